Context: an optimization exercise on an open-source flow, tuned for small area. The choices shown serve that exercise and are no tape-out recipe.
RTL that was checked went through simulation tests only; none was proved equivalent to the original.
Runs are listed by start time; runs that overlapped did not see each other's results, and the first one shown may already differ from the original design.
Some runs may be left out. An edit can pass the tests and still lose a function that they never use.
Only the layout flow was run in runs 1, 3 and 6; the RTL was not checked for function there.

==> flow/design.v <==
`timescale 1ns / 1ps
module counter
#(parameter   N=1,         
  parameter   M=2**N-1)    
(
    input clk,
    input rst,
    input E,                 
    output reg [N-1:0] C,    
    output T                 
);
    always@(posedge clk or posedge rst)
    begin
        if (rst == 1'b1)  
           C <= 'b0;
        else if (E == 1'b1)
        begin
            if (T == 1'b1)
                C <= 'b0;  
            else
                C <= C + 1'b1;  
        end
        else
            C <= C;  
    end
    assign T = (C == M) ? 1'b1 : 1'b0;  
endmodule
`timescale 1ns / 1ps
module shift_divider#(parameter DW=4)  
    (
    input [2**DW-1:0] I,
    input [DW-1:0] S,
    output [2**DW-1:0] Q,  
    output [2**DW-1:0] R   
    );
    assign Q = (I >> S);                    
    assign R = ~( {2**DW{1'b1}} << S) & I;  
endmodule
`timescale 1ns / 1ps
module lut#(
    parameter AW=1, 
    parameter DW=1, 
    parameter F="sprites.hex")
    (
    input clk,
    input rst,
    input [AW-1:0] A,
    output reg [DW-1:0] D
    );
    reg [DW-1:0] mem [2**AW-1:0];    
    initial $readmemh("sprites.hex", mem);       
    always@(posedge clk or posedge rst)
    begin
        if (rst == 1'b1)
            D <= 'b0;
        else        
            D <= mem[A];  
    end        
endmodule
`timescale 1ns / 1ps
module go_decode(
    input [9:0] gameover,
    input [3:0] addr,
    output reg [11:0] color
    );
    always@(gameover or addr)
    begin
        if (~gameover[9])
            color = 12'h000;
        else begin case (addr)  
            4'h0: color = (gameover[0] | gameover[3] | gameover[6]              ) ? 12'h0f0 : 12'h000; 
            4'h1: color = (gameover[0] | gameover[4]                            ) ? 12'h0f0 : 12'h000;
            4'h2: color = (gameover[0] | gameover[5] | gameover[7]              ) ? 12'h0f0 : 12'h000;
            4'h4: color = (gameover[1] | gameover[3]                            ) ? 12'h0f0 : 12'h000;
            4'h5: color = (gameover[1] | gameover[4] | gameover[6] | gameover[7]) ? 12'h0f0 : 12'h000;
            4'h6: color = (gameover[1] | gameover[5]                            ) ? 12'h0f0 : 12'h000;
            4'h8: color = (gameover[2] | gameover[3] | gameover[7]              ) ? 12'h0f0 : 12'h000;
            4'h9: color = (gameover[2] | gameover[4]                            ) ? 12'h0f0 : 12'h000;
            4'ha: color = (gameover[2] | gameover[5] | gameover[6]              ) ? 12'h0f0 : 12'h000;
            default: color = 12'h000;
        endcase
        end
    end     
endmodule
`timescale 1ns / 1ps
module go_encode(
    input [31:0] mem,
    output [9:0] gameover
    );
    wire [15:0] line;
    assign line[0] = (mem[0] & mem[2] & mem[4]);
    assign line[1] = (mem[8] & mem[10] & mem[12]);
    assign line[2] = (mem[16] & mem[18] & mem[20]);
    assign line[3] = (mem[0] & mem[8] & mem[16]);
    assign line[4] = (mem[2] & mem[10] & mem[18]);
    assign line[5] = (mem[4] & mem[12] & mem[20]);
    assign line[6] = (mem[0] & mem[10] & mem[20]);
    assign line[7] = (mem[4] & mem[10] & mem[16]);
    assign line[8] = (mem[1] & mem[3] & mem[5]);
    assign line[9] = (mem[9] & mem[11] & mem[13]);
    assign line[10] = (mem[17] & mem[19] & mem[21]);
    assign line[11] = (mem[1] & mem[9] & mem[17]);
    assign line[12] = (mem[3] & mem[11] & mem[19]);
    assign line[13] = (mem[5] & mem[13] & mem[21]);
    assign line[14] = (mem[1] & mem[11] & mem[21]);
    assign line[15] = (mem[5] & mem[11] & mem[17]);
    assign gameover[0] = line[0] | line[8];
    assign gameover[1] = line[1] | line[9];
    assign gameover[2] = line[2] | line[10];
    assign gameover[3] = line[3] | line[11];
    assign gameover[4] = line[4] | line[12];
    assign gameover[5] = line[5] | line[13];
    assign gameover[6] = line[6] | line[14];
    assign gameover[7] = line[7] | line[15];
    assign gameover[8] = gameover[9] & |line[15:8];  
    assign gameover[9] = |gameover[7:0];  
endmodule
`timescale 1ns / 1ps
module vga_color_sel
#(parameter LEdge = 10'd144, 
  parameter REdge = 10'd784, 
  parameter UEdge = 10'd35, 
  parameter DEdge = 10'd515, 
  parameter ImgSize=10'd128,
  parameter HMin = LEdge + 10'd127, 
  parameter HMax = HMin + 3*ImgSize - 10'd1, 
  parameter VMin = UEdge + 10'd47, 
  parameter VMax = VMin + 3*ImgSize - 10'd1
  )
(
    input clk,
    input rst,
    input [9:0] HC,
    input [9:0] VC,
    input [5:0] FC,
    input [3:0] uaddr,
    input [1:0] sprite,
    input [9:0] gameover,
    output [11:0] vga_color,
    output [3:0] saddr
    );
    wire [11:0] color, go_color;
    wire [1:0] u, d;
    wire [9:0] uoffset, doffset;
    wire in_range, on_screen, grid;
    go_decode m1 (
        .gameover(gameover),
        .addr(saddr),
        .color(go_color)
    );
    assign on_screen = (HC > LEdge && HC <= REdge && VC > UEdge && VC <= DEdge) ? 1'b1 : 1'b0;
    assign in_range =  (HC >= HMin  && HC <= HMax  && VC >= VMin  && VC <= VMax ) ? 1'b1 : 1'b0;
    assign grid = (HC == HMin || doffset == 10'd127 || VC == VMin || uoffset == 10'd127) ? 1'b1 : 1'b0;
    assign vga_color = (on_screen) ? (in_range) ? (grid) ? 12'h000 : (uaddr == saddr && FC < 6'd2 && ~gameover[9]) ? 12'hfff : (color == 12'h000) ? go_color : color : 12'hfff : 12'h000;
    assign saddr = {u, d};
    lut #(
        .AW(16),  
        .DW(12),  
        .F("sprites.hex")  
    ) m0 (
        .clk(clk),
        .rst(rst),
        .A({sprite, uoffset[6:0], doffset[6:0]}), 
        .D(color)
    );
    shift_divider #(
        .DW(4)
    ) sdV (
        .I(VC - VMin),
        .S(4'd7),
        .Q(u),
        .R(uoffset)
    );
    shift_divider #(
        .DW(4)
    ) sdH (
        .I(HC - HMin),
        .S(4'd7), 
        .Q(d),
        .R(doffset)
    );
endmodule
`timescale 1ns / 1ps
module VGA_AB(
    input clk,
    input rst,
    input [1:0] sprite,          
    input [3:0] uaddr,           
    input [9:0] gameover,        
    output reg HS,               
    output reg VS,               
    output reg [11:0] vgaRGB,    
    output wire [3:0] saddr,     
    output wire save             
    );
    wire [11:0] color;
    wire [9:0] HC, VC;   
    wire [5:0] FC;       
    wire [1:0] CC;
    wire CT, HT, VT;
    assign save = VT; 
    counter #( 2,   3) cc (clk,rst, 1'b1        , CC, CT); 
    counter #(10, 799) hc (clk,rst, CT          , HC, HT);
    counter #(10, 524) vc (clk,rst, CT & HT     , VC, VT); 
    counter #( 6,   3) fc (clk,rst, CT & HT & VT, FC,   );
    vga_color_sel m0 (
        .clk(clk),
        .rst(rst),
        .HC(HC),
        .VC(VC),
        .FC(FC),                 
        .uaddr(uaddr),
        .sprite(sprite),
        .gameover(gameover),
        .vga_color(color),
        .saddr(saddr)
    );
    always@(posedge clk) begin
        vgaRGB <= color;
        HS <= (HC <= 96) ? 1'b1 : 1'b0;
        VS <= (VC <=  2) ? 1'b1 : 1'b0;
    end
endmodule
`timescale 1ns / 1ps
module debouncer
#(parameter N=16'hffff)
    (
    input clk,
    input rst,
    input I,
    output Y
    );
    reg [15:0] C;            
    reg [1:0] ps;            
    always@(posedge clk or posedge rst)begin
        if (rst == 1'b1)
                C <= 'b0;
        else if (ps == 2'b01 || ps == 2'b10)
            C <= C + 1'b1;  
        else
            C <= 'b0;  
    end
    always@(posedge clk or posedge rst) begin  
        if (rst == 1'b1)
                ps <= 'b0;
        else begin case (ps)
            2'b00: ps <= (I) ? 2'b01 : 2'b00;                        
            2'b01: ps <= (I) ? (C == N) ? 2'b11 : 2'b01 : 2'b00;     
            2'b11: ps <= (I) ? 2'b11 : 2'b10;                        
            2'b10: ps <= (I) ? 2'b11 : (C == N) ? 2'b00 : 2'b10;     
        endcase
        end
    end
    assign Y = ps[1];  
endmodule
`timescale 1ns / 1ps
module pulser
#(parameter PE = 1)(
    input       clk,
    input       rst,
    input       I,
    output wire Y
    );
    reg [1:0] ps;  
    always@(posedge clk or posedge rst)begin
        if (rst == 1'b1)
            ps <= 2'b0;
        else begin case (ps)  
            2'b00: ps <= (I) ? 2'b01 : 2'b00;    
            2'b01: ps <= 2'b11;                  
            2'b10: ps <= 2'b00;                  
            2'b11: ps <= (I) ? 2'b11 : 2'b10;    
        endcase
        end
    end
    assign Y = (ps == (PE ? 2'b01 : 2'b10)) ? 1'b1 : 1'b0;
endmodule
`timescale 1ns / 1ps
module btn_flsm(
    input clk,
    input rst,
    input btnC,  
    input btnR,  
    input btnL,  
    input btnU,  
    input btnD,  
    input [1:0] ud,          
    input [9:0] gameover,    
    output reg [3:0] addr,   
    output reg [1:0] wd,     
    output wire wen          
    );
    wire [4:0] p, db; 
    debouncer dbC (clk, rst, btnC, db[0]); 
    debouncer dbL (clk, rst, btnL, db[1]);
    debouncer dbR (clk, rst, btnR, db[2]);
    debouncer dbU (clk, rst, btnU, db[3]);
    debouncer dbD (clk, rst, btnD, db[4]);
    pulser pC (clk, rst, db[0], p[0]); 
    pulser pL (clk, rst, db[1], p[1]);
    pulser pR (clk, rst, db[2], p[2]);
    pulser pU (clk, rst, db[3], p[3]);
    pulser pD (clk, rst, db[4], p[4]);
    assign wen = p[0];
    always@(posedge clk or posedge rst)
    begin
        if(rst)
            addr[1:0] <= 2'b00;
        else if (p[2:1] == 2'b10) 
            addr[1:0] <= (addr[1:0] == 2'd2) ? 2'd0 : addr[1:0] + 1'b1;
        else if (p[2:1] == 2'b01)
            addr[1:0] <= (addr[1:0] == 2'd0) ? 2'd2 : addr[1:0] - 1'b1;
        else
            addr[1:0] <= addr[1:0];
    end        
    always@(posedge clk or posedge rst)
    begin
        if(rst)
            addr[3:2] <= 2'b0;
        else if (p[4:3] == 2'b10)
            addr[3:2] <= (addr[3:2] == 2'd2) ? 2'd0 : addr[3:2] + 1'b1;
        else if (p[4:3] == 2'b01)
            addr[3:2] <= (addr[3:2] == 2'd0) ? 2'd0 : addr[3:2] - 1'b1;
        else
            addr[3:2] <= addr[3:2];
    end        
    always@(posedge clk or posedge rst)
    begin
        if(rst)
            wd <= 2'b01;
        else if (p[0] == 1'b1)begin
            if (gameover[9])
                wd <= {~gameover[8] , gameover[8]};   
            else if (ud == 2'b00)
                wd <= ~wd;
            else
                wd <= wd;
                end
        else
            wd <= wd;
       end     
endmodule
`timescale 1ns / 1ps
module reg_array(
    input clk,
    input rst,
    input wen,           
    input [1:0] I,       
    input [3:0] waddr,   
    input [3:0] raddr,   
    input save,          
    output [1:0] Y,      
    output [1:0] wY,     
    output [9:0] gameover,       
    output [9:0] gameover_vga   
    );
    reg [31:0] mem, memO; 
    always@(posedge clk or posedge rst)
    begin
        if (rst == 1'b1)
                mem <= 'b0;
        else  
        if(wen)begin
            if (|gameover)
                mem <= 'b0;  
            else
                mem <= (mem & ~(32'd3 << ({1'b0, waddr} << 1))) | ({30'd0, I} << ({1'b0, waddr} << 1));
            end
        else
            mem <= mem;
    end    
    always@(posedge clk or posedge rst)
    begin
        if (rst == 1'b1)
            memO <= 'b0;
        else if (save)
            memO <= mem;
        else
            memO <= memO;
    end
    assign  Y = memO >> ({1'b0, raddr} << 1);
    assign wY = mem  >> ({1'b0, waddr} << 1);  
    go_encode m0 (
        .mem(mem),
        .gameover(gameover)
    );
    go_encode m1 (
        .mem(memO),
        .gameover(gameover_vga)
    );
endmodule
`timescale 1ns / 1ps
module tictactoe_vga(
    input clk,
    input btnCpuReset,       
    input btnC,
    input btnR,
    input btnL,
    input btnU,
    input btnD,
    output HS,
    output VS,
    output [3:0] vgaR,
    output [3:0] vgaG,
    output [3:0] vgaB
    );
    wire [9:0] gameover;
    wire [9:0] gameover_vga;
    wire [3:0] uaddr;
    wire [3:0] vgaaddr;
    wire [1:0] wd;
    wire [1:0] rd;
    wire [1:0] ud;
    wire wen, rst, save;
    assign rst = ~btnCpuReset;
    btn_flsm m0 (
        .clk(clk),
        .rst(rst),
        .btnC(btnC),
        .btnR(btnR),
        .btnL(btnL),
        .btnU(btnU),
        .btnD(btnD),
        .ud(ud),
        .gameover(gameover),
        .addr(uaddr),
        .wd(wd),
        .wen(wen)
    );
    reg_array m1 (
        clk,
        rst,
        wen,
        wd,
        uaddr,
        vgaaddr,
        save,
        rd,
        ud,
        gameover,
        gameover_vga
    );
    VGA_AB m2 (
        clk,
        rst,
        rd,
        uaddr,
        gameover_vga,
        HS,
        VS,
        {vgaR, vgaG, vgaB},
        vgaaddr,
        save
    );
endmodule
==> flow/sprites.hex <==
000
000
000
000
000
000
000
000
000
000
000
000
000
000
000
000
000
000
000
000
000
000
000
000
000
000
000
000
000
000
000
000
000
000
000
000
000
000
000
000
000
000
000
000
000
000
000
000
000
000
000
000
000
000
000
000
000
000
000
000
000
000
000
000
000
000
000
000
000
000
000
000
000
000
000
000
000
000
000
000
000
000
000
000
000
000
000
000
000
000
000
000
000
000
000
000
000
000
000
000
000
000
000
000
000
000
000
000
000
000
000
000
000
000
000
000
000
000
000
000
000
000
000
000
000
000
000
000
000
000
000
000
000
000
000
000
000
000
000
000
000
000
000
000
000
000
000
000
000
000
000
000
000
000
000
000
000
000
000
000
000
000
000
000
000
000
000
000
000
000
000
000
000
000
000
000
000
000
000
000
000
000
000
000
000
000
000
000
000
000
000
000
000
000
000
000
000
000
000
000
000
000
000
000
000
000
000
000
000
000
000
000
000
000
000
000
000
000
000
000
000
000
000
000
000
000
000
000
000
000
000
000
000
000
000
000
000
000
000
000
000
000
000
000
000
000
000
000
000
000
000
000
000
000
000
000
000
000
000
000
000
000
000
000
000
000
000
000
000
000
000
000
000
000
000
000
000
000
000
000
000
000
000
000
000
000
000
000
000
000
000
000
000
000
000
000
000
000
000
000
000
000
000
000
000
000
000
000
000
000
000
000
000
000
000
000
000
000
000
000
000
000
000
000
000
000
000
000
000
000
000
000
000
000
000
000
000
000
000
000
000
000
000
000
000
000
000
000
000
000
000
000
000
000
000
000
000
000
000
000
000
000
000
000
000
000
000
000
000
000
000
000
000
000
000
000
000
000
000
000
000
000
000
000
000
000
000
000
000
000
000
000
000
000
000
000
000
000
000
000
000
000
000
000
000
000
000
000
000
000
000
000
000
000
000
000
000
000
000
000
000
000
000
000
000
000
000
000
000
000
000
000
000
000
000
000
000
000
000
000
000
000
000
000
000
000
000
000
000
000
000
000
000
000
000
000
000
000
000
000
000
000
000
000
000
000
000
000
000
000
000
000
000
000
000
000
000
000
000
000
000
000
000
000
000
000
000
000
000
000
000
000
000
000
000
000
000
000
000
000
000
000
000
000
000
000
000
000
000
000
000
000
000
000
000
000
000
000
000
000
000
000
000
000
000
000
000
000
000
000
000
000
000
000
000
000
000
000
000
000
000
000
000
000
000
000
000
000
000
000
000
000
000
000
000
000
000
000
000
000
000
000
000
000
000
000
000
000
000
000
000
000
000
000
000
000
000
000
000
000
000
000
000
000
000
000
000
000
000
000
000
000
000
000
000
000
000
000
000
000
000
000
000
000
000
000
000
000
000
000
000
000
000
000
000
000
000
000
000
000
000
000
000
000
000
000
000
000
000
000
000
000
000
000
000
000
000
000
000
000
000
000
000
000
000
000
000
000
000
000
000
000
000
000
000
000
000
000
000
000
000
000
000
000
000
000
000
000
000
000
000
000
000
000
000
000
000
000
000
000
000
000
000
000
000
000
000
000
000
000
000
000
000
000
000
000
000
000
000
000
000
000
000
000
000
000
000
000
000
000
000
000
000
000
000
000
000
000
000
000
000
000
000
000
000
000
000
000
000
000
000
000
000
000
000
000
000
000
000
000
000
000
000
000
000
000
000
000
000
000
000
000
000
000
000
000
000
000
000
000
000
000
000
000
000
000
000
000
000
000
000
000
000
000
000
000
000
000
000
000
000
000
000
000
000
000
000
000
000
000
000
000
000
000
000
000
000
000
000
000
000
000
000
000
000
000
000
000
000
000
000
000
000
000
000
000
000
000
000
000
000
000
000
000
000
000
000
000
000
000
000
000
000
000
000
000
000
000
000
000
000
000
000
000
000
000
000
000
000
000
000
000
000
000
000
000
000
000
000
000
000
000
000
000
000
000
000
000
000
000
000
000
000
000
000
000
000
000
000
000
000
000
000
000
000
000
000
000
000
000
000
000
000
000
000
000
000
000
000
000
000
000
000
000
000
000
000
000
000
000
000
000
000
000
000
000
000
000
000
000
000
000
000
000
000
000
000
000
000
000
000
000
000
000
000
000
000
000
000
000
000
000
000
000
000
000
000
000
000
000
000
000
000
000
000
000
000
000
000
000
000
000
000
000
000
000
000
000
000
000
000
000
000
000
000
000
000
000
000
000
000
000
000
000
000
000
000
000
000
000
000
000
000
000
000
000
000
000
000
000
000
000
000
000
000
000
000
000
000
000
000
000
000
000
000
000
000
000
000
000
000
000
000
000
000
000
000
000
000
000
000
000
000
000
000
000
000
000
000
000
000
000
000
000
000
000
000
000
000
000
000
000
000
000
000
000
000
000
000
000
000
000
000
000
000
000
000
000
000
000
000
000
000
000
000
000
000
000
000
000
000
000
000
000
000
000
000
000
000
000
000
000
000
000
000
000
000
000
000
000
000
000
000
000
000
000
000
000
000
000
000
000
000
000
000
000
000
000
000
000
000
000
000
000
000
000
000
000
000
000
000
000
000
000
000
000
000
000
000
000
000
000
000
000
000
000
000
000
000
000
000
000
000
000
000
000
000
000
000
000
000
000
000
000
000
000
000
000
000
000
000
000
000
000
000
000
000
000
000
000
000
000
000
000
000
000
000
000
000
000
000
000
000
000
000
000
000
000
000
000
000
000
000
000
000
000
000
000
000
000
000
000
000
000
000
000
000
000
000
000
000
000
000
000
000
000
000
000
000
000
000
000
000
000
000
000
000
000
000
000
000
000
000
000
000
000
000
000
000
000
000
000
000
000
000
000
000
000
000
000
000
000
000
000
000
000
000
000
000
000
000
000
000
000
000
000
000
000
000
000
000
000
000
000
000
000
000
000
000
000
000
000
000
000
000
000
000
000
000
000
000
000
000
000
000
000
000
000
000
000
000
000
000
000
000
000
000
000
000
000
000
000
000
000
000
000
000
000
000
000
000
000
000
000
000
000
000
000
000
000
000
000
000
000
000
000
000
000
000
000
000
000
000
000
000
000
000
000
000
000
000
000
000
000
000
000
000
000
000
000
000
000
000
000
000
000
000
000
000
000
000
000
000
000
000
000
000
000
000
000
000
000
000
000
000
000
000
000
000
000
000
000
000
000
000
000
000
000
000
000
000
000
000
000
000
000
000
000
000
000
000
000
000
000
000
000
000
000
000
000
000
000
000
000
000
000
000
000
000
000
000
000
000
000
000
000
000
000
000
000
000
000
000
000
000
000
000
000
000
000
000
000
000
000
000
000
000
000
000
000
000
000
000
000
000
000
000
000
000
000
000
000
000
000
000
000
000
000
000
000
000
000
000
000
000
000
000
000
000
000
000
000
000
000
000
000
000
000
000
000
000
000
000
000
000
000
000
000
000
000
000
000
000
000
000
000
000
000
000
000
000
000
000
000
000
000
000
000
000
000
000
000
000
000
000
000
000
000
000
000
000
000
000
000
000
000
000
000
000
000
000
000
000
000
000
000
000
000
000
000
000
000
000
000
000
000
000
000
000
000
000
000
000
000
000
000
000
000
000
000
000
000
000
000
000
000
000
000
000
000
000
000
000
000
000
000
000
000
000
000
000
000
000
000
000
000
000
000
000
000
000
000
000
000
000
000
000
000
000
000
000
000
000
000
000
000
000
000
000
000
000
000
000
000
000
000
000
000
000
000
000
000
000
000
000
000
000
000
000
000
000
000
000
000
000
000
000
000
000
000
000
000
000
000
000
000
000
000
000
000
000
000
000
000
000
000
000
000
000
000
000
000
000
000
000
000
000
000
000
000
000
000
000
000
000
000
000
000
000
000
000
000
000
000
000
000
000
000
000
000
000
000
000
000
000
000
000
000
000
000
000
000
000
000
000
000
000
000
000
000
000
000
000
000
000
000
000
000
000
000
000
000
000
000
000
000
000
000
000
000
000
000
000
000
000
000
000
000
000
000
000
000
000
000
000
000
000
000
000
000
000
000
000
000
000
000
000
000
000
000
000
000
000
000
000
000
000
000
000
000
000
000
000
000
000
000
000
000
000
000
000
000
000
000
000
000
000
000
000
000
000
000
000
000
000
000
000
000
000
000
000
000
000
000
000
000
000
000
000
000
000
000
000
000
000
000
000
000
000
000
000
000
000
000
000
000
000
000
000
000
000
000
000
000
000
000
000
000
000
000
000
000
000
000
000
000
000
000
000
000
000
000
000
000
000
000
000
000
000
000
000
000
000
000
000
000
000
000
000
000
000
000
000
000
000
000
000
000
000
000
000
000
000
000
000
000
000
000
000
000
000
000
000
000
000
000
000
000
000
000
000
000
000
000
000
000
000
000
000
000
000
000
000
000
000
000
000
000
000
000
000
000
000
000
000
000
000
000
000
000
000
000
000
000
000
000
000
000
000
000
000
000
000
000
000
000
000
000
000
000
000
000
000
000
000
000
000
000
000
000
000
000
000
000
000
000
000
000
000
000
000
000
000
000
000
000
000
000
000
000
000
000
000
000
000
000
000
000
000
000
000
000
000
000
000
000
000
000
000
000
000
000
000
000
000
000
000
000
000
000
000
000
000
000
000
000
000
000
000
000
000
000
000
000
000
000
000
000
000
000
000
000
000
000
000
000
000
000
000
000
000
000
000
000
000
000
000
000
000
000
000
000
000
000
000
000
000
000
000
000
000
000
000
000
000
000
000
000
000
000
000
000
000
000
000
000
000
000
000
000
000
000
000
000
000
000
000
000
000
000
000
000
000
000
000
000
000
000
000
000
000
000
000
000
000
000
000
000
000
000
000
000
000
000
000
000
000
000
000
000
000
000
000
000
000
000
000
000
000
000
000
000
000
000
000
000
000
000
000
000
000
000
000
000
000
000
000
000
000
000
000
000
000
000
000
000
000
000
000
000
000
000
000
000
000
000
000
000
000
000
000
000
000
000
000
000
000
000
000
000
000
000
000
000
000
000
000
000
000
000
000
000
000
000
000
000
000
000
000
000
000
000
000
000
000
000
000
000
000
000
000
000
000
000
000
000
000
000
000
000
000
000
000
000
000
000
000
000
000
000
000
000
000
000
000
000
000
000
000
000
000
000
000
000
000
000
000
000
000
000
000
000
000
000
000
000
000
000
000
000
000
000
000
000
000
000
000
000
000
000
000
000
000
000
000
000
000
000
000
000
000
000
000
000
000
000
000
000
000
000
000
000
000
000
000
000
000
000
000
000
000
000
000
000
000
000
000
000
000
000
000
000
000
000
000
000
000
000
000
000
000
000
000
000
000
000
000
000
000
000
000
000
000
000
000
000
000
000
000
000
000
000
000
000
000
000
000
000
000
000
000
000
000
000
000
000
000
000
000
000
000
000
000
000
000
000
000
000
000
000
000
000
000
000
000
000
000
000
000
000
000
000
000
000
000
000
000
000
000
000
000
000
000
000
000
000
000
000
000
000
000
000
000
000
000
000
000
000
000
000
000
000
000
000
000
000
000
000
000
000
000
000
000
000
000
000
000
000
000
000
000
000
000
000
000
000
000
000
000
000
000
000
000
000
000
000
000
000
000
000
000
000
000
000
000
000
000
000
000
000
000
000
000
000
000
000
000
000
000
000
000
000
000
000
000
000
000
000
000
000
000
000
000
000
000
000
000
000
000
000
000
000
000
000
000
000
000
000
000
000
000
000
000
000
000
000
000
000
000
000
000
000
000
000
000
000
000
000
000
000
000
000
000
000
000
000
000
000
000
000
000
000
000
000
000
000
000
000
000
000
000
000
000
000
000
000
000
000
000
000
000
000
000
000
000
000
000
000
000
000
000
000
000
000
000
000
000
000
000
000
000
000
000
000
000
000
000
000
000
000
000
000
000
000
000
000
000
000
000
000
000
000
000
000
000
000
000
000
000
000
000
000
000
000
000
000
000
000
000
000
000
000
000
000
000
000
000
000
000
000
000
000
000
000
000
000
000
000
000
000
000
000
000
000
000
000
000
000
000
000
000
000
000
000
000
000
000
000
000
000
000
000
000
000
000
000
000
000
000
000
000
000
000
000
000
000
000
000
000
000
000
000
000
000
000
000
000
000
000
000
000
000
000
000
000
000
000
000
000
000
000
000
000
000
000
000
000
000
000
000
000
000
000
000
000
000
000
000
000
000
000
000
000
000
000
000
000
000
000
000
000
000
000
000
000
000
000
000
000
000
000
000
000
000
000
000
000
000
000
000
000
000
000
000
000
000
000
000
000
000
000
000
000
000
000
000
000
000
000
000
000
000
000
000
000
000
000
000
000
000
000
000
000
000
000
000
000
000
000
000
000
000
000
000
000
000
000
000
000
000
000
000
000
000
000
000
000
000
000
000
000
000
000
000
000
000
000
000
000
000
000
000
000
000
000
000
000
000
000
000
000
000
000
000
000
000
000
000
000
000
000
000
000
000
000
000
000
000
000
000
000
000
000
000
000
000
000
000
000
000
000
000
000
000
000
000
000
000
000
000
000
000
000
000
000
000
000
000
000
000
000
000
000
000
000
000
000
000
000
000
000
000
000
000
000
000
000
000
000
000
000
000
000
000
000
000
000
000
000
000
000
000
000
000
000
000
000
000
000
000
000
000
000
000
000
000
000
000
000
000
000
000
000
000
000
000
000
000
000
000
000
000
000
000
000
000
000
000
000
000
000
000
000
000
000
000
000
000
000
000
000
000
000
000
000
000
000
000
000
000
000
000
000
000
000
000
000
000
000
000
000
000
000
000
000
000
000
000
000
000
000
000
000
000
000
000
000
000
000
000
000
000
000
000
000
000
000
000
000
000
000
000
000
000
000
000
000
000
000
000
000
000
000
000
000
000
000
000
000
000
000
000
000
000
000
000
000
000
000
000
000
000
000
000
000
000
000
000
000
000
000
000
000
000
000
000
000
000
000
000
000
000
000
000
000
000
000
000
000
000
000
000
000
000
000
000
000
000
000
000
000
000
000
000
000
000
000
000
000
000
000
000
000
000
000
000
000
000
000
000
000
000
000
000
000
000
000
000
000
000
000
000
000
000
000
000
000
000
000
000
000
000
000
000
000
000
000
000
000
000
000
000
000
000
000
000
000
000
000
000
000
000
000
000
000
000
000
000
000
000
000
000
000
000
000
000
000
000
000
000
000
000
000
000
000
000
000
000
000
000
000
000
000
000
000
000
000
000
000
000
000
000
000
000
000
000
000
000
000
000
000
000
000
000
000
000
000
000
000
000
000
000
000
000
000
000
000
000
000
000
000
000
000
000
000
000
000
000
000
000
000
000
000
000
000
000
000
000
000
000
000
000
000
000
000
000
000
000
000
000
000
000
000
000
000
000
000
000
000
000
000
000
000
000
000
000
000
000
000
000
000
000
000
000
000
000
000
000
000
000
000
000
000
000
000
000
000
000
000
000
000
000
000
000
000
000
000
000
000
000
000
000
000
000
000
000
000
000
000
000
000
000
000
000
000
000
000
000
000
000
000
000
000
000
000
000
000
000
000
000
000
000
000
000
000
000
000
000
000
000
000
000
000
000
000
000
000
000
000
000
000
000
000
000
000
000
000
000
000
000
000
000
000
000
000
000
000
000
000
000
000
000
000
000
000
000
000
000
000
000
000
000
000
000
000
000
000
000
000
000
000
000
000
000
000
000
000
000
000
000
000
000
000
000
000
000
000
000
000
000
000
000
000
000
000
000
000
000
000
000
000
000
000
000
000
000
000
000
000
000
000
000
000
000
000
000
000
000
000
000
000
000
000
000
000
000
000
000
000
000
000
000
000
000
000
000
000
000
000
000
000
000
000
000
000
000
000
000
000
000
000
000
000
000
000
000
000
000
000
000
000
000
000
000
000
000
000
000
000
000
000
000
000
000
000
000
000
000
000
000
000
000
000
000
000
000
000
000
000
000
000
000
000
000
000
000
000
000
000
000
000
000
000
000
000
000
000
000
000
000
000
000
000
000
000
000
000
000
000
000
000
000
000
000
000
000
000
000
000
000
000
000
000
000
000
000
000
000
000
000
000
000
000
000
000
000
000
000
000
000
000
000
000
000
000
000
000
000
000
000
000
000
000
000
000
000
000
000
000
000
000
000
000
000
000
000
000
000
000
000
000
000
000
000
000
000
000
000
000
000
000
000
000
000
000
000
000
000
000
000
000
000
000
000
000
000
000
000
000
000
000
000
000
000
000
000
000
000
000
000
000
000
000
000
000
000
000
000
000
000
000
000
000
000
000
000
000
000
000
000
000
000
000
000
000
000
000
000
000
000
000
000
000
000
000
000
000
000
000
000
000
000
000
000
000
000
000
000
000
000
000
000
000
000
000
000
000
000
000
000
000
000
000
000
000
000
000
000
000
000
000
000
000
000
000
000
000
000
000
000
000
000
000
000
000
000
000
000
000
000
000
000
000
000
000
000
000
000
000
000
000
000
000
000
000
000
000
000
000
000
000
000
000
000
000
000
000
000
000
000
000
000
000
000
000
000
000
000
000
000
000
000
000
000
000
000
000
000
000
000
000
000
000
000
000
000
000
000
000
000
000
000
000
000
000
000
000
000
000
000
000
000
000
000
000
000
000
000
000
000
000
000
000
000
000
000
000
000
000
000
000
000
000
000
000
000
000
000
000
000
000
000
000
000
000
000
000
000
000
000
000
000
000
000
000
000
000
000
000
000
000
000
000
000
000
000
000
000
000
000
000
000
000
000
000
000
000
000
000
000
000
000
000
000
000
000
000
000
000
000
000
000
000
000
000
000
000
000
000
000
000
000
000
000
000
000
000
000
000
000
000
000
000
000
000
000
000
000
000
000
000
000
000
000
000
000
000
000
000
000
000
000
000
000
000
000
000
000
000
000
000
000
000
000
000
000
000
000
000
000
000
000
000
000
000
000
000
000
000
000
000
000
000
000
000
000
000
000
000
000
000
000
000
000
000
000
000
000
000
000
000
000
000
000
000
000
000
000
000
000
000
000
000
000
000
000
000
000
000
000
000
000
000
000
000
000
000
000
000
000
000
000
000
000
000
000
000
000
000
000
000
000
000
000
000
000
000
000
000
000
000
000
000
000
000
000
000
000
000
000
000
000
000
000
000
000
000
000
000
000
000
000
000
000
000
000
000
000
000
000
000
000
000
000
000
000
000
000
000
000
000
000
000
000
000
000
000
000
000
000
000
000
000
000
000
000
000
000
000
000
000
000
000
000
000
000
000
000
000
000
000
000
000
000
000
000
000
000
000
000
000
000
000
000
000
000
000
000
000
000
000
000
000
000
000
000
000
000
000
000
000
000
000
000
000
000
000
000
000
000
000
000
000
000
000
000
000
000
000
000
000
000
000
000
000
000
000
000
000
000
000
000
000
000
000
000
000
000
000
000
000
000
000
000
000
000
000
000
000
000
000
000
000
000
000
000
000
000
000
000
000
000
000
000
000
000
000
000
000
000
000
000
000
000
000
000
000
000
000
000
000
000
000
000
000
000
000
000
000
000
000
000
000
000
000
000
000
000
000
000
000
000
000
000
000
000
000
000
000
000
000
000
000
000
000
000
000
000
000
000
000
000
000
000
000
000
000
000
000
000
000
000
000
000
000
000
000
000
000
000
000
000
000
000
000
000
000
000
000
000
000
000
000
000
000
000
000
000
000
000
000
000
000
000
000
000
000
000
000
000
000
000
000
000
000
000
000
000
000
000
000
000
000
000
000
000
000
000
000
000
000
000
000
000
000
000
000
000
000
000
000
000
000
000
000
000
000
000
000
000
000
000
000
000
000
000
000
000
000
000
000
000
000
000
000
000
000
000
000
000
000
000
000
000
000
000
000
000
000
000
000
000
000
000
000
000
000
000
000
000
000
000
000
000
000
000
000
000
000
000
000
000
000
000
000
000
000
000
000
000
000
000
000
000
000
000
000
000
000
000
000
000
000
000
000
000
000
000
000
000
000
000
000
000
000
000
000
000
000
000
000
000
000
000
000
000
000
000
000
000
000
000
000
000
000
000
000
000
000
000
000
000
000
000
000
000
000
000
000
000
000
000
000
000
000
000
000
000
000
000
000
000
000
000
000
000
000
000
000
000
000
000
000
000
000
000
000
000
000
000
000
000
000
000
000
000
000
000
000
000
000
000
000
000
000
000
000
000
000
000
000
000
000
000
000
000
000
000
000
000
000
000
000
000
000
000
000
000
000
000
000
000
000
000
000
000
000
000
000
000
000
000
000
000
000
000
000
000
000
000
000
000
000
000
000
000
000
000
000
000
000
000
000
000
000
000
000
000
000
000
000
000
000
000
000
000
000
000
000
000
000
000
000
000
000
000
000
000
000
000
000
000
000
000
000
000
000
000
000
000
000
000
000
000
000
000
000
000
000
000
000
000
000
000
000
000
000
000
000
000
000
000
000
000
000
000
000
000
000
000
000
000
000
000
000
000
000
000
000
000
000
000
000
000
000
000
000
000
000
000
000
000
000
000
000
000
000
000
000
000
000
000
000
000
000
000
000
000
000
000
000
000
000
000
000
000
000
000
000
000
000
000
000
000
000
000
000
000
000
000
000
000
000
000
000
000
000
000
000
000
000
000
000
000
000
000
000
000
000
000
000
000
000
000
000
000
000
000
000
000
000
000
000
000
000
000
000
000
000
000
000
000
000
000
000
000
000
000
000
000
000
000
000
000
000
000
000
000
000
000
000
000
000
000
000
000
000
000
000
000
000
000
000
000
000
000
000
000
000
000
000
000
000
000
000
000
000
000
000
000
000
000
000
000
000
000
000
000
000
000
000
000
000
000
000
000
000
000
000
000
000
000
000
000
000
000
000
000
000
000
000
000
000
000
000
000
000
000
000
000
000
000
000
000
000
000
000
000
000
000
000
000
000
000
000
000
000
000
000
000
000
000
000
000
000
000
000
000
000
000
000
000
000
000
000
000
000
000
000
000
000
000
000
000
000
000
000
000
000
000
000
000
000
000
000
000
000
000
000
000
000
000
000
000
000
000
000
000
000
000
000
000
000
000
000
000
000
000
000
000
000
000
000
000
000
000
000
000
000
000
000
000
000
000
000
000
000
000
000
000
000
000
000
000
000
000
000
000
000
000
000
000
000
000
000
000
000
000
000
000
000
000
000
000
000
000
000
000
000
000
000
000
000
000
000
000
000
000
000
000
000
000
000
000
000
000
000
000
000
000
000
000
000
000
000
000
000
000
000
000
000
000
000
000
000
000
000
000
000
000
000
000
000
000
000
000
000
000
000
000
000
000
000
000
000
000
000
000
000
000
000
000
000
000
000
000
000
000
000
000
000
000
000
000
000
000
000
000
000
000
000
000
000
000
000
000
000
000
000
000
000
000
000
000
000
000
000
000
000
000
000
000
000
000
000
000
000
000
000
000
000
000
000
000
000
000
000
000
000
000
000
000
000
000
000
000
000
000
000
000
000
000
000
000
000
000
000
000
000
000
000
000
000
000
000
000
000
000
000
000
000
000
000
000
000
000
000
000
000
000
000
000
000
000
000
000
000
000
000
000
000
000
000
000
000
000
000
000
000
000
000
000
000
000
000
000
000
000
000
000
000
000
000
000
000
000
000
000
000
000
000
000
000
000
000
000
000
000
000
000
000
000
000
000
000
000
000
000
000
000
000
000
000
000
000
000
000
000
000
000
000
000
000
000
000
000
000
000
000
000
000
000
000
000
000
000
000
000
000
000
000
000
000
000
000
000
000
000
000
000
000
000
000
000
000
000
000
000
000
000
000
000
000
000
000
000
000
000
000
000
000
000
000
000
000
000
000
000
000
000
000
000
000
000
000
000
000
000
000
000
000
000
000
000
000
000
000
000
000
000
000
000
000
000
000
000
000
000
000
000
000
000
000
000
000
000
000
000
000
000
000
000
000
000
000
000
000
000
000
000
000
000
000
000
000
000
000
000
000
000
000
000
000
000
000
000
000
000
000
000
000
000
000
000
000
000
000
000
000
000
000
000
000
000
000
000
000
000
000
000
000
000
000
000
000
000
000
000
000
000
000
000
000
000
000
000
000
000
000
000
000
000
000
000
000
000
000
000
000
000
000
000
000
000
000
000
000
000
000
000
000
000
000
000
000
000
000
000
000
000
000
000
000
000
000
000
000
000
000
000
000
000
000
000
000
000
000
000
000
000
000
000
000
000
000
000
000
000
000
000
000
000
000
000
000
000
000
000
000
000
000
000
000
000
000
000
000
000
000
000
000
000
000
000
000
000
000
000
000
000
000
000
000
000
000
000
000
000
000
000
000
000
000
000
000
000
000
000
000
000
000
000
000
000
000
000
000
000
000
000
000
000
000
000
000
000
000
000
000
000
000
000
000
000
000
000
000
000
000
000
000
000
000
000
000
000
000
000
000
000
000
000
000
000
000
000
000
000
000
000
000
000
000
000
000
000
000
000
000
000
000
000
000
000
000
000
000
000
000
000
000
000
000
000
000
000
000
000
000
000
000
000
000
000
000
000
000
000
000
000
000
000
000
000
000
000
000
000
000
000
000
000
000
000
000
000
000
000
000
000
000
000
000
000
000
000
000
000
000
000
000
000
000
000
000
000
000
000
000
000
000
000
000
000
000
000
000
000
000
000
000
000
000
000
000
000
000
000
000
000
000
000
000
000
000
000
000
000
000
000
000
000
000
000
000
000
000
000
000
000
000
000
000
000
000
000
000
000
000
000
000
000
000
000
000
000
000
000
000
000
000
000
000
000
000
000
000
000
000
000
000
000
000
000
000
000
000
000
000
000
000
000
000
000
000
000
000
000
000
000
000
000
000
000
000
000
000
000
000
000
000
000
000
000
000
000
000
000
000
000
000
000
000
000
000
000
000
000
000
000
000
000
000
000
000
000
000
000
000
000
000
000
000
000
000
000
000
000
000
000
000
000
000
000
000
000
000
000
000
000
000
000
000
000
000
000
000
000
000
000
000
000
000
000
000
000
000
000
000
000
000
000
000
000
000
000
000
000
000
000
000
000
000
000
000
000
000
000
000
000
000
000
000
000
000
000
000
000
000
000
000
000
000
000
000
000
000
000
000
000
000
000
000
000
000
000
000
000
000
000
000
000
000
000
000
000
000
000
000
000
000
000
000
000
000
000
000
000
000
000
000
000
000
000
000
000
000
000
000
000
000
000
000
000
000
000
000
000
000
000
000
000
000
000
000
000
000
000
000
000
000
000
000
000
000
000
000
000
000
000
000
000
000
000
000
000
000
000
000
000
000
000
000
000
000
000
000
000
000
000
000
000
000
000
000
000
000
000
000
000
000
000
000
000
000
000
000
000
000
000
000
000
000
000
000
000
000
000
000
000
000
000
000
000
000
000
000
000
000
000
000
000
000
000
000
000
000
000
000
000
000
000
000
000
000
000
000
000
000
000
000
000
000
000
000
000
000
000
000
000
000
000
000
000
000
000
000
000
000
000
000
000
000
000
000
000
000
000
000
000
000
000
000
000
000
000
000
000
000
000
000
000
000
000
000
000
000
000
000
000
000
000
000
000
000
000
000
000
000
000
000
000
000
000
000
000
000
000
000
000
000
000
000
000
000
000
000
000
000
000
000
000
000
000
000
000
000
000
000
000
000
000
000
000
000
000
000
000
000
000
000
000
000
000
000
000
000
000
000
000
000
000
000
000
000
000
000
000
000
000
000
000
000
000
000
000
000
000
000
000
000
000
000
000
000
000
000
000
000
000
000
000
000
000
000
000
000
000
000
000
000
000
000
000
000
000
000
000
000
000
000
000
000
000
000
000
000
000
000
000
000
000
000
000
000
000
000
000
000
000
000
000
000
000
000
000
000
000
000
000
000
000
000
000
000
000
000
000
000
000
000
000
000
000
000
000
000
000
000
000
000
000
000
000
000
000
000
000
000
000
000
000
000
000
000
000
000
000
000
000
000
000
000
000
000
000
000
000
000
000
000
000
000
000
000
000
000
000
000
000
000
000
000
000
000
000
000
000
000
000
000
000
000
000
000
000
000
000
000
000
000
000
000
000
000
000
000
000
000
000
000
000
000
000
000
000
000
000
000
000
000
000
000
000
000
000
000
000
000
000
000
000
000
000
000
000
000
000
000
000
000
000
000
000
000
000
000
000
000
000
000
000
000
000
000
000
000
000
000
000
000
000
000
000
000
000
000
000
000
000
000
000
000
000
000
000
000
000
000
000
000
000
000
000
000
000
000
000
000
000
000
000
000
000
000
000
000
000
000
000
000
000
000
000
000
000
000
000
000
000
000
000
000
000
000
000
000
000
000
000
000
000
000
000
000
000
000
000
000
000
000
000
000
000
000
000
000
000
000
000
000
000
000
000
000
000
000
000
000
000
000
000
000
000
000
000
000
000
000
000
000
000
000
000
000
000
000
000
000
000
000
000
000
000
000
000
000
000
000
000
000
000
000
000
000
000
000
000
000
000
000
000
000
000
000
000
000
000
000
000
000
000
000
000
000
000
000
000
000
000
000
000
000
000
000
000
000
000
000
000
000
000
000
000
000
000
000
000
000
000
000
000
000
000
000
000
000
000
000
000
000
000
000
000
000
000
000
000
000
000
000
000
000
000
000
000
000
000
000
000
000
000
000
000
000
000
000
000
000
000
000
000
000
000
000
000
000
000
000
000
000
000
000
000
000
000
000
000
000
000
000
000
000
000
000
000
000
000
000
000
000
000
000
000
000
000
000
000
000
000
000
000
000
000
000
000
000
000
000
000
000
000
000
000
000
000
000
000
000
000
000
000
000
000
000
000
000
000
000
000
000
000
000
000
000
000
000
000
000
000
000
000
000
000
000
000
000
000
000
000
000
000
000
000
000
000
000
000
000
000
000
000
000
000
000
000
000
000
000
000
000
000
000
000
000
000
000
000
000
000
000
000
000
000
000
000
000
000
000
000
000
000
000
000
000
000
000
000
000
000
000
000
000
000
000
000
000
000
000
000
000
000
000
000
000
000
000
000
000
000
000
000
000
000
000
000
000
000
000
000
000
000
000
000
000
000
000
000
000
000
000
000
000
000
000
000
000
000
000
000
000
000
000
000
000
000
000
000
000
000
000
000
000
000
000
000
000
000
000
000
000
000
000
000
000
000
000
000
000
000
000
000
000
000
000
000
000
000
000
000
000
000
000
000
000
000
000
000
000
000
000
000
000
000
000
000
000
000
000
000
000
000
000
000
000
000
000
000
000
000
000
000
000
000
000
000
000
000
000
000
000
000
000
000
000
000
000
000
000
000
000
000
000
000
000
000
000
000
000
000
000
000
000
000
000
000
000
000
000
000
000
000
000
000
000
000
000
000
000
000
000
000
000
000
000
000
000
000
000
000
000
000
000
000
000
000
000
000
000
000
000
000
000
000
000
000
000
000
000
000
000
000
000
000
000
000
000
000
000
000
000
000
000
000
000
000
000
000
000
000
000
000
000
000
000
000
000
000
000
000
000
000
000
000
000
000
000
000
000
000
000
000
000
000
000
000
000
000
000
000
000
000
000
000
000
000
000
000
000
000
000
000
000
000
000
000
000
000
000
000
000
000
000
000
000
000
000
000
000
000
000
000
000
000
000
000
000
000
000
000
000
000
000
000
000
000
000
000
000
000
000
000
000
000
000
000
000
000
000
000
000
000
000
000
000
000
000
000
000
000
000
000
000
000
000
000
000
000
000
000
000
000
000
000
000
000
000
000
000
000
000
000
000
000
000
000
000
000
000
000
000
000
000
000
000
000
000
000
000
000
000
000
000
000
000
000
000
000
000
000
000
000
000
000
000
000
000
000
000
000
000
000
000
000
000
000
000
000
000
000
000
000
000
000
000
000
000
000
000
000
000
000
000
000
000
000
000
000
000
000
000
000
000
000
000
000
000
000
000
000
000
000
000
000
000
000
000
000
000
000
000
000
000
000
000
000
000
000
000
000
000
000
000
000
000
000
000
000
000
000
000
000
000
000
000
000
000
000
000
000
000
000
000
000
000
000
000
000
000
000
000
000
000
000
000
000
000
000
000
000
000
000
000
000
000
000
000
000
000
000
000
000
000
000
000
000
000
000
000
000
000
000
000
000
000
000
000
000
000
000
000
000
000
000
000
000
000
000
000
000
000
000
000
000
000
000
000
000
000
000
000
000
000
000
000
000
000
000
000
000
000
000
000
000
000
000
000
000
000
000
000
000
000
000
000
000
000
000
000
000
000
000
000
000
000
000
000
000
000
000
000
000
000
000
000
000
000
000
000
000
000
000
000
000
000
000
000
000
000
000
000
000
000
000
000
000
000
000
000
000
000
000
000
000
000
000
000
000
000
000
000
000
000
000
000
000
000
000
000
000
000
000
000
000
000
000
000
000
000
000
000
000
000
000
000
000
000
000
000
000
000
000
000
000
000
000
000
000
000
000
000
000
000
000
000
000
000
000
000
000
000
000
000
000
000
000
000
000
000
000
000
000
000
000
000
000
000
000
000
000
000
000
000
000
000
000
000
000
000
000
000
000
000
000
000
000
000
000
000
000
000
000
000
000
000
000
000
000
000
000
000
000
000
000
000
000
000
000
000
000
000
000
000
000
000
000
000
000
000
000
000
000
000
000
000
000
000
000
000
000
000
000
000
000
000
000
000
000
000
000
000
000
000
000
000
000
000
000
000
000
000
000
000
000
000
000
000
000
000
000
000
000
000
000
000
000
000
000
000
000
000
000
000
000
000
000
000
000
000
000
000
000
000
000
000
000
000
000
000
000
000
000
000
000
000
000
000
000
000
000
000
000
000
000
000
000
000
000
000
000
000
000
000
000
000
000
000
000
000
000
000
000
000
000
000
000
000
000
000
000
000
000
000
000
000
000
000
000
000
000
000
000
000
000
000
000
000
000
000
000
000
000
000
000
000
000
000
000
000
000
000
000
000
000
000
000
000
000
000
000
000
000
000
000
000
000
000
000
000
000
000
000
000
000
000
000
000
000
000
000
000
000
000
000
000
000
000
000
000
000
000
000
000
000
000
000
000
000
000
000
000
000
000
000
000
000
000
000
000
000
000
000
000
000
000
000
000
000
000
000
000
000
000
000
000
000
000
000
000
000
000
000
000
000
000
000
000
000
000
000
000
000
000
000
000
000
000
000
000
000
000
000
000
000
000
000
000
000
000
000
000
000
000
000
000
000
000
000
000
000
000
000
000
000
000
000
000
000
000
000
000
000
000
000
000
000
000
000
000
000
000
000
000
000
000
000
000
000
000
000
000
000
000
000
000
000
000
000
000
000
000
000
000
000
000
000
000
000
000
000
000
000
000
000
000
000
000
000
000
000
000
000
000
000
000
000
000
000
000
000
000
000
000
000
000
000
000
000
000
000
000
000
000
000
000
000
000
000
000
000
000
000
000
000
000
000
000
000
000
000
000
000
000
000
000
000
000
000
000
000
000
000
000
000
000
000
000
000
000
000
000
000
000
000
000
000
000
000
000
000
000
000
000
000
000
000
000
000
000
000
000
000
000
000
000
000
000
000
000
000
000
000
000
000
000
000
000
000
000
000
000
000
000
000
000
000
000
000
000
000
000
000
000
000
000
000
000
000
000
000
000
000
000
000
000
000
000
000
000
000
000
000
000
000
000
000
000
000
000
000
000
000
000
000
000
000
000
000
000
000
000
000
000
000
000
000
000
000
000
000
000
000
000
000
000
000
000
000
000
000
000
000
000
000
000
000
000
000
000
000
000
000
000
000
000
000
000
000
000
000
000
000
000
000
000
000
000
000
000
000
000
000
000
000
000
000
000
000
000
000
000
000
000
000
000
000
000
000
000
000
000
000
000
000
000
000
000
000
000
000
000
000
000
000
000
000
000
000
000
000
000
000
000
000
000
000
000
000
000
000
000
000
000
000
000
000
000
000
000
000
000
000
000
000
000
000
000
000
000
000
000
000
000
000
000
000
000
000
000
000
000
000
000
000
000
000
000
000
000
000
000
000
000
000
000
000
000
000
000
000
000
000
000
000
000
000
000
000
000
000
000
000
000
000
000
000
000
000
000
000
000
000
000
000
000
000
000
000
000
000
000
000
000
000
000
000
000
000
000
000
000
000
000
000
000
000
000
000
000
000
000
000
000
000
000
000
000
000
000
000
000
000
000
000
000
000
000
000
000
000
000
000
000
000
000
000
000
000
000
000
000
000
000
000
000
000
000
000
000
000
000
000
000
000
000
000
000
000
000
000
000
000
000
000
000
000
000
000
000
000
000
000
000
000
000
000
000
000
000
000
000
000
000
000
000
000
000
000
000
000
000
000
000
000
000
000
000
000
000
000
000
000
000
000
000
000
000
000
000
000
000
000
000
000
000
000
000
000
000
000
000
000
000
000
000
000
000
000
000
000
000
000
000
000
000
000
000
000
000
000
000
000
000
000
000
000
000
000
000
000
000
000
000
000
000
000
000
000
000
000
000
000
000
000
000
000
000
000
000
000
000
000
000
000
000
000
000
000
000
000
000
000
000
000
000
000
000
000
000
000
000
000
000
000
000
000
000
000
000
000
000
000
000
000
000
000
000
000
000
000
000
000
000
000
000
000
000
000
000
000
000
000
000
000
000
000
000
000
000
000
000
000
000
000
000
000
000
000
000
000
000
000
000
000
000
000
000
000
000
000
000
000
000
000
000
000
000
000
000
000
000
000
000
000
000
000
000
000
000
000
000
000
000
000
000
000
000
000
000
000
000
000
000
000
000
000
000
000
000
000
000
000
000
000
000
000
000
000
000
000
000
000
000
000
000
000
000
000
000
000
000
000
000
000
000
000
000
000
000
000
000
000
000
000
000
000
000
000
000
000
000
000
000
000
000
000
000
000
000
000
000
000
000
000
000
000
000
000
000
000
000
000
000
000
000
000
000
000
000
000
000
000
000
000
000
000
000
000
000
000
000
000
000
000
000
000
000
000
000
000
000
000
000
000
000
000
000
000
000
000
000
000
000
000
000
000
000
000
000
000
000
000
000
000
000
000
000
000
000
000
000
000
000
000
000
000
000
000
000
000
000
000
000
000
000
000
000
000
000
000
000
000
000
000
000
000
000
000
000
000
000
000
000
000
000
000
000
000
000
000
000
000
000
000
000
000
000
000
000
000
000
000
000
000
000
000
000
000
000
000
000
000
000
000
000
000
000
000
000
000
000
000
000
000
000
000
000
000
000
000
000
000
000
000
000
000
000
000
000
000
000
000
000
000
000
000
000
000
000
000
000
000
000
000
000
000
000
000
000
000
000
000
000
000
000
000
000
000
000
000
000
000
000
000
000
000
000
000
000
000
000
000
000
000
000
000
000
000
000
000
000
000
000
000
000
000
000
000
000
000
000
000
000
000
000
000
000
000
000
000
000
000
000
000
000
000
000
000
000
000
000
000
000
000
000
000
000
000
000
000
000
000
000
000
000
000
000
000
000
000
000
000
000
000
000
000
000
000
000
000
000
000
000
000
000
000
000
000
000
000
000
000
000
000
000
000
000
000
000
000
000
000
000
000
000
000
000
000
000
000
000
000
000
000
000
000
000
000
000
000
000
000
000
000
000
000
000
000
000
000
000
000
000
000
000
000
000
000
000
000
000
000
000
000
000
000
000
000
000
000
000
000
000
000
000
000
000
000
000
000
000
000
000
000
000
000
000
000
000
000
000
000
000
000
000
000
000
000
000
000
000
000
000
000
000
000
000
000
000
000
000
000
000
000
000
000
000
000
000
000
000
000
000
000
000
000
000
000
000
000
000
000
000
000
000
000
000
000
000
000
000
000
000
000
000
000
000
000
000
000
000
000
000
000
000
000
000
000
000
000
000
000
000
000
000
000
000
000
000
000
000
000
000
000
000
000
000
000
000
000
000
000
000
000
000
000
000
000
000
000
000
000
000
000
000
000
000
000
000
000
000
000
000
000
000
000
000
000
000
000
000
000
000
000
000
000
000
000
000
000
000
000
000
000
000
000
000
000
000
000
000
000
000
000
000
000
000
000
000
000
000
000
000
000
000
000
000
000
000
000
000
000
000
000
000
000
000
000
000
000
000
000
000
000
000
000
000
000
000
000
000
000
000
000
000
000
000
000
000
000
000
000
000
000
000
000
000
000
000
000
000
000
000
000
000
000
000
000
000
000
000
000
000
000
000
000
000
000
000
000
000
000
000
000
000
000
000
000
000
000
000
000
000
000
000
000
000
000
000
000
000
000
000
000
000
000
000
000
000
000
000
000
000
000
000
000
000
000
000
000
000
000
000
000
000
000
000
000
000
000
000
000
000
000
000
000
000
000
000
000
000
000
000
000
000
000
000
000
000
000
000
000
000
000
000
000
000
000
000
000
000
000
000
000
000
000
000
000
000
000
000
000
000
000
000
000
000
000
000
000
000
000
000
000
000
000
000
000
000
000
000
000
000
000
000
000
000
000
000
000
000
000
000
000
000
000
000
000
000
000
000
000
000
000
000
000
000
000
000
000
000
000
000
000
000
000
000
000
000
000
000
000
000
000
000
000
000
000
000
000
000
000
000
000
000
000
000
000
000
000
000
000
000
000
000
000
000
000
000
000
000
000
000
000
000
000
000
000
000
000
000
000
000
000
000
000
000
000
000
000
000
000
000
000
000
000
000
000
000
000
000
000
000
000
000
000
000
000
000
000
000
000
000
000
000
000
000
000
000
000
000
000
000
000
000
000
000
000
000
000
000
000
000
000
000
000
000
000
000
000
000
000
000
000
000
000
000
000
000
000
000
000
000
000
000
000
000
000
000
000
000
000
000
000
000
000
000
000
000
000
000
000
000
000
000
000
000
000
000
000
000
000
000
000
000
000
000
000
000
000
000
000
000
000
000
000
000
000
000
000
000
000
000
000
000
000
000
000
000
000
000
000
000
000
000
000
000
000
000
000
000
000
000
000
000
000
000
000
000
000
000
000
000
000
000
000
000
000
000
000
000
000
000
000
000
000
000
000
000
000
000
000
000
000
000
000
000
000
000
000
000
000
000
000
000
000
000
000
000
000
000
000
000
000
000
000
000
000
000
000
000
000
000
000
000
000
000
000
000
000
000
000
000
000
000
000
000
000
000
000
000
000
000
000
000
000
000
000
000
000
000
000
000
000
000
000
000
000
000
000
000
000
000
000
000
000
000
000
000
000
000
000
000
000
000
000
000
000
000
000
000
000
000
000
000
000
000
000
000
000
000
000
000
000
000
000
000
000
000
000
000
000
000
000
000
000
000
000
000
000
000
000
000
000
000
000
000
000
000
000
000
000
000
000
000
000
000
000
000
000
000
000
000
000
000
000
000
000
000
000
000
000
000
000
000
000
000
000
000
000
000
000
000
000
000
000
000
000
000
000
000
000
000
000
000
000
000
000
000
000
000
000
000
000
000
000
000
000
000
000
000
000
000
000
000
000
000
000
000
000
000
000
000
000
000
000
000
000
000
000
000
000
000
000
000
000
000
000
000
000
000
000
000
000
000
000
000
000
000
000
000
000
000
000
000
000
000
000
000
000
000
000
000
000
000
000
000
000
000
000
000
000
000
000
000
000
000
000
000
000
000
000
000
000
000
000
000
000
000
000
000
000
000
000
000
000
000
000
000
000
000
000
000
000
000
000
000
000
000
000
000
000
000
000
000
000
000
000
000
000
000
000
000
000
000
000
000
000
000
000
000
000
000
000
000
000
000
000
000
000
000
000
000
000
000
000
000
000
000
000
000
000
000
000
000
000
000
000
000
000
000
000
000
000
000
000
000
000
000
000
000
000
000
000
000
000
000
000
000
000
000
000
000
000
000
000
000
000
000
000
000
000
000
000
000
000
000
000
000
000
000
000
000
000
000
000
000
000
000
000
000
000
000
000
000
000
000
000
000
000
000
000
000
000
000
000
000
000
000
000
000
000
000
000
000
000
000
000
000
000
000
000
000
000
000
000
000
000
000
000
000
000
000
000
000
000
000
000
000
000
000
000
000
000
000
000
000
000
000
000
000
000
000
000
000
000
000
000
000
000
000
000
000
000
000
000
000
000
000
000
000
000
000
000
000
000
000
000
000
000
000
000
000
000
000
000
000
000
000
000
000
000
000
000
000
000
000
000
000
000
000
000
000
000
000
000
000
000
000
000
000
000
000
000
000
000
000
000
000
000
000
000
000
000
000
000
000
000
000
000
000
000
000
000
000
000
000
000
000
000
000
000
000
000
000
000
000
000
000
000
000
000
000
000
000
000
000
000
000
000
000
000
000
000
000
000
000
000
000
000
000
000
000
000
000
000
000
000
000
000
000
000
000
000
000
000
000
000
000
000
000
000
000
000
000
000
000
000
000
000
000
000
000
000
000
000
000
000
000
000
000
000
000
000
000
000
000
000
000
000
000
000
000
000
000
000
000
000
000
000
000
000
000
000
000
000
000
000
000
000
000
000
000
000
000
000
000
000
000
000
000
000
000
000
000
000
000
000
000
000
000
000
000
000
000
000
000
000
000
000
000
000
000
000
000
000
000
000
000
000
000
000
000
000
000
000
000
000
000
000
000
000
000
000
000
000
000
000
000
000
000
000
000
000
000
000
000
000
000
000
000
000
000
000
000
000
000
000
000
000
000
000
000
000
000
000
000
000
000
000
000
000
000
000
000
000
000
000
000
000
000
000
000
000
000
000
000
000
000
000
000
000
000
000
000
000
000
000
000
000
000
000
000
000
000
000
000
000
000
000
000
000
000
000
000
000
000
000
000
000
000
000
000
000
000
000
000
000
000
000
000
000
000
000
000
000
000
000
000
000
000
000
000
000
000
000
000
000
000
000
000
000
000
000
000
000
000
000
000
000
000
000
000
000
000
000
000
000
000
000
000
000
000
000
000
000
000
000
000
000
000
000
000
000
000
000
000
000
000
000
000
000
000
000
000
000
000
000
000
000
000
000
000
000
000
000
000
000
000
000
000
000
000
000
000
000
000
000
000
000
000
000
000
000
000
000
000
000
000
000
000
000
000
000
000
000
000
000
000
000
000
000
000
000
000
000
000
000
000
000
000
000
000
000
000
000
000
000
000
000
000
000
000
000
000
000
000
000
000
000
000
000
000
000
000
000
000
000
000
000
000
000
000
000
000
000
000
000
000
000
000
000
000
000
000
000
000
000
000
000
000
000
000
000
000
000
000
000
000
000
000
000
000
000
000
000
000
000
000
000
000
000
000
000
000
000
000
000
000
000
000
000
000
000
000
000
000
000
000
000
000
000
000
000
000
000
000
000
000
000
000
000
000
000
000
000
000
000
000
000
000
000
000
000
000
000
000
000
000
000
000
000
000
000
000
000
000
000
000
000
000
000
000
000
000
000
000
000
000
000
000
000
000
000
000
000
000
000
000
000
000
000
000
000
000
000
000
000
000
000
000
000
000
000
000
000
000
000
000
000
000
000
000
000
000
000
000
000
000
000
000
000
000
000
000
000
000
000
000
000
000
000
000
000
000
000
000
000
000
000
000
000
000
000
000
000
000
000
000
000
000
000
000
000
000
000
000
000
000
000
000
000
000
000
000
000
000
000
000
000
000
000
000
000
000
000
000
000
000
000
000
000
000
000
000
000
000
000
000
000
000
000
000
000
000
000
000
000
000
000
000
000
000
000
000
000
000
000
000
000
000
000
000
000
000
000
000
000
000
000
000
000
000
000
000
000
000
000
000
000
000
000
000
000
000
000
000
000
000
000
000
000
000
000
000
000
000
000
000
000
000
000
000
000
000
000
000
000
000
000
000
000
000
000
000
000
000
000
000
000
000
000
000
000
000
000
000
000
000
000
000
000
000
000
000
000
000
000
000
000
000
000
000
000
000
000
000
000
000
000
000
000
000
000
000
000
000
000
000
000
000
000
000
000
000
000
000
000
000
000
000
000
000
000
000
000
000
000
000
000
000
000
000
000
000
000
000
000
000
000
000
000
000
000
000
000
000
000
000
000
000
000
000
000
000
000
000
000
000
000
000
000
000
000
000
000
000
000
000
000
000
000
000
000
000
000
000
000
000
000
000
000
000
000
000
000
000
000
000
000
000
000
000
000
000
000
000
000
000
000
000
000
000
000
000
000
000
000
000
000
000
000
000
000
000
000
000
000
000
000
000
000
000
000
000
000
000
000
000
000
000
000
000
000
000
000
000
000
000
000
000
000
000
000
000
000
000
000
000
000
000
000
000
000
000
000
000
000
000
000
000
000
000
000
000
000
000
000
000
000
000
000
000
000
000
000
000
000
000
000
000
000
000
000
000
000
000
000
000
000
000
000
000
000
000
000
000
000
000
000
000
000
000
000
000
000
000
000
000
000
000
000
000
000
000
000
000
000
000
000
000
000
000
000
000
000
000
000
000
000
000
000
000
000
000
000
000
000
000
000
000
000
000
000
000
000
000
000
000
000
000
000
000
000
000
000
000
000
000
000
000
000
000
000
000
000
000
000
000
000
000
000
000
000
000
000
000
000
000
000
000
000
000
000
000
000
000
000
000
000
000
000
000
000
000
000
000
000
000
000
000
000
000
000
000
000
000
000
000
000
000
000
000
000
000
000
000
000
000
000
000
000
000
000
000
000
000
000
000
000
000
000
000
000
000
000
000
000
000
000
000
000
000
000
000
000
000
000
000
000
000
000
000
000
000
000
000
000
000
000
000
000
000
000
000
000
000
000
000
000
000
000
000
000
000
000
000
000
000
000
000
000
000
000
000
000
000
000
000
000
000
000
000
000
000
000
000
000
000
000
000
000
000
000
000
000
000
000
000
000
000
000
000
000
000
000
000
000
000
000
000
000
000
000
000
000
000
000
000
000
000
000
000
000
000
000
000
000
000
000
000
000
000
000
000
000
000
000
000
000
000
000
000
000
000
000
000
000
000
000
000
000
000
000
000
000
000
000
000
000
000
000
000
000
000
000
000
000
000
000
000
000
000
000
000
000
000
000
000
000
000
000
000
000
000
000
000
000
000
000
000
000
000
000
000
000
000
000
000
000
000
000
000
000
000
000
000
000
000
000
000
000
000
000
000
000
000
000
000
000
000
000
000
000
000
000
000
000
000
000
000
000
000
000
000
000
000
000
000
000
000
000
000
000
000
000
000
000
000
000
000
000
000
000
000
000
000
000
000
000
000
000
000
000
000
000
000
000
000
000
000
000
000
000
000
000
000
000
000
000
000
000
000
000
000
000
000
000
000
000
000
000
000
000
000
000
000
000
000
000
000
000
000
000
000
000
000
000
000
000
000
000
000
000
000
000
000
000
000
000
000
000
000
000
000
000
000
000
000
000
000
000
000
000
000
000
000
000
000
000
000
000
000
000
000
000
000
000
000
000
000
000
000
000
000
000
000
000
000
000
000
000
000
000
000
000
000
000
000
000
000
000
000
000
000
000
000
000
000
000
000
000
000
000
000
000
000
000
000
000
000
000
000
000
000
000
000
000
000
000
000
000
000
000
000
000
000
000
000
000
000
000
000
000
000
000
000
000
000
000
000
000
000
000
000
000
000
000
000
000
000
000
000
000
000
000
000
000
000
000
000
000
000
000
000
000
000
000
000
000
000
000
000
000
000
000
000
000
000
000
000
000
000
000
000
000
000
000
000
000
000
000
000
000
000
000
000
000
000
000
000
000
000
000
000
000
000
000
000
000
000
000
000
000
000
000
000
000
000
000
000
000
000
000
000
000
000
000
000
000
000
000
000
000
000
000
000
000
000
000
000
000
000
000
000
000
000
000
000
000
000
000
000
000
000
000
000
000
000
000
000
000
000
000
000
000
000
000
000
000
000
000
000
000
000
000
000
000
000
000
000
000
000
000
000
000
000
000
000
000
000
000
000
000
000
000
000
000
000
000
000
000
000
000
000
000
000
000
000
000
000
000
000
000
000
000
000
000
000
000
000
000
000
000
000
000
000
000
000
000
000
000
000
000
000
000
000
000
000
000
000
000
000
000
000
000
000
000
000
000
000
000
000
000
000
000
000
000
000
000
000
000
000
000
000
000
000
000
000
000
000
000
000
000
000
000
000
000
000
000
000
000
000
000
000
000
000
000
000
000
000
000
000
000
000
000
000
000
000
000
000
000
000
000
000
000
000
000
000
000
000
000
000
000
000
000
000
000
000
000
000
000
000
000
000
000
000
000
000
000
000
000
000
000
000
000
000
000
000
000
000
000
000
000
000
000
000
000
000
000
000
000
000
000
000
000
000
000
000
000
000
000
000
000
000
000
000
000
000
000
000
000
000
000
000
000
000
000
000
000
000
000
000
000
000
000
000
000
000
000
000
000
000
000
000
000
000
000
000
000
000
000
000
000
000
000
000
000
000
000
000
000
000
000
000
000
000
000
000
000
000
000
000
000
000
000
000
000
000
000
000
000
000
000
000
000
000
000
000
000
000
000
000
000
000
000
000
000
000
000
000
000
000
000
000
000
000
000
000
000
000
000
000
000
000
000
000
000
000
000
000
000
000
000
000
000
000
000
000
000
000
000
000
000
000
000
000
000
000
000
000
000
000
000
000
000
000
000
000
000
000
000
000
000
000
000
000
000
000
000
000
000
000
000
000
000
000
000
000
000
000
000
000
000
000
000
000
000
000
000
000
000
000
000
000
000
000
000
000
000
000
000
000
000
000
000
000
000
000
000
000
000
000
000
000
000
000
000
000
000
000
000
000
000
000
000
000
000
000
000
000
000
000
000
000
000
000
000
000
000
000
000
000
000
000
000
000
000
000
000
000
000
000
000
000
000
000
000
000
000
000
000
000
000
000
000
000
000
000
000
000
000
000
000
000
000
000
000
000
000
000
000
000
000
000
000
000
000
000
000
000
000
000
000
000
000
000
000
000
000
000
000
000
000
000
000
000
000
000
000
000
000
000
000
000
000
000
000
000
000
000
000
000
000
000
000
000
000
000
000
000
000
000
000
000
000
000
000
000
000
000
000
000
000
000
000
000
000
000
000
000
000
000
000
000
000
000
000
000
000
000
000
000
000
000
000
000
000
000
000
000
000
000
000
000
000
000
000
000
000
000
000
000
000
000
000
000
000
000
000
000
000
000
000
000
000
000
000
000
000
000
000
000
000
000
000
000
000
000
000
000
000
000
000
000
000
000
000
000
000
000
000
000
000
000
000
000
000
000
000
000
000
000
000
000
000
000
000
000
000
000
000
000
000
000
000
000
000
000
000
000
000
000
000
000
000
000
000
000
000
000
000
000
000
000
000
000
000
000
000
000
000
000
000
000
000
000
000
000
000
000
000
000
000
000
000
000
000
000
000
000
000
000
000
000
000
000
000
000
000
000
000
000
000
000
000
000
000
000
000
000
000
000
000
000
000
000
000
000
000
000
000
000
000
000
000
000
000
000
000
000
000
000
000
000
000
000
000
000
000
000
000
000
000
000
000
000
000
000
000
000
000
000
000
000
000
000
000
000
000
000
000
000
000
000
000
000
000
000
000
000
000
000
000
000
000
000
000
000
000
000
000
000
000
000
000
000
000
000
000
000
000
000
000
000
000
000
000
000
000
000
000
000
000
000
000
000
000
000
000
000
000
000
000
000
000
000
000
000
000
000
000
000
000
000
000
000
000
000
000
000
000
000
000
000
000
000
000
000
000
000
000
000
000
000
000
000
000
000
000
000
000
000
000
000
000
000
000
000
000
000
000
000
000
000
000
000
000
000
000
000
000
000
000
000
000
000
000
000
000
000
000
000
000
000
000
000
000
000
000
000
000
000
000
000
000
000
000
000
000
000
000
000
000
000
000
000
000
000
000
000
000
000
000
000
000
000
000
000
000
000
000
000
000
000
000
000
000
000
000
000
000
000
000
000
000
000
000
000
000
000
000
000
000
000
000
000
000
000
000
000
000
000
000
000
000
000
000
000
000
000
000
000
000
000
000
000
000
000
000
000
000
000
000
000
000
000
000
000
000
000
000
000
000
000
000
000
000
000
000
000
000
000
000
000
000
000
000
000
000
000
000
000
000
000
000
000
000
000
000
000
000
000
000
000
000
000
000
000
000
000
000
000
000
000
000
000
000
000
000
000
000
000
000
000
000
000
000
000
000
000
000
000
000
000
000
000
000
000
000
000
000
000
000
000
000
000
000
000
000
000
000
000
000
000
000
000
000
000
000
000
000
000
000
000
000
000
000
000
000
000
000
000
000
000
000
000
000
000
000
000
000
000
000
000
000
000
000
000
000
000
000
000
000
000
000
000
000
000
000
000
000
000
000
000
000
000
000
000
000
000
000
000
000
000
000
000
000
000
000
000
000
000
000
000
000
000
000
000
000
000
000
000
000
000
000
000
000
000
000
000
000
000
000
000
000
000
000
000
000
000
000
000
000
000
000
000
000
000
000
000
000
000
000
000
000
000
000
000
000
000
000
000
000
000
000
000
000
000
000
000
000
000
000
000
000
000
000
000
000
000
000
000
000
000
000
000
000
000
000
000
000
000
000
000
000
000
000
000
000
000
000
000
000
000
000
000
000
000
000
000
000
000
000
000
000
000
000
000
000
000
000
000
000
000
000
000
000
000
000
000
000
000
000
000
000
000
000
000
000
000
000
000
000
000
000
000
000
000
000
000
000
000
000
000
000
000
000
000
000
000
000
000
000
000
000
000
000
000
000
000
000
000
000
000
000
000
000
000
000
000
000
000
000
000
000
000
000
000
000
000
000
000
000
000
000
000
000
000
000
000
000
000
000
000
000
000
000
000
000
000
000
000
000
000
000
000
000
000
000
000
000
000
000
000
000
000
000
000
000
000
000
000
000
000
000
000
000
000
000
000
000
000
000
000
000
000
000
000
000
000
000
000
000
000
000
000
000
000
000
000
000
000
000
000
000
000
000
000
000
000
000
000
000
000
000
000
000
000
000
000
000
000
000
000
000
000
000
000
000
000
000
000
000
000
000
000
000
000
000
000
000
000
000
000
000
000
000
000
000
000
000
000
000
000
000
000
000
000
000
000
000
000
000
000
000
000
000
000
000
000
000
000
000
000
000
000
000
000
000
000
000
000
000
000
000
000
000
000
000
000
000
000
000
000
000
000
000
000
000
000
000
000
000
000
000
000
000
000
000
000
000
000
000
000
000
000
000
000
000
000
000
000
000
000
000
000
000
000
000
000
000
000
000
000
000
000
000
000
000
000
000
000
000
000
000
000
000
000
000
000
000
000
000
000
000
000
000
000
000
000
000
000
000
000
000
000
000
000
000
000
000
000
000
000
000
000
000
000
000
000
000
000
000
000
000
000
000
000
000
000
000
000
000
000
000
000
000
000
000
000
000
000
000
000
000
000
000
000
000
000
000
000
000
000
000
000
000
000
000
000
000
000
000
000
000
000
000
000
000
000
000
000
000
000
000
000
000
000
000
000
000
000
000
000
000
000
000
000
000
000
000
000
000
000
000
000
000
000
000
000
000
000
000
000
000
000
000
000
000
000
000
000
000
000
000
000
000
000
000
000
000
000
000
000
000
000
000
000
000
000
000
000
000
000
000
000
000
000
000
000
000
000
000
000
000
000
000
000
000
000
000
000
000
000
000
000
000
000
000
000
000
000
000
000
000
000
000
000
000
000
000
000
000
000
000
000
000
000
000
000
000
000
000
000
000
000
000
000
000
000
000
000
000
000
000
000
000
000
000
000
000
000
000
000
000
000
000
000
000
000
000
000
000
000
000
000
000
000
000
000
000
000
000
000
000
000
000
000
000
000
000
000
000
000
000
000
000
000
000
000
000
000
000
000
000
000
000
000
000
000
000
000
000
000
000
000
000
000
000
000
000
000
000
000
000
000
000
000
000
000
000
000
000
000
000
000
000
000
000
000
000
000
000
000
000
000
000
000
000
000
000
000
000
000
000
000
000
000
000
000
000
000
000
000
000
000
000
000
000
000
000
000
000
000
000
000
000
000
000
000
000
000
000
000
000
000
000
000
000
000
000
000
000
000
000
000
000
000
000
000
000
000
000
000
000
000
000
000
000
000
000
000
000
000
000
000
000
000
000
000
000
000
000
000
000
000
000
000
000
000
000
000
000
000
000
000
000
000
000
000
000
000
000
000
000
000
000
000
000
000
000
000
000
000
000
000
000
000
000
000
000
000
000
000
000
000
000
000
000
000
000
000
000
000
000
000
000
000
000
000
000
000
000
000
000
000
000
000
000
000
000
000
000
000
000
000
000
000
000
000
000
000
000
000
000
000
000
000
000
000
000
000
000
000
000
000
000
000
000
000
000
000
000
000
000
000
000
000
000
000
000
000
000
000
000
000
000
000
000
000
000
000
000
000
000
000
000
000
000
000
000
000
000
000
000
000
000
000
000
000
000
000
000
000
000
000
000
000
000
000
000
000
000
000
000
000
000
000
000
000
000
000
000
000
000
000
000
000
000
000
000
000
000
000
000
000
000
000
000
000
000
000
000
000
000
000
000
000
000
000
000
000
000
000
000
000
000
000
000
000
000
000
000
000
000
000
000
000
000
000
000
000
000
000
000
000
000
000
000
000
000
000
000
000
000
000
000
000
000
000
000
000
000
000
000
000
000
000
000
000
000
000
000
000
000
000
000
000
000
000
000
000
000
000
000
000
000
000
000
000
000
000
000
000
000
000
000
000
000
000
000
000
000
000
000
000
000
000
000
000
000
000
000
000
000
000
000
000
000
000
000
000
000
000
000
000
000
000
000
000
000
000
000
000
000
000
000
000
000
000
000
000
000
000
000
000
000
000
000
000
000
000
000
000
000
000
000
000
000
000
000
000
000
000
000
000
000
000
000
000
000
000
000
000
000
000
000
000
000
000
000
000
000
000
000
000
000
000
000
000
000
000
000
000
000
000
000
000
000
000
000
000
000
000
000
000
000
000
000
000
000
000
000
000
000
000
000
000
000
000
000
000
000
000
000
000
000
000
000
000
000
000
000
000
000
000
000
000
000
000
000
000
000
000
000
000
000
000
000
000
000
000
000
000
000
000
000
000
000
000
000
000
000
000
000
000
000
000
000
000
000
000
000
000
000
000
000
000
000
000
000
000
000
000
000
000
000
000
000
000
000
000
000
000
000
000
000
000
000
000
000
000
000
000
000
000
000
000
000
000
000
000
000
000
000
000
000
000
000
000
000
000
000
000
000
000
000
000
000
000
000
000
000
000
000
000
000
000
000
000
000
000
000
000
000
000
000
000
000
000
000
000
000
000
000
000
000
000
000
000
000
000
000
000
000
000
000
000
000
000
000
000
000
000
000
000
000
000
000
000
000
000
000
000
000
000
000
000
000
000
000
000
000
000
000
000
000
000
000
000
000
000
000
000
000
000
000
000
000
000
000
000
000
000
000
000
000
000
000
000
000
000
000
000
000
000
000
000
000
000
000
000
000
000
000
000
000
000
000
000
000
000
000
000
000
000
000
000
000
000
000
000
000
000
000
000
000
000
000
000
000
000
000
000
000
000
000
000
000
000
000
000
000
000
000
000
000
000
000
000
000
000
000
000
000
000
000
000
000
000
000
000
000
000
000
000
000
000
000
000
000
000
000
000
000
000
000
000
000
000
000
000
000
000
000
000
000
000
000
000
000
000
000
000
000
000
000
000
000
000
000
000
000
000
000
000
000
000
000
000
000
000
000
000
000
000
000
000
000
000
000
000
000
000
000
000
000
000
000
000
000
000
000
000
000
000
000
000
000
000
000
000
000
000
000
000
000
000
000
000
000
000
000
000
000
000
000
000
000
000
000
000
000
000
000
000
000
000
000
000
000
000
000
000
000
000
000
000
000
000
000
000
000
000
000
000
000
000
000
000
000
000
000
000
000
000
000
000
000
000
000
000
000
000
000
000
000
000
000
000
000
000
000
000
000
000
000
000
000
000
000
000
000
000
000
000
000
000
000
000
000
000
000
000
000
000
000
000
000
000
000
000
000
000
000
000
000
000
000
000
000
000
000
000
000
000
000
000
000
000
000
000
000
000
000
000
000
000
000
000
000
000
000
000
000
000
000
000
000
000
000
000
000
000
000
000
000
000
000
000
000
000
000
000
000
000
000
000
000
000
000
000
000
000
000
000
000
000
000
000
000
000
000
000
000
000
000
000
000
000
000
000
000
000
000
000
000
000
000
000
000
000
000
000
000
000
000
000
000
000
000
000
000
000
000
000
000
000
000
000
000
000
000
000
000
000
000
000
000
000
000
000
000
000
000
000
000
000
000
000
000
000
000
000
000
000
000
000
000
000
000
000
000
000
000
000
000
000
000
000
000
000
000
000
000
000
000
000
000
000
000
000
000
000
000
000
000
000
000
000
000
000
000
000
000
000
000
000
000
000
000
000
000
000
000
000
000
000
000
000
000
000
000
000
000
000
000
000
000
000
000
000
000
000
000
000
000
000
000
000
000
000
000
000
000
000
000
000
000
000
000
000
000
000
000
000
000
000
000
000
000
000
000
000
000
000
000
000
000
000
000
000
000
000
000
000
000
000
000
000
000
000
000
000
000
000
000
000
000
000
000
000
000
000
000
000
000
000
000
000
000
000
000
000
000
000
000
000
000
000
000
000
000
000
000
000
000
000
000
000
000
000
000
000
000
000
000
000
000
000
000
000
000
000
000
000
000
000
000
000
000
000
000
000
000
000
000
000
000
000
000
000
000
000
000
000
000
000
000
000
000
000
000
000
000
000
000
000
000
000
000
000
000
000
000
000
000
000
000
000
000
000
000
000
000
000
000
000
000
000
000
000
000
000
000
000
000
000
000
000
000
000
000
000
000
000
000
000
000
000
000
000
000
000
000
000
000
000
000
000
000
000
000
000
000
000
000
000
000
000
000
000
000
000
000
000
000
000
000
000
000
000
000
000
000
000
000
000
000
000
000
000
000
000
000
000
000
000
000
000
000
000
000
000
000
000
000
000
000
000
000
000
000
000
000
000
000
000
000
000
000
000
000
000
000
000
000
000
000
000
000
000
000
000
000
000
000
000
000
000
000
000
000
000
000
000
000
000
000
000
000
000
000
000
000
000
000
000
000
000
000
000
000
000
000
000
000
000
000
000
000
000
000
000
000
000
000
000
000
000
000
000
000
000
000
000
000
000
000
000
000
000
000
000
000
000
000
000
000
000
000
000
000
000
000
000
000
000
000
000
000
000
000
000
000
000
000
000
000
000
000
000
000
000
000
000
000
000
000
000
000
000
000
000
000
000
000
000
000
000
000
000
000
000
000
000
000
000
000
000
000
000
000
000
000
000
000
000
000
000
000
000
000
000
000
000
000
000
000
000
000
000
000
000
000
000
000
000
000
000
000
000
000
000
000
000
000
000
000
000
000
000
000
000
000
000
000
000
000
000
000
000
000
000
000
000
000
000
000
000
000
000
000
000
000
000
000
000
000
000
000
000
000
000
000
000
000
000
000
000
000
000
000
000
000
000
000
000
000
000
000
000
000
000
000
000
000
000
000
000
000
000
000
000
000
000
000
000
000
000
000
000
000
000
000
000
000
000
000
000
000
000
000
000
000
000
000
000
000
000
000
000
000
000
000
000
000
000
000
000
000
000
000
000
000
000
000
000
000
000
000
000
000
000
000
000
000
000
000
000
000
000
000
000
000
000
000
000
000
000
000
000
000
000
000
000
000
000
000
000
000
000
000
000
000
000
000
000
000
000
000
000
000
000
000
000
000
000
000
000
000
000
000
000
000
000
000
000
000
000
000
000
000
000
000
000
000
000
000
000
000
000
000
000
000
000
000
000
000
000
000
000
000
000
000
000
000
000
000
000
000
000
000
000
000
000
000
000
000
000
000
000
000
000
000
000
000
000
000
000
000
000
000
000
000
000
000
000
000
000
000
000
000
000
000
000
000
000
000
000
000
000
000
000
000
000
000
000
000
000
000
000
000
000
000
000
000
000
000
000
000
000
000
000
000
000
000
000
000
000
000
000
000
000
000
000
000
000
000
000
000
000
000
000
000
000
000
000
000
000
000
000
000
000
000
000
000
000
000
000
000
000
000
000
000
000
000
000
000
000
000
000
000
000
000
000
000
000
000
000
000
000
000
000
000
000
000
000
000
000
000
000
000
000
000
000
000
000
000
000
000
000
000
000
000
000
000
000
000
000
000
000
000
000
000
000
000
000
000
000
000
000
000
000
000
000
000
000
000
000
000
000
000
000
000
000
000
000
000
000
000
000
000
000
000
000
000
000
000
000
000
000
000
000
000
000
000
000
000
000
000
000
000
000
000
000
000
000
000
000
000
000
000
000
000
000
000
000
000
000
000
000
000
000
000
000
000
000
000
000
000
000
000
000
000
000
000
000
000
000
000
000
000
000
000
000
000
000
000
000
000
000
000
000
000
000
000
000
000
000
000
000
000
000
000
000
000
000
000
000
000
000
000
000
000
000
000
000
000
000
000
000
000
000
000
000
000
000
000
000
000
000
000
000
000
000
000
000
000
000
000
000
000
000
000
000
000
000
000
000
000
000
000
000
000
000
000
000
000
000
000
000
000
000
000
000
000
000
000
000
000
000
000
000
000
000
000
000
000
000
000
000
000
000
000
000
000
000
000
000
000
000
000
000
000
000
000
000
000
000
000
000
000
000
000
000
000
000
000
000
000
000
000
000
000
000
000
000
000
000
000
000
000
000
000
000
000
000
000
000
000
000
000
000
000
000
000
000
000
000
000
000
000
000
000
000
000
000
000
000
000
000
000
000
000
000
000
000
000
000
000
000
000
000
000
000
000
000
000
000
000
000
000
000
000
000
000
000
000
000
000
000
000
000
000
000
000
000
000
000
000
000
000
000
000
000
000
000
000
000
000
000
000
000
000
000
000
000
000
000
000
000
000
000
000
000
000
000
000
000
000
000
000
000
000
000
000
000
000
000
000
000
000
000
000
000
000
000
000
000
000
000
000
000
000
000
000
000
000
000
000
000
000
000
000
000
000
000
000
000
000
000
000
000
000
000
000
000
000
000
000
000
000
000
000
000
000
000
000
000
000
000
000
000
000
000
000
000
000
000
000
000
000
000
000
000
000
000
000
000
000
000
000
000
000
000
000
000
000
000
000
000
000
000
000
000
000
000
000
000
000
000
000
000
000
000
000
000
000
000
000
000
000
000
000
000
000
000
000
000
000
000
000
000
000
000
000
000
000
000
000
000
000
000
000
000
000
000
000
000
000
000
000
000
000
000
000
000
000
000
000
000
000
000
000
000
000
000
000
000
000
000
000
000
000
000
000
000
000
000
000
000
000
000
000
000
000
000
000
000
000
000
000
000
000
000
000
000
000
000
000
000
000
000
000
000
000
000
000
000
000
000
000
000
000
000
000
000
000
000
000
000
000
000
000
000
000
000
000
000
000
000
000
000
000
000
000
000
000
000
000
000
000
000
000
000
000
000
000
000
000
000
000
000
000
000
000
000
000
000
000
000
000
000
000
000
000
000
000
000
000
000
000
000
000
000
000
000
000
000
000
000
000
000
000
000
000
000
000
000
000
000
000
000
000
000
000
000
000
000
000
000
000
000
000
000
000
000
000
000
000
000
000
000
000
000
000
000
000
000
000
000
000
000
000
000
000
000
000
000
000
000
000
000
000
000
000
000
000
000
000
000
000
000
000
000
000
000
000
000
000
000
000
000
000
000
000
000
000
000
000
000
000
000
000
000
000
000
000
000
000
000
000
000
000
000
000
000
000
000
000
000
000
000
000
000
000
000
000
000
000
000
000
000
000
000
000
000
000
000
000
000
000
000
000
000
000
000
000
000
000
000
000
000
000
000
000
000
000
000
000
000
000
000
000
000
000
000
000
000
000
000
000
000
000
000
000
000
000
000
000
000
000
000
000
000
000
000
000
000
000
000
000
000
000
000
000
000
000
000
000
000
000
000
000
000
000
000
000
000
000
000
000
000
000
000
000
000
000
000
000
000
000
000
000
000
000
000
000
000
000
000
000
000
000
000
000
000
000
000
000
000
000
000
000
000
000
000
000
000
000
000
000
000
000
000
000
000
000
000
000
000
000
000
000
000
000
000
000
000
000
000
000
000
000
000
000
000
000
000
000
000
000
000
000
000
000
000
000
000
000
000
000
000
000
000
000
000
000
000
000
000
000
000
000
000
000
000
000
000
000
000
000
000
000
000
000
000
000
000
000
000
000
000
000
000
000
000
000
000
000
000
000
000
000
000
000
000
000
000
000
000
000
000
000
000
000
000
000
000
000
000
000
000
000
000
000
000
000
000
000
000
000
000
000
000
000
000
000
000
000
000
000
000
000
000
000
000
000
000
000
000
000
000
000
000
000
000
000
000
000
000
000
000
000
000
000
000
000
000
000
000
000
000
000
000
000
000
000
000
000
000
000
000
000
000
000
000
000
000
000
000
000
000
000
000
000
000
000
000
000
000
000
000
000
000
000
000
000
000
000
000
000
000
000
000
000
000
000
000
000
000
000
000
000
000
000
000
000
000
000
000
000
000
000
000
000
000
000
000
000
000
000
000
000
000
000
000
000
000
000
000
000
000
000
000
000
000
000
000
000
000
000
000
000
000
000
000
000
000
000
000
000
000
000
000
000
000
000
000
000
000
000
000
000
000
000
000
000
000
000
000
000
000
000
000
000
000
000
000
000
000
000
000
000
000
000
000
000
000
000
000
000
000
000
000
000
000
000
000
000
000
000
000
000
000
000
000
000
000
000
000
000
000
000
000
000
000
000
000
000
000
000
000
000
000
000
000
000
000
000
000
000
000
000
000
000
000
000
000
000
000
000
000
000
000
000
000
000
000
000
000
000
000
000
000
000
000
000
000
000
000
000
000
000
000
000
000
000
000
000
000
000
000
000
000
000
000
000
000
000
000
000
000
000
000
000
000
000
000
000
000
000
000
000
000
000
000
000
000
000
000
000
000
000
000
000
000
000
000
000
000
000
000
000
000
000
000
000
000
000
000
000
000
000
000
000
000
000
000
000
000
000
000
000
000
000
000
000
000
000
000
000
fff
fff
fff
fff
fff
fff
fff
fff
fff
fff
fff
fff
fff
fff
fff
fff
fff
fff
fff
fff
fff
fff
fff
fff
fff
fff
fff
fff
fff
fff
fff
fff
fff
fff
fff
fff
fff
fff
fff
fff
fff
fff
fff
fff
fff
fff
fff
fff
fff
fff
fff
fff
fff
fff
fff
fff
fff
fff
fff
fff
fff
fff
fff
fff
fff
fff
fff
fff
fff
fff
fff
fff
fff
fff
fff
fff
fff
fff
fff
fff
fff
fff
fff
fff
fff
fff
fff
fff
fff
fff
fff
fff
fff
fff
fff
fff
fff
fff
fff
fff
fff
fff
fff
fff
fff
fff
fff
fff
fff
fff
fff
fff
fff
fff
fff
fff
fff
fff
fff
fff
fff
fff
fff
fff
fff
fff
fff
fff
fff
fff
fff
fff
fff
fff
fff
fff
fff
fff
fff
fff
fff
fff
fff
fff
fff
fff
fff
fff
fff
fff
fff
fff
fff
fff
fff
fff
fff
fff
fff
fff
fff
fff
fff
fff
fff
fff
fff
fff
fff
fff
fff
fff
fff
fff
fff
fff
fff
fff
fff
fff
fff
fff
fff
fff
fff
fff
fff
fff
fff
fff
fff
fff
fff
fff
fff
fff
fff
fff
fff
fff
fff
fff
fff
fff
fff
fff
fff
fff
fff
fff
fff
fff
fff
fff
fff
fff
fff
fff
fff
fff
fff
fff
fff
fff
fff
fff
fff
fff
fff
fff
fff
fff
fff
fff
fff
fff
fff
fff
fff
fff
fff
fff
fff
fff
fff
fff
fff
fff
fff
fff
fff
fff
fff
fff
fff
fff
fff
fff
fff
fff
fff
fff
fff
fff
fff
fff
fff
fff
fff
fff
fff
fff
fff
fff
fff
fff
fff
fff
fff
fff
fff
fff
fff
fff
fff
fff
fff
fff
fff
fff
fff
fff
fff
fff
fff
fff
fff
fff
fff
fff
fff
fff
fff
fff
fff
fff
fff
fff
fff
fff
fff
fff
fff
fff
fff
fff
fff
fff
fff
fff
fff
fff
fff
fff
fff
fff
fff
fff
fff
fff
fff
fff
fff
fff
fff
fff
fff
fff
fff
fff
fff
fff
fff
fff
fff
fff
fff
fff
fff
fff
fff
fff
fff
fff
fff
fff
fff
fff
fff
fff
fff
fff
fff
fff
fff
fff
fff
fff
fff
fff
fff
fff
fff
fff
fff
fff
fff
fff
fff
fff
fff
fff
fff
fff
fff
fff
fff
fff
fff
fff
fff
fff
fff
fff
fff
fff
fff
fff
fff
fff
fff
fff
fff
fff
fff
fff
fff
fff
fff
fff
fff
fff
fff
fff
fff
fff
fff
fff
fff
fff
fff
fff
fff
fff
fff
fff
fff
fff
fff
fff
fff
fff
fff
fff
fff
fff
fff
fff
fff
fff
fff
fff
fff
fff
fff
fff
fff
fff
fff
fff
fff
fff
fff
fff
fff
fff
fff
fff
fff
fff
fff
fff
fff
fff
fff
fff
fff
fff
fff
fff
fff
fff
fff
fff
fff
fff
fff
fff
fff
fff
fff
fff
fff
fff
fff
fff
fff
fff
fff
fff
fff
fff
fff
fff
fff
fff
fff
fff
fff
fff
fff
fff
fff
fff
fff
fff
fff
fff
fff
fff
fff
fff
fff
fff
fff
fff
fff
fff
fff
fff
fff
fff
fff
fff
fff
fff
fff
fff
fff
fff
fff
fff
fff
fff
fff
fff
fff
fff
fff
fff
fff
fff
fff
fff
fff
fff
fff
fff
fff
fff
fff
fff
fff
fff
fff
fff
fff
fff
fff
fff
fff
fff
fff
fff
fff
fff
fff
fff
fff
fff
fff
fff
fff
fff
fff
fff
fff
fff
fff
fff
fff
fff
fff
fff
fff
fff
fff
fff
fff
fff
fff
fff
fff
fff
fff
fff
fff
fff
fff
fff
fff
fff
fff
fff
fff
fff
fff
fff
fff
fff
fff
fff
fff
fff
fff
fff
fff
fff
fff
fff
fff
fff
fff
fff
fff
fff
fff
fff
fff
fff
fff
fff
fff
fff
fff
fff
fff
fff
fff
fff
fff
fff
fff
fff
fff
fff
fff
fff
fff
fff
fff
fff
fff
fff
fff
fff
fff
fff
fff
fff
fff
fff
fff
fff
fff
fff
fff
fff
fff
fff
fff
fff
fff
fff
fff
fff
fff
fff
fff
fff
fff
fff
fff
fff
fff
fff
fff
fff
fff
fff
fff
fff
fff
fff
fff
fff
fff
fff
fff
fff
fff
fff
fff
fff
fff
fff
fff
fff
fff
fff
fff
fff
fff
fff
fff
fff
fff
fff
fff
fff
fff
fff
fff
fff
fff
fff
fff
fff
fff
fff
fff
fff
fff
fff
fff
fff
fff
fff
fff
fff
fff
fff
fff
fff
fff
fff
fff
fff
fff
fff
fff
fff
fff
fff
fff
fff
fff
fff
fff
fff
fff
fff
fff
fff
fff
fff
fff
fff
fff
fff
fff
fff
fff
fff
fff
fff
fff
fff
fff
fff
fff
fff
fff
fff
fff
fff
fff
fff
fff
fff
fff
fff
fff
fff
fff
fff
fff
fff
fff
fff
fff
fff
fff
fff
fff
fff
fff
fff
fff
fff
fff
fff
fff
fff
fff
fff
fff
fff
fff
fff
fff
fff
fff
fff
fff
fff
fff
fff
fff
fff
fff
fff
fff
fff
fff
fff
fff
fff
fff
fff
fff
fff
fff
fff
fff
fff
fff
fff
fff
fff
fff
fff
fff
fff
fff
fff
fff
fff
fff
fff
fff
fff
fff
fff
fff
fff
fff
fff
fff
fff
fff
fff
fff
fff
fff
fff
fff
fff
fff
fff
fff
fff
fff
fff
fff
fff
fff
fff
fff
fff
fff
fff
fff
fff
fff
fff
fff
fff
fff
fff
fff
fff
fff
fff
fff
fff
fff
fff
fff
fff
fff
fff
fff
fff
fff
fff
fff
fff
fff
fff
fff
fff
fff
fff
fff
fff
fff
fff
fff
fff
fff
fff
fff
fff
fff
fff
fff
fff
fff
fff
fff
fff
fff
fff
fff
fff
fff
fff
fff
fff
fff
fff
fff
fff
fff
fff
fff
fff
fff
fff
fff
fff
fff
fff
fff
fff
fff
fff
fff
fff
fff
fff
fff
fff
fff
fff
fff
fff
fff
fff
fff
fff
fff
fff
fff
fff
fff
fff
fff
fff
fff
fff
fff
fff
fff
fff
fff
fff
fff
fff
fff
fff
fff
fff
fff
fff
fff
fff
fff
fff
fff
fff
fff
fff
fff
fff
fff
fff
fff
fff
fff
fff
fff
fff
fff
fff
fff
fff
fff
fff
fff
fff
fff
fff
fff
fff
fff
fff
fff
fff
fff
fff
fff
fff
fff
fff
fff
fff
fff
fff
fff
fff
fff
fff
fff
fff
fff
fff
fff
fff
fff
fff
fff
fff
fff
fff
fff
fff
fff
fff
fff
fff
fff
fff
fff
fff
fff
fff
fff
fff
fff
fff
fff
fff
fff
fff
fff
fff
fff
fff
fff
fff
fff
fff
fff
fff
fff
fff
fff
fff
fff
fff
fff
fff
fff
fff
fff
fff
fff
fff
fff
fff
fff
fff
fff
fff
fff
fff
fff
fff
fff
fff
fff
fff
fff
fff
fff
fff
fff
fff
fff
fff
fff
fff
fff
fff
fff
fff
fff
fff
fff
fff
fff
fff
fff
fff
fff
fff
fff
fff
fff
fff
fff
fff
fff
fff
fff
fff
fff
fff
fff
fff
fff
fff
fff
fff
fff
fff
fff
fff
fff
fff
fff
fff
fff
fff
fff
fff
fff
fff
fff
fff
fff
fff
fff
fff
fff
fff
fff
fff
fff
fff
fff
fff
fff
fff
fff
fff
fff
fff
fff
fff
fff
fff
fff
fff
fff
fff
fff
fff
fff
fff
fff
fff
fff
fff
fff
fff
fff
fff
fff
fff
fff
fff
fff
fff
fff
fff
fff
fff
fff
fff
fff
fff
fff
fff
fff
fff
fff
fff
fff
fff
fff
fff
fff
fff
fff
fff
fff
fff
fff
fff
fff
fff
fff
fff
fff
fff
fff
fff
fff
fff
fff
fff
fff
fff
fff
fff
fff
fff
fff
fff
fff
fff
fff
fff
fff
fff
fff
fff
fff
fff
fff
fff
fff
fff
fff
fff
fff
fff
000
000
000
000
000
000
000
000
000
000
fff
fff
fff
fff
fff
fff
fff
fff
fff
fff
fff
fff
fff
fff
fff
fff
fff
fff
fff
fff
fff
fff
fff
fff
fff
fff
fff
fff
fff
fff
fff
fff
fff
fff
fff
fff
fff
fff
fff
fff
fff
fff
fff
fff
fff
fff
fff
fff
fff
fff
fff
fff
fff
fff
fff
fff
fff
fff
fff
fff
fff
fff
fff
fff
fff
fff
fff
fff
fff
fff
fff
fff
fff
fff
fff
fff
fff
fff
fff
fff
fff
fff
fff
fff
fff
fff
fff
fff
fff
fff
000
000
000
000
000
000
000
000
000
000
fff
fff
fff
fff
fff
fff
fff
fff
fff
fff
fff
fff
fff
fff
fff
fff
fff
fff
000
000
000
000
000
000
000
000
000
000
000
fff
fff
fff
fff
fff
fff
fff
fff
fff
fff
fff
fff
fff
fff
fff
fff
fff
fff
fff
fff
fff
fff
fff
fff
fff
fff
fff
fff
fff
fff
fff
fff
fff
fff
fff
fff
fff
fff
fff
fff
fff
fff
fff
fff
fff
fff
fff
fff
fff
fff
fff
fff
fff
fff
fff
fff
fff
fff
fff
fff
fff
fff
fff
fff
fff
fff
fff
fff
fff
fff
fff
fff
fff
fff
fff
fff
fff
fff
fff
fff
fff
fff
fff
fff
fff
fff
fff
fff
000
000
000
000
000
000
000
000
000
000
000
fff
fff
fff
fff
fff
fff
fff
fff
fff
fff
fff
fff
fff
fff
fff
fff
fff
fff
000
000
000
000
000
000
000
000
000
000
000
000
fff
fff
fff
fff
fff
fff
fff
fff
fff
fff
fff
fff
fff
fff
fff
fff
fff
fff
fff
fff
fff
fff
fff
fff
fff
fff
fff
fff
fff
fff
fff
fff
fff
fff
fff
fff
fff
fff
fff
fff
fff
fff
fff
fff
fff
fff
fff
fff
fff
fff
fff
fff
fff
fff
fff
fff
fff
fff
fff
fff
fff
fff
fff
fff
fff
fff
fff
fff
fff
fff
fff
fff
fff
fff
fff
fff
fff
fff
fff
fff
fff
fff
fff
fff
fff
fff
000
000
000
000
000
000
000
000
000
000
000
000
fff
fff
fff
fff
fff
fff
fff
fff
fff
fff
fff
fff
fff
fff
fff
fff
fff
fff
000
000
000
000
000
000
000
000
000
000
000
000
000
fff
fff
fff
fff
fff
fff
fff
fff
fff
fff
fff
fff
fff
fff
fff
fff
fff
fff
fff
fff
fff
fff
fff
fff
fff
fff
fff
fff
fff
fff
fff
fff
fff
fff
fff
fff
fff
fff
fff
fff
fff
fff
fff
fff
fff
fff
fff
fff
fff
fff
fff
fff
fff
fff
fff
fff
fff
fff
fff
fff
fff
fff
fff
fff
fff
fff
fff
fff
fff
fff
fff
fff
fff
fff
fff
fff
fff
fff
fff
fff
fff
fff
fff
fff
000
000
000
000
000
000
000
000
000
000
000
000
000
fff
fff
fff
fff
fff
fff
fff
fff
fff
fff
fff
fff
fff
fff
fff
fff
fff
fff
000
000
000
000
000
000
000
000
000
000
000
000
000
000
fff
fff
fff
fff
fff
fff
fff
fff
fff
fff
fff
fff
fff
fff
fff
fff
fff
fff
fff
fff
fff
fff
fff
fff
fff
fff
fff
fff
fff
fff
fff
fff
fff
fff
fff
fff
fff
fff
fff
fff
fff
fff
fff
fff
fff
fff
fff
fff
fff
fff
fff
fff
fff
fff
fff
fff
fff
fff
fff
fff
fff
fff
fff
fff
fff
fff
fff
fff
fff
fff
fff
fff
fff
fff
fff
fff
fff
fff
fff
fff
fff
fff
000
000
000
000
000
000
000
000
000
000
000
000
000
000
fff
fff
fff
fff
fff
fff
fff
fff
fff
fff
fff
fff
fff
fff
fff
fff
fff
fff
000
000
000
000
000
000
000
000
000
000
000
000
000
000
000
fff
fff
fff
fff
fff
fff
fff
fff
fff
fff
fff
fff
fff
fff
fff
fff
fff
fff
fff
fff
fff
fff
fff
fff
fff
fff
fff
fff
fff
fff
fff
fff
fff
fff
fff
fff
fff
fff
fff
fff
fff
fff
fff
fff
fff
fff
fff
fff
fff
fff
fff
fff
fff
fff
fff
fff
fff
fff
fff
fff
fff
fff
fff
fff
fff
fff
fff
fff
fff
fff
fff
fff
fff
fff
fff
fff
fff
fff
fff
fff
000
000
000
000
000
000
000
000
000
000
000
000
000
000
000
fff
fff
fff
fff
fff
fff
fff
fff
fff
fff
fff
fff
fff
fff
fff
fff
fff
fff
000
000
000
000
000
000
000
000
000
000
000
000
000
000
000
000
fff
fff
fff
fff
fff
fff
fff
fff
fff
fff
fff
fff
fff
fff
fff
fff
fff
fff
fff
fff
fff
fff
fff
fff
fff
fff
fff
fff
fff
fff
fff
fff
fff
fff
fff
fff
fff
fff
fff
fff
fff
fff
fff
fff
fff
fff
fff
fff
fff
fff
fff
fff
fff
fff
fff
fff
fff
fff
fff
fff
fff
fff
fff
fff
fff
fff
fff
fff
fff
fff
fff
fff
fff
fff
fff
fff
fff
fff
000
000
000
000
000
000
000
000
000
000
000
000
000
000
000
000
fff
fff
fff
fff
fff
fff
fff
fff
fff
fff
fff
fff
fff
fff
fff
fff
fff
fff
000
000
000
000
000
000
000
000
000
000
000
000
000
000
000
000
fff
fff
fff
fff
fff
fff
fff
fff
fff
fff
fff
fff
fff
fff
fff
fff
fff
fff
fff
fff
fff
fff
fff
fff
fff
fff
fff
fff
fff
fff
fff
fff
fff
fff
fff
fff
fff
fff
fff
fff
fff
fff
fff
fff
fff
fff
fff
fff
fff
fff
fff
fff
fff
fff
fff
fff
fff
fff
fff
fff
fff
fff
fff
fff
fff
fff
fff
fff
fff
fff
fff
fff
fff
fff
fff
fff
fff
fff
000
000
000
000
000
000
000
000
000
000
000
000
000
000
000
000
fff
fff
fff
fff
fff
fff
fff
fff
fff
fff
fff
fff
fff
fff
fff
fff
fff
fff
000
000
000
000
000
000
000
000
000
000
000
000
000
000
000
000
000
fff
fff
fff
fff
fff
fff
fff
fff
fff
fff
fff
fff
fff
fff
fff
fff
fff
fff
fff
fff
fff
fff
fff
fff
fff
fff
fff
fff
fff
fff
fff
fff
fff
fff
fff
fff
fff
fff
fff
fff
fff
fff
fff
fff
fff
fff
fff
fff
fff
fff
fff
fff
fff
fff
fff
fff
fff
fff
fff
fff
fff
fff
fff
fff
fff
fff
fff
fff
fff
fff
fff
fff
fff
fff
fff
fff
000
000
000
000
000
000
000
000
000
000
000
000
000
000
000
000
000
fff
fff
fff
fff
fff
fff
fff
fff
fff
fff
fff
fff
fff
fff
fff
fff
fff
fff
000
000
000
000
000
000
000
000
000
000
000
000
000
000
000
000
000
000
fff
fff
fff
fff
fff
fff
fff
fff
fff
fff
fff
fff
fff
fff
fff
fff
fff
fff
fff
fff
fff
fff
fff
fff
fff
fff
fff
fff
fff
fff
fff
fff
fff
fff
fff
fff
fff
fff
fff
fff
fff
fff
fff
fff
fff
fff
fff
fff
fff
fff
fff
fff
fff
fff
fff
fff
fff
fff
fff
fff
fff
fff
fff
fff
fff
fff
fff
fff
fff
fff
fff
fff
fff
fff
000
000
000
000
000
000
000
000
000
000
000
000
000
000
000
000
000
000
fff
fff
fff
fff
fff
fff
fff
fff
fff
fff
fff
fff
fff
fff
fff
fff
fff
fff
fff
000
000
000
000
000
000
000
000
000
000
000
000
000
000
000
000
000
000
fff
fff
fff
fff
fff
fff
fff
fff
fff
fff
fff
fff
fff
fff
fff
fff
fff
fff
fff
fff
fff
fff
fff
fff
fff
fff
fff
fff
fff
fff
fff
fff
fff
fff
fff
fff
fff
fff
fff
fff
fff
fff
fff
fff
fff
fff
fff
fff
fff
fff
fff
fff
fff
fff
fff
fff
fff
fff
fff
fff
fff
fff
fff
fff
fff
fff
fff
fff
fff
fff
fff
fff
000
000
000
000
000
000
000
000
000
000
000
000
000
000
000
000
000
000
fff
fff
fff
fff
fff
fff
fff
fff
fff
fff
fff
fff
fff
fff
fff
fff
fff
fff
fff
fff
fff
000
000
000
000
000
000
000
000
000
000
000
000
000
000
000
000
000
000
fff
fff
fff
fff
fff
fff
fff
fff
fff
fff
fff
fff
fff
fff
fff
fff
fff
fff
fff
fff
fff
fff
fff
fff
fff
fff
fff
fff
fff
fff
fff
fff
fff
fff
fff
fff
fff
fff
fff
fff
fff
fff
fff
fff
fff
fff
fff
fff
fff
fff
fff
fff
fff
fff
fff
fff
fff
fff
fff
fff
fff
fff
fff
fff
fff
fff
fff
fff
fff
fff
000
000
000
000
000
000
000
000
000
000
000
000
000
000
000
000
000
000
fff
fff
fff
fff
fff
fff
fff
fff
fff
fff
fff
fff
fff
fff
fff
fff
fff
fff
fff
fff
fff
fff
fff
000
000
000
000
000
000
000
000
000
000
000
000
000
000
000
000
000
000
fff
fff
fff
fff
fff
fff
fff
fff
fff
fff
fff
fff
fff
fff
fff
fff
fff
fff
fff
fff
fff
fff
fff
fff
fff
fff
fff
fff
fff
fff
fff
fff
fff
fff
fff
fff
fff
fff
fff
fff
fff
fff
fff
fff
fff
fff
fff
fff
fff
fff
fff
fff
fff
fff
fff
fff
fff
fff
fff
fff
fff
fff
fff
fff
fff
fff
fff
fff
000
000
000
000
000
000
000
000
000
000
000
000
000
000
000
000
000
000
fff
fff
fff
fff
fff
fff
fff
fff
fff
fff
fff
fff
fff
fff
fff
fff
fff
fff
fff
fff
fff
fff
fff
fff
fff
000
000
000
000
000
000
000
000
000
000
000
000
000
000
000
000
000
000
fff
fff
fff
fff
fff
fff
fff
fff
fff
fff
fff
fff
fff
fff
fff
fff
fff
fff
fff
fff
fff
fff
fff
fff
fff
fff
fff
fff
fff
fff
fff
fff
fff
fff
fff
fff
fff
fff
fff
fff
fff
fff
fff
fff
fff
fff
fff
fff
fff
fff
fff
fff
fff
fff
fff
fff
fff
fff
fff
fff
fff
fff
fff
fff
fff
fff
000
000
000
000
000
000
000
000
000
000
000
000
000
000
000
000
000
000
fff
fff
fff
fff
fff
fff
fff
fff
fff
fff
fff
fff
fff
fff
fff
fff
fff
fff
fff
fff
fff
fff
fff
fff
fff
fff
fff
000
000
000
000
000
000
000
000
000
000
000
000
000
000
000
000
000
000
fff
fff
fff
fff
fff
fff
fff
fff
fff
fff
fff
fff
fff
fff
fff
fff
fff
fff
fff
fff
fff
fff
fff
fff
fff
fff
fff
fff
fff
fff
fff
fff
fff
fff
fff
fff
fff
fff
fff
fff
fff
fff
fff
fff
fff
fff
fff
fff
fff
fff
fff
fff
fff
fff
fff
fff
fff
fff
fff
fff
fff
fff
fff
fff
000
000
000
000
000
000
000
000
000
000
000
000
000
000
000
000
000
000
fff
fff
fff
fff
fff
fff
fff
fff
fff
fff
fff
fff
fff
fff
fff
fff
fff
fff
fff
fff
fff
fff
fff
fff
fff
fff
fff
fff
fff
000
000
000
000
000
000
000
000
000
000
000
000
000
000
000
000
000
000
fff
fff
fff
fff
fff
fff
fff
fff
fff
fff
fff
fff
fff
fff
fff
fff
fff
fff
fff
fff
fff
fff
fff
fff
fff
fff
fff
fff
fff
fff
fff
fff
fff
fff
fff
fff
fff
fff
fff
fff
fff
fff
fff
fff
fff
fff
fff
fff
fff
fff
fff
fff
fff
fff
fff
fff
fff
fff
fff
fff
fff
fff
000
000
000
000
000
000
000
000
000
000
000
000
000
000
000
000
000
000
fff
fff
fff
fff
fff
fff
fff
fff
fff
fff
fff
fff
fff
fff
fff
fff
fff
fff
fff
fff
fff
fff
fff
fff
fff
fff
fff
fff
fff
fff
fff
fff
000
000
000
000
000
000
000
000
000
000
000
000
000
000
000
000
000
fff
fff
fff
fff
fff
fff
fff
fff
fff
fff
fff
fff
fff
fff
fff
fff
fff
fff
fff
fff
fff
fff
fff
fff
fff
fff
fff
fff
fff
fff
fff
fff
fff
fff
fff
fff
fff
fff
fff
fff
fff
fff
fff
fff
fff
fff
fff
fff
fff
fff
fff
fff
fff
fff
fff
fff
fff
fff
fff
fff
000
000
000
000
000
000
000
000
000
000
000
000
000
000
000
000
000
fff
fff
fff
fff
fff
fff
fff
fff
fff
fff
fff
fff
fff
fff
fff
fff
fff
fff
fff
fff
fff
fff
fff
fff
fff
fff
fff
fff
fff
fff
fff
fff
fff
fff
fff
000
000
000
000
000
000
000
000
000
000
000
000
000
000
000
000
000
fff
fff
fff
fff
fff
fff
fff
fff
fff
fff
fff
fff
fff
fff
fff
fff
fff
fff
fff
fff
fff
fff
fff
fff
fff
fff
fff
fff
fff
fff
fff
fff
fff
fff
fff
fff
fff
fff
fff
fff
fff
fff
fff
fff
fff
fff
fff
fff
fff
fff
fff
fff
fff
fff
fff
fff
fff
fff
000
000
000
000
000
000
000
000
000
000
000
000
000
000
000
000
000
fff
fff
fff
fff
fff
fff
fff
fff
fff
fff
fff
fff
fff
fff
fff
fff
fff
fff
fff
fff
fff
fff
fff
fff
fff
fff
fff
fff
fff
fff
fff
fff
fff
fff
fff
fff
fff
000
000
000
000
000
000
000
000
000
000
000
000
000
000
000
000
000
fff
fff
fff
fff
fff
fff
fff
fff
fff
fff
fff
fff
fff
fff
fff
fff
fff
fff
fff
fff
fff
fff
fff
fff
fff
fff
fff
fff
fff
fff
fff
fff
fff
fff
fff
fff
fff
fff
fff
fff
fff
fff
fff
fff
fff
fff
fff
fff
fff
fff
fff
fff
fff
fff
fff
fff
000
000
000
000
000
000
000
000
000
000
000
000
000
000
000
000
000
fff
fff
fff
fff
fff
fff
fff
fff
fff
fff
fff
fff
fff
fff
fff
fff
fff
fff
fff
fff
fff
fff
fff
fff
fff
fff
fff
fff
fff
fff
fff
fff
fff
fff
fff
fff
fff
fff
fff
000
000
000
000
000
000
000
000
000
000
000
000
000
000
000
000
fff
fff
fff
fff
fff
fff
fff
fff
fff
fff
fff
fff
fff
fff
fff
fff
fff
fff
fff
fff
fff
fff
fff
fff
fff
fff
fff
fff
fff
fff
fff
fff
fff
fff
fff
fff
fff
fff
fff
fff
fff
fff
fff
fff
fff
fff
fff
fff
fff
fff
fff
fff
fff
fff
fff
fff
000
000
000
000
000
000
000
000
000
000
000
000
000
000
000
000
fff
fff
fff
fff
fff
fff
fff
fff
fff
fff
fff
fff
fff
fff
fff
fff
fff
fff
fff
fff
fff
fff
fff
fff
fff
fff
fff
fff
fff
fff
fff
fff
fff
fff
fff
fff
fff
fff
fff
fff
fff
000
000
000
000
000
000
000
000
000
000
000
000
000
000
000
000
fff
fff
fff
fff
fff
fff
fff
fff
fff
fff
fff
fff
fff
fff
fff
fff
fff
fff
fff
fff
fff
fff
fff
fff
fff
fff
fff
fff
fff
fff
fff
fff
fff
fff
fff
fff
fff
fff
fff
fff
fff
fff
fff
fff
fff
fff
fff
fff
fff
fff
fff
fff
fff
fff
000
000
000
000
000
000
000
000
000
000
000
000
000
000
000
000
fff
fff
fff
fff
fff
fff
fff
fff
fff
fff
fff
fff
fff
fff
fff
fff
fff
fff
fff
fff
fff
fff
fff
fff
fff
fff
fff
fff
fff
fff
fff
fff
fff
fff
fff
fff
fff
fff
fff
fff
fff
fff
fff
000
000
000
000
000
000
000
000
000
000
000
000
000
000
000
000
fff
fff
fff
fff
fff
fff
fff
fff
fff
fff
fff
fff
fff
fff
fff
fff
fff
fff
fff
fff
fff
fff
fff
fff
fff
fff
fff
fff
fff
fff
fff
fff
fff
fff
fff
fff
fff
fff
fff
fff
fff
fff
fff
fff
fff
fff
fff
fff
fff
fff
fff
fff
000
000
000
000
000
000
000
000
000
000
000
000
000
000
000
000
fff
fff
fff
fff
fff
fff
fff
fff
fff
fff
fff
fff
fff
fff
fff
fff
fff
fff
fff
fff
fff
fff
fff
fff
fff
fff
fff
fff
fff
fff
fff
fff
fff
fff
fff
fff
fff
fff
fff
fff
fff
fff
fff
fff
fff
000
000
000
000
000
000
000
000
000
000
000
000
000
000
000
000
fff
fff
fff
fff
fff
fff
fff
fff
fff
fff
fff
fff
fff
fff
fff
fff
fff
fff
fff
fff
fff
fff
fff
fff
fff
fff
fff
fff
fff
fff
fff
fff
fff
fff
fff
fff
fff
fff
fff
fff
fff
fff
fff
fff
fff
fff
fff
fff
fff
fff
000
000
000
000
000
000
000
000
000
000
000
000
000
000
000
000
fff
fff
fff
fff
fff
fff
fff
fff
fff
fff
fff
fff
fff
fff
fff
fff
fff
fff
fff
fff
fff
fff
fff
fff
fff
fff
fff
fff
fff
fff
fff
fff
fff
fff
fff
fff
fff
fff
fff
fff
fff
fff
fff
fff
fff
fff
fff
000
000
000
000
000
000
000
000
000
000
000
000
000
000
000
000
fff
fff
fff
fff
fff
fff
fff
fff
fff
fff
fff
fff
fff
fff
fff
fff
fff
fff
fff
fff
fff
fff
fff
fff
fff
fff
fff
fff
fff
fff
fff
fff
fff
fff
fff
fff
fff
fff
fff
fff
fff
fff
fff
fff
fff
fff
fff
fff
000
000
000
000
000
000
000
000
000
000
000
000
000
000
000
000
fff
fff
fff
fff
fff
fff
fff
fff
fff
fff
fff
fff
fff
fff
fff
fff
fff
fff
fff
fff
fff
fff
fff
fff
fff
fff
fff
fff
fff
fff
fff
fff
fff
fff
fff
fff
fff
fff
fff
fff
fff
fff
fff
fff
fff
fff
fff
fff
fff
000
000
000
000
000
000
000
000
000
000
000
000
000
000
000
000
fff
fff
fff
fff
fff
fff
fff
fff
fff
fff
fff
fff
fff
fff
fff
fff
fff
fff
fff
fff
fff
fff
fff
fff
fff
fff
fff
fff
fff
fff
fff
fff
fff
fff
fff
fff
fff
fff
fff
fff
fff
fff
fff
fff
fff
fff
000
000
000
000
000
000
000
000
000
000
000
000
000
000
000
000
fff
fff
fff
fff
fff
fff
fff
fff
fff
fff
fff
fff
fff
fff
fff
fff
fff
fff
fff
fff
fff
fff
fff
fff
fff
fff
fff
fff
fff
fff
fff
fff
fff
fff
fff
fff
fff
fff
fff
fff
fff
fff
fff
fff
fff
fff
fff
fff
fff
fff
fff
000
000
000
000
000
000
000
000
000
000
000
000
000
000
000
000
fff
fff
fff
fff
fff
fff
fff
fff
fff
fff
fff
fff
fff
fff
fff
fff
fff
fff
fff
fff
fff
fff
fff
fff
fff
fff
fff
fff
fff
fff
fff
fff
fff
fff
fff
fff
fff
fff
fff
fff
fff
fff
fff
fff
000
000
000
000
000
000
000
000
000
000
000
000
000
000
000
000
fff
fff
fff
fff
fff
fff
fff
fff
fff
fff
fff
fff
fff
fff
fff
fff
fff
fff
fff
fff
fff
fff
fff
fff
fff
fff
fff
fff
fff
fff
fff
fff
fff
fff
fff
fff
fff
fff
fff
fff
fff
fff
fff
fff
fff
fff
fff
fff
fff
fff
fff
fff
fff
000
000
000
000
000
000
000
000
000
000
000
000
000
000
000
000
fff
fff
fff
fff
fff
fff
fff
fff
fff
fff
fff
fff
fff
fff
fff
fff
fff
fff
fff
fff
fff
fff
fff
fff
fff
fff
fff
fff
fff
fff
fff
fff
fff
fff
fff
fff
fff
fff
fff
fff
fff
fff
000
000
000
000
000
000
000
000
000
000
000
000
000
000
000
000
fff
fff
fff
fff
fff
fff
fff
fff
fff
fff
fff
fff
fff
fff
fff
fff
fff
fff
fff
fff
fff
fff
fff
fff
fff
fff
fff
fff
fff
fff
fff
fff
fff
fff
fff
fff
fff
fff
fff
fff
fff
fff
fff
fff
fff
fff
fff
fff
fff
fff
fff
fff
fff
fff
fff
fff
000
000
000
000
000
000
000
000
000
000
000
000
000
000
000
fff
fff
fff
fff
fff
fff
fff
fff
fff
fff
fff
fff
fff
fff
fff
fff
fff
fff
fff
fff
fff
fff
fff
fff
fff
fff
fff
fff
fff
fff
fff
fff
fff
fff
fff
fff
fff
fff
fff
fff
000
000
000
000
000
000
000
000
000
000
000
000
000
000
000
fff
fff
fff
fff
fff
fff
fff
fff
fff
fff
fff
fff
fff
fff
fff
fff
fff
fff
fff
fff
fff
fff
fff
fff
fff
fff
fff
fff
fff
fff
fff
fff
fff
fff
fff
fff
fff
fff
fff
fff
fff
fff
fff
fff
fff
fff
fff
fff
fff
fff
fff
fff
fff
fff
fff
fff
fff
fff
fff
000
000
000
000
000
000
000
000
000
000
000
000
000
000
000
fff
fff
fff
fff
fff
fff
fff
fff
fff
fff
fff
fff
fff
fff
fff
fff
fff
fff
fff
fff
fff
fff
fff
fff
fff
fff
fff
fff
fff
fff
fff
fff
fff
fff
fff
fff
fff
fff
000
000
000
000
000
000
000
000
000
000
000
000
000
000
000
fff
fff
fff
fff
fff
fff
fff
fff
fff
fff
fff
fff
fff
fff
fff
fff
fff
fff
fff
fff
fff
fff
fff
fff
fff
fff
fff
fff
fff
fff
fff
fff
fff
fff
fff
fff
fff
fff
fff
fff
fff
fff
fff
fff
fff
fff
fff
fff
fff
fff
fff
fff
fff
fff
fff
fff
fff
fff
fff
fff
fff
000
000
000
000
000
000
000
000
000
000
000
000
000
000
000
fff
fff
fff
fff
fff
fff
fff
fff
fff
fff
fff
fff
fff
fff
fff
fff
fff
fff
fff
fff
fff
fff
fff
fff
fff
fff
fff
fff
fff
fff
fff
fff
fff
fff
fff
fff
000
000
000
000
000
000
000
000
000
000
000
000
000
000
000
fff
fff
fff
fff
fff
fff
fff
fff
fff
fff
fff
fff
fff
fff
fff
fff
fff
fff
fff
fff
fff
fff
fff
fff
fff
fff
fff
fff
fff
fff
fff
fff
fff
fff
fff
fff
fff
fff
fff
fff
fff
fff
fff
fff
fff
fff
fff
fff
fff
fff
fff
fff
fff
fff
fff
fff
fff
fff
fff
fff
fff
fff
fff
000
000
000
000
000
000
000
000
000
000
000
000
000
000
000
fff
fff
fff
fff
fff
fff
fff
fff
fff
fff
fff
fff
fff
fff
fff
fff
fff
fff
fff
fff
fff
fff
fff
fff
fff
fff
fff
fff
fff
fff
fff
fff
fff
fff
000
000
000
000
000
000
000
000
000
000
000
000
000
000
000
fff
fff
fff
fff
fff
fff
fff
fff
fff
fff
fff
fff
fff
fff
fff
fff
fff
fff
fff
fff
fff
fff
fff
fff
fff
fff
fff
fff
fff
fff
fff
fff
fff
fff
fff
fff
fff
fff
fff
fff
fff
fff
fff
fff
fff
fff
fff
fff
fff
fff
fff
fff
fff
fff
fff
fff
fff
fff
fff
fff
fff
fff
fff
fff
fff
000
000
000
000
000
000
000
000
000
000
000
000
000
000
fff
fff
fff
fff
fff
fff
fff
fff
fff
fff
fff
fff
fff
fff
fff
fff
fff
fff
fff
fff
fff
fff
fff
fff
fff
fff
fff
fff
fff
fff
fff
fff
fff
fff
000
000
000
000
000
000
000
000
000
000
000
000
000
000
fff
fff
fff
fff
fff
fff
fff
fff
fff
fff
fff
fff
fff
fff
fff
fff
fff
fff
fff
fff
fff
fff
fff
fff
fff
fff
fff
fff
fff
fff
fff
fff
fff
fff
fff
fff
fff
fff
fff
fff
fff
fff
fff
fff
fff
fff
fff
fff
fff
fff
fff
fff
fff
fff
fff
fff
fff
fff
fff
fff
fff
fff
fff
fff
fff
fff
fff
000
000
000
000
000
000
000
000
000
000
000
000
000
000
fff
fff
fff
fff
fff
fff
fff
fff
fff
fff
fff
fff
fff
fff
fff
fff
fff
fff
fff
fff
fff
fff
fff
fff
fff
fff
fff
fff
fff
fff
fff
fff
000
000
000
000
000
000
000
000
000
000
000
000
000
000
fff
fff
fff
fff
fff
fff
fff
fff
fff
fff
fff
fff
fff
fff
fff
fff
fff
fff
fff
fff
fff
fff
fff
fff
fff
fff
fff
fff
fff
fff
fff
fff
fff
fff
fff
fff
fff
fff
fff
fff
fff
fff
fff
fff
fff
fff
fff
fff
fff
fff
fff
fff
fff
fff
fff
fff
fff
fff
fff
fff
fff
fff
fff
fff
fff
fff
fff
fff
fff
000
000
000
000
000
000
000
000
000
000
000
000
000
000
fff
fff
fff
fff
fff
fff
fff
fff
fff
fff
fff
fff
fff
fff
fff
fff
fff
fff
fff
fff
fff
fff
fff
fff
fff
fff
fff
fff
fff
fff
000
000
000
000
000
000
000
000
000
000
000
000
000
000
fff
fff
fff
fff
fff
fff
fff
fff
fff
fff
fff
fff
fff
fff
fff
fff
fff
fff
fff
fff
fff
fff
fff
fff
fff
fff
fff
fff
fff
fff
fff
fff
fff
fff
fff
fff
fff
fff
fff
fff
fff
fff
fff
fff
fff
fff
fff
fff
fff
fff
fff
fff
fff
fff
fff
fff
fff
fff
fff
fff
fff
fff
fff
fff
fff
fff
fff
fff
fff
fff
fff
000
000
000
000
000
000
000
000
000
000
000
000
000
000
fff
fff
fff
fff
fff
fff
fff
fff
fff
fff
fff
fff
fff
fff
fff
fff
fff
fff
fff
fff
fff
fff
fff
fff
fff
fff
fff
fff
000
000
000
000
000
000
000
000
000
000
000
000
000
000
fff
fff
fff
fff
fff
fff
fff
fff
fff
fff
fff
fff
fff
fff
fff
fff
fff
fff
fff
fff
fff
fff
fff
fff
fff
fff
fff
fff
fff
fff
fff
fff
fff
fff
fff
fff
fff
fff
fff
fff
fff
fff
fff
fff
fff
fff
fff
fff
fff
fff
fff
fff
fff
fff
fff
fff
fff
fff
fff
fff
fff
fff
fff
fff
fff
fff
fff
fff
fff
fff
fff
fff
fff
000
000
000
000
000
000
000
000
000
000
000
000
000
000
fff
fff
fff
fff
fff
fff
fff
fff
fff
fff
fff
fff
fff
fff
fff
fff
fff
fff
fff
fff
fff
fff
fff
fff
fff
fff
000
000
000
000
000
000
000
000
000
000
000
000
000
000
fff
fff
fff
fff
fff
fff
fff
fff
fff
fff
fff
fff
fff
fff
fff
fff
fff
fff
fff
fff
fff
fff
fff
fff
fff
fff
fff
fff
fff
fff
fff
fff
fff
fff
fff
fff
fff
fff
fff
fff
fff
fff
fff
fff
fff
fff
fff
fff
fff
fff
fff
fff
fff
fff
fff
fff
fff
fff
fff
fff
fff
fff
fff
fff
fff
fff
fff
fff
fff
fff
fff
fff
fff
fff
fff
000
000
000
000
000
000
000
000
000
000
000
000
000
000
fff
fff
fff
fff
fff
fff
fff
fff
fff
fff
fff
fff
fff
fff
fff
fff
fff
fff
fff
fff
fff
fff
fff
fff
000
000
000
000
000
000
000
000
000
000
000
000
000
000
fff
fff
fff
fff
fff
fff
fff
fff
fff
fff
fff
fff
fff
fff
fff
fff
fff
fff
fff
fff
fff
fff
fff
fff
fff
fff
fff
fff
fff
fff
fff
fff
fff
fff
fff
fff
fff
fff
fff
fff
fff
fff
fff
fff
fff
fff
fff
fff
fff
fff
fff
fff
fff
fff
fff
fff
fff
fff
fff
fff
fff
fff
fff
fff
fff
fff
fff
fff
fff
fff
fff
fff
fff
fff
fff
fff
fff
000
000
000
000
000
000
000
000
000
000
000
000
000
000
fff
fff
fff
fff
fff
fff
fff
fff
fff
fff
fff
fff
fff
fff
fff
fff
fff
fff
fff
fff
fff
fff
000
000
000
000
000
000
000
000
000
000
000
000
000
000
fff
fff
fff
fff
fff
fff
fff
fff
fff
fff
fff
fff
fff
fff
fff
fff
fff
fff
fff
fff
fff
fff
fff
fff
fff
fff
fff
fff
fff
fff
fff
fff
fff
fff
fff
fff
fff
fff
fff
fff
fff
fff
fff
fff
fff
fff
fff
fff
fff
fff
fff
fff
fff
fff
fff
fff
fff
fff
fff
fff
fff
fff
fff
fff
fff
fff
fff
fff
fff
fff
fff
fff
fff
fff
fff
fff
fff
fff
fff
fff
000
000
000
000
000
000
000
000
000
000
000
000
000
fff
fff
fff
fff
fff
fff
fff
fff
fff
fff
fff
fff
fff
fff
fff
fff
fff
fff
fff
fff
000
000
000
000
000
000
000
000
000
000
000
000
000
fff
fff
fff
fff
fff
fff
fff
fff
fff
fff
fff
fff
fff
fff
fff
fff
fff
fff
fff
fff
fff
fff
fff
fff
fff
fff
fff
fff
fff
fff
fff
fff
fff
fff
fff
fff
fff
fff
fff
fff
fff
fff
fff
fff
fff
fff
fff
fff
fff
fff
fff
fff
fff
fff
fff
fff
fff
fff
fff
fff
fff
fff
fff
fff
fff
fff
fff
fff
fff
fff
fff
fff
fff
fff
fff
fff
fff
fff
fff
fff
fff
fff
fff
000
000
000
000
000
000
000
000
000
000
000
000
000
fff
fff
fff
fff
fff
fff
fff
fff
fff
fff
fff
fff
fff
fff
fff
fff
fff
fff
000
000
000
000
000
000
000
000
000
000
000
000
000
fff
fff
fff
fff
fff
fff
fff
fff
fff
fff
fff
fff
fff
fff
fff
fff
fff
fff
fff
fff
fff
fff
fff
fff
fff
fff
fff
fff
fff
fff
fff
fff
fff
fff
fff
fff
fff
fff
fff
fff
fff
fff
fff
fff
fff
fff
fff
fff
fff
fff
fff
fff
fff
fff
fff
fff
fff
fff
fff
fff
fff
fff
fff
fff
fff
fff
fff
fff
fff
fff
fff
fff
fff
fff
fff
fff
fff
fff
fff
fff
fff
fff
fff
fff
fff
000
000
000
000
000
000
000
000
000
000
000
000
000
fff
fff
fff
fff
fff
fff
fff
fff
fff
fff
fff
fff
fff
fff
fff
fff
000
000
000
000
000
000
000
000
000
000
000
000
000
fff
fff
fff
fff
fff
fff
fff
fff
fff
fff
fff
fff
fff
fff
fff
fff
fff
fff
fff
fff
fff
fff
fff
fff
fff
fff
fff
fff
fff
fff
fff
fff
fff
fff
fff
fff
fff
fff
fff
fff
fff
fff
fff
fff
fff
fff
fff
fff
fff
fff
fff
fff
fff
fff
fff
fff
fff
fff
fff
fff
fff
fff
fff
fff
fff
fff
fff
fff
fff
fff
fff
fff
fff
fff
fff
fff
fff
fff
fff
fff
fff
fff
fff
fff
fff
fff
fff
000
000
000
000
000
000
000
000
000
000
000
000
000
fff
fff
fff
fff
fff
fff
fff
fff
fff
fff
fff
fff
fff
fff
000
000
000
000
000
000
000
000
000
000
000
000
000
fff
fff
fff
fff
fff
fff
fff
fff
fff
fff
fff
fff
fff
fff
fff
fff
fff
fff
fff
fff
fff
fff
fff
fff
fff
fff
fff
fff
fff
fff
fff
fff
fff
fff
fff
fff
fff
fff
fff
fff
fff
fff
fff
fff
fff
fff
fff
fff
fff
fff
fff
fff
fff
fff
fff
fff
fff
fff
fff
fff
fff
fff
fff
fff
fff
fff
fff
fff
fff
fff
fff
fff
fff
fff
fff
fff
fff
fff
fff
fff
fff
fff
fff
fff
fff
fff
fff
fff
fff
000
000
000
000
000
000
000
000
000
000
000
000
000
fff
fff
fff
fff
fff
fff
fff
fff
fff
fff
fff
fff
000
000
000
000
000
000
000
000
000
000
000
000
000
fff
fff
fff
fff
fff
fff
fff
fff
fff
fff
fff
fff
fff
fff
fff
fff
fff
fff
fff
fff
fff
fff
fff
fff
fff
fff
fff
fff
fff
fff
fff
fff
fff
fff
fff
fff
fff
fff
fff
fff
fff
fff
fff
fff
fff
fff
fff
fff
fff
fff
fff
fff
fff
fff
fff
fff
fff
fff
fff
fff
fff
fff
fff
fff
fff
fff
fff
fff
fff
fff
fff
fff
fff
fff
fff
fff
fff
fff
fff
fff
fff
fff
fff
fff
fff
fff
fff
fff
fff
fff
fff
000
000
000
000
000
000
000
000
000
000
000
000
fff
fff
fff
fff
fff
fff
fff
fff
fff
fff
fff
fff
000
000
000
000
000
000
000
000
000
000
000
000
fff
fff
fff
fff
fff
fff
fff
fff
fff
fff
fff
fff
fff
fff
fff
fff
fff
fff
fff
fff
fff
fff
fff
fff
fff
fff
fff
fff
fff
fff
fff
fff
fff
fff
fff
fff
fff
fff
fff
fff
fff
fff
fff
fff
fff
fff
fff
fff
fff
fff
fff
fff
fff
fff
fff
fff
fff
fff
fff
fff
fff
fff
fff
fff
fff
fff
fff
fff
fff
fff
fff
fff
fff
fff
fff
fff
fff
fff
fff
fff
fff
fff
fff
fff
fff
fff
fff
fff
fff
fff
fff
fff
fff
000
000
000
000
000
000
000
000
000
000
000
000
fff
fff
fff
fff
fff
fff
fff
fff
fff
fff
000
000
000
000
000
000
000
000
000
000
000
000
fff
fff
fff
fff
fff
fff
fff
fff
fff
fff
fff
fff
fff
fff
fff
fff
fff
fff
fff
fff
fff
fff
fff
fff
fff
fff
fff
fff
fff
fff
fff
fff
fff
fff
fff
fff
fff
fff
fff
fff
fff
fff
fff
fff
fff
fff
fff
fff
fff
fff
fff
fff
fff
fff
fff
fff
fff
fff
fff
fff
fff
fff
fff
fff
fff
fff
fff
fff
fff
fff
fff
fff
fff
fff
fff
fff
fff
fff
fff
fff
fff
fff
fff
fff
fff
fff
fff
fff
fff
fff
fff
fff
fff
fff
fff
000
000
000
000
000
000
000
000
000
000
000
000
fff
fff
fff
fff
fff
fff
fff
fff
000
000
000
000
000
000
000
000
000
000
000
000
fff
fff
fff
fff
fff
fff
fff
fff
fff
fff
fff
fff
fff
fff
fff
fff
fff
fff
fff
fff
fff
fff
fff
fff
fff
fff
fff
fff
fff
fff
fff
fff
fff
fff
fff
fff
fff
fff
fff
fff
fff
fff
fff
fff
fff
fff
fff
fff
fff
fff
fff
fff
fff
fff
fff
fff
fff
fff
fff
fff
fff
fff
fff
fff
fff
fff
fff
fff
fff
fff
fff
fff
fff
fff
fff
fff
fff
fff
fff
fff
fff
fff
fff
fff
fff
fff
fff
fff
fff
fff
fff
fff
fff
fff
fff
fff
fff
000
000
000
000
000
000
000
000
000
000
000
000
fff
fff
fff
fff
fff
fff
000
000
000
000
000
000
000
000
000
000
000
000
fff
fff
fff
fff
fff
fff
fff
fff
fff
fff
fff
fff
fff
fff
fff
fff
fff
fff
fff
fff
fff
fff
fff
fff
fff
fff
fff
fff
fff
fff
fff
fff
fff
fff
fff
fff
fff
fff
fff
fff
fff
fff
fff
fff
fff
fff
fff
fff
fff
fff
fff
fff
fff
fff
fff
fff
fff
fff
fff
fff
fff
fff
fff
fff
fff
fff
fff
fff
fff
fff
fff
fff
fff
fff
fff
fff
fff
fff
fff
fff
fff
fff
fff
fff
fff
fff
fff
fff
fff
fff
fff
fff
fff
fff
fff
fff
fff
fff
fff
000
000
000
000
000
000
000
000
000
000
000
000
fff
fff
fff
fff
000
000
000
000
000
000
000
000
000
000
000
000
fff
fff
fff
fff
fff
fff
fff
fff
fff
fff
fff
fff
fff
fff
fff
fff
fff
fff
fff
fff
fff
fff
fff
fff
fff
fff
fff
fff
fff
fff
fff
fff
fff
fff
fff
fff
fff
fff
fff
fff
fff
fff
fff
fff
fff
fff
fff
fff
fff
fff
fff
fff
fff
fff
fff
fff
fff
fff
fff
fff
fff
fff
fff
fff
fff
fff
fff
fff
fff
fff
fff
fff
fff
fff
fff
fff
fff
fff
fff
fff
fff
fff
fff
fff
fff
fff
fff
fff
fff
fff
fff
fff
fff
fff
fff
fff
fff
fff
fff
fff
fff
000
000
000
000
000
000
000
000
000
000
000
000
fff
fff
000
000
000
000
000
000
000
000
000
000
000
000
fff
fff
fff
fff
fff
fff
fff
fff
fff
fff
fff
fff
fff
fff
fff
fff
fff
fff
fff
fff
fff
fff
fff
fff
fff
fff
fff
fff
fff
fff
fff
fff
fff
fff
fff
fff
fff
fff
fff
fff
fff
fff
fff
fff
fff
fff
fff
fff
fff
fff
fff
fff
fff
fff
fff
fff
fff
fff
fff
fff
fff
fff
fff
fff
fff
fff
fff
fff
fff
fff
fff
fff
fff
fff
fff
fff
fff
fff
fff
fff
fff
fff
fff
fff
fff
fff
fff
fff
fff
fff
fff
fff
fff
fff
fff
fff
fff
fff
fff
fff
fff
fff
fff
fff
000
000
000
000
000
000
000
000
000
000
000
000
000
000
000
000
000
000
000
000
000
000
fff
fff
fff
fff
fff
fff
fff
fff
fff
fff
fff
fff
fff
fff
fff
fff
fff
fff
fff
fff
fff
fff
fff
fff
fff
fff
fff
fff
fff
fff
fff
fff
fff
fff
fff
fff
fff
fff
fff
fff
fff
fff
fff
fff
fff
fff
fff
fff
fff
fff
fff
fff
fff
fff
fff
fff
fff
fff
fff
fff
fff
fff
fff
fff
fff
fff
fff
fff
fff
fff
fff
fff
fff
fff
fff
fff
fff
fff
fff
fff
fff
fff
fff
fff
fff
fff
fff
fff
fff
fff
fff
fff
fff
fff
fff
fff
fff
fff
fff
fff
fff
fff
fff
fff
fff
fff
fff
000
000
000
000
000
000
000
000
000
000
000
000
000
000
000
000
000
000
000
000
fff
fff
fff
fff
fff
fff
fff
fff
fff
fff
fff
fff
fff
fff
fff
fff
fff
fff
fff
fff
fff
fff
fff
fff
fff
fff
fff
fff
fff
fff
fff
fff
fff
fff
fff
fff
fff
fff
fff
fff
fff
fff
fff
fff
fff
fff
fff
fff
fff
fff
fff
fff
fff
fff
fff
fff
fff
fff
fff
fff
fff
fff
fff
fff
fff
fff
fff
fff
fff
fff
fff
fff
fff
fff
fff
fff
fff
fff
fff
fff
fff
fff
fff
fff
fff
fff
fff
fff
fff
fff
fff
fff
fff
fff
fff
fff
fff
fff
fff
fff
fff
fff
fff
fff
fff
fff
fff
fff
fff
000
000
000
000
000
000
000
000
000
000
000
000
000
000
000
000
000
000
fff
fff
fff
fff
fff
fff
fff
fff
fff
fff
fff
fff
fff
fff
fff
fff
fff
fff
fff
fff
fff
fff
fff
fff
fff
fff
fff
fff
fff
fff
fff
fff
fff
fff
fff
fff
fff
fff
fff
fff
fff
fff
fff
fff
fff
fff
fff
fff
fff
fff
fff
fff
fff
fff
fff
fff
fff
fff
fff
fff
fff
fff
fff
fff
fff
fff
fff
fff
fff
fff
fff
fff
fff
fff
fff
fff
fff
fff
fff
fff
fff
fff
fff
fff
fff
fff
fff
fff
fff
fff
fff
fff
fff
fff
fff
fff
fff
fff
fff
fff
fff
fff
fff
fff
fff
fff
fff
fff
fff
fff
fff
000
000
000
000
000
000
000
000
000
000
000
000
000
000
000
000
fff
fff
fff
fff
fff
fff
fff
fff
fff
fff
fff
fff
fff
fff
fff
fff
fff
fff
fff
fff
fff
fff
fff
fff
fff
fff
fff
fff
fff
fff
fff
fff
fff
fff
fff
fff
fff
fff
fff
fff
fff
fff
fff
fff
fff
fff
fff
fff
fff
fff
fff
fff
fff
fff
fff
fff
fff
fff
fff
fff
fff
fff
fff
fff
fff
fff
fff
fff
fff
fff
fff
fff
fff
fff
fff
fff
fff
fff
fff
fff
fff
fff
fff
fff
fff
fff
fff
fff
fff
fff
fff
fff
fff
fff
fff
fff
fff
fff
fff
fff
fff
fff
fff
fff
fff
fff
fff
fff
fff
fff
fff
fff
fff
000
000
000
000
000
000
000
000
000
000
000
000
000
000
fff
fff
fff
fff
fff
fff
fff
fff
fff
fff
fff
fff
fff
fff
fff
fff
fff
fff
fff
fff
fff
fff
fff
fff
fff
fff
fff
fff
fff
fff
fff
fff
fff
fff
fff
fff
fff
fff
fff
fff
fff
fff
fff
fff
fff
fff
fff
fff
fff
fff
fff
fff
fff
fff
fff
fff
fff
fff
fff
fff
fff
fff
fff
fff
fff
fff
fff
fff
fff
fff
fff
fff
fff
fff
fff
fff
fff
fff
fff
fff
fff
fff
fff
fff
fff
fff
fff
fff
fff
fff
fff
fff
fff
fff
fff
fff
fff
fff
fff
fff
fff
fff
fff
fff
fff
fff
fff
fff
fff
fff
fff
fff
fff
fff
fff
000
000
000
000
000
000
000
000
000
000
000
000
fff
fff
fff
fff
fff
fff
fff
fff
fff
fff
fff
fff
fff
fff
fff
fff
fff
fff
fff
fff
fff
fff
fff
fff
fff
fff
fff
fff
fff
fff
fff
fff
fff
fff
fff
fff
fff
fff
fff
fff
fff
fff
fff
fff
fff
fff
fff
fff
fff
fff
fff
fff
fff
fff
fff
fff
fff
fff
fff
fff
fff
fff
fff
fff
fff
fff
fff
fff
fff
fff
fff
fff
fff
fff
fff
fff
fff
fff
fff
fff
fff
fff
fff
fff
fff
fff
fff
fff
fff
fff
fff
fff
fff
fff
fff
fff
fff
fff
fff
fff
fff
fff
fff
fff
fff
fff
fff
fff
fff
fff
fff
fff
fff
fff
fff
fff
000
000
000
000
000
000
000
000
000
000
000
000
fff
fff
fff
fff
fff
fff
fff
fff
fff
fff
fff
fff
fff
fff
fff
fff
fff
fff
fff
fff
fff
fff
fff
fff
fff
fff
fff
fff
fff
fff
fff
fff
fff
fff
fff
fff
fff
fff
fff
fff
fff
fff
fff
fff
fff
fff
fff
fff
fff
fff
fff
fff
fff
fff
fff
fff
fff
fff
fff
fff
fff
fff
fff
fff
fff
fff
fff
fff
fff
fff
fff
fff
fff
fff
fff
fff
fff
fff
fff
fff
fff
fff
fff
fff
fff
fff
fff
fff
fff
fff
fff
fff
fff
fff
fff
fff
fff
fff
fff
fff
fff
fff
fff
fff
fff
fff
fff
fff
fff
fff
fff
fff
fff
fff
fff
000
000
000
000
000
000
000
000
000
000
000
000
000
000
fff
fff
fff
fff
fff
fff
fff
fff
fff
fff
fff
fff
fff
fff
fff
fff
fff
fff
fff
fff
fff
fff
fff
fff
fff
fff
fff
fff
fff
fff
fff
fff
fff
fff
fff
fff
fff
fff
fff
fff
fff
fff
fff
fff
fff
fff
fff
fff
fff
fff
fff
fff
fff
fff
fff
fff
fff
fff
fff
fff
fff
fff
fff
fff
fff
fff
fff
fff
fff
fff
fff
fff
fff
fff
fff
fff
fff
fff
fff
fff
fff
fff
fff
fff
fff
fff
fff
fff
fff
fff
fff
fff
fff
fff
fff
fff
fff
fff
fff
fff
fff
fff
fff
fff
fff
fff
fff
fff
fff
fff
fff
fff
fff
000
000
000
000
000
000
000
000
000
000
000
000
000
000
000
000
fff
fff
fff
fff
fff
fff
fff
fff
fff
fff
fff
fff
fff
fff
fff
fff
fff
fff
fff
fff
fff
fff
fff
fff
fff
fff
fff
fff
fff
fff
fff
fff
fff
fff
fff
fff
fff
fff
fff
fff
fff
fff
fff
fff
fff
fff
fff
fff
fff
fff
fff
fff
fff
fff
fff
fff
fff
fff
fff
fff
fff
fff
fff
fff
fff
fff
fff
fff
fff
fff
fff
fff
fff
fff
fff
fff
fff
fff
fff
fff
fff
fff
fff
fff
fff
fff
fff
fff
fff
fff
fff
fff
fff
fff
fff
fff
fff
fff
fff
fff
fff
fff
fff
fff
fff
fff
fff
fff
fff
fff
fff
000
000
000
000
000
000
000
000
000
000
000
000
000
000
000
000
000
000
fff
fff
fff
fff
fff
fff
fff
fff
fff
fff
fff
fff
fff
fff
fff
fff
fff
fff
fff
fff
fff
fff
fff
fff
fff
fff
fff
fff
fff
fff
fff
fff
fff
fff
fff
fff
fff
fff
fff
fff
fff
fff
fff
fff
fff
fff
fff
fff
fff
fff
fff
fff
fff
fff
fff
fff
fff
fff
fff
fff
fff
fff
fff
fff
fff
fff
fff
fff
fff
fff
fff
fff
fff
fff
fff
fff
fff
fff
fff
fff
fff
fff
fff
fff
fff
fff
fff
fff
fff
fff
fff
fff
fff
fff
fff
fff
fff
fff
fff
fff
fff
fff
fff
fff
fff
fff
fff
fff
fff
000
000
000
000
000
000
000
000
000
000
000
000
000
000
000
000
000
000
000
000
fff
fff
fff
fff
fff
fff
fff
fff
fff
fff
fff
fff
fff
fff
fff
fff
fff
fff
fff
fff
fff
fff
fff
fff
fff
fff
fff
fff
fff
fff
fff
fff
fff
fff
fff
fff
fff
fff
fff
fff
fff
fff
fff
fff
fff
fff
fff
fff
fff
fff
fff
fff
fff
fff
fff
fff
fff
fff
fff
fff
fff
fff
fff
fff
fff
fff
fff
fff
fff
fff
fff
fff
fff
fff
fff
fff
fff
fff
fff
fff
fff
fff
fff
fff
fff
fff
fff
fff
fff
fff
fff
fff
fff
fff
fff
fff
fff
fff
fff
fff
fff
fff
fff
fff
fff
fff
fff
000
000
000
000
000
000
000
000
000
000
000
000
000
000
000
000
000
000
000
000
000
000
fff
fff
fff
fff
fff
fff
fff
fff
fff
fff
fff
fff
fff
fff
fff
fff
fff
fff
fff
fff
fff
fff
fff
fff
fff
fff
fff
fff
fff
fff
fff
fff
fff
fff
fff
fff
fff
fff
fff
fff
fff
fff
fff
fff
fff
fff
fff
fff
fff
fff
fff
fff
fff
fff
fff
fff
fff
fff
fff
fff
fff
fff
fff
fff
fff
fff
fff
fff
fff
fff
fff
fff
fff
fff
fff
fff
fff
fff
fff
fff
fff
fff
fff
fff
fff
fff
fff
fff
fff
fff
fff
fff
fff
fff
fff
fff
fff
fff
fff
fff
fff
fff
fff
fff
000
000
000
000
000
000
000
000
000
000
000
000
fff
fff
000
000
000
000
000
000
000
000
000
000
000
000
fff
fff
fff
fff
fff
fff
fff
fff
fff
fff
fff
fff
fff
fff
fff
fff
fff
fff
fff
fff
fff
fff
fff
fff
fff
fff
fff
fff
fff
fff
fff
fff
fff
fff
fff
fff
fff
fff
fff
fff
fff
fff
fff
fff
fff
fff
fff
fff
fff
fff
fff
fff
fff
fff
fff
fff
fff
fff
fff
fff
fff
fff
fff
fff
fff
fff
fff
fff
fff
fff
fff
fff
fff
fff
fff
fff
fff
fff
fff
fff
fff
fff
fff
fff
fff
fff
fff
fff
fff
fff
fff
fff
fff
fff
fff
fff
fff
fff
fff
fff
fff
000
000
000
000
000
000
000
000
000
000
000
000
fff
fff
fff
fff
000
000
000
000
000
000
000
000
000
000
000
000
fff
fff
fff
fff
fff
fff
fff
fff
fff
fff
fff
fff
fff
fff
fff
fff
fff
fff
fff
fff
fff
fff
fff
fff
fff
fff
fff
fff
fff
fff
fff
fff
fff
fff
fff
fff
fff
fff
fff
fff
fff
fff
fff
fff
fff
fff
fff
fff
fff
fff
fff
fff
fff
fff
fff
fff
fff
fff
fff
fff
fff
fff
fff
fff
fff
fff
fff
fff
fff
fff
fff
fff
fff
fff
fff
fff
fff
fff
fff
fff
fff
fff
fff
fff
fff
fff
fff
fff
fff
fff
fff
fff
fff
fff
fff
fff
fff
fff
fff
000
000
000
000
000
000
000
000
000
000
000
000
fff
fff
fff
fff
fff
fff
000
000
000
000
000
000
000
000
000
000
000
000
fff
fff
fff
fff
fff
fff
fff
fff
fff
fff
fff
fff
fff
fff
fff
fff
fff
fff
fff
fff
fff
fff
fff
fff
fff
fff
fff
fff
fff
fff
fff
fff
fff
fff
fff
fff
fff
fff
fff
fff
fff
fff
fff
fff
fff
fff
fff
fff
fff
fff
fff
fff
fff
fff
fff
fff
fff
fff
fff
fff
fff
fff
fff
fff
fff
fff
fff
fff
fff
fff
fff
fff
fff
fff
fff
fff
fff
fff
fff
fff
fff
fff
fff
fff
fff
fff
fff
fff
fff
fff
fff
fff
fff
fff
fff
fff
fff
000
000
000
000
000
000
000
000
000
000
000
000
fff
fff
fff
fff
fff
fff
fff
fff
000
000
000
000
000
000
000
000
000
000
000
000
fff
fff
fff
fff
fff
fff
fff
fff
fff
fff
fff
fff
fff
fff
fff
fff
fff
fff
fff
fff
fff
fff
fff
fff
fff
fff
fff
fff
fff
fff
fff
fff
fff
fff
fff
fff
fff
fff
fff
fff
fff
fff
fff
fff
fff
fff
fff
fff
fff
fff
fff
fff
fff
fff
fff
fff
fff
fff
fff
fff
fff
fff
fff
fff
fff
fff
fff
fff
fff
fff
fff
fff
fff
fff
fff
fff
fff
fff
fff
fff
fff
fff
fff
fff
fff
fff
fff
fff
fff
fff
fff
fff
fff
fff
fff
000
000
000
000
000
000
000
000
000
000
000
000
fff
fff
fff
fff
fff
fff
fff
fff
fff
fff
000
000
000
000
000
000
000
000
000
000
000
000
fff
fff
fff
fff
fff
fff
fff
fff
fff
fff
fff
fff
fff
fff
fff
fff
fff
fff
fff
fff
fff
fff
fff
fff
fff
fff
fff
fff
fff
fff
fff
fff
fff
fff
fff
fff
fff
fff
fff
fff
fff
fff
fff
fff
fff
fff
fff
fff
fff
fff
fff
fff
fff
fff
fff
fff
fff
fff
fff
fff
fff
fff
fff
fff
fff
fff
fff
fff
fff
fff
fff
fff
fff
fff
fff
fff
fff
fff
fff
fff
fff
fff
fff
fff
fff
fff
fff
fff
fff
fff
fff
fff
fff
000
000
000
000
000
000
000
000
000
000
000
000
fff
fff
fff
fff
fff
fff
fff
fff
fff
fff
fff
fff
000
000
000
000
000
000
000
000
000
000
000
000
fff
fff
fff
fff
fff
fff
fff
fff
fff
fff
fff
fff
fff
fff
fff
fff
fff
fff
fff
fff
fff
fff
fff
fff
fff
fff
fff
fff
fff
fff
fff
fff
fff
fff
fff
fff
fff
fff
fff
fff
fff
fff
fff
fff
fff
fff
fff
fff
fff
fff
fff
fff
fff
fff
fff
fff
fff
fff
fff
fff
fff
fff
fff
fff
fff
fff
fff
fff
fff
fff
fff
fff
fff
fff
fff
fff
fff
fff
fff
fff
fff
fff
fff
fff
fff
fff
fff
fff
fff
fff
fff
000
000
000
000
000
000
000
000
000
000
000
000
000
fff
fff
fff
fff
fff
fff
fff
fff
fff
fff
fff
fff
000
000
000
000
000
000
000
000
000
000
000
000
000
fff
fff
fff
fff
fff
fff
fff
fff
fff
fff
fff
fff
fff
fff
fff
fff
fff
fff
fff
fff
fff
fff
fff
fff
fff
fff
fff
fff
fff
fff
fff
fff
fff
fff
fff
fff
fff
fff
fff
fff
fff
fff
fff
fff
fff
fff
fff
fff
fff
fff
fff
fff
fff
fff
fff
fff
fff
fff
fff
fff
fff
fff
fff
fff
fff
fff
fff
fff
fff
fff
fff
fff
fff
fff
fff
fff
fff
fff
fff
fff
fff
fff
fff
fff
fff
fff
fff
fff
fff
000
000
000
000
000
000
000
000
000
000
000
000
000
fff
fff
fff
fff
fff
fff
fff
fff
fff
fff
fff
fff
fff
fff
000
000
000
000
000
000
000
000
000
000
000
000
000
fff
fff
fff
fff
fff
fff
fff
fff
fff
fff
fff
fff
fff
fff
fff
fff
fff
fff
fff
fff
fff
fff
fff
fff
fff
fff
fff
fff
fff
fff
fff
fff
fff
fff
fff
fff
fff
fff
fff
fff
fff
fff
fff
fff
fff
fff
fff
fff
fff
fff
fff
fff
fff
fff
fff
fff
fff
fff
fff
fff
fff
fff
fff
fff
fff
fff
fff
fff
fff
fff
fff
fff
fff
fff
fff
fff
fff
fff
fff
fff
fff
fff
fff
fff
fff
fff
fff
000
000
000
000
000
000
000
000
000
000
000
000
000
fff
fff
fff
fff
fff
fff
fff
fff
fff
fff
fff
fff
fff
fff
fff
fff
000
000
000
000
000
000
000
000
000
000
000
000
000
fff
fff
fff
fff
fff
fff
fff
fff
fff
fff
fff
fff
fff
fff
fff
fff
fff
fff
fff
fff
fff
fff
fff
fff
fff
fff
fff
fff
fff
fff
fff
fff
fff
fff
fff
fff
fff
fff
fff
fff
fff
fff
fff
fff
fff
fff
fff
fff
fff
fff
fff
fff
fff
fff
fff
fff
fff
fff
fff
fff
fff
fff
fff
fff
fff
fff
fff
fff
fff
fff
fff
fff
fff
fff
fff
fff
fff
fff
fff
fff
fff
fff
fff
fff
fff
000
000
000
000
000
000
000
000
000
000
000
000
000
fff
fff
fff
fff
fff
fff
fff
fff
fff
fff
fff
fff
fff
fff
fff
fff
fff
fff
000
000
000
000
000
000
000
000
000
000
000
000
000
fff
fff
fff
fff
fff
fff
fff
fff
fff
fff
fff
fff
fff
fff
fff
fff
fff
fff
fff
fff
fff
fff
fff
fff
fff
fff
fff
fff
fff
fff
fff
fff
fff
fff
fff
fff
fff
fff
fff
fff
fff
fff
fff
fff
fff
fff
fff
fff
fff
fff
fff
fff
fff
fff
fff
fff
fff
fff
fff
fff
fff
fff
fff
fff
fff
fff
fff
fff
fff
fff
fff
fff
fff
fff
fff
fff
fff
fff
fff
fff
fff
fff
fff
000
000
000
000
000
000
000
000
000
000
000
000
000
fff
fff
fff
fff
fff
fff
fff
fff
fff
fff
fff
fff
fff
fff
fff
fff
fff
fff
fff
fff
000
000
000
000
000
000
000
000
000
000
000
000
000
fff
fff
fff
fff
fff
fff
fff
fff
fff
fff
fff
fff
fff
fff
fff
fff
fff
fff
fff
fff
fff
fff
fff
fff
fff
fff
fff
fff
fff
fff
fff
fff
fff
fff
fff
fff
fff
fff
fff
fff
fff
fff
fff
fff
fff
fff
fff
fff
fff
fff
fff
fff
fff
fff
fff
fff
fff
fff
fff
fff
fff
fff
fff
fff
fff
fff
fff
fff
fff
fff
fff
fff
fff
fff
fff
fff
fff
fff
fff
fff
000
000
000
000
000
000
000
000
000
000
000
000
000
000
fff
fff
fff
fff
fff
fff
fff
fff
fff
fff
fff
fff
fff
fff
fff
fff
fff
fff
fff
fff
fff
fff
000
000
000
000
000
000
000
000
000
000
000
000
000
000
fff
fff
fff
fff
fff
fff
fff
fff
fff
fff
fff
fff
fff
fff
fff
fff
fff
fff
fff
fff
fff
fff
fff
fff
fff
fff
fff
fff
fff
fff
fff
fff
fff
fff
fff
fff
fff
fff
fff
fff
fff
fff
fff
fff
fff
fff
fff
fff
fff
fff
fff
fff
fff
fff
fff
fff
fff
fff
fff
fff
fff
fff
fff
fff
fff
fff
fff
fff
fff
fff
fff
fff
fff
fff
fff
fff
fff
000
000
000
000
000
000
000
000
000
000
000
000
000
000
fff
fff
fff
fff
fff
fff
fff
fff
fff
fff
fff
fff
fff
fff
fff
fff
fff
fff
fff
fff
fff
fff
fff
fff
000
000
000
000
000
000
000
000
000
000
000
000
000
000
fff
fff
fff
fff
fff
fff
fff
fff
fff
fff
fff
fff
fff
fff
fff
fff
fff
fff
fff
fff
fff
fff
fff
fff
fff
fff
fff
fff
fff
fff
fff
fff
fff
fff
fff
fff
fff
fff
fff
fff
fff
fff
fff
fff
fff
fff
fff
fff
fff
fff
fff
fff
fff
fff
fff
fff
fff
fff
fff
fff
fff
fff
fff
fff
fff
fff
fff
fff
fff
fff
fff
fff
fff
fff
fff
000
000
000
000
000
000
000
000
000
000
000
000
000
000
fff
fff
fff
fff
fff
fff
fff
fff
fff
fff
fff
fff
fff
fff
fff
fff
fff
fff
fff
fff
fff
fff
fff
fff
fff
fff
000
000
000
000
000
000
000
000
000
000
000
000
000
000
fff
fff
fff
fff
fff
fff
fff
fff
fff
fff
fff
fff
fff
fff
fff
fff
fff
fff
fff
fff
fff
fff
fff
fff
fff
fff
fff
fff
fff
fff
fff
fff
fff
fff
fff
fff
fff
fff
fff
fff
fff
fff
fff
fff
fff
fff
fff
fff
fff
fff
fff
fff
fff
fff
fff
fff
fff
fff
fff
fff
fff
fff
fff
fff
fff
fff
fff
fff
fff
fff
fff
fff
fff
000
000
000
000
000
000
000
000
000
000
000
000
000
000
fff
fff
fff
fff
fff
fff
fff
fff
fff
fff
fff
fff
fff
fff
fff
fff
fff
fff
fff
fff
fff
fff
fff
fff
fff
fff
fff
fff
000
000
000
000
000
000
000
000
000
000
000
000
000
000
fff
fff
fff
fff
fff
fff
fff
fff
fff
fff
fff
fff
fff
fff
fff
fff
fff
fff
fff
fff
fff
fff
fff
fff
fff
fff
fff
fff
fff
fff
fff
fff
fff
fff
fff
fff
fff
fff
fff
fff
fff
fff
fff
fff
fff
fff
fff
fff
fff
fff
fff
fff
fff
fff
fff
fff
fff
fff
fff
fff
fff
fff
fff
fff
fff
fff
fff
fff
fff
fff
fff
000
000
000
000
000
000
000
000
000
000
000
000
000
000
fff
fff
fff
fff
fff
fff
fff
fff
fff
fff
fff
fff
fff
fff
fff
fff
fff
fff
fff
fff
fff
fff
fff
fff
fff
fff
fff
fff
fff
fff
000
000
000
000
000
000
000
000
000
000
000
000
000
000
fff
fff
fff
fff
fff
fff
fff
fff
fff
fff
fff
fff
fff
fff
fff
fff
fff
fff
fff
fff
fff
fff
fff
fff
fff
fff
fff
fff
fff
fff
fff
fff
fff
fff
fff
fff
fff
fff
fff
fff
fff
fff
fff
fff
fff
fff
fff
fff
fff
fff
fff
fff
fff
fff
fff
fff
fff
fff
fff
fff
fff
fff
fff
fff
fff
fff
fff
fff
fff
000
000
000
000
000
000
000
000
000
000
000
000
000
000
fff
fff
fff
fff
fff
fff
fff
fff
fff
fff
fff
fff
fff
fff
fff
fff
fff
fff
fff
fff
fff
fff
fff
fff
fff
fff
fff
fff
fff
fff
fff
fff
000
000
000
000
000
000
000
000
000
000
000
000
000
000
fff
fff
fff
fff
fff
fff
fff
fff
fff
fff
fff
fff
fff
fff
fff
fff
fff
fff
fff
fff
fff
fff
fff
fff
fff
fff
fff
fff
fff
fff
fff
fff
fff
fff
fff
fff
fff
fff
fff
fff
fff
fff
fff
fff
fff
fff
fff
fff
fff
fff
fff
fff
fff
fff
fff
fff
fff
fff
fff
fff
fff
fff
fff
fff
fff
fff
fff
000
000
000
000
000
000
000
000
000
000
000
000
000
000
fff
fff
fff
fff
fff
fff
fff
fff
fff
fff
fff
fff
fff
fff
fff
fff
fff
fff
fff
fff
fff
fff
fff
fff
fff
fff
fff
fff
fff
fff
fff
fff
fff
fff
000
000
000
000
000
000
000
000
000
000
000
000
000
000
fff
fff
fff
fff
fff
fff
fff
fff
fff
fff
fff
fff
fff
fff
fff
fff
fff
fff
fff
fff
fff
fff
fff
fff
fff
fff
fff
fff
fff
fff
fff
fff
fff
fff
fff
fff
fff
fff
fff
fff
fff
fff
fff
fff
fff
fff
fff
fff
fff
fff
fff
fff
fff
fff
fff
fff
fff
fff
fff
fff
fff
fff
fff
fff
fff
000
000
000
000
000
000
000
000
000
000
000
000
000
000
000
fff
fff
fff
fff
fff
fff
fff
fff
fff
fff
fff
fff
fff
fff
fff
fff
fff
fff
fff
fff
fff
fff
fff
fff
fff
fff
fff
fff
fff
fff
fff
fff
fff
fff
000
000
000
000
000
000
000
000
000
000
000
000
000
000
000
fff
fff
fff
fff
fff
fff
fff
fff
fff
fff
fff
fff
fff
fff
fff
fff
fff
fff
fff
fff
fff
fff
fff
fff
fff
fff
fff
fff
fff
fff
fff
fff
fff
fff
fff
fff
fff
fff
fff
fff
fff
fff
fff
fff
fff
fff
fff
fff
fff
fff
fff
fff
fff
fff
fff
fff
fff
fff
fff
fff
fff
fff
fff
000
000
000
000
000
000
000
000
000
000
000
000
000
000
000
fff
fff
fff
fff
fff
fff
fff
fff
fff
fff
fff
fff
fff
fff
fff
fff
fff
fff
fff
fff
fff
fff
fff
fff
fff
fff
fff
fff
fff
fff
fff
fff
fff
fff
fff
fff
000
000
000
000
000
000
000
000
000
000
000
000
000
000
000
fff
fff
fff
fff
fff
fff
fff
fff
fff
fff
fff
fff
fff
fff
fff
fff
fff
fff
fff
fff
fff
fff
fff
fff
fff
fff
fff
fff
fff
fff
fff
fff
fff
fff
fff
fff
fff
fff
fff
fff
fff
fff
fff
fff
fff
fff
fff
fff
fff
fff
fff
fff
fff
fff
fff
fff
fff
fff
fff
fff
fff
000
000
000
000
000
000
000
000
000
000
000
000
000
000
000
fff
fff
fff
fff
fff
fff
fff
fff
fff
fff
fff
fff
fff
fff
fff
fff
fff
fff
fff
fff
fff
fff
fff
fff
fff
fff
fff
fff
fff
fff
fff
fff
fff
fff
fff
fff
fff
fff
000
000
000
000
000
000
000
000
000
000
000
000
000
000
000
fff
fff
fff
fff
fff
fff
fff
fff
fff
fff
fff
fff
fff
fff
fff
fff
fff
fff
fff
fff
fff
fff
fff
fff
fff
fff
fff
fff
fff
fff
fff
fff
fff
fff
fff
fff
fff
fff
fff
fff
fff
fff
fff
fff
fff
fff
fff
fff
fff
fff
fff
fff
fff
fff
fff
fff
fff
fff
fff
000
000
000
000
000
000
000
000
000
000
000
000
000
000
000
fff
fff
fff
fff
fff
fff
fff
fff
fff
fff
fff
fff
fff
fff
fff
fff
fff
fff
fff
fff
fff
fff
fff
fff
fff
fff
fff
fff
fff
fff
fff
fff
fff
fff
fff
fff
fff
fff
fff
fff
000
000
000
000
000
000
000
000
000
000
000
000
000
000
000
fff
fff
fff
fff
fff
fff
fff
fff
fff
fff
fff
fff
fff
fff
fff
fff
fff
fff
fff
fff
fff
fff
fff
fff
fff
fff
fff
fff
fff
fff
fff
fff
fff
fff
fff
fff
fff
fff
fff
fff
fff
fff
fff
fff
fff
fff
fff
fff
fff
fff
fff
fff
fff
fff
fff
fff
000
000
000
000
000
000
000
000
000
000
000
000
000
000
000
000
fff
fff
fff
fff
fff
fff
fff
fff
fff
fff
fff
fff
fff
fff
fff
fff
fff
fff
fff
fff
fff
fff
fff
fff
fff
fff
fff
fff
fff
fff
fff
fff
fff
fff
fff
fff
fff
fff
fff
fff
fff
fff
000
000
000
000
000
000
000
000
000
000
000
000
000
000
000
000
fff
fff
fff
fff
fff
fff
fff
fff
fff
fff
fff
fff
fff
fff
fff
fff
fff
fff
fff
fff
fff
fff
fff
fff
fff
fff
fff
fff
fff
fff
fff
fff
fff
fff
fff
fff
fff
fff
fff
fff
fff
fff
fff
fff
fff
fff
fff
fff
fff
fff
fff
fff
fff
000
000
000
000
000
000
000
000
000
000
000
000
000
000
000
000
fff
fff
fff
fff
fff
fff
fff
fff
fff
fff
fff
fff
fff
fff
fff
fff
fff
fff
fff
fff
fff
fff
fff
fff
fff
fff
fff
fff
fff
fff
fff
fff
fff
fff
fff
fff
fff
fff
fff
fff
fff
fff
fff
fff
000
000
000
000
000
000
000
000
000
000
000
000
000
000
000
000
fff
fff
fff
fff
fff
fff
fff
fff
fff
fff
fff
fff
fff
fff
fff
fff
fff
fff
fff
fff
fff
fff
fff
fff
fff
fff
fff
fff
fff
fff
fff
fff
fff
fff
fff
fff
fff
fff
fff
fff
fff
fff
fff
fff
fff
fff
fff
fff
fff
fff
fff
000
000
000
000
000
000
000
000
000
000
000
000
000
000
000
000
fff
fff
fff
fff
fff
fff
fff
fff
fff
fff
fff
fff
fff
fff
fff
fff
fff
fff
fff
fff
fff
fff
fff
fff
fff
fff
fff
fff
fff
fff
fff
fff
fff
fff
fff
fff
fff
fff
fff
fff
fff
fff
fff
fff
fff
fff
000
000
000
000
000
000
000
000
000
000
000
000
000
000
000
000
fff
fff
fff
fff
fff
fff
fff
fff
fff
fff
fff
fff
fff
fff
fff
fff
fff
fff
fff
fff
fff
fff
fff
fff
fff
fff
fff
fff
fff
fff
fff
fff
fff
fff
fff
fff
fff
fff
fff
fff
fff
fff
fff
fff
fff
fff
fff
fff
fff
000
000
000
000
000
000
000
000
000
000
000
000
000
000
000
000
fff
fff
fff
fff
fff
fff
fff
fff
fff
fff
fff
fff
fff
fff
fff
fff
fff
fff
fff
fff
fff
fff
fff
fff
fff
fff
fff
fff
fff
fff
fff
fff
fff
fff
fff
fff
fff
fff
fff
fff
fff
fff
fff
fff
fff
fff
fff
fff
000
000
000
000
000
000
000
000
000
000
000
000
000
000
000
000
fff
fff
fff
fff
fff
fff
fff
fff
fff
fff
fff
fff
fff
fff
fff
fff
fff
fff
fff
fff
fff
fff
fff
fff
fff
fff
fff
fff
fff
fff
fff
fff
fff
fff
fff
fff
fff
fff
fff
fff
fff
fff
fff
fff
fff
fff
fff
000
000
000
000
000
000
000
000
000
000
000
000
000
000
000
000
fff
fff
fff
fff
fff
fff
fff
fff
fff
fff
fff
fff
fff
fff
fff
fff
fff
fff
fff
fff
fff
fff
fff
fff
fff
fff
fff
fff
fff
fff
fff
fff
fff
fff
fff
fff
fff
fff
fff
fff
fff
fff
fff
fff
fff
fff
fff
fff
fff
fff
000
000
000
000
000
000
000
000
000
000
000
000
000
000
000
000
fff
fff
fff
fff
fff
fff
fff
fff
fff
fff
fff
fff
fff
fff
fff
fff
fff
fff
fff
fff
fff
fff
fff
fff
fff
fff
fff
fff
fff
fff
fff
fff
fff
fff
fff
fff
fff
fff
fff
fff
fff
fff
fff
fff
fff
000
000
000
000
000
000
000
000
000
000
000
000
000
000
000
000
fff
fff
fff
fff
fff
fff
fff
fff
fff
fff
fff
fff
fff
fff
fff
fff
fff
fff
fff
fff
fff
fff
fff
fff
fff
fff
fff
fff
fff
fff
fff
fff
fff
fff
fff
fff
fff
fff
fff
fff
fff
fff
fff
fff
fff
fff
fff
fff
fff
fff
fff
fff
000
000
000
000
000
000
000
000
000
000
000
000
000
000
000
000
fff
fff
fff
fff
fff
fff
fff
fff
fff
fff
fff
fff
fff
fff
fff
fff
fff
fff
fff
fff
fff
fff
fff
fff
fff
fff
fff
fff
fff
fff
fff
fff
fff
fff
fff
fff
fff
fff
fff
fff
fff
fff
fff
000
000
000
000
000
000
000
000
000
000
000
000
000
000
000
000
fff
fff
fff
fff
fff
fff
fff
fff
fff
fff
fff
fff
fff
fff
fff
fff
fff
fff
fff
fff
fff
fff
fff
fff
fff
fff
fff
fff
fff
fff
fff
fff
fff
fff
fff
fff
fff
fff
fff
fff
fff
fff
fff
fff
fff
fff
fff
fff
fff
fff
fff
fff
fff
fff
000
000
000
000
000
000
000
000
000
000
000
000
000
000
000
000
fff
fff
fff
fff
fff
fff
fff
fff
fff
fff
fff
fff
fff
fff
fff
fff
fff
fff
fff
fff
fff
fff
fff
fff
fff
fff
fff
fff
fff
fff
fff
fff
fff
fff
fff
fff
fff
fff
fff
fff
fff
000
000
000
000
000
000
000
000
000
000
000
000
000
000
000
000
fff
fff
fff
fff
fff
fff
fff
fff
fff
fff
fff
fff
fff
fff
fff
fff
fff
fff
fff
fff
fff
fff
fff
fff
fff
fff
fff
fff
fff
fff
fff
fff
fff
fff
fff
fff
fff
fff
fff
fff
fff
fff
fff
fff
fff
fff
fff
fff
fff
fff
fff
fff
fff
fff
fff
fff
000
000
000
000
000
000
000
000
000
000
000
000
000
000
000
000
fff
fff
fff
fff
fff
fff
fff
fff
fff
fff
fff
fff
fff
fff
fff
fff
fff
fff
fff
fff
fff
fff
fff
fff
fff
fff
fff
fff
fff
fff
fff
fff
fff
fff
fff
fff
fff
fff
fff
000
000
000
000
000
000
000
000
000
000
000
000
000
000
000
000
000
fff
fff
fff
fff
fff
fff
fff
fff
fff
fff
fff
fff
fff
fff
fff
fff
fff
fff
fff
fff
fff
fff
fff
fff
fff
fff
fff
fff
fff
fff
fff
fff
fff
fff
fff
fff
fff
fff
fff
fff
fff
fff
fff
fff
fff
fff
fff
fff
fff
fff
fff
fff
fff
fff
fff
fff
000
000
000
000
000
000
000
000
000
000
000
000
000
000
000
000
000
fff
fff
fff
fff
fff
fff
fff
fff
fff
fff
fff
fff
fff
fff
fff
fff
fff
fff
fff
fff
fff
fff
fff
fff
fff
fff
fff
fff
fff
fff
fff
fff
fff
fff
fff
fff
fff
000
000
000
000
000
000
000
000
000
000
000
000
000
000
000
000
000
fff
fff
fff
fff
fff
fff
fff
fff
fff
fff
fff
fff
fff
fff
fff
fff
fff
fff
fff
fff
fff
fff
fff
fff
fff
fff
fff
fff
fff
fff
fff
fff
fff
fff
fff
fff
fff
fff
fff
fff
fff
fff
fff
fff
fff
fff
fff
fff
fff
fff
fff
fff
fff
fff
fff
fff
fff
fff
000
000
000
000
000
000
000
000
000
000
000
000
000
000
000
000
000
fff
fff
fff
fff
fff
fff
fff
fff
fff
fff
fff
fff
fff
fff
fff
fff
fff
fff
fff
fff
fff
fff
fff
fff
fff
fff
fff
fff
fff
fff
fff
fff
fff
fff
fff
000
000
000
000
000
000
000
000
000
000
000
000
000
000
000
000
000
fff
fff
fff
fff
fff
fff
fff
fff
fff
fff
fff
fff
fff
fff
fff
fff
fff
fff
fff
fff
fff
fff
fff
fff
fff
fff
fff
fff
fff
fff
fff
fff
fff
fff
fff
fff
fff
fff
fff
fff
fff
fff
fff
fff
fff
fff
fff
fff
fff
fff
fff
fff
fff
fff
fff
fff
fff
fff
fff
fff
000
000
000
000
000
000
000
000
000
000
000
000
000
000
000
000
000
fff
fff
fff
fff
fff
fff
fff
fff
fff
fff
fff
fff
fff
fff
fff
fff
fff
fff
fff
fff
fff
fff
fff
fff
fff
fff
fff
fff
fff
fff
fff
fff
000
000
000
000
000
000
000
000
000
000
000
000
000
000
000
000
000
000
fff
fff
fff
fff
fff
fff
fff
fff
fff
fff
fff
fff
fff
fff
fff
fff
fff
fff
fff
fff
fff
fff
fff
fff
fff
fff
fff
fff
fff
fff
fff
fff
fff
fff
fff
fff
fff
fff
fff
fff
fff
fff
fff
fff
fff
fff
fff
fff
fff
fff
fff
fff
fff
fff
fff
fff
fff
fff
fff
fff
fff
fff
000
000
000
000
000
000
000
000
000
000
000
000
000
000
000
000
000
000
fff
fff
fff
fff
fff
fff
fff
fff
fff
fff
fff
fff
fff
fff
fff
fff
fff
fff
fff
fff
fff
fff
fff
fff
fff
fff
fff
fff
fff
000
000
000
000
000
000
000
000
000
000
000
000
000
000
000
000
000
000
fff
fff
fff
fff
fff
fff
fff
fff
fff
fff
fff
fff
fff
fff
fff
fff
fff
fff
fff
fff
fff
fff
fff
fff
fff
fff
fff
fff
fff
fff
fff
fff
fff
fff
fff
fff
fff
fff
fff
fff
fff
fff
fff
fff
fff
fff
fff
fff
fff
fff
fff
fff
fff
fff
fff
fff
fff
fff
fff
fff
fff
fff
fff
fff
000
000
000
000
000
000
000
000
000
000
000
000
000
000
000
000
000
000
fff
fff
fff
fff
fff
fff
fff
fff
fff
fff
fff
fff
fff
fff
fff
fff
fff
fff
fff
fff
fff
fff
fff
fff
fff
fff
fff
000
000
000
000
000
000
000
000
000
000
000
000
000
000
000
000
000
000
fff
fff
fff
fff
fff
fff
fff
fff
fff
fff
fff
fff
fff
fff
fff
fff
fff
fff
fff
fff
fff
fff
fff
fff
fff
fff
fff
fff
fff
fff
fff
fff
fff
fff
fff
fff
fff
fff
fff
fff
fff
fff
fff
fff
fff
fff
fff
fff
fff
fff
fff
fff
fff
fff
fff
fff
fff
fff
fff
fff
fff
fff
fff
fff
fff
fff
000
000
000
000
000
000
000
000
000
000
000
000
000
000
000
000
000
000
fff
fff
fff
fff
fff
fff
fff
fff
fff
fff
fff
fff
fff
fff
fff
fff
fff
fff
fff
fff
fff
fff
fff
fff
fff
000
000
000
000
000
000
000
000
000
000
000
000
000
000
000
000
000
000
fff
fff
fff
fff
fff
fff
fff
fff
fff
fff
fff
fff
fff
fff
fff
fff
fff
fff
fff
fff
fff
fff
fff
fff
fff
fff
fff
fff
fff
fff
fff
fff
fff
fff
fff
fff
fff
fff
fff
fff
fff
fff
fff
fff
fff
fff
fff
fff
fff
fff
fff
fff
fff
fff
fff
fff
fff
fff
fff
fff
fff
fff
fff
fff
fff
fff
fff
fff
000
000
000
000
000
000
000
000
000
000
000
000
000
000
000
000
000
000
fff
fff
fff
fff
fff
fff
fff
fff
fff
fff
fff
fff
fff
fff
fff
fff
fff
fff
fff
fff
fff
fff
fff
000
000
000
000
000
000
000
000
000
000
000
000
000
000
000
000
000
000
fff
fff
fff
fff
fff
fff
fff
fff
fff
fff
fff
fff
fff
fff
fff
fff
fff
fff
fff
fff
fff
fff
fff
fff
fff
fff
fff
fff
fff
fff
fff
fff
fff
fff
fff
fff
fff
fff
fff
fff
fff
fff
fff
fff
fff
fff
fff
fff
fff
fff
fff
fff
fff
fff
fff
fff
fff
fff
fff
fff
fff
fff
fff
fff
fff
fff
fff
fff
fff
fff
000
000
000
000
000
000
000
000
000
000
000
000
000
000
000
000
000
000
fff
fff
fff
fff
fff
fff
fff
fff
fff
fff
fff
fff
fff
fff
fff
fff
fff
fff
fff
fff
fff
000
000
000
000
000
000
000
000
000
000
000
000
000
000
000
000
000
000
fff
fff
fff
fff
fff
fff
fff
fff
fff
fff
fff
fff
fff
fff
fff
fff
fff
fff
fff
fff
fff
fff
fff
fff
fff
fff
fff
fff
fff
fff
fff
fff
fff
fff
fff
fff
fff
fff
fff
fff
fff
fff
fff
fff
fff
fff
fff
fff
fff
fff
fff
fff
fff
fff
fff
fff
fff
fff
fff
fff
fff
fff
fff
fff
fff
fff
fff
fff
fff
fff
fff
fff
000
000
000
000
000
000
000
000
000
000
000
000
000
000
000
000
000
000
fff
fff
fff
fff
fff
fff
fff
fff
fff
fff
fff
fff
fff
fff
fff
fff
fff
fff
fff
000
000
000
000
000
000
000
000
000
000
000
000
000
000
000
000
000
000
fff
fff
fff
fff
fff
fff
fff
fff
fff
fff
fff
fff
fff
fff
fff
fff
fff
fff
fff
fff
fff
fff
fff
fff
fff
fff
fff
fff
fff
fff
fff
fff
fff
fff
fff
fff
fff
fff
fff
fff
fff
fff
fff
fff
fff
fff
fff
fff
fff
fff
fff
fff
fff
fff
fff
fff
fff
fff
fff
fff
fff
fff
fff
fff
fff
fff
fff
fff
fff
fff
fff
fff
fff
fff
000
000
000
000
000
000
000
000
000
000
000
000
000
000
000
000
000
000
fff
fff
fff
fff
fff
fff
fff
fff
fff
fff
fff
fff
fff
fff
fff
fff
fff
fff
000
000
000
000
000
000
000
000
000
000
000
000
000
000
000
000
000
fff
fff
fff
fff
fff
fff
fff
fff
fff
fff
fff
fff
fff
fff
fff
fff
fff
fff
fff
fff
fff
fff
fff
fff
fff
fff
fff
fff
fff
fff
fff
fff
fff
fff
fff
fff
fff
fff
fff
fff
fff
fff
fff
fff
fff
fff
fff
fff
fff
fff
fff
fff
fff
fff
fff
fff
fff
fff
fff
fff
fff
fff
fff
fff
fff
fff
fff
fff
fff
fff
fff
fff
fff
fff
fff
fff
000
000
000
000
000
000
000
000
000
000
000
000
000
000
000
000
000
fff
fff
fff
fff
fff
fff
fff
fff
fff
fff
fff
fff
fff
fff
fff
fff
fff
fff
000
000
000
000
000
000
000
000
000
000
000
000
000
000
000
000
fff
fff
fff
fff
fff
fff
fff
fff
fff
fff
fff
fff
fff
fff
fff
fff
fff
fff
fff
fff
fff
fff
fff
fff
fff
fff
fff
fff
fff
fff
fff
fff
fff
fff
fff
fff
fff
fff
fff
fff
fff
fff
fff
fff
fff
fff
fff
fff
fff
fff
fff
fff
fff
fff
fff
fff
fff
fff
fff
fff
fff
fff
fff
fff
fff
fff
fff
fff
fff
fff
fff
fff
fff
fff
fff
fff
fff
fff
000
000
000
000
000
000
000
000
000
000
000
000
000
000
000
000
fff
fff
fff
fff
fff
fff
fff
fff
fff
fff
fff
fff
fff
fff
fff
fff
fff
fff
000
000
000
000
000
000
000
000
000
000
000
000
000
000
000
000
fff
fff
fff
fff
fff
fff
fff
fff
fff
fff
fff
fff
fff
fff
fff
fff
fff
fff
fff
fff
fff
fff
fff
fff
fff
fff
fff
fff
fff
fff
fff
fff
fff
fff
fff
fff
fff
fff
fff
fff
fff
fff
fff
fff
fff
fff
fff
fff
fff
fff
fff
fff
fff
fff
fff
fff
fff
fff
fff
fff
fff
fff
fff
fff
fff
fff
fff
fff
fff
fff
fff
fff
fff
fff
fff
fff
fff
fff
000
000
000
000
000
000
000
000
000
000
000
000
000
000
000
000
fff
fff
fff
fff
fff
fff
fff
fff
fff
fff
fff
fff
fff
fff
fff
fff
fff
fff
000
000
000
000
000
000
000
000
000
000
000
000
000
000
000
fff
fff
fff
fff
fff
fff
fff
fff
fff
fff
fff
fff
fff
fff
fff
fff
fff
fff
fff
fff
fff
fff
fff
fff
fff
fff
fff
fff
fff
fff
fff
fff
fff
fff
fff
fff
fff
fff
fff
fff
fff
fff
fff
fff
fff
fff
fff
fff
fff
fff
fff
fff
fff
fff
fff
fff
fff
fff
fff
fff
fff
fff
fff
fff
fff
fff
fff
fff
fff
fff
fff
fff
fff
fff
fff
fff
fff
fff
fff
fff
000
000
000
000
000
000
000
000
000
000
000
000
000
000
000
fff
fff
fff
fff
fff
fff
fff
fff
fff
fff
fff
fff
fff
fff
fff
fff
fff
fff
000
000
000
000
000
000
000
000
000
000
000
000
000
000
fff
fff
fff
fff
fff
fff
fff
fff
fff
fff
fff
fff
fff
fff
fff
fff
fff
fff
fff
fff
fff
fff
fff
fff
fff
fff
fff
fff
fff
fff
fff
fff
fff
fff
fff
fff
fff
fff
fff
fff
fff
fff
fff
fff
fff
fff
fff
fff
fff
fff
fff
fff
fff
fff
fff
fff
fff
fff
fff
fff
fff
fff
fff
fff
fff
fff
fff
fff
fff
fff
fff
fff
fff
fff
fff
fff
fff
fff
fff
fff
fff
fff
000
000
000
000
000
000
000
000
000
000
000
000
000
000
fff
fff
fff
fff
fff
fff
fff
fff
fff
fff
fff
fff
fff
fff
fff
fff
fff
fff
000
000
000
000
000
000
000
000
000
000
000
000
000
fff
fff
fff
fff
fff
fff
fff
fff
fff
fff
fff
fff
fff
fff
fff
fff
fff
fff
fff
fff
fff
fff
fff
fff
fff
fff
fff
fff
fff
fff
fff
fff
fff
fff
fff
fff
fff
fff
fff
fff
fff
fff
fff
fff
fff
fff
fff
fff
fff
fff
fff
fff
fff
fff
fff
fff
fff
fff
fff
fff
fff
fff
fff
fff
fff
fff
fff
fff
fff
fff
fff
fff
fff
fff
fff
fff
fff
fff
fff
fff
fff
fff
fff
fff
000
000
000
000
000
000
000
000
000
000
000
000
000
fff
fff
fff
fff
fff
fff
fff
fff
fff
fff
fff
fff
fff
fff
fff
fff
fff
fff
000
000
000
000
000
000
000
000
000
000
000
000
fff
fff
fff
fff
fff
fff
fff
fff
fff
fff
fff
fff
fff
fff
fff
fff
fff
fff
fff
fff
fff
fff
fff
fff
fff
fff
fff
fff
fff
fff
fff
fff
fff
fff
fff
fff
fff
fff
fff
fff
fff
fff
fff
fff
fff
fff
fff
fff
fff
fff
fff
fff
fff
fff
fff
fff
fff
fff
fff
fff
fff
fff
fff
fff
fff
fff
fff
fff
fff
fff
fff
fff
fff
fff
fff
fff
fff
fff
fff
fff
fff
fff
fff
fff
fff
fff
000
000
000
000
000
000
000
000
000
000
000
000
fff
fff
fff
fff
fff
fff
fff
fff
fff
fff
fff
fff
fff
fff
fff
fff
fff
fff
000
000
000
000
000
000
000
000
000
000
000
fff
fff
fff
fff
fff
fff
fff
fff
fff
fff
fff
fff
fff
fff
fff
fff
fff
fff
fff
fff
fff
fff
fff
fff
fff
fff
fff
fff
fff
fff
fff
fff
fff
fff
fff
fff
fff
fff
fff
fff
fff
fff
fff
fff
fff
fff
fff
fff
fff
fff
fff
fff
fff
fff
fff
fff
fff
fff
fff
fff
fff
fff
fff
fff
fff
fff
fff
fff
fff
fff
fff
fff
fff
fff
fff
fff
fff
fff
fff
fff
fff
fff
fff
fff
fff
fff
fff
fff
000
000
000
000
000
000
000
000
000
000
000
fff
fff
fff
fff
fff
fff
fff
fff
fff
fff
fff
fff
fff
fff
fff
fff
fff
fff
000
000
000
000
000
000
000
000
000
000
fff
fff
fff
fff
fff
fff
fff
fff
fff
fff
fff
fff
fff
fff
fff
fff
fff
fff
fff
fff
fff
fff
fff
fff
fff
fff
fff
fff
fff
fff
fff
fff
fff
fff
fff
fff
fff
fff
fff
fff
fff
fff
fff
fff
fff
fff
fff
fff
fff
fff
fff
fff
fff
fff
fff
fff
fff
fff
fff
fff
fff
fff
fff
fff
fff
fff
fff
fff
fff
fff
fff
fff
fff
fff
fff
fff
fff
fff
fff
fff
fff
fff
fff
fff
fff
fff
fff
fff
fff
fff
000
000
000
000
000
000
000
000
000
000
fff
fff
fff
fff
fff
fff
fff
fff
fff
fff
fff
fff
fff
fff
fff
fff
fff
fff
fff
fff
fff
fff
fff
fff
fff
fff
fff
fff
fff
fff
fff
fff
fff
fff
fff
fff
fff
fff
fff
fff
fff
fff
fff
fff
fff
fff
fff
fff
fff
fff
fff
fff
fff
fff
fff
fff
fff
fff
fff
fff
fff
fff
fff
fff
fff
fff
fff
fff
fff
fff
fff
fff
fff
fff
fff
fff
fff
fff
fff
fff
fff
fff
fff
fff
fff
fff
fff
fff
fff
fff
fff
fff
fff
fff
fff
fff
fff
fff
fff
fff
fff
fff
fff
fff
fff
fff
fff
fff
fff
fff
fff
fff
fff
fff
fff
fff
fff
fff
fff
fff
fff
fff
fff
fff
fff
fff
fff
fff
fff
fff
fff
fff
fff
fff
fff
fff
fff
fff
fff
fff
fff
fff
fff
fff
fff
fff
fff
fff
fff
fff
fff
fff
fff
fff
fff
fff
fff
fff
fff
fff
fff
fff
fff
fff
fff
fff
fff
fff
fff
fff
fff
fff
fff
fff
fff
fff
fff
fff
fff
fff
fff
fff
fff
fff
fff
fff
fff
fff
fff
fff
fff
fff
fff
fff
fff
fff
fff
fff
fff
fff
fff
fff
fff
fff
fff
fff
fff
fff
fff
fff
fff
fff
fff
fff
fff
fff
fff
fff
fff
fff
fff
fff
fff
fff
fff
fff
fff
fff
fff
fff
fff
fff
fff
fff
fff
fff
fff
fff
fff
fff
fff
fff
fff
fff
fff
fff
fff
fff
fff
fff
fff
fff
fff
fff
fff
fff
fff
fff
fff
fff
fff
fff
fff
fff
fff
fff
fff
fff
fff
fff
fff
fff
fff
fff
fff
fff
fff
fff
fff
fff
fff
fff
fff
fff
fff
fff
fff
fff
fff
fff
fff
fff
fff
fff
fff
fff
fff
fff
fff
fff
fff
fff
fff
fff
fff
fff
fff
fff
fff
fff
fff
fff
fff
fff
fff
fff
fff
fff
fff
fff
fff
fff
fff
fff
fff
fff
fff
fff
fff
fff
fff
fff
fff
fff
fff
fff
fff
fff
fff
fff
fff
fff
fff
fff
fff
fff
fff
fff
fff
fff
fff
fff
fff
fff
fff
fff
fff
fff
fff
fff
fff
fff
fff
fff
fff
fff
fff
fff
fff
fff
fff
fff
fff
fff
fff
fff
fff
fff
fff
fff
fff
fff
fff
fff
fff
fff
fff
fff
fff
fff
fff
fff
fff
fff
fff
fff
fff
fff
fff
fff
fff
fff
fff
fff
fff
fff
fff
fff
fff
fff
fff
fff
fff
fff
fff
fff
fff
fff
fff
fff
fff
fff
fff
fff
fff
fff
fff
fff
fff
fff
fff
fff
fff
fff
fff
fff
fff
fff
fff
fff
fff
fff
fff
fff
fff
fff
fff
fff
fff
fff
fff
fff
fff
fff
fff
fff
fff
fff
fff
fff
fff
fff
fff
fff
fff
fff
fff
fff
fff
fff
fff
fff
fff
fff
fff
fff
fff
fff
fff
fff
fff
fff
fff
fff
fff
fff
fff
fff
fff
fff
fff
fff
fff
fff
fff
fff
fff
fff
fff
fff
fff
fff
fff
fff
fff
fff
fff
fff
fff
fff
fff
fff
fff
fff
fff
fff
fff
fff
fff
fff
fff
fff
fff
fff
fff
fff
fff
fff
fff
fff
fff
fff
fff
fff
fff
fff
fff
fff
fff
fff
fff
fff
fff
fff
fff
fff
fff
fff
fff
fff
fff
fff
fff
fff
fff
fff
fff
fff
fff
fff
fff
fff
fff
fff
fff
fff
fff
fff
fff
fff
fff
fff
fff
fff
fff
fff
fff
fff
fff
fff
fff
fff
fff
fff
fff
fff
fff
fff
fff
fff
fff
fff
fff
fff
fff
fff
fff
fff
fff
fff
fff
fff
fff
fff
fff
fff
fff
fff
fff
fff
fff
fff
fff
fff
fff
fff
fff
fff
fff
fff
fff
fff
fff
fff
fff
fff
fff
fff
fff
fff
fff
fff
fff
fff
fff
fff
fff
fff
fff
fff
fff
fff
fff
fff
fff
fff
fff
fff
fff
fff
fff
fff
fff
fff
fff
fff
fff
fff
fff
fff
fff
fff
fff
fff
fff
fff
fff
fff
fff
fff
fff
fff
fff
fff
fff
fff
fff
fff
fff
fff
fff
fff
fff
fff
fff
fff
fff
fff
fff
fff
fff
fff
fff
fff
fff
fff
fff
fff
fff
fff
fff
fff
fff
fff
fff
fff
fff
fff
fff
fff
fff
fff
fff
fff
fff
fff
fff
fff
fff
fff
fff
fff
fff
fff
fff
fff
fff
fff
fff
fff
fff
fff
fff
fff
fff
fff
fff
fff
fff
fff
fff
fff
fff
fff
fff
fff
fff
fff
fff
fff
fff
fff
fff
fff
fff
fff
fff
fff
fff
fff
fff
fff
fff
fff
fff
fff
fff
fff
fff
fff
fff
fff
fff
fff
fff
fff
fff
fff
fff
fff
fff
fff
fff
fff
fff
fff
fff
fff
fff
fff
fff
fff
fff
fff
fff
fff
fff
fff
fff
fff
fff
fff
fff
fff
fff
fff
fff
fff
fff
fff
fff
fff
fff
fff
fff
fff
fff
fff
fff
fff
fff
fff
fff
fff
fff
fff
fff
fff
fff
fff
fff
fff
fff
fff
fff
fff
fff
fff
fff
fff
fff
fff
fff
fff
fff
fff
fff
fff
fff
fff
fff
fff
fff
fff
fff
fff
fff
fff
fff
fff
fff
fff
fff
fff
fff
fff
fff
fff
fff
fff
fff
fff
fff
fff
fff
fff
fff
fff
fff
fff
fff
fff
fff
fff
fff
fff
fff
fff
fff
fff
fff
fff
fff
fff
fff
fff
fff
fff
fff
fff
fff
fff
fff
fff
fff
fff
fff
fff
fff
fff
fff
fff
fff
fff
fff
fff
fff
fff
fff
fff
fff
fff
fff
fff
fff
fff
fff
fff
fff
fff
fff
fff
fff
fff
fff
fff
fff
fff
fff
fff
fff
fff
fff
fff
fff
fff
fff
fff
fff
fff
fff
fff
fff
fff
fff
fff
fff
fff
fff
fff
fff
fff
fff
fff
fff
fff
fff
fff
fff
fff
fff
fff
fff
fff
fff
fff
fff
fff
fff
fff
fff
fff
fff
fff
fff
fff
fff
fff
fff
fff
fff
fff
fff
fff
fff
fff
fff
fff
fff
fff
fff
fff
fff
fff
fff
fff
fff
fff
fff
fff
fff
fff
fff
fff
fff
fff
fff
fff
fff
fff
fff
fff
fff
fff
fff
fff
fff
fff
fff
fff
fff
fff
fff
fff
fff
fff
fff
fff
fff
fff
fff
fff
fff
fff
fff
fff
fff
fff
fff
fff
fff
fff
fff
fff
fff
fff
fff
fff
fff
fff
fff
fff
fff
fff
fff
fff
fff
fff
fff
fff
fff
fff
fff
fff
fff
fff
fff
fff
fff
fff
fff
fff
fff
fff
fff
fff
fff
fff
fff
fff
fff
fff
fff
fff
fff
fff
fff
fff
fff
fff
fff
fff
fff
fff
fff
fff
fff
fff
fff
fff
fff
fff
fff
fff
fff
fff
fff
fff
fff
fff
fff
fff
fff
fff
fff
fff
fff
fff
fff
fff
fff
fff
fff
fff
fff
fff
fff
fff
fff
fff
fff
fff
fff
fff
fff
fff
fff
fff
fff
fff
fff
fff
fff
fff
fff
fff
fff
fff
fff
fff
fff
fff
fff
fff
fff
fff
fff
fff
fff
fff
fff
fff
fff
fff
fff
fff
fff
fff
fff
fff
fff
fff
fff
fff
fff
fff
fff
fff
fff
fff
fff
fff
fff
fff
fff
fff
fff
fff
fff
fff
fff
fff
fff
fff
fff
fff
fff
fff
fff
fff
fff
fff
fff
fff
fff
fff
fff
fff
fff
fff
fff
fff
fff
fff
fff
fff
fff
fff
fff
fff
fff
fff
fff
fff
fff
fff
fff
fff
fff
fff
fff
fff
fff
fff
fff
fff
fff
fff
fff
fff
fff
fff
fff
fff
fff
fff
fff
fff
fff
fff
fff
fff
fff
fff
fff
fff
fff
fff
fff
fff
fff
fff
fff
fff
fff
fff
fff
fff
fff
fff
fff
fff
fff
fff
fff
fff
fff
fff
fff
fff
fff
fff
fff
fff
fff
fff
fff
fff
fff
fff
fff
fff
fff
fff
fff
fff
fff
fff
fff
fff
fff
fff
fff
fff
fff
fff
fff
fff
fff
fff
fff
fff
fff
fff
fff
fff
fff
fff
fff
fff
fff
fff
fff
fff
fff
fff
fff
fff
fff
fff
fff
fff
fff
fff
fff
fff
fff
fff
fff
fff
fff
fff
fff
fff
fff
fff
fff
fff
fff
fff
fff
fff
fff
fff
fff
fff
fff
fff
fff
fff
fff
fff
fff
fff
fff
fff
fff
fff
fff
fff
fff
fff
fff
fff
fff
fff
fff
fff
fff
fff
fff
fff
fff
fff
fff
fff
fff
fff
fff
fff
fff
fff
fff
fff
fff
fff
fff
fff
fff
fff
fff
fff
fff
fff
fff
fff
fff
fff
fff
fff
fff
fff
fff
fff
fff
fff
fff
fff
fff
fff
fff
fff
fff
fff
fff
fff
fff
fff
fff
fff
fff
fff
fff
fff
fff
fff
fff
fff
fff
fff
fff
fff
fff
fff
fff
fff
fff
fff
fff
fff
fff
fff
fff
fff
fff
fff
fff
fff
fff
fff
fff
fff
fff
fff
fff
fff
fff
fff
fff
fff
fff
fff
fff
fff
fff
fff
fff
fff
fff
fff
fff
fff
fff
fff
fff
fff
fff
fff
fff
fff
fff
fff
fff
fff
fff
fff
fff
fff
fff
fff
fff
fff
fff
fff
fff
fff
fff
fff
fff
fff
fff
fff
fff
fff
fff
fff
fff
fff
fff
fff
fff
fff
fff
fff
fff
fff
fff
fff
fff
fff
fff
fff
fff
fff
fff
fff
fff
fff
fff
fff
fff
fff
fff
fff
fff
fff
fff
fff
fff
fff
fff
fff
fff
fff
fff
fff
fff
fff
fff
fff
fff
fff
fff
fff
fff
fff
fff
fff
fff
fff
fff
fff
fff
fff
fff
fff
fff
fff
fff
fff
fff
fff
fff
fff
fff
fff
fff
fff
fff
fff
fff
fff
fff
fff
fff
fff
fff
fff
fff
fff
fff
fff
fff
fff
fff
fff
fff
fff
fff
fff
fff
fff
fff
fff
fff
fff
fff
fff
fff
fff
fff
fff
fff
fff
fff
fff
fff
fff
fff
fff
fff
fff
fff
fff
fff
fff
fff
fff
fff
fff
fff
fff
fff
fff
fff
fff
fff
fff
fff
fff
fff
fff
fff
fff
fff
fff
fff
fff
fff
fff
fff
fff
fff
fff
fff
fff
fff
fff
fff
fff
fff
fff
fff
fff
fff
fff
fff
fff
fff
fff
fff
fff
fff
fff
fff
fff
fff
fff
fff
fff
fff
fff
fff
fff
fff
fff
fff
fff
fff
fff
fff
fff
fff
fff
fff
fff
fff
fff
fff
fff
fff
fff
fff
fff
fff
fff
fff
fff
fff
fff
fff
fff
fff
fff
fff
fff
fff
fff
fff
fff
fff
fff
fff
fff
fff
fff
fff
fff
fff
fff
fff
fff
fff
fff
fff
fff
fff
fff
fff
fff
fff
fff
fff
fff
fff
fff
fff
fff
fff
fff
fff
fff
fff
fff
fff
fff
fff
fff
fff
fff
fff
fff
fff
fff
fff
fff
fff
fff
fff
fff
fff
fff
fff
fff
fff
fff
fff
fff
fff
fff
fff
fff
fff
fff
fff
fff
fff
fff
fff
fff
fff
fff
fff
fff
fff
fff
fff
fff
fff
fff
fff
fff
fff
fff
fff
fff
fff
fff
fff
fff
fff
fff
fff
fff
fff
fff
fff
fff
fff
fff
fff
fff
fff
fff
fff
fff
fff
fff
fff
fff
fff
fff
fff
fff
fff
fff
fff
fff
fff
fff
fff
fff
fff
fff
fff
fff
fff
fff
fff
fff
fff
fff
fff
fff
fff
fff
fff
fff
fff
fff
fff
fff
fff
fff
fff
fff
fff
fff
fff
fff
fff
fff
fff
fff
fff
fff
fff
fff
fff
fff
fff
fff
fff
fff
fff
fff
fff
fff
fff
fff
fff
fff
fff
fff
fff
fff
fff
fff
fff
fff
fff
fff
fff
fff
fff
fff
fff
fff
fff
fff
fff
fff
fff
fff
fff
fff
fff
fff
fff
fff
fff
fff
fff
fff
fff
fff
fff
fff
fff
fff
fff
fff
fff
fff
fff
fff
fff
fff
fff
fff
fff
fff
fff
fff
fff
fff
fff
fff
fff
fff
fff
fff
fff
fff
fff
fff
fff
fff
fff
fff
fff
fff
fff
fff
fff
fff
fff
fff
fff
fff
fff
fff
fff
fff
fff
fff
fff
fff
fff
fff
fff
fff
fff
fff
fff
fff
fff
fff
fff
fff
fff
fff
fff
fff
fff
fff
fff
fff
fff
fff
fff
fff
fff
fff
fff
fff
fff
fff
fff
fff
fff
fff
fff
fff
fff
fff
fff
fff
fff
fff
fff
fff
fff
fff
fff
fff
fff
fff
fff
fff
fff
fff
fff
fff
fff
fff
fff
fff
fff
fff
fff
fff
fff
fff
fff
fff
fff
fff
fff
fff
fff
fff
fff
fff
fff
fff
fff
fff
fff
fff
fff
fff
fff
fff
fff
fff
fff
fff
fff
fff
fff
fff
fff
fff
fff
fff
fff
fff
fff
fff
fff
fff
fff
fff
fff
fff
fff
fff
fff
fff
fff
fff
fff
fff
fff
fff
fff
fff
fff
fff
fff
fff
fff
fff
fff
fff
fff
fff
fff
fff
fff
fff
fff
fff
fff
fff
fff
fff
fff
fff
fff
fff
fff
fff
fff
fff
fff
fff
fff
fff
fff
fff
fff
fff
fff
fff
fff
fff
fff
fff
fff
fff
fff
fff
fff
fff
fff
fff
fff
fff
fff
fff
fff
fff
fff
fff
fff
fff
fff
fff
fff
fff
fff
fff
fff
fff
fff
fff
fff
fff
fff
fff
fff
fff
fff
fff
fff
fff
fff
fff
fff
fff
fff
fff
fff
fff
fff
fff
fff
fff
fff
fff
fff
fff
fff
fff
fff
fff
fff
fff
fff
fff
fff
fff
fff
fff
fff
fff
fff
fff
fff
fff
fff
fff
fff
fff
fff
fff
fff
fff
fff
fff
fff
fff
fff
fff
fff
fff
fff
fff
fff
fff
fff
fff
fff
fff
fff
fff
fff
fff
fff
fff
fff
fff
fff
fff
fff
fff
fff
fff
fff
fff
fff
fff
fff
fff
fff
fff
fff
fff
fff
fff
fff
fff
fff
fff
fff
fff
fff
fff
fff
fff
fff
fff
fff
fff
fff
fff
fff
fff
fff
fff
fff
fff
fff
fff
fff
fff
fff
fff
fff
fff
fff
fff
fff
fff
fff
fff
fff
fff
fff
fff
fff
fff
fff
fff
fff
fff
fff
fff
fff
fff
fff
fff
fff
fff
fff
fff
fff
fff
fff
fff
fff
fff
fff
fff
fff
fff
fff
fff
fff
fff
fff
fff
fff
fff
fff
fff
fff
fff
fff
fff
fff
fff
fff
fff
fff
fff
fff
fff
fff
fff
fff
fff
fff
fff
fff
fff
fff
fff
fff
fff
fff
fff
fff
fff
fff
fff
fff
fff
fff
fff
fff
fff
fff
fff
fff
fff
fff
fff
fff
fff
fff
fff
fff
fff
fff
fff
fff
fff
fff
fff
fff
fff
fff
fff
fff
fff
fff
fff
fff
fff
fff
fff
fff
fff
fff
fff
fff
fff
fff
fff
fff
fff
fff
fff
fff
fff
fff
fff
fff
fff
fff
fff
fff
fff
fff
fff
fff
fff
fff
fff
fff
fff
fff
fff
fff
fff
fff
fff
fff
fff
fff
fff
fff
fff
fff
fff
fff
fff
fff
fff
fff
fff
fff
fff
fff
fff
fff
fff
fff
fff
fff
fff
fff
fff
fff
fff
fff
fff
fff
fff
fff
fff
fff
000
000
000
000
000
000
000
000
000
000
000
000
000
000
000
000
000
000
000
000
fff
fff
fff
fff
fff
fff
fff
fff
fff
fff
fff
fff
fff
fff
fff
fff
fff
fff
fff
fff
fff
fff
fff
fff
fff
fff
fff
fff
fff
fff
fff
fff
fff
fff
fff
fff
fff
fff
fff
fff
fff
fff
fff
fff
fff
fff
fff
fff
fff
fff
fff
fff
fff
fff
fff
fff
fff
fff
fff
fff
fff
fff
fff
fff
fff
fff
fff
fff
fff
fff
fff
fff
fff
fff
fff
fff
fff
fff
fff
fff
fff
fff
fff
fff
fff
fff
fff
fff
fff
fff
fff
fff
fff
fff
fff
fff
fff
fff
fff
fff
fff
fff
fff
000
000
000
000
000
000
000
000
000
000
000
000
000
000
000
000
000
000
000
000
000
000
000
000
000
000
000
000
000
000
fff
fff
fff
fff
fff
fff
fff
fff
fff
fff
fff
fff
fff
fff
fff
fff
fff
fff
fff
fff
fff
fff
fff
fff
fff
fff
fff
fff
fff
fff
fff
fff
fff
fff
fff
fff
fff
fff
fff
fff
fff
fff
fff
fff
fff
fff
fff
fff
fff
fff
fff
fff
fff
fff
fff
fff
fff
fff
fff
fff
fff
fff
fff
fff
fff
fff
fff
fff
fff
fff
fff
fff
fff
fff
fff
fff
fff
fff
fff
fff
fff
fff
fff
fff
fff
fff
fff
fff
fff
fff
fff
fff
fff
fff
fff
000
000
000
000
000
000
000
000
000
000
000
000
000
000
000
000
000
000
000
000
000
000
000
000
000
000
000
000
000
000
000
000
000
000
000
000
fff
fff
fff
fff
fff
fff
fff
fff
fff
fff
fff
fff
fff
fff
fff
fff
fff
fff
fff
fff
fff
fff
fff
fff
fff
fff
fff
fff
fff
fff
fff
fff
fff
fff
fff
fff
fff
fff
fff
fff
fff
fff
fff
fff
fff
fff
fff
fff
fff
fff
fff
fff
fff
fff
fff
fff
fff
fff
fff
fff
fff
fff
fff
fff
fff
fff
fff
fff
fff
fff
fff
fff
fff
fff
fff
fff
fff
fff
fff
fff
fff
fff
fff
fff
fff
fff
fff
fff
fff
fff
000
000
000
000
000
000
000
000
000
000
000
000
000
000
000
000
000
000
000
000
000
000
000
000
000
000
000
000
000
000
000
000
000
000
000
000
000
000
000
000
fff
fff
fff
fff
fff
fff
fff
fff
fff
fff
fff
fff
fff
fff
fff
fff
fff
fff
fff
fff
fff
fff
fff
fff
fff
fff
fff
fff
fff
fff
fff
fff
fff
fff
fff
fff
fff
fff
fff
fff
fff
fff
fff
fff
fff
fff
fff
fff
fff
fff
fff
fff
fff
fff
fff
fff
fff
fff
fff
fff
fff
fff
fff
fff
fff
fff
fff
fff
fff
fff
fff
fff
fff
fff
fff
fff
fff
fff
fff
fff
fff
fff
fff
fff
fff
000
000
000
000
000
000
000
000
000
000
000
000
000
000
000
000
000
000
000
000
000
000
000
000
000
000
000
000
000
000
000
000
000
000
000
000
000
000
000
000
000
000
000
000
000
000
fff
fff
fff
fff
fff
fff
fff
fff
fff
fff
fff
fff
fff
fff
fff
fff
fff
fff
fff
fff
fff
fff
fff
fff
fff
fff
fff
fff
fff
fff
fff
fff
fff
fff
fff
fff
fff
fff
fff
fff
fff
fff
fff
fff
fff
fff
fff
fff
fff
fff
fff
fff
fff
fff
fff
fff
fff
fff
fff
fff
fff
fff
fff
fff
fff
fff
fff
fff
fff
fff
fff
fff
fff
fff
fff
fff
fff
fff
fff
fff
000
000
000
000
000
000
000
000
000
000
000
000
000
000
000
000
000
000
000
000
000
000
000
000
000
000
000
000
000
000
000
000
000
000
000
000
000
000
000
000
000
000
000
000
000
000
000
000
000
000
fff
fff
fff
fff
fff
fff
fff
fff
fff
fff
fff
fff
fff
fff
fff
fff
fff
fff
fff
fff
fff
fff
fff
fff
fff
fff
fff
fff
fff
fff
fff
fff
fff
fff
fff
fff
fff
fff
fff
fff
fff
fff
fff
fff
fff
fff
fff
fff
fff
fff
fff
fff
fff
fff
fff
fff
fff
fff
fff
fff
fff
fff
fff
fff
fff
fff
fff
fff
fff
fff
fff
fff
fff
fff
fff
fff
000
000
000
000
000
000
000
000
000
000
000
000
000
000
000
000
000
000
000
000
000
000
000
000
000
000
000
000
000
000
000
000
000
000
000
000
000
000
000
000
000
000
000
000
000
000
000
000
000
000
000
000
000
000
fff
fff
fff
fff
fff
fff
fff
fff
fff
fff
fff
fff
fff
fff
fff
fff
fff
fff
fff
fff
fff
fff
fff
fff
fff
fff
fff
fff
fff
fff
fff
fff
fff
fff
fff
fff
fff
fff
fff
fff
fff
fff
fff
fff
fff
fff
fff
fff
fff
fff
fff
fff
fff
fff
fff
fff
fff
fff
fff
fff
fff
fff
fff
fff
fff
fff
fff
fff
fff
fff
fff
fff
fff
000
000
000
000
000
000
000
000
000
000
000
000
000
000
000
000
000
000
000
000
000
000
000
000
000
000
000
000
000
000
000
000
000
000
000
000
000
000
000
000
000
000
000
000
000
000
000
000
000
000
000
000
000
000
000
000
fff
fff
fff
fff
fff
fff
fff
fff
fff
fff
fff
fff
fff
fff
fff
fff
fff
fff
fff
fff
fff
fff
fff
fff
fff
fff
fff
fff
fff
fff
fff
fff
fff
fff
fff
fff
fff
fff
fff
fff
fff
fff
fff
fff
fff
fff
fff
fff
fff
fff
fff
fff
fff
fff
fff
fff
fff
fff
fff
fff
fff
fff
fff
fff
fff
fff
fff
fff
fff
fff
000
000
000
000
000
000
000
000
000
000
000
000
000
000
000
000
000
000
000
000
000
000
000
000
000
000
000
000
000
000
000
000
000
000
000
000
000
000
000
000
000
000
000
000
000
000
000
000
000
000
000
000
000
000
000
000
000
000
000
000
fff
fff
fff
fff
fff
fff
fff
fff
fff
fff
fff
fff
fff
fff
fff
fff
fff
fff
fff
fff
fff
fff
fff
fff
fff
fff
fff
fff
fff
fff
fff
fff
fff
fff
fff
fff
fff
fff
fff
fff
fff
fff
fff
fff
fff
fff
fff
fff
fff
fff
fff
fff
fff
fff
fff
fff
fff
fff
fff
fff
fff
fff
fff
fff
fff
fff
fff
000
000
000
000
000
000
000
000
000
000
000
000
000
000
000
000
000
000
000
000
000
000
fff
fff
fff
fff
fff
fff
fff
fff
fff
fff
fff
fff
fff
fff
fff
fff
fff
fff
000
000
000
000
000
000
000
000
000
000
000
000
000
000
000
000
000
000
000
000
000
000
fff
fff
fff
fff
fff
fff
fff
fff
fff
fff
fff
fff
fff
fff
fff
fff
fff
fff
fff
fff
fff
fff
fff
fff
fff
fff
fff
fff
fff
fff
fff
fff
fff
fff
fff
fff
fff
fff
fff
fff
fff
fff
fff
fff
fff
fff
fff
fff
fff
fff
fff
fff
fff
fff
fff
fff
fff
fff
fff
fff
fff
fff
fff
fff
000
000
000
000
000
000
000
000
000
000
000
000
000
000
000
000
000
000
000
000
fff
fff
fff
fff
fff
fff
fff
fff
fff
fff
fff
fff
fff
fff
fff
fff
fff
fff
fff
fff
fff
fff
fff
fff
fff
fff
000
000
000
000
000
000
000
000
000
000
000
000
000
000
000
000
000
000
000
000
fff
fff
fff
fff
fff
fff
fff
fff
fff
fff
fff
fff
fff
fff
fff
fff
fff
fff
fff
fff
fff
fff
fff
fff
fff
fff
fff
fff
fff
fff
fff
fff
fff
fff
fff
fff
fff
fff
fff
fff
fff
fff
fff
fff
fff
fff
fff
fff
fff
fff
fff
fff
fff
fff
fff
fff
fff
fff
fff
fff
fff
000
000
000
000
000
000
000
000
000
000
000
000
000
000
000
000
000
000
fff
fff
fff
fff
fff
fff
fff
fff
fff
fff
fff
fff
fff
fff
fff
fff
fff
fff
fff
fff
fff
fff
fff
fff
fff
fff
fff
fff
fff
fff
fff
fff
000
000
000
000
000
000
000
000
000
000
000
000
000
000
000
000
000
000
fff
fff
fff
fff
fff
fff
fff
fff
fff
fff
fff
fff
fff
fff
fff
fff
fff
fff
fff
fff
fff
fff
fff
fff
fff
fff
fff
fff
fff
fff
fff
fff
fff
fff
fff
fff
fff
fff
fff
fff
fff
fff
fff
fff
fff
fff
fff
fff
fff
fff
fff
fff
fff
fff
fff
fff
fff
fff
fff
000
000
000
000
000
000
000
000
000
000
000
000
000
000
000
000
fff
fff
fff
fff
fff
fff
fff
fff
fff
fff
fff
fff
fff
fff
fff
fff
fff
fff
fff
fff
fff
fff
fff
fff
fff
fff
fff
fff
fff
fff
fff
fff
fff
fff
fff
fff
fff
fff
000
000
000
000
000
000
000
000
000
000
000
000
000
000
000
000
fff
fff
fff
fff
fff
fff
fff
fff
fff
fff
fff
fff
fff
fff
fff
fff
fff
fff
fff
fff
fff
fff
fff
fff
fff
fff
fff
fff
fff
fff
fff
fff
fff
fff
fff
fff
fff
fff
fff
fff
fff
fff
fff
fff
fff
fff
fff
fff
fff
fff
fff
fff
fff
fff
fff
fff
fff
000
000
000
000
000
000
000
000
000
000
000
000
000
000
000
fff
fff
fff
fff
fff
fff
fff
fff
fff
fff
fff
fff
fff
fff
fff
fff
fff
fff
fff
fff
fff
fff
fff
fff
fff
fff
fff
fff
fff
fff
fff
fff
fff
fff
fff
fff
fff
fff
fff
fff
fff
fff
000
000
000
000
000
000
000
000
000
000
000
000
000
000
000
fff
fff
fff
fff
fff
fff
fff
fff
fff
fff
fff
fff
fff
fff
fff
fff
fff
fff
fff
fff
fff
fff
fff
fff
fff
fff
fff
fff
fff
fff
fff
fff
fff
fff
fff
fff
fff
fff
fff
fff
fff
fff
fff
fff
fff
fff
fff
fff
fff
fff
fff
fff
fff
fff
000
000
000
000
000
000
000
000
000
000
000
000
000
000
000
000
fff
fff
fff
fff
fff
fff
fff
fff
fff
fff
fff
fff
fff
fff
fff
fff
fff
fff
fff
fff
fff
fff
fff
fff
fff
fff
fff
fff
fff
fff
fff
fff
fff
fff
fff
fff
fff
fff
fff
fff
fff
fff
fff
fff
000
000
000
000
000
000
000
000
000
000
000
000
000
000
000
000
fff
fff
fff
fff
fff
fff
fff
fff
fff
fff
fff
fff
fff
fff
fff
fff
fff
fff
fff
fff
fff
fff
fff
fff
fff
fff
fff
fff
fff
fff
fff
fff
fff
fff
fff
fff
fff
fff
fff
fff
fff
fff
fff
fff
fff
fff
fff
fff
fff
fff
fff
000
000
000
000
000
000
000
000
000
000
000
000
000
000
000
fff
fff
fff
fff
fff
fff
fff
fff
fff
fff
fff
fff
fff
fff
fff
fff
fff
fff
fff
fff
fff
fff
fff
fff
fff
fff
fff
fff
fff
fff
fff
fff
fff
fff
fff
fff
fff
fff
fff
fff
fff
fff
fff
fff
fff
fff
fff
fff
000
000
000
000
000
000
000
000
000
000
000
000
000
000
000
fff
fff
fff
fff
fff
fff
fff
fff
fff
fff
fff
fff
fff
fff
fff
fff
fff
fff
fff
fff
fff
fff
fff
fff
fff
fff
fff
fff
fff
fff
fff
fff
fff
fff
fff
fff
fff
fff
fff
fff
fff
fff
fff
fff
fff
fff
fff
fff
fff
000
000
000
000
000
000
000
000
000
000
000
000
000
000
fff
fff
fff
fff
fff
fff
fff
fff
fff
fff
fff
fff
fff
fff
fff
fff
fff
fff
fff
fff
fff
fff
fff
fff
fff
fff
fff
fff
fff
fff
fff
fff
fff
fff
fff
fff
fff
fff
fff
fff
fff
fff
fff
fff
fff
fff
fff
fff
fff
fff
fff
fff
000
000
000
000
000
000
000
000
000
000
000
000
000
000
fff
fff
fff
fff
fff
fff
fff
fff
fff
fff
fff
fff
fff
fff
fff
fff
fff
fff
fff
fff
fff
fff
fff
fff
fff
fff
fff
fff
fff
fff
fff
fff
fff
fff
fff
fff
fff
fff
fff
fff
fff
fff
fff
fff
fff
fff
fff
fff
000
000
000
000
000
000
000
000
000
000
000
000
000
fff
fff
fff
fff
fff
fff
fff
fff
fff
fff
fff
fff
fff
fff
fff
fff
fff
fff
fff
fff
fff
fff
fff
fff
fff
fff
fff
fff
fff
fff
fff
fff
fff
fff
fff
fff
fff
fff
fff
fff
fff
fff
fff
fff
fff
fff
fff
fff
fff
fff
fff
fff
fff
fff
000
000
000
000
000
000
000
000
000
000
000
000
000
fff
fff
fff
fff
fff
fff
fff
fff
fff
fff
fff
fff
fff
fff
fff
fff
fff
fff
fff
fff
fff
fff
fff
fff
fff
fff
fff
fff
fff
fff
fff
fff
fff
fff
fff
fff
fff
fff
fff
fff
fff
fff
fff
fff
fff
fff
fff
000
000
000
000
000
000
000
000
000
000
000
000
000
fff
fff
fff
fff
fff
fff
fff
fff
fff
fff
fff
fff
fff
fff
fff
fff
fff
fff
fff
fff
fff
fff
fff
fff
fff
fff
fff
fff
fff
fff
fff
fff
fff
fff
fff
fff
fff
fff
fff
fff
fff
fff
fff
fff
fff
fff
fff
fff
fff
fff
fff
fff
fff
fff
fff
fff
000
000
000
000
000
000
000
000
000
000
000
000
000
fff
fff
fff
fff
fff
fff
fff
fff
fff
fff
fff
fff
fff
fff
fff
fff
fff
fff
fff
fff
fff
fff
fff
fff
fff
fff
fff
fff
fff
fff
fff
fff
fff
fff
fff
fff
fff
fff
fff
fff
fff
fff
fff
fff
fff
000
000
000
000
000
000
000
000
000
000
000
000
fff
fff
fff
fff
fff
fff
fff
fff
fff
fff
fff
fff
fff
fff
fff
fff
fff
fff
fff
fff
fff
fff
fff
fff
fff
fff
fff
fff
fff
fff
fff
fff
fff
fff
fff
fff
fff
fff
fff
fff
fff
fff
fff
fff
fff
fff
fff
fff
fff
fff
fff
fff
fff
fff
fff
fff
fff
fff
fff
fff
000
000
000
000
000
000
000
000
000
000
000
000
fff
fff
fff
fff
fff
fff
fff
fff
fff
fff
fff
fff
fff
fff
fff
fff
fff
fff
fff
fff
fff
fff
fff
fff
fff
fff
fff
fff
fff
fff
fff
fff
fff
fff
fff
fff
fff
fff
fff
fff
fff
fff
fff
000
000
000
000
000
000
000
000
000
000
000
000
fff
fff
fff
fff
fff
fff
fff
fff
fff
fff
fff
fff
fff
fff
fff
fff
fff
fff
fff
fff
fff
fff
fff
fff
fff
fff
fff
fff
fff
fff
fff
fff
fff
fff
fff
fff
fff
fff
fff
fff
fff
fff
fff
fff
fff
fff
fff
fff
fff
fff
fff
fff
fff
fff
fff
fff
fff
fff
fff
fff
fff
fff
000
000
000
000
000
000
000
000
000
000
000
000
fff
fff
fff
fff
fff
fff
fff
fff
fff
fff
fff
fff
fff
fff
fff
fff
fff
fff
fff
fff
fff
fff
fff
fff
fff
fff
fff
fff
fff
fff
fff
fff
fff
fff
fff
fff
fff
fff
fff
fff
fff
000
000
000
000
000
000
000
000
000
000
000
000
fff
fff
fff
fff
fff
fff
fff
fff
fff
fff
fff
fff
fff
fff
fff
fff
fff
fff
fff
fff
fff
fff
fff
fff
fff
fff
fff
fff
fff
fff
fff
fff
fff
fff
fff
fff
fff
fff
fff
fff
fff
fff
fff
fff
fff
fff
fff
fff
fff
fff
fff
fff
fff
fff
fff
fff
fff
fff
fff
fff
fff
fff
fff
fff
000
000
000
000
000
000
000
000
000
000
000
000
fff
fff
fff
fff
fff
fff
fff
fff
fff
fff
fff
fff
fff
fff
fff
fff
fff
fff
fff
fff
fff
fff
fff
fff
fff
fff
fff
fff
fff
fff
fff
fff
fff
fff
fff
fff
fff
fff
fff
fff
000
000
000
000
000
000
000
000
000
000
000
fff
fff
fff
fff
fff
fff
fff
fff
fff
fff
fff
fff
fff
fff
fff
fff
fff
fff
fff
fff
fff
fff
fff
fff
fff
fff
fff
fff
fff
fff
fff
fff
fff
fff
fff
fff
fff
fff
fff
fff
fff
fff
fff
fff
fff
fff
fff
fff
fff
fff
fff
fff
fff
fff
fff
fff
fff
fff
fff
fff
fff
fff
fff
fff
fff
fff
000
000
000
000
000
000
000
000
000
000
000
fff
fff
fff
fff
fff
fff
fff
fff
fff
fff
fff
fff
fff
fff
fff
fff
fff
fff
fff
fff
fff
fff
fff
fff
fff
fff
fff
fff
fff
fff
fff
fff
fff
fff
fff
fff
fff
fff
fff
000
000
000
000
000
000
000
000
000
000
000
fff
fff
fff
fff
fff
fff
fff
fff
fff
fff
fff
fff
fff
fff
fff
fff
fff
fff
fff
fff
fff
fff
fff
fff
fff
fff
fff
fff
fff
fff
fff
fff
fff
fff
fff
fff
fff
fff
fff
fff
fff
fff
fff
fff
fff
fff
fff
fff
fff
fff
fff
fff
fff
fff
fff
fff
fff
fff
fff
fff
fff
fff
fff
fff
fff
fff
fff
fff
000
000
000
000
000
000
000
000
000
000
000
fff
fff
fff
fff
fff
fff
fff
fff
fff
fff
fff
fff
fff
fff
fff
fff
fff
fff
fff
fff
fff
fff
fff
fff
fff
fff
fff
fff
fff
fff
fff
fff
fff
fff
fff
fff
fff
000
000
000
000
000
000
000
000
000
000
000
fff
fff
fff
fff
fff
fff
fff
fff
fff
fff
fff
fff
fff
fff
fff
fff
fff
fff
fff
fff
fff
fff
fff
fff
fff
fff
fff
fff
fff
fff
fff
fff
fff
fff
fff
fff
fff
fff
fff
fff
fff
fff
fff
fff
fff
fff
fff
fff
fff
fff
fff
fff
fff
fff
fff
fff
fff
fff
fff
fff
fff
fff
fff
fff
fff
fff
fff
fff
fff
fff
000
000
000
000
000
000
000
000
000
000
000
fff
fff
fff
fff
fff
fff
fff
fff
fff
fff
fff
fff
fff
fff
fff
fff
fff
fff
fff
fff
fff
fff
fff
fff
fff
fff
fff
fff
fff
fff
fff
fff
fff
fff
fff
fff
000
000
000
000
000
000
000
000
000
000
000
fff
fff
fff
fff
fff
fff
fff
fff
fff
fff
fff
fff
fff
fff
fff
fff
fff
fff
fff
fff
fff
fff
fff
fff
fff
fff
fff
fff
fff
fff
fff
fff
fff
fff
fff
fff
fff
fff
fff
fff
fff
fff
fff
fff
fff
fff
fff
fff
fff
fff
fff
fff
fff
fff
fff
fff
fff
fff
fff
fff
fff
fff
fff
fff
fff
fff
fff
fff
fff
fff
000
000
000
000
000
000
000
000
000
000
000
fff
fff
fff
fff
fff
fff
fff
fff
fff
fff
fff
fff
fff
fff
fff
fff
fff
fff
fff
fff
fff
fff
fff
fff
fff
fff
fff
fff
fff
fff
fff
fff
fff
fff
fff
000
000
000
000
000
000
000
000
000
000
000
fff
fff
fff
fff
fff
fff
fff
fff
fff
fff
fff
fff
fff
fff
fff
fff
fff
fff
fff
fff
fff
fff
fff
fff
fff
fff
fff
fff
fff
fff
fff
fff
fff
fff
fff
fff
fff
fff
fff
fff
fff
fff
fff
fff
fff
fff
fff
fff
fff
fff
fff
fff
fff
fff
fff
fff
fff
fff
fff
fff
fff
fff
fff
fff
fff
fff
fff
fff
fff
fff
fff
fff
000
000
000
000
000
000
000
000
000
000
000
fff
fff
fff
fff
fff
fff
fff
fff
fff
fff
fff
fff
fff
fff
fff
fff
fff
fff
fff
fff
fff
fff
fff
fff
fff
fff
fff
fff
fff
fff
fff
fff
fff
000
000
000
000
000
000
000
000
000
000
000
fff
fff
fff
fff
fff
fff
fff
fff
fff
fff
fff
fff
fff
fff
fff
fff
fff
fff
fff
fff
fff
fff
fff
fff
fff
fff
fff
fff
fff
fff
fff
fff
fff
fff
fff
fff
fff
fff
fff
fff
fff
fff
fff
fff
fff
fff
fff
fff
fff
fff
fff
fff
fff
fff
fff
fff
fff
fff
fff
fff
fff
fff
fff
fff
fff
fff
fff
fff
fff
fff
fff
fff
fff
fff
000
000
000
000
000
000
000
000
000
000
000
fff
fff
fff
fff
fff
fff
fff
fff
fff
fff
fff
fff
fff
fff
fff
fff
fff
fff
fff
fff
fff
fff
fff
fff
fff
fff
fff
fff
fff
fff
fff
fff
000
000
000
000
000
000
000
000
000
000
fff
fff
fff
fff
fff
fff
fff
fff
fff
fff
fff
fff
fff
fff
fff
fff
fff
fff
fff
fff
fff
fff
fff
fff
fff
fff
fff
fff
fff
fff
fff
fff
fff
fff
fff
fff
fff
fff
fff
fff
fff
fff
fff
fff
fff
fff
fff
fff
fff
fff
fff
fff
fff
fff
fff
fff
fff
fff
fff
fff
fff
fff
fff
fff
fff
fff
fff
fff
fff
fff
fff
fff
fff
fff
fff
fff
000
000
000
000
000
000
000
000
000
000
fff
fff
fff
fff
fff
fff
fff
fff
fff
fff
fff
fff
fff
fff
fff
fff
fff
fff
fff
fff
fff
fff
fff
fff
fff
fff
fff
fff
fff
fff
fff
000
000
000
000
000
000
000
000
000
000
000
fff
fff
fff
fff
fff
fff
fff
fff
fff
fff
fff
fff
fff
fff
fff
fff
fff
fff
fff
fff
fff
fff
fff
fff
fff
fff
fff
fff
fff
fff
fff
fff
fff
fff
fff
fff
fff
fff
fff
fff
fff
fff
fff
fff
fff
fff
fff
fff
fff
fff
fff
fff
fff
fff
fff
fff
fff
fff
fff
fff
fff
fff
fff
fff
fff
fff
fff
fff
fff
fff
fff
fff
fff
fff
fff
fff
000
000
000
000
000
000
000
000
000
000
000
fff
fff
fff
fff
fff
fff
fff
fff
fff
fff
fff
fff
fff
fff
fff
fff
fff
fff
fff
fff
fff
fff
fff
fff
fff
fff
fff
fff
fff
fff
000
000
000
000
000
000
000
000
000
000
fff
fff
fff
fff
fff
fff
fff
fff
fff
fff
fff
fff
fff
fff
fff
fff
fff
fff
fff
fff
fff
fff
fff
fff
fff
fff
fff
fff
fff
fff
fff
fff
fff
fff
fff
fff
fff
fff
fff
fff
fff
fff
fff
fff
fff
fff
fff
fff
fff
fff
fff
fff
fff
fff
fff
fff
fff
fff
fff
fff
fff
fff
fff
fff
fff
fff
fff
fff
fff
fff
fff
fff
fff
fff
fff
fff
fff
fff
000
000
000
000
000
000
000
000
000
000
fff
fff
fff
fff
fff
fff
fff
fff
fff
fff
fff
fff
fff
fff
fff
fff
fff
fff
fff
fff
fff
fff
fff
fff
fff
fff
fff
fff
fff
000
000
000
000
000
000
000
000
000
000
000
fff
fff
fff
fff
fff
fff
fff
fff
fff
fff
fff
fff
fff
fff
fff
fff
fff
fff
fff
fff
fff
fff
fff
fff
fff
fff
fff
fff
fff
fff
fff
fff
fff
fff
fff
fff
fff
fff
fff
fff
fff
fff
fff
fff
fff
fff
fff
fff
fff
fff
fff
fff
fff
fff
fff
fff
fff
fff
fff
fff
fff
fff
fff
fff
fff
fff
fff
fff
fff
fff
fff
fff
fff
fff
fff
fff
fff
fff
000
000
000
000
000
000
000
000
000
000
000
fff
fff
fff
fff
fff
fff
fff
fff
fff
fff
fff
fff
fff
fff
fff
fff
fff
fff
fff
fff
fff
fff
fff
fff
fff
fff
fff
fff
000
000
000
000
000
000
000
000
000
000
fff
fff
fff
fff
fff
fff
fff
fff
fff
fff
fff
fff
fff
fff
fff
fff
fff
fff
fff
fff
fff
fff
fff
fff
fff
fff
fff
fff
fff
fff
fff
fff
fff
fff
fff
fff
fff
fff
fff
fff
fff
fff
fff
fff
fff
fff
fff
fff
fff
fff
fff
fff
fff
fff
fff
fff
fff
fff
fff
fff
fff
fff
fff
fff
fff
fff
fff
fff
fff
fff
fff
fff
fff
fff
fff
fff
fff
fff
fff
fff
000
000
000
000
000
000
000
000
000
000
fff
fff
fff
fff
fff
fff
fff
fff
fff
fff
fff
fff
fff
fff
fff
fff
fff
fff
fff
fff
fff
fff
fff
fff
fff
fff
fff
fff
000
000
000
000
000
000
000
000
000
fff
fff
fff
fff
fff
fff
fff
fff
fff
fff
fff
fff
fff
fff
fff
fff
fff
fff
fff
fff
fff
fff
fff
fff
fff
fff
fff
fff
fff
fff
fff
fff
fff
fff
fff
fff
fff
fff
fff
fff
fff
fff
fff
fff
fff
fff
fff
fff
fff
fff
fff
fff
fff
fff
fff
fff
fff
fff
fff
fff
fff
fff
fff
fff
fff
fff
fff
fff
fff
fff
fff
fff
fff
fff
fff
fff
fff
fff
fff
fff
fff
fff
000
000
000
000
000
000
000
000
000
fff
fff
fff
fff
fff
fff
fff
fff
fff
fff
fff
fff
fff
fff
fff
fff
fff
fff
fff
fff
fff
fff
fff
fff
fff
fff
fff
000
000
000
000
000
000
000
000
000
000
fff
fff
fff
fff
fff
fff
fff
fff
fff
fff
fff
fff
fff
fff
fff
fff
fff
fff
fff
fff
fff
fff
fff
fff
fff
fff
fff
fff
fff
fff
fff
fff
fff
fff
fff
fff
fff
fff
fff
fff
fff
fff
fff
fff
fff
fff
fff
fff
fff
fff
fff
fff
fff
fff
fff
fff
fff
fff
fff
fff
fff
fff
fff
fff
fff
fff
fff
fff
fff
fff
fff
fff
fff
fff
fff
fff
fff
fff
fff
fff
fff
fff
000
000
000
000
000
000
000
000
000
000
fff
fff
fff
fff
fff
fff
fff
fff
fff
fff
fff
fff
fff
fff
fff
fff
fff
fff
fff
fff
fff
fff
fff
fff
fff
fff
000
000
000
000
000
000
000
000
000
fff
fff
fff
fff
fff
fff
fff
fff
fff
fff
fff
fff
fff
fff
fff
fff
fff
fff
fff
fff
fff
fff
fff
fff
fff
fff
fff
fff
fff
fff
fff
fff
fff
fff
fff
fff
fff
fff
fff
fff
fff
fff
fff
fff
fff
fff
fff
fff
fff
fff
fff
fff
fff
fff
fff
fff
fff
fff
fff
fff
fff
fff
fff
fff
fff
fff
fff
fff
fff
fff
fff
fff
fff
fff
fff
fff
fff
fff
fff
fff
fff
fff
fff
fff
000
000
000
000
000
000
000
000
000
fff
fff
fff
fff
fff
fff
fff
fff
fff
fff
fff
fff
fff
fff
fff
fff
fff
fff
fff
fff
fff
fff
fff
fff
fff
000
000
000
000
000
000
000
000
000
000
fff
fff
fff
fff
fff
fff
fff
fff
fff
fff
fff
fff
fff
fff
fff
fff
fff
fff
fff
fff
fff
fff
fff
fff
fff
fff
fff
fff
fff
fff
fff
fff
fff
fff
fff
fff
fff
fff
fff
fff
fff
fff
fff
fff
fff
fff
fff
fff
fff
fff
fff
fff
fff
fff
fff
fff
fff
fff
fff
fff
fff
fff
fff
fff
fff
fff
fff
fff
fff
fff
fff
fff
fff
fff
fff
fff
fff
fff
fff
fff
fff
fff
fff
fff
000
000
000
000
000
000
000
000
000
000
fff
fff
fff
fff
fff
fff
fff
fff
fff
fff
fff
fff
fff
fff
fff
fff
fff
fff
fff
fff
fff
fff
fff
fff
000
000
000
000
000
000
000
000
000
000
fff
fff
fff
fff
fff
fff
fff
fff
fff
fff
fff
fff
fff
fff
fff
fff
fff
fff
fff
fff
fff
fff
fff
fff
fff
fff
fff
fff
fff
fff
fff
fff
fff
fff
fff
fff
fff
fff
fff
fff
fff
fff
fff
fff
fff
fff
fff
fff
fff
fff
fff
fff
fff
fff
fff
fff
fff
fff
fff
fff
fff
fff
fff
fff
fff
fff
fff
fff
fff
fff
fff
fff
fff
fff
fff
fff
fff
fff
fff
fff
fff
fff
fff
fff
000
000
000
000
000
000
000
000
000
000
fff
fff
fff
fff
fff
fff
fff
fff
fff
fff
fff
fff
fff
fff
fff
fff
fff
fff
fff
fff
fff
fff
fff
fff
000
000
000
000
000
000
000
000
000
fff
fff
fff
fff
fff
fff
fff
fff
fff
fff
fff
fff
fff
fff
fff
fff
fff
fff
fff
fff
fff
fff
fff
fff
fff
fff
fff
fff
fff
fff
fff
fff
fff
fff
fff
fff
fff
fff
fff
fff
fff
fff
fff
fff
fff
fff
fff
fff
fff
fff
fff
fff
fff
fff
fff
fff
fff
fff
fff
fff
fff
fff
fff
fff
fff
fff
fff
fff
fff
fff
fff
fff
fff
fff
fff
fff
fff
fff
fff
fff
fff
fff
fff
fff
fff
fff
000
000
000
000
000
000
000
000
000
fff
fff
fff
fff
fff
fff
fff
fff
fff
fff
fff
fff
fff
fff
fff
fff
fff
fff
fff
fff
fff
fff
fff
000
000
000
000
000
000
000
000
000
000
fff
fff
fff
fff
fff
fff
fff
fff
fff
fff
fff
fff
fff
fff
fff
fff
fff
fff
fff
fff
fff
fff
fff
fff
fff
fff
fff
fff
fff
fff
fff
fff
fff
fff
fff
fff
fff
fff
fff
fff
fff
fff
fff
fff
fff
fff
fff
fff
fff
fff
fff
fff
fff
fff
fff
fff
fff
fff
fff
fff
fff
fff
fff
fff
fff
fff
fff
fff
fff
fff
fff
fff
fff
fff
fff
fff
fff
fff
fff
fff
fff
fff
fff
fff
fff
fff
000
000
000
000
000
000
000
000
000
000
fff
fff
fff
fff
fff
fff
fff
fff
fff
fff
fff
fff
fff
fff
fff
fff
fff
fff
fff
fff
fff
fff
000
000
000
000
000
000
000
000
000
000
fff
fff
fff
fff
fff
fff
fff
fff
fff
fff
fff
fff
fff
fff
fff
fff
fff
fff
fff
fff
fff
fff
fff
fff
fff
fff
fff
fff
fff
fff
fff
fff
fff
fff
fff
fff
fff
fff
fff
fff
fff
fff
fff
fff
fff
fff
fff
fff
fff
fff
fff
fff
fff
fff
fff
fff
fff
fff
fff
fff
fff
fff
fff
fff
fff
fff
fff
fff
fff
fff
fff
fff
fff
fff
fff
fff
fff
fff
fff
fff
fff
fff
fff
fff
fff
fff
000
000
000
000
000
000
000
000
000
000
fff
fff
fff
fff
fff
fff
fff
fff
fff
fff
fff
fff
fff
fff
fff
fff
fff
fff
fff
fff
fff
fff
000
000
000
000
000
000
000
000
000
fff
fff
fff
fff
fff
fff
fff
fff
fff
fff
fff
fff
fff
fff
fff
fff
fff
fff
fff
fff
fff
fff
fff
fff
fff
fff
fff
fff
fff
fff
fff
fff
fff
fff
fff
fff
fff
fff
fff
fff
fff
fff
fff
fff
fff
fff
fff
fff
fff
fff
fff
fff
fff
fff
fff
fff
fff
fff
fff
fff
fff
fff
fff
fff
fff
fff
fff
fff
fff
fff
fff
fff
fff
fff
fff
fff
fff
fff
fff
fff
fff
fff
fff
fff
fff
fff
fff
fff
000
000
000
000
000
000
000
000
000
fff
fff
fff
fff
fff
fff
fff
fff
fff
fff
fff
fff
fff
fff
fff
fff
fff
fff
fff
fff
fff
fff
000
000
000
000
000
000
000
000
000
fff
fff
fff
fff
fff
fff
fff
fff
fff
fff
fff
fff
fff
fff
fff
fff
fff
fff
fff
fff
fff
fff
fff
fff
fff
fff
fff
fff
fff
fff
fff
fff
fff
fff
fff
fff
fff
fff
fff
fff
fff
fff
fff
fff
fff
fff
fff
fff
fff
fff
fff
fff
fff
fff
fff
fff
fff
fff
fff
fff
fff
fff
fff
fff
fff
fff
fff
fff
fff
fff
fff
fff
fff
fff
fff
fff
fff
fff
fff
fff
fff
fff
fff
fff
fff
fff
fff
fff
000
000
000
000
000
000
000
000
000
fff
fff
fff
fff
fff
fff
fff
fff
fff
fff
fff
fff
fff
fff
fff
fff
fff
fff
fff
fff
fff
fff
000
000
000
000
000
000
000
000
000
fff
fff
fff
fff
fff
fff
fff
fff
fff
fff
fff
fff
fff
fff
fff
fff
fff
fff
fff
fff
fff
fff
fff
fff
fff
fff
fff
fff
fff
fff
fff
fff
fff
fff
fff
fff
fff
fff
fff
fff
fff
fff
fff
fff
fff
fff
fff
fff
fff
fff
fff
fff
fff
fff
fff
fff
fff
fff
fff
fff
fff
fff
fff
fff
fff
fff
fff
fff
fff
fff
fff
fff
fff
fff
fff
fff
fff
fff
fff
fff
fff
fff
fff
fff
fff
fff
fff
fff
000
000
000
000
000
000
000
000
000
fff
fff
fff
fff
fff
fff
fff
fff
fff
fff
fff
fff
fff
fff
fff
fff
fff
fff
fff
fff
fff
000
000
000
000
000
000
000
000
000
000
fff
fff
fff
fff
fff
fff
fff
fff
fff
fff
fff
fff
fff
fff
fff
fff
fff
fff
fff
fff
fff
fff
fff
fff
fff
fff
fff
fff
fff
fff
fff
fff
fff
fff
fff
fff
fff
fff
fff
fff
fff
fff
fff
fff
fff
fff
fff
fff
fff
fff
fff
fff
fff
fff
fff
fff
fff
fff
fff
fff
fff
fff
fff
fff
fff
fff
fff
fff
fff
fff
fff
fff
fff
fff
fff
fff
fff
fff
fff
fff
fff
fff
fff
fff
fff
fff
fff
fff
000
000
000
000
000
000
000
000
000
000
fff
fff
fff
fff
fff
fff
fff
fff
fff
fff
fff
fff
fff
fff
fff
fff
fff
fff
fff
fff
000
000
000
000
000
000
000
000
000
fff
fff
fff
fff
fff
fff
fff
fff
fff
fff
fff
fff
fff
fff
fff
fff
fff
fff
fff
fff
fff
fff
fff
fff
fff
fff
fff
fff
fff
fff
fff
fff
fff
fff
fff
fff
fff
fff
fff
fff
fff
fff
fff
fff
fff
fff
fff
fff
fff
fff
fff
fff
fff
fff
fff
fff
fff
fff
fff
fff
fff
fff
fff
fff
fff
fff
fff
fff
fff
fff
fff
fff
fff
fff
fff
fff
fff
fff
fff
fff
fff
fff
fff
fff
fff
fff
fff
fff
fff
fff
000
000
000
000
000
000
000
000
000
fff
fff
fff
fff
fff
fff
fff
fff
fff
fff
fff
fff
fff
fff
fff
fff
fff
fff
fff
fff
000
000
000
000
000
000
000
000
000
fff
fff
fff
fff
fff
fff
fff
fff
fff
fff
fff
fff
fff
fff
fff
fff
fff
fff
fff
fff
fff
fff
fff
fff
fff
fff
fff
fff
fff
fff
fff
fff
fff
fff
fff
fff
fff
fff
fff
fff
fff
fff
fff
fff
fff
fff
fff
fff
fff
fff
fff
fff
fff
fff
fff
fff
fff
fff
fff
fff
fff
fff
fff
fff
fff
fff
fff
fff
fff
fff
fff
fff
fff
fff
fff
fff
fff
fff
fff
fff
fff
fff
fff
fff
fff
fff
fff
fff
fff
fff
000
000
000
000
000
000
000
000
000
fff
fff
fff
fff
fff
fff
fff
fff
fff
fff
fff
fff
fff
fff
fff
fff
fff
fff
fff
fff
000
000
000
000
000
000
000
000
000
fff
fff
fff
fff
fff
fff
fff
fff
fff
fff
fff
fff
fff
fff
fff
fff
fff
fff
fff
fff
fff
fff
fff
fff
fff
fff
fff
fff
fff
fff
fff
fff
fff
fff
fff
fff
fff
fff
fff
fff
fff
fff
fff
fff
fff
fff
fff
fff
fff
fff
fff
fff
fff
fff
fff
fff
fff
fff
fff
fff
fff
fff
fff
fff
fff
fff
fff
fff
fff
fff
fff
fff
fff
fff
fff
fff
fff
fff
fff
fff
fff
fff
fff
fff
fff
fff
fff
fff
fff
fff
000
000
000
000
000
000
000
000
000
fff
fff
fff
fff
fff
fff
fff
fff
fff
fff
fff
fff
fff
fff
fff
fff
fff
fff
fff
fff
000
000
000
000
000
000
000
000
000
fff
fff
fff
fff
fff
fff
fff
fff
fff
fff
fff
fff
fff
fff
fff
fff
fff
fff
fff
fff
fff
fff
fff
fff
fff
fff
fff
fff
fff
fff
fff
fff
fff
fff
fff
fff
fff
fff
fff
fff
fff
fff
fff
fff
fff
fff
fff
fff
fff
fff
fff
fff
fff
fff
fff
fff
fff
fff
fff
fff
fff
fff
fff
fff
fff
fff
fff
fff
fff
fff
fff
fff
fff
fff
fff
fff
fff
fff
fff
fff
fff
fff
fff
fff
fff
fff
fff
fff
fff
fff
000
000
000
000
000
000
000
000
000
fff
fff
fff
fff
fff
fff
fff
fff
fff
fff
fff
fff
fff
fff
fff
fff
fff
fff
fff
fff
000
000
000
000
000
000
000
000
000
fff
fff
fff
fff
fff
fff
fff
fff
fff
fff
fff
fff
fff
fff
fff
fff
fff
fff
fff
fff
fff
fff
fff
fff
fff
fff
fff
fff
fff
fff
fff
fff
fff
fff
fff
fff
fff
fff
fff
fff
fff
fff
fff
fff
fff
fff
fff
fff
fff
fff
fff
fff
fff
fff
fff
fff
fff
fff
fff
fff
fff
fff
fff
fff
fff
fff
fff
fff
fff
fff
fff
fff
fff
fff
fff
fff
fff
fff
fff
fff
fff
fff
fff
fff
fff
fff
fff
fff
fff
fff
000
000
000
000
000
000
000
000
000
fff
fff
fff
fff
fff
fff
fff
fff
fff
fff
fff
fff
fff
fff
fff
fff
fff
fff
fff
fff
000
000
000
000
000
000
000
000
000
fff
fff
fff
fff
fff
fff
fff
fff
fff
fff
fff
fff
fff
fff
fff
fff
fff
fff
fff
fff
fff
fff
fff
fff
fff
fff
fff
fff
fff
fff
fff
fff
fff
fff
fff
fff
fff
fff
fff
fff
fff
fff
fff
fff
fff
fff
fff
fff
fff
fff
fff
fff
fff
fff
fff
fff
fff
fff
fff
fff
fff
fff
fff
fff
fff
fff
fff
fff
fff
fff
fff
fff
fff
fff
fff
fff
fff
fff
fff
fff
fff
fff
fff
fff
fff
fff
fff
fff
fff
fff
000
000
000
000
000
000
000
000
000
fff
fff
fff
fff
fff
fff
fff
fff
fff
fff
fff
fff
fff
fff
fff
fff
fff
fff
fff
fff
000
000
000
000
000
000
000
000
000
fff
fff
fff
fff
fff
fff
fff
fff
fff
fff
fff
fff
fff
fff
fff
fff
fff
fff
fff
fff
fff
fff
fff
fff
fff
fff
fff
fff
fff
fff
fff
fff
fff
fff
fff
fff
fff
fff
fff
fff
fff
fff
fff
fff
fff
fff
fff
fff
fff
fff
fff
fff
fff
fff
fff
fff
fff
fff
fff
fff
fff
fff
fff
fff
fff
fff
fff
fff
fff
fff
fff
fff
fff
fff
fff
fff
fff
fff
fff
fff
fff
fff
fff
fff
fff
fff
fff
fff
fff
fff
000
000
000
000
000
000
000
000
000
fff
fff
fff
fff
fff
fff
fff
fff
fff
fff
fff
fff
fff
fff
fff
fff
fff
fff
fff
fff
000
000
000
000
000
000
000
000
000
fff
fff
fff
fff
fff
fff
fff
fff
fff
fff
fff
fff
fff
fff
fff
fff
fff
fff
fff
fff
fff
fff
fff
fff
fff
fff
fff
fff
fff
fff
fff
fff
fff
fff
fff
fff
fff
fff
fff
fff
fff
fff
fff
fff
fff
fff
fff
fff
fff
fff
fff
fff
fff
fff
fff
fff
fff
fff
fff
fff
fff
fff
fff
fff
fff
fff
fff
fff
fff
fff
fff
fff
fff
fff
fff
fff
fff
fff
fff
fff
fff
fff
fff
fff
fff
fff
fff
fff
fff
fff
000
000
000
000
000
000
000
000
000
fff
fff
fff
fff
fff
fff
fff
fff
fff
fff
fff
fff
fff
fff
fff
fff
fff
fff
fff
fff
000
000
000
000
000
000
000
000
000
fff
fff
fff
fff
fff
fff
fff
fff
fff
fff
fff
fff
fff
fff
fff
fff
fff
fff
fff
fff
fff
fff
fff
fff
fff
fff
fff
fff
fff
fff
fff
fff
fff
fff
fff
fff
fff
fff
fff
fff
fff
fff
fff
fff
fff
fff
fff
fff
fff
fff
fff
fff
fff
fff
fff
fff
fff
fff
fff
fff
fff
fff
fff
fff
fff
fff
fff
fff
fff
fff
fff
fff
fff
fff
fff
fff
fff
fff
fff
fff
fff
fff
fff
fff
fff
fff
fff
fff
fff
fff
000
000
000
000
000
000
000
000
000
fff
fff
fff
fff
fff
fff
fff
fff
fff
fff
fff
fff
fff
fff
fff
fff
fff
fff
fff
fff
000
000
000
000
000
000
000
000
000
fff
fff
fff
fff
fff
fff
fff
fff
fff
fff
fff
fff
fff
fff
fff
fff
fff
fff
fff
fff
fff
fff
fff
fff
fff
fff
fff
fff
fff
fff
fff
fff
fff
fff
fff
fff
fff
fff
fff
fff
fff
fff
fff
fff
fff
fff
fff
fff
fff
fff
fff
fff
fff
fff
fff
fff
fff
fff
fff
fff
fff
fff
fff
fff
fff
fff
fff
fff
fff
fff
fff
fff
fff
fff
fff
fff
fff
fff
fff
fff
fff
fff
fff
fff
fff
fff
fff
fff
fff
fff
000
000
000
000
000
000
000
000
000
fff
fff
fff
fff
fff
fff
fff
fff
fff
fff
fff
fff
fff
fff
fff
fff
fff
fff
fff
fff
000
000
000
000
000
000
000
000
000
fff
fff
fff
fff
fff
fff
fff
fff
fff
fff
fff
fff
fff
fff
fff
fff
fff
fff
fff
fff
fff
fff
fff
fff
fff
fff
fff
fff
fff
fff
fff
fff
fff
fff
fff
fff
fff
fff
fff
fff
fff
fff
fff
fff
fff
fff
fff
fff
fff
fff
fff
fff
fff
fff
fff
fff
fff
fff
fff
fff
fff
fff
fff
fff
fff
fff
fff
fff
fff
fff
fff
fff
fff
fff
fff
fff
fff
fff
fff
fff
fff
fff
fff
fff
fff
fff
fff
fff
fff
fff
000
000
000
000
000
000
000
000
000
fff
fff
fff
fff
fff
fff
fff
fff
fff
fff
fff
fff
fff
fff
fff
fff
fff
fff
fff
fff
000
000
000
000
000
000
000
000
000
fff
fff
fff
fff
fff
fff
fff
fff
fff
fff
fff
fff
fff
fff
fff
fff
fff
fff
fff
fff
fff
fff
fff
fff
fff
fff
fff
fff
fff
fff
fff
fff
fff
fff
fff
fff
fff
fff
fff
fff
fff
fff
fff
fff
fff
fff
fff
fff
fff
fff
fff
fff
fff
fff
fff
fff
fff
fff
fff
fff
fff
fff
fff
fff
fff
fff
fff
fff
fff
fff
fff
fff
fff
fff
fff
fff
fff
fff
fff
fff
fff
fff
fff
fff
fff
fff
fff
fff
fff
fff
000
000
000
000
000
000
000
000
000
fff
fff
fff
fff
fff
fff
fff
fff
fff
fff
fff
fff
fff
fff
fff
fff
fff
fff
fff
fff
000
000
000
000
000
000
000
000
000
fff
fff
fff
fff
fff
fff
fff
fff
fff
fff
fff
fff
fff
fff
fff
fff
fff
fff
fff
fff
fff
fff
fff
fff
fff
fff
fff
fff
fff
fff
fff
fff
fff
fff
fff
fff
fff
fff
fff
fff
fff
fff
fff
fff
fff
fff
fff
fff
fff
fff
fff
fff
fff
fff
fff
fff
fff
fff
fff
fff
fff
fff
fff
fff
fff
fff
fff
fff
fff
fff
fff
fff
fff
fff
fff
fff
fff
fff
fff
fff
fff
fff
fff
fff
fff
fff
fff
fff
fff
fff
000
000
000
000
000
000
000
000
000
fff
fff
fff
fff
fff
fff
fff
fff
fff
fff
fff
fff
fff
fff
fff
fff
fff
fff
fff
fff
000
000
000
000
000
000
000
000
000
fff
fff
fff
fff
fff
fff
fff
fff
fff
fff
fff
fff
fff
fff
fff
fff
fff
fff
fff
fff
fff
fff
fff
fff
fff
fff
fff
fff
fff
fff
fff
fff
fff
fff
fff
fff
fff
fff
fff
fff
fff
fff
fff
fff
fff
fff
fff
fff
fff
fff
fff
fff
fff
fff
fff
fff
fff
fff
fff
fff
fff
fff
fff
fff
fff
fff
fff
fff
fff
fff
fff
fff
fff
fff
fff
fff
fff
fff
fff
fff
fff
fff
fff
fff
fff
fff
fff
fff
fff
fff
000
000
000
000
000
000
000
000
000
fff
fff
fff
fff
fff
fff
fff
fff
fff
fff
fff
fff
fff
fff
fff
fff
fff
fff
fff
fff
000
000
000
000
000
000
000
000
000
fff
fff
fff
fff
fff
fff
fff
fff
fff
fff
fff
fff
fff
fff
fff
fff
fff
fff
fff
fff
fff
fff
fff
fff
fff
fff
fff
fff
fff
fff
fff
fff
fff
fff
fff
fff
fff
fff
fff
fff
fff
fff
fff
fff
fff
fff
fff
fff
fff
fff
fff
fff
fff
fff
fff
fff
fff
fff
fff
fff
fff
fff
fff
fff
fff
fff
fff
fff
fff
fff
fff
fff
fff
fff
fff
fff
fff
fff
fff
fff
fff
fff
fff
fff
fff
fff
fff
fff
fff
fff
000
000
000
000
000
000
000
000
000
fff
fff
fff
fff
fff
fff
fff
fff
fff
fff
fff
fff
fff
fff
fff
fff
fff
fff
fff
fff
000
000
000
000
000
000
000
000
000
fff
fff
fff
fff
fff
fff
fff
fff
fff
fff
fff
fff
fff
fff
fff
fff
fff
fff
fff
fff
fff
fff
fff
fff
fff
fff
fff
fff
fff
fff
fff
fff
fff
fff
fff
fff
fff
fff
fff
fff
fff
fff
fff
fff
fff
fff
fff
fff
fff
fff
fff
fff
fff
fff
fff
fff
fff
fff
fff
fff
fff
fff
fff
fff
fff
fff
fff
fff
fff
fff
fff
fff
fff
fff
fff
fff
fff
fff
fff
fff
fff
fff
fff
fff
fff
fff
fff
fff
fff
fff
000
000
000
000
000
000
000
000
000
fff
fff
fff
fff
fff
fff
fff
fff
fff
fff
fff
fff
fff
fff
fff
fff
fff
fff
fff
fff
000
000
000
000
000
000
000
000
000
fff
fff
fff
fff
fff
fff
fff
fff
fff
fff
fff
fff
fff
fff
fff
fff
fff
fff
fff
fff
fff
fff
fff
fff
fff
fff
fff
fff
fff
fff
fff
fff
fff
fff
fff
fff
fff
fff
fff
fff
fff
fff
fff
fff
fff
fff
fff
fff
fff
fff
fff
fff
fff
fff
fff
fff
fff
fff
fff
fff
fff
fff
fff
fff
fff
fff
fff
fff
fff
fff
fff
fff
fff
fff
fff
fff
fff
fff
fff
fff
fff
fff
fff
fff
fff
fff
fff
fff
fff
fff
000
000
000
000
000
000
000
000
000
fff
fff
fff
fff
fff
fff
fff
fff
fff
fff
fff
fff
fff
fff
fff
fff
fff
fff
fff
fff
000
000
000
000
000
000
000
000
000
fff
fff
fff
fff
fff
fff
fff
fff
fff
fff
fff
fff
fff
fff
fff
fff
fff
fff
fff
fff
fff
fff
fff
fff
fff
fff
fff
fff
fff
fff
fff
fff
fff
fff
fff
fff
fff
fff
fff
fff
fff
fff
fff
fff
fff
fff
fff
fff
fff
fff
fff
fff
fff
fff
fff
fff
fff
fff
fff
fff
fff
fff
fff
fff
fff
fff
fff
fff
fff
fff
fff
fff
fff
fff
fff
fff
fff
fff
fff
fff
fff
fff
fff
fff
fff
fff
fff
fff
fff
fff
000
000
000
000
000
000
000
000
000
fff
fff
fff
fff
fff
fff
fff
fff
fff
fff
fff
fff
fff
fff
fff
fff
fff
fff
fff
fff
000
000
000
000
000
000
000
000
000
000
fff
fff
fff
fff
fff
fff
fff
fff
fff
fff
fff
fff
fff
fff
fff
fff
fff
fff
fff
fff
fff
fff
fff
fff
fff
fff
fff
fff
fff
fff
fff
fff
fff
fff
fff
fff
fff
fff
fff
fff
fff
fff
fff
fff
fff
fff
fff
fff
fff
fff
fff
fff
fff
fff
fff
fff
fff
fff
fff
fff
fff
fff
fff
fff
fff
fff
fff
fff
fff
fff
fff
fff
fff
fff
fff
fff
fff
fff
fff
fff
fff
fff
fff
fff
fff
fff
fff
fff
000
000
000
000
000
000
000
000
000
000
fff
fff
fff
fff
fff
fff
fff
fff
fff
fff
fff
fff
fff
fff
fff
fff
fff
fff
fff
fff
fff
000
000
000
000
000
000
000
000
000
fff
fff
fff
fff
fff
fff
fff
fff
fff
fff
fff
fff
fff
fff
fff
fff
fff
fff
fff
fff
fff
fff
fff
fff
fff
fff
fff
fff
fff
fff
fff
fff
fff
fff
fff
fff
fff
fff
fff
fff
fff
fff
fff
fff
fff
fff
fff
fff
fff
fff
fff
fff
fff
fff
fff
fff
fff
fff
fff
fff
fff
fff
fff
fff
fff
fff
fff
fff
fff
fff
fff
fff
fff
fff
fff
fff
fff
fff
fff
fff
fff
fff
fff
fff
fff
fff
fff
fff
000
000
000
000
000
000
000
000
000
fff
fff
fff
fff
fff
fff
fff
fff
fff
fff
fff
fff
fff
fff
fff
fff
fff
fff
fff
fff
fff
fff
000
000
000
000
000
000
000
000
000
fff
fff
fff
fff
fff
fff
fff
fff
fff
fff
fff
fff
fff
fff
fff
fff
fff
fff
fff
fff
fff
fff
fff
fff
fff
fff
fff
fff
fff
fff
fff
fff
fff
fff
fff
fff
fff
fff
fff
fff
fff
fff
fff
fff
fff
fff
fff
fff
fff
fff
fff
fff
fff
fff
fff
fff
fff
fff
fff
fff
fff
fff
fff
fff
fff
fff
fff
fff
fff
fff
fff
fff
fff
fff
fff
fff
fff
fff
fff
fff
fff
fff
fff
fff
fff
fff
fff
fff
000
000
000
000
000
000
000
000
000
fff
fff
fff
fff
fff
fff
fff
fff
fff
fff
fff
fff
fff
fff
fff
fff
fff
fff
fff
fff
fff
fff
000
000
000
000
000
000
000
000
000
fff
fff
fff
fff
fff
fff
fff
fff
fff
fff
fff
fff
fff
fff
fff
fff
fff
fff
fff
fff
fff
fff
fff
fff
fff
fff
fff
fff
fff
fff
fff
fff
fff
fff
fff
fff
fff
fff
fff
fff
fff
fff
fff
fff
fff
fff
fff
fff
fff
fff
fff
fff
fff
fff
fff
fff
fff
fff
fff
fff
fff
fff
fff
fff
fff
fff
fff
fff
fff
fff
fff
fff
fff
fff
fff
fff
fff
fff
fff
fff
fff
fff
fff
fff
fff
fff
fff
fff
000
000
000
000
000
000
000
000
000
fff
fff
fff
fff
fff
fff
fff
fff
fff
fff
fff
fff
fff
fff
fff
fff
fff
fff
fff
fff
fff
fff
000
000
000
000
000
000
000
000
000
000
fff
fff
fff
fff
fff
fff
fff
fff
fff
fff
fff
fff
fff
fff
fff
fff
fff
fff
fff
fff
fff
fff
fff
fff
fff
fff
fff
fff
fff
fff
fff
fff
fff
fff
fff
fff
fff
fff
fff
fff
fff
fff
fff
fff
fff
fff
fff
fff
fff
fff
fff
fff
fff
fff
fff
fff
fff
fff
fff
fff
fff
fff
fff
fff
fff
fff
fff
fff
fff
fff
fff
fff
fff
fff
fff
fff
fff
fff
fff
fff
fff
fff
fff
fff
fff
fff
000
000
000
000
000
000
000
000
000
000
fff
fff
fff
fff
fff
fff
fff
fff
fff
fff
fff
fff
fff
fff
fff
fff
fff
fff
fff
fff
fff
fff
000
000
000
000
000
000
000
000
000
000
fff
fff
fff
fff
fff
fff
fff
fff
fff
fff
fff
fff
fff
fff
fff
fff
fff
fff
fff
fff
fff
fff
fff
fff
fff
fff
fff
fff
fff
fff
fff
fff
fff
fff
fff
fff
fff
fff
fff
fff
fff
fff
fff
fff
fff
fff
fff
fff
fff
fff
fff
fff
fff
fff
fff
fff
fff
fff
fff
fff
fff
fff
fff
fff
fff
fff
fff
fff
fff
fff
fff
fff
fff
fff
fff
fff
fff
fff
fff
fff
fff
fff
fff
fff
fff
fff
000
000
000
000
000
000
000
000
000
000
fff
fff
fff
fff
fff
fff
fff
fff
fff
fff
fff
fff
fff
fff
fff
fff
fff
fff
fff
fff
fff
fff
fff
000
000
000
000
000
000
000
000
000
fff
fff
fff
fff
fff
fff
fff
fff
fff
fff
fff
fff
fff
fff
fff
fff
fff
fff
fff
fff
fff
fff
fff
fff
fff
fff
fff
fff
fff
fff
fff
fff
fff
fff
fff
fff
fff
fff
fff
fff
fff
fff
fff
fff
fff
fff
fff
fff
fff
fff
fff
fff
fff
fff
fff
fff
fff
fff
fff
fff
fff
fff
fff
fff
fff
fff
fff
fff
fff
fff
fff
fff
fff
fff
fff
fff
fff
fff
fff
fff
fff
fff
fff
fff
fff
fff
000
000
000
000
000
000
000
000
000
fff
fff
fff
fff
fff
fff
fff
fff
fff
fff
fff
fff
fff
fff
fff
fff
fff
fff
fff
fff
fff
fff
fff
fff
000
000
000
000
000
000
000
000
000
000
fff
fff
fff
fff
fff
fff
fff
fff
fff
fff
fff
fff
fff
fff
fff
fff
fff
fff
fff
fff
fff
fff
fff
fff
fff
fff
fff
fff
fff
fff
fff
fff
fff
fff
fff
fff
fff
fff
fff
fff
fff
fff
fff
fff
fff
fff
fff
fff
fff
fff
fff
fff
fff
fff
fff
fff
fff
fff
fff
fff
fff
fff
fff
fff
fff
fff
fff
fff
fff
fff
fff
fff
fff
fff
fff
fff
fff
fff
fff
fff
fff
fff
fff
fff
000
000
000
000
000
000
000
000
000
000
fff
fff
fff
fff
fff
fff
fff
fff
fff
fff
fff
fff
fff
fff
fff
fff
fff
fff
fff
fff
fff
fff
fff
fff
000
000
000
000
000
000
000
000
000
000
fff
fff
fff
fff
fff
fff
fff
fff
fff
fff
fff
fff
fff
fff
fff
fff
fff
fff
fff
fff
fff
fff
fff
fff
fff
fff
fff
fff
fff
fff
fff
fff
fff
fff
fff
fff
fff
fff
fff
fff
fff
fff
fff
fff
fff
fff
fff
fff
fff
fff
fff
fff
fff
fff
fff
fff
fff
fff
fff
fff
fff
fff
fff
fff
fff
fff
fff
fff
fff
fff
fff
fff
fff
fff
fff
fff
fff
fff
fff
fff
fff
fff
fff
fff
000
000
000
000
000
000
000
000
000
000
fff
fff
fff
fff
fff
fff
fff
fff
fff
fff
fff
fff
fff
fff
fff
fff
fff
fff
fff
fff
fff
fff
fff
fff
fff
000
000
000
000
000
000
000
000
000
fff
fff
fff
fff
fff
fff
fff
fff
fff
fff
fff
fff
fff
fff
fff
fff
fff
fff
fff
fff
fff
fff
fff
fff
fff
fff
fff
fff
fff
fff
fff
fff
fff
fff
fff
fff
fff
fff
fff
fff
fff
fff
fff
fff
fff
fff
fff
fff
fff
fff
fff
fff
fff
fff
fff
fff
fff
fff
fff
fff
fff
fff
fff
fff
fff
fff
fff
fff
fff
fff
fff
fff
fff
fff
fff
fff
fff
fff
fff
fff
fff
fff
fff
fff
000
000
000
000
000
000
000
000
000
fff
fff
fff
fff
fff
fff
fff
fff
fff
fff
fff
fff
fff
fff
fff
fff
fff
fff
fff
fff
fff
fff
fff
fff
fff
fff
000
000
000
000
000
000
000
000
000
000
fff
fff
fff
fff
fff
fff
fff
fff
fff
fff
fff
fff
fff
fff
fff
fff
fff
fff
fff
fff
fff
fff
fff
fff
fff
fff
fff
fff
fff
fff
fff
fff
fff
fff
fff
fff
fff
fff
fff
fff
fff
fff
fff
fff
fff
fff
fff
fff
fff
fff
fff
fff
fff
fff
fff
fff
fff
fff
fff
fff
fff
fff
fff
fff
fff
fff
fff
fff
fff
fff
fff
fff
fff
fff
fff
fff
fff
fff
fff
fff
fff
fff
000
000
000
000
000
000
000
000
000
000
fff
fff
fff
fff
fff
fff
fff
fff
fff
fff
fff
fff
fff
fff
fff
fff
fff
fff
fff
fff
fff
fff
fff
fff
fff
fff
fff
000
000
000
000
000
000
000
000
000
fff
fff
fff
fff
fff
fff
fff
fff
fff
fff
fff
fff
fff
fff
fff
fff
fff
fff
fff
fff
fff
fff
fff
fff
fff
fff
fff
fff
fff
fff
fff
fff
fff
fff
fff
fff
fff
fff
fff
fff
fff
fff
fff
fff
fff
fff
fff
fff
fff
fff
fff
fff
fff
fff
fff
fff
fff
fff
fff
fff
fff
fff
fff
fff
fff
fff
fff
fff
fff
fff
fff
fff
fff
fff
fff
fff
fff
fff
fff
fff
fff
fff
000
000
000
000
000
000
000
000
000
fff
fff
fff
fff
fff
fff
fff
fff
fff
fff
fff
fff
fff
fff
fff
fff
fff
fff
fff
fff
fff
fff
fff
fff
fff
fff
fff
fff
000
000
000
000
000
000
000
000
000
000
fff
fff
fff
fff
fff
fff
fff
fff
fff
fff
fff
fff
fff
fff
fff
fff
fff
fff
fff
fff
fff
fff
fff
fff
fff
fff
fff
fff
fff
fff
fff
fff
fff
fff
fff
fff
fff
fff
fff
fff
fff
fff
fff
fff
fff
fff
fff
fff
fff
fff
fff
fff
fff
fff
fff
fff
fff
fff
fff
fff
fff
fff
fff
fff
fff
fff
fff
fff
fff
fff
fff
fff
fff
fff
fff
fff
fff
fff
fff
fff
000
000
000
000
000
000
000
000
000
000
fff
fff
fff
fff
fff
fff
fff
fff
fff
fff
fff
fff
fff
fff
fff
fff
fff
fff
fff
fff
fff
fff
fff
fff
fff
fff
fff
fff
000
000
000
000
000
000
000
000
000
000
000
fff
fff
fff
fff
fff
fff
fff
fff
fff
fff
fff
fff
fff
fff
fff
fff
fff
fff
fff
fff
fff
fff
fff
fff
fff
fff
fff
fff
fff
fff
fff
fff
fff
fff
fff
fff
fff
fff
fff
fff
fff
fff
fff
fff
fff
fff
fff
fff
fff
fff
fff
fff
fff
fff
fff
fff
fff
fff
fff
fff
fff
fff
fff
fff
fff
fff
fff
fff
fff
fff
fff
fff
fff
fff
fff
fff
fff
fff
000
000
000
000
000
000
000
000
000
000
000
fff
fff
fff
fff
fff
fff
fff
fff
fff
fff
fff
fff
fff
fff
fff
fff
fff
fff
fff
fff
fff
fff
fff
fff
fff
fff
fff
fff
fff
000
000
000
000
000
000
000
000
000
000
fff
fff
fff
fff
fff
fff
fff
fff
fff
fff
fff
fff
fff
fff
fff
fff
fff
fff
fff
fff
fff
fff
fff
fff
fff
fff
fff
fff
fff
fff
fff
fff
fff
fff
fff
fff
fff
fff
fff
fff
fff
fff
fff
fff
fff
fff
fff
fff
fff
fff
fff
fff
fff
fff
fff
fff
fff
fff
fff
fff
fff
fff
fff
fff
fff
fff
fff
fff
fff
fff
fff
fff
fff
fff
fff
fff
fff
fff
000
000
000
000
000
000
000
000
000
000
fff
fff
fff
fff
fff
fff
fff
fff
fff
fff
fff
fff
fff
fff
fff
fff
fff
fff
fff
fff
fff
fff
fff
fff
fff
fff
fff
fff
fff
fff
000
000
000
000
000
000
000
000
000
000
000
fff
fff
fff
fff
fff
fff
fff
fff
fff
fff
fff
fff
fff
fff
fff
fff
fff
fff
fff
fff
fff
fff
fff
fff
fff
fff
fff
fff
fff
fff
fff
fff
fff
fff
fff
fff
fff
fff
fff
fff
fff
fff
fff
fff
fff
fff
fff
fff
fff
fff
fff
fff
fff
fff
fff
fff
fff
fff
fff
fff
fff
fff
fff
fff
fff
fff
fff
fff
fff
fff
fff
fff
fff
fff
fff
fff
000
000
000
000
000
000
000
000
000
000
000
fff
fff
fff
fff
fff
fff
fff
fff
fff
fff
fff
fff
fff
fff
fff
fff
fff
fff
fff
fff
fff
fff
fff
fff
fff
fff
fff
fff
fff
fff
fff
000
000
000
000
000
000
000
000
000
000
fff
fff
fff
fff
fff
fff
fff
fff
fff
fff
fff
fff
fff
fff
fff
fff
fff
fff
fff
fff
fff
fff
fff
fff
fff
fff
fff
fff
fff
fff
fff
fff
fff
fff
fff
fff
fff
fff
fff
fff
fff
fff
fff
fff
fff
fff
fff
fff
fff
fff
fff
fff
fff
fff
fff
fff
fff
fff
fff
fff
fff
fff
fff
fff
fff
fff
fff
fff
fff
fff
fff
fff
fff
fff
fff
fff
000
000
000
000
000
000
000
000
000
000
fff
fff
fff
fff
fff
fff
fff
fff
fff
fff
fff
fff
fff
fff
fff
fff
fff
fff
fff
fff
fff
fff
fff
fff
fff
fff
fff
fff
fff
fff
fff
fff
000
000
000
000
000
000
000
000
000
000
000
fff
fff
fff
fff
fff
fff
fff
fff
fff
fff
fff
fff
fff
fff
fff
fff
fff
fff
fff
fff
fff
fff
fff
fff
fff
fff
fff
fff
fff
fff
fff
fff
fff
fff
fff
fff
fff
fff
fff
fff
fff
fff
fff
fff
fff
fff
fff
fff
fff
fff
fff
fff
fff
fff
fff
fff
fff
fff
fff
fff
fff
fff
fff
fff
fff
fff
fff
fff
fff
fff
fff
fff
fff
fff
000
000
000
000
000
000
000
000
000
000
000
fff
fff
fff
fff
fff
fff
fff
fff
fff
fff
fff
fff
fff
fff
fff
fff
fff
fff
fff
fff
fff
fff
fff
fff
fff
fff
fff
fff
fff
fff
fff
fff
fff
000
000
000
000
000
000
000
000
000
000
000
fff
fff
fff
fff
fff
fff
fff
fff
fff
fff
fff
fff
fff
fff
fff
fff
fff
fff
fff
fff
fff
fff
fff
fff
fff
fff
fff
fff
fff
fff
fff
fff
fff
fff
fff
fff
fff
fff
fff
fff
fff
fff
fff
fff
fff
fff
fff
fff
fff
fff
fff
fff
fff
fff
fff
fff
fff
fff
fff
fff
fff
fff
fff
fff
fff
fff
fff
fff
fff
fff
fff
fff
000
000
000
000
000
000
000
000
000
000
000
fff
fff
fff
fff
fff
fff
fff
fff
fff
fff
fff
fff
fff
fff
fff
fff
fff
fff
fff
fff
fff
fff
fff
fff
fff
fff
fff
fff
fff
fff
fff
fff
fff
fff
fff
000
000
000
000
000
000
000
000
000
000
000
fff
fff
fff
fff
fff
fff
fff
fff
fff
fff
fff
fff
fff
fff
fff
fff
fff
fff
fff
fff
fff
fff
fff
fff
fff
fff
fff
fff
fff
fff
fff
fff
fff
fff
fff
fff
fff
fff
fff
fff
fff
fff
fff
fff
fff
fff
fff
fff
fff
fff
fff
fff
fff
fff
fff
fff
fff
fff
fff
fff
fff
fff
fff
fff
fff
fff
fff
fff
fff
fff
000
000
000
000
000
000
000
000
000
000
000
fff
fff
fff
fff
fff
fff
fff
fff
fff
fff
fff
fff
fff
fff
fff
fff
fff
fff
fff
fff
fff
fff
fff
fff
fff
fff
fff
fff
fff
fff
fff
fff
fff
fff
fff
fff
000
000
000
000
000
000
000
000
000
000
000
fff
fff
fff
fff
fff
fff
fff
fff
fff
fff
fff
fff
fff
fff
fff
fff
fff
fff
fff
fff
fff
fff
fff
fff
fff
fff
fff
fff
fff
fff
fff
fff
fff
fff
fff
fff
fff
fff
fff
fff
fff
fff
fff
fff
fff
fff
fff
fff
fff
fff
fff
fff
fff
fff
fff
fff
fff
fff
fff
fff
fff
fff
fff
fff
fff
fff
fff
fff
fff
fff
000
000
000
000
000
000
000
000
000
000
000
fff
fff
fff
fff
fff
fff
fff
fff
fff
fff
fff
fff
fff
fff
fff
fff
fff
fff
fff
fff
fff
fff
fff
fff
fff
fff
fff
fff
fff
fff
fff
fff
fff
fff
fff
fff
fff
000
000
000
000
000
000
000
000
000
000
000
fff
fff
fff
fff
fff
fff
fff
fff
fff
fff
fff
fff
fff
fff
fff
fff
fff
fff
fff
fff
fff
fff
fff
fff
fff
fff
fff
fff
fff
fff
fff
fff
fff
fff
fff
fff
fff
fff
fff
fff
fff
fff
fff
fff
fff
fff
fff
fff
fff
fff
fff
fff
fff
fff
fff
fff
fff
fff
fff
fff
fff
fff
fff
fff
fff
fff
fff
fff
000
000
000
000
000
000
000
000
000
000
000
fff
fff
fff
fff
fff
fff
fff
fff
fff
fff
fff
fff
fff
fff
fff
fff
fff
fff
fff
fff
fff
fff
fff
fff
fff
fff
fff
fff
fff
fff
fff
fff
fff
fff
fff
fff
fff
fff
fff
000
000
000
000
000
000
000
000
000
000
000
fff
fff
fff
fff
fff
fff
fff
fff
fff
fff
fff
fff
fff
fff
fff
fff
fff
fff
fff
fff
fff
fff
fff
fff
fff
fff
fff
fff
fff
fff
fff
fff
fff
fff
fff
fff
fff
fff
fff
fff
fff
fff
fff
fff
fff
fff
fff
fff
fff
fff
fff
fff
fff
fff
fff
fff
fff
fff
fff
fff
fff
fff
fff
fff
fff
fff
000
000
000
000
000
000
000
000
000
000
000
fff
fff
fff
fff
fff
fff
fff
fff
fff
fff
fff
fff
fff
fff
fff
fff
fff
fff
fff
fff
fff
fff
fff
fff
fff
fff
fff
fff
fff
fff
fff
fff
fff
fff
fff
fff
fff
fff
fff
fff
000
000
000
000
000
000
000
000
000
000
000
000
fff
fff
fff
fff
fff
fff
fff
fff
fff
fff
fff
fff
fff
fff
fff
fff
fff
fff
fff
fff
fff
fff
fff
fff
fff
fff
fff
fff
fff
fff
fff
fff
fff
fff
fff
fff
fff
fff
fff
fff
fff
fff
fff
fff
fff
fff
fff
fff
fff
fff
fff
fff
fff
fff
fff
fff
fff
fff
fff
fff
fff
fff
fff
fff
000
000
000
000
000
000
000
000
000
000
000
000
fff
fff
fff
fff
fff
fff
fff
fff
fff
fff
fff
fff
fff
fff
fff
fff
fff
fff
fff
fff
fff
fff
fff
fff
fff
fff
fff
fff
fff
fff
fff
fff
fff
fff
fff
fff
fff
fff
fff
fff
fff
000
000
000
000
000
000
000
000
000
000
000
000
fff
fff
fff
fff
fff
fff
fff
fff
fff
fff
fff
fff
fff
fff
fff
fff
fff
fff
fff
fff
fff
fff
fff
fff
fff
fff
fff
fff
fff
fff
fff
fff
fff
fff
fff
fff
fff
fff
fff
fff
fff
fff
fff
fff
fff
fff
fff
fff
fff
fff
fff
fff
fff
fff
fff
fff
fff
fff
fff
fff
fff
fff
000
000
000
000
000
000
000
000
000
000
000
000
fff
fff
fff
fff
fff
fff
fff
fff
fff
fff
fff
fff
fff
fff
fff
fff
fff
fff
fff
fff
fff
fff
fff
fff
fff
fff
fff
fff
fff
fff
fff
fff
fff
fff
fff
fff
fff
fff
fff
fff
fff
fff
fff
000
000
000
000
000
000
000
000
000
000
000
000
fff
fff
fff
fff
fff
fff
fff
fff
fff
fff
fff
fff
fff
fff
fff
fff
fff
fff
fff
fff
fff
fff
fff
fff
fff
fff
fff
fff
fff
fff
fff
fff
fff
fff
fff
fff
fff
fff
fff
fff
fff
fff
fff
fff
fff
fff
fff
fff
fff
fff
fff
fff
fff
fff
fff
fff
fff
fff
fff
fff
000
000
000
000
000
000
000
000
000
000
000
000
fff
fff
fff
fff
fff
fff
fff
fff
fff
fff
fff
fff
fff
fff
fff
fff
fff
fff
fff
fff
fff
fff
fff
fff
fff
fff
fff
fff
fff
fff
fff
fff
fff
fff
fff
fff
fff
fff
fff
fff
fff
fff
fff
fff
fff
000
000
000
000
000
000
000
000
000
000
000
000
000
fff
fff
fff
fff
fff
fff
fff
fff
fff
fff
fff
fff
fff
fff
fff
fff
fff
fff
fff
fff
fff
fff
fff
fff
fff
fff
fff
fff
fff
fff
fff
fff
fff
fff
fff
fff
fff
fff
fff
fff
fff
fff
fff
fff
fff
fff
fff
fff
fff
fff
fff
fff
fff
fff
fff
fff
000
000
000
000
000
000
000
000
000
000
000
000
000
fff
fff
fff
fff
fff
fff
fff
fff
fff
fff
fff
fff
fff
fff
fff
fff
fff
fff
fff
fff
fff
fff
fff
fff
fff
fff
fff
fff
fff
fff
fff
fff
fff
fff
fff
fff
fff
fff
fff
fff
fff
fff
fff
fff
fff
fff
fff
000
000
000
000
000
000
000
000
000
000
000
000
000
fff
fff
fff
fff
fff
fff
fff
fff
fff
fff
fff
fff
fff
fff
fff
fff
fff
fff
fff
fff
fff
fff
fff
fff
fff
fff
fff
fff
fff
fff
fff
fff
fff
fff
fff
fff
fff
fff
fff
fff
fff
fff
fff
fff
fff
fff
fff
fff
fff
fff
fff
fff
fff
fff
000
000
000
000
000
000
000
000
000
000
000
000
000
fff
fff
fff
fff
fff
fff
fff
fff
fff
fff
fff
fff
fff
fff
fff
fff
fff
fff
fff
fff
fff
fff
fff
fff
fff
fff
fff
fff
fff
fff
fff
fff
fff
fff
fff
fff
fff
fff
fff
fff
fff
fff
fff
fff
fff
fff
fff
fff
000
000
000
000
000
000
000
000
000
000
000
000
000
000
fff
fff
fff
fff
fff
fff
fff
fff
fff
fff
fff
fff
fff
fff
fff
fff
fff
fff
fff
fff
fff
fff
fff
fff
fff
fff
fff
fff
fff
fff
fff
fff
fff
fff
fff
fff
fff
fff
fff
fff
fff
fff
fff
fff
fff
fff
fff
fff
fff
fff
fff
fff
000
000
000
000
000
000
000
000
000
000
000
000
000
000
fff
fff
fff
fff
fff
fff
fff
fff
fff
fff
fff
fff
fff
fff
fff
fff
fff
fff
fff
fff
fff
fff
fff
fff
fff
fff
fff
fff
fff
fff
fff
fff
fff
fff
fff
fff
fff
fff
fff
fff
fff
fff
fff
fff
fff
fff
fff
fff
fff
000
000
000
000
000
000
000
000
000
000
000
000
000
000
000
fff
fff
fff
fff
fff
fff
fff
fff
fff
fff
fff
fff
fff
fff
fff
fff
fff
fff
fff
fff
fff
fff
fff
fff
fff
fff
fff
fff
fff
fff
fff
fff
fff
fff
fff
fff
fff
fff
fff
fff
fff
fff
fff
fff
fff
fff
fff
fff
000
000
000
000
000
000
000
000
000
000
000
000
000
000
000
fff
fff
fff
fff
fff
fff
fff
fff
fff
fff
fff
fff
fff
fff
fff
fff
fff
fff
fff
fff
fff
fff
fff
fff
fff
fff
fff
fff
fff
fff
fff
fff
fff
fff
fff
fff
fff
fff
fff
fff
fff
fff
fff
fff
fff
fff
fff
fff
fff
fff
fff
000
000
000
000
000
000
000
000
000
000
000
000
000
000
000
000
fff
fff
fff
fff
fff
fff
fff
fff
fff
fff
fff
fff
fff
fff
fff
fff
fff
fff
fff
fff
fff
fff
fff
fff
fff
fff
fff
fff
fff
fff
fff
fff
fff
fff
fff
fff
fff
fff
fff
fff
fff
fff
fff
fff
000
000
000
000
000
000
000
000
000
000
000
000
000
000
000
000
fff
fff
fff
fff
fff
fff
fff
fff
fff
fff
fff
fff
fff
fff
fff
fff
fff
fff
fff
fff
fff
fff
fff
fff
fff
fff
fff
fff
fff
fff
fff
fff
fff
fff
fff
fff
fff
fff
fff
fff
fff
fff
fff
fff
fff
fff
fff
fff
fff
fff
fff
fff
fff
fff
000
000
000
000
000
000
000
000
000
000
000
000
000
000
000
fff
fff
fff
fff
fff
fff
fff
fff
fff
fff
fff
fff
fff
fff
fff
fff
fff
fff
fff
fff
fff
fff
fff
fff
fff
fff
fff
fff
fff
fff
fff
fff
fff
fff
fff
fff
fff
fff
fff
fff
fff
fff
000
000
000
000
000
000
000
000
000
000
000
000
000
000
000
fff
fff
fff
fff
fff
fff
fff
fff
fff
fff
fff
fff
fff
fff
fff
fff
fff
fff
fff
fff
fff
fff
fff
fff
fff
fff
fff
fff
fff
fff
fff
fff
fff
fff
fff
fff
fff
fff
fff
fff
fff
fff
fff
fff
fff
fff
fff
fff
fff
fff
fff
fff
fff
fff
fff
fff
fff
000
000
000
000
000
000
000
000
000
000
000
000
000
000
000
000
fff
fff
fff
fff
fff
fff
fff
fff
fff
fff
fff
fff
fff
fff
fff
fff
fff
fff
fff
fff
fff
fff
fff
fff
fff
fff
fff
fff
fff
fff
fff
fff
fff
fff
fff
fff
fff
fff
000
000
000
000
000
000
000
000
000
000
000
000
000
000
000
000
fff
fff
fff
fff
fff
fff
fff
fff
fff
fff
fff
fff
fff
fff
fff
fff
fff
fff
fff
fff
fff
fff
fff
fff
fff
fff
fff
fff
fff
fff
fff
fff
fff
fff
fff
fff
fff
fff
fff
fff
fff
fff
fff
fff
fff
fff
fff
fff
fff
fff
fff
fff
fff
fff
fff
fff
fff
fff
fff
000
000
000
000
000
000
000
000
000
000
000
000
000
000
000
000
000
000
fff
fff
fff
fff
fff
fff
fff
fff
fff
fff
fff
fff
fff
fff
fff
fff
fff
fff
fff
fff
fff
fff
fff
fff
fff
fff
fff
fff
fff
fff
fff
fff
000
000
000
000
000
000
000
000
000
000
000
000
000
000
000
000
000
000
fff
fff
fff
fff
fff
fff
fff
fff
fff
fff
fff
fff
fff
fff
fff
fff
fff
fff
fff
fff
fff
fff
fff
fff
fff
fff
fff
fff
fff
fff
fff
fff
fff
fff
fff
fff
fff
fff
fff
fff
fff
fff
fff
fff
fff
fff
fff
fff
fff
fff
fff
fff
fff
fff
fff
fff
fff
fff
fff
fff
fff
000
000
000
000
000
000
000
000
000
000
000
000
000
000
000
000
000
000
000
000
fff
fff
fff
fff
fff
fff
fff
fff
fff
fff
fff
fff
fff
fff
fff
fff
fff
fff
fff
fff
fff
fff
fff
fff
fff
fff
000
000
000
000
000
000
000
000
000
000
000
000
000
000
000
000
000
000
000
000
fff
fff
fff
fff
fff
fff
fff
fff
fff
fff
fff
fff
fff
fff
fff
fff
fff
fff
fff
fff
fff
fff
fff
fff
fff
fff
fff
fff
fff
fff
fff
fff
fff
fff
fff
fff
fff
fff
fff
fff
fff
fff
fff
fff
fff
fff
fff
fff
fff
fff
fff
fff
fff
fff
fff
fff
fff
fff
fff
fff
fff
fff
fff
fff
000
000
000
000
000
000
000
000
000
000
000
000
000
000
000
000
000
000
000
000
000
000
fff
fff
fff
fff
fff
fff
fff
fff
fff
fff
fff
fff
fff
fff
fff
fff
fff
fff
000
000
000
000
000
000
000
000
000
000
000
000
000
000
000
000
000
000
000
000
000
000
fff
fff
fff
fff
fff
fff
fff
fff
fff
fff
fff
fff
fff
fff
fff
fff
fff
fff
fff
fff
fff
fff
fff
fff
fff
fff
fff
fff
fff
fff
fff
fff
fff
fff
fff
fff
fff
fff
fff
fff
fff
fff
fff
fff
fff
fff
fff
fff
fff
fff
fff
fff
fff
fff
fff
fff
fff
fff
fff
fff
fff
fff
fff
fff
fff
fff
fff
000
000
000
000
000
000
000
000
000
000
000
000
000
000
000
000
000
000
000
000
000
000
000
000
000
000
000
000
000
000
000
000
000
000
000
000
000
000
000
000
000
000
000
000
000
000
000
000
000
000
000
000
000
000
000
000
000
000
000
000
fff
fff
fff
fff
fff
fff
fff
fff
fff
fff
fff
fff
fff
fff
fff
fff
fff
fff
fff
fff
fff
fff
fff
fff
fff
fff
fff
fff
fff
fff
fff
fff
fff
fff
fff
fff
fff
fff
fff
fff
fff
fff
fff
fff
fff
fff
fff
fff
fff
fff
fff
fff
fff
fff
fff
fff
fff
fff
fff
fff
fff
fff
fff
fff
fff
fff
fff
fff
fff
fff
000
000
000
000
000
000
000
000
000
000
000
000
000
000
000
000
000
000
000
000
000
000
000
000
000
000
000
000
000
000
000
000
000
000
000
000
000
000
000
000
000
000
000
000
000
000
000
000
000
000
000
000
000
000
000
000
fff
fff
fff
fff
fff
fff
fff
fff
fff
fff
fff
fff
fff
fff
fff
fff
fff
fff
fff
fff
fff
fff
fff
fff
fff
fff
fff
fff
fff
fff
fff
fff
fff
fff
fff
fff
fff
fff
fff
fff
fff
fff
fff
fff
fff
fff
fff
fff
fff
fff
fff
fff
fff
fff
fff
fff
fff
fff
fff
fff
fff
fff
fff
fff
fff
fff
fff
fff
fff
fff
fff
fff
fff
000
000
000
000
000
000
000
000
000
000
000
000
000
000
000
000
000
000
000
000
000
000
000
000
000
000
000
000
000
000
000
000
000
000
000
000
000
000
000
000
000
000
000
000
000
000
000
000
000
000
000
000
000
000
fff
fff
fff
fff
fff
fff
fff
fff
fff
fff
fff
fff
fff
fff
fff
fff
fff
fff
fff
fff
fff
fff
fff
fff
fff
fff
fff
fff
fff
fff
fff
fff
fff
fff
fff
fff
fff
fff
fff
fff
fff
fff
fff
fff
fff
fff
fff
fff
fff
fff
fff
fff
fff
fff
fff
fff
fff
fff
fff
fff
fff
fff
fff
fff
fff
fff
fff
fff
fff
fff
fff
fff
fff
fff
fff
fff
000
000
000
000
000
000
000
000
000
000
000
000
000
000
000
000
000
000
000
000
000
000
000
000
000
000
000
000
000
000
000
000
000
000
000
000
000
000
000
000
000
000
000
000
000
000
000
000
000
000
fff
fff
fff
fff
fff
fff
fff
fff
fff
fff
fff
fff
fff
fff
fff
fff
fff
fff
fff
fff
fff
fff
fff
fff
fff
fff
fff
fff
fff
fff
fff
fff
fff
fff
fff
fff
fff
fff
fff
fff
fff
fff
fff
fff
fff
fff
fff
fff
fff
fff
fff
fff
fff
fff
fff
fff
fff
fff
fff
fff
fff
fff
fff
fff
fff
fff
fff
fff
fff
fff
fff
fff
fff
fff
fff
fff
fff
fff
fff
fff
000
000
000
000
000
000
000
000
000
000
000
000
000
000
000
000
000
000
000
000
000
000
000
000
000
000
000
000
000
000
000
000
000
000
000
000
000
000
000
000
000
000
000
000
000
000
fff
fff
fff
fff
fff
fff
fff
fff
fff
fff
fff
fff
fff
fff
fff
fff
fff
fff
fff
fff
fff
fff
fff
fff
fff
fff
fff
fff
fff
fff
fff
fff
fff
fff
fff
fff
fff
fff
fff
fff
fff
fff
fff
fff
fff
fff
fff
fff
fff
fff
fff
fff
fff
fff
fff
fff
fff
fff
fff
fff
fff
fff
fff
fff
fff
fff
fff
fff
fff
fff
fff
fff
fff
fff
fff
fff
fff
fff
fff
fff
fff
fff
fff
fff
fff
000
000
000
000
000
000
000
000
000
000
000
000
000
000
000
000
000
000
000
000
000
000
000
000
000
000
000
000
000
000
000
000
000
000
000
000
000
000
000
000
fff
fff
fff
fff
fff
fff
fff
fff
fff
fff
fff
fff
fff
fff
fff
fff
fff
fff
fff
fff
fff
fff
fff
fff
fff
fff
fff
fff
fff
fff
fff
fff
fff
fff
fff
fff
fff
fff
fff
fff
fff
fff
fff
fff
fff
fff
fff
fff
fff
fff
fff
fff
fff
fff
fff
fff
fff
fff
fff
fff
fff
fff
fff
fff
fff
fff
fff
fff
fff
fff
fff
fff
fff
fff
fff
fff
fff
fff
fff
fff
fff
fff
fff
fff
fff
fff
fff
fff
fff
fff
000
000
000
000
000
000
000
000
000
000
000
000
000
000
000
000
000
000
000
000
000
000
000
000
000
000
000
000
000
000
000
000
000
000
000
000
fff
fff
fff
fff
fff
fff
fff
fff
fff
fff
fff
fff
fff
fff
fff
fff
fff
fff
fff
fff
fff
fff
fff
fff
fff
fff
fff
fff
fff
fff
fff
fff
fff
fff
fff
fff
fff
fff
fff
fff
fff
fff
fff
fff
fff
fff
fff
fff
fff
fff
fff
fff
fff
fff
fff
fff
fff
fff
fff
fff
fff
fff
fff
fff
fff
fff
fff
fff
fff
fff
fff
fff
fff
fff
fff
fff
fff
fff
fff
fff
fff
fff
fff
fff
fff
fff
fff
fff
fff
fff
fff
fff
fff
fff
fff
000
000
000
000
000
000
000
000
000
000
000
000
000
000
000
000
000
000
000
000
000
000
000
000
000
000
000
000
000
000
fff
fff
fff
fff
fff
fff
fff
fff
fff
fff
fff
fff
fff
fff
fff
fff
fff
fff
fff
fff
fff
fff
fff
fff
fff
fff
fff
fff
fff
fff
fff
fff
fff
fff
fff
fff
fff
fff
fff
fff
fff
fff
fff
fff
fff
fff
fff
fff
fff
fff
fff
fff
fff
fff
fff
fff
fff
fff
fff
fff
fff
fff
fff
fff
fff
fff
fff
fff
fff
fff
fff
fff
fff
fff
fff
fff
fff
fff
fff
fff
fff
fff
fff
fff
fff
fff
fff
fff
fff
fff
fff
fff
fff
fff
fff
fff
fff
fff
fff
fff
fff
fff
fff
000
000
000
000
000
000
000
000
000
000
000
000
000
000
000
000
000
000
000
000
fff
fff
fff
fff
fff
fff
fff
fff
fff
fff
fff
fff
fff
fff
fff
fff
fff
fff
fff
fff
fff
fff
fff
fff
fff
fff
fff
fff
fff
fff
fff
fff
fff
fff
fff
fff
fff
fff
fff
fff
fff
fff
fff
fff
fff
fff
fff
fff
fff
fff
fff
fff
fff
fff
fff
fff
fff
fff
fff
fff
fff
fff
fff
fff
fff
fff
fff
fff
fff
fff
fff
fff
fff
fff
fff
fff
fff
fff
fff
fff
fff
fff
fff
fff
fff
fff
fff
fff
fff
fff
fff
fff
fff
fff
fff
fff
fff
fff
fff
fff
fff
fff
fff
fff
fff
fff
fff
fff
fff
fff
fff
fff
fff
fff
fff
fff
fff
fff
fff
fff
fff
fff
fff
fff
fff
fff
fff
fff
fff
fff
fff
fff
fff
fff
fff
fff
fff
fff
fff
fff
fff
fff
fff
fff
fff
fff
fff
fff
fff
fff
fff
fff
fff
fff
fff
fff
fff
fff
fff
fff
fff
fff
fff
fff
fff
fff
fff
fff
fff
fff
fff
fff
fff
fff
fff
fff
fff
fff
fff
fff
fff
fff
fff
fff
fff
fff
fff
fff
fff
fff
fff
fff
fff
fff
fff
fff
fff
fff
fff
fff
fff
fff
fff
fff
fff
fff
fff
fff
fff
fff
fff
fff
fff
fff
fff
fff
fff
fff
fff
fff
fff
fff
fff
fff
fff
fff
fff
fff
fff
fff
fff
fff
fff
fff
fff
fff
fff
fff
fff
fff
fff
fff
fff
fff
fff
fff
fff
fff
fff
fff
fff
fff
fff
fff
fff
fff
fff
fff
fff
fff
fff
fff
fff
fff
fff
fff
fff
fff
fff
fff
fff
fff
fff
fff
fff
fff
fff
fff
fff
fff
fff
fff
fff
fff
fff
fff
fff
fff
fff
fff
fff
fff
fff
fff
fff
fff
fff
fff
fff
fff
fff
fff
fff
fff
fff
fff
fff
fff
fff
fff
fff
fff
fff
fff
fff
fff
fff
fff
fff
fff
fff
fff
fff
fff
fff
fff
fff
fff
fff
fff
fff
fff
fff
fff
fff
fff
fff
fff
fff
fff
fff
fff
fff
fff
fff
fff
fff
fff
fff
fff
fff
fff
fff
fff
fff
fff
fff
fff
fff
fff
fff
fff
fff
fff
fff
fff
fff
fff
fff
fff
fff
fff
fff
fff
fff
fff
fff
fff
fff
fff
fff
fff
fff
fff
fff
fff
fff
fff
fff
fff
fff
fff
fff
fff
fff
fff
fff
fff
fff
fff
fff
fff
fff
fff
fff
fff
fff
fff
fff
fff
fff
fff
fff
fff
fff
fff
fff
fff
fff
fff
fff
fff
fff
fff
fff
fff
fff
fff
fff
fff
fff
fff
fff
fff
fff
fff
fff
fff
fff
fff
fff
fff
fff
fff
fff
fff
fff
fff
fff
fff
fff
fff
fff
fff
fff
fff
fff
fff
fff
fff
fff
fff
fff
fff
fff
fff
fff
fff
fff
fff
fff
fff
fff
fff
fff
fff
fff
fff
fff
fff
fff
fff
fff
fff
fff
fff
fff
fff
fff
fff
fff
fff
fff
fff
fff
fff
fff
fff
fff
fff
fff
fff
fff
fff
fff
fff
fff
fff
fff
fff
fff
fff
fff
fff
fff
fff
fff
fff
fff
fff
fff
fff
fff
fff
fff
fff
fff
fff
fff
fff
fff
fff
fff
fff
fff
fff
fff
fff
fff
fff
fff
fff
fff
fff
fff
fff
fff
fff
fff
fff
fff
fff
fff
fff
fff
fff
fff
fff
fff
fff
fff
fff
fff
fff
fff
fff
fff
fff
fff
fff
fff
fff
fff
fff
fff
fff
fff
fff
fff
fff
fff
fff
fff
fff
fff
fff
fff
fff
fff
fff
fff
fff
fff
fff
fff
fff
fff
fff
fff
fff
fff
fff
fff
fff
fff
fff
fff
fff
fff
fff
fff
fff
fff
fff
fff
fff
fff
fff
fff
fff
fff
fff
fff
fff
fff
fff
fff
fff
fff
fff
fff
fff
fff
fff
fff
fff
fff
fff
fff
fff
fff
fff
fff
fff
fff
fff
fff
fff
fff
fff
fff
fff
fff
fff
fff
fff
fff
fff
fff
fff
fff
fff
fff
fff
fff
fff
fff
fff
fff
fff
fff
fff
fff
fff
fff
fff
fff
fff
fff
fff
fff
fff
fff
fff
fff
fff
fff
fff
fff
fff
fff
fff
fff
fff
fff
fff
fff
fff
fff
fff
fff
fff
fff
fff
fff
fff
fff
fff
fff
fff
fff
fff
fff
fff
fff
fff
fff
fff
fff
fff
fff
fff
fff
fff
fff
fff
fff
fff
fff
fff
fff
fff
fff
fff
fff
fff
fff
fff
fff
fff
fff
fff
fff
fff
fff
fff
fff
fff
fff
fff
fff
fff
fff
fff
fff
fff
fff
fff
fff
fff
fff
fff
fff
fff
fff
fff
fff
fff
fff
fff
fff
fff
fff
fff
fff
fff
fff
fff
fff
fff
fff
fff
fff
fff
fff
fff
fff
fff
fff
fff
fff
fff
fff
fff
fff
fff
fff
fff
fff
fff
fff
fff
fff
fff
fff
fff
fff
fff
fff
fff
fff
fff
fff
fff
fff
fff
fff
fff
fff
fff
fff
fff
fff
fff
fff
fff
fff
fff
fff
fff
fff
fff
fff
fff
fff
fff
fff
fff
fff
fff
fff
fff
fff
fff
fff
fff
fff
fff
fff
fff
fff
fff
fff
fff
fff
fff
fff
fff
fff
fff
fff
fff
fff
fff
fff
fff
fff
fff
fff
fff
fff
fff
fff
fff
fff
fff
fff
fff
fff
fff
fff
fff
fff
fff
fff
fff
fff
fff
fff
fff
fff
fff
fff
fff
fff
fff
fff
fff
fff
fff
fff
fff
fff
fff
fff
fff
fff
fff
fff
fff
fff
fff
fff
fff
fff
fff
fff
fff
fff
fff
fff
fff
fff
fff
fff
fff
fff
fff
fff
fff
fff
fff
fff
fff
fff
fff
fff
fff
fff
fff
fff
fff
fff
fff
fff
fff
fff
fff
fff
fff
fff
fff
fff
fff
fff
fff
fff
fff
fff
fff
fff
fff
fff
fff
fff
fff
fff
fff
fff
fff
fff
fff
fff
fff
fff
fff
fff
fff
fff
fff
fff
fff
fff
fff
fff
fff
fff
fff
fff
fff
fff
fff
fff
fff
fff
fff
fff
fff
fff
fff
fff
fff
fff
fff
fff
fff
fff
fff
fff
fff
fff
fff
fff
fff
fff
fff
fff
fff
fff
fff
fff
fff
fff
fff
fff
fff
fff
fff
fff
fff
fff
fff
fff
fff
fff
fff
fff
fff
fff
fff
fff
fff
fff
fff
fff
fff
fff
fff
fff
fff
fff
fff
fff
fff
fff
fff
fff
fff
fff
fff
fff
fff
fff
fff
fff
fff
fff
fff
fff
fff
fff
fff
fff
fff
fff
fff
fff
fff
fff
fff
fff
fff
fff
fff
fff
fff
fff
fff
fff
fff
fff
fff
fff
fff
fff
fff
fff
fff
fff
fff
fff
fff
fff
fff
fff
fff
fff
fff
fff
fff
fff
fff
fff
fff
fff
fff
fff
fff
fff
fff
fff
fff
fff
fff
fff
fff
fff
fff
fff
fff
fff
fff
fff
fff
fff
fff
fff
fff
fff
fff
fff
fff
fff
fff
fff
fff
fff
fff
fff
fff
fff
fff
fff
fff
fff
fff
fff
fff
fff
fff
fff
fff
fff
fff
fff
fff
fff
fff
fff
fff
fff
fff
fff
fff
fff
fff
fff
fff
fff
fff
fff
fff
fff
fff
fff
fff
fff
fff
fff
fff
fff
fff
fff
fff
fff
fff
fff
fff
fff
fff
fff
fff
fff
fff
fff
000
000
000
000
000
000
000
000
000
000
000
000
000
000
000
000
000
000
000
000
000
000
000
000
000
000
000
000
000
000
000
000
000
000
000
000
000
000
000
000
000
000
000
000
000
000
000
000
000
000
000
000
000
000
000
000
000
000
000
000
000
000
000
000
000
000
000
000
000
000
000
000
000
000
000
000
000
000
000
000
000
000
000
000
000
000
000
000
000
000
000
000
000
000
000
000
000
000
000
000
000
000
000
000
000
000
000
000
000
000
000
000
000
000
000
000
000
000
000
000
000
000
000
000
000
000
000
000
000
000
000
000
000
000
000
000
000
000
000
000
000
000
000
000
000
000
000
000
000
000
000
000
000
000
000
000
000
000
000
000
000
000
000
000
000
000
000
000
000
000
000
000
000
000
000
000
000
000
000
000
000
000
000
000
000
000
000
000
000
000
000
000
000
000
000
000
000
000
000
000
000
000
000
000
000
000
000
000
000
000
000
000
000
000
000
000
000
000
000
000
000
000
000
000
000
000
000
000
000
000
000
000
000
000
000
000
000
000
000
000
000
000
000
000
000
000
000
000
000
000
000
000
000
000
000
000
000
000
000
000
000
000
000
000
000
000
000
000
000
000
000
000
000
000
000
000
000
000
000
000
000
000
000
000
000
000
000
000
000
000
000
000
000
000
000
000
000
000
000
000
000
000
000
000
000
000
000
000
000
000
000
000
000
000
000
000
000
000
000
000
000
000
000
000
000
000
000
000
000
000
000
000
000
000
000
000
000
000
000
000
000
000
000
000
000
000
000
000
000
000
000
000
000
000
000
000
000
000
000
000
000
000
000
000
000
000
000
000
000
000
000
000
000
000
000
000
000
000
000
000
000
000
000
000
000
000
000
000
000
000
000
000
000
000
000
000
000
000
000
000
000
000
000
000
000
000
000
000
000
000
000
000
000
000
000
000
000
000
000
000
000
000
000
000
000
000
000
000
000
000
000
000
000
000
000
000
000
000
000
000
000
000
000
000
000
000
000
000
000
000
000
000
000
000
000
000
000
000
000
000
000
000
000
000
000
000
000
000
000
000
000
000
000
000
000
000
000
000
000
000
000
000
000
000
000
000
000
000
000
000
000
000
000
000
000
000
000
000
000
000
000
000
000
000
000
000
000
000
000
000
000
000
000
000
000
000
000
000
000
000
000
000
000
000
000
000
000
000
000
000
000
000
000
000
000
000
000
000
000
000
000
000
000
000
000
000
000
000
000
000
000
000
000
000
000
000
000
000
000
000
000
000
000
000
000
000
000
000
000
000
000
000
000
000
000
000
000
000
000
000
000
000
000
000
000
000
000
000
000
000
000
000
000
000
000
000
000
000
000
000
000
000
000
000
000
000
000
000
000
000
000
000
000
000
000
000
000
000
000
000
000
000
000
000
000
000
000
000
000
000
000
000
000
000
000
000
000
000
000
000
000
000
000
000
000
000
000
000
000
000
000
000
000
000
000
000
000
000
000
000
000
000
000
000
000
000
000
000
000
000
000
000
000
000
000
000
000
000
000
000
000
000
000
000
000
000
000
000
000
000
000
000
000
000
000
000
000
000
000
000
000
000
000
000
000
000
000
000
000
000
000
000
000
000
000
000
000
000
000
000
000
000
000
000
000
000
000
000
000
000
000
000
000
000
000
000
000
000
000
000
000
000
000
000
000
000
000
000
000
000
000
000
000
000
000
000
000
000
000
000
000
000
000
000
000
000
000
000
000
000
000
000
000
000
000
000
000
000
000
000
000
000
000
000
000
000
000
000
000
000
000
000
000
000
000
000
000
000
000
000
000
000
000
000
000
000
000
000
000
000
000
000
000
000
000
000
000
000
000
000
000
000
000
000
000
000
000
000
000
000
000
000
000
000
000
000
000
000
000
000
000
000
000
000
000
000
000
000
000
000
000
000
000
000
000
000
000
000
000
000
000
000
000
000
000
000
000
000
000
000
000
000
000
000
000
000
000
000
000
000
000
000
000
000
000
000
000
000
000
000
000
000
000
000
000
000
000
000
000
000
000
000
000
000
000
000
000
000
000
000
000
000
000
000
000
000
000
000
000
000
000
000
000
000
000
000
000
000
000
000
000
000
000
000
000
000
000
000
000
000
000
000
000
000
000
000
000
000
000
000
000
000
000
000
000
000
000
000
000
000
000
000
000
000
000
000
000
000
000
000
000
000
000
000
000
000
000
000
000
000
000
000
000
000
000
000
000
000
000
000
000
000
000
000
000
000
000
000
000
000
000
000
000
000
000
000
000
000
000
000
000
000
000
000
000
000
000
000
000
000
000
000
000
000
000
000
000
000
000
000
000
000
000
000
000
000
000
000
000
000
000
000
000
000
000
000
000
000
000
000
000
000
000
000
000
000
000
000
000
000
000
000
000
000
000
000
000
000
000
000
000
000
000
000
000
000
000
000
000
000
000
000
000
000
000
000
000
000
000
000
000
000
000
000
000
000
000
000
000
000
000
000
000
000
000
000
000
000
000
000
000
000
000
000
000
000
000
000
000
000
000
000
000
000
000
000
000
000
000
000
000
000
000
000
000
000
000
000
000
000
000
000
000
000
000
000
000
000
000
000
000
000
000
000
000
000
000
000
000
000
000
000
000
000
000
000
000
000
000
000
000
000
000
000
000
000
000
000
000
000
000
000
000
000
000
000
000
000
000
000
000
000
000
000
000
000
000
000
000
000
000
000
000
000
000
000
000
000
000
000
000
000
000
000
000
000
000
000
000
000
000
000
000
000
000
000
000
000
000
000
000
000
000
000
000
000
000
000
000
000
000
000
000
000
000
000
000
000
000
000
000
000
000
000
000
000
000
000
000
000
000
000
000
000
000
000
000
000
000
000
000
000
000
000
000
000
000
000
000
000
000
000
000
000
000
000
000
000
000
000
000
000
000
000
000
000
000
000
000
000
000
000
000
000
000
000
000
000
000
000
000
000
000
000
000
000
000
000
000
000
000
000
000
000
000
000
000
000
000
000
000
000
000
000
000
000
000
000
000
000
000
000
000
000
000
000
000
000
000
000
000
000
000
000
000
000
000
000
000
000
000
000
000
000
000
000
000
000
000
000
000
000
000
000
000
000
000
000
000
000
000
000
000
000
000
000
000
000
000
000
000
000
000
000
000
000
000
000
000
000
000
000
000
000
000
000
000
000
000
000
000
000
000
000
000
000
000
000
000
000
000
000
000
000
000
000
000
000
000
000
000
000
000
000
000
000
000
000
000
000
000
000
000
000
000
000
000
000
000
000
000
000
000
000
000
000
000
000
000
000
000
000
000
000
000
000
000
000
000
000
000
000
000
000
000
000
000
000
000
000
000
000
000
000
000
000
000
000
000
000
000
000
000
000
000
000
000
000
000
000
000
000
000
000
000
000
000
000
000
000
000
000
000
000
000
000
000
000
000
000
000
000
000
000
000
000
000
000
000
000
000
000
000
000
000
000
000
000
000
000
000
000
000
000
000
000
000
000
000
000
000
000
000
000
000
000
000
000
000
000
000
000
000
000
000
000
000
000
000
000
000
000
000
000
000
000
000
000
000
000
000
000
000
000
000
000
000
000
000
000
000
000
000
000
000
000
000
000
000
000
000
000
000
000
000
000
000
000
000
000
000
000
000
000
000
000
000
000
000
000
000
000
000
000
000
000
000
000
000
000
000
000
000
000
000
000
000
000
000
000
000
000
000
000
000
000
000
000
000
000
000
000
000
000
000
000
000
000
000
000
000
000
000
000
000
000
000
000
000
000
000
000
000
000
000
000
000
000
000
000
000
000
000
000
000
000
000
000
000
000
000
000
000
000
000
000
000
000
000
000
000
000
000
000
000
000
000
000
000
000
000
000
000
000
000
000
000
000
000
000
000
000
000
000
000
000
000
000
000
000
000
000
000
000
000
000
000
000
000
000
000
000
000
000
000
000
000
000
000
000
000
000
000
000
000
000
000
000
000
000
000
000
000
000
000
000
000
000
000
000
000
000
000
000
000
000
000
000
000
000
000
000
000
000
000
000
000
000
000
000
000
000
000
000
000
000
000
000
000
000
000
000
000
000
000
000
000
000
000
000
000
000
000
000
000
000
000
000
000
000
000
000
000
000
000
000
000
000
000
000
000
000
000
000
000
000
000
000
000
000
000
000
000
000
000
000
000
000
000
000
000
000
000
000
000
000
000
000
000
000
000
000
000
000
000
000
000
000
000
000
000
000
000
000
000
000
000
000
000
000
000
000
000
000
000
000
000
000
000
000
000
000
000
000
000
000
000
000
000
000
000
000
000
000
000
000
000
000
000
000
000
000
000
000
000
000
000
000
000
000
000
000
000
000
000
000
000
000
000
000
000
000
000
000
000
000
000
000
000
000
000
000
000
000
000
000
000
000
000
000
000
000
000
000
000
000
000
000
000
000
000
000
000
000
000
000
000
000
000
000
000
000
000
000
000
000
000
000
000
000
000
000
000
000
000
000
000
000
000
000
000
000
000
000
000
000
000
000
000
000
000
000
000
000
000
000
000
000
000
000
000
000
000
000
000
000
000
000
000
000
000
000
000
000
000
000
000
000
000
000
000
000
000
000
000
000
000
000
000
000
000
000
000
000
000
000
000
000
000
000
000
000
000
000
000
000
000
000
000
000
000
000
000
000
000
000
000
000
000
000
000
000
000
000
000
000
000
000
000
000
000
000
000
000
000
000
000
000
000
000
000
000
000
000
000
000
000
000
000
000
000
000
000
000
000
000
000
000
000
000
000
000
000
000
000
000
000
000
000
000
000
000
000
000
000
000
000
000
000
000
000
000
000
000
000
000
000
000
000
000
000
000
000
000
000
000
000
000
000
000
000
000
000
000
000
000
000
000
000
000
000
000
000
000
000
000
000
000
000
000
000
000
000
000
000
000
000
000
000
000
000
000
000
000
000
000
000
000
000
000
000
000
000
000
000
000
000
000
000
000
000
000
000
000
000
000
000
000
000
000
000
000
000
000
000
000
000
000
000
000
000
000
000
000
000
000
000
000
000
000
000
000
000
000
000
000
000
000
000
000
000
000
000
000
000
000
000
000
000
000
000
000
000
000
000
000
000
000
000
000
000
000
000
000
000
000
000
000
000
000
000
000
000
000
000
000
000
000
000
000
000
000
000
000
000
000
000
000
000
000
000
000
000
000
000
000
000
000
000
000
000
000
000
000
000
000
000
000
000
000
000
000
000
000
000
000
000
000
000
000
000
000
000
000
000
000
000
000
000
000
000
000
000
000
000
000
000
000
000
000
000
000
000
000
000
000
000
000
000
000
000
000
000
000
000
000
000
000
000
000
000
000
000
000
000
000
000
000
000
000
000
000
000
000
000
000
000
000
000
000
000
000
000
000
000
000
000
000
000
000
000
000
000
000
000
000
000
000
000
000
000
000
000
000
000
000
000
000
000
000
000
000
000
000
000
000
000
000
000
000
000
000
000
000
000
000
000
000
000
000
000
000
000
000
000
000
000
000
000
000
000
000
000
000
000
000
000
000
000
000
000
000
000
000
000
000
000
000
000
000
000
000
000
000
000
000
000
000
000
000
000
000
000
000
000
000
000
000
000
000
000
000
000
000
000
000
000
000
000
000
000
000
000
000
000
000
000
000
000
000
000
000
000
000
000
000
000
000
000
000
000
000
000
000
000
000
000
000
000
000
000
000
000
000
000
000
000
000
000
000
000
000
000
000
000
000
000
000
000
000
000
000
000
000
000
000
000
000
000
000
000
000
000
000
000
000
000
000
000
000
000
000
000
000
000
000
000
000
000
000
000
000
000
000
000
000
000
000
000
000
000
000
000
000
000
000
000
000
000
000
000
000
000
000
000
000
000
000
000
000
000
000
000
000
000
000
000
000
000
000
000
000
000
000
000
000
000
000
000
000
000
000
000
000
000
000
000
000
000
000
000
000
000
000
000
000
000
000
000
000
000
000
000
000
000
000
000
000
000
000
000
000
000
000
000
000
000
000
000
000
000
000
000
000
000
000
000
000
000
000
000
000
000
000
000
000
000
000
000
000
000
000
000
000
000
000
000
000
000
000
000
000
000
000
000
000
000
000
000
000
000
000
000
000
000
000
000
000
000
000
000
000
000
000
000
000
000
000
000
000
000
000
000
000
000
000
000
000
000
000
000
000
000
000
000
000
000
000
000
000
000
000
000
000
000
000
000
000
000
000
000
000
000
000
000
000
000
000
000
000
000
000
000
000
000
000
000
000
000
000
000
000
000
000
000
000
000
000
000
000
000
000
000
000
000
000
000
000
000
000
000
000
000
000
000
000
000
000
000
000
000
000
000
000
000
000
000
000
000
000
000
000
000
000
000
000
000
000
000
000
000
000
000
000
000
000
000
000
000
000
000
000
000
000
000
000
000
000
000
000
000
000
000
000
000
000
000
000
000
000
000
000
000
000
000
000
000
000
000
000
000
000
000
000
000
000
000
000
000
000
000
000
000
000
000
000
000
000
000
000
000
000
000
000
000
000
000
000
000
000
000
000
000
000
000
000
000
000
000
000
000
000
000
000
000
000
000
000
000
000
000
000
000
000
000
000
000
000
000
000
000
000
000
000
000
000
000
000
000
000
000
000
000
000
000
000
000
000
000
000
000
000
000
000
000
000
000
000
000
000
000
000
000
000
000
000
000
000
000
000
000
000
000
000
000
000
000
000
000
000
000
000
000
000
000
000
000
000
000
000
000
000
000
000
000
000
000
000
000
000
000
000
000
000
000
000
000
000
000
000
000
000
000
000
000
000
000
000
000
000
000
000
000
000
000
000
000
000
000
000
000
000
000
000
000
000
000
000
000
000
000
000
000
000
000
000
000
000
000
000
000
000
000
000
000
000
000
000
000
000
000
000
000
000
000
000
000
000
000
000
000
000
000
000
000
000
000
000
000
000
000
000
000
000
000
000
000
000
000
000
000
000
000
000
000
000
000
000
000
000
000
000
000
000
000
000
000
000
000
000
000
000
000
000
000
000
000
000
000
000
000
000
000
000
000
000
000
000
000
000
000
000
000
000
000
000
000
000
000
000
000
000
000
000
000
000
000
000
000
000
000
000
000
000
000
000
000
000
000
000
000
000
000
000
000
000
000
000
000
000
000
000
000
000
000
000
000
000
000
000
000
000
000
000
000
000
000
000
000
000
000
000
000
000
000
000
000
000
000
000
000
000
000
000
000
000
000
000
000
000
000
000
000
000
000
000
000
000
000
000
000
000
000
000
000
000
000
000
000
000
000
000
000
000
000
000
000
000
000
000
000
000
000
000
000
000
000
000
000
000
000
000
000
000
000
000
000
000
000
000
000
000
000
000
000
000
000
000
000
000
000
000
000
000
000
000
000
000
000
000
000
000
000
000
000
000
000
000
000
000
000
000
000
000
000
000
000
000
000
000
000
000
000
000
000
000
000
000
000
000
000
000
000
000
000
000
000
000
000
000
000
000
000
000
000
000
000
000
000
000
000
000
000
000
000
000
000
000
000
000
000
000
000
000
000
000
000
000
000
000
000
000
000
000
000
000
000
000
000
000
000
000
000
000
000
000
000
000
000
000
000
000
000
000
000
000
000
000
000
000
000
000
000
000
000
000
000
000
000
000
000
000
000
000
000
000
000
000
000
000
000
000
000
000
000
000
000
000
000
000
000
000
000
000
000
000
000
000
000
000
000
000
000
000
000
000
000
000
000
000
000
000
000
000
000
000
000
000
000
000
000
000
000
000
000
000
000
000
000
000
000
000
000
000
000
000
000
000
000
000
000
000
000
000
000
000
000
000
000
000
000
000
000
000
000
000
000
000
000
000
000
000
000
000
000
000
000
000
000
000
000
000
000
000
000
000
000
000
000
000
000
000
000
000
000
000
000
000
000
000
000
000
000
000
000
000
000
000
000
000
000
000
000
000
000
000
000
000
000
000
000
000
000
000
000
000
000
000
000
000
000
000
000
000
000
000
000
000
000
000
000
000
000
000
000
000
000
000
000
000
000
000
000
000
000
000
000
000
000
000
000
000
000
000
000
000
000
000
000
000
000
000
000
000
000
000
000
000
000
000
000
000
000
000
000
000
000
000
000
000
000
000
000
000
000
000
000
000
000
000
000
000
000
000
000
000
000
000
000
000
000
000
000
000
000
000
000
000
000
000
000
000
000
000
000
000
000
000
000
000
000
000
000
000
000
000
000
000
000
000
000
000
000
000
000
000
000
000
000
000
000
000
000
000
000
000
000
000
000
000
000
000
000
000
000
000
000
000
000
000
000
000
000
000
000
000
000
000
000
000
000
000
000
000
000
000
000
000
000
000
000
000
000
000
000
000
000
000
000
000
000
000
000
000
000
000
000
000
000
000
000
000
000
000
000
000
000
000
000
000
000
000
000
000
000
000
000
000
000
000
000
000
000
000
000
000
000
000
000
000
000
000
000
000
000
000
000
000
000
000
000
000
000
000
000
000
000
000
000
000
000
000
000
000
000
000
000
000
000
000
000
000
000
000
000
000
000
000
000
000
000
000
000
000
000
000
000
000
000
000
000
000
000
000
000
000
000
000
000
000
000
000
000
000
000
000
000
000
000
000
000
000
000
000
000
000
000
000
000
000
000
000
000
000
000
000
000
000
000
000
000
000
000
000
000
000
000
000
000
000
000
000
000
000
000
000
000
000
000
000
000
000
000
000
000
000
000
000
000
000
000
000
000
000
000
000
000
000
000
000
000
000
000
000
000
000
000
000
000
000
000
000
000
000
000
000
000
000
000
000
000
000
000
000
000
000
000
000
000
000
000
000
000
000
000
000
000
000
000
000
000
000
000
000
000
000
000
000
000
000
000
000
000
000
000
000
000
000
000
000
000
000
000
000
000
000
000
000
000
000
000
000
000
000
000
000
000
000
000
000
000
000
000
000
000
000
000
000
000
000
000
000
000
000
000
000
000
000
000
000
000
000
000
000
000
000
000
000
000
000
000
000
000
000
000
000
000
000
000
000
000
000
000
000
000
000
000
000
000
000
000
000
000
000
000
000
000
000
000
000
000
000
000
000
000
000
000
000
000
000
000
000
000
000
000
000
000
000
000
000
000
000
000
000
000
000
000
000
000
000
000
000
000
000
000
000
000
000
000
000
000
000
000
000
000
000
000
000
000
000
000
000
000
000
000
000
000
000
000
000
000
000
000
000
000
000
000
000
000
000
000
000
000
000
000
000
000
000
000
000
000
000
000
000
000
000
000
000
000
000
000
000
000
000
000
000
000
000
000
000
000
000
000
000
000
000
000
000
000
000
000
000
000
000
000
000
000
000
000
000
000
000
000
000
000
000
000
000
000
000
000
000
000
000
000
000
000
000
000
000
000
000
000
000
000
000
000
000
000
000
000
000
000
000
000
000
000
000
000
000
000
000
000
000
000
000
000
000
000
000
000
000
000
000
000
000
000
000
000
000
000
000
000
000
000
000
000
000
000
000
000
000
000
000
000
000
000
000
000
000
000
000
000
000
000
000
000
000
000
000
000
000
000
000
000
000
000
000
000
000
000
000
000
000
000
000
000
000
000
000
000
000
000
000
000
000
000
000
000
000
000
000
000
000
000
000
000
000
000
000
000
000
000
000
000
000
000
000
000
000
000
000
000
000
000
000
000
000
000
000
000
000
000
000
000
000
000
000
000
000
000
000
000
000
000
000
000
000
000
000
000
000
000
000
000
000
000
000
000
000
000
000
000
000
000
000
000
000
000
000
000
000
000
000
000
000
000
000
000
000
000
000
000
000
000
000
000
000
000
000
000
000
000
000
000
000
000
000
000
000
000
000
000
000
000
000
000
000
000
000
000
000
000
000
000
000
000
000
000
000
000
000
000
000
000
000
000
000
000
000
000
000
000
000
000
000
000
000
000
000
000
000
000
000
000
000
000
000
000
000
000
000
000
000
000
000
000
000
000
000
000
000
000
000
000
000
000
000
000
000
000
000
000
000
000
000
000
000
000
000
000
000
000
000
000
000
000
000
000
000
000
000
000
000
000
000
000
000
000
000
000
000
000
000
000
000
000
000
000
000
000
000
000
000
000
000
000
000
000
000
000
000
000
000
000
000
000
000
000
000
000
000
000
000
000
000
000
000
000
000
000
000
000
000
000
000
000
000
000
000
000
000
000
000
000
000
000
000
000
000
000
000
000
000
000
000
000
000
000
000
000
000
000
000
000
000
000
000
000
000
000
000
000
000
000
000
000
000
000
000
000
000
000
000
000
000
000
000
000
000
000
000
000
000
000
000
000
000
000
000
000
000
000
000
000
000
000
000
000
000
000
000
000
000
000
000
000
000
000
000
000
000
000
000
000
000
000
000
000
000
000
000
000
000
000
000
000
000
000
000
000
000
000
000
000
000
000
000
000
000
000
000
000
000
000
000
000
000
000
000
000
000
000
000
000
000
000
000
000
000
000
000
000
000
000
000
000
000
000
000
000
000
000
000
000
000
000
000
000
000
000
000
000
000
000
000
000
000
000
000
000
000
000
000
000
000
000
000
000
000
000
000
000
000
000
000
000
000
000
000
000
000
000
000
000
000
000
000
000
000
000
000
000
000
000
000
000
000
000
000
000
000
000
000
000
000
000
000
000
000
000
000
000
000
000
000
000
000
000
000
000
000
000
000
000
000
000
000
000
000
000
000
000
000
000
000
000
000
000
000
000
000
000
000
000
000
000
000
000
000
000
000
000
000
000
000
000
000
000
000
000
000
000
000
000
000
000
000
000
000
000
000
000
000
000
000
000
000
000
000
000
000
000
000
000
000
000
000
000
000
000
000
000
000
000
000
000
000
000
000
000
000
000
000
000
000
000
000
000
000
000
000
000
000
000
000
000
000
000
000
000
000
000
000
000
000
000
000
000
000
000
000
000
000
000
000
000
000
000
000
000
000
000
000
000
000
000
000
000
000
000
000
000
000
000
000
000
000
000
000
000
000
000
000
000
000
000
000
000
000
000
000
000
000
000
000
000
000
000
000
000
000
000
000
000
000
000
000
000
000
000
000
000
000
000
000
000
000
000
000
000
000
000
000
000
000
000
000
000
000
000
000
000
000
000
000
000
000
000
000
000
000
000
000
000
000
000
000
000
000
000
000
000
000
000
000
000
000
000
000
000
000
000
000
000
000
000
000
000
000
000
000
000
000
000
000
000
000
000
000
000
000
000
000
000
000
000
000
000
000
000
000
000
000
000
000
000
000
000
000
000
000
000
000
000
000
000
000
000
000
000
000
000
000
000
000
000
000
000
000
000
000
000
000
000
000
000
000
000
000
000
000
000
000
000
000
000
000
000
000
000
000
000
000
000
000
000
000
000
000
000
000
000
000
000
000
000
000
000
000
000
000
000
000
000
000
000
000
000
000
000
000
000
000
000
000
000
000
000
000
000
000
000
000
000
000
000
000
000
000
000
000
000
000
000
000
000
000
000
000
000
000
000
000
000
000
000
000
000
000
000
000
000
000
000
000
000
000
000
000
000
000
000
000
000
000
000
000
000
000
000
000
000
000
000
000
000
000
000
000
000
000
000
000
000
000
000
000
000
000
000
000
000
000
000
000
000
000
000
000
000
000
000
000
000
000
000
000
000
000
000
000
000
000
000
000
000
000
000
000
000
000
000
000
000
000
000
000
000
000
000
000
000
000
000
000
000
000
000
000
000
000
000
000
000
000
000
000
000
000
000
000
000
000
000
000
000
000
000
000
000
000
000
000
000
000
000
000
000
000
000
000
000
000
000
000
000
000
000
000
000
000
000
000
000
000
000
000
000
000
000
000
000
000
000
000
000
000
000
000
000
000
000
000
000
000
000
000
000
000
000
000
000
000
000
000
000
000
000
000
000
000
000
000
000
000
000
000
000
000
000
000
000
000
000
000
000
000
000
000
000
000
000
000
000
000
000
000
000
000
000
000
000
000
000
000
000
000
000
000
000
000
000
000
000
000
000
000
000
000
000
000
000
000
000
000
000
000
000
000
000
000
000
000
000
000
000
000
000
000
000
000
000
000
000
000
000
000
000
000
000
000
000
000
000
000
000
000
000
000
000
000
000
000
000
000
000
000
000
000
000
000
000
000
000
000
000
000
000
000
000
000
000
000
000
000
000
000
000
000
000
000
000
000
000
000
000
000
000
000
000
000
000
000
000
000
000
000
000
000
000
000
000
000
000
000
000
000
000
000
000
000
000
000
000
000
000
000
000
000
000
000
000
000
000
000
000
000
000
000
000
000
000
000
000
000
000
000
000
000
000
000
000
000
000
000
000
000
000
000
000
000
000
000
000
000
000
000
000
000
000
000
000
000
000
000
000
000
000
000
000
000
000
000
000
000
000
000
000
000
000
000
000
000
000
000
000
000
000
000
000
000
000
000
000
000
000
000
000
000
000
000
000
000
000
000
000
000
000
000
000
000
000
000
000
000
000
000
000
000
000
000
000
000
000
000
000
000
000
000
000
000
000
000
000
000
000
000
000
000
000
000
000
000
000
000
000
000
000
000
000
000
000
000
000
000
000
000
000
000
000
000
000
000
000
000
000
000
000
000
000
000
000
000
000
000
000
000
000
000
000
000
000
000
000
000
000
000
000
000
000
000
000
000
000
000
000
000
000
000
000
000
000
000
000
000
000
000
000
000
000
000
000
000
000
000
000
000
000
000
000
000
000
000
000
000
000
000
000
000
000
000
000
000
000
000
000
000
000
000
000
000
000
000
000
000
000
000
000
000
000
000
000
000
000
000
000
000
000
000
000
000
000
000
000
000
000
000
000
000
000
000
000
000
000
000
000
000
000
000
000
000
000
000
000
000
000
000
000
000
000
000
000
000
000
000
000
000
000
000
000
000
000
000
000
000
000
000
000
000
000
000
000
000
000
000
000
000
000
000
000
000
000
000
000
000
000
000
000
000
000
000
000
000
000
000
000
000
000
000
000
000
000
000
000
000
000
000
000
000
000
000
000
000
000
000
000
000
000
000
000
000
000
000
000
000
000
000
000
000
000
000
000
000
000
000
000
000
000
000
000
000
000
000
000
000
000
000
000
000
000
000
000
000
000
000
000
000
000
000
000
000
000
000
000
000
000
000
000
000
000
000
000
000
000
000
000
000
000
000
000
000
000
000
000
000
000
000
000
000
000
000
000
000
000
000
000
000
000
000
000
000
000
000
000
000
000
000
000
000
000
000
000
000
000
000
000
000
000
000
000
000
000
000
000
000
000
000
000
000
000
000
000
000
000
000
000
000
000
000
000
000
000
000
000
000
000
000
000
000
000
000
000
000
000
000
000
000
000
000
000
000
000
000
000
000
000
000
000
000
000
000
000
000
000
000
000
000
000
000
000
000
000
000
000
000
000
000
000
000
000
000
000
000
000
000
000
000
000
000
000
000
000
000
000
000
000
000
000
000
000
000
000
000
000
000
000
000
000
000
000
000
000
000
000
000
000
000
000
000
000
000
000
000
000
000
000
000
000
000
000
000
000
000
000
000
000
000
000
000
000
000
000
000
000
000
000
000
000
000
000
000
000
000
000
000
000
000
000
000
000
000
000
000
000
000
000
000
000
000
000
000
000
000
000
000
000
000
000
000
000
000
000
000
000
000
000
000
000
000
000
000
000
000
000
000
000
000
000
000
000
000
000
000
000
000
000
000
000
000
000
000
000
000
000
000
000
000
000
000
000
000
000
000
000
000
000
000
000
000
000
000
000
000
000
000
000
000
000
000
000
000
000
000
000
000
000
000
000
000
000
000
000
000
000
000
000
000
000
000
000
000
000
000
000
000
000
000
000
000
000
000
000
000
000
000
000
000
000
000
000
000
000
000
000
000
000
000
000
000
000
000
000
000
000
000
000
000
000
000
000
000
000
000
000
000
000
000
000
000
000
000
000
000
000
000
000
000
000
000
000
000
000
000
000
000
000
000
000
000
000
000
000
000
000
000
000
000
000
000
000
000
000
000
000
000
000
000
000
000
000
000
000
000
000
000
000
000
000
000
000
000
000
000
000
000
000
000
000
000
000
000
000
000
000
000
000
000
000
000
000
000
000
000
000
000
000
000
000
000
000
000
000
000
000
000
000
000
000
000
000
000
000
000
000
000
000
000
000
000
000
000
000
000
000
000
000
000
000
000
000
000
000
000
000
000
000
000
000
000
000
000
000
000
000
000
000
000
000
000
000
000
000
000
000
000
000
000
000
000
000
000
000
000
000
000
000
000
000
000
000
000
000
000
000
000
000
000
000
000
000
000
000
000
000
000
000
000
000
000
000
000
000
000
000
000
000
000
000
000
000
000
000
000
000
000
000
000
000
000
000
000
000
000
000
000
000
000
000
000
000
000
000
000
000
000
000
000
000
000
000
000
000
000
000
000
000
000
000
000
000
000
000
000
000
000
000
000
000
000
000
000
000
000
000
000
000
000
000
000
000
000
000
000
000
000
000
000
000
000
000
000
000
000
000
000
000
000
000
000
000
000
000
000
000
000
000
000
000
000
000
000
000
000
000
000
000
000
000
000
000
000
000
000
000
000
000
000
000
000
000
000
000
000
000
000
000
000
000
000
000
000
000
000
000
000
000
000
000
000
000
000
000
000
000
000
000
000
000
000
000
000
000
000
000
000
000
000
000
000
000
000
000
000
000
000
000
000
000
000
000
000
000
000
000
000
000
000
000
000
000
000
000
000
000
000
000
000
000
000
000
000
000
000
000
000
000
000
000
000
000
000
000
000
000
000
000
000
000
000
000
000
000
000
000
000
000
000
000
000
000
000
000
000
000
000
000
000
000
000
000
000
000
000
000
000
000
000
000
000
000
000
000
000
000
000
000
000
000
000
000
000
000
000
000
000
000
000
000
000
000
000
000
000
000
000
000
000
000
000
000
000
000
000
000
000
000
000
000
000
000
000
000
000
000
000
000
000
000
000
000
000
000
000
000
000
000
000
000
000
000
000
000
000
000
000
000
000
000
000
000
000
000
000
000
000
000
000
000
000
000
000
000
000
000
000
000
000
000
000
000
000
000
000
000
000
000
000
000
000
000
000
000
000
000
000
000
000
000
000
000
000
000
000
000
000
000
000
000
000
000
000
000
000
000
000
000
000
000
000
000
000
000
000
000
000
000
000
000
000
000
000
000
000
000
000
000
000
000
000
000
000
000
000
000
000
000
000
000
000
000
000
000
000
000
000
000
000
000
000
000
000
000
000
000
000
000
000
000
000
000
000
000
000
000
000
000
000
000
000
000
000
000
000
000
000
000
000
000
000
000
000
000
000
000
000
000
000
000
000
000
000
000
000
000
000
000
000
000
000
000
000
000
000
000
000
000
000
000
000
000
000
000
000
000
000
000
000
000
000
000
000
000
000
000
000
000
000
000
000
000
000
000
000
000
000
000
000
000
000
000
000
000
000
000
000
000
000
000
000
000
000
000
000
000
000
000
000
000
000
000
000
000
000
000
000
000
000
000
000
000
000
000
000
000
000
000
000
000
000
000
000
000
000
000
000
000
000
000
000
000
000
000
000
000
000
000
000
000
000
000
000
000
000
000
000
000
000
000
000
000
000
000
000
000
000
000
000
000
000
000
000
000
000
000
000
000
000
000
000
000
000
000
000
000
000
000
000
000
000
000
000
000
000
000
000
000
000
000
000
000
000
000
000
000
000
000
000
000
000
000
000
000
000
000
000
000
000
000
000
000
000
000
000
000
000
000
000
000
000
000
000
000
000
000
000
000
000
000
000
000
000
000
000
000
000
000
000
000
000
000
000
000
000
000
000
000
000
000
000
000
000
000
000
000
000
000
000
000
000
000
000
000
000
000
000
000
000
000
000
000
000
000
000
000
000
000
000
000
000
000
000
000
000
000
000
000
000
000
000
000
000
000
000
000
000
000
000
000
000
000
000
000
000
000
000
000
000
000
000
000
000
000
000
000
000
000
000
000
000
000
000
000
000
000
000
000
000
000
000
000
000
000
000
000
000
000
000
000
000
000
000
000
000
000
000
000
000
000
000
000
000
000
000
000
000
000
000
000
000
000
000
000
000
000
000
000
000
000
000
000
000
000
000
000
000
000
000
000
000
000
000
000
000
000
000
000
000
000
000
000
000
000
000
000
000
000
000
000
000
000
000
000
000
000
000
000
000
000
000
000
000
000
000
000
000
000
000
000
000
000
000
000
000
000
000
000
000
000
000
000
000
000
000
000
000
000
000
000
000
000
000
000
000
000
000
000
000
000
000
000
000
000
000
000
000
000
000
000
000
000
000
000
000
000
000
000
000
000
000
000
000
000
000
000
000
000
000
000
000
000
000
000
000
000
000
000
000
000
000
000
000
000
000
000
000
000
000
000
000
000
000
000
000
000
000
000
000
000
000
000
000
000
000
000
000
000
000
000
000
000
000
000
000
000
000
000
000
000
000
000
000
000
000
000
000
000
000
000
000
000
000
000
000
000
000
000
000
000
000
000
000
000
000
000
000
000
000
000
000
000
000
000
000
000
000
000
000
000
000
000
000
000
000
000
000
000
000
000
000
000
000
000
000
000
000
000
000
000
000
000
000
000
000
000
000
000
000
000
000
000
000
000
000
000
000
000
000
000
000
000
000
000
000
000
000
000
000
000
000
000
000
000
000
000
000
000
000
000
000
000
000
000
000
000
000
000
000
000
000
000
000
000
000
000
000
000
000
000
000
000
000
000
000
000
000
000
000
000
000
000
000
000
000
000
000
000
000
000
000
000
000
000
000
000
000
000
000
000
000
000
000
000
000
000
000
000
000
000
000
000
000
000
000
000
000
000
000
000
000
000
000
000
000
000
000
000
000
000
000
000
000
000
000
000
000
000
000
000
000
000
000
000
000
000
000
000
000
000
000
000
000
000
000
000
000
000
000
000
000
000
000
000
000
000
000
000
000
000
000
000
000
000
000
000
000
000
000
000
000
000
000
000
000
000
000
000
000
000
000
000
000
000
000
000
000
000
000
000
000
000
000
000
000
000
000
000
000
000
000
000
000
000
000
000
000
000
000
000
000
000
000
000
000
000
000
000
000
000
000
000
000
000
000
000
000
000
000
000
000
000
000
000
000
000
000
000
000
000
000
000
000
000
000
000
000
000
000
000
000
000
000
000
000
000
000
000
000
000
000
000
000
000
000
000
000
000
000
000
000
000
000
000
000
000
000
000
000
000
000
000
000
000
000
000
000
000
000
000
000
000
000
000
000
000
000
000
000
000
000
000
000
000
000
000
000
000
000
000
000
000
000
000
000
000
000
000
000
000
000
000
000
000
000
000
000
000
000
000
000
000
000
000
000
000
000
000
000
000
000
000
000
000
000
000
000
000
000
000
000
000
000
000
000
000
000
000
000
000
000
000
000
000
000
000
000
000
000
000
000
000
000
000
000
000
000
000
000
000
000
000
000
000
000
000
000
000
000
000
000
000
000
000
000
000
000
000
000
000
000
000
000
000
000
000
000
000
000
000
000
000
000
000
000
000
000
000
000
000
000
000
000
000
000
000
000
000
000
000
000
000
000
000
000
000
000
000
000
000
000
000
000
000
000
000
000
000
000
000
000
000
000
000
000
000
000
000
000
000
000
000
000
000
000
000
000
000
000
000
000
000
000
000
000
000
000
000
000
000
000
000
000
000
000
000
000
000
000
000
000
000
000
000
000
000
000
000
000
000
000
000
000
000
000
000
000
000
000
000
000
000
000
000
000
000
000
000
000
000
000
000
000
000
000
000
000
000
000
000
000
000
000
000
000
000
000
000
000
000
000
000
000
000
000
000
000
000
000
000
000
000
000
000
000
000
000
000
000
000
000
000
000
000
000
000
000
000
000
000
000
000
000
000
000
000
000
000
000
000
000
000
000
000
000
000
000
000
000
000
000
000
000
000
000
000
000
000
000
000
000
000
000
000
000
000
000
000
000
000
000
000
000
000
000
000
000
000
000
000
000
000
000
000
000
000
000
000
000
000
000
000
000
000
000
000
000
000
000
000
000
000
000
000
000
000
000
000
000
000
000
000
000
000
000
000
000
000
000
000
000
000
000
000
000
000
000
000
000
000
000
000
000
000
000
000
000
000
000
000
000
000
000
000
000
000
000
000
000
000
000
000
000
000
000
000
000
000
000
000
000
000
000
000
000
000
000
000
000
000
000
000
000
000
000
000
000
000
000
000
000
000
000
000
000
000
000
000
000
000
000
000
000
000
000
000
000
000
000
000
000
000
000
000
000
000
000
000
000
000
000
000
000
000
000
000
000
000
000
000
000
000
000
000
000
000
000
000
000
000
000
000
000
000
000
000
000
000
000
000
000
000
000
000
000
000
000
000
000
000
000
000
000
000
000
000
000
000
000
000
000
000
000
000
000
000
000
000
000
000
000
000
000
000
000
000
000
000
000
000
000
000
000
000
000
000
000
000
000
000
000
000
000
000
000
000
000
000
000
000
000
000
000
000
000
000
000
000
000
000
000
000
000
000
000
000
000
000
000
000
000
000
000
000
000
000
000
000
000
000
000
000
000
000
000
000
000
000
000
000
000
000
000
000
000
000
000
000
000
000
000
000
000
000
000
000
000
000
000
000
000
000
000
000
000
000
000
000
000
000
000
000
000
000
000
000
000
000
000
000
000
000
000
000
000
000
000
000
000
000
000
000
000
000
000
000
000
000
000
000
000
000
000
000
000
000
000
000
000
000
000
000
000
000
000
000
000
000
000
000
000
000
000
000
000
000
000
000
000
000
000
000
000
000
000
000
000
000
000
000
000
000
000
000
000
000
000
000
000
000
000
000
000
000
000
000
000
000
000
000
000
000
000
000
000
000
000
000
000
000
000
000
000
000
000
000
000
000
000
000
000
000
000
000
000
000
000
000
000
000
000
000
000
000
000
000
000
000
000
000
000
000
000
000
000
000
000
000
000
000
000
000
000
000
000
000
000
000
000
000
000
000
000
000
000
000
000
000
000
000
000
000
000
000
000
000
000
000
000
000
000
000
000
000
000
000
000
000
000
000
000
000
000
000
000
000
000
000
000
000
000
000
000
000
000
000
000
000
000
000
000
000
000
000
000
000
000
000
000
000
000
000
000
000
000
000
000
000
000
000
000
000
000
000
000
000
000
000
000
000
000
000
000
000
000
000
000
000
000
000
000
000
000
000
000
000
000
000
000
000
000
000
000
000
000
000
000
000
000
000
000
000
000
000
000
000
000
000
000
000
000
000
000
000
000
000
000
000
000
000
000
000
000
000
000
000
000
000
000
000
000
000
000
000
000
000
000
000
000
000
000
000
000
000
000
000
000
000
000
000
000
000
000
000
000
000
000
000
000
000
000
000
000
000
000
000
000
000
000
000
000
000
000
000
000
000
000
000
000
000
000
000
000
000
000
000
000
000
000
000
000
000
000
000
000
000
000
000
000
000
000
000
000
000
000
000
000
000
000
000
000
000
000
000
000
000
000
000
000
000
000
000
000
000
000
000
000
000
000
000
000
000
000
000
000
000
000
000
000
000
000
000
000
000
000
000
000
000
000
000
000
000
000
000
000
000
000
000
000
000
000
000
000
000
000
000
000
000
000
000
000
000
000
000
000
000
000
000
000
000
000
000
000
000
000
000
000
000
000
000
000
000
000
000
000
000
000
000
000
000
000
000
000
000
000
000
000
000
000
000
000
000
000
000
000
000
000
000
000
000
000
000
000
000
000
000
000
000
000
000
000
000
000
000
000
000
000
000
000
000
000
000
000
000
000
000
000
000
000
000
000
000
000
000
000
000
000
000
000
000
000
000
000
000
000
000
000
000
000
000
000
000
000
000
000
000
000
000
000
000
000
000
000
000
000
000
000
000
000
000
000
000
000
000
000
000
000
000
000
000
000
000
000
000
000
000
000
000
000
000
000
000
000
000
000
000
000
000
000
000
000
000
000
000
000
000
000
000
000
000
000
000
000
000
000
000
000
000
000
000
000
000
000
000
000
000
000
000
000
000
000
000
000
000
000
000
000
000
000
000
000
000
000
000
000
000
000
000
000
000
000
000
000
000
000
000
000
000
000
000
000
000
000
000
000
000
000
000
000
000
000
000
000
000
000
000
000
000
000
000
000
000
000
000
000
000
000
000
000
000
000
000
000
000
000
000
000
000
000
000
000
000
000
000
000
000
000
000
000
000
000
000
000
000
000
000
000
000
000
000
000
000
000
000
000
000
000
000
000
000
000
000
000
000
000
000
000
000
000
000
000
000
000
000
000
000
000
000
000
000
000
000
000
000
000
000
000
000
000
000
000
000
000
000
000
000
000
000
000
000
000
000
000
000
000
000
000
000
000
000
000
000
000
000
000
000
000
000
000
000
000
000
000
000
000
000
000
000
000
000
000
000
000
000
000
000
000
000
000
000
000
000
000
000
000
000
000
000
000
000
000
000
000
000
000
000
000
000
000
000
000
000
000
000
000
000
000
000
000
000
000
000
000
000
000
000
000
000
000
000
000
000
000
000
000
000
000
000
000
000
000
000
000
000
000
000
000
000
000
000
000
000
000
000
000
000
000
000
000
000
000
000
000
000
000
000
000
000
000
000
000
000
000
000
000
000
000
000
000
000
000
000
000
000
000
000
000
000
000
000
000
000
000
000
000
000
000
000
000
000
000
000
000
000
000
000
000
000
000
000
000
000
000
000
000
000
000
000
000
000
000
000
000
000
000
000
000
000
000
000
000
000
000
000
000
000
000
000
000
000
000
000
000
000
000
000
000
000
000
000
000
000
000
000
000
000
000
000
000
000
000
000
000
000
000
000
000
000
000
000
000
000
000
000
000
000
000
000
000
000
000
000
000
000
000
000
000
000
000
000
000
000
000
000
000
000
000
000
000
000
000
000
000
000
000
000
000
000
000
000
000
000
000
000
000
000
000
000
000
000
000
000
000
000
000
000
000
000
000
000
000
000
000
000
000
000
000
000
000
000
000
000
000
000
000
000
000
000
000
000
000
000
000
000
000
000
000
000
000
000
000
000
000
000
000
000
000
000
000
000
000
000
000
000
000
000
000
000
000
000
000
000
000
000
000
000
000
000
000
000
000
000
000
000
000
000
000
000
000
000
000
000
000
000
000
000
000
000
000
000
000
000
000
000
000
000
000
000
000
000
000
000
000
000
000
000
000
000
000
000
000
000
000
000
000
000
000
000
000
000
000
000
000
000
000
000
000
000
000
000
000
000
000
000
000
000
000
000
000
000
000
000
000
000
000
000
000
000
000
000
000
000
000
000
000
000
000
000
000
000
000
000
000
000
000
000
000
000
000
000
000
000
000
000
000
000
000
000
000
000
000
000
000
000
000
000
000
000
000
000
000
000
000
000
000
000
000
000
000
000
000
000
000
000
000
000
000
000
000
000
000
000
000
000
000
000
000
000
000
000
000
000
000
000
000
000
000
000
000
000
000
000
000
000
000
000
000
000
000
000
000
000
000
000
000
000
000
000
000
000
000
000
000
000
000
000
000
000
000
000
000
000
000
000
000
000
000
000
000
000
000
000
000
000
000
000
000
000
000
000
000
000
000
000
000
000
000
000
000
000
000
000
000
000
000
000
000
000
000
000
000
000
000
000
000
000
000
000
000
000
000
000
000
000
000
000
000
000
000
000
000
000
000
000
000
000
000
000
000
000
000
000
000
000
000
000
000
000
000
000
000
000
000
000
000
000
000
000
000
000
000
000
000
000
000
000
000
000
000
000
000
000
000
000
000
000
000
000
000
000
000
000
000
000
000
000
000
000
000
000
000
000
000
000
000
000
000
000
000
000
000
000
000
000
000
000
000
000
000
000
000
000
000
000
000
000
000
000
000
000
000
000
000
000
000
000
000
000
000
000
000
000
000
000
000
000
000
000
000
000
000
000
000
000
000
000
000
000
000
000
000
000
000
000
000
000
000
000
000
000
000
000
000
000
000
000
000
000
000
000
000
000
000
000
000
000
000
000
000
000
000
000
000
000
000
000
000
000
000
000
000
000
000
000
000
000
000
000
000
000
000
000
000
000
000
000
000
000
000
000
000
000
000
000
000
000
000
000
000
000
000
000
000
000
000
000
000
000
000
000
000
000
000
000
000
000
000
000
000
000
000
000
000
000
000
000
000
000
000
000
000
000
000
000
000
000
000
000
000
000
000
000
000
000
000
000
000
000
000
000
000
000
000
000
000
000
000
000
000
000
000
000
000
000
000
000
000
000
000
000
000
000
000
000
000
000
000
000
000
000
000
000
000
000
000
000
000
000
000
000
000
000
000
000
000
000
000
000
000
000
000
000
000
000
000
000
000
000
000
000
000
000
000
000
000
000
000
000
000
000
000
000
000
000
000
000
000
000
000
000
000
000
000
000
000
000
000
000
000
000
000
000
000
000
000
000
000
000
000
000
000
000
000
000
000
000
000
000
000
000
000
000
000
000
000
000
000
000
000
000
000
000
000
000
000
000
000
000
000
000
000
000
000
000
000
000
000
000
000
000
000
000
000
000
000
000
000
000
000
000
000
000
000
000
000
000
000
000
000
000
000
000
000
000
000
000
000
000
000
000
000
000
000
000
000
000
000
000
000
000
000
000
000
000
000
000
000
000
000
000
000
000
000
000
000
000
000
000
000
000
000
000
000
000
000
000
000
000
000
000
000
000
000
000
000
000
000
000
000
000
000
000
000
000
000
000
000
000
000
000
000
000
000
000
000
000
000
000
000
000
000
000
000
000
000
000
000
000
000
000
000
000
000
000
000
000
000
000
000
000
000
000
000
000
000
000
000
000
000
000
000
000
000
000
000
000
000
000
000
000
000
000
000
000
000
000
000
000
000
000
000
000
000
000
000
000
000
000
000
000
000
000
000
000
000
000
000
000
000
000
000
000
000
000
000
000
000
000
000
000
000
000
000
000
000
000
000
000
000
000
000
000
000
000
000
000
000
000
000
000
000
000
000
000
000
000
000
000
000
000
000
000
000
000
000
000
000
000
000
000
000
000
000
000
000
000
000
000
000
000
000
000
000
000
000
000
000
000
000
000
000
000
000
000
000
000
000
000
000
000
000
000
000
000
000
000
000
000
000
000
000
000
000
000
000
000
000
000
000
000
000
000
000
000
000
000
000
000
000
000
000
000
000
000
000
000
000
000
000
000
000
000
000
000
000
000
000
000
000
000
000
000
000
000
000
000
000
000
000
000
000
000
000
000
000
000
000
000
000
000
000
000
000
000
000
000
000
000
000
000
000
000
000
000
000
000
000
000
000
000
000
000
000
000
000
000
000
000
000
000
000
000
000
000
000
000
000
000
000
000
000
000
000
000
000
000
000
000
000
000
000
000
000
000
000
000
000
000
000
000
000
000
000
000
000
000
000
000
000
000
000
000
000
000
000
000
000
000
000
000
000
000
000
000
000
000
000
000
000
000
000
000
000
000
000
000
000
000
000
000
000
000
000
000
000
000
000
000
000
000
000
000
000
000
000
000
000
000
000
000
000
000
000
000
000
000
000
000
000
000
000
000
000
000
000
000
000
000
000
000
000
000
000
000
000
000
000
000
000
000
000
000
000
000
000
000
000
000
000
000
000
000
000
000
000
000
000
000
000
000
000
000
000
000
000
000
000
000
000
000
000
000
000
000
000
000
000
000
000
000
000
000
000
000
000
000
000
000
000
000
000
000
000
000
000
000
000
000
000
000
000
000
000
000
000
000
000
000
000
000
000
000
000
000
000
000
000
000
000
000
000
000
000
000
000
000
000
000
000
000
000
000
000
000
000
000
000
000
000
000
000
000
000
000
000
000
000
000
000
000
000
000
000
000
000
000
000
000
000
000
000
000
000
000
000
000
000
000
000
000
000
000
000
000
000
000
000
000
000
000
000
000
000
000
000
000
000
000
000
000
000
000
000
000
000
000
000
000
000
000
000
000
000
000
000
000
000
000
000
000
000
000
000
000
000
000
000
000
000
000
000
000
000
000
000
000
000
000
000
000
000
000
000
000
000
000
000
000
000
000
000
000
000
000
000
000
000
000
000
000
000
000
000
000
000
000
000
000
000
000
000
000
000
000
000
000
000
000
000
000
000
000
000
000
000
000
000
000
000
000
000
000
000
000
000
000
000
000
000
000
000
000
000
000
000
000
000
000
000
000
000
000
000
000
000
000
000
000
000
000
000
000
000
000
000
000
000
000
000
000
000
000
000
000
000
000
000
000
000
000
000
000
000
000
000
000
000
000
000
000
000
000
000
000
000
000
000
000
000
000
000
000
000
000
000
000
000
000
000
000
000
000
000
000
000
000
000
000
000
000
000
000
000
000
000
000
000
000
000
000
000
000
000
000
000
000
000
000
000
000
000
000
000
000
000
000
000
000
000
000
000
000
000
000
000
000
000
000
000
000
000
000
000
000
000
000
000
000
000
000
000
000
000
000
000
000
000
000
000
000
000
000
000
000
000
000
000
000
000
000
000
000
000
000
000
000
000
000
000
000
000
000
000
000
000
000
000
000
000
000
000
000
000
000
000
000
000
000
000
000
000
000
000
000
000
000
000
000
000
000
000
000
000
000
000
000
000
000
000
000
000
000
000
000
000
000
000
000
000
000
000
000
000
000
000
000
000
000
000
000
000
000
000
000
000
000
000
000
000
000
000
000
000
000
000
000
000
000
000
000
000
000
000
000
000
000
000
000
000
000
000
000
000
000
000
000
000
000
000
000
000
000
000
000
000
000
000
000
000
000
000
000
000
000
000
000
000
000
000
000
000
000
000
000
000
000
000
000
000
000
000
000
000
000
000
000
000
000
000
000
000
000
000
000
000
000
000
000
000
000
000
000
000
000
000
000
000
000
000
000
000
000
000
000
000
000
000
000
000
000
000
000
000
000
000
000
000
000
000
000
000
000
000
000
000
000
000
000
000
000
000
000
000
000
000
000
000
000
000
000
000
000
000
000
000
000
000
000
000
000
000
000
000
000
000
000
000
000
000
000
000
000
000
000
000
000
000
000
000
000
000
000
000
000
000
000
000
000
000
000
000
000
000
000
000
000
000
000
000
000
000
000
000
000
000
000
000
000
000
000
000
000
000
000
000
000
000
000
000
000
000
000
000
000
000
000
000
000
000
000
000
000
000
000
000
000
000
000
000
000
000
000
000
000
000
000
000
000
000
000
000
000
000
000
000
000
000
000
000
000
000
000
000
000
000
000
000
000
000
000
000
000
000
000
000
000
000
000
000
000
000
000
000
000
000
000
000
000
000
000
000
000
000
000
000
000
000
000
000
000
000
000
000
000
000
000
000
000
000
000
000
000
000
000
000
000
000
000
000
000
000
000
000
000
000
000
000
000
000
000
000
000
000
000
000
000
000
000
000
000
000
000
000
000
000
000
000
000
000
000
000
000
000
000
000
000
000
000
000
000
000
000
000
000
000
000
000
000
000
000
000
000
000
000
000
000
000
000
000
000
000
000
000
000
000
000
000
000
000
000
000
000
000
000
000
000
000
000
000
000
000
000
000
000
000
000
000
000
000
000
000
000
000
000
000
000
000
000
000
000
000
000
000
000
000
000
000
000
000
000
000
000
000
000
000
000
000
000
000
000
000
000
000
000
000
000
000
000
000
000
000
000
000
000
000
000
000
000
000
000
000
000
000
000
000
000
000
000
000
000
000
000
000
000
000
000
000
000
000
000
000
000
000
000
000
000
000
000
000
000
000
000
000
000
000
000
000
000
000
000
000
000
000
000
000
000
000
000
000
000
000
000
000
000
000
000
000
000
000
000
000
000
000
000
000
000
000
000
000
000
000
000
000
000
000
000
000
000
000
000
000
000
000
000
000
000
000
000
000
000
000
000
000
000
000
000
000
000
000
000
000
000
000
000
000
000
000
000
000
000
000
000
000
000
000
000
000
000
000
000
000
000
000
000
000
000
000
000
000
000
000
000
000
000
000
000
000
000
000
000
000
000
000
000
000
000
000
000
000
000
000
000
000
000
000
000
000
000
000
000
000
000
000
000
000
000
000
000
000
000
000
000
000
000
000
000
000
000
000
000
000
000
000
000
000
000
000
000
000
000
000
000
000
000
000
000
000
000
000
000
000
000
000
000
000
000
000
000
000
000
000
000
000
000
000
000
000
000
000
000
000
000
000
000
000
000
000
000
000
000
000
000
000
000
000
000
000
000
000
000
000
000
000
000
000
000
000
000
000
000
000
000
000
000
000
000
000
000
000
000
000
000
000
000
000
000
000
000
000
000
000
000
000
000
000
000
000
000
000
000
000
000
000
000
000
000
000
000
000
000
000
000
000
000
000
000
000
000
000
000
000
000
000
000
000
000
000
000
000
000
000
000
000
000
000
000
000
000
000
000
000
000
000
000
000
000
000
000
000
000
000
000
000
000
000
000
000
000
000
000
000
000
000
000
000
000
000
000
000
000
000
000
000
000
000
000
000
000
000
000
000
000
000
000
000
000
000
000
000
000
000
000
000
000
000
000
000
000
000
000
000
000
000
000
000
000
000
000
000
000
000
000
000
000
000
000
000
000
000
000
000
000
000
000
000
000
000
000
000
000
000
000
000
000
000
000
000
000
000
000
000
000
000
000
000
000
000
000
000
000
000
000
000
000
000
000
000
000
000
000
000
000
000
000
000
000
000
000
000
000
000
000
000
000
000
000
000
000
000
000
000
000
000
000
000
000
000
000
000
000
000
000
000
000
000
000
000
000
000
000
000
000
000
000
000
000
000
000
000
000
000
000
000
000
000
000
000
000
000
000
000
000
000
000
000
000
000
000
000
000
000
000
000
000
000
000
000
000
000
000
000
000
000
000
000
000
000
000
000
000
000
000
000
000
000
000
000
000
000
000
000
000
000
000
000
000
000
000
000
000
000
000
000
000
000
000
000
000
000
000
000
000
000
000
000
000
000
000
000
000
000
000
000
000
000
000
000
000
000
000
000
000
000
000
000
000
000
000
000
000
000
000
000
000
000
000
000
000
000
000
000
000
000
000
000
000
000
000
000
000
000
000
000
000
000
000
000
000
000
000
000
000
000
000
000
000
000
000
000
000
000
000
000
000
000
000
000
000
000
000
000
000
000
000
000
000
000
000
000
000
000
000
000
000
000
000
000
000
000
000
000
000
000
000
000
000
000
000
000
000
000
000
000
000
000
000
000
000
000
000
000
000
000
000
000
000
000
000
000
000
000
000
000
000
000
000
000
000
000
000
000
000
000
000
000
000
000
000
000
000
000
000
000
000
000
000
000
000
000
000
000
000
000
000
000
000
000
000
000
000
000
000
000
000
000
000
000
000
000
000
000
000
000
000
000
000
000
000
000
000
000
000
000
000
000
000
000
000
000
000
000
000
000
000
000
000
000
000
000
000
000
000
000
000
000
000
000
000
000
000
000
000
000
000
000
000
000
000
000
000
000
000
000
000
000
000
000
000
000
000
000
000
000
000
000
000
000
000
000
000
000
000
000
000
000
000
000
000
000
000
000
000
000
000
000
000
000
000
000
000
000
000
000
000
000
000
000
000
000
000
000
000
000
000
000
000
000
000
000
000
000
000
000
000
000
000
000
000
000
000
000
000
000
000
000
000
000
000
000
000
000
000
000
000
000
000
000
000
000
000
000
000
000
000
000
000
000
000
000
000
000
000
000
000
000
000
000
000
000
000
000
000
000
000
000
000
000
000
000
000
000
000
000
000
000
000
000
000
000
000
000
000
000
000
000
000
000
000
000
000
000
000
000
000
000
000
000
000
000
000
000
000
000
000
000
000
000
000
000
000
000
000
000
000
000
000
000
000
000
000
000
000
000
000
000
000
000
000
000
000
000
000
000
000
000
000
000
000
000
000
000
000
000
000
000
000
000
000
000
000
000
000
000
000
000
000
000
000
000
000
000
000
000
000
000
000
000
000
000
000
000
000
000
000
000
000
000
000
000
000
000
000
000
000
000
000
000
000
000
000
000
000
000
000
000
000
000
000
000
000
000
000
000
000
000
000
000
000
000
000
000
000
000
000
000
000
000
000
000
000
000
000
000
000
000
000
000
000
000
000
000
000
000
000
000
000
000
000
000
000
000
000
000
000
000
000
000
000
000
000
000
000
000
000
000
000
000
000
000
000
000
000
000
000
000
000
000
000
000
000
000
000
000
000
000
000
000
000
000
000
000
000
000
000
000
000
000
000
000
000
000
000
000
000
000
000
000
000
000
000
000
000
000
000
000
000
000
000
000
000
000
000
000
000
000
000
000
000
000
000
000
000
000
000
000
000
000
000
000
000
000
000
000
000
000
000
000
000
000
000
000
000
000
000
000
000
000
000
000
000
000
000
000
000
000
000
000
000
000
000
000
000
000
000
000
000
000
000
000
000
000
000
000
000
000
000
000
000
000
000
000
000
000
000
000
000
000
000
000
000
000
000
000
000
000
000
000
000
000
000
000
000
000
000
000
000
000
000
000
000
000
000
000
000
000
000
000
000
000
000
000
000
000
000
000
000
000
000
000
000
000
000
000
000
000
000
000
000
000
000
000
000
000
000
000
000
000
000
000
000
000
000
000
000
000
000
000
000
000
000
000
000
000
000
000
000
000
000
000
000
000
000
000
000
000
000
000
000
000
000
000
000
000
000
000
000
000
000
000
000
000
000
000
000
000
000
000
000
000
000
000
000
000
000
000
000
000
000
000
000
000
000
000
000
000
000
000
000
000
000
000
000
000
000
000
000
000
000
000
000
000
000
000
000
000
000
000
000
000
000
000
000
000
000
000
000
000
000
000
000
000
000
000
000
000
000
000
000
000
000
000
000
000
000
000
000
000
000
000
000
000
000
000
000
000
000
000
000
000
000
000
000
000
000
000
000
000
000
000
000
000
000
000
000
000
000
000
000
000
000
000
000
000
000
000
000
000
000
000
000
000
000
000
000
000
000
000
000
000
000
000
000
000
000
000
000
000
000
000
000
000
000
000
000
000
000
000
000
000
000
000
000
000
000
000
000
000
000
000
000
000
000
000
000
000
000
000
000
000
000
000
000
000
000
000
000
000
000
000
000
000
000
000
000
000
000
000
000
000
000
000
000
000
000
000
000
000
000
000
000
000
000
000
000
000
000
000
000
000
000
000
000
000
000
000
000
000
000
000
000
000
000
000
000
000
000
000
000
000
000
000
000
000
000
000
000
000
000
000
000
000
000
000
000
000
000
000
000
000
000
000
000
000
000
000
000
000
000
000
000
000
000
000
000
000
000
000
000
000
000
000
000
000
000
000
000
000
000
000
000
000
000
000
000
000
000
000
000
000
000
000
000
000
000
000
000
000
000
000
000
000
000
000
000
000
000
000
000
000
000
000
000
000
000
000
000
000
000
000
000
000
000
000
000
000
000
000
000
000
000
000
000
000
000
000
000
000
000
000
000
000
000
000
000
000
000
000
000
000
000
000
000
000
000
000
000
000
000
000
000
000
000
000
000
000
000
000
000
000
000
000
000
000
000
000
000
000
000
000
000
000
000
000
000
000
000
000
000
000
000
000
000
000
000
000
000
000
000
000
000
000
000
000
000
000
000
000
000
000
000
000
000
000
000
000
000
000
000
000
000
000
000
000
000
000
000
000
000
000
000
000
000
000
000
000
000
000
000
000
000
000
000
000
000
000
000
000
000
000
000
000
000
000
000
000
000
000
000
000
000
000
000
000
000
000
000
000
000
000
000
000
000
000
000
000
000
000
000
000
000
000
000
000
000
000
000
000
000
000
000
000
000
000
000
000
000
000
000
000
000
000
000
000
000
000
000
000
000
000
000
000
000
000
000
000
000
000
000
000
000
000
000
000
000
000
000
000
000
000
000
000
000
000
000
000
000
000
000
000
000
000
000
000
000
000
000
000
000
000
000
000
000
000
000
000
000
000
000
000
000
000
000
000
000
000
000
000
000
000
000
000
000
000
000
000
000
000
000
000
000
000
000
000
000
000
000
000
000
000
000
000
000
000
000
000
000
000
000
000
000
000
000
000
000
000
000
000
000
000
000
000
000
000
000
000
000
000
000
000
000
000
000
000
000
000
000
000
000
000
000
000
000
000
000
000
000
000
000
000
000
000
000
000
000
000
000
000
000
000
000
000
000
000
000
000
000
000
000
000
000
000
000
000
000
000
000
000
000
000
000
000
000
000
000
000
000
000
000
000
000
000
000
000
000
000
000
000
000
000
000
000
000
000
000
000
000
000
000
000
000
000
000
000
000
000
000
000
000
000
000
000
000
000
000
000
000
000
000
000
000
000
000
000
000
000
000
000
000
000
000
000
000
000
000
000
000
000
000
000
000
000
000
000
000
000
000
000
000
000
000
000
000
000
000
000
000
000
000
000
000
000
000
000
000
000
000
000
000
000
000
000
000
000
000
000
000
000
000
000
000
000
000
000
000
000
000
000
000
000
000
000
000
000
000
000
000
000
000
000
000
000
000
000
000
000
000
000
000
000
000
000
000
000
000
000
000
000
000
000
000
000
000
000
000
000
000
000
000
000
000
000
000
000
000
000
000
000
000
000
000
000
000
000
000
000
000
000
000
000
000
000
000
000
000
000
000
000
000
000
000
000
000
000
000
000
000
000
000
000
000
000
000
000
000
000
000
000
000
000
000
000
000
000
000
000
000
000
000
000
000
000
000
000
000
000
000
000
000
000
000
000
000
000
000
000
000
000
000
000
000
000
000
000
000
000
000
000
000
000
000
000
000
000
000
000
000
000
000
000
000
000
000
000
000
000
000
000
000
000
000
000
000
000
000
000
000
000
000
000
000
000
000
000
000
000
000
000
000
000
000
000
000
000
000
000
000
000
000
000
000
000
000
000
000
000
000
000
000
000
000
000
000
000
000
000
000
000
000
000
000
000
000
000
000
000
000
000
000
000
000
000
000
000
000
000
000
000
000
000
000
000
000
000
000
000
000
000
000
000
000
000
000
000
000
000
000
000
000
000
000
000
000
000
000
000
000
000
000
000
000
000
000
000
000
000
000
000
000
000
000
000
000
000
000
000
000
000
000
000
000
000
000
000
000
000
000
000
000
000
000
000
000
000
000
000
000
000
000
000
000
000
000
000
000
000
000
000
000
000
000
000
000
000
000
000
000
000
000
000
000
000
000
000
000
000
000
000
000
000
000
000
000
000
000
000
000
000
000
000
000
000
000
000
000
000
000
000
000
000
000
000
000
000
000
000
000
000
000
000
000
000
000
000
000
000
000
000
000
000
000
000
000
000
000
000
000
000
000
000
000
000
000
000
000
000
000
000
000
000
000
000
000
000
000
000
000
000
000
000
000
000
000
000
000
000
000
000
000
000
000
000
000
000
000
000
000
000
000
000
000
000
000
000
000
000
000
000
000
000
000
000
000
000
000
000
000
000
000
000
000
000
000
000
000
000
000
000
000
000
000
000
000
000
000
000
000
000
000
000
000
000
000
000
000
000
000
000
000
000
000
000
000
000
000
000
000
000
000
000
000
000
000
000
000
000
000
000
000
000
000
000
000
000
000
000
000
000
000
000
000
000
000
000
000
000
000
000
000
000
000
000
000
000
000
000
000
000
000
000
000
000
000
000
000
000
000
000
000
000
000
000
000
000
000
000
000
000
000
000
000
000
000
000
000
000
000
000
000
000
000
000
000
000
000
000
000
000
000
000
000
000
000
000
000
000
000
000
000
000
000
000
000
000
000
000
000
000
000
000
000
000
000
000
000
000
000
000
000
000
000
000
000
000
000
000
000
000
000
000
000
000
000
000
000
000
000
000
000
000
000
000
000
000
000
000
000
000
000
000
000
000
000
000
000
000
000
000
000
000
000
000
000
000
000
000
000
000
000
000
000
000
000
000
000
000
000
000
000
000
000
000
000
000
000
000
000
000
000
000
000
000
000
000
000
000
000
000
000
000
000
000
000
000
000
000
000
000
000
000
000
000
000
000
000
000
000
000
000
000
000
000
000
000
000
000
000
000
000
000
000
000
000
000
000
000
000
000
000
000
000
000
000
000
000
000
000
000
000
000
000
000
000
000
000
000
000
000
000
000
000
000
000
000
000
000
000
000
000
000
000
000
000
000
000
000
000
000
000
000
000
000
000
000
000
000
000
000
000
000
000
000
000
000
000
000
000
000
000
000
000
000
000
000
000
000
000
000
000
000
000
000
000
000
000
000
000
000
000
000
000
000
000
000
000
000
000
000
000
000
000
000
000
000
000
000
000
000
000
000
000
000
000
000
000
000
000
000
000
000
000
000
000
000
000
000
000
000
000
000
000
000
000
000
000
000
000
000
000
000
000
000
000
000
000
000
000
000
000
000
000
000
000
000
000
000
000
000
000
000
000
000
000
000
000
000
000
000
000
000
000
000
000
000
000
000
000
000
000
000
000
000
000
000
000
000
000
000
000
000
000
000
000
000
000
000
000
000
000
000
000
000
000
000
000
000
000
000
000
000
000
000
000
000
000
000
000
000
000
000
000
000
000
000
000
000
000
000
000
000
000
000
000
000
000
000
000
000
000
000
000
000
000
000
000
000
000
000
000
000
000
000
000
000
000
000
000
000
000
000
000
000
000
000
000
000
000
000
000
000
000
000
000
000
000
000
000
000
000
000
000
000
000
000
000
000
000
000
000
000
000
000
000
000
000
000
000
000
000
000
000
000
000
000
000
000
000
000
000
000
000
000
000
000
000
000
000
000
000
000
000
000
000
000
000
000
000
000
000
000
000
000
000
000
000
000
000
000
000
000
000
000
000
000
000
000
000
000
000
000
000
000
000
000
000
000
000
000
000
000
000
000
000
000
000
000
000
000
000
000
000
000
000
000
000
000
000
000
000
000
000
000
000
000
000
000
000
000
000
000
000
000
000
000
000
000
000
000
000
000
000
000
000
000
000
000
000
000
000
000
000
000
000
000
000
000
000
000
000
000
000
000
000
000
000
000
000
000
000
000
000
000
000
000
000
000
000
000
000
000
000
000
000
000
000
000
000
000
000
000
000
000
000
000
000
000
000
000
000
000
000
000
000
000
000
000
000
000
000
000
000
000
000
000
000
000
000
000
000
000
000
000
000
000
000
000
000
000
000
000
000
000
000
000
000
000
000
000
000
000
000
000
000
000
000
000
000
000
000
000
000
000
000
000
000
000
000
000
000
000
000
000
000
000
000
000
000
000
000
000
000
000
000
000
000
000
000
000
000
000
000
000
000
000
000
000
000
000
000
000
000
000
000
000
000
000
000
000
000
000
000
000
000
000
000
000
000
000
000
000
000
000
000
000
000
000
000
000
000
000
000
000
000
000
000
000
000
000
000
000
000
000
000
000
000
000
000
000
000
000
000
000
000
000
000
000
000
000
000
000
000
000
000
000
000
000
000
000
000
000
000
000
000
000
000
000
000
000
000
000
000
000
000
000
000
000
000
000
000
000
000
000
000
000
000
000
000
000
000
000
000
000
000
000
000
000
000
000
000
000
000
000
000
000
000
000
000
000
000
000
000
000
000
000
000
000
000
000
000
000
000
000
000
000
000
000
000
000
000
000
000
000
000
000
000
000
000
000
000
000
000
000
000
000
000
000
000
000
000
000
000
000
000
000
000
000
000
000
000
000
000
000
000
000
000
000
000
000
000
000
000
000
000
000
000
000
000
000
000
000
000
000
000
000
000
000
000
000
000
000
000
000
000
000
000
000
000
000
000
000
000
000
000
000
000
000
000
000
000
000
000
000
000
000
000
000
000
000
000
000
000
000
000
000
000
000
000
000
000
000
000
000
000
000
000
000
000
000
000
000
000
000
000
000
000
000
000
000
000
000
000
000
000
000
000
000
000
000
000
000
000
000
000
000
000
000
000
000
000
000
000
000
000
000
000
000
000
000
000
000
000
000
000
000
000
000
000
000
000
000
000
000
000
000
000
000
000
000
000
000
000
000
000
000
000
000
000
000
000
000
000
000
000
000
000
000
000
000
000
000
000
000
000
000
000
000
000
000
000
000
000
000
000
000
000
000
000
000
000
000
000
000
000
000
000
000
000
000
000
000
000
000
000
000
000
000
000
000
000
000
000
000
000
000
000
000
000
000
000
000
000
000
000
000
000
000
000
000
000
000
000
000
000
000
000
000
000
000
000
000
000
000
000
000
000
000
000
000
000
000
000
000
000
000
000
000
000
000
000
000
000
000
000
000
000
000
000
000
000
000
000
000
000
000
000
000
000
000
000
000
000
000
000
000
000
000
000
000
000
000
000
000
000
000
000
000
000
000
000
000
000
000
000
000
000
000
000
000
000
000
000
000
000
000
000
000
000
000
000
000
000
000
000
000
000
000
000
000
000
000
000
000
000
000
000
000
000
000
000
000
000
000
000
000
000
000
000
000
000
000
000
000
000
000
000
000
000
000
000
000
000
000
000
000
000
000
000
000
000
000
000
000
000
000
000
000
000
000
000
000
000
000
000
000
000
000
000
000
000
000
000
000
000
000
000
000
000
000
000
000
000
000
000
000
000
000
000
000
000
000
000
000
000
000
000
000
000
000
000
000
000
000
000
000
000
000
000
000
000
000
000
000
000
000
000
000
000
000
000
000
000
000
000
000
000
000
000
000
000
000
000
000
000
000
000
000
000
000
000
000
000
000
000
000
000
000
000
000
000
000
000
000
000
000
000
000
000
000
000
000
000
000
000
000
000
000
000
000
000
000
000
000
000
000
000
000
000
000
000
000
000
000
000
000
000
000
000
000
000
000
000
000
000
000
000
000
000
000
000
000
000
000
000
000
000
000
000
000
000
000
000
000
000
000
000
000
000
000
000
000
000
000
000
000
000
000
000
000
000
000
000
000
000
000
000
000
000
000
000
000
000
000
000
000
000
000
000
000
000
000
000
000
000
000
000
000
000
000
000
000
000
000
000
000
000
000
000
000
000
000
000
000
000
000
000
000
000
000
000
000
000
000
000
000
000
000
000
000
000
000
000
000
000
000
000
000
000
000
000
000
000
000
000
000
000
000
000
000
000
000
000
000
000
000
000
000
000
000
000
000
000
000
000
000
000
000
000
000
000
000
000
000
000
000
000
000
000
000
000
000
000
000
000
000
000
000
000
000
000
000
000
000
000
000
000
000
000
000
000
000
000
000
000
000
000
000
000
000
000
000
000
000
000
000
000
000
000
000
000
000
000
000
000
000
000
000
000
000
000
000
000
000
000
000
000
000
000
000
000
000
000
000
000
000
000
000
000
000
000
000
000
000
000
000
000
000
000
000
000
000
000
000
000
000
000
000
000
000
000
000
000
000
000
000
000
000
000
000
000
000
000
000
000
000
000
000
000
000
000
000
000
000
000
000
000
000
000
000
000
000
000
000
000
000
000
000
000
000
000
000
000
000
000
000
000
000
000
000
000
000
000
000
000
000
000
000
000
000
000
000
000
000
000
000
000
000
000
000
000
000
000
000
000
000
000
000
000
000
000
000
000
000
000
000
000
000
000
000
000
000
000
000
000
000
000
000
000
000
000
000
000
000
000
000
000
000
000
000
000
000
000
000
000
000
000
000
000
000
000
000
000
000
000
000
000
000
000
000
000
000
000
000
000
000
000
000
000
000
000
000
000
000
000
000
000
000
000
000
000
000
000
000
000
000
000
000
000
000
000
000
000
000
000
000
000
000
000
000
000
000
000
000
000
000
000
000
000
000
000
000
000
000
000
000
000
000
000
000
000
000
000
000
000
000
000
000
000
000
000
000
000
000
000
000
000
000
000
000
000
000
000
000
000
000
000
000
000
000
000
000
000
000
000
000
000
000
000
000
000
000
000
000
000
000
000
000
000
000
000
000
000
000
000
000
000
000
000
000
000
000
000
000
000
000
000
000
000
000
000
000
000
000
000
000
000
000
000
000
000
000
000
000
000
000
000
000
000
000
000
000
000
000
000
000
000
000
000
000
000
000
000
000
000
000
000
000
000
000
000
000
000
000
000
000
000
000
000
000
000
000
000
000
000
000
000
000
000
000
000
000
000
000
000
000
000
000
000
000
000
000
000
000
000
000
000
000
000
000
000
000
000
000
000
000
000
000
000
000
000
000
000
000
000
000
000
000
000
000
000
000
000
000
000
000
000
000
000
000
000
000
000
000
000
000
000
000
000
000
000
000
000
000
000
000
000
000
000
000
000
000
000
000
000
000
000
000
000
000
000
000
000
000
000
000
000
000
000
000
000
000
000
000
000
000
000
000
000
000
000
000
000
000
000
000
000
000
000
000
000
000
000
000
000
000
000
000
000
000
000
000
000
000
000
000
000
000
000
000
000
000
000
000
000
000
000
000
000
000
000
000
000
000
000
000
000
000
000
000
000
000
000
000
000
000
000
000
000
000
000
000
000
000
000
000
000
000
000
000
000
000
000
000
000
000
000
000
000
000
000
000
000
000
000
000
000
000
000
000
000
000
000
000
000
000
000
000
000
000
000
000
000
000
000
000
000
000
000
000
000
000
000
000
000
000
000
000
000
000
000
000
000
000
000
000
000
000
000
000
000
000
000
000
000
000
000
000
000
000
000
000
000
000
000
000
000
000
000
000
000
000
000
000
000
000
000
000
000
000
000
000
000
000
000
000
000
000
000
000
000
000
000
000
000
000
000
000
000
000
000
000
000
000
000
000
000
000
000
000
000
000
000
000
000
000
000
000
000
000
000
000
000
000
000
000
000
000
000
000
000
000
000
000
000
000
000
000
000
000
000
000
000
000
000
000
000
000
000
000
000
000
000
000
000
000
000
000
000
000
000
000
000
000
000
000
000
000
000
000
000
000
000
000
000
000
000
000
000
000
000
000
000
000
000
000
000
000
000
000
000
000
000
000
000
000
000
000
000
000
000
000
000
000
000
000
000
000
000
000
000
000
000
000
000
000
000
000
000
000
000
000
000
000
000
000
000
000
000
000
000
000
000
000
000
000
000
000
000
000
000
000
000
000
000
000
000
000
000
000
000
000
000
000
000
000
000
000
==> flow/run.sh <==
#!/bin/bash
# synth_recipe.tcl (not shown) runs the flow's synth.tcl, then flattens the netlist and writes it again
# the make line also repeats each setting of config.mk as NAME=value (left out here)
make -C /OpenROAD-flow-scripts/flow DESIGN_CONFIG=/design/flow/config.mk WORK_HOME=/design/flow/orfs CLKGATE_MAP_FILE= SYNTH_SCRIPT=/design/flow/synth_recipe.tcl finish
==> flow/config.mk <==
export PLATFORM = sky130hd
export DESIGN_NAME = tictactoe_vga
export DESIGN_NICKNAME = tictactoe_vga
export VERILOG_FILES = /design/flow/design.v
export SDC_FILE = /design/flow/constraint.sdc
export NUM_CORES = 4
export LEC_CHECK = 0
export CAP_MARGIN = 20
export CORE_MARGIN = 2
export CORE_UTILIZATION = 40
export SLEW_MARGIN = 20
export SYNTH_MEMORY_MAX_BITS = 1048576
==> flow/constraint.sdc <==
create_clock -name core_clock -period 10.0 [get_ports {clk}]
set_input_delay 2.0000 -clock core_clock [delete_from_list [all_inputs] [get_ports {clk}]]
set_output_delay 2.0000 -clock core_clock [all_outputs]
set_load 0.01 [all_outputs]
==> results of run 1 <==
==> cells in the mapped netlist (8+ instances only) <==
master	count
and2_1	75
a22oi_1	11
a221oi_1	12
nor3_1	46
o31ai_1	10
xnor2_1	48
ha_1	51
clkbuf_1	65
a31oi_1	20
mux2i_1	28
a32oi_1	10
or3_1	36
nor2b_1	15
nand2b_1	21
a21oi_1	72
mux2_2	36
buf_1	9
a41o_1	8
inv_1	37
o21ai_0	129
and3_1	23
a22o_1	24
o211ai_1	14
buf_4	21
xor2_1	26
nand3_1	114
a21boi_0	28
nand2_1	153
buf_2	28
nor4_1	15
a211oi_1	25
nor2_1	126
o22ai_1	24
o221ai_1	21
nand4_1	23
o31a_1	8
dfrtp_1	198
==> flip-flops by register name (all words and copies together), names as in the netlist, 4 cells and up <==
| signal | count |
|---|---|
| m2.fc.C | 6 |
| m2.hc.C | 10 |
| m1.memO | 32 |
| m0.dbU.C | 16 |
| m1.mem | 32 |
| m0.dbR.C | 16 |
| m0.dbL.C | 16 |
| m0.addr | 4 |
| m0.dbC.C | 16 |
| m0.dbD.C | 16 |
| m2.vc.C | 10 |
==> area by class of cell <==
cell class                 instances  area [um^2]  share of cell area [%]
sequential                       203         5060                    31.0
inverter                          40          150                   0.919
clock inverter                    12          195                    1.19
clock buffer                      27          611                    3.74
multi-input combinational       1407         9320                    57.0
tap                              511          639                    3.91
timing repair buffer              39          367                    2.24
==> stage by stage <==
step,worst slack (ns),std cells,utilization (%),hold slack [ns]
3_3_place_gp,5.33,2199,41.5,0.357
6_report,5.29,2239,43.7,0.378
5_1_grt,5.10,2239,43.7,0.392
2_1_floorplan,6.52,1777,-,0.403
4_1_cts,5.46,2238,43.6,0.381
3_5_place_dp,5.50,2199,41.5,0.367
==> metal layers <==
metal,track usage [%],routed length (um),vias to the layer above
li1,-,-,6475
met1,35.2,20900,6897
met2,39.6,22200,750
met3,4.19,4450,162
met4,10.2,2030,2
met5,0,16,-
==> final timing paths <==
path / to / cells after the start / from / slack (ns)
worst min-delay path: m0.pC.ps[1] / 0 / m0.pC.ps[0] / 0.38
worst min register to register: m0.pC.ps[1] / 0 / m0.pC.ps[0] / 0.38
max in group asynchronous: m2.vc.C[1] / 2 / btnCpuReset / 7.33
worst max-delay path: m2.m0.m0.D[10] / 12 / m2.hc.C[2] / 5.29
min in group asynchronous: m0.dbC.ps[1] / 1 / btnCpuReset / 1.45
worst max register to register: m2.m0.m0.D[10] / 12 / m2.hc.C[2] / 5.29
==> cell usage in the layout (no fill, tap or decap), types with 24 or more instances in the layout <==
cell type / Yosys / final
a21boi_0: 28 / 28
nand3_1: 114 / 114
nand2_1: 153 / 153
nor2_1: 126 / 124
a21oi_1: 72 / 72
mux2i_1: 28 / 28
a211oi_1: 25 / 25
xnor2_1: 48 / 47
o21ai_0: 129 / 129
or3_1: 36 / 36
dfrtp_1: 198 / 197
nor3_1: 46 / 46
inv_1: 37 / 37
o22ai_1: 24 / 24
a22o_1: 24 / 24
mux2_2: 36 / 36
and2_1: 75 / 75
xor2_1: 26 / 25
ha_1: 51 / 51
==> critical path, delay by kind of cell, from the launching register on <==
family                 cells  cell delay [ns]
XOR/XNOR                   1             0.16
AND/OR/NAND/NOR            4             1.69
flip-flops                 1             0.64
buffers and inverters      2             0.83
AO/OA/AOI/OAI              5             1.26
==> kinds of logic after synthesis <==
kind of cell | count (synthesis)
and+or+nand+nor | 692
xor gates and xnor gates | 78
adders and majority gates | 51
buffers and inverters | 167
DFF | 203
AOI/OAI and AO/OA | 517
muxes | 69
==> summary.txt, run 1 <==
STA
  – Fin Setup TNS: 0 ns
  – Clk_skew: ~0.023 ns
  – Final hold viol count: 0
  – RSZ-0062 raised after global routing: no
  – Crit path time final: between 4 and 5 ns
  – Slew Limit Fails: 0
  – Max transition margin: 28.4%
  – Fmax: between 200 and 250 MHz
  – Setup violations, final: 0
  – Worst-Margin Slew: about 1.1 ns
  – Final worst path period share: a little under half

Clock network
  – CTS resizes: 0
  – Hold_buf cts: 0
  – Depth of the CTS H-tree: 1
  – CTS clock-pin slew for the worst setup and hold paths: around 0.06 ns
  – CTS tree: yes
  – Clock buffer count from CTS: 23
  – # clock sinks: 203
  – Clk root buf: clkbuf_16
  – Clock Path Buffers: 3
  – Number of setup buffers added after CTS: 0
  – Clk Latency, worst-skew pair: roughly 0.53 ns

Critical path
  – CP Data Required Time: 10.40 ns
  – Crit Path Max Fanout: roughly 40
  – Top cell by count, worst path: o21ai_0
  – Critical path class: reg2reg
  – CP max stage cell: dfrtp_1
  – Largest stage delay on the critical path: 0.64 ns
  – Worst Setup Start Kind: flip-flop
  – Crit path arrival time: just over 5 ns
  – Worst setup EP type: flip-flop
  – CP cell instances: and3_1 -> xor2_4 -> buf_4 -> inv_2 -> nor2_1 -> o22ai_1 -> o21ai_0 -> o21ai_0 -> nor4b_1 -> nor4_1 -> a211oi_1 -> o32ai_1

Logic synthesis
  – Synth top area share: roughly 33%
  – Yosys top cell by area: dfrtp_1
  – Warnings, synthesis: 17
  – Post-synthesis register bit count: roughly 200
  – Number of synthesized flops with an enable pin: 0
  – Syn Nets: ~1.8k
  – Top FF cell, synth: dfrtp_1
  – Synth top area cells: dfrtp_1 33%, o21ai_0 4.3%, ha_1 4.2%, nand2_1 3.8%, nand3_1 3.8%
  – Synth Area in Simple Gates: about a quarter
  – Sequential-to-total area share from yosys stat: between 30 and 40%
  – Compound-Gate Fraction of Synth Area: between 20% and 30%
  – Ys async rst share: a little over nine tenths
  – Synth Area in Adders: under 10%
  – Largest family of logic cells by synthesized area: compound AO/OA/AOI/OAI gates
  – Yosys cell types: 100
  – Cell area after technology mapping: about 15000 um^2
  – Multiplexer share of the synthesized area: roughly 5.2%
  – Post-Syn Instances: 1777
  – Avg Cell Area, Syn: approximately 8.5 um^2
  – Synth Area in XOR/XNOR: ~4.8%

Placed design
  – Hpwl dp: 34800 um
  – Port buffer count: 20
  – GPL Wtd Cong: 1.04
  – Post-DP Area: between 15000 and 20000 um^2

GRT
  – First-pass GRT wire length: around 79000 um
  – Total gr overflow: 0
  – Antenna violations before repair: 1
  – Total track usage: roughly 25%
  – Largest net degree at the start of global routing: a little over 80
  – Number of global-route vias before repair: around 14k

Die
  – # rows: 71
  – Die area: 39400 um^2
  – Core area: roughly 37000 um^2
  – DIE WIDTH: ~200 um
  – Top Ports: 21
  – Die height: roughly 200 um
  – Initial Utilization: between 40% and 50%

Final layout
  – Number of nets in the layout: 1772
  – Share of post-route cells with drive strength above 1: 8.45%
  – Layout Cell Area excl Fill: 16300 um^2
  – Filler cells: about 3.7k
  – Area Overhead vs Synth: 8.09%
  – Diodes inserted: 0

Run status
  – Status: no timing/DRC/antenna violations

Drt
  – DRC: 0
  – Drt initial violations: 1871
  – DR pass1 iterations: 9
  – DR WL/cell: roughly 22 um
  – Routed Antenna Nets: 0
  – Final Routed Wirelength: around 50000 um
  – Via-to-Cell Ratio: approximately 6.4
  – Via count: approximately 14k

Worst hold path
  – Hold Path Class: reg2reg

Flow run
  – Max cap viols: 0
Power of run 1 is not shown: the default activity estimate is doubtful for this run.
==> run 2, diff against run 1 <==
==> flow/design.v (replaced) <==
module lut(
    input  [1:0] s,
    input  [6:0] y,
    input  [6:0] x,
    output white
    );
    wire [6:0] px = x - 7'd65, py = y - 7'd65;
    wire [5:0] i = px[6] ? ~px[5:0] : px[5:0];
    wire [5:0] j = py[6] ? ~py[5:0] : py[5:0];
    localparam [8191:0] T = 8192'h3ff0000000000007fff000000000003ffff00000000000fffff00000000007fffff0000000001ffffff0000000007ffffff000000000fffffff000000003fffffff000000007ffffe0000000001ffffe00000000003ffff000000000007fff800000000000fffe000000000003fffc000000000007fff000000000000fffc000000000000fff8000000000001fff0000000000003ffc0000000000007ff8000000000000fff0000000000000ffe0000000000001ffc0000000000003ff80000000000003ff80000000000007ff0000000000000ffe0000000000000ffc0000000000001ffc0000000000001ff80000000000003ff80000000000003ff00000000000003fe00000000000007fe00000000000007fc0000000000000ffc0000000000000ffc0000000000000ff80000000000001ff80000000000001ff80000000000001ff00000000000001ff00000000000001ff00000000000003ff00000000000003fe00000000000003fe00000000000003fe00000000000003fe00000000000003fe00000000000003fe00000000000003fe00000000000003fe00000000000003fe00000000000000000000000000000000000000000000000000000000000000000000000000000000000000000000000000000000000000000000000000000000000000000000000000000000000007fe00000000000007ff00000000000007ff80000000000007ffc0000000000007ffe0000000000007fff0000000000007fff8000000000007fff8000000000007fffc000000000007fffe000000000003ffff000000000001ffff800000000000ffffc000000000007fffe000000000003ffff000000000001ffff8000000000007fffc000000000003fffe000000000001ffff000000000000ffff0000000000007fff8000000000003fffc000000000001fffe000000000000ffff0000000000007fff8000000000003fffc000000000001fffe0000000000007fff0000000000003fff8000000000001fffc000000000000fffe0000000000007ffe0000000000003fff0000000000001fff8000000000000fffc0000000000007ffe0000000000003fff0000000000001fff80000000000007ffc0000000000003ffe0000000000001fff0000000000000fff80000000000007ffc0000000000003ffc0000000000001ffe0000000000000fff00000000000007ff80000000000003ffc0000000000001ffe00000000000007ff00000000000003ff00000000000001ff00000000000000ff000000000000007f000000000000003f;
    wire blk = T[{s[1], j, i}];
    assign white = (s[0] | s[1]) & ~blk;
endmodule
module debouncer(
    input  clk,
    input  rst,
    input  I,
    output reg p
    );
    localparam [16:0] SEED = 17'h00001;
    localparam [16:0] TERM = 17'h00102;   
    localparam [16:0] POL  = 17'h0aaaa;   
    reg o, k;
    reg [16:0] q;                         
    wire [16:0] c = q ^ POL;
    wire m = I ^ o;                       
    wire term = (c == TERM);
    wire km = k & m;
    always @(posedge clk or posedge rst)
        if (rst) begin
            o <= 1'b0;
            k <= 1'b0;
        end else begin
            o <= o ^ (km & term);
            k <= m & ~(k & term);
        end
    always @(posedge clk) begin
        q <= (km ? {c[15:0], c[16] ^ c[13]} : SEED) ^ POL;
        p <= ~k & o & c[2];
    end
endmodule
`timescale 1ns / 1ps
module tictactoe_vga(
    input clk,
    input btnCpuReset,       
    input btnC,
    input btnR,
    input btnL,
    input btnU,
    input btnD,
    output HS,
    output VS,
    output [3:0] vgaR,
    output [3:0] vgaG,
    output [3:0] vgaB
    );
    wire rst = ~btnCpuReset;
    wire pC, pR, pL, pU, pD;
    debouncer dbC (.clk(clk), .rst(rst), .I(btnC), .p(pC));
    debouncer dbL (.clk(clk), .rst(rst), .I(btnL), .p(pL));
    debouncer dbR (.clk(clk), .rst(rst), .I(btnR), .p(pR));
    debouncer dbU (.clk(clk), .rst(rst), .I(btnU), .p(pU));
    debouncer dbD (.clk(clk), .rst(rst), .I(btnD), .p(pD));
    reg [1:0] col, row;      
    reg       wdo;           
    reg [8:0] mx, mo;        
    reg [8:0] vx, vo;        
    function [8:0] lines;    
        input [8:0] b;
        lines = {b[2] & b[4] & b[6], b[0] & b[4] & b[8],
                 b[2] & b[5] & b[8], b[1] & b[4] & b[7], b[0] & b[3] & b[6],
                 b[6] & b[7] & b[8], b[3] & b[4] & b[5], b[0] & b[1] & b[2]};
    endfunction
    wire xwon = |lines(mx);
    wire owon = |lines(mo);
    wire over = xwon | owon;
    wire [3:0] cidx = {row, 2'b00} - {2'b00, row} + {2'b00, col};   
    wire [8:0] csel = 9'd1 << cidx;
    wire cempty = ~|((mx | mo) & csel);
    always @(posedge clk or posedge rst)
        if (rst) begin
            col <= 2'd0;
            row <= 2'd0;
            wdo <= 1'b0;
            mx  <= 9'd0;
            mo  <= 9'd0;
        end else begin
            if (pR & ~pL)
                col <= (col == 2'd2) ? 2'd0 : col + 2'd1;
            else if (pL & ~pR)
                col <= (col == 2'd0) ? 2'd2 : col - 2'd1;
            if (pD & ~pU)
                row <= (row == 2'd2) ? 2'd0 : row + 2'd1;
            else if (pU & ~pD)
                row <= (row == 2'd0) ? 2'd0 : row - 2'd1;
            if (pC) begin
                if (over) begin
                    wdo <= ~owon;    
                    mx  <= 9'd0;
                    mo  <= 9'd0;
                end else begin
                    if (cempty)
                        wdo <= ~wdo;
                    mx <= (mx & ~csel) | (wdo ? 9'd0 : csel);
                    mo <= (mo & ~csel) | (wdo ? csel : 9'd0);
                end
            end
        end
    reg [1:0] cc;
    reg [9:0] hc, vc;
    reg [1:0] fc;
    wire ct = (cc == 2'd3);
    wire ht = (hc == 10'd799);
    wire vt = (vc == 10'd524);
    always @(posedge clk or posedge rst)
        if (rst) begin
            cc <= 2'd0;
            hc <= 10'd0;
            vc <= 10'd0;
            fc <= 2'd0;
            vx <= 9'd0;
            vo <= 9'd0;
        end else begin
            cc <= cc + 2'd1;
            if (ct) begin
                hc <= ht ? 10'd0 : hc + 10'd1;
                if (ht) begin
                    vc <= vt ? 10'd0 : vc + 10'd1;
                    if (vt)
                        fc <= fc + 2'd1;
                end
            end
            if (vt) begin
                vx <= mx;
                vo <= mo;
            end
        end
    wire [9:0] hx = hc - 10'd271;
    wire [9:0] vy = vc - 10'd82;
    wire [1:0] d = hx[8:7], u = vy[8:7];
    wire [6:0] x = hx[6:0], y = vy[6:0];
    wire on_screen = (hc > 10'd144) && (hc <= 10'd784) && (vc > 10'd35) && (vc <= 10'd515);
    wire in_range  = (hc >= 10'd271) && (hc <= 10'd654) && (vc >= 10'd82) && (vc <= 10'd465);
    wire grid = (hc == 10'd271) || (x == 7'd127) || (vc == 10'd82) || (y == 7'd127);
    wire [3:0] vidx = {u, 2'b00} - {2'b00, u} + {2'b00, d};    
    wire [8:0] vsel = 9'd1 << vidx;
    wire sx = |(vx & vsel);
    wire so = |(vo & vsel);
    wire [7:0] vl = lines(vx) | lines(vo);
    wire vover = |vl;
    wire [8:0] onl = {vl[2] | vl[5] | vl[6], vl[2] | vl[4], vl[2] | vl[3] | vl[7],
                      vl[1] | vl[5],         vl[1] | vl[4] | vl[6] | vl[7], vl[1] | vl[3],
                      vl[0] | vl[5] | vl[7], vl[0] | vl[4], vl[0] | vl[3] | vl[6]};
    wire green = |(onl & vsel);
    wire cur = (row == u) && (col == d) && ~fc[1] && ~vover;
    wire white;
    lut spr (.s({so, sx}), .y(y), .x(x), .white(white));
    reg dw;                  
    reg hs, vs, rb, g;
    always @(posedge clk) begin
        dw <= white;
        hs <= (hc <= 10'd96);
        vs <= (vc <= 10'd2);
        rb <= on_screen & (~in_range | (~grid & (cur | dw)));
        g  <= on_screen & (~in_range | (~grid & (cur | dw | green)));
    end
    assign HS = hs;
    assign VS = vs;
    assign vgaR = {4{rb}};
    assign vgaG = {4{g}};
    assign vgaB = {4{rb}};
endmodule
--- a/flow/config.mk
+++ b/flow/config.mk
@@ -6,4 +6,5 @@
 export NUM_CORES = 4
 export LEC_CHECK = 0
+export ABC_AREA = 1
 export CAP_MARGIN = 20
 export CORE_MARGIN = 2
removed: flow/sprites.hex
==> run 2 against run 1 <==
Cell count shrank 23%; setup slack gained 0.93 ns; fmax grew 25%.
==> summary.txt, run 2 <==
Final layout
  – Area Overhead vs Synth: 9.85% (was 8.09%)
  – Diodes inserted: 0 (unchanged)
  – Multi-input gate area: 5370 um^2 (was 9320 um^2)
  – Commonest non-fill, non-tap cell in the layout: nand2_1 (was dfrtp_1)
  – Commonest non-fill, non-tap cells in the layout: 364 x nand2_1, 153 x nor2_1, 150 x inv_1 (was 197 x dfrtp_1, 153 x nand2_1, 129 x o21ai_0)
  – Register area: 3780 um^2 (was 5060 um^2)
  – Filler cells: 2448 (was 3716)
  – Share of post-route cells with drive strength above 1: 8.67% (was 8.45%)
  – Number of nets in the layout: 1425 (was 1772)

Clock network
  – Hold_buf cts: 0 (unchanged)
  – Clock Path Buffers: 2 (was 3)
  – Clk root buf: clkbuf_16 (unchanged)
  – # clock sinks: 170 (was 203)
  – CTS tree: yes (unchanged)
  – CTS clock-pin slew for the worst setup and hold paths: 0.08 ns (was 0.06 ns)
  – Clk Latency, worst-skew pair: 0.43 ns (was 0.53 ns)
  – Depth of the CTS H-tree: 4 (was 1)
  – Clock buffer count from CTS: 17 (was 23)
  – Number of setup buffers added after CTS: 0 (unchanged)
  – CTS resizes: 0 (unchanged)

STA
  – Final worst path period share: 37.7% (was 47.1%)
  – Clk_skew: 0.0127 ns (was 0.0229 ns)
  – RSZ-0062 raised after global routing: no (unchanged)
  – Slew Limit Fails: 0 (unchanged)
  – Setup violations, final: 0 (unchanged)
  – Crit path time final: 3.77 ns (was 4.71 ns)
  – Max transition margin: 39.2% (was 28.4%)
  – Fin Setup TNS: 0 ns (unchanged)
  – Fmax: 265 MHz (was 212 MHz)
  – Worst-Margin Slew: 0.912 ns (was 1.07 ns)
  – Final hold viol count: 0 (unchanged)

Critical path
  – CP Data Required Time: 10.36 ns (was 10.40 ns)
  – Top cell by count, worst path: nand2_1 (was o21ai_0)
  – Worst Path Buf+Inv: 5 (was 2)
  – CP cell instances: inv_1 -> ha_1 -> nand2_1 -> nand2_1 -> a21oi_1 -> inv_1 -> nand2_1 -> nand2_1 -> inv_1 -> ha_1 -> inv_1 -> fa_1 -> xnor2_1 -> inv_1 -> nor3_1 -> nand2_1 -> o21ai_0 -> a211oi_1 -> nand4_1 -> nand2_1 -> a21oi_1 (was and3_1 -> xor2_4 -> buf_4 -> inv_2 -> nor2_1 -> o22ai_1 -> o21ai_0 -> o21ai_0 -> nor4b_1 -> nor4_1 -> a211oi_1 -> o32ai_1)
  – CP delay by family, top: simple AND/OR/NAND/NOR gates (unchanged)
  – Largest stage delay on the critical path: 0.52 ns (was 0.64 ns)
  – Worst setup EP type: flip-flop (unchanged)
  – Worst Setup Start Kind: flip-flop (unchanged)
  – Crit Path Max Fanout: 8 (was 41)
  – Crit path arrival time: 4.14 ns (was 5.11 ns)
  – CP max stage cell: dfrtp_1 (unchanged)
  – Critical path class: reg2reg (unchanged)

GRT
  – Number of global-route vias before repair: 8487 (was 13.5k)
  – Antenna violations before repair: 0 (was 1)
  – Total gr overflow: 0 (unchanged)
  – First-pass GRT wire length: 41600 um (was 78600 um)
  – Largest net degree at the start of global routing: 70 (was 82)
  – Total track usage: 19.1% (was 25.4%)

Die
  – DIE WIDTH: 162 um (was 198 um)
  – Die height: 162 um (was 198 um)
  – Die area: 26300 um^2 (was 39400 um^2)
  – # rows: 57 (was 71)
  – Core area: 24500 um^2 (was 37400 um^2)
  – Initial Utilization: 41.0% (was 40.4%)
  – Top Ports: 21 (unchanged)

Logic synthesis
  – Top FF cell, synth: dfxtp_1 (was dfrtp_1)
  – Syn Nets: 1422 (was 1835)
  – Warnings, synthesis: 2 (was 17)
  – Cell area after technology mapping: 10000 um^2 (was 15100 um^2)
  – Synth top area share: 19.0% (was 32.8%)
  – Post-synthesis register bit count: 170 (was 203)
  – Avg Cell Area, Syn: 7.21 um^2 (was 8.51 um^2)
  – Ys async rst share: 44.1% (was 98.0%)
  – Most frequent cell after synthesis: nand2_1 (was dfrtp_1)
  – Yosys cell types: 57 (was 100)
  – Synth top area cells: dfxtp_1 19%, dfrtp_1 19%, nand2_1 14%, nand3_1 6.6%, nor2_1 5.7% (was dfrtp_1 33%, o21ai_0 4.3%, ha_1 4.2%, nand2_1 3.8%, nand3_1 3.8%)
  – Post-Syn Instances: 1391 (was 1777)
  – Commonest cells in the netlist: 364 x nand2_1, 153 x nor2_1, 150 x inv_1 (was 198 x dfrtp_1, 153 x nand2_1, 129 x o21ai_0)
  – Sequential-to-total area share from yosys stat: 37.7% (was 33.5%)
  – Yosys top cell by area: dfxtp_1 (was dfrtp_1)
  – Number of synthesized flops with an enable pin: 0 (unchanged)

Drt
  – Final Routed Wirelength: 24200 um (was 49500 um)
  – Via-to-Cell Ratio: 5.15 (was 6.38)
  – DR WL/cell: 14.0 um (was 22.1 um)
  – Routed Antenna Nets: 0 (unchanged)
  – Via count: 8909 (was 14.3k)
  – DR pass1 iterations: 5 (was 9)
  – DRC: 0 (unchanged)
  – Drt initial violations: 870 (was 1871)

Flow run
  – Max cap viols: 0 (unchanged)

Placed design
  – Hpwl dp: 18200 um (was 34800 um)
  – Port buffer count: 20 (unchanged)
  – GPL Wtd Cong: 0.918 (was 1.04)

Run status
  – Status: no timing/DRC/antenna violations (unchanged)

Worst hold path
  – Hold Path Class: reg2reg (unchanged)
[run 2: changes by cell type in the layout (fill, tap and decap cells not counted), moves of 36 or more]
cell	before	now
o21ai_0	129	52
dfrtp_1	197	75
and2_1	75	0
a21oi_1	72	34
mux2_2	36	0
xnor2_1	47	10
inv_1	37	150
dfxtp_1	4	95
nand2_1	153	364
[run 2: cell type report]
cell class | instances | area share [%]
Clock buffer | 18 | 3.99
Inverter | 167 | 5.76
Timing Repair Buffer | 22 | 1.93
Sequential cell | 170 | 34.3
Multi-Input combinational cell | 1016 | 48.8
Tap cell | 324 | 3.68
Clock inverter | 14 | 1.55
[run 2: per-stage QoR]
stage	worst slack (ns)	hold WS, ns	util [%]	area (um^2)	cells
final	6.23	0.383	45.0	11000	1731
after detailed placement	6.26	0.371	42.5	10400	1699
after global routing	5.73	0.390	45.0	11000	1731
after floorplan	6.75	0.361	-	10000	1391
after global placement	6.32	0.371	42.5	10400	1699
after CTS	6.24	0.386	45.0	11000	1731
[run 2: logic make-up (layout without fill, tap and decap cells)]
kind of cell    count (synthesis)  in the layout  synth area share, %
compound gates                150            150                 9.00
buf+inv                       205            221                 8.72
xor+xnor                       42             42                 4.27
simple gates                  800            800                 37.2
flops                         170            170                 37.7
fa+ha+maj                      24             24                 3.14
[run 2: path summary, 6_finish.rpt]
check,slack (ns),startpoint,end,cells past startpoint
max in group asynchronous,7.54,btnCpuReset,hc[9],2
setup / recovery,6.23,vc[1],g,21
hold / removal,0.38,dbC.q[8],dbC.q[9],1
min in group asynchronous,1.37,btnCpuReset,vo[8],1
hold reg to reg,0.38,dbC.q[8],dbC.q[9],1
setup reg to reg,6.23,vc[1],g,21
[run 2: metal layers]
| layer | wire length, um | up-vias | GRT usage (%) |
|---|---|---|---|
| li1 | - | 4532 | - |
| met1 | 11500 | 4050 | 26.4 |
| met2 | 11100 | 270 | 30.6 |
| met3 | 1070 | 57 | 2.50 |
| met4 | 580 | 0 | 7.32 |
| met5 | 0 | - | 0 |
Power of run 2 is not shown: the default activity estimate is doubtful for this run.
==> run 3, diff against run 2 <==
--- a/flow/design.v
+++ b/flow/design.v
@@ -66,4 +66,5 @@
     reg [8:0] mx, mo;        
     reg [8:0] vx, vo;        
+    reg       vvalid;        
     function [8:0] lines;    
         input [8:0] b;
@@ -119,6 +120,5 @@
             vc <= 10'd0;
             fc <= 2'd0;
-            vx <= 9'd0;
-            vo <= 9'd0;
+            vvalid <= 1'b0;
         end else begin
             cc <= cc + 2'd1;
@@ -131,8 +131,11 @@
                 end
             end
-            if (vt) begin
-                vx <= mx;
-                vo <= mo;
-            end
+            if (vt)
+                vvalid <= 1'b1;
+        end
+    always @(posedge clk)
+        if (vt) begin
+            vx <= mx;
+            vo <= mo;
         end
     wire [9:0] hx = hc - 10'd271;
@@ -145,12 +148,12 @@
     wire [3:0] vidx = {u, 2'b00} - {2'b00, u} + {2'b00, d};    
     wire [8:0] vsel = 9'd1 << vidx;
-    wire sx = |(vx & vsel);
-    wire so = |(vo & vsel);
+    wire sx = vvalid & |(vx & vsel);
+    wire so = vvalid & |(vo & vsel);
     wire [7:0] vl = lines(vx) | lines(vo);
-    wire vover = |vl;
+    wire vover = vvalid & |vl;
     wire [8:0] onl = {vl[2] | vl[5] | vl[6], vl[2] | vl[4], vl[2] | vl[3] | vl[7],
                       vl[1] | vl[5],         vl[1] | vl[4] | vl[6] | vl[7], vl[1] | vl[3],
                       vl[0] | vl[5] | vl[7], vl[0] | vl[4], vl[0] | vl[3] | vl[6]};
-    wire green = |(onl & vsel);
+    wire green = vvalid & |(onl & vsel);
     wire cur = (row == u) && (col == d) && ~fc[1] && ~vover;
     wire white;
--- a/flow/config.mk
+++ b/flow/config.mk
@@ -10,4 +10,5 @@
 export CORE_MARGIN = 2
 export CORE_UTILIZATION = 40
+export CTS_BUF_LIST = sky130_fd_sc_hd__clkbuf_8
 export SLEW_MARGIN = 20
 export SYNTH_MEMORY_MAX_BITS = 1048576
==> run 3 against run 2 <==
Cell count down 2.4%; core utilization is 1.3 points lower; synthesized cell count decreased by 3.1%; fmax shrank 5.0%; routed wire length is 2.6% higher; sequential cell count up 1; highest routed layer unchanged; synthesized area down 1.6%; global-route usage rose by 0.49 points; first-iteration DRC count down 4.0%; critical path depth up 1; cell area is 3.8% lower.
==> summary.txt, run 3 <==
Final layout
  – Diodes inserted: 0 (unchanged)
  – Layout Cell Area excl Fill: 10600 um^2 (was 11000 um^2)
  – Number of nets in the layout: 1384 (was 1425)
  – Share of post-route cells with drive strength above 1: 8.57% (was 8.67%)
  – Filler cells: 2517 (was 2448)
  – Commonest non-fill, non-tap cells in the layout: 357 x nand2_1, 151 x inv_1, 139 x nor2_1 (was 364 x nand2_1, 153 x nor2_1, 150 x inv_1)
  – Area Overhead vs Synth: 7.43% (was 9.85%)
  – Commonest non-fill, non-tap cell in the layout: nand2_1 (unchanged)

GRT
  – First-pass GRT wire length: 41500 um (was 41600 um)
  – Largest net degree at the start of global routing: 59 (was 70)
  – Total gr overflow: 0 (unchanged)
  – Number of global-route vias before repair: 8460 (was 8487)
  – Total track usage: 19.6% (was 19.1%)
  – Antenna violations before repair: 0 (unchanged)

Logic synthesis
  – Sequential-to-total area share from yosys stat: 39.5% (was 37.7%)
  – Most frequent cell after synthesis: nand2_1 (unchanged)
  – Warnings, synthesis: 2 (unchanged)
  – Number of synthesized flops with an enable pin: 18 (was 0)
  – Top FF cell, synth: dfxtp_1 (unchanged)
  – Avg Cell Area, Syn: 7.32 um^2 (was 7.21 um^2)
  – Syn Nets: 1379 (was 1422)
  – Ys async rst share: 33.9% (was 44.1%)
  – Cell area after technology mapping: 9860 um^2 (was 10000 um^2)
  – Yosys top cell by area: dfxtp_1 (unchanged)
  – Post-Syn Instances: 1348 (was 1391)
  – Synth top area share: 19.3% (was 19.0%)
  – Yosys cell types: 55 (was 57)
  – Post-synthesis register bit count: 171 (was 170)
  – Synth top area cells: dfxtp_1 19%, dfrtp_1 15%, nand2_1 14%, nand3_1 6.6%, inv_1 5.7% (was dfxtp_1 19%, dfrtp_1 19%, nand2_1 14%, nand3_1 6.6%, nor2_1 5.7%)
  – Commonest cells in the netlist: 357 x nand2_1, 150 x inv_1, 139 x nor2_1 (was 364 x nand2_1, 153 x nor2_1, 150 x inv_1)

Placed design
  – GPL Wtd Cong: 0.959 (was 0.918)
  – DP Worst Slack: 6.04 ns (was 6.26 ns)
  – Port buffer count: 20 (unchanged)
  – Post-DP Area: 10200 um^2 (was 10400 um^2)
  – Hpwl dp: 18500 um (was 18200 um)

Clock network
  – Clock Path Buffers: 2 (unchanged)
  – Clk Latency, worst-skew pair: 0.47 ns (was 0.43 ns)
  – CTS resizes: 0 (unchanged)
  – Number of setup buffers added after CTS: 0 (unchanged)
  – Clk root buf: clkbuf_8 (was clkbuf_16)
  – CTS tree: yes (unchanged)
  – # clock sinks: 171 (was 170)
  – Hold_buf cts: 0 (unchanged)
  – Depth of the CTS H-tree: 4 (unchanged)
  – CTS clock-pin slew for the worst setup and hold paths: 0.10 ns (was 0.08 ns)
  – Clock buffer count from CTS: 17 (unchanged)

Critical path
  – Critical path class: reg2reg (unchanged)
  – Crit path arrival time: 4.35 ns (was 4.14 ns)
  – Crit Path Max Fanout: 8 (unchanged)
  – Worst setup EP type: flip-flop (unchanged)
  – Worst Setup Start Kind: flip-flop (unchanged)
  – CP Data Required Time: 10.37 ns (was 10.36 ns)
  – Worst r2r src: vc[1] (unchanged)
  – Reg2reg path depth: 22 (was 21)
  – Launch point of the worst path: vc[1] (unchanged)

Drt
  – DRC: 0 (unchanged)
  – Drt initial violations: 835 (was 870)
  – DR WL/cell: 14.7 um (was 14.0 um)
  – DR pass1 iterations: 7 (was 5)
  – Routed Antenna Nets: 0 (unchanged)
  – Via count: 8833 (was 8909)
  – Final Routed Wirelength: 24800 um (was 24200 um)
  – Via-to-Cell Ratio: 5.23 (was 5.15)

Die
  – Top Ports: 21 (unchanged)
  – Die area: 25900 um^2 (was 26300 um^2)
  – DIE WIDTH: 161 um (was 162 um)
  – Core area: 24200 um^2 (was 24500 um^2)
  – Initial Utilization: 40.7% (was 41.0%)
  – # rows: 57 (unchanged)
  – Die height: 161 um (was 162 um)

STA
  – Fmax: 252 MHz (was 265 MHz)
  – Crit path time final: 3.97 ns (was 3.77 ns)
  – Setup violations, final: 0 (unchanged)
  – Final worst path period share: 39.7% (was 37.7%)
  – Max transition margin: 43.8% (was 39.2%)
  – Clk_skew: 0.0175 ns (was 0.0127 ns)
  – RSZ-0062 raised after global routing: no (unchanged)
  – Final hold viol count: 0 (unchanged)
  – WHS: 0.381 ns (was 0.383 ns)
  – Slew Limit Fails: 0 (unchanged)
  – Fin Setup TNS: 0 ns (unchanged)
  – Worst-Margin Slew: 0.841 ns (was 0.912 ns)
  – Final WS setup: 6.03 ns (was 6.23 ns)

Worst hold path
  – Start point of the worst hold path: dbD.q[10] (was dbC.q[8])
  – Worst hold path stage count: 1 (unchanged)
  – Hold Path Class: reg2reg (unchanged)

Run status
  – Status: no timing/DRC/antenna violations (unchanged)

Flow run
  – Max cap viols: 0 (unchanged)
run 3: path summary, 6_finish.rpt:
path	to	slack [ns]
min reg2reg	dbD.q[11]	0.38
max	dw	6.03
max in group asynchronous	mo[1]	7.74
min in group asynchronous	vc[0]	1.71
max reg2reg	dw	6.03
min	dbD.q[11]	0.38
run 3: routing by layer:
layer  routed length (um)  share of wire, %  vias up  GRT usage [%]
li1                     -                 -     4407              -
met1                10800                44     4031           24.6
met2                11700                47      312           32.8
met3                 1310               5.3       83           3.21
met4                  933               3.8        0           9.98
met5                    0                 0        -              0
run 3: layout make-up:
| type | count | area, um^2 | area share [%] |
|---|---|---|---|
| clock inverters | 15 | 131 | 1.24 |
| well taps | 324 | 405 | 3.83 |
| multi-input cells | 971 | 5080 | 48.0 |
| flip-flops and latches | 171 | 3890 | 36.7 |
| inverters | 170 | 638 | 6.02 |
| repair buffers | 22 | 210 | 1.98 |
| clock buffers | 17 | 234 | 2.21 |
run 3: critical path, cell delays in order, from the launching register on:
cell	delay [ns]
dfrtp_1	0.50
inv_1	0.19
ha_1	0.23
nand2_1	0.10
nand2_1	0.09
a21oi_1	0.09
or2_2	0.30
nand2_2	0.10
ha_1	0.15
inv_1	0.05
fa_1	0.37
xor2_1	0.27
inv_2	0.10
nor4_1	0.60
nand2_1	0.09
o21ai_1	0.11
a21oi_1	0.06
nand3_1	0.11
nand2_1	0.09
inv_1	0.08
nand3_1	0.07
nand2_1	0.07
nor2_2	0.03
run 3: cell families (layout without fill, tap and decap cells):
logic type               count (synthesis)  count (layout)  share of synthesized area, %
AO/OA/AOI/OAI                          147             147                          9.04
XOR/XNOR                                37              37                          4.05
adder cells (fa/ha/maj)                 24              24                          3.20
buffers and inverters                  206             224                          9.04
flip-flops                             171             171                          39.5
AND/OR/NAND/NOR                        763             763                          35.2
run 3: per-stage QoR:
stage	std cells	utilization, %
finish	1690	43.7
global route	1690	43.7
CTS	1690	43.7
detailed placement	1658	42.2
global placement	1658	42.2
floorplan	1348	-
Power of run 3 is not shown: the default activity estimate is doubtful for this run.
==> run 4: too many edits to list; what changed since run 3 <==
flow/design.v: 175 -> 3977 lines; modules unchanged: 0
  tictactoe_vga: edited, 133 -> 3977 lines, shown in part
  removed: lut, debouncer
  code outside the modules changed too, not shown
==> module tictactoe_vga as of run 4, first 114 of 3977 lines <==
module tictactoe_vga(clk, btnCpuReset, btnC, btnR, btnL, btnU, btnD, HS, VS, vgaR, vgaG, vgaB);
  input clk;
  wire clk;
  input btnCpuReset;
  wire btnCpuReset;
  input btnC;
  wire btnC;
  input btnR;
  wire btnR;
  input btnL;
  wire btnL;
  input btnU;
  wire btnU;
  input btnD;
  wire btnD;
  output HS;
  reg HS;
  output VS;
  reg VS;
  output [3:0] vgaR;
  wire [3:0] vgaR;
  output [3:0] vgaG;
  wire [3:0] vgaG;
  output [3:0] vgaB;
  wire [3:0] vgaB;
  wire g_0000;
  wire g_0001;
  wire g_0002;
  wire g_0003;
  wire g_0004;
  wire g_0005;
  wire g_0006;
  wire g_0007;
  wire g_0008;
  wire g_0009;
  wire g_0010;
  wire g_0011;
  wire g_0012;
  wire g_0013;
  wire g_0014;
  wire g_0015;
  wire g_0016;
  wire g_0017;
  wire g_0018;
  wire g_0019;
  wire g_0020;
  wire g_0021;
  wire g_0022;
  wire g_0023;
  wire g_0024;
  wire g_0025;
  wire g_0026;
  wire g_0027;
  wire g_0028;
  wire g_0029;
  wire g_0030;
  wire g_0031;
  wire g_0032;
  wire g_0033;
  wire g_0034;
  wire g_0035;
  wire g_0036;
  wire g_0037;
  wire g_0038;
  wire g_0039;
  wire g_0040;
  wire g_0041;
  wire g_0042;
  wire g_0043;
  wire g_0044;
  wire g_0045;
  wire g_0046;
  wire g_0047;
  wire g_0048;
  wire g_0049;
  wire g_0050;
  wire g_0051;
  wire g_0052;
  wire g_0053;
  wire g_0054;
  wire g_0055;
  wire g_0056;
  wire g_0057;
  wire g_0058;
  wire g_0059;
  wire g_0060;
  wire g_0061;
  wire g_0062;
  wire g_0063;
  wire g_0064;
  wire g_0065;
  wire g_0066;
  wire g_0067;
  wire g_0068;
  wire g_0069;
  wire g_0070;
  wire g_0071;
  wire g_0072;
  wire g_0073;
  wire g_0074;
  wire g_0075;
  wire g_0076;
  wire g_0077;
  wire g_0078;
  wire g_0079;
  wire g_0080;
  wire g_0081;
  wire g_0082;
  wire g_0083;
  wire g_0084;
  wire g_0085;
  wire g_0086;
  wire g_0087;
  wire g_0088;
==> run 4 against run 3 <==
Non-clock buffer count increased by 1; clock skew decreased by 0.0021 ns; register-to-register slack improved by 0.94 ns; critical path depth decreased by 21; sequential cell count unchanged; setup slack improved by 0.51 ns; fmax increased by 15%; critical path type is now reg2out; hold slack got worse by 0.0014 ns; core utilization increased by 1.4 points; largest cell class is now sequential cells.
==> summary.txt, run 4 <==
Critical path
  – CP cell instances: clkdlybuf4s50_1 (was inv_1 -> ha_1 -> nand2_1 -> nand2_1 -> a21oi_1 -> or2_2 -> nand2_2 -> ha_1 -> inv_1 -> fa_1 -> xor2_1 -> inv_2 -> nor4_1 -> nand2_1 -> o21ai_1 -> a21oi_1 -> nand3_1 -> nand2_1 -> inv_1 -> nand3_1 -> nand2_1 -> nor2_2)
  – Crit Path Max Fanout: 8 (unchanged)
  – Largest stage delay on the critical path: 0.58 ns (was 0.60 ns)
  – CP Data Required Time: 8.00 ns (was 10.37 ns)
  – Critical path class: reg2out (was reg2reg)
  – CP delay by family, top: buffers and inverters (was simple AND/OR/NAND/NOR gates)
  – Worst Setup Start Kind: flip-flop (unchanged)
  – Worst setup EP type: output pin (was flip-flop)
  – CP max stage cell: clkdlybuf4s50_1 (was nor4_1)
  – Crit path arrival time: 1.47 ns (was 4.35 ns)
  – Worst Path Buf+Inv: 1 (was 4)

GRT
  – Number of global-route vias before repair: 6132 (was 8460)
  – Largest net degree at the start of global routing: 59 (unchanged)
  – Total track usage: 16.7% (was 19.6%)
  – Total gr overflow: 0 (unchanged)
  – First-pass GRT wire length: 29400 um (was 41500 um)
  – Antenna violations before repair: 0 (unchanged)

Clock network
  – CTS clock-pin slew for the worst setup and hold paths: 0.09 ns (was 0.10 ns)
  – Clock buffer count from CTS: 17 (unchanged)
  – CTS tree: yes (unchanged)
  – Clock Path Buffers: 2 (unchanged)
  – Depth of the CTS H-tree: 4 (unchanged)
  – CTS resizes: 0 (unchanged)
  – # clock sinks: 171 (unchanged)
  – Clk root buf: clkbuf_8 (unchanged)
  – Clk Latency, worst-skew pair: 0.46 ns (was 0.47 ns)
  – Hold_buf cts: 0 (unchanged)
  – Number of setup buffers added after CTS: 0 (unchanged)

STA
  – Crit path time final: 3.47 ns (was 3.97 ns)
  – Worst-Margin Slew: 0.985 ns (was 0.841 ns)
  – Final hold viol count: 0 (unchanged)
  – RSZ-0062 raised after global routing: no (unchanged)
  – WHS: 0.380 ns (was 0.381 ns)
  – Clk_skew: 0.0153 ns (was 0.0175 ns)
  – Fin Setup TNS: 0 ns (unchanged)
  – Final worst path period share: 34.7% (was 39.7%)
  – Fmax: 288 MHz (was 252 MHz)
  – Max transition margin: 34.1% (was 43.8%)
  – Slew Limit Fails: 0 (unchanged)
  – Setup violations, final: 0 (unchanged)

Final layout
  – Diodes inserted: 0 (unchanged)
  – Commonest non-fill, non-tap cell in the layout: nand2_1 (unchanged)
  – Filler cells: 1949 (was 2517)
  – Post-route insts no fill: 1275 (was 1690)
  – Number of nets in the layout: 1035 (was 1384)
  – Commonest non-fill, non-tap cells in the layout: 216 x nand2_1, 114 x inv_1, 113 x nor2_1 (was 357 x nand2_1, 151 x inv_1, 139 x nor2_1)
  – Share of post-route cells with drive strength above 1: 8.32% (was 8.57%)
  – Area Overhead vs Synth: 10.1% (was 7.43%)

Logic synthesis
  – Compound-Gate Fraction of Synth Area: 10.3% (was 9.04%)
  – Synth Area in Simple Gates: 25.8% (was 35.2%)
  – Most frequent cell after synthesis: nand2_1 (unchanged)
  – Commonest cells in the netlist: 216 x nand2_1, 114 x inv_1, 113 x nor2_1 (was 357 x nand2_1, 150 x inv_1, 139 x nor2_1)
  – Ys async rst share: 33.9% (unchanged)
  – Number of synthesized flops with an enable pin: 18 (unchanged)
  – Yosys cell types: 57 (was 55)
  – Top FF cell, synth: dfxtp_1 (unchanged)
  – Synth Area in XOR/XNOR: 2.62% (was 4.05%)
  – Largest family of logic cells by synthesized area: simple AND/OR/NAND/NOR gates (unchanged)
  – Syn Nets: 1014 (was 1379)
  – Synth Area in Adders: 4.68% (was 3.20%)
  – Warnings, synthesis: 1 (was 2)
  – Post-synthesis register bit count: 171 (unchanged)
  – Avg Cell Area, Syn: 8.22 um^2 (was 7.32 um^2)
  – Cell area after technology mapping: 8030 um^2 (was 9860 um^2)
  – Yosys top cell by area: dfxtp_1 (unchanged)
  – Synth top area cells: dfxtp_1 24%, dfrtp_1 15%, nand2_1 10%, edfxtp_1 6.7%, inv_1 5.3% (was dfxtp_1 19%, dfrtp_1 15%, nand2_1 14%, nand3_1 6.6%, inv_1 5.7%)
  – Synth top area share: 23.7% (was 19.3%)
  – Multiplexer share of the synthesized area: 0% (unchanged)
  – Sequential-to-total area share from yosys stat: 48.7% (was 39.5%)
  – Post-Syn Instances: 977 (was 1348)

Die
  – Die area: 21200 um^2 (was 25900 um^2)
  – Core area: 19600 um^2 (was 24200 um^2)
  – Initial Utilization: 41.0% (was 40.7%)
  – DIE WIDTH: 146 um (was 161 um)
  – Top Ports: 21 (unchanged)
  – Die height: 146 um (was 161 um)
  – # rows: 51 (was 57)

Placed design
  – Port buffer count: 20 (unchanged)
  – # placed instances: 1244 (was 1658)
  – Hpwl dp: 12600 um (was 18500 um)
  – GPL Wtd Cong: 0.901 (was 0.959)

Drt
  – Via count: 6372 (was 8833)
  – Routed Antenna Nets: 0 (unchanged)
  – Via-to-Cell Ratio: 5.00 (was 5.23)
  – Final Routed Wirelength: 17000 um (was 24800 um)
  – Drt initial violations: 429 (was 835)
  – DR WL/cell: 13.3 um (was 14.7 um)
  – DRC: 0 (unchanged)
  – DR pass1 iterations: 5 (was 7)

Worst hold path
  – Hold Path Class: reg2reg (unchanged)

Run status
  – Status: no timing/DRC/antenna violations (unchanged)

Flow run
  – Max cap viols: 0 (unchanged)
[run 4: cell families after synthesis]
family                   count (synthesis)
AND/OR/NAND/NOR                        462
flip-flops                             171
buffers and inverters                  150
AO/OA/AOI/OAI                          140
adder cells (fa/ha/maj)                 30
XOR/XNOR                                24
[run 4: layout make-up]
| cell class | instances | area [um^2] | area share [%] |
|---|---|---|---|
| inverter | 129 | 489 | 5.54 |
| timing repair buffer | 23 | 218 | 2.46 |
| tap | 265 | 332 | 3.75 |
| clock buffer | 19 | 262 | 2.96 |
| multi-input combinational | 656 | 3490 | 39.5 |
| sequential | 171 | 3910 | 44.2 |
| clock inverter | 12 | 140 | 1.59 |
[run 4: routing by layer]
layer,GRT usage [%],share of wire [%],vias to the layer above
met5,0,0,-
met4,6.08,2.1,0
met3,2.79,4.2,29
met2,27.8,46,170
met1,22.0,47,2924
li1,-,-,3249
[run 4: final timing paths]
| kind | cells past startpoint | start | to | slack [ns] |
|---|---|---|---|---|
| max reg2reg | 14 | hc[4] | px.dw | 6.97 |
| min reg2reg | 1 | dbD.c[10] | dbD.q[11] | 0.38 |
| max | 1 | px.rb | vgaB[2] | 6.53 |
| max in group asynchronous | 2 | btnCpuReset | fc[1] | 7.78 |
| min | 1 | dbD.c[10] | dbD.q[11] | 0.38 |
| min in group asynchronous | 2 | btnCpuReset | dbU.k | 1.69 |
[run 4: metrics by stage]
step	setup slack (ns)	cell area (um^2)	utilization, %
after global routing	6.43	8830	45.1
after detailed placement	6.15	8430	43.0
after CTS	6.49	8830	45.1
after floorplan	6.85	8030	-
after global placement	6.23	8430	43.0
final	6.53	8830	45.1
Power of run 4 is not shown: the default activity estimate is doubtful for this run.
==> run 5, diff against run 4 <==
==> flow/flow/run.sh (new file) <==
#!/bin/bash
set -euo pipefail
W=$(pwd)
R=$W/orfs/results/$FLOW_PLATFORM/tictactoe_vga/base
YOSYS=$FLOW_HOME/../tools/install/yosys/bin/yosys
[ -x "$YOSYS" ] || YOSYS=yosys

bash standard.sh synth > "$W/log_1_standard_synth.log" 2>&1

cp "$R/1_2_yosys.v" "$W/netlist_standard.v"
# ABC's dont-use list: the one the standard synthesis gave ABC
DONT=$(grep -o -- '-dont_use [^ ]*' "$W/orfs/logs/$FLOW_PLATFORM/tictactoe_vga/base/1_2_yosys.log" | sort -u | tr '\n' ' ' || true)
export REMAP_LIB=$FLOW_HOME/platforms/$FLOW_PLATFORM/lib/sky130_fd_sc_hd__tt_025C_1v80.lib
export REMAP_IN=$W/netlist_standard.v REMAP_OUT=$W/netlist_remapped.v
export REMAP_SCRIPT=$W/flow/area.abc REMAP_TOP=$FLOW_TOP REMAP_DONT="$DONT"
"$YOSYS" -c "$W/flow/remap.tcl" > "$W/log_2_remap.log" 2>&1

cp "$W/netlist_remapped.v" "$R/1_2_yosys.v"
rm -f "$R/1_synth.odb" "$R/1_synth.sdc"
bash standard.sh "BUFFER_PORTS_ARGS=-buffer_cell sky130_fd_sc_hd__buf_1" \
  "CTS_ARGS=-sink_clustering_enable -repair_clock_nets -buf_list sky130_fd_sc_hd__clkbuf_8 -dont_use_dummy_load" \
  finish > "$W/log_3_standard_layout.log" 2>&1
test -s "$W/out/final.def"
==> flow/flow/area.abc (new file) <==
strash
balance -l
resub -K 6 -l
rewrite -l
resub -K 6 -N 2 -l
refactor -l
resub -K 8 -l
balance -l
resub -K 8 -N 2 -l
rewrite -l
resub -K 10 -l
rewrite -z -l
resub -K 10 -N 2 -l
balance -l
resub -K 12 -l
refactor -z -l
resub -K 12 -N 2 -l
rewrite -z -l
balance -l
balance -l
resub -K 6 -l
rewrite -l
resub -K 6 -N 2 -l
refactor -l
resub -K 8 -l
balance -l
resub -K 8 -N 2 -l
rewrite -l
resub -K 10 -l
rewrite -z -l
resub -K 10 -N 2 -l
balance -l
resub -K 12 -l
refactor -z -l
resub -K 12 -N 2 -l
rewrite -z -l
balance -l
balance -l
resub -K 6 -l
rewrite -l
resub -K 6 -N 2 -l
refactor -l
resub -K 8 -l
balance -l
resub -K 8 -N 2 -l
rewrite -l
resub -K 10 -l
rewrite -z -l
resub -K 10 -N 2 -l
balance -l
resub -K 12 -l
refactor -z -l
resub -K 12 -N 2 -l
rewrite -z -l
balance -l
balance -l
resub -K 6 -l
rewrite -l
resub -K 6 -N 2 -l
refactor -l
resub -K 8 -l
balance -l
resub -K 8 -N 2 -l
rewrite -l
resub -K 10 -l
rewrite -z -l
resub -K 10 -N 2 -l
balance -l
resub -K 12 -l
refactor -z -l
resub -K 12 -N 2 -l
rewrite -z -l
balance -l
&get -n
&deepsyn -T 300
&dch -f
&nf -R 1000
&put
topo
stime -c
==> flow/flow/remap.tcl (new file) <==
# Re-map the combinational logic of the standard synthesis netlist for area.
# Registers (sequential cells) stay as they are: same instances, names and cell types.
yosys -import
set lib $::env(REMAP_LIB)
read_liberty -ignore_miss_func $lib
read_verilog $::env(REMAP_IN)
hierarchy -top $::env(REMAP_TOP)
set seq {sky130_fd_sc_hd__df* sky130_fd_sc_hd__edf* sky130_fd_sc_hd__sdf* sky130_fd_sc_hd__dl*}
foreach p $seq { catch { setattr -mod -set keep_hierarchy 1 $p } }
tee -o /dev/stdout stat -liberty $lib
flatten
# the flattened cells' port wires get private names, so the netlist keeps its own net names
yosys rename -hide w:_*_.*
# the registers' cell models are not needed any more: only their instances are kept
foreach p $seq { catch { blackbox $p } }
opt_clean
abc -liberty $lib -script $::env(REMAP_SCRIPT) {*}$::env(REMAP_DONT)
opt_clean
setundef -zero
hilomap -singleton -hicell sky130_fd_sc_hd__conb_1 HI -locell sky130_fd_sc_hd__conb_1 LO
insbuf -buf sky130_fd_sc_hd__buf_1 A X
splitnets
tee -o /dev/stdout stat -liberty $lib
yosys check
write_verilog -noattr $::env(REMAP_OUT)
==> flow/standard.sh (new file) <==
#!/bin/bash
# synth_recipe.tcl (not shown) runs the flow's synth.tcl, then flattens the netlist and writes it again
# the make line also repeats each setting of config.mk as NAME=value (left out here)
make -C /OpenROAD-flow-scripts/flow DESIGN_CONFIG=/design/flow/config.mk WORK_HOME=/design/flow/orfs CLKGATE_MAP_FILE= SYNTH_SCRIPT=/design/flow/synth_recipe.tcl "${@:-finish}"
--- a/flow/config.mk
+++ b/flow/config.mk
@@ -10,5 +10,4 @@
 export CORE_MARGIN = 2
 export CORE_UTILIZATION = 40
-export CTS_BUF_LIST = sky130_fd_sc_hd__clkbuf_8
 export SLEW_MARGIN = 20
 export SYNTH_MEMORY_MAX_BITS = 1048576
removed: flow/run.sh
==> run 5 against run 4 <==
Hold slack worse by 0.017 ns; clock-buffer cell count down 2; critical path depth up 12; global-route usage down 0.45 points; setup slack worse by 0.31 ns; sequential cell count unchanged; highest routed layer unchanged.
==> summary.txt, run 5 <==
Placed design
  – Hpwl dp: 10700 um (was 12600 um)
  – DP Worst Slack: 6.33 ns (was 6.15 ns)
  – Port buffer count: 20 (unchanged)
  – GPL Wtd Cong: 0.927 (was 0.901)

Clock network
  – CTS tree: yes (unchanged)
  – CTS resizes: 0 (unchanged)
  – Clk Latency, worst-skew pair: 0.45 ns (was 0.46 ns)
  – # clock sinks: 171 (unchanged)
  – Clk root buf: clkbuf_8 (unchanged)
  – Hold_buf cts: 0 (unchanged)
  – Depth of the CTS H-tree: 4 (unchanged)
  – Clock buffer count from CTS: 17 (unchanged)
  – CTS clock-pin slew for the worst setup and hold paths: 0.08 ns (was 0.09 ns)
  – Number of setup buffers added after CTS: 0 (unchanged)
  – Clock Path Buffers: 2 (unchanged)

Logic synthesis
  – Avg Cell Area, Syn: 9.52 um^2 (was 8.22 um^2)
  – Syn Nets: 762 (was 1014)
  – Warnings, synthesis: 1 (unchanged)
  – Post-Syn Instances: 755 (was 977)
  – Cell area after technology mapping: 7190 um^2 (was 8030 um^2)

Final layout
  – Register area: 3910 um^2 (unchanged)
  – Commonest non-fill, non-tap cells in the layout: 119 x nand2_1, 112 x nor2_1, 95 x dfxtp_1 (was 216 x nand2_1, 114 x inv_1, 113 x nor2_1)
  – Multi-input gate area: 3190 um^2 (was 3490 um^2)
  – Share of post-route cells with drive strength above 1: 4.21% (was 8.32%)
  – Number of nets in the layout: 793 (was 1035)
  – Filler cells: 1759 (was 1949)
  – Commonest non-fill, non-tap cell in the layout: nand2_1 (unchanged)
  – Diodes inserted: 0 (unchanged)
  – Area Overhead vs Synth: 8.10% (was 10.1%)

GRT
  – Total track usage: 16.3% (was 16.7%)
  – Total gr overflow: 0 (unchanged)
  – First-pass GRT wire length: 25700 um (was 29400 um)
  – Number of global-route vias before repair: 5255 (was 6132)
  – Largest net degree at the start of global routing: 59 (unchanged)
  – Antenna violations before repair: 0 (unchanged)

Critical path
  – Largest stage delay on the critical path: 0.77 ns (was 0.58 ns)
  – Worst Path Buf+Inv: 0 (was 1)
  – CP delay by family, top: compound AO/OA/AOI/OAI gates (was buffers and inverters)
  – Critical path class: reg2reg (was reg2out)
  – CP max stage cell: dfstp_2 (was clkdlybuf4s50_1)
  – CP cell instances: xnor2_1 -> nor2_1 -> and4_1 -> a21o_1 -> xnor2_1 -> nand2_1 -> nor2_1 -> a22oi_1 -> o32ai_1 -> a21oi_1 -> o22ai_1 -> o21ai_0 -> a21boi_0 (was clkdlybuf4s50_1)
  – Worst setup EP type: flip-flop (was output pin)
  – Crit path arrival time: 4.16 ns (was 1.47 ns)
  – Worst Setup Start Kind: flip-flop (unchanged)
  – Crit Path Max Fanout: 16 (was 8)
  – CP Data Required Time: 10.38 ns (was 8.00 ns)

STA
  – Final WS setup: 6.22 ns (was 6.53 ns)
  – RSZ-0062 raised after global routing: no (unchanged)
  – Setup violations, final: 0 (unchanged)
  – Crit path time final: 3.78 ns (was 3.47 ns)
  – Worst-Margin Slew: 0.884 ns (was 0.985 ns)
  – WHS: 0.363 ns (was 0.380 ns)
  – Fin Setup TNS: 0 ns (unchanged)
  – Final worst path period share: 37.8% (was 34.7%)
  – Max transition margin: 40.6% (was 34.1%)
  – Clk_skew: 0.0200 ns (was 0.0153 ns)
  – Slew Limit Fails: 0 (unchanged)
  – Final hold viol count: 0 (unchanged)
  – Fmax: 265 MHz (was 288 MHz)

Run status
  – Status: no timing/DRC/antenna violations (unchanged)

Worst hold path
  – Hold Path Class: reg2reg (unchanged)

Drt
  – Drt initial violations: 369 (was 429)
  – Via-to-Cell Ratio: 5.48 (was 5.00)
  – Routed Antenna Nets: 0 (unchanged)
  – DR pass1 iterations: 6 (was 5)
  – Final Routed Wirelength: 15200 um (was 17000 um)
  – Via count: 5550 (was 6372)
  – DRC: 0 (unchanged)
  – DR WL/cell: 15.0 um (was 13.3 um)

Die
  – # rows: 49 (was 51)
  – Top Ports: 21 (unchanged)
  – Die area: 19100 um^2 (was 21200 um^2)
  – DIE WIDTH: 138 um (was 146 um)
  – Die height: 138 um (was 146 um)
  – Core area: 17800 um^2 (was 19600 um^2)
  – Initial Utilization: 40.4% (was 41.0%)

Flow run
  – Max cap viols: 0 (unchanged)
==> run 5: area by class of cell <==
cell class	count	share of cell area, %
Tap cell	229	3.69
Multi-Input combinational cell	560	41.1
Sequential cell	171	50.3
Clock buffer	17	3.01
Inverter	12	0.580
Timing Repair Buffer	24	1.37
==> run 5: path summary, 6_finish.rpt <==
check | slack (ns) | cells after the start | to | from
max in group asynchronous | 7.80 | 2 | gm.row[1] | btnCpuReset
setup reg to reg | 6.22 | 13 | px.dw | px.spr.py[6]
setup / recovery | 6.22 | 13 | px.dw | px.spr.py[6]
min in group asynchronous | 1.69 | 2 | dbL.o | btnCpuReset
hold / removal | 0.36 | 1 | dbL.q[1] | dbL.c[0]
hold reg to reg | 0.36 | 1 | dbL.q[1] | dbL.c[0]
==> run 5: layer usage <==
metal / up-vias / GRT usage, % / wire [um]
met5: - / 0 / 0
met4: 0 / 7.52 / 372
met3: 37 / 3.53 / 834
met2: 190 / 24.7 / 6760
met1: 2571 / 22.4 / 7250
li1: 2752 / - / -
==> run 5: per-stage QoR <==
stage	area (um^2)	utilization (%)	std cells
finish	7770	43.7	1013
global route	7770	43.7	1013
CTS	7770	43.7	1013
detailed placement	7530	42.4	996
global placement	7530	42.4	996
floorplan	7190	-	755
Power of run 5 is not shown: the default activity estimate is doubtful for this run.
--- run 6: outline of the changes from run 5 ---
flow/design.v: 3977 -> 4031 lines; modules unchanged: 0
  tictactoe_vga: edited, 3977 -> 4031 lines, shown in part
==> module tictactoe_vga, changes in run 6, first 70 of 3165 lines <==
@@ -1616,4 +1616,31 @@
   wire g_1590;
   wire g_1591;
+  wire g_1592;
+  wire g_1593;
+  wire g_1594;
+  wire g_1595;
+  wire g_1596;
+  wire g_1597;
+  wire g_1598;
+  wire g_1599;
+  wire g_1600;
+  wire g_1601;
+  wire g_1602;
+  wire g_1603;
+  wire g_1604;
+  wire g_1605;
+  wire g_1606;
+  wire g_1607;
+  wire g_1608;
+  wire g_1609;
+  wire g_1610;
+  wire g_1611;
+  wire g_1612;
+  wire g_1613;
+  wire g_1614;
+  wire g_1615;
+  wire g_1616;
+  wire g_1617;
+  wire g_1618;
   reg \dbC.c[0] ;
   reg \dbC.c[10] ;
@@ -1883,211 +1910,220 @@
   reg \tm.cc[0] ;
   reg \tm.cc[1] ;
-  assign g_1046 = ~\gm.row[0] ;
-  assign g_1047 = ~\gm.row[1] ;
-  assign g_1048 = ~\dbU.p ;
-  assign g_1049 = \dbD.p  & g_1048;
-  assign g_1050 = ~g_1049;
-  assign g_1051 = g_1050 & g_1047;
-  assign g_1052 = ~g_1051;
-  assign g_1053 = g_1049 & \gm.row[1] ;
-  assign g_1054 = ~g_1053;
-  assign g_1055 = g_1054 & g_1052;
-  assign g_0069 = g_1055 & g_1046;
-  assign g_1056 = ~\gm.col[0] ;
-  assign g_1057 = ~\dbL.p ;
-  assign g_1058 = \dbR.p  & g_1057;
-  assign g_1059 = ~g_1058;
-  assign g_1060 = g_1059 & \gm.col[1] ;
-  assign g_1061 = ~g_1060;
-  assign g_1062 = ~\gm.col[1] ;
-  assign g_1063 = g_1058 & g_1062;
-  assign g_1064 = ~g_1063;
-  assign g_1065 = g_1064 & g_1061;
-  assign g_1066 = ~g_1065;
-  assign g_0067 = g_1066 & g_1056;
-  assign g_1067 = \gm.l1.b[8]  & \gm.l1.b[0] ;
-  assign g_1068 = ~g_1067;
-  assign g_1069 = \gm.l1.b[2]  & \gm.l1.b[6] ;
-  assign g_1070 = ~g_1069;
-  assign g_1071 = g_1070 & g_1068;
-  assign g_1072 = \gm.l1.b[1]  & \gm.l1.b[7] ;
-  assign g_1073 = ~g_1072;
-  assign g_1074 = \gm.l1.b[3]  & \gm.l1.b[5] ;
-  assign g_1075 = ~g_1074;
-  assign g_1076 = g_1075 & g_1073;
-  assign g_1077 = g_1076 & g_1071;
-  assign g_1078 = ~g_1077;
--- a/flow/flow/area.abc
+++ b/flow/flow/area.abc
@@ -73,5 +73,5 @@
 balance -l
 &get -n
-&deepsyn -T 300
+&deepsyn -T 600
 &dch -f
 &nf -R 1000
==> run 6 against run 5 <==
Core utilization decreased by 0.14 points; register-to-register slack improved by 0.24 ns; clock skew increased by 0.017 ns; cell area about the same; sequential share of layout area about the same; first-iteration DRC count is 42% higher; via count is 1.1% lower; hold slack better by 0.018 ns; global-route usage is 0.54 points higher; routed wire length is 1.7% higher; critical path depth down 2; synthesized area increased by 0.23%; largest cell class unchanged; highest routed layer unchanged.
==> summary.txt, run 6 <==
Run status
  – Status: no timing/DRC/antenna violations (unchanged)

Clock network
  – Clk root buf: clkbuf_8 (unchanged)
  – Clock buffer count from CTS: 17 (unchanged)
  – CTS resizes: 0 (unchanged)
  – Hold_buf cts: 0 (unchanged)
  – Depth of the CTS H-tree: 4 (unchanged)
  – Clk Latency, worst-skew pair: 0.45 ns (about the same)
  – # clock sinks: 171 (unchanged)
  – CTS tree: yes (unchanged)
  – Number of setup buffers added after CTS: 0 (unchanged)
  – Clock Path Buffers: 2 (unchanged)
  – CTS clock-pin slew for the worst setup and hold paths: 0.07 ns (was 0.08 ns)

Critical path
  – Worst setup EP type: flip-flop (unchanged)
  – Crit Path Max Fanout: 15 (was 16)
  – Critical path class: reg2reg (unchanged)
  – Crit path arrival time: 3.91 ns (was 4.16 ns)
  – CP Data Required Time: 10.37 ns (was 10.38 ns)
  – Worst Setup Start Kind: flip-flop (unchanged)

Final layout
  – Share of post-route cells with drive strength above 1: 4.07% (was 4.21%)
  – Commonest non-fill, non-tap cells in the layout: 128 x nor2_1, 117 x nand2_1, 95 x dfxtp_1 (was 119 x nand2_1, 112 x nor2_1, 95 x dfxtp_1)
  – Max reg flops: 10
  – Area Overhead vs Synth: 7.87% (was 8.10%)
  – Reg with most FFs: hc
  – Number of nets in the layout: 796 (was 793)
  – Diodes inserted: 0 (unchanged)
  – Commonest non-fill, non-tap cell in the layout: nor2_1 (was nand2_1)

Placed design
  – GPL Wtd Cong: 0.919 (was 0.927)
  – Port buffer count: 20 (unchanged)
  – Hpwl dp: 11100 um (was 10700 um)

Drt
  – DRC: 0 (unchanged)
  – DR pass1 iterations: 5 (was 6)
  – Via-to-Cell Ratio: 5.40 (was 5.48)
  – Via count: 5488 (was 5550)
  – Routed Antenna Nets: 0 (unchanged)
  – Final Routed Wirelength: 15500 um (was 15200 um)
  – DR WL/cell: 15.2 um (was 15.0 um)
  – Drt initial violations: 525 (was 369)

GRT
  – Total track usage: 16.8% (was 16.3%)
  – Total gr overflow: 0 (unchanged)
  – Largest net degree at the start of global routing: 59 (unchanged)
  – Number of global-route vias before repair: 5268 (was 5255)
  – First-pass GRT wire length: 26400 um (was 25700 um)
  – Antenna violations before repair: 0 (unchanged)

STA
  – Crit path time final: 3.54 ns (was 3.78 ns)
  – Worst-Margin Slew: 0.920 ns (was 0.884 ns)
  – Final hold viol count: 0 (unchanged)
  – Final worst path period share: 35.4% (was 37.8%)
  – Setup violations, final: 0 (unchanged)
  – Fin Setup TNS: 0 ns (unchanged)
  – Fmax: 282 MHz (was 265 MHz)
  – Max transition margin: 38.2% (was 40.6%)
  – Slew Limit Fails: 0 (unchanged)
  – RSZ-0062 raised after global routing: no (unchanged)
  – Clk_skew: 0.0367 ns (was 0.0200 ns)

Logic synthesis
  – Cell area after technology mapping: 7200 um^2 (was 7190 um^2)
  – Post-Syn Instances: 760 (was 755)
  – Warnings, synthesis: 1 (unchanged)
  – Avg Cell Area, Syn: 9.48 um^2 (was 9.52 um^2)
  – Syn Nets: 767 (was 762)

Flow run
  – Max cap viols: 0 (unchanged)

Die
  – DIE WIDTH: 138 um (about the same)
  – Top Ports: 21 (unchanged)
  – Core area: 17800 um^2 (about the same)
  – Die area: 19100 um^2 (about the same)
  – Initial Utilization: 40.4% (about the same)
  – # rows: 49 (unchanged)
  – Die height: 138 um (about the same)

Worst hold path
  – Hold Path Class: reg2reg (unchanged)
run 6: changes by cell type in the layout (fill, tap and decap cells not counted), sizes merged, moves of 4 or more:
| cell | previous run | this run |
|---|---|---|
| nor2 | 112 | 128 |
| o21ai | 21 | 26 |
| a31oi | 11 | 6 |
| mux2i | 1 | 6 |
| xnor2 | 21 | 31 |
| and4 | 5 | 0 |
| nor4 | 13 | 17 |
| nand4 | 7 | 2 |
| or3 | 0 | 4 |
run 6: final cells by class:
cell class / count / area (um^2)
tap: 229 / 287
fill: 1710 / 10100
inverter: 13 / 48.8
sequential: 171 / 3910
clock buffer: 17 / 234
timing repair buffer: 22 / 91.3
multi-input combinational: 564 / 3200
run 6: stage by stage:
step	cell area [um^2]	hold WS (ns)	util (%)	std cells	worst slack, ns
floorplan	7200	0.353	-	760	6.74
global placement	7540	0.365	42.2	999	6.49
detailed placement	7540	0.367	42.2	999	6.47
CTS	7770	0.383	43.6	1016	6.51
global route	7770	0.389	43.6	1016	6.06
finish	7770	0.381	43.6	1016	6.46
run 6: metal layers:
| layer | up-vias | GRT usage, % | part of all wire [%] |
|---|---|---|---|
| met1 | 2573 | 23.1 | 48 |
| met3 | 28 | 4.23 | 4.7 |
| met5 | - | 0 | 0 |
| met4 | 0 | 6.28 | 1.9 |
| met2 | 162 | 25.8 | 46 |
| li1 | 2725 | - | - |
run 6: final timing paths:
check | to | cells past startpoint | startpoint | slack [ns]
max | g | 11 | hc[6] | 6.46
min | dbC.q[9] | 1 | dbC.c[8] | 0.38
max reg2reg | g | 11 | hc[6] | 6.46
min reg2reg | dbC.q[9] | 1 | dbC.c[8] | 0.38
max in group asynchronous | gm.wdo | 2 | btnCpuReset | 7.76
min in group asynchronous | hc[0] | 2 | btnCpuReset | 1.71
run 6: critical path, cell delays in order (launching register included):
cell and delay, ns:
dfrtp_1 0.72, xor2_1 0.42, nand2_1 0.15, nor2_1 0.26, a21oi_1 0.15, xnor2_1 0.76
nor2_1 0.10, a2111oi_0 0.31, a21oi_1 0.12, o21ai_0 0.17, o2111a_1 0.23, or2_0 0.10
Power of run 6 is not shown: the default activity estimate is doubtful for this run.
==> run 7, diff against run 6 <==
==> flow/design.v: back to that of run 4 <==
--- a/flow/flow/run.sh
+++ b/flow/flow/run.sh
@@ -13,5 +13,5 @@
 export REMAP_LIB=$FLOW_HOME/platforms/$FLOW_PLATFORM/lib/sky130_fd_sc_hd__tt_025C_1v80.lib
 export REMAP_IN=$W/netlist_standard.v REMAP_OUT=$W/netlist_remapped.v
-export REMAP_SCRIPT=$W/flow/area.abc REMAP_TOP=$FLOW_TOP REMAP_DONT="$DONT"
+export REMAP_DIR=$W/flow REMAP_WORK=$W REMAP_DEEPSYN=30 REMAP_TOP=$FLOW_TOP REMAP_DONT="$DONT"
 "$YOSYS" -c "$W/flow/remap.tcl" > "$W/log_2_remap.log" 2>&1
 
==> flow/flow/map1.abc (new file) <==
strash
&get -n
&dch -f
&nf -R 1000
&put
topo
==> flow/flow/map2.abc (new file) <==
strash
&get -n
&dch -f
&nf -R 1000 -p
&put
topo
==> flow/flow/map3.abc (new file) <==
strash
dch -f
map -a
topo
==> flow/flow/map4.abc (new file) <==
strash
&get -n
&nf -R 1000
&put
topo
==> flow/flow/map5.abc (new file) <==
strash
dch -f
amap
topo
==> flow/flow/map6.abc (new file) <==
strash
&get -n
&nf -R 1000 -F 8 -A 8
&put
topo
==> flow/flow/map7.abc (new file) <==
strash
&get -n
&dch
&nf -R 1000
&put
topo
==> flow/flow/opt.abc.in (new file) <==
strash
balance -l
resub -K 6 -l
rewrite -l
resub -K 6 -N 2 -l
refactor -l
resub -K 8 -l
balance -l
resub -K 8 -N 2 -l
rewrite -l
resub -K 10 -l
rewrite -z -l
resub -K 10 -N 2 -l
balance -l
resub -K 12 -l
refactor -z -l
resub -K 12 -N 2 -l
rewrite -z -l
balance -l
balance -l
resub -K 6 -l
rewrite -l
resub -K 6 -N 2 -l
refactor -l
resub -K 8 -l
balance -l
resub -K 8 -N 2 -l
rewrite -l
resub -K 10 -l
rewrite -z -l
resub -K 10 -N 2 -l
balance -l
resub -K 12 -l
refactor -z -l
resub -K 12 -N 2 -l
rewrite -z -l
balance -l
balance -l
resub -K 6 -l
rewrite -l
resub -K 6 -N 2 -l
refactor -l
resub -K 8 -l
balance -l
resub -K 8 -N 2 -l
rewrite -l
resub -K 10 -l
rewrite -z -l
resub -K 10 -N 2 -l
balance -l
resub -K 12 -l
refactor -z -l
resub -K 12 -N 2 -l
rewrite -z -l
balance -l
balance -l
resub -K 6 -l
rewrite -l
resub -K 6 -N 2 -l
refactor -l
resub -K 8 -l
balance -l
resub -K 8 -N 2 -l
rewrite -l
resub -K 10 -l
rewrite -z -l
resub -K 10 -N 2 -l
balance -l
resub -K 12 -l
refactor -z -l
resub -K 12 -N 2 -l
rewrite -z -l
balance -l
&get -n
&deepsyn -T $DS
&put
map
==> flow/flow/remap.tcl (replaced) <==
# Re-map the combinational logic of the standard synthesis netlist for area.
# Registers (sequential cells) stay as they are: same instances, names and cell types.
# The logic is optimised once (opt.abc, with ABC's &deepsyn), then mapped to the
# library with each of map*.abc; the smallest mapping is kept.
yosys -import
set lib $::env(REMAP_LIB)
set dir $::env(REMAP_DIR)
read_liberty -ignore_miss_func $lib
read_verilog $::env(REMAP_IN)
hierarchy -top $::env(REMAP_TOP)
set seq {sky130_fd_sc_hd__df* sky130_fd_sc_hd__edf* sky130_fd_sc_hd__sdf* sky130_fd_sc_hd__dl*}
foreach p $seq { catch { setattr -mod -set keep_hierarchy 1 $p } }
tee -o $::env(REMAP_WORK)/stat_standard.txt stat -liberty $lib
flatten
# the flattened cells' port wires get private names, so the netlist keeps its own net names
yosys rename -hide w:_*_.*
# the registers' cell models are not needed any more: only their instances are kept
foreach p $seq { catch { blackbox $p } }
opt_clean
# optimise the logic (AND/NOT gates)
set f [open $dir/opt.abc.in r]; set s [read $f]; close $f
set f [open $::env(REMAP_WORK)/opt.abc w]; puts -nonewline $f [string map [list {$DS} $::env(REMAP_DEEPSYN)] $s]; close $f
abc -g AND -script $::env(REMAP_WORK)/opt.abc
opt_clean
design -save optimised
set best_area 1e12
set best ""
foreach m [lsort [glob $dir/map*.abc]] {
  design -load optimised
  abc -liberty $lib -script $m {*}$::env(REMAP_DONT)
  opt_clean
  set sf $::env(REMAP_WORK)/stat_[file rootname [file tail $m]].txt
  tee -q -o $sf stat -liberty $lib
  set f [open $sf r]; set txt [read $f]; close $f
  regexp {Chip area for module '[^']*': ([0-9.]+)} $txt -> area
  puts "REMAP $m area $area"
  if {$area < $best_area} { set best_area $area; set best $m; design -save best }
}
puts "REMAP best $best area $best_area"
design -load best
setundef -zero
hilomap -singleton -hicell sky130_fd_sc_hd__conb_1 HI -locell sky130_fd_sc_hd__conb_1 LO
insbuf -buf sky130_fd_sc_hd__buf_1 A X
splitnets
tee -o $::env(REMAP_WORK)/stat_remapped.txt stat -liberty $lib
yosys check
write_verilog -noattr $::env(REMAP_OUT)
removed: flow/flow/area.abc
==> run 7 against run 6 <==
Critical path depth is 1 higher; synthesized area is 0.78% higher; via count is 3.8% higher; register-to-register slack worse by 0.46 ns; hold slack worse by 0.0067 ns; first-iteration DRC count is 1.3% lower; clock-buffer cell count stayed put; core utilization is 0.28 points higher; non-clock buffer count is 2 higher; critical endpoint unchanged; largest cell class unchanged.
==> summary.txt, run 7 <==
Run status
  – Status: no timing/DRC/antenna violations (unchanged)

Clock network
  – Clock buffer count from CTS: 17 (unchanged)
  – Depth of the CTS H-tree: 4 (unchanged)
  – CTS clock-pin slew for the worst setup and hold paths: 0.08 ns (was 0.07 ns)
  – Clk root buf: clkbuf_8 (unchanged)
  – Hold_buf cts: 0 (unchanged)
  – CTS tree: yes (unchanged)
  – Clk Latency, worst-skew pair: 0.45 ns (about the same)
  – CTS resizes: 0 (unchanged)
  – # clock sinks: 171 (unchanged)
  – Clock Path Buffers: 2 (unchanged)
  – Number of setup buffers added after CTS: 0 (unchanged)

Critical path
  – Critical path class: reg2reg (unchanged)
  – Cell depth of the worst setup path: 12 (was 11)
  – Worst setup EP type: flip-flop (unchanged)
  – Reg2reg path depth: 12 (was 11)
  – Crit path arrival time: 4.36 ns (was 3.91 ns)
  – Worst Path Buf+Inv: 1 (was 0)
  – Crit Path Max Fanout: 10 (was 15)
  – Largest stage delay on the critical path: 0.68 ns (was 0.76 ns)
  – CP delay by family, top: compound AO/OA/AOI/OAI gates (was XOR/XNOR gates)
  – Worst Setup Start Kind: flip-flop (unchanged)
  – Worst r2r src: hc[4] (was hc[6])
  – Launch point of the worst path: hc[4] (was hc[6])
  – Worst R2R Setup Slack: 6.00 ns (was 6.46 ns)
  – CP endpoint: g (unchanged)
  – CP max stage cell: a2111oi_0 (was xnor2_1)
  – CP Data Required Time: 10.36 ns (was 10.37 ns)
  – CP cell instances: and2_0 -> and3_1 -> a31oi_1 -> nor2b_1 -> xnor2_1 -> nand2b_1 -> nor2_1 -> clkinv_1 -> a221oi_1 -> o21ai_0 -> a2111oi_0 -> a31o_1 (was xor2_1 -> nand2_1 -> nor2_1 -> a21oi_1 -> xnor2_1 -> nor2_1 -> a2111oi_0 -> a21oi_1 -> o21ai_0 -> o2111a_1 -> or2_0)
  – Worst R2R End: g (unchanged)

Placed design
  – Hpwl dp: 11200 um (was 11100 um)
  – GPL Wtd Cong: 0.944 (was 0.919)
  – Port buffer count: 20 (unchanged)

Drt
  – DRC: 0 (unchanged)
  – DR WL/cell: 15.5 um (was 15.2 um)
  – Via-to-Cell Ratio: 5.55 (was 5.40)
  – DR pass1 iterations: 5 (unchanged)
  – Routed Antenna Nets: 0 (unchanged)
  – Drt initial violations: 518 (was 525)
  – Final Routed Wirelength: 16000 um (was 15500 um)
  – Via count: 5698 (was 5488)

Flow run
  – Max cap viols: 0 (unchanged)

Die
  – Die height: 139 um (was 138 um)
  – Core area: 17900 um^2 (was 17800 um^2)
  – DIE WIDTH: 139 um (was 138 um)
  – Die area: 19200 um^2 (was 19100 um^2)
  – Initial Utilization: 40.6% (was 40.4%)
  – Top Ports: 21 (unchanged)
  – # rows: 49 (unchanged)

GRT
  – Antenna violations before repair: 0 (unchanged)
  – Number of global-route vias before repair: 5359 (was 5268)
  – Largest net degree at the start of global routing: 59 (unchanged)
  – Total track usage: 16.8% (about the same)
  – First-pass GRT wire length: 26600 um (was 26400 um)
  – Total gr overflow: 0 (unchanged)

Final layout
  – Commonest non-fill, non-tap cells in the layout: 108 x nand2_1, 102 x nor2_1, 95 x dfxtp_1 (was 128 x nor2_1, 117 x nand2_1, 95 x dfxtp_1)
  – Share of post-route cells with drive strength above 1: 4.26% (was 4.07%)
  – Number of nets in the layout: 807 (was 796)
  – Area Overhead vs Synth: 8.08% (was 7.87%)
  – Diodes inserted: 0 (unchanged)
  – Commonest non-fill, non-tap cell in the layout: nand2_1 (was nor2_1)

STA
  – RSZ-0062 raised after global routing: no (unchanged)
  – Max transition margin: 32.3% (was 38.2%)
  – Worst-Margin Slew: 1.01 ns (was 0.920 ns)
  – Clk_skew: 0.0332 ns (was 0.0367 ns)
  – Fmax: 250 MHz (was 282 MHz)
  – Slew Limit Fails: 0 (unchanged)
  – Final worst path period share: 40.0% (was 35.4%)
  – Crit path time final: 4.00 ns (was 3.54 ns)
  – Fin Setup TNS: 0 ns (unchanged)
  – Setup violations, final: 0 (unchanged)
  – Final hold viol count: 0 (unchanged)

Logic synthesis
  – Cell area after technology mapping: 7260 um^2 (was 7200 um^2)
  – Avg Cell Area, Syn: 9.44 um^2 (was 9.48 um^2)
  – Syn Nets: 776 (was 767)
  – Warnings, synthesis: 1 (unchanged)
  – Post-Syn Instances: 769 (was 760)

Worst hold path
  – Start point of the worst hold path: dbC.c[12] (was dbC.c[8])
  – Hold Path Class: reg2reg (unchanged)
run 7: cell types whose count changed in the layout (fill, tap and decap cells not counted), moves of 7 or more:
cell      change
a21oi_1       +8
a222oi_1      +7
a22o_1       -19
nand2_1       -9
nand4_1       +8
nor2_1       -26
nor2b_1       +9
o21ai_0      +16
run 7: routing by layer:
metal  global-route usage (%)  wire, um  up-vias
met4                     5.95       252        0
li1                         -         -     2817
met1                     24.1      7670     2683
met2                     25.2      7170      175
met3                     3.87       855       23
met5                        0         0        -
run 7: metrics by stage:
stage                     utilization (%)  hold WS (ns)  instances  setup WS (ns)  cell area, um^2
after global placement               42.5         0.364       1010           6.17             7610
final                                43.8         0.374       1027           6.00             7850
after global routing                 43.8         0.395       1027           5.68             7850
after floorplan                         -         0.353        769           6.64             7260
after CTS                            43.8         0.373       1027           6.14             7840
after detailed placement             42.5         0.366       1010           6.26             7610
run 7: worst min path at each step:
stage                            to  cells after the start  slack, ns
after global placement     dbL.q[5]                      1       0.36
after global routing       dbD.q[9]                      1       0.40
after floorplan           dbC.q[13]                      1       0.35
final                     dbC.q[13]                      1       0.37
after CTS                 dbC.q[13]                      1       0.37
after detailed placement  dbU.q[15]                      1       0.37
run 7: area by class of cell:
class,count,area [um^2]
Sequential cell,171,3910
Multi-Input combinational cell,573,3260
Clock buffer,17,234
Timing Repair Buffer,24,106
Tap cell,229,287
Fill cell,1772,10100
Inverter,13,48.8
run 7: worst reg2reg max path, cell delays in order, from the launching register on:
cell and delay [ns]:
dfstp_2 0.65, and2_0 0.27, and3_1 0.22, a31oi_1 0.12
nor2b_1 0.19, xnor2_1 0.24, nand2b_1 0.17, nor2_1 0.51
clkinv_1 0.24, a221oi_1 0.34, o21ai_0 0.11, a2111oi_0 0.68
a31o_1 0.21
Power of run 7 is not shown: the default activity estimate is doubtful for this run.
## Run 8: large edit since run 7, in outline
flow/design.v: 3977 -> 4037 lines; modules unchanged: 0
  tictactoe_vga: edited, 3977 -> 4037 lines, shown in part
==> module tictactoe_vga, changes in run 8, first 82 of 3295 lines <==
@@ -1616,4 +1616,23 @@
   wire g_1590;
   wire g_1591;
+  wire g_1592;
+  wire g_1593;
+  wire g_1594;
+  wire g_1595;
+  wire g_1596;
+  wire g_1597;
+  wire g_1598;
+  wire g_1599;
+  wire g_1600;
+  wire g_1601;
+  wire g_1602;
+  wire g_1603;
+  wire g_1604;
+  wire g_1605;
+  wire g_1606;
+  wire g_1607;
+  wire g_1608;
+  wire g_1609;
+  wire g_1610;
   reg \dbC.c[0] ;
   reg \dbC.c[10] ;
@@ -1836,10 +1855,10 @@
   reg \hc[2] ;
   reg \hc[3] ;
-  reg \hc[4] ;
-  reg \hc[5] ;
+  wire \hc[4] ;
+  wire \hc[5] ;
   reg \hc[6] ;
-  reg \hc[7] ;
+  wire \hc[7] ;
   reg \hc[8] ;
-  reg \hc[9] ;
+  wire \hc[9] ;
   reg \px.dw ;
   reg \px.l0.b[0] ;
@@ -1862,11 +1881,11 @@
   reg \px.l1.b[8] ;
   reg \px.rb ;
-  reg \px.spr.py[0] ;
+  wire \px.spr.py[0] ;
   reg \px.spr.py[1] ;
-  reg \px.spr.py[2] ;
-  reg \px.spr.py[3] ;
+  wire \px.spr.py[2] ;
+  wire \px.spr.py[3] ;
   reg \px.spr.py[4] ;
-  reg \px.spr.py[5] ;
-  reg \px.spr.py[6] ;
+  wire \px.spr.py[5] ;
+  wire \px.spr.py[6] ;
   wire \px.spr.white ;
   wire \px.vc[0] ;
@@ -1878,216 +1897,131 @@
   wire \px.vc[6] ;
   reg \px.vc[7] ;
-  reg \px.vc[8] ;
-  reg \px.vc[9] ;
+  wire \px.vc[8] ;
+  wire \px.vc[9] ;
   reg \px.vvalid ;
   reg \tm.cc[0] ;
   reg \tm.cc[1] ;
-  assign g_1046 = ~\gm.row[0] ;
-  assign g_1047 = ~\gm.row[1] ;
-  assign g_1048 = ~\dbU.p ;
-  assign g_1049 = \dbD.p  & g_1048;
-  assign g_1050 = ~g_1049;
-  assign g_1051 = g_1050 & g_1047;
-  assign g_1052 = ~g_1051;
-  assign g_1053 = g_1049 & \gm.row[1] ;
-  assign g_1054 = ~g_1053;
-  assign g_1055 = g_1054 & g_1052;
-  assign g_0069 = g_1055 & g_1046;
-  assign g_1056 = ~\gm.col[0] ;
-  assign g_1057 = ~\dbL.p ;
-  assign g_1058 = \dbR.p  & g_1057;
-  assign g_1059 = ~g_1058;
-  assign g_1060 = g_1059 & \gm.col[1] ;
--- a/flow/flow/run.sh
+++ b/flow/flow/run.sh
@@ -13,5 +13,5 @@
 export REMAP_LIB=$FLOW_HOME/platforms/$FLOW_PLATFORM/lib/sky130_fd_sc_hd__tt_025C_1v80.lib
 export REMAP_IN=$W/netlist_standard.v REMAP_OUT=$W/netlist_remapped.v
-export REMAP_DIR=$W/flow REMAP_WORK=$W REMAP_DEEPSYN=30 REMAP_TOP=$FLOW_TOP REMAP_DONT="$DONT"
+export REMAP_DIR=$W/flow REMAP_WORK=$W REMAP_DEEPSYN=600 REMAP_TOP=$FLOW_TOP REMAP_DONT="$DONT"
 "$YOSYS" -c "$W/flow/remap.tcl" > "$W/log_2_remap.log" 2>&1
 
==> run 8 against run 7 <==
First-iteration DRC count shrank 9.1%; global-route usage grew 1.4 points; core utilization grew 0.59 points; cell area shrank 1.7%; cell count shrank 1.1%; synthesized area shrank 1.8%; routed wire length grew 1.1%; fmax shrank 1.3%; via count grew 0.19%; synthesized cell count shrank 0.91%.
==> summary.txt, run 8 <==
Final layout
  – Post-route insts no fill: 1016 (was 1027)
  – Commonest non-fill, non-tap cell in the layout: nor2_1 (was nand2_1)
  – Share of post-route cells with drive strength above 1: 2.91% (was 4.26%)
  – Diodes inserted: 0 (unchanged)
  – Commonest non-fill, non-tap cells in the layout: 125 x nor2_1, 113 x nand2_1, 95 x dfxtp_1 (was 108 x nand2_1, 102 x nor2_1, 95 x dfxtp_1)
  – Layout Cell Area excl Fill: 7710 um^2 (was 7850 um^2)
  – Number of nets in the layout: 800 (was 807)
  – Area Overhead vs Synth: 8.16% (was 8.08%)

Logic synthesis
  – Avg Cell Area, Syn: 9.35 um^2 (was 9.44 um^2)
  – Syn Nets: 769 (was 776)
  – Cell area after technology mapping: 7130 um^2 (was 7260 um^2)
  – Warnings, synthesis: 1 (unchanged)
  – Post-Syn Instances: 762 (was 769)

Critical path
  – Worst setup EP type: flip-flop (unchanged)
  – Reg2reg path depth: 15 (was 12)
  – Crit Path Max Fanout: 17 (was 10)
  – Worst r2r src: hc[6] (was hc[4])
  – Critical path class: reg2reg (unchanged)
  – Crit path arrival time: 4.35 ns (was 4.36 ns)
  – Worst Setup Start Kind: flip-flop (unchanged)
  – Worst R2R Setup Slack: 5.95 ns (was 6.00 ns)
  – Worst R2R End: px.dw (was g)
  – Launch point of the worst path: hc[6] (was hc[4])
  – CP Data Required Time: 10.30 ns (was 10.36 ns)

STA
  – Clk_skew: 0.0344 ns (was 0.0332 ns)
  – Final worst path period share: 40.5% (was 40.0%)
  – Crit path time final: 4.05 ns (was 4.00 ns)
  – Fin Setup TNS: 0 ns (unchanged)
  – Max transition margin: 36.1% (was 32.3%)
  – Final hold viol count: 0 (unchanged)
  – Slew Limit Fails: 0 (unchanged)
  – RSZ-0062 raised after global routing: no (unchanged)
  – Fmax: 247 MHz (was 250 MHz)
  – WHS: 0.385 ns (was 0.374 ns)
  – Setup violations, final: 0 (unchanged)
  – Worst-Margin Slew: 0.955 ns (was 1.01 ns)

Drt
  – Via count: 5709 (was 5698)
  – Routed Antenna Nets: 0 (unchanged)
  – Drt initial violations: 471 (was 518)
  – DR WL/cell: 15.9 um (was 15.5 um)
  – DR pass1 iterations: 6 (was 5)
  – Via-to-Cell Ratio: 5.62 (was 5.55)
  – DRC: 0 (unchanged)
  – Final Routed Wirelength: 16100 um (was 16000 um)

GRT
  – Number of global-route vias before repair: 5492 (was 5359)
  – Largest net degree at the start of global routing: 59 (unchanged)
  – Antenna violations before repair: 0 (unchanged)
  – First-pass GRT wire length: 27100 um (was 26600 um)
  – Total gr overflow: 0 (unchanged)
  – Total track usage: 18.2% (was 16.8%)

Worst hold path
  – Worst hold path stage count: 1 (unchanged)
  – Hold Path End: dbC.q[1] (was dbC.q[13])
  – Start point of the worst hold path: dbC.c[0] (was dbC.c[12])
  – Hold Path Class: reg2reg (unchanged)

Clock network
  – CTS tree: yes (unchanged)
  – Clk root buf: clkbuf_8 (unchanged)
  – Depth of the CTS H-tree: 4 (unchanged)
  – Hold_buf cts: 0 (unchanged)
  – Clock Path Buffers: 2 (unchanged)
  – Clk Latency, worst-skew pair: 0.45 ns (about the same)
  – CTS resizes: 0 (unchanged)
  – Clock buffer count from CTS: 17 (unchanged)
  – CTS clock-pin slew for the worst setup and hold paths: 0.08 ns (about the same)
  – Number of setup buffers added after CTS: 0 (unchanged)
  – # clock sinks: 171 (unchanged)

Flow run
  – Max cap viols: 0 (unchanged)

Run status
  – Status: no timing/DRC/antenna violations (unchanged)

Die
  – Core area: 17400 um^2 (was 17900 um^2)
  – Top Ports: 21 (unchanged)
  – # rows: 48 (was 49)
  – DIE WIDTH: 137 um (was 139 um)
  – Die area: 18900 um^2 (was 19200 um^2)
  – Initial Utilization: 41.1% (was 40.6%)
  – Die height: 137 um (was 139 um)

Placed design
  – Port buffer count: 20 (unchanged)
  – Hpwl dp: 11600 um (was 11200 um)
  – Post-DP Area: 7480 um^2 (was 7610 um^2)
  – GPL Wtd Cong: 0.968 (was 0.944)
  – # placed instances: 999 (was 1010)
[run 8: final cells by class]
class                           instances  area, um^2
Clock buffer                           17         234
Fill cell                            1687        9650
Inverter                               16        60.1
Multi-Input combinational cell        563        3130
Sequential cell                       171        3890
Tap cell                              225         282
Timing Repair Buffer                   24         106
[run 8: worst max-delay path, cell delays in order (launching register included)]
cell and delay [ns]:
dfrtp_1 0.79, xnor2_1 0.26, nor2_1 0.37, nand2_1 0.17
nor2_1 0.19, nand2_1 0.07, nand2_1 0.11, mux2i_1 0.08
nor2_1 0.52, nor2_1 0.26, nand2_1 0.12, nor2_1 0.11
a222oi_1 0.42, o22ai_1 0.20, o22ai_1 0.14, a21boi_0 0.10
[run 8: routing by layer]
| layer | global-route usage [%] | vias to the layer above | routed length, um | part of all wire (%) |
|---|---|---|---|---|
| met4 | 6.24 | 0 | 321 | 2.0 |
| met5 | 0 | - | 0 | 0 |
| met3 | 3.97 | 33 | 739 | 4.6 |
| li1 | - | 2756 | - | - |
| met1 | 25.0 | 2745 | 7690 | 48 |
| met2 | 28.5 | 175 | 7380 | 46 |
[run 8: through the flow]
stage | setup slack [ns] | utilization [%]
final | 5.95 | 44.4
after global routing | 5.57 | 44.4
after CTS | 6.05 | 44.4
after detailed placement | 6.05 | 43.1
after global placement | 6.05 | 43.1
after floorplan | 6.67 | -
[run 8: worst max path at each step]
stage	end	slack [ns]	cells past startpoint
after CTS	px.dw	6.05	15
after global routing	px.dw	5.57	15
final	px.dw	5.95	15
after detailed placement	px.dw	6.05	15
after global placement	px.dw	6.05	15
after floorplan	px.l0.b[0]	6.67	6
Power of run 8 is not shown: the default activity estimate is doubtful for this run.
==> run 9, diff against run 8 <==
--- a/flow/flow/run.sh
+++ b/flow/flow/run.sh
@@ -13,5 +13,5 @@
 export REMAP_LIB=$FLOW_HOME/platforms/$FLOW_PLATFORM/lib/sky130_fd_sc_hd__tt_025C_1v80.lib
 export REMAP_IN=$W/netlist_standard.v REMAP_OUT=$W/netlist_remapped.v
-export REMAP_DIR=$W/flow REMAP_WORK=$W REMAP_DEEPSYN=600 REMAP_TOP=$FLOW_TOP REMAP_DONT="$DONT"
+export REMAP_DIR=$W/flow REMAP_WORK=$W REMAP_DEEPSYN=1500 REMAP_TOP=$FLOW_TOP REMAP_DONT="$DONT"
 "$YOSYS" -c "$W/flow/remap.tcl" > "$W/log_2_remap.log" 2>&1
 
==> run 9 against run 8 <==
Still clean; sequential share of layout area stayed put; core utilization stayed put; setup slack stayed put.
==> summary.txt, run 9 <==
Run status
  – Status: no timing/DRC/antenna violations (unchanged)

STA
  – Fmax: 247 MHz (unchanged)
  – Clk_skew: 0.0344 ns (unchanged)
  – Setup violations, final: 0 (unchanged)
  – Max transition margin: 36.1% (unchanged)
  – Slew Limit Fails: 0 (unchanged)
  – Worst-Margin Slew: 0.955 ns (unchanged)
  – RSZ-0062 raised after global routing: no (unchanged)
  – Final worst path period share: 40.5% (unchanged)
  – Fin Setup TNS: 0 ns (unchanged)
  – Final hold viol count: 0 (unchanged)
  – Crit path time final: 4.05 ns (unchanged)
  – WHS: 0.385 ns (unchanged)

Die
  – # rows: 48 (unchanged)
  – Initial Utilization: 41.1% (unchanged)
  – Top Ports: 21 (unchanged)
  – DIE WIDTH: 137 um (unchanged)
  – Die area: 18900 um^2 (unchanged)
  – Die height: 137 um (unchanged)
  – Core area: 17400 um^2 (unchanged)

Logic synthesis
  – Post-Syn Instances: 762 (unchanged)
  – Avg Cell Area, Syn: 9.35 um^2 (unchanged)
  – Syn Nets: 769 (unchanged)
  – Cell area after technology mapping: 7130 um^2 (unchanged)
  – Warnings, synthesis: 1 (unchanged)

Clock network
  – Clk Latency, worst-skew pair: 0.45 ns (about the same)
  – CTS tree: yes (unchanged)
  – Clk root buf: clkbuf_8 (unchanged)
  – Hold_buf cts: 0 (unchanged)
  – CTS clock-pin slew for the worst setup and hold paths: 0.08 ns (about the same)
  – Depth of the CTS H-tree: 4 (unchanged)
  – Clock buffer count from CTS: 17 (unchanged)
  – CTS resizes: 0 (unchanged)
  – Number of setup buffers added after CTS: 0 (unchanged)
  – Clock Path Buffers: 2 (unchanged)
  – # clock sinks: 171 (unchanged)

Final layout
  – Filler cells: 1687 (unchanged)
  – Commonest non-fill, non-tap cell in the layout: nor2_1 (unchanged)
  – Share of post-route cells with drive strength above 1: 2.91% (unchanged)
  – Number of nets in the layout: 800 (unchanged)
  – Commonest non-fill, non-tap cells in the layout: 125 x nor2_1, 113 x nand2_1, 95 x dfxtp_1 (unchanged)
  – Diodes inserted: 0 (unchanged)
  – Area Overhead vs Synth: 8.16% (unchanged)

Critical path
  – Largest stage delay on the critical path: 0.79 ns (about the same)
  – CP Data Required Time: 10.30 ns (about the same)
  – Worst Setup Start Kind: flip-flop (unchanged)
  – Crit Path Max Fanout: 17 (unchanged)
  – Top cell by count, worst path: nor2_1 (unchanged)
  – Crit path arrival time: 4.35 ns (about the same)
  – Critical path class: reg2reg (unchanged)
  – CP max stage cell: dfrtp_1 (unchanged)
  – CP cell instances: xnor2_1 -> nor2_1 -> nand2_1 -> nor2_1 -> nand2_1 -> nand2_1 -> mux2i_1 -> nor2_1 -> nor2_1 -> nand2_1 -> nor2_1 -> a222oi_1 -> o22ai_1 -> o22ai_1 -> a21boi_0 (unchanged)
  – CP delay by family, top: simple AND/OR/NAND/NOR gates (unchanged)
  – Worst setup EP type: flip-flop (unchanged)
  – Worst Path Buf+Inv: 0 (unchanged)

Placed design
  – GPL Wtd Cong: 0.968 (unchanged)
  – Port buffer count: 20 (unchanged)
  – Hpwl dp: 11600 um (unchanged)

Drt
  – Final Routed Wirelength: 16100 um (unchanged)
  – DR pass1 iterations: 6 (unchanged)
  – Drt initial violations: 471 (unchanged)
  – DRC: 0 (unchanged)
  – Via-to-Cell Ratio: 5.62 (unchanged)
  – Routed Antenna Nets: 0 (unchanged)
  – DR WL/cell: 15.9 um (unchanged)
  – Via count: 5709 (unchanged)

GRT
  – Largest net degree at the start of global routing: 59 (unchanged)
  – Total track usage: 18.2% (unchanged)
  – Antenna violations before repair: 0 (unchanged)
  – Total gr overflow: 0 (unchanged)
  – First-pass GRT wire length: 27100 um (unchanged)
  – Number of global-route vias before repair: 5492 (unchanged)

Worst hold path
  – Hold Path Class: reg2reg (unchanged)

Flow run
  – Max cap viols: 0 (unchanged)
## run 9: path summary, 6_finish.rpt
kind,start,slack (ns),to,cells past startpoint
max reg2reg,hc[6],5.95,px.dw,15
max,hc[6],5.95,px.dw,15
min in group asynchronous,btnCpuReset,1.71,dbC.o,2
min,dbC.c[0],0.38,dbC.q[1],1
min reg2reg,dbC.c[0],0.38,dbC.q[1],1
max in group asynchronous,btnCpuReset,7.76,gm.l0.b[5],2
## run 9: metal layers
metal | GRT usage (%) | vias to the layer above | part of all wire (%) | wire, um
met1 | 25.0 | 2745 | 48 | 7690
met2 | 28.5 | 175 | 46 | 7380
met5 | 0 | - | 0 | 0
met3 | 3.97 | 33 | 4.6 | 739
li1 | - | 2756 | - | -
met4 | 6.24 | 0 | 2.0 | 321
## run 9: final cells by class
type / count / area (um^2) / area share, %
timing repair buffer: 24 / 106 / 1.38
clock buffer: 17 / 234 / 3.03
tap: 225 / 282 / 3.65
inverter: 16 / 60.1 / 0.779
multi-input combinational: 563 / 3130 / 40.7
sequential: 171 / 3890 / 50.5
## run 9: per-stage QoR
stage	util [%]	area, um^2	cells	setup WS, ns
6_report	44.4	7710	1016	5.95
5_1_grt	44.4	7710	1016	5.57
4_1_cts	44.4	7710	1016	6.05
3_5_place_dp	43.1	7480	999	6.05
3_3_place_gp	43.1	7480	999	6.05
2_1_floorplan	-	7130	762	6.67
Power of run 9 is not shown: the default activity estimate is doubtful for this run.

[separate check: timing with driven ports]
The results above use ideal ports. As a check the final layouts listed here were re-extracted and re-timed, cells and wires unchanged.
Step 1 (the two cells are an assumption about what drives the block):
set clk [get_ports {clk}]
set_driving_cell -lib_cell sky130_fd_sc_hd__clkbuf_16 $clk
set_driving_cell -lib_cell sky130_fd_sc_hd__buf_2 [delete_from_list [all_inputs] $clk]
Step 2 moves the port delays by t, midway between the first and last clock arrival at a register: inputs arrive t later, outputs are due t later. That takes back most of the time a late clock gives input paths.
Three values: ideal ports, drivers, drivers and shift; two values: the first two.
run | t (ns) | slack for setup (ns) | worst setup path at the end | latest minus earliest clock arrival (ns) | worst slew at a driven data input, ns
run 1 | 0.567 | 5.292 / 5.292 / 5.292 | register to register | 0.023 / 0.024 | 0.06
run 2 | 0.468 | 6.225 / 6.225 / 6.225 | register to register | 0.014 / 0.013 | 0.03
run 3 | 0.500 | 6.026 / 6.026 / 6.026 | register to register | 0.022 / 0.022 | 0.04
run 4 | 0.484 | 6.534 / 6.499 / 6.161 | input to register | 0.016 / 0.016 | 0.03
run 5 | 0.475 | 6.224 / 6.224 / 6.224 | register to register | 0.020 / 0.020 | 0.03
run 6 | 0.474 | 6.459 / 6.459 / 6.454 | input to register | 0.039 / 0.039 | 0.03
run 7 | 0.470 | 5.998 / 5.998 / 5.998 | register to register | 0.044 / 0.044 | 0.04
run 8 | 0.469 | 5.947 / 5.947 / 5.947 | register to register | 0.036 / 0.036 | 0.03
run 9 | 0.469 | 5.947 / 5.947 / 5.947 | register to register | 0.036 / 0.036 | 0.03
After both steps every run listed still meets setup and hold. The setup slack of run 4, which loses most, moves by -0.035 ns with the drivers and by -0.373 ns with both steps.
